This design comes from an exercise in tuning for small area and a short achievable clock period on the open sky130 flow, not from production work.
RTL that was checked went through simulation tests only; none was proved equivalent to the original.
Runs are listed by start time; runs that overlapped did not see each other's results, and the first one shown may already differ from the original design.
Not every run is shown, and edits may drop behaviour that the tests do not exercise.
Function not checked in runs 2 to 11, 13, 24 and 25: the RTL went through the layout flow alone.
Power and IR drop assume default switching activity.

<file path="design.v">
module CSA (
    input  signed [63:0] A, B, C,
    output signed [63:0] Sum, Carry
);  
    genvar i;
    generate
        for (i = 0; i < 64; i = i + 1) begin : CSA_LOOP
            assign Sum[i] = A[i] ^ B[i] ^ C[i];
            assign Carry[i] = ((A[i] ^ B[i]) & C[i]) | (!(A[i] ^ B[i]) & A[i]);
        end
    endgenerate
endmodule
module KSA(
    input  [63:0] A, B,
    input         Cin,
    output [63:0] Sum,
    output        Cout
);
    wire [63:0] G0, P0;
    assign G0 = A & B;
    assign P0 = A ^ B;
    wire [63:0] G1, P1;
    wire [63:0] G2, P2;
    wire [63:0] G3, P3;
    wire [63:0] G4, P4;
    wire [63:0] G5, P5;
    wire [63:0] G6, P6;
    assign G1[0] = G0[0];
    assign P1[0] = P0[0];
    genvar i;
    generate
        for (i = 1; i < 64; i = i + 1) begin
            assign G1[i] = G0[i] | (P0[i] & G0[i-1]);
            assign P1[i] = P0[i] & P0[i-1];
        end
    endgenerate
    assign G2[1:0] = G1[1:0];
    assign P2[1:0] = P1[1:0];
    generate
        for (i = 2; i < 64; i = i + 1) begin
            assign G2[i] = G1[i] | (P1[i] & G1[i-2]);
            assign P2[i] = P1[i] & P1[i-2];
        end
    endgenerate
    assign G3[3:0] = G2[3:0];
    assign P3[3:0] = P2[3:0];
    generate
        for (i = 4; i < 64; i = i + 1) begin
            assign G3[i] = G2[i] | (P2[i] & G2[i-4]);
            assign P3[i] = P2[i] & P2[i-4];
        end
    endgenerate
    assign G4[7:0] = G3[7:0];
    assign P4[7:0] = P3[7:0];
    generate
        for (i = 8; i < 64; i = i + 1) begin
            assign G4[i] = G3[i] | (P3[i] & G3[i-8]);
            assign P4[i] = P3[i] & P3[i-8];
        end
    endgenerate
    assign G5[15:0] = G4[15:0];
    assign P5[15:0] = P4[15:0];
    generate
        for (i = 16; i < 64; i = i + 1) begin
            assign G5[i] = G4[i] | (P4[i] & G4[i-16]);
            assign P5[i] = P4[i] & P4[i-16];
        end
    endgenerate
    assign G6[31:0] = G5[31:0];
    assign P6[31:0] = P5[31:0];
    generate
        for (i = 32; i < 64; i = i + 1) begin
             assign G6[i] = G5[i] | (P5[i] & G5[i-32]);
             assign P6[i] = P5[i] & P5[i-32];          
        end
    endgenerate
    wire [64:0] C;
    assign C[0] = Cin;
    generate
        for (i = 0; i < 64; i = i + 1) begin
            assign C[i+1] = G6[i] | (P6[i] & Cin);
        end
    endgenerate
    assign Sum  = P0 ^ C[63:0];
    assign Cout = C[64];
endmodule
module Booth #(
    parameter WIDTH = 32,
    parameter N     = WIDTH / 2    
)(
    input  CLK, RST,
    input  [WIDTH-1:0] x, y,
    output reg [2*WIDTH-1:0] p
);
    reg  [2:0] cc [0:N-1];                    
    reg  signed [WIDTH+1:0] pp  [0:N-1];      
    reg  signed [2*WIDTH-1:0] spp [0:N-1];    
    reg  signed [WIDTH:0] inv_x;              
    wire signed [2*WIDTH-1:0] prod;           
    integer kk;
    always @(*) begin
        inv_x = {~x[WIDTH-1], ~x} + 1;
        cc[0] = {y[1], y[0], 1'b0};
        for (kk = 1; kk < N; kk = kk + 1)
            cc[kk] = {y[2*kk + 1], y[2*kk], y[2*kk - 1]};
        for (kk = 0; kk < N; kk = kk + 1) begin
            case (cc[kk])
                3'b000, 3'b111: pp[kk] = 0;                       
                3'b001, 3'b010: pp[kk] = {{2{x[WIDTH-1]}}, x};    
                3'b011:         pp[kk] = {x[WIDTH-1], x, 1'b0};   
                3'b100:         pp[kk] = {inv_x, 1'b0};           
                3'b101, 3'b110: pp[kk] = {inv_x[WIDTH], inv_x};   
                default:        pp[kk] = 0;
            endcase
            spp[kk] = $signed(pp[kk]) <<< (2 * kk);
        end
    end
    wire [63:0] S0,  C0,  S1,  C1,  S2,  C2,  S3,  C3,  S4,  C4;
    wire [63:0] S5,  C5,  S6,  C6,  S7,  C7;
    wire [63:0] S8,  C8,  S9,  C9;
    wire [63:0] S10, C10, S11, C11;
    wire [63:0] S12, C12;
    wire [63:0] S13, C13;
    CSA csa1 (.A(spp[0]),  .B(spp[1]),  .C(spp[2]),  .Sum(S0),  .Carry(C0));
    CSA csa2 (.A(spp[3]),  .B(spp[4]),  .C(spp[5]),  .Sum(S1),  .Carry(C1));
    CSA csa3 (.A(spp[6]),  .B(spp[7]),  .C(spp[8]),  .Sum(S2),  .Carry(C2));
    CSA csa4 (.A(spp[9]),  .B(spp[10]), .C(spp[11]), .Sum(S3),  .Carry(C3));
    CSA csa5 (.A(spp[12]), .B(spp[13]), .C(spp[14]), .Sum(S4),  .Carry(C4));
    CSA csa6 (.A(S0),  .B({C0[62:0],1'b0}), .C(S1),  .Sum(S5),  .Carry(C5));
    CSA csa7 (.A({C1[62:0],1'b0}), .B(S2),  .C({C2[62:0],1'b0}), .Sum(S6), .Carry(C6));
    CSA csa8 (.A(S3),  .B({C3[62:0],1'b0}), .C(S4),  .Sum(S7),  .Carry(C7));
    CSA csa9  (.A(S5), .B({C5[62:0],1'b0}), .C(S6),  .Sum(S8),  .Carry(C8));
    CSA csa10 (.A({C6[62:0],1'b0}), .B(S7), .C({C7[62:0],1'b0}), .Sum(S9), .Carry(C9));
    CSA csa11 (.A(S8), .B({C8[62:0],1'b0}), .C(S9),  .Sum(S10), .Carry(C10));
    CSA csa12 (.A({C9[62:0],1'b0}), .B({C4[62:0],1'b0}), .C(spp[15]), .Sum(S11), .Carry(C11));
    CSA csa13 (.A(S10), .B({C10[62:0],1'b0}), .C(S11), .Sum(S12), .Carry(C12));
    CSA csa14 (.A(S12), .B({C12[62:0],1'b0}), .C({C11[62:0],1'b0}), .Sum(S13), .Carry(C13));
    reg signed [63:0] C13_reg, S13_reg;
    always @(posedge CLK) begin
        if (RST) begin
            C13_reg <= 0;
            S13_reg <= 0;
        end else begin
            C13_reg <= C13;
            S13_reg <= S13;
        end
    end
    KSA CPA (.A(S13_reg), .B({C13_reg[62:0],1'b0}), .Cin(1'b0), .Sum(prod));
    always @(posedge CLK) begin
        if (RST)
            p <= 0;
        else
            p <= prod;
    end
endmodule
</file>
<file path="run.sh">
#!/bin/bash
# synth_recipe.tcl (not shown) runs the flow's synth.tcl, then flattens the netlist and writes it again
# the make line also repeats each setting of config.mk as NAME=value (left out here)
make -C /OpenROAD-flow-scripts/flow DESIGN_CONFIG=/design/flow/config.mk WORK_HOME=/design/flow/orfs CLKGATE_MAP_FILE= SYNTH_SCRIPT=/design/flow/synth_recipe.tcl finish
</file>
<file path="config.mk">
export PLATFORM = sky130hd
export DESIGN_NAME = Booth
export DESIGN_NICKNAME = Booth
export VERILOG_FILES = /design/flow/design.v
export SDC_FILE = /design/flow/constraint.sdc
export NUM_CORES = 4
export LEC_CHECK = 0
export CAP_MARGIN = 20
export CORE_MARGIN = 2
export CORE_UTILIZATION = 40
export SLEW_MARGIN = 20
</file>
<file path="constraint.sdc">
create_clock -name core_clock -period 7.5 [get_ports {CLK}]
set_input_delay 1.5000 -clock core_clock [delete_from_list [all_inputs] [get_ports {CLK}]]
set_output_delay 1.5000 -clock core_clock [all_outputs]
set_load 0.01 [all_outputs]
</file>
==> results.txt, run 1 <==
* Via-per-instance ratio at 6.77
* Pwr Total at 0.0237 W
* Worst Setup SP: x[17]
* Unrepaired setup endpoints after global routing: false
* Clock transition at path regs at 0.08 ns
* Layout cells sized above 1 at 0.175
* Critical path's most frequent cell: xnor2_1
* Max_cap viols at 0
* Max frequency at 138 MHz
* Sequential Power Share at 0.066
* Hold Path Class: reg2reg
* Slowest cell on crit path: o21ai_0
* Most frequent cells in the layout: 1047 x buf_4, 864 x xnor2_1, 659 x nand2_1, 633 x nor2_1, 595 x o21ai_0
* Routed WL at 325000 um
* Slew @ Worst Pin at 1.27 ns
* Fin worst setup slack at 0.263 ns
* DRC errors left at 0
* CP bufs+invs at 3
* Antenna violations before repair at 21
* Clock sinks at 184
* R2R Path End: p[62]
* Critical-path cell list: clkdlybuf4s50_1 -> or4_4 -> buf_4 -> nor4_4 -> buf_4 -> nand3_1 -> and2_1 -> o21ai_0 -> xor2_1 -> xnor2_1 -> xnor3_1 -> or3_1 -> and2_1 -> xnor2_1 -> maj3_1 -> xnor2_1 -> xnor2_1 -> nor2_1
* Tcrit/Tclk final at 0.965
* Layout Nets at 7558
* #FFs+latches synth at 184
* Netlist cell types at 98
* CP required at 7.82 ns
* Largest fanout on the critical path at 12
* Vias post-DR at 60304
* Vias in the first global route at 54130
* IO Port Bufs at 129
* Area after DPL at 0.0557 sq mm
* Slew margin rel. at 0.142
* DR iter-0 viols at 10531
* Mapped Cells at 6742
* I/O pin total at 130
* Num rows at 125
* PwrDens at 421 mW/mm^2
* Hold WS at 0.443 ns
* Final max-slew violation count at 0
* Initial Utilization at 0.402
* Reg2Reg Depth at 19
* Ranking of synthesized cells by area: xnor2_1 16%, dfxtp_1 7.9%, maj3_1 7.2%, o21ai_0 6.4%, a21oi_1 5.7%
* Net switching fraction of the power at 0.483
* Flop-to-flop setup slack at 1.98 ns
* Number of synthesized flops with an enable pin at 0
* Reg-to-Reg Start: C13_reg[7]
* All-layer global routing usage at 0.523
* Core area at 0.116 sq mm
* CTS tree: done
* Final Hold Violating Endpoints at 0
* Ys async rst share at 0
* P_sw at 0.0114 W
* Clock Latency Late Sink at 0.47 ns
* Routability cong. at 1.11
* VDD IR max at 0.434 mV
* Status: finished clean
* Die height at 345 um
* Largest net degree at the start of global routing at 80
* H-tree levels at 4
* Post-CTS Setup Bufs at 0
* CTS Buf Count at 17
* Post-route ant nets at 0
* Design area at 0.0564 sq mm
* Leak at 22.7 nW
* Synth-to-Final Area Change at 21.3%
* Crit Path Class: in2reg
* Post-synth top area share at 0.163
* CP endpoint: S13_reg[49]
* Routed WL per cell at 36.5 um
* Dominant synthesized flop cell: dfxtp_1
* Pre-CTS WS at -0.0255 ns
* Critical Path Max Stage Delay at 0.67 ns
* Drt pass-1 iters at 10
* GRT overflow at 0
* CP endpoint kind: flop
* Post-DP HPWL at 258000 um
* Most common cell after layout, fill and taps aside: buf_4
* Largest area contributor in the netlist: xnor2_1
* Crit path time final at 7.24 ns
* CP delay by family, top: simple AND/OR/NAND/NOR gates
* Setup Viol. Count Final at 0
* Arr. time, crit path at 7.56 ns
* CP Depth at 18
* Die area at 0.119 sq mm
* Seq/Total Area, Yosys at 0.0793
* Max Clock Skew at 0.0141 ns
* Number of warnings issued by yosys at 7
* Clock power frac at 0.040
* Fill cell count at 11828
* Clock Path Buffers at 2
* First-pass GRT wire length at 438000 um
* Hold buffers post-CTS at 0
* Total negative setup slack at 0 ns
* Die X at 345 um
* Post-cts gate resize count at 0
* Synthesized area at 0.0465 sq mm
* Mean Syn Cell Area at 6.89 sq um
* Cell internal pwr at 0.0123 W
* Power share of the combinational group at 0.894
* CP Launch Type: primary input
* CTS Root Cell: clkbuf_16
==> kinds of logic after synthesis <==
kind of cell | synth area share
xor gates and xnor gates | 0.241
adders and majority gates | 0.109
buffers and inverters | 0.0648
muxes | 0.0317
AOI/OAI and AO/OA | 0.303
and+or+nand+nor | 0.171
DFF | 0.0793
==> layer usage <==
metal,wire (um),global-route usage
met1,124000,0.663
met2,123000,0.710
met3,53600,0.245
met4,25000,0.319
met5,79,0
==> layout make-up <==
type | count | area (sq um) | area share
diodes | 14 | 35.0 | 0.000621
multi-input cells | 5780 | 39900 | 0.707
clock buffers | 17 | 425 | 0.00754
flip-flops and latches | 184 | 3680 | 0.0653
clock inverters | 15 | 215 | 0.00382
well taps | 1524 | 1910 | 0.0338
inverters | 167 | 627 | 0.0111
repair buffers | 1210 | 9640 | 0.171
==> power by group through the flow <==
stage	Sequential, W	Combinational, W	Clock, W
2_1_floorplan	0.00162	0.0138	0
3_3_place_gp	0.00159	0.0203	0
3_5_place_dp	0.00159	0.0207	0
4_1_cts	0.00157	0.0208	0.000973
5_1_grt	0.00160	0.0227	0.00101
6_report	0.00157	0.0212	0.000954
==> Yosys cell counts (all sizes together) (96+ instances only) <==
master and n:
xnor2 868, nand2 659, nor2 640, o21ai 599
a21oi 533, clkbuf 458, maj3 340, xor2 263
dfxtp 184, inv 154, buf 153, o22ai 132
ha 129, mux2i 120, nor3 116, nor2b 96
==> per-stage QoR <==
step,util,cells
after floorplan,-,6742
after global placement,0.481,8862
after detailed placement,0.481,8864
after CTS,0.487,8896
after global routing,0.487,8898
final,0.487,8911
==> worst min-delay path by stage <==
| stage | start | end | slack, ns | depth (start not counted) |
|---|---|---|---|---|
| floorplan | S13_reg[0] | p[0] | 0.41 | 1 |
| global placement | S13_reg[5] | p[5] | 0.42 | 1 |
| detailed placement | S13_reg[3] | p[3] | 0.43 | 1 |
| CTS | S13_reg[3] | p[3] | 0.45 | 1 |
| global route | S13_reg[4] | p[4] | 0.46 | 1 |
| finish | S13_reg[3] | p[3] | 0.44 | 1 |
==> run 2: too many edits to list; what changed since run 1 <==
design.v: 155 -> 2765 lines; modules unchanged: 0
  FA: new, 7 lines
  BSEL: new, 6 lines
  BSELN: new, 6 lines
  HA: new, 7 lines
  KSA: edited, 74 -> 6 lines
  Booth: edited, 69 -> 2733 lines, shown in part
  removed: CSA
==> module FA as of run 2 <==
module FA (
    input  a, b, c,
    output s, co
);
    assign s  = a ^ b ^ c;
    assign co = (a & b) | (a & c) | (b & c);
endmodule
==> module BSEL as of run 2 <==
module BSEL (
    input  one, two, neg, a, b,
    output pp
);
    assign pp = neg ^ ((one & a) | (two & b));
endmodule
==> module BSELN as of run 2 <==
module BSELN (
    input  one, two, neg, a, b,
    output pp
);
    assign pp = ~(neg ^ ((one & a) | (two & b)));
endmodule
==> module HA as of run 2 <==
module HA (
    input  a, b,
    output s, co
);
    assign s  = a ^ b;
    assign co = a & b;
endmodule
==> module KSA as of run 2 <==
module KSA (
    input  [63:0] A, B,
    output [63:0] Sum
);
    assign Sum = A + B;
endmodule
==> module Booth as of run 2, first 44 of 2733 lines <==
module Booth (
    input  CLK, RST,
    input  [31:0] x, y,
    output [63:0] p
);
    reg [31:0] xr, yr;
    reg        rst_r;
    always @(posedge CLK) begin
        xr <= x;
        yr <= y;
        rst_r <= RST;
    end
    wire [15:0] one, two, neg;
    wire [32:0] yy = {yr, 1'b0};
    genvar j;
    generate
        for (j = 0; j < 16; j = j + 1) begin : enc
            assign one[j] = yy[2*j+1] ^ yy[2*j];
            assign two[j] = (yy[2*j+2] & ~yy[2*j+1] & ~yy[2*j]) | (~yy[2*j+2] & yy[2*j+1] & yy[2*j]);
            assign neg[j] = yy[2*j+2];
        end
    endgenerate
    wire [33:0] xe = {xr[31], xr, 1'b0};
    wire pp0_0;
    BSEL u_b0_0 (.one(one[0]), .two(two[0]), .neg(neg[0]), .a(xe[1]), .b(xe[0]), .pp(pp0_0));
    wire pp0_1;
    BSEL u_b0_1 (.one(one[0]), .two(two[0]), .neg(neg[0]), .a(xe[2]), .b(xe[1]), .pp(pp0_1));
    wire pp0_2;
    BSEL u_b0_2 (.one(one[0]), .two(two[0]), .neg(neg[0]), .a(xe[3]), .b(xe[2]), .pp(pp0_2));
    wire pp0_3;
    BSEL u_b0_3 (.one(one[0]), .two(two[0]), .neg(neg[0]), .a(xe[4]), .b(xe[3]), .pp(pp0_3));
    wire pp0_4;
    BSEL u_b0_4 (.one(one[0]), .two(two[0]), .neg(neg[0]), .a(xe[5]), .b(xe[4]), .pp(pp0_4));
    wire pp0_5;
    BSEL u_b0_5 (.one(one[0]), .two(two[0]), .neg(neg[0]), .a(xe[6]), .b(xe[5]), .pp(pp0_5));
    wire pp0_6;
    BSEL u_b0_6 (.one(one[0]), .two(two[0]), .neg(neg[0]), .a(xe[7]), .b(xe[6]), .pp(pp0_6));
    wire pp0_7;
    BSEL u_b0_7 (.one(one[0]), .two(two[0]), .neg(neg[0]), .a(xe[8]), .b(xe[7]), .pp(pp0_7));
    wire pp0_8;
    BSEL u_b0_8 (.one(one[0]), .two(two[0]), .neg(neg[0]), .a(xe[9]), .b(xe[8]), .pp(pp0_8));
    wire pp0_9;
    BSEL u_b0_9 (.one(one[0]), .two(two[0]), .neg(neg[0]), .a(xe[10]), .b(xe[9]), .pp(pp0_9));
    wire pp0_10;
--- a/config.mk
+++ b/config.mk
@@ -9,3 +9,5 @@
 export CORE_MARGIN = 2
 export CORE_UTILIZATION = 40
 export SLEW_MARGIN = 20
+export SYNTH_HIERARCHICAL = 1
+export SYNTH_MINIMUM_KEEP_SIZE = 0
==> run 2 against run 1 <==
Compared with the run above: global-route usage fell by 25 points; register-to-register slack worse by 0.13 ns; clock skew increased by 0.0019 ns; non-clock buffer count is 992 lower.
==> results.txt, run 2 <==
* IO Port Bufs at 129
* Max Clock Skew at 0.0160 ns
* Core area at 0.0727 sq mm
* DR iter-0 viols at 1887
* Routed WL at 103000 um
* Max FFs per register at 64
* Synthesized area at 0.0293 sq mm
* Leak at 11.3 nW
* Dominant synthesized flop cell: dfxtp_1
* CTS tree: done
* Power share of the combinational group at 0.824
* Post-CTS Setup Bufs at 0
* Final max-slew violation count at 0
* Slew @ Worst Pin at 1.23 ns
* PwrDens at 501 mW/mm^2
* Mean Syn Cell Area at 12.1 sq um
* Crit path time final at 5.97 ns
* First-pass GRT wire length at 155000 um
* Crit Path Class: reg2out
* Arr. time, crit path at 4.47 ns
* Net switching fraction of the power at 0.488
* Clock power frac at 0.056
* Via-per-instance ratio at 6.04
* GRT overflow at 0
* Largest fanout on the critical path at 6
* Hold Path Class: reg2reg
* Netlist cell types at 58
* CP required at 6.00 ns
* DRC errors left at 0
* Critical-path cell list: ha_1 -> fa_1 -> a21o_1 -> nand3_1 -> a311o_1 -> a21o_1 -> nand2_1 -> a41oi_1 -> a21oi_1 -> a221oi_1 -> o21ai_0 -> xor2_1 -> nor2b_2 -> clkdlybuf4s50_1
* CTS Root Cell: clkbuf_16
* Flop-to-flop setup slack at 1.85 ns
* Total negative setup slack at 0 ns
* Fill cell count at 6551
* Vias in the first global route at 23517
* Largest net degree at the start of global routing at 59
* Post-synth top area share at 0.298
* CTS Buf Count at 17
* Most frequent cells in the layout: 550 x xnor2_1, 528 x a22oi_2, 435 x fa_1, 141 x dfxtp_1, 129 x clkdlybuf4s50_1
* Largest area contributor in the netlist: fa_1
* Sequential Power Share at 0.119
* Commonest cells in the netlist: 550 x xnor2_1, 528 x a22oi_2, 435 x fa_1
* Slew margin rel. at 0.178
* Number of diodes at 0
* Die X at 275 um
* Critical path's most frequent cell: a21o_1
* Mapped Cells at 2429
* CP bufs+invs at 1
* Post-route ant nets at 0
* Routed WL per cell at 28.3 um
* Most frequent cell after synthesis: xnor2_1
* CP Launch Type: flop
* Unrepaired setup endpoints after global routing: false
* Clock Latency Late Sink at 0.50 ns
* Initial Utilization at 0.403
* Number of warnings issued by yosys at 7
* H-tree levels at 4
* All-layer global routing usage at 0.276
* Hold buffers post-CTS at 0
* Layout Nets at 3278
* P_sw at 0.00818 W
* Ranking of synthesized cells by area: fa_1 30%, a22oi_2 23%, xnor2_1 16%, dfxtp_1 13%, ha_1 5.3%
* Num rows at 99
* Tcrit/Tclk final at 0.796
* I/O pin total at 130
* Critical Path Max Stage Delay at 0.55 ns
* Most common cell after layout, fill and taps aside: xnor2_1
* Seq/Total Area, Yosys at 0.131
* Cell internal pwr at 0.00859 W
* Vias post-DR at 21906
* Clock Path Buffers at 2
* Number of synthesized flops with an enable pin at 0
* Final Hold Violating Endpoints at 0
* Die area at 0.0754 sq mm
* Max frequency at 168 MHz
* Largest reg by FF count: sa
* #FFs+latches synth at 191
* VDD IR max at 0.434 mV
* Slowest cell on crit path: a221oi_1
* Max_cap viols at 0
* CP endpoint kind: output port
* CP delay by family, top: compound AO/OA/AOI/OAI gates
* Routability cong. at 0.912
* Status: finished clean
* Post-cts gate resize count at 0
* Die height at 275 um
* Synth-to-Final Area Change at 14.4%
* Pwr Total at 0.0168 W
* Setup Viol. Count Final at 0
* Hold WS at 0.697 ns
* Drt pass-1 iters at 7
* Clock sinks at 191
* Ys async rst share at 0
* Post-DP HPWL at 74900 um
* Layout cells sized above 1 at 0.302
* Antenna violations before repair at 1
* Clock transition at path regs at 0.08 ns
==> run 2: worst paths after layout <==
path | from | end | cells past startpoint
max | sa[0] | p[56] | 14
min | yr[1] | fb_in[0] | 1
max reg2reg | yr[25] | fb_in[41] | 12
min reg2reg | yr[1] | fb_in[0] | 1
==> run 2: area by class of cell <==
cell class | count | area, sq um | area share
inverters | 29 | 109 | 0.00325
clock inverters | 13 | 139 | 0.00415
multi-input cells | 2196 | 25700 | 0.767
repair buffers | 218 | 2010 | 0.0601
flip-flops and latches | 191 | 3890 | 0.116
clock buffers | 19 | 443 | 0.0132
well taps | 959 | 1200 | 0.0358
==> run 2: modules after synthesis, one instance, submodules excluded <==
| module | cells inside | flops+latches | copies in the design |
|---|---|---|---|
| BSEL | 2 | 0 | 512 |
| BSELN | 2 | 0 | 16 |
| FA | 1 | 0 | 434 |
| KSA | 537 | 0 | 1 |
| HA | 1 | 0 | 61 |
| Booth | 341 | 191 | 1 |
==> run 2: kinds of logic after synthesis <==
family                     Yosys count  synth area share
AOI/OAI and AO/OA                  758             0.275
xor gates and xnor gates           603             0.180
adders and majority gates          559             0.351
and+or+nand+nor                    257            0.0532
DFF                                191             0.131
buffers and inverters               60           0.00987
other                                1          0.000128
==> run 2: power groups by stage <==
stage,sequential (W),clock (W),combinational (W)
final,0.00200,0.000945,0.0138
after global routing,0.00201,0.00101,0.0155
after CTS,0.00199,0.000983,0.0138
after detailed placement,0.00201,0,0.0137
after global placement,0.00202,0,0.0133
after floorplan,0.00197,0,0.00899
==> run 2: metrics by stage <==
step	cells	worst slack [ns]	utilization	instance area, sq um
global placement	3591	1.99	0.452	32800
finish	3625	1.53	0.460	33500
CTS	3623	1.47	0.460	33400
floorplan	2447	0.614	-	29400
detailed placement	3591	1.96	0.452	32800
global route	3625	1.28	0.460	33500
==> run 2: routing by layer <==
layer / wire, um / track usage / vias up
met5: 0 / 0.00313 / -
met1: 44600 / 0.385 / 11412
met2: 46700 / 0.429 / 1052
met4: 3320 / 0.0951 / 0
met3: 8110 / 0.0507 / 179
li1: - / - / 9263
==> run 3, diff against run 2 <==
--- a/design.v
+++ b/design.v
@@ -28,30 +28,481 @@
     input  [63:0] A, B,
     output [63:0] Sum
 );
-    assign Sum = A + B;
+    wire [63:0] g0 = A & B;
+    wire [63:0] p0 = A ^ B;
+    wire gg0 = g0[1] | (p0[1] & g0[0]);
+    wire pp0 = p0[1] & p0[0];
+    wire gg1 = g0[3] | (p0[3] & g0[2]);
+    wire pp1 = p0[3] & p0[2];
+    wire gg2 = g0[5] | (p0[5] & g0[4]);
+    wire pp2 = p0[5] & p0[4];
+    wire gg3 = g0[7] | (p0[7] & g0[6]);
+    wire pp3 = p0[7] & p0[6];
+    wire gg4 = g0[9] | (p0[9] & g0[8]);
+    wire pp4 = p0[9] & p0[8];
+    wire gg5 = g0[11] | (p0[11] & g0[10]);
+    wire pp5 = p0[11] & p0[10];
+    wire gg6 = g0[13] | (p0[13] & g0[12]);
+    wire pp6 = p0[13] & p0[12];
+    wire gg7 = g0[15] | (p0[15] & g0[14]);
+    wire pp7 = p0[15] & p0[14];
+    wire gg8 = g0[17] | (p0[17] & g0[16]);
+    wire pp8 = p0[17] & p0[16];
+    wire gg9 = g0[19] | (p0[19] & g0[18]);
+    wire pp9 = p0[19] & p0[18];
+    wire gg10 = g0[21] | (p0[21] & g0[20]);
+    wire pp10 = p0[21] & p0[20];
+    wire gg11 = g0[23] | (p0[23] & g0[22]);
+    wire pp11 = p0[23] & p0[22];
+    wire gg12 = g0[25] | (p0[25] & g0[24]);
+    wire pp12 = p0[25] & p0[24];
+    wire gg13 = g0[27] | (p0[27] & g0[26]);
+    wire pp13 = p0[27] & p0[26];
+    wire gg14 = g0[29] | (p0[29] & g0[28]);
+    wire pp14 = p0[29] & p0[28];
+    wire gg15 = g0[31] | (p0[31] & g0[30]);
+    wire pp15 = p0[31] & p0[30];
+    wire gg16 = g0[33] | (p0[33] & g0[32]);
+    wire pp16 = p0[33] & p0[32];
+    wire gg17 = g0[35] | (p0[35] & g0[34]);
+    wire pp17 = p0[35] & p0[34];
+    wire gg18 = g0[37] | (p0[37] & g0[36]);
+    wire pp18 = p0[37] & p0[36];
+    wire gg19 = g0[39] | (p0[39] & g0[38]);
+    wire pp19 = p0[39] & p0[38];
+    wire gg20 = g0[41] | (p0[41] & g0[40]);
+    wire pp20 = p0[41] & p0[40];
+    wire gg21 = g0[43] | (p0[43] & g0[42]);
+    wire pp21 = p0[43] & p0[42];
+    wire gg22 = g0[45] | (p0[45] & g0[44]);
+    wire pp22 = p0[45] & p0[44];
+    wire gg23 = g0[47] | (p0[47] & g0[46]);
+    wire pp23 = p0[47] & p0[46];
+    wire gg24 = g0[49] | (p0[49] & g0[48]);
+    wire pp24 = p0[49] & p0[48];
+    wire gg25 = g0[51] | (p0[51] & g0[50]);
+    wire pp25 = p0[51] & p0[50];
+    wire gg26 = g0[53] | (p0[53] & g0[52]);
+    wire pp26 = p0[53] & p0[52];
+    wire gg27 = g0[55] | (p0[55] & g0[54]);
+    wire pp27 = p0[55] & p0[54];
+    wire gg28 = g0[57] | (p0[57] & g0[56]);
+    wire pp28 = p0[57] & p0[56];
+    wire gg29 = g0[59] | (p0[59] & g0[58]);
+    wire pp29 = p0[59] & p0[58];
+    wire gg30 = g0[61] | (p0[61] & g0[60]);
+    wire pp30 = p0[61] & p0[60];
+    wire gg31 = g0[63] | (p0[63] & g0[62]);
+    wire pp31 = p0[63] & p0[62];
+    wire gg32 = g0[2] | (p0[2] & gg0);
+    wire pp32 = p0[2] & pp0;
+    wire gg33 = gg1 | (pp1 & gg0);
+    wire pp33 = pp1 & pp0;
+    wire gg34 = g0[6] | (p0[6] & gg2);
+    wire pp34 = p0[6] & pp2;
+    wire gg35 = gg3 | (pp3 & gg2);
+    wire pp35 = pp3 & pp2;
+    wire gg36 = g0[10] | (p0[10] & gg4);
+    wire pp36 = p0[10] & pp4;
+    wire gg37 = gg5 | (pp5 & gg4);
+    wire pp37 = pp5 & pp4;
+    wire gg38 = g0[14] | (p0[14] & gg6);
+    wire pp38 = p0[14] & pp6;
+    wire gg39 = gg7 | (pp7 & gg6);
+    wire pp39 = pp7 & pp6;
+    wire gg40 = g0[18] | (p0[18] & gg8);
+    wire pp40 = p0[18] & pp8;
+    wire gg41 = gg9 | (pp9 & gg8);
+    wire pp41 = pp9 & pp8;
+    wire gg42 = g0[22] | (p0[22] & gg10);
+    wire pp42 = p0[22] & pp10;
+    wire gg43 = gg11 | (pp11 & gg10);
+    wire pp43 = pp11 & pp10;
+    wire gg44 = g0[26] | (p0[26] & gg12);
+    wire pp44 = p0[26] & pp12;
+    wire gg45 = gg13 | (pp13 & gg12);
+    wire pp45 = pp13 & pp12;
+    wire gg46 = g0[30] | (p0[30] & gg14);
+    wire pp46 = p0[30] & pp14;
+    wire gg47 = gg15 | (pp15 & gg14);
+    wire pp47 = pp15 & pp14;
+    wire gg48 = g0[34] | (p0[34] & gg16);
+    wire pp48 = p0[34] & pp16;
+    wire gg49 = gg17 | (pp17 & gg16);
+    wire pp49 = pp17 & pp16;
+    wire gg50 = g0[38] | (p0[38] & gg18);
+    wire pp50 = p0[38] & pp18;
+    wire gg51 = gg19 | (pp19 & gg18);
+    wire pp51 = pp19 & pp18;
+    wire gg52 = g0[42] | (p0[42] & gg20);
+    wire pp52 = p0[42] & pp20;
+    wire gg53 = gg21 | (pp21 & gg20);
+    wire pp53 = pp21 & pp20;
+    wire gg54 = g0[46] | (p0[46] & gg22);
+    wire pp54 = p0[46] & pp22;
+    wire gg55 = gg23 | (pp23 & gg22);
+    wire pp55 = pp23 & pp22;
+    wire gg56 = g0[50] | (p0[50] & gg24);
+    wire pp56 = p0[50] & pp24;
+    wire gg57 = gg25 | (pp25 & gg24);
+    wire pp57 = pp25 & pp24;
+    wire gg58 = g0[54] | (p0[54] & gg26);
+    wire pp58 = p0[54] & pp26;
+    wire gg59 = gg27 | (pp27 & gg26);
+    wire pp59 = pp27 & pp26;
+    wire gg60 = g0[58] | (p0[58] & gg28);
+    wire pp60 = p0[58] & pp28;
+    wire gg61 = gg29 | (pp29 & gg28);
+    wire pp61 = pp29 & pp28;
+    wire gg62 = g0[62] | (p0[62] & gg30);
+    wire pp62 = p0[62] & pp30;
+    wire gg63 = gg31 | (pp31 & gg30);
+    wire pp63 = pp31 & pp30;
+    wire gg64 = g0[4] | (p0[4] & gg33);
+    wire pp64 = p0[4] & pp33;
+    wire gg65 = gg2 | (pp2 & gg33);
+    wire pp65 = pp2 & pp33;
+    wire gg66 = gg34 | (pp34 & gg33);
+    wire pp66 = pp34 & pp33;
+    wire gg67 = gg35 | (pp35 & gg33);
+    wire pp67 = pp35 & pp33;
+    wire gg68 = g0[12] | (p0[12] & gg37);
+    wire pp68 = p0[12] & pp37;
+    wire gg69 = gg6 | (pp6 & gg37);
+    wire pp69 = pp6 & pp37;
+    wire gg70 = gg38 | (pp38 & gg37);
+    wire pp70 = pp38 & pp37;
+    wire gg71 = gg39 | (pp39 & gg37);
+    wire pp71 = pp39 & pp37;
+    wire gg72 = g0[20] | (p0[20] & gg41);
+    wire pp72 = p0[20] & pp41;
+    wire gg73 = gg10 | (pp10 & gg41);
+    wire pp73 = pp10 & pp41;
+    wire gg74 = gg42 | (pp42 & gg41);
+    wire pp74 = pp42 & pp41;
+    wire gg75 = gg43 | (pp43 & gg41);
+    wire pp75 = pp43 & pp41;
+    wire gg76 = g0[28] | (p0[28] & gg45);
+    wire pp76 = p0[28] & pp45;
+    wire gg77 = gg14 | (pp14 & gg45);
+    wire pp77 = pp14 & pp45;
+    wire gg78 = gg46 | (pp46 & gg45);
+    wire pp78 = pp46 & pp45;
+    wire gg79 = gg47 | (pp47 & gg45);
+    wire pp79 = pp47 & pp45;
+    wire gg80 = g0[36] | (p0[36] & gg49);
+    wire pp80 = p0[36] & pp49;
+    wire gg81 = gg18 | (pp18 & gg49);
+    wire pp81 = pp18 & pp49;
+    wire gg82 = gg50 | (pp50 & gg49);
+    wire pp82 = pp50 & pp49;
+    wire gg83 = gg51 | (pp51 & gg49);
+    wire pp83 = pp51 & pp49;
+    wire gg84 = g0[44] | (p0[44] & gg53);
+    wire pp84 = p0[44] & pp53;
+    wire gg85 = gg22 | (pp22 & gg53);
+    wire pp85 = pp22 & pp53;
+    wire gg86 = gg54 | (pp54 & gg53);
+    wire pp86 = pp54 & pp53;
+    wire gg87 = gg55 | (pp55 & gg53);
+    wire pp87 = pp55 & pp53;
+    wire gg88 = g0[52] | (p0[52] & gg57);
+    wire pp88 = p0[52] & pp57;
+    wire gg89 = gg26 | (pp26 & gg57);
+    wire pp89 = pp26 & pp57;
+    wire gg90 = gg58 | (pp58 & gg57);
+    wire pp90 = pp58 & pp57;
+    wire gg91 = gg59 | (pp59 & gg57);
+    wire pp91 = pp59 & pp57;
+    wire gg92 = g0[60] | (p0[60] & gg61);
+    wire pp92 = p0[60] & pp61;
+    wire gg93 = gg30 | (pp30 & gg61);
+    wire pp93 = pp30 & pp61;
+    wire gg94 = gg62 | (pp62 & gg61);
+    wire pp94 = pp62 & pp61;
+    wire gg95 = gg63 | (pp63 & gg61);
+    wire pp95 = pp63 & pp61;
+    wire gg96 = g0[8] | (p0[8] & gg67);
+    wire pp96 = p0[8] & pp67;
+    wire gg97 = gg4 | (pp4 & gg67);
+    wire pp97 = pp4 & pp67;
+    wire gg98 = gg36 | (pp36 & gg67);
+    wire pp98 = pp36 & pp67;
+    wire gg99 = gg37 | (pp37 & gg67);
+    wire pp99 = pp37 & pp67;
+    wire gg100 = gg68 | (pp68 & gg67);
+    wire pp100 = pp68 & pp67;
+    wire gg101 = gg69 | (pp69 & gg67);
+    wire pp101 = pp69 & pp67;
+    wire gg102 = gg70 | (pp70 & gg67);
+    wire pp102 = pp70 & pp67;
+    wire gg103 = gg71 | (pp71 & gg67);
+    wire pp103 = pp71 & pp67;
+    wire gg104 = g0[24] | (p0[24] & gg75);
+    wire pp104 = p0[24] & pp75;
+    wire gg105 = gg12 | (pp12 & gg75);
+    wire pp105 = pp12 & pp75;
+    wire gg106 = gg44 | (pp44 & gg75);
+    wire pp106 = pp44 & pp75;
+    wire gg107 = gg45 | (pp45 & gg75);
+    wire pp107 = pp45 & pp75;
+    wire gg108 = gg76 | (pp76 & gg75);
+    wire pp108 = pp76 & pp75;
+    wire gg109 = gg77 | (pp77 & gg75);
+    wire pp109 = pp77 & pp75;
+    wire gg110 = gg78 | (pp78 & gg75);
+    wire pp110 = pp78 & pp75;
+    wire gg111 = gg79 | (pp79 & gg75);
+    wire pp111 = pp79 & pp75;
+    wire gg112 = g0[40] | (p0[40] & gg83);
+    wire pp112 = p0[40] & pp83;
+    wire gg113 = gg20 | (pp20 & gg83);
+    wire pp113 = pp20 & pp83;
+    wire gg114 = gg52 | (pp52 & gg83);
+    wire pp114 = pp52 & pp83;
+    wire gg115 = gg53 | (pp53 & gg83);
+    wire pp115 = pp53 & pp83;
+    wire gg116 = gg84 | (pp84 & gg83);
+    wire pp116 = pp84 & pp83;
+    wire gg117 = gg85 | (pp85 & gg83);
+    wire pp117 = pp85 & pp83;
+    wire gg118 = gg86 | (pp86 & gg83);
+    wire pp118 = pp86 & pp83;
+    wire gg119 = gg87 | (pp87 & gg83);
+    wire pp119 = pp87 & pp83;
+    wire gg120 = g0[56] | (p0[56] & gg91);
+    wire pp120 = p0[56] & pp91;
+    wire gg121 = gg28 | (pp28 & gg91);
+    wire pp121 = pp28 & pp91;
+    wire gg122 = gg60 | (pp60 & gg91);
+    wire pp122 = pp60 & pp91;
+    wire gg123 = gg61 | (pp61 & gg91);
+    wire pp123 = pp61 & pp91;
+    wire gg124 = gg92 | (pp92 & gg91);
+    wire pp124 = pp92 & pp91;
+    wire gg125 = gg93 | (pp93 & gg91);
+    wire pp125 = pp93 & pp91;
+    wire gg126 = gg94 | (pp94 & gg91);
+    wire pp126 = pp94 & pp91;
+    wire gg127 = gg95 | (pp95 & gg91);
+    wire pp127 = pp95 & pp91;
+    wire gg128 = g0[16] | (p0[16] & gg103);
+    wire pp128 = p0[16] & pp103;
+    wire gg129 = gg8 | (pp8 & gg103);
+    wire pp129 = pp8 & pp103;
+    wire gg130 = gg40 | (pp40 & gg103);
+    wire pp130 = pp40 & pp103;
+    wire gg131 = gg41 | (pp41 & gg103);
+    wire pp131 = pp41 & pp103;
+    wire gg132 = gg72 | (pp72 & gg103);
+    wire pp132 = pp72 & pp103;
+    wire gg133 = gg73 | (pp73 & gg103);
+    wire pp133 = pp73 & pp103;
+    wire gg134 = gg74 | (pp74 & gg103);
+    wire pp134 = pp74 & pp103;
+    wire gg135 = gg75 | (pp75 & gg103);
+    wire pp135 = pp75 & pp103;
+    wire gg136 = gg104 | (pp104 & gg103);
+    wire pp136 = pp104 & pp103;
+    wire gg137 = gg105 | (pp105 & gg103);
+    wire pp137 = pp105 & pp103;
+    wire gg138 = gg106 | (pp106 & gg103);
+    wire pp138 = pp106 & pp103;
+    wire gg139 = gg107 | (pp107 & gg103);
+    wire pp139 = pp107 & pp103;
+    wire gg140 = gg108 | (pp108 & gg103);
+    wire pp140 = pp108 & pp103;
+    wire gg141 = gg109 | (pp109 & gg103);
+    wire pp141 = pp109 & pp103;
+    wire gg142 = gg110 | (pp110 & gg103);
+    wire pp142 = pp110 & pp103;
+    wire gg143 = gg111 | (pp111 & gg103);
+    wire pp143 = pp111 & pp103;
+    wire gg144 = g0[48] | (p0[48] & gg119);
+    wire pp144 = p0[48] & pp119;
+    wire gg145 = gg24 | (pp24 & gg119);
+    wire pp145 = pp24 & pp119;
+    wire gg146 = gg56 | (pp56 & gg119);
+    wire pp146 = pp56 & pp119;
+    wire gg147 = gg57 | (pp57 & gg119);
+    wire pp147 = pp57 & pp119;
+    wire gg148 = gg88 | (pp88 & gg119);
+    wire pp148 = pp88 & pp119;
+    wire gg149 = gg89 | (pp89 & gg119);
+    wire pp149 = pp89 & pp119;
+    wire gg150 = gg90 | (pp90 & gg119);
+    wire pp150 = pp90 & pp119;
+    wire gg151 = gg91 | (pp91 & gg119);
+    wire pp151 = pp91 & pp119;
+    wire gg152 = gg120 | (pp120 & gg119);
+    wire pp152 = pp120 & pp119;
+    wire gg153 = gg121 | (pp121 & gg119);
+    wire pp153 = pp121 & pp119;
+    wire gg154 = gg122 | (pp122 & gg119);
+    wire pp154 = pp122 & pp119;
+    wire gg155 = gg123 | (pp123 & gg119);
+    wire pp155 = pp123 & pp119;
+    wire gg156 = gg124 | (pp124 & gg119);
+    wire pp156 = pp124 & pp119;
+    wire gg157 = gg125 | (pp125 & gg119);
+    wire pp157 = pp125 & pp119;
+    wire gg158 = gg126 | (pp126 & gg119);
+    wire pp158 = pp126 & pp119;
+    wire gg159 = gg127 | (pp127 & gg119);
+    wire pp159 = pp127 & pp119;
+    wire gg160 = g0[32] | (p0[32] & gg143);
+    wire pp160 = p0[32] & pp143;
+    wire gg161 = gg16 | (pp16 & gg143);
+    wire pp161 = pp16 & pp143;
+    wire gg162 = gg48 | (pp48 & gg143);
+    wire pp162 = pp48 & pp143;
+    wire gg163 = gg49 | (pp49 & gg143);
+    wire pp163 = pp49 & pp143;
+    wire gg164 = gg80 | (pp80 & gg143);
+    wire pp164 = pp80 & pp143;
+    wire gg165 = gg81 | (pp81 & gg143);
+    wire pp165 = pp81 & pp143;
+    wire gg166 = gg82 | (pp82 & gg143);
+    wire pp166 = pp82 & pp143;
+    wire gg167 = gg83 | (pp83 & gg143);
+    wire pp167 = pp83 & pp143;
+    wire gg168 = gg112 | (pp112 & gg143);
+    wire pp168 = pp112 & pp143;
+    wire gg169 = gg113 | (pp113 & gg143);
+    wire pp169 = pp113 & pp143;
+    wire gg170 = gg114 | (pp114 & gg143);
+    wire pp170 = pp114 & pp143;
+    wire gg171 = gg115 | (pp115 & gg143);
+    wire pp171 = pp115 & pp143;
+    wire gg172 = gg116 | (pp116 & gg143);
+    wire pp172 = pp116 & pp143;
+    wire gg173 = gg117 | (pp117 & gg143);
+    wire pp173 = pp117 & pp143;
+    wire gg174 = gg118 | (pp118 & gg143);
+    wire pp174 = pp118 & pp143;
+    wire gg175 = gg119 | (pp119 & gg143);
+    wire pp175 = pp119 & pp143;
+    wire gg176 = gg144 | (pp144 & gg143);
+    wire pp176 = pp144 & pp143;
+    wire gg177 = gg145 | (pp145 & gg143);
+    wire pp177 = pp145 & pp143;
+    wire gg178 = gg146 | (pp146 & gg143);
+    wire pp178 = pp146 & pp143;
+    wire gg179 = gg147 | (pp147 & gg143);
+    wire pp179 = pp147 & pp143;
+    wire gg180 = gg148 | (pp148 & gg143);
+    wire pp180 = pp148 & pp143;
+    wire gg181 = gg149 | (pp149 & gg143);
+    wire pp181 = pp149 & pp143;
+    wire gg182 = gg150 | (pp150 & gg143);
+    wire pp182 = pp150 & pp143;
+    wire gg183 = gg151 | (pp151 & gg143);
+    wire pp183 = pp151 & pp143;
+    wire gg184 = gg152 | (pp152 & gg143);
+    wire pp184 = pp152 & pp143;
+    wire gg185 = gg153 | (pp153 & gg143);
+    wire pp185 = pp153 & pp143;
+    wire gg186 = gg154 | (pp154 & gg143);
+    wire pp186 = pp154 & pp143;
+    wire gg187 = gg155 | (pp155 & gg143);
+    wire pp187 = pp155 & pp143;
+    wire gg188 = gg156 | (pp156 & gg143);
+    wire pp188 = pp156 & pp143;
+    wire gg189 = gg157 | (pp157 & gg143);
+    wire pp189 = pp157 & pp143;
+    wire gg190 = gg158 | (pp158 & gg143);
+    wire pp190 = pp158 & pp143;
+    wire gg191 = gg159 | (pp159 & gg143);
+    wire pp191 = pp159 & pp143;
+    assign Sum[0] = p0[0];
+    assign Sum[1] = p0[1] ^ g0[0];
+    assign Sum[2] = p0[2] ^ gg0;
+    assign Sum[3] = p0[3] ^ gg32;
+    assign Sum[4] = p0[4] ^ gg33;
+    assign Sum[5] = p0[5] ^ gg64;
+    assign Sum[6] = p0[6] ^ gg65;
+    assign Sum[7] = p0[7] ^ gg66;
+    assign Sum[8] = p0[8] ^ gg67;
+    assign Sum[9] = p0[9] ^ gg96;
+    assign Sum[10] = p0[10] ^ gg97;
+    assign Sum[11] = p0[11] ^ gg98;
+    assign Sum[12] = p0[12] ^ gg99;
+    assign Sum[13] = p0[13] ^ gg100;
+    assign Sum[14] = p0[14] ^ gg101;
+    assign Sum[15] = p0[15] ^ gg102;
+    assign Sum[16] = p0[16] ^ gg103;
+    assign Sum[17] = p0[17] ^ gg128;
+    assign Sum[18] = p0[18] ^ gg129;
+    assign Sum[19] = p0[19] ^ gg130;
+    assign Sum[20] = p0[20] ^ gg131;
+    assign Sum[21] = p0[21] ^ gg132;
+    assign Sum[22] = p0[22] ^ gg133;
+    assign Sum[23] = p0[23] ^ gg134;
+    assign Sum[24] = p0[24] ^ gg135;
+    assign Sum[25] = p0[25] ^ gg136;
+    assign Sum[26] = p0[26] ^ gg137;
+    assign Sum[27] = p0[27] ^ gg138;
+    assign Sum[28] = p0[28] ^ gg139;
+    assign Sum[29] = p0[29] ^ gg140;
+    assign Sum[30] = p0[30] ^ gg141;
+    assign Sum[31] = p0[31] ^ gg142;
+    assign Sum[32] = p0[32] ^ gg143;
+    assign Sum[33] = p0[33] ^ gg160;
+    assign Sum[34] = p0[34] ^ gg161;
+    assign Sum[35] = p0[35] ^ gg162;
+    assign Sum[36] = p0[36] ^ gg163;
+    assign Sum[37] = p0[37] ^ gg164;
+    assign Sum[38] = p0[38] ^ gg165;
+    assign Sum[39] = p0[39] ^ gg166;
+    assign Sum[40] = p0[40] ^ gg167;
+    assign Sum[41] = p0[41] ^ gg168;
+    assign Sum[42] = p0[42] ^ gg169;
+    assign Sum[43] = p0[43] ^ gg170;
+    assign Sum[44] = p0[44] ^ gg171;
+    assign Sum[45] = p0[45] ^ gg172;
+    assign Sum[46] = p0[46] ^ gg173;
+    assign Sum[47] = p0[47] ^ gg174;
+    assign Sum[48] = p0[48] ^ gg175;
+    assign Sum[49] = p0[49] ^ gg176;
+    assign Sum[50] = p0[50] ^ gg177;
+    assign Sum[51] = p0[51] ^ gg178;
+    assign Sum[52] = p0[52] ^ gg179;
+    assign Sum[53] = p0[53] ^ gg180;
+    assign Sum[54] = p0[54] ^ gg181;
+    assign Sum[55] = p0[55] ^ gg182;
+    assign Sum[56] = p0[56] ^ gg183;
+    assign Sum[57] = p0[57] ^ gg184;
+    assign Sum[58] = p0[58] ^ gg185;
+    assign Sum[59] = p0[59] ^ gg186;
+    assign Sum[60] = p0[60] ^ gg187;
+    assign Sum[61] = p0[61] ^ gg188;
+    assign Sum[62] = p0[62] ^ gg189;
+    assign Sum[63] = p0[63] ^ gg190;
 endmodule
 module Booth (
     input  CLK, RST,
     input  [31:0] x, y,
     output [63:0] p
 );
-    reg [31:0] xr, yr;
-    reg        rst_r;
-    always @(posedge CLK) begin
-        xr <= x;
-        yr <= y;
-        rst_r <= RST;
-    end
-    wire [15:0] one, two, neg;
-    wire [32:0] yy = {yr, 1'b0};
+    wire [32:0] yy = {y, 1'b0};
+    wire [15:0] one_d, two_d;
     genvar j;
     generate
         for (j = 0; j < 16; j = j + 1) begin : enc
-            assign one[j] = yy[2*j+1] ^ yy[2*j];
-            assign two[j] = (yy[2*j+2] & ~yy[2*j+1] & ~yy[2*j]) | (~yy[2*j+2] & yy[2*j+1] & yy[2*j]);
-            assign neg[j] = yy[2*j+2];
+            assign one_d[j] = yy[2*j+1] ^ yy[2*j];
+            assign two_d[j] = (yy[2*j+2] & ~yy[2*j+1] & ~yy[2*j]) | (~yy[2*j+2] & yy[2*j+1] & yy[2*j]);
         end
     endgenerate
+    reg [31:0] xr;
+    reg [15:0] one, two, neg;
+    reg        rst_r;
+    always @(posedge CLK) begin
+        xr    <= x;
+        one   <= one_d;
+        two   <= two_d;
+        neg   <= {y[31], y[29], y[27], y[25], y[23], y[21], y[19], y[17], y[15], y[13], y[11], y[9], y[7], y[5], y[3], y[1]};
+        rst_r <= RST;
+    end
     wire [33:0] xe = {xr[31], xr, 1'b0};
     wire pp0_0;
     BSEL u_b0_0 (.one(one[0]), .two(two[0]), .neg(neg[0]), .a(xe[1]), .b(xe[0]), .pp(pp0_0));
@@ -2204,7 +2655,7 @@
     FA u_fa68 (.a(fc58), .b(fs64), .c(fs65), .s(fs68), .co(fc68));
     FA u_fa69 (.a(fs66), .b(fc59), .c(fc60), .s(fs69), .co(fc69));
     FA u_fa70 (.a(fs67), .b(fs68), .c(fc61), .s(fs70), .co(fc70));
-    FA u_fa71 (.a(fc62), .b(fs69), .c(fs70), .s(fs71), .co(fc71));
+    FA u_fa71 (.a(fs69), .b(fc62), .c(fs70), .s(fs71), .co(fc71));
     HA u_ha17 (.a(fc63), .b(hc16), .s(hs17), .co(hc17));
     FA u_fa72 (.a(neg[10]), .b(pp0_20), .c(pp1_18), .s(fs72), .co(fc72));
     FA u_fa73 (.a(pp2_16), .b(pp3_14), .c(pp4_12), .s(fs73), .co(fc73));
@@ -2257,7 +2708,7 @@
     FA u_fa116 (.a(fs110), .b(fs111), .c(fs112), .s(fs116), .co(fc116));
     FA u_fa117 (.a(fs113), .b(fc104), .c(fc105), .s(fs117), .co(fc117));
     FA u_fa118 (.a(fs114), .b(fs115), .c(fs116), .s(fs118), .co(fc118));
-    FA u_fa119 (.a(fc106), .b(fc107), .c(fs117), .s(fs119), .co(fc119));
+    FA u_fa119 (.a(fc106), .b(fs117), .c(fc107), .s(fs119), .co(fc119));
     FA u_fa120 (.a(fs118), .b(fc108), .c(fs119), .s(fs120), .co(fc120));
     HA u_ha22 (.a(fc109), .b(fs120), .s(hs22), .co(hc22));
     FA u_fa121 (.a(pp0_25), .b(pp1_23), .c(pp2_21), .s(fs121), .co(fc121));
@@ -2269,7 +2720,7 @@
     FA u_fa127 (.a(fs122), .b(fs123), .c(fs124), .s(fs127), .co(fc127));
     FA u_fa128 (.a(fc114), .b(fc115), .c(fc116), .s(fs128), .co(fc128));
     FA u_fa129 (.a(fs125), .b(fs126), .c(fs127), .s(fs129), .co(fc129));
-    FA u_fa130 (.a(fc117), .b(fc118), .c(fs128), .s(fs130), .co(fc130));
+    FA u_fa130 (.a(fc117), .b(fs128), .c(fc118), .s(fs130), .co(fc130));
     FA u_fa131 (.a(fs129), .b(fc119), .c(fs130), .s(fs131), .co(fc131));
     HA u_ha23 (.a(fc120), .b(fs131), .s(hs23), .co(hc23));
     FA u_fa132 (.a(neg[13]), .b(pp0_26), .c(pp1_24), .s(fs132), .co(fc132));
@@ -2282,7 +2733,7 @@
     FA u_fa139 (.a(fs134), .b(fs135), .c(fs136), .s(fs139), .co(fc139));
     FA u_fa140 (.a(fc125), .b(fc126), .c(fc127), .s(fs140), .co(fc140));
     FA u_fa141 (.a(fs137), .b(fs138), .c(fs139), .s(fs141), .co(fc141));
-    FA u_fa142 (.a(fc128), .b(fc129), .c(fs140), .s(fs142), .co(fc142));
+    FA u_fa142 (.a(fc128), .b(fs140), .c(fc129), .s(fs142), .co(fc142));
     FA u_fa143 (.a(fs141), .b(fc130), .c(fs142), .s(fs143), .co(fc143));
     HA u_ha24 (.a(fc131), .b(fs143), .s(hs24), .co(hc24));
     FA u_fa144 (.a(pp0_27), .b(pp1_25), .c(pp2_23), .s(fs144), .co(fc144));
@@ -2295,8 +2746,8 @@
     FA u_fa151 (.a(fs146), .b(fs147), .c(fc137), .s(fs151), .co(fc151));
     FA u_fa152 (.a(fc138), .b(fc139), .c(fs148), .s(fs152), .co(fc152));
     FA u_fa153 (.a(fs149), .b(fs150), .c(fc140), .s(fs153), .co(fc153));
-    FA u_fa154 (.a(fs151), .b(fc141), .c(fs152), .s(fs154), .co(fc154));
-    FA u_fa155 (.a(fc142), .b(fs153), .c(fs154), .s(fs155), .co(fc155));
+    FA u_fa154 (.a(fs151), .b(fs152), .c(fc141), .s(fs154), .co(fc154));
+    FA u_fa155 (.a(fs153), .b(fc142), .c(fs154), .s(fs155), .co(fc155));
     HA u_ha25 (.a(fc143), .b(fs155), .s(hs25), .co(hc25));
     FA u_fa156 (.a(neg[14]), .b(pp0_28), .c(pp1_26), .s(fs156), .co(fc156));
     FA u_fa157 (.a(pp2_24), .b(pp3_22), .c(pp4_20), .s(fs157), .co(fc157));
@@ -2310,7 +2761,7 @@
     FA u_fa165 (.a(fc150), .b(fs161), .c(fs162), .s(fs165), .co(fc165));
     FA u_fa166 (.a(fs163), .b(fc151), .c(fc152), .s(fs166), .co(fc166));
     FA u_fa167 (.a(fs164), .b(fs165), .c(fc153), .s(fs167), .co(fc167));
-    FA u_fa168 (.a(fc154), .b(fs166), .c(fs167), .s(fs168), .co(fc168));
+    FA u_fa168 (.a(fs166), .b(fc154), .c(fs167), .s(fs168), .co(fc168));
     HA u_ha26 (.a(fc155), .b(hc25), .s(hs26), .co(hc26));
     FA u_fa169 (.a(pp0_29), .b(pp1_27), .c(pp2_25), .s(fs169), .co(fc169));
     FA u_fa170 (.a(pp3_23), .b(pp4_21), .c(pp5_19), .s(fs170), .co(fc170));
@@ -2322,8 +2773,8 @@
     FA u_fa176 (.a(fs170), .b(fs171), .c(fs172), .s(fs176), .co(fc176));
     FA u_fa177 (.a(fs173), .b(fc161), .c(fc162), .s(fs177), .co(fc177));
     FA u_fa178 (.a(fc163), .b(fs174), .c(fs175), .s(fs178), .co(fc178));
-    FA u_fa179 (.a(fs176), .b(fc164), .c(fc165), .s(fs179), .co(fc179));
-    FA u_fa180 (.a(fs177), .b(fs178), .c(fc166), .s(fs180), .co(fc180));
+    FA u_fa179 (.a(fs176), .b(fc164), .c(fs177), .s(fs179), .co(fc179));
+    FA u_fa180 (.a(fc165), .b(fs178), .c(fc166), .s(fs180), .co(fc180));
     FA u_fa181 (.a(fs179), .b(fc167), .c(fs180), .s(fs181), .co(fc181));
     HA u_ha27 (.a(fc168), .b(fs181), .s(hs27), .co(hc27));
     FA u_fa182 (.a(neg[15]), .b(pp0_30), .c(pp1_28), .s(fs182), .co(fc182));
@@ -2337,8 +2788,8 @@
     FA u_fa190 (.a(fs184), .b(fs185), .c(fs186), .s(fs190), .co(fc190));
     FA u_fa191 (.a(fc174), .b(fc175), .c(fc176), .s(fs191), .co(fc191));
     FA u_fa192 (.a(fs187), .b(fs188), .c(fs189), .s(fs192), .co(fc192));
-    FA u_fa193 (.a(fs190), .b(fc177), .c(fc178), .s(fs193), .co(fc193));
-    FA u_fa194 (.a(fs191), .b(fs192), .c(fc179), .s(fs194), .co(fc194));
+    FA u_fa193 (.a(fs190), .b(fc177), .c(fs191), .s(fs193), .co(fc193));
+    FA u_fa194 (.a(fc178), .b(fs192), .c(fc179), .s(fs194), .co(fc194));
     FA u_fa195 (.a(fs193), .b(fc180), .c(fs194), .s(fs195), .co(fc195));
     HA u_ha28 (.a(fc181), .b(fs195), .s(hs28), .co(hc28));
     FA u_fa196 (.a(pp0_31), .b(pp1_29), .c(pp2_27), .s(fs196), .co(fc196));
@@ -2352,8 +2803,8 @@
     FA u_fa204 (.a(fs199), .b(fs200), .c(fc187), .s(fs204), .co(fc204));
     FA u_fa205 (.a(fc188), .b(fc189), .c(fc190), .s(fs205), .co(fc205));
     FA u_fa206 (.a(fs201), .b(fs202), .c(fs203), .s(fs206), .co(fc206));
-    FA u_fa207 (.a(fc191), .b(fs204), .c(fc192), .s(fs207), .co(fc207));
-    FA u_fa208 (.a(fs205), .b(fs206), .c(fc193), .s(fs208), .co(fc208));
+    FA u_fa207 (.a(fc191), .b(fs204), .c(fs205), .s(fs207), .co(fc207));
+    FA u_fa208 (.a(fc192), .b(fs206), .c(fc193), .s(fs208), .co(fc208));
     FA u_fa209 (.a(fs207), .b(fc194), .c(fs208), .s(fs209), .co(fc209));
     HA u_ha29 (.a(fc195), .b(fs209), .s(hs29), .co(hc29));
     assign iv0 = ~pp0_32;
@@ -2368,8 +2819,8 @@
     FA u_fa218 (.a(fs213), .b(fs214), .c(fc201), .s(fs218), .co(fc218));
     FA u_fa219 (.a(fc202), .b(fc203), .c(fs215), .s(fs219), .co(fc219));
     FA u_fa220 (.a(fs216), .b(fs217), .c(fc204), .s(fs220), .co(fc220));
-    FA u_fa221 (.a(fc205), .b(fs218), .c(fc206), .s(fs221), .co(fc221));
-    FA u_fa222 (.a(fs219), .b(fs220), .c(fc207), .s(fs222), .co(fc222));
+    FA u_fa221 (.a(fc205), .b(fs218), .c(fs219), .s(fs221), .co(fc221));
+    FA u_fa222 (.a(fc206), .b(fs220), .c(fc207), .s(fs222), .co(fc222));
     FA u_fa223 (.a(fs221), .b(fc208), .c(fs222), .s(fs223), .co(fc223));
     HA u_ha30 (.a(fc209), .b(fs223), .s(hs30), .co(hc30));
     assign iv1 = ~pp1_31;
@@ -2442,8 +2893,8 @@
     FA u_fa284 (.a(fs278), .b(fs279), .c(fs280), .s(fs284), .co(fc284));
     FA u_fa285 (.a(fs281), .b(fc270), .c(fc271), .s(fs285), .co(fc285));
     FA u_fa286 (.a(fc272), .b(fs282), .c(fs283), .s(fs286), .co(fc286));
-    FA u_fa287 (.a(fs284), .b(fc273), .c(fc274), .s(fs287), .co(fc287));
-    FA u_fa288 (.a(fs285), .b(fs286), .c(fc275), .s(fs288), .co(fc288));
+    FA u_fa287 (.a(fs284), .b(fc273), .c(fs285), .s(fs287), .co(fc287));
+    FA u_fa288 (.a(fs286), .b(fc274), .c(fc275), .s(fs288), .co(fc288));
     FA u_fa289 (.a(fs287), .b(fc276), .c(fs288), .s(fs289), .co(fc289));
     HA u_ha35 (.a(fc277), .b(fs289), .s(hs35), .co(hc35));
     FA u_fa290 (.a(pp3_32), .b(pp4_30), .c(pp5_28), .s(fs290), .co(fc290));
@@ -2535,8 +2986,8 @@
     FA u_fa365 (.a(fc353), .b(fc354), .c(fc355), .s(fs365), .co(fc365));
     FA u_fa366 (.a(fs362), .b(fs363), .c(fs364), .s(fs366), .co(fc366));
     FA u_fa367 (.a(fc356), .b(fc357), .c(fs365), .s(fs367), .co(fc367));
-    FA u_fa368 (.a(fs366), .b(fc358), .c(fc359), .s(fs368), .co(fc368));
-    FA u_fa369 (.a(fs367), .b(fc360), .c(fs368), .s(fs369), .co(fc369));
+    FA u_fa368 (.a(fs366), .b(fc358), .c(fs367), .s(fs368), .co(fc368));
+    FA u_fa369 (.a(fc359), .b(fc360), .c(fs368), .s(fs369), .co(fc369));
     HA u_ha43 (.a(fc361), .b(fs369), .s(hs43), .co(hc43));
     FA u_fa370 (.a(pp7_32), .b(pp8_30), .c(pp9_28), .s(fs370), .co(fc370));
     FA u_fa371 (.a(pp10_26), .b(pp11_24), .c(pp12_22), .s(fs371), .co(fc371));
@@ -2577,7 +3028,7 @@
     FA u_fa400 (.a(pp15_20), .b(pp9_31), .c(fc392), .s(fs400), .co(fc400));
     FA u_fa401 (.a(fc393), .b(fs398), .c(fs399), .s(fs401), .co(fc401));
     FA u_fa402 (.a(fc394), .b(fc395), .c(fs400), .s(fs402), .co(fc402));
-    FA u_fa403 (.a(fs401), .b(fc396), .c(fs402), .s(fs403), .co(fc403));
+    FA u_fa403 (.a(fs401), .b(fs402), .c(fc396), .s(fs403), .co(fc403));
     HA u_ha48 (.a(fs403), .b(fc397), .s(hs48), .co(hc48));
     assign iv10 = ~pp10_31;
     FA u_fa404 (.a(pp11_29), .b(pp12_27), .c(pp13_25), .s(fs404), .co(fc404));
==> run 3 against run 2 <==
Compared with the run above: still clean; hold slack gained 0.056 ns; via count fell by 5.4%; utilization rose by 0.15 points; synthesized cell count is 6.9% lower; maximum frequency fell by 9.3%; critical path depth is the same; routed wire length fell by 3.4%; non-clock buffer count up 5; highest routed layer unchanged.
==> results.txt, run 3 <==
* Largest net degree at the start of global routing at 39
* Largest area contributor in the netlist: fa_1
* CP bufs+invs at 2
* Worst Setup SP: sa[0]
* Number of synthesized flops with an enable pin at 0
* Total negative setup slack at 0 ns
* #FFs+latches synth at 207
* Routed WL at 99300 um
* Crit path time final at 6.58 ns
* CP endpoint kind: output port
* Reg-to-Reg Start: xr[20]
* Critical Path Max Stage Delay at 0.84 ns
* Fill cell count at 6437
* Post-DP HPWL at 71900 um
* Post-synth top area share at 0.307
* Commonest cells in the netlist: 546 x xnor2_1, 528 x a22oi_2, 440 x fa_1
* Layout Nets at 3152
* Sequential Area at 0.00426 sq mm
* Post-Synth XOR/XNOR Area at 0.182
* Cell Count, Final, Fillers Out at 3495
* Crit Path Class: reg2out
* Hold Path Class: reg2reg
* DRC errors left at 0
* Max Clock Skew at 0.0236 ns
* Ranking of synthesized cells by area: fa_1 31%, a22oi_2 23%, xnor2_1 17%, dfxtp_1 14%, ha_1 5.4%
* Ys async rst share at 0
* Most common cell after layout, fill and taps aside: xnor2_1
* Status: finished clean
* Number of warnings issued by yosys at 7
* Vias post-DR at 20718
* Slowest cell on crit path: o31ai_2
* Mean Syn Cell Area at 12.7 sq um
* Mux cell area share after synthesis at 0
* Num rows at 98
* CTS Root Cell: clkbuf_16
* Routability cong. at 0.900
* VDD IR max at 0.405 mV
* Clock Path Buffers at 3
* Largest fanout on the critical path at 5
* CTS Buf Count at 27
* Seq/Total Area, Yosys at 0.145
* Largest reg by FF count: sa
* Die height at 272 um
* CTS tree: done
* GRT overflow at 0
* Clock Latency Late Sink at 0.59 ns
* Post-synthesis compound-gate area fraction at 0.260
* H-tree levels at 1
* Final Hold Violating Endpoints at 0
* IO Port Bufs at 129
* Clock sinks at 207
* Hold wc startpoint: neg[0]
* Fin worst setup slack at 0.921 ns
* DR iter-0 viols at 1670
* Slew @ Worst Pin at 1.13 ns
* Via-per-instance ratio at 5.93
* Core area at 0.0712 sq mm
* Dominant synthesized flop cell: dfxtp_1
* Setup Viol. Count Final at 0
* Placed cell count at 3443
* Adder-cell share of the synthesized area at 0.361
* Max frequency at 152 MHz
* Pre-CTS WS at 1.55 ns
* Simple-gate portion of the synthesized area at 0.0418
* Critical-path cell list: ha_1 -> inv_1 -> fa_1 -> nand2b_1 -> a211oi_2 -> o21ai_1 -> a211oi_1 -> o31ai_2 -> o22ai_2 -> or2_1 -> a21oi_2 -> xnor2_1 -> nor2b_2 -> clkdlybuf4s50_1
* Leak at 11.1 nW
* Final max-slew violation count at 0
* Layout cells sized above 1 at 0.325
* Initial Utilization at 0.402
* Main combinational cell family by area after synthesis: adder cells
* Post-cts gate resize count at 0
* Synth-to-Final Area Change at 14.8%
* Tcrit/Tclk final at 0.877
* Antenna violations before repair at 1
* First-pass GRT wire length at 148000 um
* I/O pin total at 130
* Synthesized area at 0.0287 sq mm
* Netlist cell types at 62
* Slew margin rel. at 0.250
* Vias in the first global route at 22597
* Post-CTS Setup Bufs at 0
* Final core occ at 0.462
* All-layer global routing usage at 0.267
* Hold buffers post-CTS at 0
* Clock transition at path regs at 0.06 ns
* Routed WL per cell at 28.4 um
* Hold WS at 0.753 ns
* Unrepaired setup endpoints after global routing: false
* Mapped Cells at 2262
* Die X at 272 um
* CP delay by family, top: compound AO/OA/AOI/OAI gates
* PwrDens at 496 mW/mm^2
* Max_cap viols at 0
* Footprint of the multi-input gates at 0.0243 sq mm
* Drt pass-1 iters at 5
* Post-route ant nets at 0
* Arr. time, crit path at 5.08 ns
* Most frequent cell after synthesis: xnor2_1
* Most frequent cells in the layout: 546 x xnor2_1, 528 x a22oi_2, 440 x fa_1, 129 x clkdlybuf4s50_1, 126 x dfxtp_1
* Max FFs per register at 64
* CP required at 6.00 ns
* Die area at 0.0738 sq mm
* CP Launch Type: flop
[run 3: cell count changes in the layout (fill, tap and decap cells not counted), sizes merged, moves of 7 or more]
cell    before  now
a21oi       75   34
nand2       55   18
a21o        37    7
inv         37   60
o21ai       52   34
dfxtp      191  207
clkbuf      19   34
nand4       16    4
o21a        13    3
nor2        33   25
o21bai      15    7
nand3       18   11
[run 3: power by group]
part | total (W) | leakage [nW] | internal (W) | switching (W)
Sequential | 0.00218 | 1.74 | 0.00181 | 0.000372
Clock | 0.00143 | 0.475 | 0.000866 | 0.000567
Combinational | 0.0127 | 8.86 | 0.00615 | 0.00656
[run 3: path summary, 6_finish.rpt]
check,end,slack (ns),cells after the start
setup / recovery,p[58],0.92,14
hold / removal,fb_in[0],0.75,1
setup reg to reg,fb_in[36],2.50,10
hold reg to reg,fb_in[0],0.75,1
[run 3: final cells by class]
| cell class | instances | area share |
|---|---|---|
| antenna | 1 | 0.0000760 |
| clock buffer | 33 | 0.0219 |
| clock inverter | 17 | 0.00757 |
| inverter | 55 | 0.00627 |
| multi-input combinational | 2009 | 0.738 |
| sequential | 207 | 0.129 |
| tap | 950 | 0.0361 |
| timing repair buffer | 223 | 0.0611 |
[run 3: cell families (layout without fill, tap and decap cells)]
group | after synthesis | in the layout
flops | 207 | 207
compound gates | 649 | 649
other cells | 1 | 19
simple gates | 184 | 184
fa+ha+maj | 563 | 563
buf+inv | 63 | 328
xor+xnor | 595 | 595
[run 3: Yosys stat by module, one instance, submodules excluded]
module	cell area, sq um	cells inside	flops+latches	times used
Booth	5270	357	207	1
KSA	2700	354	0	1
BSEL	21.3	2	0	512
BSELN	21.3	2	0	16
FA	20.0	1	0	434
HA	12.5	1	0	61
[run 3: per-stage QoR]
| step | cell area [sq um] | total power (W) |
|---|---|---|
| final | 32900 | 0.0163 |
| after global routing | 32900 | 0.0181 |
| after CTS | 32900 | 0.0166 |
| after detailed placement | 31900 | 0.0150 |
| after global placement | 31900 | 0.0150 |
| after floorplan | 28700 | 0.0105 |
[run 3: routing by layer]
metal  up-vias  share of wire  GRT usage
met1     10779           0.41      0.346
met5         -              0          0
li1       8677              -          -
met2       993           0.46      0.425
met3       269          0.083     0.0563
met4         0          0.050      0.127
==> run 4, diff against run 3 <==
--- a/config.mk
+++ b/config.mk
@@ -8,6 +8,7 @@
 export CAP_MARGIN = 20
 export CORE_MARGIN = 2
 export CORE_UTILIZATION = 40
+export SETUP_SLACK_MARGIN = 3.8
 export SLEW_MARGIN = 20
 export SYNTH_HIERARCHICAL = 1
 export SYNTH_MINIMUM_KEEP_SIZE = 0
==> run 4 against run 3 <==
Compared with the run above: non-clock buffer count grew 474; utilization rose by 12 points; synthesized cell count stayed put; clock-buffer cell count grew 5; via count rose by 20%; critical path depth up 3.
==> results.txt, run 4 <==
* Most frequent cell after synthesis: xnor2_1
* Pwr Total at 0.0198 W
* Slew margin rel. at 0.445
* Number of warnings issued by yosys at 7
* Layout cells sized above 1 at 0.589
* Clock transition at path regs at 0.06 ns
* Die area at 0.0738 sq mm
* Commonest cells in the netlist: 546 x xnor2_1, 528 x a22oi_2, 440 x fa_1
* Initial Utilization at 0.402
* Antenna violations before repair at 0
* Die X at 272 um
* Area after DPL at 0.0320 sq mm
* Max FFs per register at 64
* Sequential Area at 0.00446 sq mm
* Core area at 0.0712 sq mm
* Via-per-instance ratio at 6.29
* Num rows at 98
* M2 GR Usage at 0.550
* Max_cap viols at 0
* Placed cell count at 3353
* All-layer global routing usage at 0.361
* DRC errors left at 0
* Hold Path Class: reg2reg
* Footprint of the multi-input gates at 0.0266 sq mm
* Clock sinks at 207
* PwrDens at 476 mW/mm^2
* Routability cong. at 0.822
* Post-DP HPWL at 62500 um
* Setup Viol. Count Final at 0
* Synth-to-Final Area Change at 45.3%
* GR peak layer: met2
* Worst Setup SP: sa[0]
* Die height at 272 um
* Fill cell count at 5419
* Total negative setup slack at 0 ns
* Routed WL at 136000 um
* #FFs+latches synth at 207
* Seq/Total Area, Yosys at 0.145
* Vias in the first global route at 26552
* Number of synthesized flops with an enable pin at 0
* Unrepaired setup endpoints after global routing: true
* H-tree levels at 1
* Tcrit/Tclk final at 0.715
* I/O pin total at 130
* First-pass GRT wire length at 192000 um
* Ranking of synthesized cells by area: fa_1 31%, a22oi_2 23%, xnor2_1 17%, dfxtp_1 14%, ha_1 5.4%
* Max Clock Skew at 0.0215 ns
* DR iter-0 viols at 2760
* Synthesized area at 0.0287 sq mm
* Status: finished clean
* CP Launch Type: flop
* Post-synth top area share at 0.307
* Max frequency at 186 MHz
* Slowest cell on crit path: fa_2
* CTS Root Cell: clkbuf_16
* Ys async rst share at 0
* Number of diodes at 0
* Slew @ Worst Pin at 0.833 ns
* CP bufs+invs at 5
* M1 GR Usage at 0.428
* Hold wc startpoint: neg[0]
* CP delay by family, top: compound AO/OA/AOI/OAI gates
* Critical-path cell list: ha_2 -> inv_2 -> fa_2 -> nand2b_4 -> a211oi_4 -> o21ai_4 -> a211oi_4 -> buf_6 -> o31ai_4 -> buf_6 -> o22ai_4 -> or2_1 -> buf_4 -> a21oi_2 -> xnor2_1 -> nor2b_4 -> dlygate4sd2_1
* Vias post-DR at 24917
* Largest area contributor in the netlist: fa_1
* Crit Path Class: reg2out
* Drt pass-1 iters at 6
* Final Hold Violating Endpoints at 0
* Critical Path Max Stage Delay at 0.35 ns
* Design area at 0.0416 sq mm
* VDD IR max at 0.438 mV
* Mapped Cells at 2262
* Most common cell after layout, fill and taps aside: a22oi_2
* Largest net degree at the start of global routing at 29
* CTS tree: done
* Routed WL per cell at 34.4 um
* Final core occ at 0.584
* Crit path time final at 5.36 ns
* Arr. time, crit path at 3.86 ns
* Layout Nets at 3624
* Largest fanout on the critical path at 4
* Reg-to-Reg Start: one[1]
* Final max-slew violation count at 0
* CTS Buf Count at 25
* Post-route ant nets at 0
* Largest reg by FF count: sa
* Leak at 15.0 nW
* GRT overflow at 0
* Netlist cell types at 62
* CP endpoint kind: output port
* Most frequent cells in the layout: 528 x a22oi_2, 468 x xnor2_1, 289 x buf_4, 236 x fa_1, 204 x fa_2
* IO Port Bufs at 129
* Dominant synthesized flop cell: dfxtp_1
* Clock Latency Late Sink at 0.62 ns
* CP required at 6.00 ns
* Cell Count, Final, Fillers Out at 3964
* Grt met3 use at 0.120
* Clock Path Buffers at 3
* Mean Syn Cell Area at 12.7 sq um
[run 4: timing repair]
action | CTS | global route
gates cloned | 2 | 0
gates resized for setup | 532 | 201
endpoints found under the hold margin | 0 | 0
pin swaps | 179 | 155
hold buffers | 0 | 0
setup buffers | 512 | 51
setup endpoints to repair | 130 | 134
[run 4: final timing paths]
kind              slack [ns]         to  depth (start not counted)
setup / recovery        2.14      p[58]                         17
hold / removal          0.91   fb_in[0]                          2
setup reg to reg        3.42  fb_in[36]                         10
hold reg to reg         0.91   fb_in[0]                          2
[run 4: cells by family (layout without fill, tap and decap cells)]
logic type | count (synthesis) | in the layout | synth area share
buffers and inverters | 63 | 798 | 0.0104
AND/OR/NAND/NOR | 184 | 184 | 0.0418
adder cells (fa/ha/maj) | 563 | 563 | 0.361
flip-flops | 207 | 207 | 0.145
AO/OA/AOI/OAI | 649 | 649 | 0.260
XOR/XNOR | 595 | 595 | 0.182
other | 1 | 18 | 0.000131
[run 4: layer usage]
metal	vias to the layer above	wire (um)
met5	-	0
met3	605	16400
met2	1954	59700
li1	9639	-
met1	12719	48000
met4	0	12100
[run 4: final cells by class]
| cell class | instances | share of cell area |
|---|---|---|
| Clock buffer | 38 | 0.0174 |
| Clock inverter | 8 | 0.00252 |
| Inverter | 55 | 0.00496 |
| Multi-Input combinational cell | 2009 | 0.638 |
| Sequential cell | 207 | 0.107 |
| Tap cell | 950 | 0.0286 |
| Timing Repair Buffer | 697 | 0.202 |
[run 4: stage by stage]
| step | hold slack [ns] | setup WS, ns |
|---|---|---|
| after floorplan | 0.586 | 3.41 |
| after global placement | 0.691 | 1.96 |
| after detailed placement | 0.696 | 1.88 |
| after CTS | 0.874 | 2.16 |
| after global routing | 0.899 | 2.02 |
| final | 0.908 | 2.14 |
[run 4: per-module statistics from Yosys (local to each module, per instance)]
module	cells inside	flops+latches	times used	area [sq um]
HA	1	0	61	12.5
Booth	357	207	1	5270
BSELN	2	0	16	21.3
KSA	354	0	1	2700
FA	1	0	434	20.0
BSEL	2	0	512	21.3
[run 4: power breakdown]
group	switching, W	internal, W
logic	0.00809	0.00837
clock network	0.000566	0.000736
registers	0.000241	0.00181
total	0.00890	0.0109
[run 4: worst reg2reg max path, cell delays in order, from the launching register on]
cell and delay [ns]:
dfxtp_4 0.42, buf_6 0.16, a22oi_2 0.15, xor2_1 0.25, fa_2 0.52, fa_2 0.41
fa_2 0.46, fa_2 0.36, fa_2 0.54, fa_1 0.41, ha_2 0.33
==> run 5, diff against run 4 <==
--- a/config.mk
+++ b/config.mk
@@ -8,7 +8,7 @@
 export CAP_MARGIN = 20
 export CORE_MARGIN = 2
 export CORE_UTILIZATION = 40
-export SETUP_SLACK_MARGIN = 3.8
+export SETUP_SLACK_MARGIN = 3.0
 export SLEW_MARGIN = 20
 export SYNTH_HIERARCHICAL = 1
 export SYNTH_MINIMUM_KEEP_SIZE = 0
==> run 5 against run 4 <==
Compared with the run above: cell count fell by 8.7%; via count is 13% lower; flip-flop and latch count did not move; largest power group unchanged; die area unchanged; combinational power shrank 18%; clock-buffer cell count down 3; largest cell class unchanged; setup slack better by 0.011 ns; global-route usage decreased by 8.8 points; critical endpoint is now p[43]; synthesized cell count unchanged; sequential power grew 5%; hold slack got worse by 0.19 ns; non-clock buffer count is 345 lower.
==> results.txt, run 5 <==
* Clock Latency Late Sink at 0.61 ns
* Arr. time, crit path at 3.85 ns
* Max_cap viols at 0
* Number of diodes at 0
* Cell internal pwr at 0.00912 W
* Critical-path cell list: ha_2 -> inv_2 -> fa_2 -> nand2b_4 -> a211oi_4 -> o21ai_4 -> a211oi_4 -> buf_6 -> a31oi_4 -> o21ai_4 -> buf_6 -> a311oi_4 -> o21ba_1 -> xnor2_1 -> nor2b_2 -> buf_2
* Largest net degree at the start of global routing at 35
* Design area at 0.0349 sq mm
* Max Clock Skew at 0.0158 ns
* Post-synth top area share at 0.307
* Drt pass-1 iters at 6
* Leak at 12.1 nW
* CTS Buf Count at 27
* Number of synthesized flops with an enable pin at 0
* Netlist cell types at 62
* Largest reg by FF count: sa
* Die height at 272 um
* Final core occ at 0.490
* CP Launch Type: flop
* Clock transition at path regs at 0.06 ns
* Seq/Total Area, Yosys at 0.145
* Mux cell area share after synthesis at 0
* First-pass GRT wire length at 151000 um
* Most frequent cells in the layout: 534 x xnor2_1, 528 x a22oi_2, 437 x fa_1, 160 x buf_4, 122 x dfxtp_1
* CP required at 6.00 ns
* Initial Utilization at 0.402
* Routed WL per cell at 28.4 um
* GRT overflow at 0
* CTS tree: done
* Synthesized area at 0.0287 sq mm
* Crit Path Class: reg2out
* Status: finished clean
* Dominant synthesized flop cell: dfxtp_1
* Setup Viol. Count Final at 0
* I/O pin total at 130
* Net switching fraction of the power at 0.464
* Post-Synth XOR/XNOR Area at 0.182
* Sequential Area at 0.00439 sq mm
* Hold buffers post-CTS at 0
* Mean Syn Cell Area at 12.7 sq um
* CP endpoint kind: output port
* Most common cell after layout, fill and taps aside: xnor2_1
* Largest fanout on the critical path at 4
* Post-synthesis compound-gate area fraction at 0.260
* Die area at 0.0738 sq mm
* Ranking of synthesized cells by area: fa_1 31%, a22oi_2 23%, xnor2_1 17%, dfxtp_1 14%, ha_1 5.4%
* Mapped Cells at 2262
* Layout cells sized above 1 at 0.418
* Core area at 0.0712 sq mm
* Final max-slew violation count at 0
* Via-per-instance ratio at 5.95
* #FFs+latches synth at 207
* Layout Nets at 3281
* Hold WS at 0.718 ns
* DR iter-0 viols at 1726
* Routability cong. at 0.893
* Post-DP HPWL at 71500 um
* Max FFs per register at 64
* Total negative setup slack at 0 ns
* Hold Path Class: reg2reg
* P_sw at 0.00789 W
* Synth-to-Final Area Change at 21.9%
* Slew @ Worst Pin at 0.900 ns
* All-layer global routing usage at 0.273
* Commonest cells in the netlist: 546 x xnor2_1, 528 x a22oi_2, 440 x fa_1
* Number of warnings issued by yosys at 7
* Fill cell count at 6317
* Routed WL at 103000 um
* Slowest cell on crit path: fa_2
* VDD IR max at 0.324 mV
* Ys async rst share at 0
* Max frequency at 187 MHz
* CTS Root Cell: clkbuf_16
* Die X at 272 um
* Critical Path Max Stage Delay at 0.36 ns
* Tcrit/Tclk final at 0.714
* Sequential Power Share at 0.127
* Crit path time final at 5.35 ns
* Clock power frac at 0.080
* Vias in the first global route at 23086
* Main combinational cell family by area after synthesis: adder cells
* Area after DPL at 0.0319 sq mm
* Vias post-DR at 21554
* PwrDens at 487 mW/mm^2
* Final Hold Violating Endpoints at 0
* Post-route ant nets at 0
* H-tree levels at 1
* Clock sinks at 207
* Antenna violations before repair at 1
* Power share of the combinational group at 0.793
* Largest area contributor in the netlist: fa_1
* Slew margin rel. at 0.400
* Most frequent cell after synthesis: xnor2_1
* Clock Path Buffers at 3
* Unrepaired setup endpoints after global routing: true
* Num rows at 98
* IO Port Bufs at 129
* DRC errors left at 0
* Adder-cell share of the synthesized area at 0.361
* Footprint of the multi-input gates at 0.0251 sq mm
* Simple-gate portion of the synthesized area at 0.0418
-- run 5: worst paths after layout --
check	start	to	slack, ns	depth (start not counted)
max	sa[0]	p[43]	2.15	16
min	neg[1]	sa[2]	0.72	1
max reg2reg	xr[26]	fb_in[32]	3.07	10
min reg2reg	neg[1]	sa[2]	0.72	1
-- run 5: worst max-delay path: cells and delay by family (launching register included) --
kind	cells	cell delay (ns)
XOR/XNOR	1	0.11
AND/OR/NAND/NOR	2	0.30
adder cells (fa/ha/maj)	2	0.52
AO/OA/AOI/OAI	7	1.50
buffers and inverters	4	0.49
flip-flops	1	0.31
-- run 5: Yosys stat by module (local to each module, per instance) --
module	flip-flops and latches	cells inside	cell area (sq um)	copies in the design
FA	0	1	20.0	434
Booth	207	357	5270	1
HA	0	1	12.5	61
KSA	0	354	2700	1
BSELN	0	2	21.3	16
BSEL	0	2	21.3	512
-- run 5: metal layers --
metal | routed length (um) | global-route usage
met5 | 0 | 0
met3 | 8350 | 0.0546
met4 | 4310 | 0.105
met1 | 41700 | 0.356
met2 | 48600 | 0.447
-- run 5: cell type report --
cell class / instances / area share
clock buffers: 35 / 0.0216
inverters: 55 / 0.00591
multi-input cells: 2009 / 0.719
flip-flops and latches: 207 / 0.126
well taps: 950 / 0.0340
repair buffers: 352 / 0.0892
clock inverters: 12 / 0.00473
-- run 5: cells by family after synthesis --
logic type | Yosys count
AOI/OAI and AO/OA | 649
other | 1
xor gates and xnor gates | 595
adders and majority gates | 563
and+or+nand+nor | 184
DFF | 207
buffers and inverters | 63
-- run 5: power groups by stage --
stage	clock, W	combinational, W	sequential, W
floorplan	0	0.00822	0.00224
global placement	0	0.0126	0.00220
detailed placement	0	0.0127	0.00222
CTS	0.00140	0.0133	0.00219
global route	0.00143	0.0152	0.00218
finish	0.00136	0.0135	0.00216
-- run 5: stage by stage --
stage                     worst slack [ns]  power (W)  instances
after floorplan                       3.20     0.0105       2279
after global placement                1.62     0.0148       3444
after detailed placement              1.63     0.0149       3444
after CTS                             2.10     0.0169       3532
after global routing                  2.01     0.0188       3620
final                                 2.15     0.0170       3620
-- run 5: repair_timing --
action | CTS | global route
buffers inserted | 41 | 88
setup endpoints to repair | 103 | 82
hold endpoints to repair | 0 | 0
pin swaps | 69 | 49
resized for setup | 357 | 137
gates cloned | 0 | 0
## Run 6: large edit since run 5, in outline
design.v: 3216 -> 3321 lines; modules unchanged: 4
  KSA: edited, 455 -> 537 lines
  CPALEAF: new, 8 lines
  Booth: edited, 2735 -> 2750 lines, shown in part
==> module KSA, changes in run 6 <==
@@ -1,9 +1,91 @@
 module KSA (
     input  [63:0] A, B,
+    input  clr,
     output [63:0] Sum
 );
-    wire [63:0] g0 = A & B;
-    wire [63:0] p0 = A ^ B;
+    wire [63:0] g0, p0, h;
+    assign g0[0] = 1'b0;
+    assign p0[0] = A[0];
+    assign h[0] = A[0] & ~clr;
+    assign g0[1] = 1'b0;
+    assign p0[1] = A[1];
+    assign h[1] = A[1] & ~clr;
+    assign g0[2] = 1'b0;
+    assign p0[2] = A[2];
+    assign h[2] = A[2] & ~clr;
+    assign g0[3] = 1'b0;
+    assign p0[3] = A[3];
+    assign h[3] = A[3] & ~clr;
+    assign g0[4] = 1'b0;
+    assign p0[4] = A[4];
+    assign h[4] = A[4] & ~clr;
+    assign g0[5] = 1'b0;
+    assign p0[5] = A[5];
+    assign h[5] = A[5] & ~clr;
+    assign g0[6] = 1'b0;
+    assign p0[6] = A[6];
+    assign h[6] = A[6] & ~clr;
+    assign g0[7] = 1'b0;
+    assign p0[7] = A[7];
+    assign h[7] = A[7] & ~clr;
+    CPALEAF u_l8 (.a(A[8]), .b(B[8]), .clr(clr), .g(g0[8]), .p(p0[8]), .h(h[8]));
+    CPALEAF u_l9 (.a(A[9]), .b(B[9]), .clr(clr), .g(g0[9]), .p(p0[9]), .h(h[9]));
+    CPALEAF u_l10 (.a(A[10]), .b(B[10]), .clr(clr), .g(g0[10]), .p(p0[10]), .h(h[10]));
+    CPALEAF u_l11 (.a(A[11]), .b(B[11]), .clr(clr), .g(g0[11]), .p(p0[11]), .h(h[11]));
+    CPALEAF u_l12 (.a(A[12]), .b(B[12]), .clr(clr), .g(g0[12]), .p(p0[12]), .h(h[12]));
+    CPALEAF u_l13 (.a(A[13]), .b(B[13]), .clr(clr), .g(g0[13]), .p(p0[13]), .h(h[13]));
+    CPALEAF u_l14 (.a(A[14]), .b(B[14]), .clr(clr), .g(g0[14]), .p(p0[14]), .h(h[14]));
+    CPALEAF u_l15 (.a(A[15]), .b(B[15]), .clr(clr), .g(g0[15]), .p(p0[15]), .h(h[15]));
+    CPALEAF u_l16 (.a(A[16]), .b(B[16]), .clr(clr), .g(g0[16]), .p(p0[16]), .h(h[16]));
+    CPALEAF u_l17 (.a(A[17]), .b(B[17]), .clr(clr), .g(g0[17]), .p(p0[17]), .h(h[17]));
+    CPALEAF u_l18 (.a(A[18]), .b(B[18]), .clr(clr), .g(g0[18]), .p(p0[18]), .h(h[18]));
+    CPALEAF u_l19 (.a(A[19]), .b(B[19]), .clr(clr), .g(g0[19]), .p(p0[19]), .h(h[19]));
+    CPALEAF u_l20 (.a(A[20]), .b(B[20]), .clr(clr), .g(g0[20]), .p(p0[20]), .h(h[20]));
+    CPALEAF u_l21 (.a(A[21]), .b(B[21]), .clr(clr), .g(g0[21]), .p(p0[21]), .h(h[21]));
+    CPALEAF u_l22 (.a(A[22]), .b(B[22]), .clr(clr), .g(g0[22]), .p(p0[22]), .h(h[22]));
+    CPALEAF u_l23 (.a(A[23]), .b(B[23]), .clr(clr), .g(g0[23]), .p(p0[23]), .h(h[23]));
+    CPALEAF u_l24 (.a(A[24]), .b(B[24]), .clr(clr), .g(g0[24]), .p(p0[24]), .h(h[24]));
+    CPALEAF u_l25 (.a(A[25]), .b(B[25]), .clr(clr), .g(g0[25]), .p(p0[25]), .h(h[25]));
+    CPALEAF u_l26 (.a(A[26]), .b(B[26]), .clr(clr), .g(g0[26]), .p(p0[26]), .h(h[26]));
+    CPALEAF u_l27 (.a(A[27]), .b(B[27]), .clr(clr), .g(g0[27]), .p(p0[27]), .h(h[27]));
+    CPALEAF u_l28 (.a(A[28]), .b(B[28]), .clr(clr), .g(g0[28]), .p(p0[28]), .h(h[28]));
+    CPALEAF u_l29 (.a(A[29]), .b(B[29]), .clr(clr), .g(g0[29]), .p(p0[29]), .h(h[29]));
+    CPALEAF u_l30 (.a(A[30]), .b(B[30]), .clr(clr), .g(g0[30]), .p(p0[30]), .h(h[30]));
+    CPALEAF u_l31 (.a(A[31]), .b(B[31]), .clr(clr), .g(g0[31]), .p(p0[31]), .h(h[31]));
+    CPALEAF u_l32 (.a(A[32]), .b(B[32]), .clr(clr), .g(g0[32]), .p(p0[32]), .h(h[32]));
+    CPALEAF u_l33 (.a(A[33]), .b(B[33]), .clr(clr), .g(g0[33]), .p(p0[33]), .h(h[33]));
+    CPALEAF u_l34 (.a(A[34]), .b(B[34]), .clr(clr), .g(g0[34]), .p(p0[34]), .h(h[34]));
+    CPALEAF u_l35 (.a(A[35]), .b(B[35]), .clr(clr), .g(g0[35]), .p(p0[35]), .h(h[35]));
+    CPALEAF u_l36 (.a(A[36]), .b(B[36]), .clr(clr), .g(g0[36]), .p(p0[36]), .h(h[36]));
+    CPALEAF u_l37 (.a(A[37]), .b(B[37]), .clr(clr), .g(g0[37]), .p(p0[37]), .h(h[37]));
+    CPALEAF u_l38 (.a(A[38]), .b(B[38]), .clr(clr), .g(g0[38]), .p(p0[38]), .h(h[38]));
+    CPALEAF u_l39 (.a(A[39]), .b(B[39]), .clr(clr), .g(g0[39]), .p(p0[39]), .h(h[39]));
+    CPALEAF u_l40 (.a(A[40]), .b(B[40]), .clr(clr), .g(g0[40]), .p(p0[40]), .h(h[40]));
+    CPALEAF u_l41 (.a(A[41]), .b(B[41]), .clr(clr), .g(g0[41]), .p(p0[41]), .h(h[41]));
+    CPALEAF u_l42 (.a(A[42]), .b(B[42]), .clr(clr), .g(g0[42]), .p(p0[42]), .h(h[42]));
+    CPALEAF u_l43 (.a(A[43]), .b(B[43]), .clr(clr), .g(g0[43]), .p(p0[43]), .h(h[43]));
+    CPALEAF u_l44 (.a(A[44]), .b(B[44]), .clr(clr), .g(g0[44]), .p(p0[44]), .h(h[44]));
+    CPALEAF u_l45 (.a(A[45]), .b(B[45]), .clr(clr), .g(g0[45]), .p(p0[45]), .h(h[45]));
+    CPALEAF u_l46 (.a(A[46]), .b(B[46]), .clr(clr), .g(g0[46]), .p(p0[46]), .h(h[46]));
+    CPALEAF u_l47 (.a(A[47]), .b(B[47]), .clr(clr), .g(g0[47]), .p(p0[47]), .h(h[47]));
+    CPALEAF u_l48 (.a(A[48]), .b(B[48]), .clr(clr), .g(g0[48]), .p(p0[48]), .h(h[48]));
+    CPALEAF u_l49 (.a(A[49]), .b(B[49]), .clr(clr), .g(g0[49]), .p(p0[49]), .h(h[49]));
+    CPALEAF u_l50 (.a(A[50]), .b(B[50]), .clr(clr), .g(g0[50]), .p(p0[50]), .h(h[50]));
+    CPALEAF u_l51 (.a(A[51]), .b(B[51]), .clr(clr), .g(g0[51]), .p(p0[51]), .h(h[51]));
+    CPALEAF u_l52 (.a(A[52]), .b(B[52]), .clr(clr), .g(g0[52]), .p(p0[52]), .h(h[52]));
+    CPALEAF u_l53 (.a(A[53]), .b(B[53]), .clr(clr), .g(g0[53]), .p(p0[53]), .h(h[53]));
+    CPALEAF u_l54 (.a(A[54]), .b(B[54]), .clr(clr), .g(g0[54]), .p(p0[54]), .h(h[54]));
+    CPALEAF u_l55 (.a(A[55]), .b(B[55]), .clr(clr), .g(g0[55]), .p(p0[55]), .h(h[55]));
+    CPALEAF u_l56 (.a(A[56]), .b(B[56]), .clr(clr), .g(g0[56]), .p(p0[56]), .h(h[56]));
+    CPALEAF u_l57 (.a(A[57]), .b(B[57]), .clr(clr), .g(g0[57]), .p(p0[57]), .h(h[57]));
+    CPALEAF u_l58 (.a(A[58]), .b(B[58]), .clr(clr), .g(g0[58]), .p(p0[58]), .h(h[58]));
+    CPALEAF u_l59 (.a(A[59]), .b(B[59]), .clr(clr), .g(g0[59]), .p(p0[59]), .h(h[59]));
+    CPALEAF u_l60 (.a(A[60]), .b(B[60]), .clr(clr), .g(g0[60]), .p(p0[60]), .h(h[60]));
+    CPALEAF u_l61 (.a(A[61]), .b(B[61]), .clr(clr), .g(g0[61]), .p(p0[61]), .h(h[61]));
+    CPALEAF u_l62 (.a(A[62]), .b(B[62]), .clr(clr), .g(g0[62]), .p(p0[62]), .h(h[62]));
+    assign g0[63] = 1'b0;
+    assign p0[63] = A[63];
+    assign h[63] = A[63] & ~clr;
     wire gg0 = g0[1] | (p0[1] & g0[0]);
     wire pp0 = p0[1] & p0[0];
     wire gg1 = g0[3] | (p0[3] & g0[2]);
@@ -388,68 +470,68 @@
     wire pp190 = pp158 & pp143;
     wire gg191 = gg159 | (pp159 & gg143);
     wire pp191 = pp159 & pp143;
-    assign Sum[0] = p0[0];
-    assign Sum[1] = p0[1] ^ g0[0];
-    assign Sum[2] = p0[2] ^ gg0;
-    assign Sum[3] = p0[3] ^ gg32;
-    assign Sum[4] = p0[4] ^ gg33;
-    assign Sum[5] = p0[5] ^ gg64;
-    assign Sum[6] = p0[6] ^ gg65;
-    assign Sum[7] = p0[7] ^ gg66;
-    assign Sum[8] = p0[8] ^ gg67;
-    assign Sum[9] = p0[9] ^ gg96;
-    assign Sum[10] = p0[10] ^ gg97;
-    assign Sum[11] = p0[11] ^ gg98;
-    assign Sum[12] = p0[12] ^ gg99;
-    assign Sum[13] = p0[13] ^ gg100;
-    assign Sum[14] = p0[14] ^ gg101;
-    assign Sum[15] = p0[15] ^ gg102;
-    assign Sum[16] = p0[16] ^ gg103;
-    assign Sum[17] = p0[17] ^ gg128;
-    assign Sum[18] = p0[18] ^ gg129;
-    assign Sum[19] = p0[19] ^ gg130;
-    assign Sum[20] = p0[20] ^ gg131;
-    assign Sum[21] = p0[21] ^ gg132;
-    assign Sum[22] = p0[22] ^ gg133;
-    assign Sum[23] = p0[23] ^ gg134;
-    assign Sum[24] = p0[24] ^ gg135;
-    assign Sum[25] = p0[25] ^ gg136;
-    assign Sum[26] = p0[26] ^ gg137;
-    assign Sum[27] = p0[27] ^ gg138;
-    assign Sum[28] = p0[28] ^ gg139;
-    assign Sum[29] = p0[29] ^ gg140;
-    assign Sum[30] = p0[30] ^ gg141;
-    assign Sum[31] = p0[31] ^ gg142;
-    assign Sum[32] = p0[32] ^ gg143;
-    assign Sum[33] = p0[33] ^ gg160;
-    assign Sum[34] = p0[34] ^ gg161;
-    assign Sum[35] = p0[35] ^ gg162;
-    assign Sum[36] = p0[36] ^ gg163;
-    assign Sum[37] = p0[37] ^ gg164;
-    assign Sum[38] = p0[38] ^ gg165;
-    assign Sum[39] = p0[39] ^ gg166;
-    assign Sum[40] = p0[40] ^ gg167;
-    assign Sum[41] = p0[41] ^ gg168;
-    assign Sum[42] = p0[42] ^ gg169;
-    assign Sum[43] = p0[43] ^ gg170;
-    assign Sum[44] = p0[44] ^ gg171;
-    assign Sum[45] = p0[45] ^ gg172;
-    assign Sum[46] = p0[46] ^ gg173;
-    assign Sum[47] = p0[47] ^ gg174;
-    assign Sum[48] = p0[48] ^ gg175;
-    assign Sum[49] = p0[49] ^ gg176;
-    assign Sum[50] = p0[50] ^ gg177;
-    assign Sum[51] = p0[51] ^ gg178;
-    assign Sum[52] = p0[52] ^ gg179;
-    assign Sum[53] = p0[53] ^ gg180;
-    assign Sum[54] = p0[54] ^ gg181;
-    assign Sum[55] = p0[55] ^ gg182;
-    assign Sum[56] = p0[56] ^ gg183;
-    assign Sum[57] = p0[57] ^ gg184;
-    assign Sum[58] = p0[58] ^ gg185;
-    assign Sum[59] = p0[59] ^ gg186;
-    assign Sum[60] = p0[60] ^ gg187;
-    assign Sum[61] = p0[61] ^ gg188;
-    assign Sum[62] = p0[62] ^ gg189;
-    assign Sum[63] = p0[63] ^ gg190;
+    assign Sum[0] = h[0];
+    assign Sum[1] = h[1] ^ g0[0];
+    assign Sum[2] = h[2] ^ gg0;
+    assign Sum[3] = h[3] ^ gg32;
+    assign Sum[4] = h[4] ^ gg33;
+    assign Sum[5] = h[5] ^ gg64;
+    assign Sum[6] = h[6] ^ gg65;
+    assign Sum[7] = h[7] ^ gg66;
+    assign Sum[8] = h[8] ^ gg67;
+    assign Sum[9] = h[9] ^ gg96;
+    assign Sum[10] = h[10] ^ gg97;
+    assign Sum[11] = h[11] ^ gg98;
+    assign Sum[12] = h[12] ^ gg99;
+    assign Sum[13] = h[13] ^ gg100;
+    assign Sum[14] = h[14] ^ gg101;
+    assign Sum[15] = h[15] ^ gg102;
+    assign Sum[16] = h[16] ^ gg103;
+    assign Sum[17] = h[17] ^ gg128;
+    assign Sum[18] = h[18] ^ gg129;
+    assign Sum[19] = h[19] ^ gg130;
+    assign Sum[20] = h[20] ^ gg131;
+    assign Sum[21] = h[21] ^ gg132;
+    assign Sum[22] = h[22] ^ gg133;
+    assign Sum[23] = h[23] ^ gg134;
+    assign Sum[24] = h[24] ^ gg135;
+    assign Sum[25] = h[25] ^ gg136;
+    assign Sum[26] = h[26] ^ gg137;
+    assign Sum[27] = h[27] ^ gg138;
+    assign Sum[28] = h[28] ^ gg139;
+    assign Sum[29] = h[29] ^ gg140;
+    assign Sum[30] = h[30] ^ gg141;
+    assign Sum[31] = h[31] ^ gg142;
+    assign Sum[32] = h[32] ^ gg143;
+    assign Sum[33] = h[33] ^ gg160;
+    assign Sum[34] = h[34] ^ gg161;
+    assign Sum[35] = h[35] ^ gg162;
+    assign Sum[36] = h[36] ^ gg163;
+    assign Sum[37] = h[37] ^ gg164;
+    assign Sum[38] = h[38] ^ gg165;
+    assign Sum[39] = h[39] ^ gg166;
+    assign Sum[40] = h[40] ^ gg167;
+    assign Sum[41] = h[41] ^ gg168;
+    assign Sum[42] = h[42] ^ gg169;
+    assign Sum[43] = h[43] ^ gg170;
+    assign Sum[44] = h[44] ^ gg171;
+    assign Sum[45] = h[45] ^ gg172;
+    assign Sum[46] = h[46] ^ gg173;
+    assign Sum[47] = h[47] ^ gg174;
+    assign Sum[48] = h[48] ^ gg175;
+    assign Sum[49] = h[49] ^ gg176;
+    assign Sum[50] = h[50] ^ gg177;
+    assign Sum[51] = h[51] ^ gg178;
+    assign Sum[52] = h[52] ^ gg179;
+    assign Sum[53] = h[53] ^ gg180;
+    assign Sum[54] = h[54] ^ gg181;
+    assign Sum[55] = h[55] ^ gg182;
+    assign Sum[56] = h[56] ^ gg183;
+    assign Sum[57] = h[57] ^ gg184;
+    assign Sum[58] = h[58] ^ gg185;
+    assign Sum[59] = h[59] ^ gg186;
+    assign Sum[60] = h[60] ^ gg187;
+    assign Sum[61] = h[61] ^ gg188;
+    assign Sum[62] = h[62] ^ gg189;
+    assign Sum[63] = h[63] ^ gg190;
 endmodule
==> module CPALEAF as of run 6 <==
module CPALEAF (
    input  a, b, clr,
    output g, p, h
);
    assign g = a & b & ~clr;
    assign p = a ^ b;
    assign h = p & ~clr;
endmodule
==> module Booth, changes in run 6, first 109 of 2016 lines <==
@@ -1127,46 +1127,46 @@
     wire fc14;
     wire fs15;
     wire fc15;
-    wire hs8;
-    wire hc8;
     wire fs16;
     wire fc16;
     wire fs17;
     wire fc17;
     wire fs18;
     wire fc18;
+    wire hs8;
+    wire hc8;
     wire fs19;
     wire fc19;
-    wire hs9;
-    wire hc9;
     wire fs20;
     wire fc20;
     wire fs21;
     wire fc21;
     wire fs22;
     wire fc22;
+    wire hs9;
+    wire hc9;
     wire fs23;
     wire fc23;
     wire fs24;
     wire fc24;
-    wire hs10;
-    wire hc10;
     wire fs25;
     wire fc25;
     wire fs26;
     wire fc26;
+    wire hs10;
+    wire hc10;
     wire fs27;
     wire fc27;
     wire fs28;
     wire fc28;
     wire fs29;
     wire fc29;
-    wire hs11;
-    wire hc11;
     wire fs30;
     wire fc30;
     wire fs31;
     wire fc31;
+    wire hs11;
+    wire hc11;
     wire fs32;
     wire fc32;
     wire fs33;
@@ -1175,10 +1175,10 @@
     wire fc34;
     wire fs35;
     wire fc35;
-    wire hs12;
-    wire hc12;
     wire fs36;
     wire fc36;
+    wire hs12;
+    wire hc12;
     wire fs37;
     wire fc37;
     wire fs38;
@@ -1189,10 +1189,10 @@
     wire fc40;
     wire fs41;
     wire fc41;
-    wire hs13;
-    wire hc13;
     wire fs42;
     wire fc42;
+    wire hs13;
+    wire hc13;
     wire fs43;
     wire fc43;
     wire fs44;
@@ -1237,10 +1237,10 @@
     wire fc61;
     wire fs62;
     wire fc62;
-    wire fs63;
-    wire fc63;
     wire hs16;
     wire hc16;
+    wire fs63;
+    wire fc63;
     wire fs64;
     wire fc64;
     wire fs65;
@@ -1255,10 +1255,10 @@
     wire fc69;
     wire fs70;
     wire fc70;
-    wire fs71;
-    wire fc71;
     wire hs17;
     wire hc17;
+    wire fs71;
+    wire fc71;
     wire fs72;
     wire fc72;
     wire fs73;
@@ -1273,12 +1273,12 @@
     wire fc77;
--- a/config.mk
+++ b/config.mk
@@ -8,7 +8,7 @@
 export CAP_MARGIN = 20
 export CORE_MARGIN = 2
 export CORE_UTILIZATION = 40
-export SETUP_SLACK_MARGIN = 3.0
+export SETUP_SLACK_MARGIN = 3.3
 export SLEW_MARGIN = 20
 export SYNTH_HIERARCHICAL = 1
 export SYNTH_MINIMUM_KEEP_SIZE = 0
==> run 6 against run 5 <==
Compared with the run above: non-clock buffer count increased by 215; combinational power about the same; synthesized area decreased by 0.82%; hold slack improved by 0.20 ns; synthesized cell count about the same; die area decreased by 0.80%; flip-flop and latch count decreased by 7; highest routed layer unchanged.
==> results.txt, run 6 <==
* Clock Latency Late Sink at 0.53 ns
* Clock Path Buffers at 2
* Total negative setup slack at 0 ns
* Layout cells sized above 1 at 0.441
* Largest reg by FF count: sa
* Largest net degree at the start of global routing at 33
* Post-DP HPWL at 63600 um
* DRC errors left at 0
* Vias post-DR at 23578
* Commonest cells in the netlist: 538 x xnor2_1, 528 x a22oi_2, 441 x fa_1
* Critical-path cell list: ha_4 -> nand4_1 -> or2_1 -> or3_4 -> nor4_4 -> buf_6 -> o21ai_4 -> buf_12 -> o21bai_4 -> a221oi_4 -> o21a_2 -> buf_6 -> o311ai_4 -> buf_2
* Setup Viol. Count Final at 0
* IO Port Bufs at 129
* Die X at 271 um
* Core area at 0.0701 sq mm
* Num rows at 97
* Critical path's most frequent cell: buf_6
* Max FFs per register at 64
* Netlist cell types at 55
* Mean Syn Cell Area at 12.6 sq um
* Final Hold Violating Endpoints at 0
* Largest fanout on the critical path at 5
* Most common cell after layout, fill and taps aside: a22oi_2
* CTS Buf Count at 17
* Post-synth top area share at 0.311
* Dominant synthesized flop cell: dfxtp_1
* CP endpoint kind: output port
* Tcrit/Tclk final at 0.677
* DR iter-0 viols at 2417
* Largest area contributor in the netlist: fa_1
* Ys async rst share at 0
* H-tree levels at 4
* Post-route ant nets at 0
* Hold Path Class: reg2reg
* Die height at 271 um
* Reg2Reg Depth at 10
* Initial Utilization at 0.405
* Clock transition at path regs at 0.09 ns
* Max frequency at 197 MHz
* Unrepaired setup endpoints after global routing: true
* Synthesized area at 0.0284 sq mm
* Antenna violations before repair at 1
* Footprint of the multi-input gates at 0.0250 sq mm
* CP Launch Type: flop
* Hold WS at 0.918 ns
* Max_cap viols at 0
* Vias in the first global route at 25210
* Routed WL at 116000 um
* Crit Path Class: reg2out
* Slowest cell on crit path: or3_4
* Routability cong. at 0.882
* Die area at 0.0732 sq mm
* Seq/Total Area, Yosys at 0.141
* First-pass GRT wire length at 168000 um
* I/O pin total at 130
* Sequential Area at 0.00431 sq mm
* Synth-to-Final Area Change at 32.5%
* Mapped Cells at 2263
* Number of synthesized flops with an enable pin at 0
* Hold Path Depth at 2
* #FFs+latches synth at 200
* GRT overflow at 0
* Drt pass-1 iters at 7
* Max Clock Skew at 0.0222 ns
* PwrDens at 447 mW/mm^2
* Ranking of synthesized cells by area: fa_1 31%, a22oi_2 23%, xnor2_1 17%, dfxtp_1 14%, ha_1 5.2%
* Routed WL per cell at 30.5 um
* Via-per-instance ratio at 6.19
* Layout Nets at 3479
* CP required at 6.00 ns
* Crit path time final at 5.08 ns
* CTS tree: done
* Clock sinks at 200
* VDD IR max at 0.495 mV
* Leak at 13.5 nW
* Status: finished clean
* All-layer global routing usage at 0.312
* CTS Root Cell: clkbuf_16
* Most frequent cells in the layout: 528 x a22oi_2, 516 x xnor2_1, 401 x fa_1, 243 x buf_4, 125 x buf_12
* Fill cell count at 5929
* Final max-slew violation count at 0
* Critical Path Max Stage Delay at 0.40 ns
* Most frequent cell after synthesis: xnor2_1
* Number of warnings issued by yosys at 7
* Arr. time, crit path at 3.58 ns
## run 6: metal layers
| layer | track usage | up-vias | part of all wire |
|---|---|---|---|
| li1 | - | 9367 | - |
| met1 | 0.382 | 12021 | 0.37 |
| met2 | 0.485 | 1680 | 0.45 |
| met3 | 0.0794 | 510 | 0.11 |
| met4 | 0.212 | 0 | 0.074 |
| met5 | 0 | - | 0 |
## run 6: cell families (layout without fill, tap and decap cells)
| logic type | after synthesis | in the layout | share of synthesized area |
|---|---|---|---|
| other | 1 | 17 | 0.000132 |
| multiplexers | 2 | 2 | 0.000704 |
| XOR/XNOR | 594 | 594 | 0.183 |
| buffers and inverters | 41 | 631 | 0.00660 |
| adder cells (fa/ha/maj) | 558 | 558 | 0.362 |
| AND/OR/NAND/NOR | 222 | 222 | 0.0469 |
| AO/OA/AOI/OAI | 645 | 645 | 0.259 |
| flip-flops | 200 | 200 | 0.141 |
## run 6: path summary, 6_finish.rpt
check,startpoint,endpoint,slack (ns)
worst min-delay path,neg[0],sa[0],0.92
worst max register to register,xr[4],fb_in[28],3.28
worst max-delay path,fb_in[24],p[62],2.42
worst min register to register,neg[0],sa[0],0.92
## run 6: repair_timing
item / CTS / global route
endpoints found under the setup margin: 115 / 82
pin swaps: 51 / 59
gates cloned: 3 / 0
gates resized for setup: 326 / 127
hold buffers: 0 / 0
setup buffers: 271 / 114
## run 6: critical path: cells and delay by family, from the launching register on
kind	cells	cell delay, ns
AOI/OAI and AO/OA	5	0.79
adders and majority gates	1	0.27
buffers and inverters	4	0.62
DFF	1	0.35
and+or+nand+nor	4	1.01
## run 6: power breakdown
group / total [W] / leakage [nW] / internal, W / switching, W
Combinational: 0.0138 / 11.5 / 0.00654 / 0.00728
Sequential: 0.00198 / 1.71 / 0.00176 / 0.000219
Clock: 0.00104 / 0.312 / 0.000473 / 0.000566
## run 6: per-stage QoR
| step | cells | total power [W] | worst slack [ns] | instance area, sq um | util |
|---|---|---|---|---|---|
| 2_1_floorplan | 2278 | 0.00986 | 3.25 | 28800 | - |
| 5_1_grt | 3808 | 0.0184 | 2.27 | 37700 | 0.537 |
| 3_5_place_dp | 3388 | 0.0146 | 2.01 | 31600 | 0.450 |
| 6_report | 3809 | 0.0168 | 2.42 | 37700 | 0.537 |
| 3_3_place_gp | 3388 | 0.0147 | 2.06 | 31600 | 0.450 |
| 4_1_cts | 3694 | 0.0162 | 2.44 | 36200 | 0.516 |
## run 6: modules after synthesis (local to each module, per instance)
module | times used | flops+latches | cells inside | area [sq um]
HA | 62 | 0 | 1 | 12.5
FA | 441 | 0 | 1 | 20.0
BSEL | 512 | 0 | 2 | 21.3
Booth | 1 | 200 | 279 | 4490
CPALEAF | 55 | 0 | 3 | 25.0
BSELN | 16 | 0 | 2 | 21.3
KSA | 1 | 0 | 260 | 1720
## run 6: final cells by class
type	count	area share
Inverter	32	0.00319
Tap cell	940	0.0312
Multi-Input combinational cell	2037	0.663
Clock inverter	15	0.00601
Sequential cell	200	0.114
Timing Repair Buffer	567	0.171
Antenna cell	1	0.0000664
Clock buffer	17	0.0113
==> run 7, diff against run 6 <==
==> flow/run.sh (new file) <==
#!/bin/bash
# Own layout flow: the standard flow, plus one step after floorplan that
# sets every combinational cell to the smallest drive strength of its family
# (Yosys/ABC map with a fixed load and tends to pick oversized gates). The
# later resizer steps (repair_design, repair_timing) size up what needs it.
set -euo pipefail
here=$(pwd)
export POST_FLOORPLAN_TCL="$here/flow/downsize.tcl"
bash standard.sh > "$here/standard.log" 2>&1
==> flow/downsize.tcl (new file) <==
# Swap each combinational standard cell for the smallest-drive cell of the same
# function (same footprint family); leave flops, adders, buffers and ties alone.
set n 0
foreach inst [get_cells *] {
  set master [get_property $inst ref_name]
  if {![regexp {^sky130_fd_sc_hd__([a-z0-9]+)_([0-9]+)$} $master -> base size]} { continue }
  if {[regexp {^(df|sdf|edf|dl|fa|ha|conb|tap|fill|decap|buf|clkbuf|clkdly|dlygate|dlymetal|inv|clkinv|diode|lpflow|probe)} $base]} { continue }
  set best ""
  set bestsize 1000
  foreach lc [get_lib_cells sky130_fd_sc_hd__${base}_*] {
    set nm [get_name $lc]
    if {![regexp "^sky130_fd_sc_hd__${base}_(\[0-9\]+)\$" $nm -> s]} { continue }
    if {[get_property $lc dont_use]} { continue }
    if {$s < $bestsize} { set bestsize $s; set best $nm }
  }
  if {$best ne "" && $best ne $master} {
    replace_cell $inst $best
    incr n
  }
}
puts "downsize: replaced $n cells"
==> standard.sh (new file) <==
#!/bin/bash
# synth_recipe.tcl (not shown) runs the flow's synth.tcl, then flattens the netlist and writes it again
# the make line also repeats each setting of config.mk as NAME=value (left out here)
make -C /OpenROAD-flow-scripts/flow DESIGN_CONFIG=/design/flow/config.mk WORK_HOME=/design/flow/orfs CLKGATE_MAP_FILE= SYNTH_SCRIPT=/design/flow/synth_recipe.tcl "${@:-finish}"
removed: run.sh
==> run 7 against run 6 <==
Compared with the run above: non-clock buffer count down 72; still clean on timing, DRC and antenna; maximum frequency down 1.4%; critical path depth grew 3; synthesized cell count did not move; global-route usage decreased by 2.8 points; utilization is 5.1 points lower; routed wire length shrank 8.0%; cell count decreased by 1.9%; via count down 2.1%.
==> results.txt, run 7 <==
* Mean Syn Cell Area at 12.6 sq um
* Post-synth top area share at 0.311
* Power share of the combinational group at 0.817
* Dominant synthesized flop cell: dfxtp_1
* Net switching fraction of the power at 0.474
* Cell internal pwr at 0.00850 W
* H-tree levels at 4
* Max Clock Skew at 0.0171 ns
* Num rows at 97
* Slowest cell on crit path: dfxtp_2
* Die X at 271 um
* Leak at 12.7 nW
* Final core occ at 0.486
* Status: finished clean
* Crit path time final at 5.15 ns
* P_sw at 0.00765 W
* Total negative setup slack at 0 ns
* Mapped Cells at 2263
* Design area at 0.0341 sq mm
* Most common cell after layout, fill and taps aside: xnor2_1
* Critical path's most frequent cell: buf_6
* Hold buffers post-CTS at 0
* Hold wc startpoint: neg[0]
* Die area at 0.0732 sq mm
* Clock transition at path regs at 0.08 ns
* Sequential Power Share at 0.125
* #FFs+latches synth at 200
* CP required at 6.00 ns
* Largest reg by FF count: sa
* GRT overflow at 0
* IO Port Bufs at 129
* Slew @ Worst Pin at 0.618 ns
* Clock Latency Late Sink at 0.52 ns
* Antenna violations before repair at 3
* Seq/Total Area, Yosys at 0.141
* Number of diodes at 0
* CP Launch Type: flop
* Final max-slew violation count at 0
* Setup Viol. Count Final at 0
* Vias in the first global route at 24546
* Arr. time, crit path at 3.65 ns
* Slew margin rel. at 0.587
* Pwr Total at 0.0161 W
* Via-per-instance ratio at 6.18
* Ranking of synthesized cells by area: fa_1 31%, a22oi_2 23%, xnor2_1 17%, dfxtp_1 14%, ha_1 5.2%
* Number of synthesized flops with an enable pin at 0
* CP endpoint kind: output port
* Worst Setup SP: fb_in[24]
* CTS tree: done
* Clock Path Buffers at 2
* Layout cells sized above 1 at 0.246
* DR iter-0 viols at 2867
* Commonest cells in the netlist: 538 x xnor2_1, 528 x a22oi_2, 441 x fa_1
* Critical-path cell list: ha_4 -> nand4_1 -> buf_4 -> buf_6 -> buf_6 -> nor4_4 -> a221oi_2 -> o211ai_1 -> buf_4 -> o21ai_2 -> buf_6 -> o22ai_4 -> buf_6 -> nand4_1 -> a311oi_2 -> xor2_1 -> buf_2
* Fin worst setup slack at 2.35 ns
* Core area at 0.0701 sq mm
* I/O pin total at 130
* Drt pass-1 iters at 8
* All-layer global routing usage at 0.285
* CTS Root Cell: clkbuf_16
* Layout Nets at 3407
* Synthesized area at 0.0284 sq mm
* Critical Path Max Stage Delay at 0.33 ns
* Max FFs per register at 64
* DRC errors left at 0
* Initial Utilization at 0.405
* Most frequent cell after synthesis: xnor2_1
* CTS Buf Count at 17
* Clock sinks at 200
* Routability cong. at 0.869
* Max_cap viols at 0
* Post-DP HPWL at 58000 um
* Crit Path Class: reg2out
* Most frequent cells in the layout: 522 x xnor2_1, 507 x a22oi_1, 411 x fa_1, 197 x buf_4, 115 x nor2b_1
* Flop-to-flop setup slack at 3.24 ns
* Number of warnings issued by yosys at 7
* Vias post-DR at 23080
* Fill cell count at 6321
* Pre-CTS WS at 1.31 ns
* Reg-to-Reg Start: one[5]
* Largest area contributor in the netlist: fa_1
* Clock power frac at 0.058
* PwrDens at 474 mW/mm^2
* First-pass GRT wire length at 155000 um
* Die height at 271 um
* Final Hold Violating Endpoints at 0
* Synth-to-Final Area Change at 19.9%
* Largest net degree at the start of global routing at 37
* Post-route ant nets at 0
* Unrepaired setup endpoints after global routing: true
* Hold Path Class: reg2reg
* VDD IR max at 0.561 mV
* CP delay by family, top: buffers and inverters
* Tcrit/Tclk final at 0.687
* Routed WL at 107000 um
* CP bufs+invs at 7
* Largest fanout on the critical path at 5
* Max frequency at 194 MHz
* Area after DPL at 0.0287 sq mm
* Routed WL per cell at 28.6 um
* Ys async rst share at 0
* Netlist cell types at 55
==> run 7: cell counts after synthesis <==
Identical to the previous run, type by type.
==> run 7: area by class of cell <==
cell class | count | area, sq um | share of cell area
clock buffer | 17 | 425 | 0.0125
clock inverter | 15 | 154 | 0.00452
inverter | 32 | 120 | 0.00353
multi-input combinational | 2037 | 22500 | 0.661
sequential | 200 | 4300 | 0.126
tap | 940 | 1180 | 0.0345
timing repair buffer | 495 | 5370 | 0.158
==> run 7: metal layers <==
layer	vias to the layer above	GRT usage	share of wire
li1	9213	-	-
met1	11523	0.334	0.35
met2	1825	0.438	0.45
met3	514	0.110	0.13
met4	5	0.177	0.069
met5	-	0.0138	0.00098
==> run 7: tightest hold or removal path: stages (launching register included) <==
cell and delay (ns):
dfxtp_4 0.38, buf_4 0.26, ha_1 0.18
==> run 7: Yosys stat by module, one instance, submodules excluded <==
module	flops+latches	copies in the design	area [sq um]
BSEL	0	512	21.3
BSELN	0	16	21.3
Booth	200	1	4490
CPALEAF	0	55	25.0
FA	0	441	20.0
HA	0	62	12.5
KSA	0	1	1720
==> run 7: kinds of logic after synthesis <==
| logic type | Yosys count | synth area share |
|---|---|---|
| flip-flops | 200 | 0.141 |
| buffers and inverters | 41 | 0.00660 |
| XOR/XNOR | 594 | 0.183 |
| other | 1 | 0.000132 |
| AO/OA/AOI/OAI | 645 | 0.259 |
| adder cells (fa/ha/maj) | 558 | 0.362 |
| multiplexers | 2 | 0.000704 |
| AND/OR/NAND/NOR | 222 | 0.0469 |
==> run 7: worst paths after layout <==
kind                                  end  depth (start not counted)
worst max-delay path                p[53]                         17
worst min-delay path                sa[0]                          2
worst max register to register  fb_in[32]                         10
worst min register to register      sa[0]                          2
==> run 7: through the flow <==
stage / cells / hold slack, ns
3_5_place_dp: 3380 / 0.801
6_report: 3736 / 0.850
4_1_cts: 3656 / 0.843
5_1_grt: 3736 / 0.872
2_1_floorplan: 2278 / 0.910
3_3_place_gp: 3380 / 0.793
==> run 7: what timing repair did <==
action                                  in CTS  in global routing
pin swaps                                   62                 68
resized for setup                          440                102
gates cloned                                 4                  1
endpoints found under the setup margin     103                 71
buffers inserted                           240                 79
==> run 7: power groups by stage <==
stage	registers, W	clock network (W)	logic, W
floorplan	0.00219	0	0.00767
global placement	0.00218	0	0.0118
detailed placement	0.00219	0	0.0119
CTS	0.00203	0.000965	0.0129
global route	0.00204	0.00100	0.0148
finish	0.00202	0.000935	0.0132
## Run 8: large edit since run 7, in outline
design.v: 3321 -> 2331 lines; modules unchanged: 2
  BSEL8: new, 6 lines
  BSEL8N: new, 6 lines
  BSEL8B: new, 6 lines
  BSEL8A: new, 6 lines
  GPLEAF: new, 7 lines
  PLEAF: new, 6 lines
  KSA: edited, 537 -> 390 lines, not shown
  X3ADD: new, 159 lines
  Booth: edited, 2750 -> 1731 lines, shown in part
  removed: BSEL, BSELN, CPALEAF
==> module BSEL8 as of run 8 <==
module BSEL8 (
    input  s1, s2, s3, s4, neg, a, b, t, c,
    output pp
);
    assign pp = neg ^ ((s1 & a) | (s2 & b) | (s3 & t) | (s4 & c));
endmodule
==> module BSEL8N as of run 8 <==
module BSEL8N (
    input  s1, s2, s3, s4, neg, a, b, t, c,
    output pp
);
    assign pp = ~(neg ^ ((s1 & a) | (s2 & b) | (s3 & t) | (s4 & c)));
endmodule
==> module BSEL8B as of run 8 <==
module BSEL8B (
    input  s1, s2, s3, neg, a, b, t,
    output pp
);
    assign pp = neg ^ ((s1 & a) | (s2 & b) | (s3 & t));
endmodule
==> module BSEL8A as of run 8 <==
module BSEL8A (
    input  s13, neg, a,
    output pp
);
    assign pp = neg ^ (s13 & a);
endmodule
==> module GPLEAF as of run 8 <==
module GPLEAF (
    input  a, b, rst,
    output g, p
);
    assign g = a & b & ~rst;
    assign p = (a ^ b) & ~rst;
endmodule
==> module PLEAF as of run 8 <==
module PLEAF (
    input  a, rst,
    output p
);
    assign p = a & ~rst;
endmodule
==> module X3ADD as of run 8 <==
module X3ADD (
    input  [31:0] x,
    output [33:0] x3
);
    wire [33:0] a = {x[31], x[31], x};
    wire [33:0] b = {x[31], x, 1'b0};
    wire [33:1] g, p;
    HA u_h1 (.a(a[1]), .b(b[1]), .s(p[1]), .co(g[1]));
    HA u_h2 (.a(a[2]), .b(b[2]), .s(p[2]), .co(g[2]));
    HA u_h3 (.a(a[3]), .b(b[3]), .s(p[3]), .co(g[3]));
    HA u_h4 (.a(a[4]), .b(b[4]), .s(p[4]), .co(g[4]));
    HA u_h5 (.a(a[5]), .b(b[5]), .s(p[5]), .co(g[5]));
    HA u_h6 (.a(a[6]), .b(b[6]), .s(p[6]), .co(g[6]));
    HA u_h7 (.a(a[7]), .b(b[7]), .s(p[7]), .co(g[7]));
    HA u_h8 (.a(a[8]), .b(b[8]), .s(p[8]), .co(g[8]));
    HA u_h9 (.a(a[9]), .b(b[9]), .s(p[9]), .co(g[9]));
    HA u_h10 (.a(a[10]), .b(b[10]), .s(p[10]), .co(g[10]));
    HA u_h11 (.a(a[11]), .b(b[11]), .s(p[11]), .co(g[11]));
    HA u_h12 (.a(a[12]), .b(b[12]), .s(p[12]), .co(g[12]));
    HA u_h13 (.a(a[13]), .b(b[13]), .s(p[13]), .co(g[13]));
    HA u_h14 (.a(a[14]), .b(b[14]), .s(p[14]), .co(g[14]));
    HA u_h15 (.a(a[15]), .b(b[15]), .s(p[15]), .co(g[15]));
    HA u_h16 (.a(a[16]), .b(b[16]), .s(p[16]), .co(g[16]));
    HA u_h17 (.a(a[17]), .b(b[17]), .s(p[17]), .co(g[17]));
    HA u_h18 (.a(a[18]), .b(b[18]), .s(p[18]), .co(g[18]));
    HA u_h19 (.a(a[19]), .b(b[19]), .s(p[19]), .co(g[19]));
    HA u_h20 (.a(a[20]), .b(b[20]), .s(p[20]), .co(g[20]));
    HA u_h21 (.a(a[21]), .b(b[21]), .s(p[21]), .co(g[21]));
    HA u_h22 (.a(a[22]), .b(b[22]), .s(p[22]), .co(g[22]));
    HA u_h23 (.a(a[23]), .b(b[23]), .s(p[23]), .co(g[23]));
    HA u_h24 (.a(a[24]), .b(b[24]), .s(p[24]), .co(g[24]));
    HA u_h25 (.a(a[25]), .b(b[25]), .s(p[25]), .co(g[25]));
    HA u_h26 (.a(a[26]), .b(b[26]), .s(p[26]), .co(g[26]));
    HA u_h27 (.a(a[27]), .b(b[27]), .s(p[27]), .co(g[27]));
    HA u_h28 (.a(a[28]), .b(b[28]), .s(p[28]), .co(g[28]));
    HA u_h29 (.a(a[29]), .b(b[29]), .s(p[29]), .co(g[29]));
    HA u_h30 (.a(a[30]), .b(b[30]), .s(p[30]), .co(g[30]));
    HA u_h31 (.a(a[31]), .b(b[31]), .s(p[31]), .co(g[31]));
    HA u_h32 (.a(a[32]), .b(b[32]), .s(p[32]), .co(g[32]));
    HA u_h33 (.a(a[33]), .b(b[33]), .s(p[33]), .co(g[33]));
    wire gg0 = g[2] | (p[2] & g[1]);
    wire gg1 = g[4] | (p[4] & g[3]);
    wire pp1 = p[4] & p[3];
    wire gg2 = g[6] | (p[6] & g[5]);
    wire pp2 = p[6] & p[5];
    wire gg3 = g[8] | (p[8] & g[7]);
    wire pp3 = p[8] & p[7];
    wire gg4 = g[10] | (p[10] & g[9]);
    wire pp4 = p[10] & p[9];
    wire gg5 = g[12] | (p[12] & g[11]);
    wire pp5 = p[12] & p[11];
    wire gg6 = g[14] | (p[14] & g[13]);
    wire pp6 = p[14] & p[13];
    wire gg7 = g[16] | (p[16] & g[15]);
    wire pp7 = p[16] & p[15];
    wire gg8 = g[18] | (p[18] & g[17]);
    wire pp8 = p[18] & p[17];
    wire gg9 = g[20] | (p[20] & g[19]);
    wire pp9 = p[20] & p[19];
    wire gg10 = g[22] | (p[22] & g[21]);
    wire pp10 = p[22] & p[21];
    wire gg11 = g[24] | (p[24] & g[23]);
    wire pp11 = p[24] & p[23];
    wire gg12 = g[26] | (p[26] & g[25]);
    wire pp12 = p[26] & p[25];
    wire gg13 = g[28] | (p[28] & g[27]);
    wire pp13 = p[28] & p[27];
    wire gg14 = g[30] | (p[30] & g[29]);
    wire pp14 = p[30] & p[29];
    wire gg15 = g[32] | (p[32] & g[31]);
    wire pp15 = p[32] & p[31];
    wire gg16 = gg1 | (pp1 & gg0);
    wire gg17 = gg3 | (pp3 & gg2);
    wire pp17 = pp3 & pp2;
    wire gg18 = gg5 | (pp5 & gg4);
    wire pp18 = pp5 & pp4;
    wire gg19 = gg7 | (pp7 & gg6);
    wire pp19 = pp7 & pp6;
    wire gg20 = gg9 | (pp9 & gg8);
    wire pp20 = pp9 & pp8;
    wire gg21 = gg11 | (pp11 & gg10);
    wire pp21 = pp11 & pp10;
    wire gg22 = gg13 | (pp13 & gg12);
    wire pp22 = pp13 & pp12;
    wire gg23 = gg15 | (pp15 & gg14);
    wire pp23 = pp15 & pp14;
    wire gg24 = gg17 | (pp17 & gg16);
    wire gg25 = gg19 | (pp19 & gg18);
    wire pp25 = pp19 & pp18;
    wire gg26 = gg21 | (pp21 & gg20);
    wire pp26 = pp21 & pp20;
    wire gg27 = gg23 | (pp23 & gg22);
    wire pp27 = pp23 & pp22;
    wire gg28 = gg25 | (pp25 & gg24);
    wire gg29 = gg27 | (pp27 & gg26);
    wire pp29 = pp27 & pp26;
    wire gg30 = gg29 | (pp29 & gg28);
    wire gg31 = gg26 | (pp26 & gg28);
    wire gg32 = gg18 | (pp18 & gg24);
    wire gg33 = gg20 | (pp20 & gg28);
    wire gg34 = gg22 | (pp22 & gg31);
    wire gg35 = gg2 | (pp2 & gg16);
    wire gg36 = gg4 | (pp4 & gg24);
    wire gg37 = gg6 | (pp6 & gg32);
    wire gg38 = gg8 | (pp8 & gg28);
    wire gg39 = gg10 | (pp10 & gg33);
    wire gg40 = gg12 | (pp12 & gg31);
    wire gg41 = gg14 | (pp14 & gg34);
    wire gg42 = g[3] | (p[3] & gg0);
    wire gg43 = g[5] | (p[5] & gg16);
    wire gg44 = g[7] | (p[7] & gg35);
    wire gg45 = g[9] | (p[9] & gg24);
    wire gg46 = g[11] | (p[11] & gg36);
    wire gg47 = g[13] | (p[13] & gg32);
    wire gg48 = g[15] | (p[15] & gg37);
    wire gg49 = g[17] | (p[17] & gg28);
    wire gg50 = g[19] | (p[19] & gg38);
    wire gg51 = g[21] | (p[21] & gg33);
    wire gg52 = g[23] | (p[23] & gg39);
    wire gg53 = g[25] | (p[25] & gg31);
    wire gg54 = g[27] | (p[27] & gg40);
    wire gg55 = g[29] | (p[29] & gg34);
    wire gg56 = g[31] | (p[31] & gg41);
    wire gg57 = g[33] | (p[33] & gg30);
    assign x3[0] = x[0];
    assign x3[1] = p[1];
    assign x3[2] = p[2] ^ g[1];
    assign x3[3] = p[3] ^ gg0;
    assign x3[4] = p[4] ^ gg42;
    assign x3[5] = p[5] ^ gg16;
    assign x3[6] = p[6] ^ gg43;
    assign x3[7] = p[7] ^ gg35;
    assign x3[8] = p[8] ^ gg44;
    assign x3[9] = p[9] ^ gg24;
    assign x3[10] = p[10] ^ gg45;
    assign x3[11] = p[11] ^ gg36;
    assign x3[12] = p[12] ^ gg46;
    assign x3[13] = p[13] ^ gg32;
    assign x3[14] = p[14] ^ gg47;
    assign x3[15] = p[15] ^ gg37;
    assign x3[16] = p[16] ^ gg48;
    assign x3[17] = p[17] ^ gg28;
    assign x3[18] = p[18] ^ gg49;
    assign x3[19] = p[19] ^ gg38;
    assign x3[20] = p[20] ^ gg50;
    assign x3[21] = p[21] ^ gg33;
    assign x3[22] = p[22] ^ gg51;
    assign x3[23] = p[23] ^ gg39;
    assign x3[24] = p[24] ^ gg52;
    assign x3[25] = p[25] ^ gg31;
    assign x3[26] = p[26] ^ gg53;
    assign x3[27] = p[27] ^ gg40;
    assign x3[28] = p[28] ^ gg54;
    assign x3[29] = p[29] ^ gg34;
    assign x3[30] = p[30] ^ gg55;
    assign x3[31] = p[31] ^ gg41;
    assign x3[32] = p[32] ^ gg56;
    assign x3[33] = p[33] ^ gg30;
endmodule
==> module Booth, changes in run 8, first 48 of 3698 lines <==
@@ -3,1160 +3,506 @@
     input  [31:0] x, y,
     output [63:0] p
 );
-    wire [32:0] yy = {y, 1'b0};
-    wire [15:0] one_d, two_d;
+    wire [34:0] yy = {y[31], y[31], y, 1'b0};    
+    wire [10:0] s1_d, s2_d, s3_d, s4_d, neg_d;
     genvar j;
     generate
-        for (j = 0; j < 16; j = j + 1) begin : enc
-            assign one_d[j] = yy[2*j+1] ^ yy[2*j];
-            assign two_d[j] = (yy[2*j+2] & ~yy[2*j+1] & ~yy[2*j]) | (~yy[2*j+2] & yy[2*j+1] & yy[2*j]);
+        for (j = 0; j < 11; j = j + 1) begin : enc
+            wire       b3 = yy[3*j+3];
+            wire [2:0] u  = {yy[3*j+2], yy[3*j+1], yy[3*j]} ^ {3{b3}};
+            assign s1_d[j]  = ~u[2] & (u[1] ^ u[0]);
+            assign s2_d[j]  = (~u[2] & u[1] & u[0]) | (u[2] & ~u[1] & ~u[0]);
+            assign s3_d[j]  = u[2] & (u[1] ^ u[0]);
+            assign s4_d[j]  = u[2] & u[1] & u[0];
+            assign neg_d[j] = b3;
         end
     endgenerate
+    wire [33:0] x3_d;
+    X3ADD u_x3 (.x(x), .x3(x3_d));
     reg [31:0] xr;
-    reg [15:0] one, two, neg;
-    reg        rst_r;
+    reg [33:1] x3r;
+    reg [10:0] s1, s2, s3, s4, neg;
     always @(posedge CLK) begin
-        xr    <= x;
-        one   <= one_d;
-        two   <= two_d;
-        neg   <= {y[31], y[29], y[27], y[25], y[23], y[21], y[19], y[17], y[15], y[13], y[11], y[9], y[7], y[5], y[3], y[1]};
-        rst_r <= RST;
+        xr  <= x;
+        x3r <= x3_d[33:1];
+        s1  <= s1_d;
+        s2  <= s2_d;
+        s3  <= s3_d;
+        s4  <= s4_d;
+        neg <= neg_d;
     end
-    wire [33:0] xe = {xr[31], xr, 1'b0};
-    wire pp0_0;
-    BSEL u_b0_0 (.one(one[0]), .two(two[0]), .neg(neg[0]), .a(xe[1]), .b(xe[0]), .pp(pp0_0));
-    wire pp0_1;
--- a/config.mk
+++ b/config.mk
@@ -5,10 +5,11 @@
 export SDC_FILE = /design/flow/constraint.sdc
 export NUM_CORES = 4
 export LEC_CHECK = 0
+export ABC_CLOCK_PERIOD_IN_PS = 1500
 export CAP_MARGIN = 20
 export CORE_MARGIN = 2
 export CORE_UTILIZATION = 40
-export SETUP_SLACK_MARGIN = 3.3
+export SETUP_SLACK_MARGIN = 3.5
 export SLEW_MARGIN = 20
 export SYNTH_HIERARCHICAL = 1
 export SYNTH_MINIMUM_KEEP_SIZE = 0
==> run 8 against run 7 <==
Compared with the run above: routed wire length is 13% higher; design area is 8.0% higher; clock-buffer cell count up 16; total power rose by 40%; clock power up 52%; critical path type unchanged.
==> results.txt, run 8 <==
* Max frequency at 205 MHz
* Leak at 13.6 nW
* Sequential Area at 0.00516 sq mm
* CP Launch Type: flop
* Worst Setup SP: pr[41]
* Unrepaired setup endpoints after global routing: true
* Die area at 0.0753 sq mm
* Reg2Reg Depth at 10
* CP required at 6.00 ns
* R2R Path End: pr[38]
* Most frequent cells in the layout: 412 x xnor2_1, 361 x a22o_1, 204 x a221oi_1, 157 x a221oi_2, 155 x fa_2
* Fill cell count at 6275
* Max Clock Skew at 0.0121 ns
* Footprint of the multi-input gates at 0.0251 sq mm
* Largest net degree at the start of global routing at 73
* Layout Nets at 3539
* Vias post-DR at 26506
* IO Port Bufs at 129
* Clock transition at path regs at 0.07 ns
* Routed WL per cell at 30.2 um
* Clock sinks at 237
* DRC errors left at 0
* Routed WL at 120000 um
* Crit path time final at 4.87 ns
* Status: finished clean
* Setup Viol. Count Final at 0
* Slew @ Worst Pin at 0.993 ns
* Via-per-instance ratio at 6.65
* Mapped Cells at 2512
* Die X at 274 um
* Slowest cell on crit path: a221o_2
* Crit Path Class: reg2out
* Final max-slew violation count at 0
* Total negative setup slack at 0 ns
* Max_cap viols at 0
* CTS Buf Count at 26
* All-layer global routing usage at 0.305
* Synth-to-Final Area Change at 25.8%
* CP endpoint kind: output port
* Drt pass-1 iters at 12
* GRT overflow at 0
* Initial Utilization at 0.402
* Die height at 274 um
* Final Hold Violating Endpoints at 0
* Number of warnings issued by yosys at 7
* I/O pin total at 130
* Clock Path Buffers at 3
* Hold buffers post-CTS at 0
* Arr. time, crit path at 3.37 ns
* Design area at 0.0368 sq mm
* Clock Latency Late Sink at 0.61 ns
* Slew margin rel. at 0.338
* Layout cells sized above 1 at 0.332
* Reg-to-Reg Start: s1[8]
* Flop-to-flop setup slack at 3.13 ns
* Post-DP HPWL at 68400 um
* Tcrit/Tclk final at 0.650
* Post-route ant nets at 0
* Pwr Total at 0.0226 W
* H-tree levels at 1
* Core area at 0.0727 sq mm
* PwrDens at 615 mW/mm^2
* DR iter-0 viols at 3762
* Largest fanout on the critical path at 5
* Critical Path Max Stage Delay at 0.44 ns
* Area after DPL at 0.0302 sq mm
* Most common cell after layout, fill and taps aside: xnor2_1
* Max FFs per register at 64
* Critical-path cell list: a211oi_4 -> o31ai_2 -> o41a_1 -> a221o_2 -> a22o_4 -> a2111o_1 -> a221oi_2 -> xnor2_1 -> buf_2
* CTS Root Cell: clkbuf_16
* Routability cong. at 0.921
* Mean Syn Cell Area at 11.6 sq um
* Num rows at 99
* Vias in the first global route at 26708
* Antenna violations before repair at 1
* CP endpoint: p[59]
* Synthesized area at 0.0292 sq mm
* First-pass GRT wire length at 174000 um
* Largest reg by FF count: pr
* Hold Path Class: reg2reg
* VDD IR max at 0.592 mV
* CTS tree: done
==> run 8: metrics by stage <==
| step | instances | setup slack [ns] | utilization | hold WS (ns) |
|---|---|---|---|---|
| floorplan | 2592 | 2.98 | - | 0.935 |
| global placement | 3701 | 2.21 | 0.416 | 1.03 |
| detailed placement | 3701 | 2.16 | 0.416 | 1.06 |
| CTS | 3916 | 2.59 | 0.480 | 1.02 |
| global route | 3984 | 2.52 | 0.506 | 1.05 |
| finish | 3984 | 2.63 | 0.506 | 1.02 |
==> run 8: layout make-up <==
type / count / share of cell area
multi-input cells: 2307 / 0.683
flip-flops and latches: 237 / 0.140
repair buffers: 394 / 0.114
well taps: 959 / 0.0326
clock buffers: 33 / 0.0201
clock inverters: 15 / 0.00592
inverters: 38 / 0.00388
diodes: 1 / 0.0000680
==> run 8: how the worst min path moves through the flow <==
stage                      start  endpoint  slack, ns  depth (start not counted)
final                      xr[0]     pr[0]       1.02                          4
after global routing       xr[0]     pr[0]       1.05                          4
after CTS                  xr[0]     pr[0]       1.02                          4
after global placement    neg[0]     pr[0]       1.03                          3
after floorplan           neg[0]     pr[0]       0.93                          3
after detailed placement  neg[0]     pr[0]       1.06                          2
==> run 8: critical path, delay by kind of cell, from the launching register on <==
kind	cells	cell delay, ns
buffers and inverters	1	0.15
DFF	1	0.36
xor gates and xnor gates	1	0.15
AOI/OAI and AO/OA	7	2.12
==> run 8: metal layers <==
metal / vias to the layer above / GRT usage / wire length, um
met5: - / 0.00834 / 265
met4: 8 / 0.179 / 9300
met3: 679 / 0.116 / 16400
met2: 2094 / 0.453 / 49900
met1: 12833 / 0.376 / 44500
li1: 10892 / - / -
==> run 8: power by group <==
part / total, W / switching [W] / internal [W]
combinational: 0.0187 / 0.00805 / 0.0106
sequential: 0.00252 / 0.000786 / 0.00174
clock: 0.00142 / 0.000580 / 0.000841
total: 0.0226 / 0.00941 / 0.0132
==> run 8: what timing repair did <==
item / 4_1_cts / 5_1_grt
gates resized for setup: 708 / 249
setup buffers: 164 / 61
gates cloned: 3 / 6
endpoints found under the setup margin: 120 / 128
pin swaps: 208 / 181
hold endpoints to repair: 0 / 0
==> run 9, diff against run 8 <==
--- a/design.v
+++ b/design.v
@@ -53,327 +53,390 @@
     input  [63:0] G, P,
     output [63:0] Sum
 );
-    wire gg0 = G[1] | (P[1] & G[0]);
-    wire gg1 = G[3] | (P[3] & G[2]);
-    wire pp1 = P[3] & P[2];
-    wire gg2 = G[5] | (P[5] & G[4]);
-    wire pp2 = P[5] & P[4];
-    wire gg3 = G[7] | (P[7] & G[6]);
-    wire pp3 = P[7] & P[6];
-    wire gg4 = G[9] | (P[9] & G[8]);
-    wire pp4 = P[9] & P[8];
-    wire gg5 = G[11] | (P[11] & G[10]);
-    wire pp5 = P[11] & P[10];
-    wire gg6 = G[13] | (P[13] & G[12]);
-    wire pp6 = P[13] & P[12];
-    wire gg7 = G[15] | (P[15] & G[14]);
-    wire pp7 = P[15] & P[14];
-    wire gg8 = G[17] | (P[17] & G[16]);
-    wire pp8 = P[17] & P[16];
-    wire gg9 = G[19] | (P[19] & G[18]);
-    wire pp9 = P[19] & P[18];
-    wire gg10 = G[21] | (P[21] & G[20]);
-    wire pp10 = P[21] & P[20];
-    wire gg11 = G[23] | (P[23] & G[22]);
-    wire pp11 = P[23] & P[22];
-    wire gg12 = G[25] | (P[25] & G[24]);
-    wire pp12 = P[25] & P[24];
-    wire gg13 = G[27] | (P[27] & G[26]);
-    wire pp13 = P[27] & P[26];
-    wire gg14 = G[29] | (P[29] & G[28]);
-    wire pp14 = P[29] & P[28];
-    wire gg15 = G[31] | (P[31] & G[30]);
-    wire pp15 = P[31] & P[30];
-    wire gg16 = G[33] | (P[33] & G[32]);
-    wire pp16 = P[33] & P[32];
-    wire gg17 = G[35] | (P[35] & G[34]);
-    wire pp17 = P[35] & P[34];
-    wire gg18 = G[37] | (P[37] & G[36]);
-    wire pp18 = P[37] & P[36];
-    wire gg19 = G[39] | (P[39] & G[38]);
-    wire pp19 = P[39] & P[38];
-    wire gg20 = G[41] | (P[41] & G[40]);
-    wire pp20 = P[41] & P[40];
-    wire gg21 = G[43] | (P[43] & G[42]);
-    wire pp21 = P[43] & P[42];
-    wire gg22 = G[45] | (P[45] & G[44]);
-    wire pp22 = P[45] & P[44];
-    wire gg23 = G[47] | (P[47] & G[46]);
-    wire pp23 = P[47] & P[46];
-    wire gg24 = G[49] | (P[49] & G[48]);
-    wire pp24 = P[49] & P[48];
-    wire gg25 = G[51] | (P[51] & G[50]);
-    wire pp25 = P[51] & P[50];
-    wire gg26 = G[53] | (P[53] & G[52]);
-    wire pp26 = P[53] & P[52];
-    wire gg27 = G[55] | (P[55] & G[54]);
-    wire pp27 = P[55] & P[54];
-    wire gg28 = G[57] | (P[57] & G[56]);
-    wire pp28 = P[57] & P[56];
-    wire gg29 = G[59] | (P[59] & G[58]);
-    wire pp29 = P[59] & P[58];
-    wire gg30 = G[61] | (P[61] & G[60]);
-    wire pp30 = P[61] & P[60];
-    wire gg31 = G[63] | (P[63] & G[62]);
-    wire pp31 = P[63] & P[62];
-    wire gg32 = G[2] | (P[2] & gg0);
-    wire gg33 = gg1 | (pp1 & gg0);
-    wire gg34 = G[6] | (P[6] & gg2);
-    wire pp34 = P[6] & pp2;
-    wire gg35 = gg3 | (pp3 & gg2);
-    wire pp35 = pp3 & pp2;
-    wire gg36 = G[10] | (P[10] & gg4);
-    wire pp36 = P[10] & pp4;
-    wire gg37 = gg5 | (pp5 & gg4);
-    wire pp37 = pp5 & pp4;
-    wire gg38 = G[14] | (P[14] & gg6);
-    wire pp38 = P[14] & pp6;
-    wire gg39 = gg7 | (pp7 & gg6);
-    wire pp39 = pp7 & pp6;
-    wire gg40 = G[18] | (P[18] & gg8);
-    wire pp40 = P[18] & pp8;
-    wire gg41 = gg9 | (pp9 & gg8);
-    wire pp41 = pp9 & pp8;
-    wire gg42 = G[22] | (P[22] & gg10);
-    wire pp42 = P[22] & pp10;
-    wire gg43 = gg11 | (pp11 & gg10);
-    wire pp43 = pp11 & pp10;
-    wire gg44 = G[26] | (P[26] & gg12);
-    wire pp44 = P[26] & pp12;
-    wire gg45 = gg13 | (pp13 & gg12);
-    wire pp45 = pp13 & pp12;
-    wire gg46 = G[30] | (P[30] & gg14);
-    wire pp46 = P[30] & pp14;
-    wire gg47 = gg15 | (pp15 & gg14);
-    wire pp47 = pp15 & pp14;
-    wire gg48 = G[34] | (P[34] & gg16);
-    wire pp48 = P[34] & pp16;
-    wire gg49 = gg17 | (pp17 & gg16);
-    wire pp49 = pp17 & pp16;
-    wire gg50 = G[38] | (P[38] & gg18);
-    wire pp50 = P[38] & pp18;
-    wire gg51 = gg19 | (pp19 & gg18);
-    wire pp51 = pp19 & pp18;
-    wire gg52 = G[42] | (P[42] & gg20);
-    wire pp52 = P[42] & pp20;
-    wire gg53 = gg21 | (pp21 & gg20);
-    wire pp53 = pp21 & pp20;
-    wire gg54 = G[46] | (P[46] & gg22);
-    wire pp54 = P[46] & pp22;
-    wire gg55 = gg23 | (pp23 & gg22);
-    wire pp55 = pp23 & pp22;
-    wire gg56 = G[50] | (P[50] & gg24);
-    wire pp56 = P[50] & pp24;
-    wire gg57 = gg25 | (pp25 & gg24);
-    wire pp57 = pp25 & pp24;
-    wire gg58 = G[54] | (P[54] & gg26);
-    wire pp58 = P[54] & pp26;
-    wire gg59 = gg27 | (pp27 & gg26);
-    wire pp59 = pp27 & pp26;
-    wire gg60 = G[58] | (P[58] & gg28);
-    wire pp60 = P[58] & pp28;
-    wire gg61 = gg29 | (pp29 & gg28);
-    wire pp61 = pp29 & pp28;
-    wire gg62 = G[62] | (P[62] & gg30);
-    wire pp62 = P[62] & pp30;
-    wire gg63 = gg31 | (pp31 & gg30);
-    wire pp63 = pp31 & pp30;
-    wire gg64 = G[4] | (P[4] & gg33);
-    wire gg65 = gg2 | (pp2 & gg33);
-    wire gg66 = gg34 | (pp34 & gg33);
-    wire gg67 = gg35 | (pp35 & gg33);
-    wire gg68 = G[12] | (P[12] & gg37);
-    wire pp68 = P[12] & pp37;
-    wire gg69 = gg6 | (pp6 & gg37);
-    wire pp69 = pp6 & pp37;
-    wire gg70 = gg38 | (pp38 & gg37);
-    wire pp70 = pp38 & pp37;
-    wire gg71 = gg39 | (pp39 & gg37);
-    wire pp71 = pp39 & pp37;
-    wire gg72 = G[20] | (P[20] & gg41);
-    wire pp72 = P[20] & pp41;
-    wire gg73 = gg10 | (pp10 & gg41);
-    wire pp73 = pp10 & pp41;
-    wire gg74 = gg42 | (pp42 & gg41);
-    wire pp74 = pp42 & pp41;
-    wire gg75 = gg43 | (pp43 & gg41);
-    wire pp75 = pp43 & pp41;
-    wire gg76 = G[28] | (P[28] & gg45);
-    wire pp76 = P[28] & pp45;
-    wire gg77 = gg14 | (pp14 & gg45);
-    wire pp77 = pp14 & pp45;
-    wire gg78 = gg46 | (pp46 & gg45);
-    wire pp78 = pp46 & pp45;
-    wire gg79 = gg47 | (pp47 & gg45);
-    wire pp79 = pp47 & pp45;
-    wire gg80 = G[36] | (P[36] & gg49);
-    wire pp80 = P[36] & pp49;
-    wire gg81 = gg18 | (pp18 & gg49);
-    wire pp81 = pp18 & pp49;
-    wire gg82 = gg50 | (pp50 & gg49);
-    wire pp82 = pp50 & pp49;
-    wire gg83 = gg51 | (pp51 & gg49);
-    wire pp83 = pp51 & pp49;
-    wire gg84 = G[44] | (P[44] & gg53);
-    wire pp84 = P[44] & pp53;
-    wire gg85 = gg22 | (pp22 & gg53);
-    wire pp85 = pp22 & pp53;
-    wire gg86 = gg54 | (pp54 & gg53);
-    wire pp86 = pp54 & pp53;
-    wire gg87 = gg55 | (pp55 & gg53);
-    wire pp87 = pp55 & pp53;
-    wire gg88 = G[52] | (P[52] & gg57);
-    wire pp88 = P[52] & pp57;
-    wire gg89 = gg26 | (pp26 & gg57);
-    wire pp89 = pp26 & pp57;
-    wire gg90 = gg58 | (pp58 & gg57);
-    wire pp90 = pp58 & pp57;
-    wire gg91 = gg59 | (pp59 & gg57);
-    wire pp91 = pp59 & pp57;
-    wire gg92 = G[60] | (P[60] & gg61);
-    wire pp92 = P[60] & pp61;
-    wire gg93 = gg30 | (pp30 & gg61);
-    wire pp93 = pp30 & pp61;
-    wire gg94 = gg62 | (pp62 & gg61);
-    wire pp94 = pp62 & pp61;
-    wire gg95 = gg63 | (pp63 & gg61);
-    wire pp95 = pp63 & pp61;
-    wire gg96 = G[8] | (P[8] & gg67);
-    wire gg97 = gg4 | (pp4 & gg67);
-    wire gg98 = gg36 | (pp36 & gg67);
-    wire gg99 = gg37 | (pp37 & gg67);
-    wire gg100 = gg68 | (pp68 & gg67);
-    wire gg101 = gg69 | (pp69 & gg67);
-    wire gg102 = gg70 | (pp70 & gg67);
-    wire gg103 = gg71 | (pp71 & gg67);
-    wire gg104 = G[24] | (P[24] & gg75);
-    wire pp104 = P[24] & pp75;
-    wire gg105 = gg12 | (pp12 & gg75);
-    wire pp105 = pp12 & pp75;
-    wire gg106 = gg44 | (pp44 & gg75);
-    wire pp106 = pp44 & pp75;
-    wire gg107 = gg45 | (pp45 & gg75);
-    wire pp107 = pp45 & pp75;
-    wire gg108 = gg76 | (pp76 & gg75);
-    wire pp108 = pp76 & pp75;
-    wire gg109 = gg77 | (pp77 & gg75);
-    wire pp109 = pp77 & pp75;
-    wire gg110 = gg78 | (pp78 & gg75);
-    wire pp110 = pp78 & pp75;
-    wire gg111 = gg79 | (pp79 & gg75);
-    wire pp111 = pp79 & pp75;
-    wire gg112 = G[40] | (P[40] & gg83);
-    wire pp112 = P[40] & pp83;
-    wire gg113 = gg20 | (pp20 & gg83);
-    wire pp113 = pp20 & pp83;
-    wire gg114 = gg52 | (pp52 & gg83);
-    wire pp114 = pp52 & pp83;
-    wire gg115 = gg53 | (pp53 & gg83);
-    wire pp115 = pp53 & pp83;
-    wire gg116 = gg84 | (pp84 & gg83);
-    wire pp116 = pp84 & pp83;
-    wire gg117 = gg85 | (pp85 & gg83);
-    wire pp117 = pp85 & pp83;
-    wire gg118 = gg86 | (pp86 & gg83);
-    wire pp118 = pp86 & pp83;
-    wire gg119 = gg87 | (pp87 & gg83);
-    wire pp119 = pp87 & pp83;
-    wire gg120 = G[56] | (P[56] & gg91);
-    wire pp120 = P[56] & pp91;
-    wire gg121 = gg28 | (pp28 & gg91);
-    wire pp121 = pp28 & pp91;
-    wire gg122 = gg60 | (pp60 & gg91);
-    wire pp122 = pp60 & pp91;
-    wire gg123 = gg61 | (pp61 & gg91);
-    wire pp123 = pp61 & pp91;
-    wire gg124 = gg92 | (pp92 & gg91);
-    wire pp124 = pp92 & pp91;
-    wire gg125 = gg93 | (pp93 & gg91);
-    wire pp125 = pp93 & pp91;
-    wire gg126 = gg94 | (pp94 & gg91);
-    wire pp126 = pp94 & pp91;
-    wire gg127 = gg95 | (pp95 & gg91);
-    wire pp127 = pp95 & pp91;
-    wire gg128 = G[16] | (P[16] & gg103);
-    wire gg129 = gg8 | (pp8 & gg103);
-    wire gg130 = gg40 | (pp40 & gg103);
-    wire gg131 = gg41 | (pp41 & gg103);
-    wire gg132 = gg72 | (pp72 & gg103);
-    wire gg133 = gg73 | (pp73 & gg103);
-    wire gg134 = gg74 | (pp74 & gg103);
-    wire gg135 = gg75 | (pp75 & gg103);
-    wire gg136 = gg104 | (pp104 & gg103);
-    wire gg137 = gg105 | (pp105 & gg103);
-    wire gg138 = gg106 | (pp106 & gg103);
-    wire gg139 = gg107 | (pp107 & gg103);
-    wire gg140 = gg108 | (pp108 & gg103);
-    wire gg141 = gg109 | (pp109 & gg103);
-    wire gg142 = gg110 | (pp110 & gg103);
-    wire gg143 = gg111 | (pp111 & gg103);
-    wire gg144 = G[48] | (P[48] & gg119);
-    wire pp144 = P[48] & pp119;
-    wire gg145 = gg24 | (pp24 & gg119);
-    wire pp145 = pp24 & pp119;
-    wire gg146 = gg56 | (pp56 & gg119);
-    wire pp146 = pp56 & pp119;
-    wire gg147 = gg57 | (pp57 & gg119);
-    wire pp147 = pp57 & pp119;
-    wire gg148 = gg88 | (pp88 & gg119);
-    wire pp148 = pp88 & pp119;
-    wire gg149 = gg89 | (pp89 & gg119);
-    wire pp149 = pp89 & pp119;
-    wire gg150 = gg90 | (pp90 & gg119);
-    wire pp150 = pp90 & pp119;
-    wire gg151 = gg91 | (pp91 & gg119);
-    wire pp151 = pp91 & pp119;
-    wire gg152 = gg120 | (pp120 & gg119);
-    wire pp152 = pp120 & pp119;
-    wire gg153 = gg121 | (pp121 & gg119);
-    wire pp153 = pp121 & pp119;
-    wire gg154 = gg122 | (pp122 & gg119);
-    wire pp154 = pp122 & pp119;
-    wire gg155 = gg123 | (pp123 & gg119);
-    wire pp155 = pp123 & pp119;
-    wire gg156 = gg124 | (pp124 & gg119);
-    wire pp156 = pp124 & pp119;
-    wire gg157 = gg125 | (pp125 & gg119);
-    wire pp157 = pp125 & pp119;
-    wire gg158 = gg126 | (pp126 & gg119);
-    wire pp158 = pp126 & pp119;
-    wire gg159 = gg127 | (pp127 & gg119);
-    wire pp159 = pp127 & pp119;
-    wire gg160 = G[32] | (P[32] & gg143);
-    wire gg161 = gg16 | (pp16 & gg143);
-    wire gg162 = gg48 | (pp48 & gg143);
-    wire gg163 = gg49 | (pp49 & gg143);
-    wire gg164 = gg80 | (pp80 & gg143);
-    wire gg165 = gg81 | (pp81 & gg143);
-    wire gg166 = gg82 | (pp82 & gg143);
-    wire gg167 = gg83 | (pp83 & gg143);
-    wire gg168 = gg112 | (pp112 & gg143);
-    wire gg169 = gg113 | (pp113 & gg143);
-    wire gg170 = gg114 | (pp114 & gg143);
-    wire gg171 = gg115 | (pp115 & gg143);
-    wire gg172 = gg116 | (pp116 & gg143);
-    wire gg173 = gg117 | (pp117 & gg143);
-    wire gg174 = gg118 | (pp118 & gg143);
-    wire gg175 = gg119 | (pp119 & gg143);
-    wire gg176 = gg144 | (pp144 & gg143);
-    wire gg177 = gg145 | (pp145 & gg143);
-    wire gg178 = gg146 | (pp146 & gg143);
-    wire gg179 = gg147 | (pp147 & gg143);
-    wire gg180 = gg148 | (pp148 & gg143);
-    wire gg181 = gg149 | (pp149 & gg143);
-    wire gg182 = gg150 | (pp150 & gg143);
-    wire gg183 = gg151 | (pp151 & gg143);
-    wire gg184 = gg152 | (pp152 & gg143);
-    wire gg185 = gg153 | (pp153 & gg143);
-    wire gg186 = gg154 | (pp154 & gg143);
-    wire gg187 = gg155 | (pp155 & gg143);
-    wire gg188 = gg156 | (pp156 & gg143);
-    wire gg189 = gg157 | (pp157 & gg143);
-    wire gg190 = gg158 | (pp158 & gg143);
-    wire gg191 = gg159 | (pp159 & gg143);
+    wire gg0;
+    PGGRY u_pg0 (.gh(G[1]), .ph(P[1]), .gl(G[0]), .g(gg0));
+    wire gg1, pp1;
+    PGBLK u_pg1 (.gh(G[3]), .ph(P[3]), .gl(G[2]), .pl(P[2]), .g(gg1), .p(pp1));
+    wire gg2, pp2;
+    PGBLK u_pg2 (.gh(G[5]), .ph(P[5]), .gl(G[4]), .pl(P[4]), .g(gg2), .p(pp2));
+    wire gg3, pp3;
+    PGBLK u_pg3 (.gh(G[7]), .ph(P[7]), .gl(G[6]), .pl(P[6]), .g(gg3), .p(pp3));
+    wire gg4, pp4;
+    PGBLK u_pg4 (.gh(G[9]), .ph(P[9]), .gl(G[8]), .pl(P[8]), .g(gg4), .p(pp4));
+    wire gg5, pp5;
+    PGBLK u_pg5 (.gh(G[11]), .ph(P[11]), .gl(G[10]), .pl(P[10]), .g(gg5), .p(pp5));
+    wire gg6, pp6;
+    PGBLK u_pg6 (.gh(G[13]), .ph(P[13]), .gl(G[12]), .pl(P[12]), .g(gg6), .p(pp6));
+    wire gg7, pp7;
+    PGBLK u_pg7 (.gh(G[15]), .ph(P[15]), .gl(G[14]), .pl(P[14]), .g(gg7), .p(pp7));
+    wire gg8, pp8;
+    PGBLK u_pg8 (.gh(G[17]), .ph(P[17]), .gl(G[16]), .pl(P[16]), .g(gg8), .p(pp8));
+    wire gg9, pp9;
+    PGBLK u_pg9 (.gh(G[19]), .ph(P[19]), .gl(G[18]), .pl(P[18]), .g(gg9), .p(pp9));
+    wire gg10, pp10;
+    PGBLK u_pg10 (.gh(G[21]), .ph(P[21]), .gl(G[20]), .pl(P[20]), .g(gg10), .p(pp10));
+    wire gg11, pp11;
+    PGBLK u_pg11 (.gh(G[23]), .ph(P[23]), .gl(G[22]), .pl(P[22]), .g(gg11), .p(pp11));
+    wire gg12, pp12;
+    PGBLK u_pg12 (.gh(G[25]), .ph(P[25]), .gl(G[24]), .pl(P[24]), .g(gg12), .p(pp12));
+    wire gg13, pp13;
+    PGBLK u_pg13 (.gh(G[27]), .ph(P[27]), .gl(G[26]), .pl(P[26]), .g(gg13), .p(pp13));
+    wire gg14, pp14;
+    PGBLK u_pg14 (.gh(G[29]), .ph(P[29]), .gl(G[28]), .pl(P[28]), .g(gg14), .p(pp14));
+    wire gg15, pp15;
+    PGBLK u_pg15 (.gh(G[31]), .ph(P[31]), .gl(G[30]), .pl(P[30]), .g(gg15), .p(pp15));
+    wire gg16, pp16;
+    PGBLK u_pg16 (.gh(G[33]), .ph(P[33]), .gl(G[32]), .pl(P[32]), .g(gg16), .p(pp16));
+    wire gg17, pp17;
+    PGBLK u_pg17 (.gh(G[35]), .ph(P[35]), .gl(G[34]), .pl(P[34]), .g(gg17), .p(pp17));
+    wire gg18, pp18;
+    PGBLK u_pg18 (.gh(G[37]), .ph(P[37]), .gl(G[36]), .pl(P[36]), .g(gg18), .p(pp18));
+    wire gg19, pp19;
+    PGBLK u_pg19 (.gh(G[39]), .ph(P[39]), .gl(G[38]), .pl(P[38]), .g(gg19), .p(pp19));
+    wire gg20, pp20;
+    PGBLK u_pg20 (.gh(G[41]), .ph(P[41]), .gl(G[40]), .pl(P[40]), .g(gg20), .p(pp20));
+    wire gg21, pp21;
+    PGBLK u_pg21 (.gh(G[43]), .ph(P[43]), .gl(G[42]), .pl(P[42]), .g(gg21), .p(pp21));
+    wire gg22, pp22;
+    PGBLK u_pg22 (.gh(G[45]), .ph(P[45]), .gl(G[44]), .pl(P[44]), .g(gg22), .p(pp22));
+    wire gg23, pp23;
+    PGBLK u_pg23 (.gh(G[47]), .ph(P[47]), .gl(G[46]), .pl(P[46]), .g(gg23), .p(pp23));
+    wire gg24, pp24;
+    PGBLK u_pg24 (.gh(G[49]), .ph(P[49]), .gl(G[48]), .pl(P[48]), .g(gg24), .p(pp24));
+    wire gg25, pp25;
+    PGBLK u_pg25 (.gh(G[51]), .ph(P[51]), .gl(G[50]), .pl(P[50]), .g(gg25), .p(pp25));
+    wire gg26, pp26;
+    PGBLK u_pg26 (.gh(G[53]), .ph(P[53]), .gl(G[52]), .pl(P[52]), .g(gg26), .p(pp26));
+    wire gg27, pp27;
+    PGBLK u_pg27 (.gh(G[55]), .ph(P[55]), .gl(G[54]), .pl(P[54]), .g(gg27), .p(pp27));
+    wire gg28, pp28;
+    PGBLK u_pg28 (.gh(G[57]), .ph(P[57]), .gl(G[56]), .pl(P[56]), .g(gg28), .p(pp28));
+    wire gg29, pp29;
+    PGBLK u_pg29 (.gh(G[59]), .ph(P[59]), .gl(G[58]), .pl(P[58]), .g(gg29), .p(pp29));
+    wire gg30, pp30;
+    PGBLK u_pg30 (.gh(G[61]), .ph(P[61]), .gl(G[60]), .pl(P[60]), .g(gg30), .p(pp30));
+    wire gg31, pp31;
+    PGBLK u_pg31 (.gh(G[63]), .ph(P[63]), .gl(G[62]), .pl(P[62]), .g(gg31), .p(pp31));
+    wire gg32;
+    PGGRY u_pg32 (.gh(G[2]), .ph(P[2]), .gl(gg0), .g(gg32));
+    wire gg33;
+    PGGRY u_pg33 (.gh(gg1), .ph(pp1), .gl(gg0), .g(gg33));
+    wire gg34, pp34;
+    PGBLK u_pg34 (.gh(G[6]), .ph(P[6]), .gl(gg2), .pl(pp2), .g(gg34), .p(pp34));
+    wire gg35, pp35;
+    PGBLK u_pg35 (.gh(gg3), .ph(pp3), .gl(gg2), .pl(pp2), .g(gg35), .p(pp35));
+    wire gg36, pp36;
+    PGBLK u_pg36 (.gh(G[10]), .ph(P[10]), .gl(gg4), .pl(pp4), .g(gg36), .p(pp36));
+    wire gg37, pp37;
+    PGBLK u_pg37 (.gh(gg5), .ph(pp5), .gl(gg4), .pl(pp4), .g(gg37), .p(pp37));
+    wire gg38, pp38;
+    PGBLK u_pg38 (.gh(G[14]), .ph(P[14]), .gl(gg6), .pl(pp6), .g(gg38), .p(pp38));
+    wire gg39, pp39;
+    PGBLK u_pg39 (.gh(gg7), .ph(pp7), .gl(gg6), .pl(pp6), .g(gg39), .p(pp39));
+    wire gg40, pp40;
+    PGBLK u_pg40 (.gh(G[18]), .ph(P[18]), .gl(gg8), .pl(pp8), .g(gg40), .p(pp40));
+    wire gg41, pp41;
+    PGBLK u_pg41 (.gh(gg9), .ph(pp9), .gl(gg8), .pl(pp8), .g(gg41), .p(pp41));
+    wire gg42, pp42;
+    PGBLK u_pg42 (.gh(G[22]), .ph(P[22]), .gl(gg10), .pl(pp10), .g(gg42), .p(pp42));
+    wire gg43, pp43;
+    PGBLK u_pg43 (.gh(gg11), .ph(pp11), .gl(gg10), .pl(pp10), .g(gg43), .p(pp43));
+    wire gg44, pp44;
+    PGBLK u_pg44 (.gh(G[26]), .ph(P[26]), .gl(gg12), .pl(pp12), .g(gg44), .p(pp44));
+    wire gg45, pp45;
+    PGBLK u_pg45 (.gh(gg13), .ph(pp13), .gl(gg12), .pl(pp12), .g(gg45), .p(pp45));
+    wire gg46, pp46;
+    PGBLK u_pg46 (.gh(G[30]), .ph(P[30]), .gl(gg14), .pl(pp14), .g(gg46), .p(pp46));
+    wire gg47, pp47;
+    PGBLK u_pg47 (.gh(gg15), .ph(pp15), .gl(gg14), .pl(pp14), .g(gg47), .p(pp47));
+    wire gg48, pp48;
+    PGBLK u_pg48 (.gh(G[34]), .ph(P[34]), .gl(gg16), .pl(pp16), .g(gg48), .p(pp48));
+    wire gg49, pp49;
+    PGBLK u_pg49 (.gh(gg17), .ph(pp17), .gl(gg16), .pl(pp16), .g(gg49), .p(pp49));
+    wire gg50, pp50;
+    PGBLK u_pg50 (.gh(G[38]), .ph(P[38]), .gl(gg18), .pl(pp18), .g(gg50), .p(pp50));
+    wire gg51, pp51;
+    PGBLK u_pg51 (.gh(gg19), .ph(pp19), .gl(gg18), .pl(pp18), .g(gg51), .p(pp51));
+    wire gg52, pp52;
+    PGBLK u_pg52 (.gh(G[42]), .ph(P[42]), .gl(gg20), .pl(pp20), .g(gg52), .p(pp52));
+    wire gg53, pp53;
+    PGBLK u_pg53 (.gh(gg21), .ph(pp21), .gl(gg20), .pl(pp20), .g(gg53), .p(pp53));
+    wire gg54, pp54;
+    PGBLK u_pg54 (.gh(G[46]), .ph(P[46]), .gl(gg22), .pl(pp22), .g(gg54), .p(pp54));
+    wire gg55, pp55;
+    PGBLK u_pg55 (.gh(gg23), .ph(pp23), .gl(gg22), .pl(pp22), .g(gg55), .p(pp55));
+    wire gg56, pp56;
+    PGBLK u_pg56 (.gh(G[50]), .ph(P[50]), .gl(gg24), .pl(pp24), .g(gg56), .p(pp56));
+    wire gg57, pp57;
+    PGBLK u_pg57 (.gh(gg25), .ph(pp25), .gl(gg24), .pl(pp24), .g(gg57), .p(pp57));
+    wire gg58, pp58;
+    PGBLK u_pg58 (.gh(G[54]), .ph(P[54]), .gl(gg26), .pl(pp26), .g(gg58), .p(pp58));
+    wire gg59, pp59;
+    PGBLK u_pg59 (.gh(gg27), .ph(pp27), .gl(gg26), .pl(pp26), .g(gg59), .p(pp59));
+    wire gg60, pp60;
+    PGBLK u_pg60 (.gh(G[58]), .ph(P[58]), .gl(gg28), .pl(pp28), .g(gg60), .p(pp60));
+    wire gg61, pp61;
+    PGBLK u_pg61 (.gh(gg29), .ph(pp29), .gl(gg28), .pl(pp28), .g(gg61), .p(pp61));
+    wire gg62, pp62;
+    PGBLK u_pg62 (.gh(G[62]), .ph(P[62]), .gl(gg30), .pl(pp30), .g(gg62), .p(pp62));
+    wire gg63, pp63;
+    PGBLK u_pg63 (.gh(gg31), .ph(pp31), .gl(gg30), .pl(pp30), .g(gg63), .p(pp63));
+    wire gg64;
+    PGGRY u_pg64 (.gh(G[4]), .ph(P[4]), .gl(gg33), .g(gg64));
+    wire gg65;
+    PGGRY u_pg65 (.gh(gg2), .ph(pp2), .gl(gg33), .g(gg65));
+    wire gg66;
+    PGGRY u_pg66 (.gh(gg34), .ph(pp34), .gl(gg33), .g(gg66));
+    wire gg67;
+    PGGRY u_pg67 (.gh(gg35), .ph(pp35), .gl(gg33), .g(gg67));
+    wire gg68, pp68;
+    PGBLK u_pg68 (.gh(G[12]), .ph(P[12]), .gl(gg37), .pl(pp37), .g(gg68), .p(pp68));
+    wire gg69, pp69;
+    PGBLK u_pg69 (.gh(gg6), .ph(pp6), .gl(gg37), .pl(pp37), .g(gg69), .p(pp69));
+    wire gg70, pp70;
+    PGBLK u_pg70 (.gh(gg38), .ph(pp38), .gl(gg37), .pl(pp37), .g(gg70), .p(pp70));
+    wire gg71, pp71;
+    PGBLK u_pg71 (.gh(gg39), .ph(pp39), .gl(gg37), .pl(pp37), .g(gg71), .p(pp71));
+    wire gg72, pp72;
+    PGBLK u_pg72 (.gh(G[20]), .ph(P[20]), .gl(gg41), .pl(pp41), .g(gg72), .p(pp72));
+    wire gg73, pp73;
+    PGBLK u_pg73 (.gh(gg10), .ph(pp10), .gl(gg41), .pl(pp41), .g(gg73), .p(pp73));
+    wire gg74, pp74;
+    PGBLK u_pg74 (.gh(gg42), .ph(pp42), .gl(gg41), .pl(pp41), .g(gg74), .p(pp74));
+    wire gg75, pp75;
+    PGBLK u_pg75 (.gh(gg43), .ph(pp43), .gl(gg41), .pl(pp41), .g(gg75), .p(pp75));
+    wire gg76, pp76;
+    PGBLK u_pg76 (.gh(G[28]), .ph(P[28]), .gl(gg45), .pl(pp45), .g(gg76), .p(pp76));
+    wire gg77, pp77;
+    PGBLK u_pg77 (.gh(gg14), .ph(pp14), .gl(gg45), .pl(pp45), .g(gg77), .p(pp77));
+    wire gg78, pp78;
+    PGBLK u_pg78 (.gh(gg46), .ph(pp46), .gl(gg45), .pl(pp45), .g(gg78), .p(pp78));
+    wire gg79, pp79;
+    PGBLK u_pg79 (.gh(gg47), .ph(pp47), .gl(gg45), .pl(pp45), .g(gg79), .p(pp79));
+    wire gg80, pp80;
+    PGBLK u_pg80 (.gh(G[36]), .ph(P[36]), .gl(gg49), .pl(pp49), .g(gg80), .p(pp80));
+    wire gg81, pp81;
+    PGBLK u_pg81 (.gh(gg18), .ph(pp18), .gl(gg49), .pl(pp49), .g(gg81), .p(pp81));
+    wire gg82, pp82;
+    PGBLK u_pg82 (.gh(gg50), .ph(pp50), .gl(gg49), .pl(pp49), .g(gg82), .p(pp82));
+    wire gg83, pp83;
+    PGBLK u_pg83 (.gh(gg51), .ph(pp51), .gl(gg49), .pl(pp49), .g(gg83), .p(pp83));
+    wire gg84, pp84;
+    PGBLK u_pg84 (.gh(G[44]), .ph(P[44]), .gl(gg53), .pl(pp53), .g(gg84), .p(pp84));
+    wire gg85, pp85;
+    PGBLK u_pg85 (.gh(gg22), .ph(pp22), .gl(gg53), .pl(pp53), .g(gg85), .p(pp85));
+    wire gg86, pp86;
+    PGBLK u_pg86 (.gh(gg54), .ph(pp54), .gl(gg53), .pl(pp53), .g(gg86), .p(pp86));
+    wire gg87, pp87;
+    PGBLK u_pg87 (.gh(gg55), .ph(pp55), .gl(gg53), .pl(pp53), .g(gg87), .p(pp87));
+    wire gg88, pp88;
+    PGBLK u_pg88 (.gh(G[52]), .ph(P[52]), .gl(gg57), .pl(pp57), .g(gg88), .p(pp88));
+    wire gg89, pp89;
+    PGBLK u_pg89 (.gh(gg26), .ph(pp26), .gl(gg57), .pl(pp57), .g(gg89), .p(pp89));
+    wire gg90, pp90;
+    PGBLK u_pg90 (.gh(gg58), .ph(pp58), .gl(gg57), .pl(pp57), .g(gg90), .p(pp90));
+    wire gg91, pp91;
+    PGBLK u_pg91 (.gh(gg59), .ph(pp59), .gl(gg57), .pl(pp57), .g(gg91), .p(pp91));
+    wire gg92, pp92;
+    PGBLK u_pg92 (.gh(G[60]), .ph(P[60]), .gl(gg61), .pl(pp61), .g(gg92), .p(pp92));
+    wire gg93, pp93;
+    PGBLK u_pg93 (.gh(gg30), .ph(pp30), .gl(gg61), .pl(pp61), .g(gg93), .p(pp93));
+    wire gg94, pp94;
+    PGBLK u_pg94 (.gh(gg62), .ph(pp62), .gl(gg61), .pl(pp61), .g(gg94), .p(pp94));
+    wire gg95, pp95;
+    PGBLK u_pg95 (.gh(gg63), .ph(pp63), .gl(gg61), .pl(pp61), .g(gg95), .p(pp95));
+    wire gg96;
+    PGGRY u_pg96 (.gh(G[8]), .ph(P[8]), .gl(gg67), .g(gg96));
+    wire gg97;
+    PGGRY u_pg97 (.gh(gg4), .ph(pp4), .gl(gg67), .g(gg97));
+    wire gg98;
+    PGGRY u_pg98 (.gh(gg36), .ph(pp36), .gl(gg67), .g(gg98));
+    wire gg99;
+    PGGRY u_pg99 (.gh(gg37), .ph(pp37), .gl(gg67), .g(gg99));
+    wire gg100;
+    PGGRY u_pg100 (.gh(gg68), .ph(pp68), .gl(gg67), .g(gg100));
+    wire gg101;
+    PGGRY u_pg101 (.gh(gg69), .ph(pp69), .gl(gg67), .g(gg101));
+    wire gg102;
+    PGGRY u_pg102 (.gh(gg70), .ph(pp70), .gl(gg67), .g(gg102));
+    wire gg103;
+    PGGRY u_pg103 (.gh(gg71), .ph(pp71), .gl(gg67), .g(gg103));
+    wire gg104, pp104;
+    PGBLK u_pg104 (.gh(G[24]), .ph(P[24]), .gl(gg75), .pl(pp75), .g(gg104), .p(pp104));
+    wire gg105, pp105;
+    PGBLK u_pg105 (.gh(gg12), .ph(pp12), .gl(gg75), .pl(pp75), .g(gg105), .p(pp105));
+    wire gg106, pp106;
+    PGBLK u_pg106 (.gh(gg44), .ph(pp44), .gl(gg75), .pl(pp75), .g(gg106), .p(pp106));
+    wire gg107, pp107;
+    PGBLK u_pg107 (.gh(gg45), .ph(pp45), .gl(gg75), .pl(pp75), .g(gg107), .p(pp107));
+    wire gg108, pp108;
+    PGBLK u_pg108 (.gh(gg76), .ph(pp76), .gl(gg75), .pl(pp75), .g(gg108), .p(pp108));
+    wire gg109, pp109;
+    PGBLK u_pg109 (.gh(gg77), .ph(pp77), .gl(gg75), .pl(pp75), .g(gg109), .p(pp109));
+    wire gg110, pp110;
+    PGBLK u_pg110 (.gh(gg78), .ph(pp78), .gl(gg75), .pl(pp75), .g(gg110), .p(pp110));
+    wire gg111, pp111;
+    PGBLK u_pg111 (.gh(gg79), .ph(pp79), .gl(gg75), .pl(pp75), .g(gg111), .p(pp111));
+    wire gg112, pp112;
+    PGBLK u_pg112 (.gh(G[40]), .ph(P[40]), .gl(gg83), .pl(pp83), .g(gg112), .p(pp112));
+    wire gg113, pp113;
+    PGBLK u_pg113 (.gh(gg20), .ph(pp20), .gl(gg83), .pl(pp83), .g(gg113), .p(pp113));
+    wire gg114, pp114;
+    PGBLK u_pg114 (.gh(gg52), .ph(pp52), .gl(gg83), .pl(pp83), .g(gg114), .p(pp114));
+    wire gg115, pp115;
+    PGBLK u_pg115 (.gh(gg53), .ph(pp53), .gl(gg83), .pl(pp83), .g(gg115), .p(pp115));
+    wire gg116, pp116;
+    PGBLK u_pg116 (.gh(gg84), .ph(pp84), .gl(gg83), .pl(pp83), .g(gg116), .p(pp116));
+    wire gg117, pp117;
+    PGBLK u_pg117 (.gh(gg85), .ph(pp85), .gl(gg83), .pl(pp83), .g(gg117), .p(pp117));
+    wire gg118, pp118;
+    PGBLK u_pg118 (.gh(gg86), .ph(pp86), .gl(gg83), .pl(pp83), .g(gg118), .p(pp118));
+    wire gg119, pp119;
+    PGBLK u_pg119 (.gh(gg87), .ph(pp87), .gl(gg83), .pl(pp83), .g(gg119), .p(pp119));
+    wire gg120, pp120;
+    PGBLK u_pg120 (.gh(G[56]), .ph(P[56]), .gl(gg91), .pl(pp91), .g(gg120), .p(pp120));
+    wire gg121, pp121;
+    PGBLK u_pg121 (.gh(gg28), .ph(pp28), .gl(gg91), .pl(pp91), .g(gg121), .p(pp121));
+    wire gg122, pp122;
+    PGBLK u_pg122 (.gh(gg60), .ph(pp60), .gl(gg91), .pl(pp91), .g(gg122), .p(pp122));
+    wire gg123, pp123;
+    PGBLK u_pg123 (.gh(gg61), .ph(pp61), .gl(gg91), .pl(pp91), .g(gg123), .p(pp123));
+    wire gg124, pp124;
+    PGBLK u_pg124 (.gh(gg92), .ph(pp92), .gl(gg91), .pl(pp91), .g(gg124), .p(pp124));
+    wire gg125, pp125;
+    PGBLK u_pg125 (.gh(gg93), .ph(pp93), .gl(gg91), .pl(pp91), .g(gg125), .p(pp125));
+    wire gg126, pp126;
+    PGBLK u_pg126 (.gh(gg94), .ph(pp94), .gl(gg91), .pl(pp91), .g(gg126), .p(pp126));
+    wire gg127, pp127;
+    PGBLK u_pg127 (.gh(gg95), .ph(pp95), .gl(gg91), .pl(pp91), .g(gg127), .p(pp127));
+    wire gg128;
+    PGGRY u_pg128 (.gh(G[16]), .ph(P[16]), .gl(gg103), .g(gg128));
+    wire gg129;
+    PGGRY u_pg129 (.gh(gg8), .ph(pp8), .gl(gg103), .g(gg129));
+    wire gg130;
+    PGGRY u_pg130 (.gh(gg40), .ph(pp40), .gl(gg103), .g(gg130));
+    wire gg131;
+    PGGRY u_pg131 (.gh(gg41), .ph(pp41), .gl(gg103), .g(gg131));
+    wire gg132;
+    PGGRY u_pg132 (.gh(gg72), .ph(pp72), .gl(gg103), .g(gg132));
+    wire gg133;
+    PGGRY u_pg133 (.gh(gg73), .ph(pp73), .gl(gg103), .g(gg133));
+    wire gg134;
+    PGGRY u_pg134 (.gh(gg74), .ph(pp74), .gl(gg103), .g(gg134));
+    wire gg135;
+    PGGRY u_pg135 (.gh(gg75), .ph(pp75), .gl(gg103), .g(gg135));
+    wire gg136;
+    PGGRY u_pg136 (.gh(gg104), .ph(pp104), .gl(gg103), .g(gg136));
+    wire gg137;
+    PGGRY u_pg137 (.gh(gg105), .ph(pp105), .gl(gg103), .g(gg137));
+    wire gg138;
+    PGGRY u_pg138 (.gh(gg106), .ph(pp106), .gl(gg103), .g(gg138));
+    wire gg139;
+    PGGRY u_pg139 (.gh(gg107), .ph(pp107), .gl(gg103), .g(gg139));
+    wire gg140;
+    PGGRY u_pg140 (.gh(gg108), .ph(pp108), .gl(gg103), .g(gg140));
+    wire gg141;
+    PGGRY u_pg141 (.gh(gg109), .ph(pp109), .gl(gg103), .g(gg141));
+    wire gg142;
+    PGGRY u_pg142 (.gh(gg110), .ph(pp110), .gl(gg103), .g(gg142));
+    wire gg143;
+    PGGRY u_pg143 (.gh(gg111), .ph(pp111), .gl(gg103), .g(gg143));
+    wire gg144, pp144;
+    PGBLK u_pg144 (.gh(G[48]), .ph(P[48]), .gl(gg119), .pl(pp119), .g(gg144), .p(pp144));
+    wire gg145, pp145;
+    PGBLK u_pg145 (.gh(gg24), .ph(pp24), .gl(gg119), .pl(pp119), .g(gg145), .p(pp145));
+    wire gg146, pp146;
+    PGBLK u_pg146 (.gh(gg56), .ph(pp56), .gl(gg119), .pl(pp119), .g(gg146), .p(pp146));
+    wire gg147, pp147;
+    PGBLK u_pg147 (.gh(gg57), .ph(pp57), .gl(gg119), .pl(pp119), .g(gg147), .p(pp147));
+    wire gg148, pp148;
+    PGBLK u_pg148 (.gh(gg88), .ph(pp88), .gl(gg119), .pl(pp119), .g(gg148), .p(pp148));
+    wire gg149, pp149;
+    PGBLK u_pg149 (.gh(gg89), .ph(pp89), .gl(gg119), .pl(pp119), .g(gg149), .p(pp149));
+    wire gg150, pp150;
+    PGBLK u_pg150 (.gh(gg90), .ph(pp90), .gl(gg119), .pl(pp119), .g(gg150), .p(pp150));
+    wire gg151, pp151;
+    PGBLK u_pg151 (.gh(gg91), .ph(pp91), .gl(gg119), .pl(pp119), .g(gg151), .p(pp151));
+    wire gg152, pp152;
+    PGBLK u_pg152 (.gh(gg120), .ph(pp120), .gl(gg119), .pl(pp119), .g(gg152), .p(pp152));
+    wire gg153, pp153;
+    PGBLK u_pg153 (.gh(gg121), .ph(pp121), .gl(gg119), .pl(pp119), .g(gg153), .p(pp153));
+    wire gg154, pp154;
+    PGBLK u_pg154 (.gh(gg122), .ph(pp122), .gl(gg119), .pl(pp119), .g(gg154), .p(pp154));
+    wire gg155, pp155;
+    PGBLK u_pg155 (.gh(gg123), .ph(pp123), .gl(gg119), .pl(pp119), .g(gg155), .p(pp155));
+    wire gg156, pp156;
+    PGBLK u_pg156 (.gh(gg124), .ph(pp124), .gl(gg119), .pl(pp119), .g(gg156), .p(pp156));
+    wire gg157, pp157;
+    PGBLK u_pg157 (.gh(gg125), .ph(pp125), .gl(gg119), .pl(pp119), .g(gg157), .p(pp157));
+    wire gg158, pp158;
+    PGBLK u_pg158 (.gh(gg126), .ph(pp126), .gl(gg119), .pl(pp119), .g(gg158), .p(pp158));
+    wire gg159, pp159;
+    PGBLK u_pg159 (.gh(gg127), .ph(pp127), .gl(gg119), .pl(pp119), .g(gg159), .p(pp159));
+    wire gg160;
+    PGGRY u_pg160 (.gh(G[32]), .ph(P[32]), .gl(gg143), .g(gg160));
+    wire gg161;
+    PGGRY u_pg161 (.gh(gg16), .ph(pp16), .gl(gg143), .g(gg161));
+    wire gg162;
+    PGGRY u_pg162 (.gh(gg48), .ph(pp48), .gl(gg143), .g(gg162));
+    wire gg163;
+    PGGRY u_pg163 (.gh(gg49), .ph(pp49), .gl(gg143), .g(gg163));
+    wire gg164;
+    PGGRY u_pg164 (.gh(gg80), .ph(pp80), .gl(gg143), .g(gg164));
+    wire gg165;
+    PGGRY u_pg165 (.gh(gg81), .ph(pp81), .gl(gg143), .g(gg165));
+    wire gg166;
+    PGGRY u_pg166 (.gh(gg82), .ph(pp82), .gl(gg143), .g(gg166));
+    wire gg167;
+    PGGRY u_pg167 (.gh(gg83), .ph(pp83), .gl(gg143), .g(gg167));
+    wire gg168;
+    PGGRY u_pg168 (.gh(gg112), .ph(pp112), .gl(gg143), .g(gg168));
+    wire gg169;
+    PGGRY u_pg169 (.gh(gg113), .ph(pp113), .gl(gg143), .g(gg169));
+    wire gg170;
+    PGGRY u_pg170 (.gh(gg114), .ph(pp114), .gl(gg143), .g(gg170));
+    wire gg171;
+    PGGRY u_pg171 (.gh(gg115), .ph(pp115), .gl(gg143), .g(gg171));
+    wire gg172;
+    PGGRY u_pg172 (.gh(gg116), .ph(pp116), .gl(gg143), .g(gg172));
+    wire gg173;
+    PGGRY u_pg173 (.gh(gg117), .ph(pp117), .gl(gg143), .g(gg173));
+    wire gg174;
+    PGGRY u_pg174 (.gh(gg118), .ph(pp118), .gl(gg143), .g(gg174));
+    wire gg175;
+    PGGRY u_pg175 (.gh(gg119), .ph(pp119), .gl(gg143), .g(gg175));
+    wire gg176;
+    PGGRY u_pg176 (.gh(gg144), .ph(pp144), .gl(gg143), .g(gg176));
+    wire gg177;
+    PGGRY u_pg177 (.gh(gg145), .ph(pp145), .gl(gg143), .g(gg177));
+    wire gg178;
+    PGGRY u_pg178 (.gh(gg146), .ph(pp146), .gl(gg143), .g(gg178));
+    wire gg179;
+    PGGRY u_pg179 (.gh(gg147), .ph(pp147), .gl(gg143), .g(gg179));
+    wire gg180;
+    PGGRY u_pg180 (.gh(gg148), .ph(pp148), .gl(gg143), .g(gg180));
+    wire gg181;
+    PGGRY u_pg181 (.gh(gg149), .ph(pp149), .gl(gg143), .g(gg181));
+    wire gg182;
+    PGGRY u_pg182 (.gh(gg150), .ph(pp150), .gl(gg143), .g(gg182));
+    wire gg183;
+    PGGRY u_pg183 (.gh(gg151), .ph(pp151), .gl(gg143), .g(gg183));
+    wire gg184;
+    PGGRY u_pg184 (.gh(gg152), .ph(pp152), .gl(gg143), .g(gg184));
+    wire gg185;
+    PGGRY u_pg185 (.gh(gg153), .ph(pp153), .gl(gg143), .g(gg185));
+    wire gg186;
+    PGGRY u_pg186 (.gh(gg154), .ph(pp154), .gl(gg143), .g(gg186));
+    wire gg187;
+    PGGRY u_pg187 (.gh(gg155), .ph(pp155), .gl(gg143), .g(gg187));
+    wire gg188;
+    PGGRY u_pg188 (.gh(gg156), .ph(pp156), .gl(gg143), .g(gg188));
+    wire gg189;
+    PGGRY u_pg189 (.gh(gg157), .ph(pp157), .gl(gg143), .g(gg189));
+    wire gg190;
+    PGGRY u_pg190 (.gh(gg158), .ph(pp158), .gl(gg143), .g(gg190));
+    wire gg191;
+    PGGRY u_pg191 (.gh(gg159), .ph(pp159), .gl(gg143), .g(gg191));
     assign Sum[0] = P[0];
     assign Sum[1] = P[1] ^ G[0];
     assign Sum[2] = P[2] ^ gg0;
@@ -479,90 +542,122 @@
     HA u_h31 (.a(a[31]), .b(b[31]), .s(p[31]), .co(g[31]));
     HA u_h32 (.a(a[32]), .b(b[32]), .s(p[32]), .co(g[32]));
     HA u_h33 (.a(a[33]), .b(b[33]), .s(p[33]), .co(g[33]));
-    wire gg0 = g[2] | (p[2] & g[1]);
-    wire gg1 = g[4] | (p[4] & g[3]);
-    wire pp1 = p[4] & p[3];
-    wire gg2 = g[6] | (p[6] & g[5]);
-    wire pp2 = p[6] & p[5];
-    wire gg3 = g[8] | (p[8] & g[7]);
-    wire pp3 = p[8] & p[7];
-    wire gg4 = g[10] | (p[10] & g[9]);
-    wire pp4 = p[10] & p[9];
-    wire gg5 = g[12] | (p[12] & g[11]);
-    wire pp5 = p[12] & p[11];
-    wire gg6 = g[14] | (p[14] & g[13]);
-    wire pp6 = p[14] & p[13];
-    wire gg7 = g[16] | (p[16] & g[15]);
-    wire pp7 = p[16] & p[15];
-    wire gg8 = g[18] | (p[18] & g[17]);
-    wire pp8 = p[18] & p[17];
-    wire gg9 = g[20] | (p[20] & g[19]);
-    wire pp9 = p[20] & p[19];
-    wire gg10 = g[22] | (p[22] & g[21]);
-    wire pp10 = p[22] & p[21];
-    wire gg11 = g[24] | (p[24] & g[23]);
-    wire pp11 = p[24] & p[23];
-    wire gg12 = g[26] | (p[26] & g[25]);
-    wire pp12 = p[26] & p[25];
-    wire gg13 = g[28] | (p[28] & g[27]);
-    wire pp13 = p[28] & p[27];
-    wire gg14 = g[30] | (p[30] & g[29]);
-    wire pp14 = p[30] & p[29];
-    wire gg15 = g[32] | (p[32] & g[31]);
-    wire pp15 = p[32] & p[31];
-    wire gg16 = gg1 | (pp1 & gg0);
-    wire gg17 = gg3 | (pp3 & gg2);
-    wire pp17 = pp3 & pp2;
-    wire gg18 = gg5 | (pp5 & gg4);
-    wire pp18 = pp5 & pp4;
-    wire gg19 = gg7 | (pp7 & gg6);
-    wire pp19 = pp7 & pp6;
-    wire gg20 = gg9 | (pp9 & gg8);
-    wire pp20 = pp9 & pp8;
-    wire gg21 = gg11 | (pp11 & gg10);
-    wire pp21 = pp11 & pp10;
-    wire gg22 = gg13 | (pp13 & gg12);
-    wire pp22 = pp13 & pp12;
-    wire gg23 = gg15 | (pp15 & gg14);
-    wire pp23 = pp15 & pp14;
-    wire gg24 = gg17 | (pp17 & gg16);
-    wire gg25 = gg19 | (pp19 & gg18);
-    wire pp25 = pp19 & pp18;
-    wire gg26 = gg21 | (pp21 & gg20);
-    wire pp26 = pp21 & pp20;
-    wire gg27 = gg23 | (pp23 & gg22);
-    wire pp27 = pp23 & pp22;
-    wire gg28 = gg25 | (pp25 & gg24);
-    wire gg29 = gg27 | (pp27 & gg26);
-    wire pp29 = pp27 & pp26;
-    wire gg30 = gg29 | (pp29 & gg28);
-    wire gg31 = gg26 | (pp26 & gg28);
-    wire gg32 = gg18 | (pp18 & gg24);
-    wire gg33 = gg20 | (pp20 & gg28);
-    wire gg34 = gg22 | (pp22 & gg31);
-    wire gg35 = gg2 | (pp2 & gg16);
-    wire gg36 = gg4 | (pp4 & gg24);
-    wire gg37 = gg6 | (pp6 & gg32);
-    wire gg38 = gg8 | (pp8 & gg28);
-    wire gg39 = gg10 | (pp10 & gg33);
-    wire gg40 = gg12 | (pp12 & gg31);
-    wire gg41 = gg14 | (pp14 & gg34);
-    wire gg42 = g[3] | (p[3] & gg0);
-    wire gg43 = g[5] | (p[5] & gg16);
-    wire gg44 = g[7] | (p[7] & gg35);
-    wire gg45 = g[9] | (p[9] & gg24);
-    wire gg46 = g[11] | (p[11] & gg36);
-    wire gg47 = g[13] | (p[13] & gg32);
-    wire gg48 = g[15] | (p[15] & gg37);
-    wire gg49 = g[17] | (p[17] & gg28);
-    wire gg50 = g[19] | (p[19] & gg38);
-    wire gg51 = g[21] | (p[21] & gg33);
-    wire gg52 = g[23] | (p[23] & gg39);
-    wire gg53 = g[25] | (p[25] & gg31);
-    wire gg54 = g[27] | (p[27] & gg40);
-    wire gg55 = g[29] | (p[29] & gg34);
-    wire gg56 = g[31] | (p[31] & gg41);
-    wire gg57 = g[33] | (p[33] & gg30);
+    wire gg0;
+    PGGRY u_pg0 (.gh(g[2]), .ph(p[2]), .gl(g[1]), .g(gg0));
+    wire gg1, pp1;
+    PGBLK u_pg1 (.gh(g[4]), .ph(p[4]), .gl(g[3]), .pl(p[3]), .g(gg1), .p(pp1));
+    wire gg2, pp2;
+    PGBLK u_pg2 (.gh(g[6]), .ph(p[6]), .gl(g[5]), .pl(p[5]), .g(gg2), .p(pp2));
+    wire gg3, pp3;
+    PGBLK u_pg3 (.gh(g[8]), .ph(p[8]), .gl(g[7]), .pl(p[7]), .g(gg3), .p(pp3));
+    wire gg4, pp4;
+    PGBLK u_pg4 (.gh(g[10]), .ph(p[10]), .gl(g[9]), .pl(p[9]), .g(gg4), .p(pp4));
+    wire gg5, pp5;
+    PGBLK u_pg5 (.gh(g[12]), .ph(p[12]), .gl(g[11]), .pl(p[11]), .g(gg5), .p(pp5));
+    wire gg6, pp6;
+    PGBLK u_pg6 (.gh(g[14]), .ph(p[14]), .gl(g[13]), .pl(p[13]), .g(gg6), .p(pp6));
+    wire gg7, pp7;
+    PGBLK u_pg7 (.gh(g[16]), .ph(p[16]), .gl(g[15]), .pl(p[15]), .g(gg7), .p(pp7));
+    wire gg8, pp8;
+    PGBLK u_pg8 (.gh(g[18]), .ph(p[18]), .gl(g[17]), .pl(p[17]), .g(gg8), .p(pp8));
+    wire gg9, pp9;
+    PGBLK u_pg9 (.gh(g[20]), .ph(p[20]), .gl(g[19]), .pl(p[19]), .g(gg9), .p(pp9));
+    wire gg10, pp10;
+    PGBLK u_pg10 (.gh(g[22]), .ph(p[22]), .gl(g[21]), .pl(p[21]), .g(gg10), .p(pp10));
+    wire gg11, pp11;
+    PGBLK u_pg11 (.gh(g[24]), .ph(p[24]), .gl(g[23]), .pl(p[23]), .g(gg11), .p(pp11));
+    wire gg12, pp12;
+    PGBLK u_pg12 (.gh(g[26]), .ph(p[26]), .gl(g[25]), .pl(p[25]), .g(gg12), .p(pp12));
+    wire gg13, pp13;
+    PGBLK u_pg13 (.gh(g[28]), .ph(p[28]), .gl(g[27]), .pl(p[27]), .g(gg13), .p(pp13));
+    wire gg14, pp14;
+    PGBLK u_pg14 (.gh(g[30]), .ph(p[30]), .gl(g[29]), .pl(p[29]), .g(gg14), .p(pp14));
+    wire gg15, pp15;
+    PGBLK u_pg15 (.gh(g[32]), .ph(p[32]), .gl(g[31]), .pl(p[31]), .g(gg15), .p(pp15));
+    wire gg16;
+    PGGRY u_pg16 (.gh(gg1), .ph(pp1), .gl(gg0), .g(gg16));
+    wire gg17, pp17;
+    PGBLK u_pg17 (.gh(gg3), .ph(pp3), .gl(gg2), .pl(pp2), .g(gg17), .p(pp17));
+    wire gg18, pp18;
+    PGBLK u_pg18 (.gh(gg5), .ph(pp5), .gl(gg4), .pl(pp4), .g(gg18), .p(pp18));
+    wire gg19, pp19;
+    PGBLK u_pg19 (.gh(gg7), .ph(pp7), .gl(gg6), .pl(pp6), .g(gg19), .p(pp19));
+    wire gg20, pp20;
+    PGBLK u_pg20 (.gh(gg9), .ph(pp9), .gl(gg8), .pl(pp8), .g(gg20), .p(pp20));
+    wire gg21, pp21;
+    PGBLK u_pg21 (.gh(gg11), .ph(pp11), .gl(gg10), .pl(pp10), .g(gg21), .p(pp21));
+    wire gg22, pp22;
+    PGBLK u_pg22 (.gh(gg13), .ph(pp13), .gl(gg12), .pl(pp12), .g(gg22), .p(pp22));
+    wire gg23, pp23;
+    PGBLK u_pg23 (.gh(gg15), .ph(pp15), .gl(gg14), .pl(pp14), .g(gg23), .p(pp23));
+    wire gg24;
+    PGGRY u_pg24 (.gh(gg17), .ph(pp17), .gl(gg16), .g(gg24));
+    wire gg25, pp25;
+    PGBLK u_pg25 (.gh(gg19), .ph(pp19), .gl(gg18), .pl(pp18), .g(gg25), .p(pp25));
+    wire gg26, pp26;
+    PGBLK u_pg26 (.gh(gg21), .ph(pp21), .gl(gg20), .pl(pp20), .g(gg26), .p(pp26));
+    wire gg27, pp27;
+    PGBLK u_pg27 (.gh(gg23), .ph(pp23), .gl(gg22), .pl(pp22), .g(gg27), .p(pp27));
+    wire gg28;
+    PGGRY u_pg28 (.gh(gg25), .ph(pp25), .gl(gg24), .g(gg28));
+    wire gg29, pp29;
+    PGBLK u_pg29 (.gh(gg27), .ph(pp27), .gl(gg26), .pl(pp26), .g(gg29), .p(pp29));
+    wire gg30;
+    PGGRY u_pg30 (.gh(gg29), .ph(pp29), .gl(gg28), .g(gg30));
+    wire gg31;
+    PGGRY u_pg31 (.gh(gg26), .ph(pp26), .gl(gg28), .g(gg31));
+    wire gg32;
+    PGGRY u_pg32 (.gh(gg18), .ph(pp18), .gl(gg24), .g(gg32));
+    wire gg33;
+    PGGRY u_pg33 (.gh(gg20), .ph(pp20), .gl(gg28), .g(gg33));
+    wire gg34;
+    PGGRY u_pg34 (.gh(gg22), .ph(pp22), .gl(gg31), .g(gg34));
+    wire gg35;
+    PGGRY u_pg35 (.gh(gg2), .ph(pp2), .gl(gg16), .g(gg35));
+    wire gg36;
+    PGGRY u_pg36 (.gh(gg4), .ph(pp4), .gl(gg24), .g(gg36));
+    wire gg37;
+    PGGRY u_pg37 (.gh(gg6), .ph(pp6), .gl(gg32), .g(gg37));
+    wire gg38;
+    PGGRY u_pg38 (.gh(gg8), .ph(pp8), .gl(gg28), .g(gg38));
+    wire gg39;
+    PGGRY u_pg39 (.gh(gg10), .ph(pp10), .gl(gg33), .g(gg39));
+    wire gg40;
+    PGGRY u_pg40 (.gh(gg12), .ph(pp12), .gl(gg31), .g(gg40));
+    wire gg41;
+    PGGRY u_pg41 (.gh(gg14), .ph(pp14), .gl(gg34), .g(gg41));
+    wire gg42;
+    PGGRY u_pg42 (.gh(g[3]), .ph(p[3]), .gl(gg0), .g(gg42));
+    wire gg43;
+    PGGRY u_pg43 (.gh(g[5]), .ph(p[5]), .gl(gg16), .g(gg43));
+    wire gg44;
+    PGGRY u_pg44 (.gh(g[7]), .ph(p[7]), .gl(gg35), .g(gg44));
+    wire gg45;
+    PGGRY u_pg45 (.gh(g[9]), .ph(p[9]), .gl(gg24), .g(gg45));
+    wire gg46;
+    PGGRY u_pg46 (.gh(g[11]), .ph(p[11]), .gl(gg36), .g(gg46));
+    wire gg47;
+    PGGRY u_pg47 (.gh(g[13]), .ph(p[13]), .gl(gg32), .g(gg47));
+    wire gg48;
+    PGGRY u_pg48 (.gh(g[15]), .ph(p[15]), .gl(gg37), .g(gg48));
+    wire gg49;
+    PGGRY u_pg49 (.gh(g[17]), .ph(p[17]), .gl(gg28), .g(gg49));
+    wire gg50;
+    PGGRY u_pg50 (.gh(g[19]), .ph(p[19]), .gl(gg38), .g(gg50));
+    wire gg51;
+    PGGRY u_pg51 (.gh(g[21]), .ph(p[21]), .gl(gg33), .g(gg51));
+    wire gg52;
+    PGGRY u_pg52 (.gh(g[23]), .ph(p[23]), .gl(gg39), .g(gg52));
+    wire gg53;
+    PGGRY u_pg53 (.gh(g[25]), .ph(p[25]), .gl(gg31), .g(gg53));
+    wire gg54;
+    PGGRY u_pg54 (.gh(g[27]), .ph(p[27]), .gl(gg40), .g(gg54));
+    wire gg55;
+    PGGRY u_pg55 (.gh(g[29]), .ph(p[29]), .gl(gg34), .g(gg55));
+    wire gg56;
+    PGGRY u_pg56 (.gh(g[31]), .ph(p[31]), .gl(gg41), .g(gg56));
+    wire gg57;
+    PGGRY u_pg57 (.gh(g[33]), .ph(p[33]), .gl(gg30), .g(gg57));
     assign x3[0] = x[0];
     assign x3[1] = p[1];
     assign x3[2] = p[2] ^ g[1];
@@ -598,6 +693,19 @@
     assign x3[32] = p[32] ^ gg56;
     assign x3[33] = p[33] ^ gg30;
 endmodule
+module PGBLK (
+    input  gh, ph, gl, pl,
+    output g, p
+);
+    assign g = gh | (ph & gl);
+    assign p = ph & pl;
+endmodule
+module PGGRY (
+    input  gh, ph, gl,
+    output g
+);
+    assign g = gh | (ph & gl);
+endmodule
 module Booth (
     input  CLK, RST,
     input  [31:0] x, y,
--- a/config.mk
+++ b/config.mk
@@ -5,7 +5,6 @@
 export SDC_FILE = /design/flow/constraint.sdc
 export NUM_CORES = 4
 export LEC_CHECK = 0
-export ABC_CLOCK_PERIOD_IN_PS = 1500
 export CAP_MARGIN = 20
 export CORE_MARGIN = 2
 export CORE_UTILIZATION = 40
==> run 9 against run 8 <==
Compared with the run above: still clean on timing, DRC and antenna; total power down 6.3%; maximum frequency up 11%; die area up 2.5%.
==> results.txt, run 9 <==
* Fill cell count at 6688
* Worst Setup SP: pr[9]
* Largest fanout on the critical path at 8
* All-layer global routing usage at 0.307
* Hold Path Class: reg2reg
* Max frequency at 228 MHz
* Number of warnings issued by yosys at 7
* Clock Latency Late Sink at 0.59 ns
* Synthesized area at 0.0300 sq mm
* Vias in the first global route at 27227
* Crit path time final at 4.39 ns
* Crit Path Class: reg2out
* Most frequent cells in the layout: 370 x xnor2_1, 362 x a22o_1, 237 x a21o_1, 193 x a221oi_1, 166 x a221oi_2
* CTS tree: done
* DR iter-0 viols at 4277
* Setup Viol. Count Final at 0
* Clock Path Buffers at 3
* Clock sinks at 237
* Initial Utilization at 0.403
* First-pass GRT wire length at 179000 um
* Layout cells sized above 1 at 0.276
* Slew @ Worst Pin at 1.02 ns
* Num rows at 100
* Status: finished clean
* CP endpoint kind: output port
* Critical path's most frequent cell: a21o_1
* GRT overflow at 0
* Antenna violations before repair at 4
* IO Port Bufs at 129
* Die X at 278 um
* CTS Root Cell: clkbuf_16
* DRC errors left at 0
* CTS Buf Count at 27
* Vias post-DR at 27065
* Clock transition at path regs at 0.06 ns
* Layout Nets at 3507
* Routed WL per cell at 31.5 um
* H-tree levels at 1
* Leak at 15.2 nW
* VDD IR max at 0.766 mV
* Critical Path Max Stage Delay at 0.32 ns
* Footprint of the multi-input gates at 0.0253 sq mm
* Post-DP HPWL at 66300 um
* Pre-CTS WS at 2.73 ns
* Tcrit/Tclk final at 0.585
* Max Clock Skew at 0.0195 ns
* Grt met3 use at 0.149
* Mapped Cells at 2561
* Via-per-instance ratio at 6.79
* PwrDens at 578 mW/mm^2
* Hold wc startpoint: neg[10]
* Final max-slew violation count at 0
* Fin worst setup slack at 3.11 ns
* Largest net degree at the start of global routing at 85
* Slowest cell on crit path: dfxtp_2
* Mean Syn Cell Area at 11.7 sq um
* Routability cong. at 0.927
* GR peak layer: met2
* Most common cell after layout, fill and taps aside: xnor2_1
* Reg-to-Reg Start: s3[4]
* Total negative setup slack at 0 ns
* CP required at 6.00 ns
* Die height at 278 um
* Arr. time, crit path at 2.89 ns
* Post-route ant nets at 0
* Max FFs per register at 64
* M1 GR Usage at 0.369
* Drt pass-1 iters at 10
* Max_cap viols at 0
* I/O pin total at 130
* Hold buffers post-CTS at 0
* Final Hold Violating Endpoints at 0
* Slew margin rel. at 0.320
* Core area at 0.0743 sq mm
* Critical-path cell list: a21o_1 -> a21o_1 -> a21o_1 -> a21o_4 -> buf_12 -> a21o_4 -> clkbuf_16 -> a21o_1 -> xor2_2 -> buf_2
* Unrepaired setup endpoints after global routing: true
* Synth-to-Final Area Change at 22.3%
* Sequential Area at 0.00510 sq mm
* Die area at 0.0772 sq mm
* Routed WL at 126000 um
* CP Launch Type: flop
* M2 GR Usage at 0.439
* Largest reg by FF count: pr
==> run 9: worst paths after layout <==
check                               to  slack (ns)  cells past startpoint
worst min-delay path            pr[63]        1.06                      5
worst max-delay path             p[38]        3.11                     10
worst min register to register  pr[63]        1.06                      5
worst max register to register  pr[38]        3.12                     12
==> run 9: area by class of cell <==
| cell class | count | share of cell area |
|---|---|---|
| antenna | 3 | 0.000205 |
| tap | 969 | 0.0331 |
| timing repair buffer | 338 | 0.110 |
| clock buffer | 38 | 0.0218 |
| inverter | 22 | 0.00225 |
| multi-input combinational | 2368 | 0.691 |
| clock inverter | 11 | 0.00276 |
| sequential | 237 | 0.139 |
==> run 9: what timing repair did <==
item	in CTS	in global routing
buffers inserted	107	53
cloned	8	9
endpoints found under the hold margin	0	0
gates resized for setup	502	241
setup endpoints to repair	120	123
pin swaps	149	152
==> run 9: report_power, final <==
group	internal, W	switching [W]	total [W]
sequential	0.00173	0.000701	0.00243
combinational	0.00955	0.00789	0.0174
clock	0.000777	0.000565	0.00134
total	0.0121	0.00916	0.0212
==> run 9: per-layer routing <==
metal	vias to the layer above	part of all wire	wire [um]
met5	-	0.0024	300
met4	14	0.082	10400
met3	764	0.16	19800
met2	2286	0.40	50300
met1	13129	0.36	45000
li1	10872	-	-
==> run 9: per-stage QoR <==
step	std cells	hold slack [ns]	instance area (sq um)	util	total power, W
after floorplan	2637	0.935	30700	-	0.0122
after global placement	3757	1.06	31000	0.418	0.0161
after detailed placement	3757	1.08	31000	0.418	0.0163
after CTS	3921	1.07	35200	0.474	0.0197
after global routing	3983	1.13	36700	0.493	0.0233
final	3986	1.06	36700	0.493	0.0212
==> run 9: worst max-delay path, delay by kind of cell (launching register included) <==
| family | cells | cell delay [ns] |
|---|---|---|
| buffers and inverters | 3 | 0.51 |
| DFF | 1 | 0.32 |
| xor gates and xnor gates | 1 | 0.22 |
| AOI/OAI and AO/OA | 6 | 1.25 |
==> run 10, diff against run 9 <==
--- a/flow/run.sh
+++ b/flow/run.sh
@@ -6,4 +6,6 @@
 set -euo pipefail
 here=$(pwd)
 export POST_FLOORPLAN_TCL="$here/flow/downsize.tcl"
+# buffer the ports with a plain buffer (the default pick is a slow delay cell)
+export BUFFER_PORTS_ARGS="-buffer_cell sky130_fd_sc_hd__buf_2"
 bash standard.sh > "$here/standard.log" 2>&1
--- a/config.mk
+++ b/config.mk
@@ -8,7 +8,7 @@
 export CAP_MARGIN = 20
 export CORE_MARGIN = 2
 export CORE_UTILIZATION = 40
-export SETUP_SLACK_MARGIN = 3.5
+export SETUP_SLACK_MARGIN = 3.1
 export SLEW_MARGIN = 20
 export SYNTH_HIERARCHICAL = 1
 export SYNTH_MINIMUM_KEEP_SIZE = 0
==> run 10 against run 9 <==
Compared with the run above: cell count down 1.9%; design area fell by 8.7%; sequential share of layout area increased by 1.1 points; non-clock buffer count down 72; critical path depth is 2 higher; flip-flop and latch count did not move; global-route usage fell by 3.2 points; still clean on timing, DRC and antenna; maximum frequency down 1.1%; total power fell by 18%.
==> results.txt, run 10 <==
* Status: finished clean
* CP delay by family, top: adder cells
* Flop-to-flop setup slack at 3.06 ns
* CTS Buf Count at 27
* Clock transition at path regs at 0.06 ns
* Slowest cell on crit path: fa_2
* Vias in the first global route at 25936
* Number of warnings issued by yosys at 7
* Critical path's most frequent cell: fa_1
* Hold WS at 1.06 ns
* Slew @ Worst Pin at 0.656 ns
* Initial Utilization at 0.403
* Die area at 0.0772 sq mm
* I/O pin total at 130
* IO Port Bufs at 129
* Clock Latency Late Sink at 0.59 ns
* CP required at 7.93 ns
* Hold buffers post-CTS at 0
* Final max-slew violation count at 0
* Post-DP HPWL at 68600 um
* PwrDens at 519 mW/mm^2
* Slew margin rel. at 0.563
* Synth-to-Final Area Change at 11.7%
* Hold Path Class: in2reg
* All-layer global routing usage at 0.276
* Layout Nets at 3435
* Crit path time final at 4.44 ns
* CTS tree: done
* Leak at 14.4 nW
* Unrepaired setup endpoints after global routing: true
* Die X at 278 um
* Largest net degree at the start of global routing at 70
* Tcrit/Tclk final at 0.592
* GRT overflow at 0
* Core area at 0.0743 sq mm
* Synthesized area at 0.0300 sq mm
* Critical-path cell list: buf_6 -> a22o_1 -> a221oi_1 -> xnor2_1 -> fa_1 -> fa_1 -> fa_2 -> fa_1 -> fa_2 -> ha_4 -> ha_4 -> nor2b_1
* Routed WL per cell at 29.3 um
* Max frequency at 225 MHz
* CP endpoint kind: flop
* Via-per-instance ratio at 6.60
* Footprint of the multi-input gates at 0.0239 sq mm
* Layout cells sized above 1 at 0.198
* Crit Path Class: reg2reg
* Setup Viol. Count Final at 0
* DRC errors left at 0
* Clock Path Buffers at 3
* H-tree levels at 1
* Num rows at 100
* Drt pass-1 iters at 13
* Largest fanout on the critical path at 35
* Die height at 278 um
* First-pass GRT wire length at 163000 um
* Most frequent cells in the layout: 380 x xnor2_1, 362 x a22o_1, 273 x a221oi_1, 240 x a21o_1, 234 x fa_1
* Final Hold Violating Endpoints at 0
* Clock sinks at 237
* Most common cell after layout, fill and taps aside: xnor2_1
* Routability cong. at 0.969
* Mapped Cells at 2561
* CTS Root Cell: clkbuf_16
* Vias post-DR at 25806
* Post-route ant nets at 0
* Largest reg by FF count: pr
* Fill cell count at 6950
* Max FFs per register at 64
* Mean Syn Cell Area at 11.7 sq um
* CP bufs+invs at 1
* Routed WL at 115000 um
* Max Clock Skew at 0.0201 ns
* Total negative setup slack at 0 ns
* DR iter-0 viols at 3274
* CP Launch Type: flop
* Sequential Area at 0.00504 sq mm
* Max_cap viols at 0
* Critical Path Max Stage Delay at 0.58 ns
* Antenna violations before repair at 2
* VDD IR max at 0.423 mV
* Arr. time, crit path at 4.87 ns
==> run 10: layout make-up <==
cell class,count,share of cell area
antenna,1,0.0000747
tap,969,0.0362
multi-input combinational,2368,0.714
clock inverter,6,0.00194
sequential,237,0.150
timing repair buffer,266,0.0707
inverter,22,0.00247
clock buffer,41,0.0242
==> run 10: metal layers <==
layer / vias to the layer above / share of wire / global-route usage
li1: 10689 / - / -
met1: 12665 / 0.37 / 0.344
met4: 6 / 0.069 / 0.145
met2: 1899 / 0.43 / 0.422
met3: 547 / 0.13 / 0.0909
met5: - / 0.00058 / 0
==> run 10: timing repair <==
action / in CTS / in global routing
setup buffers: 21 / 54
endpoints found under the setup margin: 85 / 65
cloned: 0 / 2
resized for setup: 167 / 172
pin swaps: 15 / 53
==> run 10: power breakdown <==
part	switching, W	leakage (nW)	internal (W)
sequential	0.000634	2.00	0.00173
combinational	0.00661	12.0	0.00709
clock	0.000547	0.427	0.000772
==> run 10: final timing paths <==
kind	from	endpoint	cells after the start
hold reg to reg	neg[0]	pr[0]	4
setup / recovery	s3[9]	pr[38]	12
setup reg to reg	s3[9]	pr[38]	12
hold / removal	x[0]	xr[0]	1
==> run 10: metrics by stage <==
stage / util / area, sq um / setup WS, ns / total power (W) / cells
final: 0.451 / 33500 / 3.06 / 0.0174 / 3910
after global routing: 0.451 / 33500 / 2.96 / 0.0195 / 3909
after CTS: 0.430 / 31900 / 3.08 / 0.0168 / 3853
after detailed placement: 0.407 / 30300 / 2.39 / 0.0151 / 3785
after global placement: 0.407 / 30300 / 2.45 / 0.0150 / 3785
after floorplan: - / 30400 / 2.98 / 0.0113 / 2637
==> run 11, diff against run 10 <==
--- a/design.v
+++ b/design.v
@@ -16,13 +16,36 @@
     input  s1, s2, s3, s4, neg, a, b, t, c,
     output pp
 );
-    assign pp = neg ^ ((s1 & a) | (s2 & b) | (s3 & t) | (s4 & c));
+    wire u, v;
+    AOI22X2 u0 (.s1(s1), .a(a), .s2(s2), .b(b), .s3(s3), .t(t), .s4(s4), .c(c), .u(u), .v(v));
+    NANDXOR u2 (.u(u), .v(v), .neg(neg), .pp(pp));
 endmodule
 module BSEL8N (
     input  s1, s2, s3, s4, neg, a, b, t, c,
     output pp
 );
-    assign pp = ~(neg ^ ((s1 & a) | (s2 & b) | (s3 & t) | (s4 & c)));
+    wire u, v;
+    AOI22X2 u0 (.s1(s1), .a(a), .s2(s2), .b(b), .s3(s3), .t(t), .s4(s4), .c(c), .u(u), .v(v));
+    NANDXNOR u2 (.u(u), .v(v), .neg(neg), .pp(pp));
+endmodule
+module AOI22X2 (
+    input  s1, a, s2, b, s3, t, s4, c,
+    output u, v
+);
+    assign u = ~((s1 & a) | (s2 & b));
+    assign v = ~((s3 & t) | (s4 & c));
+endmodule
+module NANDXOR (
+    input  u, v, neg,
+    output pp
+);
+    assign pp = neg ^ ~(u & v);
+endmodule
+module NANDXNOR (
+    input  u, v, neg,
+    output pp
+);
+    assign pp = ~(neg ^ ~(u & v));
 endmodule
 module BSEL8B (
     input  s1, s2, s3, neg, a, b, t,
@@ -36,21 +59,28 @@
 );
     assign pp = neg ^ (s13 & a);
 endmodule
+module BSEL4 (
+    input  s1, s2, neg, a, b,
+    output pp
+);
+    assign pp = neg ^ ((s1 & a) | (s2 & b));
+endmodule
+module BSEL4N (
+    input  s1, s2, neg, a, b,
+    output pp
+);
+    assign pp = ~(neg ^ ((s1 & a) | (s2 & b)));
+endmodule
 module GPLEAF (
     input  a, b, rst,
     output g, p
 );
     assign g = a & b & ~rst;
-    assign p = (a ^ b) & ~rst;
-endmodule
-module PLEAF (
-    input  a, rst,
-    output p
-);
-    assign p = a & ~rst;
+    assign p = a ^ b;
 endmodule
 module KSA (
     input  [63:0] G, P,
+    input  clr,
     output [63:0] Sum
 );
     wire gg0;
@@ -437,70 +467,71 @@
     PGGRY u_pg190 (.gh(gg158), .ph(pp158), .gl(gg143), .g(gg190));
     wire gg191;
     PGGRY u_pg191 (.gh(gg159), .ph(pp159), .gl(gg143), .g(gg191));
-    assign Sum[0] = P[0];
-    assign Sum[1] = P[1] ^ G[0];
-    assign Sum[2] = P[2] ^ gg0;
-    assign Sum[3] = P[3] ^ gg32;
-    assign Sum[4] = P[4] ^ gg33;
-    assign Sum[5] = P[5] ^ gg64;
-    assign Sum[6] = P[6] ^ gg65;
-    assign Sum[7] = P[7] ^ gg66;
-    assign Sum[8] = P[8] ^ gg67;
-    assign Sum[9] = P[9] ^ gg96;
-    assign Sum[10] = P[10] ^ gg97;
-    assign Sum[11] = P[11] ^ gg98;
-    assign Sum[12] = P[12] ^ gg99;
-    assign Sum[13] = P[13] ^ gg100;
-    assign Sum[14] = P[14] ^ gg101;
-    assign Sum[15] = P[15] ^ gg102;
-    assign Sum[16] = P[16] ^ gg103;
-    assign Sum[17] = P[17] ^ gg128;
-    assign Sum[18] = P[18] ^ gg129;
-    assign Sum[19] = P[19] ^ gg130;
-    assign Sum[20] = P[20] ^ gg131;
-    assign Sum[21] = P[21] ^ gg132;
-    assign Sum[22] = P[22] ^ gg133;
-    assign Sum[23] = P[23] ^ gg134;
-    assign Sum[24] = P[24] ^ gg135;
-    assign Sum[25] = P[25] ^ gg136;
-    assign Sum[26] = P[26] ^ gg137;
-    assign Sum[27] = P[27] ^ gg138;
-    assign Sum[28] = P[28] ^ gg139;
-    assign Sum[29] = P[29] ^ gg140;
-    assign Sum[30] = P[30] ^ gg141;
-    assign Sum[31] = P[31] ^ gg142;
-    assign Sum[32] = P[32] ^ gg143;
-    assign Sum[33] = P[33] ^ gg160;
-    assign Sum[34] = P[34] ^ gg161;
-    assign Sum[35] = P[35] ^ gg162;
-    assign Sum[36] = P[36] ^ gg163;
-    assign Sum[37] = P[37] ^ gg164;
-    assign Sum[38] = P[38] ^ gg165;
-    assign Sum[39] = P[39] ^ gg166;
-    assign Sum[40] = P[40] ^ gg167;
-    assign Sum[41] = P[41] ^ gg168;
-    assign Sum[42] = P[42] ^ gg169;
-    assign Sum[43] = P[43] ^ gg170;
-    assign Sum[44] = P[44] ^ gg171;
-    assign Sum[45] = P[45] ^ gg172;
-    assign Sum[46] = P[46] ^ gg173;
-    assign Sum[47] = P[47] ^ gg174;
-    assign Sum[48] = P[48] ^ gg175;
-    assign Sum[49] = P[49] ^ gg176;
-    assign Sum[50] = P[50] ^ gg177;
-    assign Sum[51] = P[51] ^ gg178;
-    assign Sum[52] = P[52] ^ gg179;
-    assign Sum[53] = P[53] ^ gg180;
-    assign Sum[54] = P[54] ^ gg181;
-    assign Sum[55] = P[55] ^ gg182;
-    assign Sum[56] = P[56] ^ gg183;
-    assign Sum[57] = P[57] ^ gg184;
-    assign Sum[58] = P[58] ^ gg185;
-    assign Sum[59] = P[59] ^ gg186;
-    assign Sum[60] = P[60] ^ gg187;
-    assign Sum[61] = P[61] ^ gg188;
-    assign Sum[62] = P[62] ^ gg189;
-    assign Sum[63] = P[63] ^ gg190;
+    wire [63:0] h = P & ~{64{clr}};
+    assign Sum[0] = h[0];
+    assign Sum[1] = h[1] ^ G[0];
+    assign Sum[2] = h[2] ^ gg0;
+    assign Sum[3] = h[3] ^ gg32;
+    assign Sum[4] = h[4] ^ gg33;
+    assign Sum[5] = h[5] ^ gg64;
+    assign Sum[6] = h[6] ^ gg65;
+    assign Sum[7] = h[7] ^ gg66;
+    assign Sum[8] = h[8] ^ gg67;
+    assign Sum[9] = h[9] ^ gg96;
+    assign Sum[10] = h[10] ^ gg97;
+    assign Sum[11] = h[11] ^ gg98;
+    assign Sum[12] = h[12] ^ gg99;
+    assign Sum[13] = h[13] ^ gg100;
+    assign Sum[14] = h[14] ^ gg101;
+    assign Sum[15] = h[15] ^ gg102;
+    assign Sum[16] = h[16] ^ gg103;
+    assign Sum[17] = h[17] ^ gg128;
+    assign Sum[18] = h[18] ^ gg129;
+    assign Sum[19] = h[19] ^ gg130;
+    assign Sum[20] = h[20] ^ gg131;
+    assign Sum[21] = h[21] ^ gg132;
+    assign Sum[22] = h[22] ^ gg133;
+    assign Sum[23] = h[23] ^ gg134;
+    assign Sum[24] = h[24] ^ gg135;
+    assign Sum[25] = h[25] ^ gg136;
+    assign Sum[26] = h[26] ^ gg137;
+    assign Sum[27] = h[27] ^ gg138;
+    assign Sum[28] = h[28] ^ gg139;
+    assign Sum[29] = h[29] ^ gg140;
+    assign Sum[30] = h[30] ^ gg141;
+    assign Sum[31] = h[31] ^ gg142;
+    assign Sum[32] = h[32] ^ gg143;
+    assign Sum[33] = h[33] ^ gg160;
+    assign Sum[34] = h[34] ^ gg161;
+    assign Sum[35] = h[35] ^ gg162;
+    assign Sum[36] = h[36] ^ gg163;
+    assign Sum[37] = h[37] ^ gg164;
+    assign Sum[38] = h[38] ^ gg165;
+    assign Sum[39] = h[39] ^ gg166;
+    assign Sum[40] = h[40] ^ gg167;
+    assign Sum[41] = h[41] ^ gg168;
+    assign Sum[42] = h[42] ^ gg169;
+    assign Sum[43] = h[43] ^ gg170;
+    assign Sum[44] = h[44] ^ gg171;
+    assign Sum[45] = h[45] ^ gg172;
+    assign Sum[46] = h[46] ^ gg173;
+    assign Sum[47] = h[47] ^ gg174;
+    assign Sum[48] = h[48] ^ gg175;
+    assign Sum[49] = h[49] ^ gg176;
+    assign Sum[50] = h[50] ^ gg177;
+    assign Sum[51] = h[51] ^ gg178;
+    assign Sum[52] = h[52] ^ gg179;
+    assign Sum[53] = h[53] ^ gg180;
+    assign Sum[54] = h[54] ^ gg181;
+    assign Sum[55] = h[55] ^ gg182;
+    assign Sum[56] = h[56] ^ gg183;
+    assign Sum[57] = h[57] ^ gg184;
+    assign Sum[58] = h[58] ^ gg185;
+    assign Sum[59] = h[59] ^ gg186;
+    assign Sum[60] = h[60] ^ gg187;
+    assign Sum[61] = h[61] ^ gg188;
+    assign Sum[62] = h[62] ^ gg189;
+    assign Sum[63] = h[63] ^ gg190;
 endmodule
 module X3ADD (
     input  [31:0] x,
@@ -1093,38 +1124,38 @@
     wire pp9_34; BSEL8N u_b9_34 (.s1(s1[9]), .s2(s2[9]), .s3(s3[9]), .s4(s4[9]), .neg(neg[9]), .a(xe[36]), .b(xe[35]), .t(x3e[34]), .c(xe[34]), .pp(pp9_34));
     wire pp10_0; BSEL8A u_b10_0 (.s13(s1[10] | s3[10]), .neg(neg[10]), .a(xr[0]), .pp(pp10_0));
     wire pp10_1; BSEL8B u_b10_1 (.s1(s1[10]), .s2(s2[10]), .s3(s3[10]), .neg(neg[10]), .a(xe[3]), .b(xe[2]), .t(x3e[1]), .pp(pp10_1));
-    wire pp10_2; BSEL8 u_b10_2 (.s1(s1[10]), .s2(s2[10]), .s3(s3[10]), .s4(s4[10]), .neg(neg[10]), .a(xe[4]), .b(xe[3]), .t(x3e[2]), .c(xe[2]), .pp(pp10_2));
-    wire pp10_3; BSEL8 u_b10_3 (.s1(s1[10]), .s2(s2[10]), .s3(s3[10]), .s4(s4[10]), .neg(neg[10]), .a(xe[5]), .b(xe[4]), .t(x3e[3]), .c(xe[3]), .pp(pp10_3));
-    wire pp10_4; BSEL8 u_b10_4 (.s1(s1[10]), .s2(s2[10]), .s3(s3[10]), .s4(s4[10]), .neg(neg[10]), .a(xe[6]), .b(xe[5]), .t(x3e[4]), .c(xe[4]), .pp(pp10_4));
-    wire pp10_5; BSEL8 u_b10_5 (.s1(s1[10]), .s2(s2[10]), .s3(s3[10]), .s4(s4[10]), .neg(neg[10]), .a(xe[7]), .b(xe[6]), .t(x3e[5]), .c(xe[5]), .pp(pp10_5));
-    wire pp10_6; BSEL8 u_b10_6 (.s1(s1[10]), .s2(s2[10]), .s3(s3[10]), .s4(s4[10]), .neg(neg[10]), .a(xe[8]), .b(xe[7]), .t(x3e[6]), .c(xe[6]), .pp(pp10_6));
-    wire pp10_7; BSEL8 u_b10_7 (.s1(s1[10]), .s2(s2[10]), .s3(s3[10]), .s4(s4[10]), .neg(neg[10]), .a(xe[9]), .b(xe[8]), .t(x3e[7]), .c(xe[7]), .pp(pp10_7));
-    wire pp10_8; BSEL8 u_b10_8 (.s1(s1[10]), .s2(s2[10]), .s3(s3[10]), .s4(s4[10]), .neg(neg[10]), .a(xe[10]), .b(xe[9]), .t(x3e[8]), .c(xe[8]), .pp(pp10_8));
-    wire pp10_9; BSEL8 u_b10_9 (.s1(s1[10]), .s2(s2[10]), .s3(s3[10]), .s4(s4[10]), .neg(neg[10]), .a(xe[11]), .b(xe[10]), .t(x3e[9]), .c(xe[9]), .pp(pp10_9));
-    wire pp10_10; BSEL8 u_b10_10 (.s1(s1[10]), .s2(s2[10]), .s3(s3[10]), .s4(s4[10]), .neg(neg[10]), .a(xe[12]), .b(xe[11]), .t(x3e[10]), .c(xe[10]), .pp(pp10_10));
-    wire pp10_11; BSEL8 u_b10_11 (.s1(s1[10]), .s2(s2[10]), .s3(s3[10]), .s4(s4[10]), .neg(neg[10]), .a(xe[13]), .b(xe[12]), .t(x3e[11]), .c(xe[11]), .pp(pp10_11));
-    wire pp10_12; BSEL8 u_b10_12 (.s1(s1[10]), .s2(s2[10]), .s3(s3[10]), .s4(s4[10]), .neg(neg[10]), .a(xe[14]), .b(xe[13]), .t(x3e[12]), .c(xe[12]), .pp(pp10_12));
-    wire pp10_13; BSEL8 u_b10_13 (.s1(s1[10]), .s2(s2[10]), .s3(s3[10]), .s4(s4[10]), .neg(neg[10]), .a(xe[15]), .b(xe[14]), .t(x3e[13]), .c(xe[13]), .pp(pp10_13));
-    wire pp10_14; BSEL8 u_b10_14 (.s1(s1[10]), .s2(s2[10]), .s3(s3[10]), .s4(s4[10]), .neg(neg[10]), .a(xe[16]), .b(xe[15]), .t(x3e[14]), .c(xe[14]), .pp(pp10_14));
-    wire pp10_15; BSEL8 u_b10_15 (.s1(s1[10]), .s2(s2[10]), .s3(s3[10]), .s4(s4[10]), .neg(neg[10]), .a(xe[17]), .b(xe[16]), .t(x3e[15]), .c(xe[15]), .pp(pp10_15));
-    wire pp10_16; BSEL8 u_b10_16 (.s1(s1[10]), .s2(s2[10]), .s3(s3[10]), .s4(s4[10]), .neg(neg[10]), .a(xe[18]), .b(xe[17]), .t(x3e[16]), .c(xe[16]), .pp(pp10_16));
-    wire pp10_17; BSEL8 u_b10_17 (.s1(s1[10]), .s2(s2[10]), .s3(s3[10]), .s4(s4[10]), .neg(neg[10]), .a(xe[19]), .b(xe[18]), .t(x3e[17]), .c(xe[17]), .pp(pp10_17));
-    wire pp10_18; BSEL8 u_b10_18 (.s1(s1[10]), .s2(s2[10]), .s3(s3[10]), .s4(s4[10]), .neg(neg[10]), .a(xe[20]), .b(xe[19]), .t(x3e[18]), .c(xe[18]), .pp(pp10_18));
-    wire pp10_19; BSEL8 u_b10_19 (.s1(s1[10]), .s2(s2[10]), .s3(s3[10]), .s4(s4[10]), .neg(neg[10]), .a(xe[21]), .b(xe[20]), .t(x3e[19]), .c(xe[19]), .pp(pp10_19));
-    wire pp10_20; BSEL8 u_b10_20 (.s1(s1[10]), .s2(s2[10]), .s3(s3[10]), .s4(s4[10]), .neg(neg[10]), .a(xe[22]), .b(xe[21]), .t(x3e[20]), .c(xe[20]), .pp(pp10_20));
-    wire pp10_21; BSEL8 u_b10_21 (.s1(s1[10]), .s2(s2[10]), .s3(s3[10]), .s4(s4[10]), .neg(neg[10]), .a(xe[23]), .b(xe[22]), .t(x3e[21]), .c(xe[21]), .pp(pp10_21));
-    wire pp10_22; BSEL8 u_b10_22 (.s1(s1[10]), .s2(s2[10]), .s3(s3[10]), .s4(s4[10]), .neg(neg[10]), .a(xe[24]), .b(xe[23]), .t(x3e[22]), .c(xe[22]), .pp(pp10_22));
-    wire pp10_23; BSEL8 u_b10_23 (.s1(s1[10]), .s2(s2[10]), .s3(s3[10]), .s4(s4[10]), .neg(neg[10]), .a(xe[25]), .b(xe[24]), .t(x3e[23]), .c(xe[23]), .pp(pp10_23));
-    wire pp10_24; BSEL8 u_b10_24 (.s1(s1[10]), .s2(s2[10]), .s3(s3[10]), .s4(s4[10]), .neg(neg[10]), .a(xe[26]), .b(xe[25]), .t(x3e[24]), .c(xe[24]), .pp(pp10_24));
-    wire pp10_25; BSEL8 u_b10_25 (.s1(s1[10]), .s2(s2[10]), .s3(s3[10]), .s4(s4[10]), .neg(neg[10]), .a(xe[27]), .b(xe[26]), .t(x3e[25]), .c(xe[25]), .pp(pp10_25));
-    wire pp10_26; BSEL8 u_b10_26 (.s1(s1[10]), .s2(s2[10]), .s3(s3[10]), .s4(s4[10]), .neg(neg[10]), .a(xe[28]), .b(xe[27]), .t(x3e[26]), .c(xe[26]), .pp(pp10_26));
-    wire pp10_27; BSEL8 u_b10_27 (.s1(s1[10]), .s2(s2[10]), .s3(s3[10]), .s4(s4[10]), .neg(neg[10]), .a(xe[29]), .b(xe[28]), .t(x3e[27]), .c(xe[27]), .pp(pp10_27));
-    wire pp10_28; BSEL8 u_b10_28 (.s1(s1[10]), .s2(s2[10]), .s3(s3[10]), .s4(s4[10]), .neg(neg[10]), .a(xe[30]), .b(xe[29]), .t(x3e[28]), .c(xe[28]), .pp(pp10_28));
-    wire pp10_29; BSEL8 u_b10_29 (.s1(s1[10]), .s2(s2[10]), .s3(s3[10]), .s4(s4[10]), .neg(neg[10]), .a(xe[31]), .b(xe[30]), .t(x3e[29]), .c(xe[29]), .pp(pp10_29));
-    wire pp10_30; BSEL8 u_b10_30 (.s1(s1[10]), .s2(s2[10]), .s3(s3[10]), .s4(s4[10]), .neg(neg[10]), .a(xe[32]), .b(xe[31]), .t(x3e[30]), .c(xe[30]), .pp(pp10_30));
-    wire pp10_31; BSEL8 u_b10_31 (.s1(s1[10]), .s2(s2[10]), .s3(s3[10]), .s4(s4[10]), .neg(neg[10]), .a(xe[33]), .b(xe[32]), .t(x3e[31]), .c(xe[31]), .pp(pp10_31));
-    wire pp10_32; BSEL8 u_b10_32 (.s1(s1[10]), .s2(s2[10]), .s3(s3[10]), .s4(s4[10]), .neg(neg[10]), .a(xe[34]), .b(xe[33]), .t(x3e[32]), .c(xe[32]), .pp(pp10_32));
-    wire pp10_33; BSEL8 u_b10_33 (.s1(s1[10]), .s2(s2[10]), .s3(s3[10]), .s4(s4[10]), .neg(neg[10]), .a(xe[35]), .b(xe[34]), .t(x3e[33]), .c(xe[33]), .pp(pp10_33));
+    wire pp10_2; BSEL4 u_b10_2 (.s1(s1[10]), .s2(s2[10]), .neg(neg[10]), .a(xe[4]), .b(xe[3]), .pp(pp10_2));
+    wire pp10_3; BSEL4 u_b10_3 (.s1(s1[10]), .s2(s2[10]), .neg(neg[10]), .a(xe[5]), .b(xe[4]), .pp(pp10_3));
+    wire pp10_4; BSEL4 u_b10_4 (.s1(s1[10]), .s2(s2[10]), .neg(neg[10]), .a(xe[6]), .b(xe[5]), .pp(pp10_4));
+    wire pp10_5; BSEL4 u_b10_5 (.s1(s1[10]), .s2(s2[10]), .neg(neg[10]), .a(xe[7]), .b(xe[6]), .pp(pp10_5));
+    wire pp10_6; BSEL4 u_b10_6 (.s1(s1[10]), .s2(s2[10]), .neg(neg[10]), .a(xe[8]), .b(xe[7]), .pp(pp10_6));
+    wire pp10_7; BSEL4 u_b10_7 (.s1(s1[10]), .s2(s2[10]), .neg(neg[10]), .a(xe[9]), .b(xe[8]), .pp(pp10_7));
+    wire pp10_8; BSEL4 u_b10_8 (.s1(s1[10]), .s2(s2[10]), .neg(neg[10]), .a(xe[10]), .b(xe[9]), .pp(pp10_8));
+    wire pp10_9; BSEL4 u_b10_9 (.s1(s1[10]), .s2(s2[10]), .neg(neg[10]), .a(xe[11]), .b(xe[10]), .pp(pp10_9));
+    wire pp10_10; BSEL4 u_b10_10 (.s1(s1[10]), .s2(s2[10]), .neg(neg[10]), .a(xe[12]), .b(xe[11]), .pp(pp10_10));
+    wire pp10_11; BSEL4 u_b10_11 (.s1(s1[10]), .s2(s2[10]), .neg(neg[10]), .a(xe[13]), .b(xe[12]), .pp(pp10_11));
+    wire pp10_12; BSEL4 u_b10_12 (.s1(s1[10]), .s2(s2[10]), .neg(neg[10]), .a(xe[14]), .b(xe[13]), .pp(pp10_12));
+    wire pp10_13; BSEL4 u_b10_13 (.s1(s1[10]), .s2(s2[10]), .neg(neg[10]), .a(xe[15]), .b(xe[14]), .pp(pp10_13));
+    wire pp10_14; BSEL4 u_b10_14 (.s1(s1[10]), .s2(s2[10]), .neg(neg[10]), .a(xe[16]), .b(xe[15]), .pp(pp10_14));
+    wire pp10_15; BSEL4 u_b10_15 (.s1(s1[10]), .s2(s2[10]), .neg(neg[10]), .a(xe[17]), .b(xe[16]), .pp(pp10_15));
+    wire pp10_16; BSEL4 u_b10_16 (.s1(s1[10]), .s2(s2[10]), .neg(neg[10]), .a(xe[18]), .b(xe[17]), .pp(pp10_16));
+    wire pp10_17; BSEL4 u_b10_17 (.s1(s1[10]), .s2(s2[10]), .neg(neg[10]), .a(xe[19]), .b(xe[18]), .pp(pp10_17));
+    wire pp10_18; BSEL4 u_b10_18 (.s1(s1[10]), .s2(s2[10]), .neg(neg[10]), .a(xe[20]), .b(xe[19]), .pp(pp10_18));
+    wire pp10_19; BSEL4 u_b10_19 (.s1(s1[10]), .s2(s2[10]), .neg(neg[10]), .a(xe[21]), .b(xe[20]), .pp(pp10_19));
+    wire pp10_20; BSEL4 u_b10_20 (.s1(s1[10]), .s2(s2[10]), .neg(neg[10]), .a(xe[22]), .b(xe[21]), .pp(pp10_20));
+    wire pp10_21; BSEL4 u_b10_21 (.s1(s1[10]), .s2(s2[10]), .neg(neg[10]), .a(xe[23]), .b(xe[22]), .pp(pp10_21));
+    wire pp10_22; BSEL4 u_b10_22 (.s1(s1[10]), .s2(s2[10]), .neg(neg[10]), .a(xe[24]), .b(xe[23]), .pp(pp10_22));
+    wire pp10_23; BSEL4 u_b10_23 (.s1(s1[10]), .s2(s2[10]), .neg(neg[10]), .a(xe[25]), .b(xe[24]), .pp(pp10_23));
+    wire pp10_24; BSEL4 u_b10_24 (.s1(s1[10]), .s2(s2[10]), .neg(neg[10]), .a(xe[26]), .b(xe[25]), .pp(pp10_24));
+    wire pp10_25; BSEL4 u_b10_25 (.s1(s1[10]), .s2(s2[10]), .neg(neg[10]), .a(xe[27]), .b(xe[26]), .pp(pp10_25));
+    wire pp10_26; BSEL4 u_b10_26 (.s1(s1[10]), .s2(s2[10]), .neg(neg[10]), .a(xe[28]), .b(xe[27]), .pp(pp10_26));
+    wire pp10_27; BSEL4 u_b10_27 (.s1(s1[10]), .s2(s2[10]), .neg(neg[10]), .a(xe[29]), .b(xe[28]), .pp(pp10_27));
+    wire pp10_28; BSEL4 u_b10_28 (.s1(s1[10]), .s2(s2[10]), .neg(neg[10]), .a(xe[30]), .b(xe[29]), .pp(pp10_28));
+    wire pp10_29; BSEL4 u_b10_29 (.s1(s1[10]), .s2(s2[10]), .neg(neg[10]), .a(xe[31]), .b(xe[30]), .pp(pp10_29));
+    wire pp10_30; BSEL4 u_b10_30 (.s1(s1[10]), .s2(s2[10]), .neg(neg[10]), .a(xe[32]), .b(xe[31]), .pp(pp10_30));
+    wire pp10_31; BSEL4 u_b10_31 (.s1(s1[10]), .s2(s2[10]), .neg(neg[10]), .a(xe[33]), .b(xe[32]), .pp(pp10_31));
+    wire pp10_32; BSEL4 u_b10_32 (.s1(s1[10]), .s2(s2[10]), .neg(neg[10]), .a(xe[34]), .b(xe[33]), .pp(pp10_32));
+    wire pp10_33; BSEL4 u_b10_33 (.s1(s1[10]), .s2(s2[10]), .neg(neg[10]), .a(xe[35]), .b(xe[34]), .pp(pp10_33));
     wire hs0;
     wire hc0;
     wire hs1;
@@ -2239,23 +2270,24 @@
     assign iv20 = ~pp10_33;
     HA u_ha62 (.a(pp10_32), .b(iv20), .s(hs62), .co(hc62));
     reg  [63:0] gr, pr;
+    reg         rst_r;
     wire [63:0] g_d, p_d;
     assign g_d[0] = 1'b0;
-    PLEAF u_gp0 (.a(hs0), .rst(RST), .p(p_d[0]));
+    assign p_d[0] = hs0;
     assign g_d[1] = 1'b0;
-    PLEAF u_gp1 (.a(hs1), .rst(RST), .p(p_d[1]));
+    assign p_d[1] = hs1;
     assign g_d[2] = 1'b0;
-    PLEAF u_gp2 (.a(hs2), .rst(RST), .p(p_d[2]));
+    assign p_d[2] = hs2;
     assign g_d[3] = 1'b0;
-    PLEAF u_gp3 (.a(hs3), .rst(RST), .p(p_d[3]));
+    assign p_d[3] = hs3;
     assign g_d[4] = 1'b0;
-    PLEAF u_gp4 (.a(hs4), .rst(RST), .p(p_d[4]));
+    assign p_d[4] = hs4;
     assign g_d[5] = 1'b0;
-    PLEAF u_gp5 (.a(hs5), .rst(RST), .p(p_d[5]));
+    assign p_d[5] = hs5;
     assign g_d[6] = 1'b0;
-    PLEAF u_gp6 (.a(hs6), .rst(RST), .p(p_d[6]));
+    assign p_d[6] = hs6;
     assign g_d[7] = 1'b0;
-    PLEAF u_gp7 (.a(hs7), .rst(RST), .p(p_d[7]));
+    assign p_d[7] = hs7;
     GPLEAF u_gp8 (.a(hc7), .b(fs8), .rst(RST), .g(g_d[8]), .p(p_d[8]));
     GPLEAF u_gp9 (.a(fc8), .b(hs8), .rst(RST), .g(g_d[9]), .p(p_d[9]));
     GPLEAF u_gp10 (.a(hc8), .b(hs9), .rst(RST), .g(g_d[10]), .p(p_d[10]));
@@ -2313,6 +2345,7 @@
     GPLEAF u_gp62 (.a(hc60), .b(hs61), .rst(RST), .g(g_d[62]), .p(p_d[62]));
     GPLEAF u_gp63 (.a(hc61), .b(hs62), .rst(RST), .g(g_d[63]), .p(p_d[63]));
     always @(posedge CLK) begin
+        rst_r <= RST;
         pr[0] <= p_d[0];
         pr[1] <= p_d[1];
         pr[2] <= p_d[2];
@@ -2435,5 +2468,5 @@
         pr[63] <= p_d[63];
     end
     wire [63:0] gq = {gr[63], gr[62], gr[61], gr[60], gr[59], gr[58], gr[57], gr[56], gr[55], gr[54], gr[53], gr[52], gr[51], gr[50], gr[49], gr[48], gr[47], gr[46], gr[45], gr[44], gr[43], gr[42], gr[41], gr[40], gr[39], gr[38], gr[37], gr[36], gr[35], gr[34], gr[33], gr[32], gr[31], gr[30], gr[29], gr[28], gr[27], gr[26], gr[25], gr[24], gr[23], gr[22], gr[21], gr[20], gr[19], gr[18], gr[17], gr[16], gr[15], gr[14], gr[13], gr[12], gr[11], gr[10], gr[9], gr[8], 1'b0, 1'b0, 1'b0, 1'b0, 1'b0, 1'b0, 1'b0, 1'b0};
-    KSA u_cpa (.G(gq), .P(pr), .Sum(p));
+    KSA u_cpa (.G(gq), .P(pr), .clr(rst_r), .Sum(p));
 endmodule
==> run 11 against run 10 <==
Compared with the run above: hold slack got worse by 0.16 ns; synthesized cell count increased by 12%; clock skew increased by 0.011 ns; sequential power increased by 14%; highest routed layer is now met4; total power decreased by 10%; design area decreased by 5.9%; non-clock buffer count decreased by 89; critical path type unchanged; synthesized area increased by 8.8%; still clean on timing, DRC and antenna; combinational power decreased by 17%.
==> results.txt, run 11 <==
* I/O pin total at 130
* Most common cell after layout, fill and taps aside: a22oi_1
* Max_cap viols at 0
* Core area at 0.0807 sq mm
* R2R Path End: gr[32]
* Clock transition at path regs at 0.06 ns
* DR iter-0 viols at 3779
* CP Launch Type: flop
* Fin worst setup slack at 3.16 ns
* Total negative setup slack at 0 ns
* IO Port Bufs at 129
* Clock Path Buffers at 3
* Largest reg by FF count: pr
* Die height at 290 um
* Sequential Power Share at 0.172
* Largest net degree at the start of global routing at 65
* Max Clock Skew at 0.0306 ns
* Most frequent cells in the layout: 692 x a22oi_1, 359 x xor2_1, 350 x nand2_1, 281 x fa_1, 240 x a21o_1
* Hold buffers post-CTS at 0
* CP endpoint kind: flop
* Slew margin rel. at 0.298
* Synthesized area at 0.0326 sq mm
* CTS Root Cell: clkbuf_16
* H-tree levels at 1
* Vias in the first global route at 25475
* Largest fanout on the critical path at 10
* CTS Buf Count at 27
* Final Hold Violating Endpoints at 0
* Clock Latency Late Sink at 0.58 ns
* Initial Utilization at 0.404
* Mapped Cells at 2866
* Reg2Reg Depth at 11
* Clock power frac at 0.095
* GRT overflow at 0
* Drt pass-1 iters at 11
* Number of warnings issued by yosys at 7
* Tcrit/Tclk final at 0.579
* Unrepaired setup endpoints after global routing: true
* First-pass GRT wire length at 158000 um
* CP required at 7.94 ns
* All-layer global routing usage at 0.245
* Power share of the combinational group at 0.734
* Reg-to-Reg Start: x3r[9]
* Hold Path Class: reg2reg
* Layout Nets at 3581
* Vias post-DR at 25240
* Max frequency at 230 MHz
* Final core occ at 0.391
* Leak at 14.6 nW
* Sequential Area at 0.00504 sq mm
* Crit path time final at 4.34 ns
* Layout cells sized above 1 at 0.113
* Antenna violations before repair at 4
* Die area at 0.0839 sq mm
* CTS tree: done
* Crit Path Class: reg2reg
* Post-route ant nets at 0
* Routed WL at 104000 um
* Cell internal pwr at 0.00838 W
* Status: finished clean
* Mean Syn Cell Area at 11.4 sq um
* Net switching fraction of the power at 0.463
* Routed WL per cell at 25.1 um
* Num rows at 104
* Hold WS at 0.904 ns
* Max FFs per register at 64
* Setup Viol. Count Final at 0
* Arr. time, crit path at 4.79 ns
* DRC errors left at 0
* Hold wc startpoint: neg[0]
* Footprint of the multi-input gates at 0.0230 sq mm
* Flop-to-flop setup slack at 3.16 ns
* Fill cell count at 7993
* Routability cong. at 0.914
* Post-DP HPWL at 65800 um
* Final max-slew violation count at 0
* VDD IR max at 0.467 mV
* P_sw at 0.00722 W
* Clock sinks at 238
* Synth-to-Final Area Change at -3.37%
* Pre-CTS WS at 2.91 ns
* Via-per-instance ratio at 6.08
* Hold Path End: pr[0]
* Die X at 290 um
* Slew @ Worst Pin at 1.05 ns
* PwrDens at 495 mW/mm^2
* Hold Path Depth at 2
-- run 11: timing repair --
action                     4_1_cts  5_1_grt
setup buffers                    1        6
setup endpoints to repair       61       70
resized for setup               57       59
pin swaps                        0        2
-- run 11: cell type report --
class                           instances  share of cell area
Antenna cell                            2            0.000159
Clock buffer                           39              0.0261
Clock inverter                         10             0.00571
Inverter                               22             0.00262
Multi-Input combinational cell       2602               0.728
Sequential cell                       238               0.160
Tap cell                             1060              0.0421
Timing Repair Buffer                  177              0.0353
-- run 11: power by group through the flow --
stage	Clock, W	Combinational, W	Sequential [W]
CTS	0.00151	0.0116	0.00263
detailed placement	0	0.0114	0.00266
global route	0.00156	0.0134	0.00269
floorplan	0	0.00908	0.00266
finish	0.00147	0.0114	0.00268
global placement	0	0.0112	0.00266
-- run 11: worst max-delay path by stage --
stage                start      to  slack [ns]  cells after the start
floorplan           xr[31]  gr[38]        3.01                     11
global placement    neg[3]  gr[32]        2.95                     10
detailed placement  neg[3]  gr[32]        2.91                     10
CTS                 gr[32]   p[61]        3.06                      8
global route         s1[0]  gr[32]        3.08                     12
finish              x3r[9]  gr[32]        3.16                     11
-- run 11: per-stage QoR --
stage	area, sq um	std cells	power [W]
finish	31500	4150	0.0156
global route	31500	4150	0.0177
CTS	31300	4142	0.0158
detailed placement	30100	4092	0.0140
global placement	30100	4092	0.0138
floorplan	32800	2878	0.0117
-- run 11: worst max-delay path, cell delays in order (launching register included) --
cell	delay [ns]
dfxtp_1	0.84
a22oi_1	0.21
nand2_1	0.12
xor2_1	0.20
fa_1	0.46
fa_1	0.40
fa_1	0.47
fa_1	0.54
fa_1	0.41
ha_1	0.29
ha_1	0.17
nor2b_1	0.12
-- run 11: metal layers --
layer  share of wire  up-vias  track usage
met3            0.13      393       0.0702
met2            0.43     1752        0.370
met4           0.053        0        0.127
li1                -    10903            -
met1            0.39    12192        0.319
met5               0        -            0
==> run 12, diff against run 11 <==
--- a/design.v
+++ b/design.v
@@ -16,36 +16,13 @@
     input  s1, s2, s3, s4, neg, a, b, t, c,
     output pp
 );
-    wire u, v;
-    AOI22X2 u0 (.s1(s1), .a(a), .s2(s2), .b(b), .s3(s3), .t(t), .s4(s4), .c(c), .u(u), .v(v));
-    NANDXOR u2 (.u(u), .v(v), .neg(neg), .pp(pp));
+    assign pp = neg ^ ((s1 & a) | (s2 & b) | (s3 & t) | (s4 & c));
 endmodule
 module BSEL8N (
     input  s1, s2, s3, s4, neg, a, b, t, c,
     output pp
 );
-    wire u, v;
-    AOI22X2 u0 (.s1(s1), .a(a), .s2(s2), .b(b), .s3(s3), .t(t), .s4(s4), .c(c), .u(u), .v(v));
-    NANDXNOR u2 (.u(u), .v(v), .neg(neg), .pp(pp));
-endmodule
-module AOI22X2 (
-    input  s1, a, s2, b, s3, t, s4, c,
-    output u, v
-);
-    assign u = ~((s1 & a) | (s2 & b));
-    assign v = ~((s3 & t) | (s4 & c));
-endmodule
-module NANDXOR (
-    input  u, v, neg,
-    output pp
-);
-    assign pp = neg ^ ~(u & v);
-endmodule
-module NANDXNOR (
-    input  u, v, neg,
-    output pp
-);
-    assign pp = ~(neg ^ ~(u & v));
+    assign pp = ~(neg ^ ((s1 & a) | (s2 & b) | (s3 & t) | (s4 & c)));
 endmodule
 module BSEL8B (
     input  s1, s2, s3, neg, a, b, t,
==> run 12 against run 11 <==
Compared with the run above: cell count decreased by 7.7%; via count decreased by 2.3%; still clean on timing, DRC and antenna; highest routed layer is now met5; first-iteration DRC count is 5.6% lower; utilization up 2.3 points; design area grew 1.1%; clock power hardly changed; non-clock buffer count up 31; critical path type unchanged; critical endpoint is now gr[41]; synthesized cell count decreased by 12%; die area decreased by 5.0%.
==> results.txt, run 12 <==
* Clock Path Buffers at 3
* Flop-to-flop setup slack at 3.14 ns
* Synth-to-Final Area Change at 2.91%
* CTS Root Cell: clkbuf_16
* Largest fanout on the critical path at 10
* DRC errors left at 0
* Crit path time final at 4.36 ns
* Antenna violations before repair at 5
* Most common cell after layout, fill and taps aside: xnor2_1
* Pre-CTS WS at 2.57 ns
* Die X at 282 um
* Max_cap viols at 0
* Critical-path cell list: a22o_1 -> a221oi_1 -> xnor2_1 -> fa_1 -> fa_1 -> fa_1 -> fa_1 -> fa_1 -> ha_1 -> ha_1 -> nor2b_1
* Crit Path Class: reg2reg
* CTS tree: done
* Cell Count, Final, Fillers Out at 3832
* Hold Path End: pr[0]
* CP Launch Type: flop
* Arr. time, crit path at 4.79 ns
* CP Depth at 11
* All-layer global routing usage at 0.254
* Initial Utilization at 0.402
* Clock transition at path regs at 0.06 ns
* Number of warnings issued by yosys at 7
* Reg2Reg Depth at 11
* Mean Syn Cell Area at 12.2 sq um
* Final Hold Violating Endpoints at 0
* Final core occ at 0.414
* Routed WL per cell at 27.9 um
* Hold Path Class: reg2reg
* Routed WL at 107000 um
* Vias in the first global route at 24703
* Layout cells sized above 1 at 0.158
* Mapped Cells at 2536
* Routability cong. at 0.939
* Drt pass-1 iters at 6
* Hold WS at 0.972 ns
* R2R Path End: gr[41]
* CTS Buf Count at 27
* Fill cell count at 7368
* Vias post-DR at 24666
* Slowest cell on crit path: dfxtp_2
* Max FFs per register at 64
* Clock Latency Late Sink at 0.59 ns
* Via-per-instance ratio at 6.44
* Synthesized area at 0.0310 sq mm
* Tcrit/Tclk final at 0.581
* Clock power frac at 0.092
* Post-DP HPWL at 68300 um
* Final max-slew violation count at 0
* Most frequent cells in the layout: 439 x xnor2_1, 330 x a22o_1, 288 x a221oi_1, 271 x fa_1, 239 x a21o_1
* Total negative setup slack at 0 ns
* Slew margin rel. at 0.533
* Critical path's most frequent cell: fa_1
* Critical Path Max Stage Delay at 0.61 ns
* CP endpoint kind: flop
* Layout Nets at 3282
* Max Clock Skew at 0.0212 ns
* I/O pin total at 130
* First-pass GRT wire length at 156000 um
* DR iter-0 viols at 3567
* Cell internal pwr at 0.00862 W
* Sequential Power Share at 0.165
* Hold wc startpoint: xr[0]
* Reg-to-Reg Start: x3r[24]
* Placed cell count at 3756
* IO Port Bufs at 129
* Fin worst setup slack at 3.14 ns
* P_sw at 0.00732 W
* Status: finished clean
* Setup Viol. Count Final at 0
* Largest net degree at the start of global routing at 65
* Clock sinks at 238
* Num rows at 102
* Hold buffers post-CTS at 0
* Core area at 0.0771 sq mm
* Net switching fraction of the power at 0.459
* Unrepaired setup endpoints after global routing: true
* Die height at 282 um
* Slew @ Worst Pin at 0.700 ns
* Power share of the combinational group at 0.743
* Hold Path Depth at 4
* Largest reg by FF count: pr
* Die area at 0.0797 sq mm
* Post-route ant nets at 0
* H-tree levels at 1
* GRT overflow at 0
* CP bufs+invs at 0
* Leak at 13.3 nW
* CP required at 7.94 ns
* VDD IR max at 0.290 mV
* PwrDens at 500 mW/mm^2
* Max frequency at 229 MHz
* CP delay by family, top: adder cells
## run 12: timing repair
action	in CTS	in global routing
hold endpoints to repair	0	0
cloned	0	0
gates resized for setup	112	118
setup endpoints to repair	86	65
pin swaps	7	22
setup buffers	4	20
## run 12: area by class of cell
cell class,count,area [sq um],share of cell area
well taps,1040,1300,0.0408
clock inverters,15,215,0.00675
inverters,22,82.6,0.00259
repair buffers,208,1550,0.0486
clock buffers,35,766,0.0240
flip-flops and latches,238,5060,0.159
multi-input cells,2272,22900,0.718
diodes,2,5.00,0.000157
## run 12: metal layers
metal / GRT usage / wire length [um] / vias up
li1: - / - / 10324
met1: 0.330 / 39900 / 12065
met2: 0.386 / 45400 / 1777
met3: 0.0729 / 14400 / 494
met4: 0.126 / 6920 / 6
met5: 0 / 45 / -
## run 12: worst min-delay path, stage by stage, from the launching register on
cell and delay, ns:
dfxtp_1 0.30, buf_4 0.26, nand2_1 0.14, xnor2_1 0.12
ha_1 0.11
## run 12: stage by stage
stage	total power, W	instance area [sq um]
final	0.0159	31900
after global routing	0.0178	31900
after CTS	0.0159	31100
after detailed placement	0.0142	29800
after global placement	0.0140	29800
after floorplan	0.0117	31100
## run 12: worst max path at each step
stage,end,from
2_1_floorplan,gr[38],xr[31]
3_3_place_gp,gr[41],s3[6]
3_5_place_dp,gr[41],s3[6]
4_1_cts,gr[38],neg[7]
5_1_grt,gr[33],s3[2]
6_report,gr[41],x3r[24]
## run 12: power by group through the flow
stage / clock (W) / sequential [W] / combinational (W)
floorplan: 0 / 0.00255 / 0.00918
global placement: 0 / 0.00260 / 0.0114
detailed placement: 0 / 0.00261 / 0.0116
CTS: 0.00149 / 0.00258 / 0.0119
global route: 0.00154 / 0.00263 / 0.0137
finish: 0.00146 / 0.00263 / 0.0118
==> run 13, diff against run 12 <==
--- a/design.v
+++ b/design.v
@@ -16,13 +16,36 @@
     input  s1, s2, s3, s4, neg, a, b, t, c,
     output pp
 );
-    assign pp = neg ^ ((s1 & a) | (s2 & b) | (s3 & t) | (s4 & c));
+    wire u, v;
+    AOI22X2 u0 (.s1(s1), .a(a), .s2(s2), .b(b), .s3(s3), .t(t), .s4(s4), .c(c), .u(u), .v(v));
+    NANDXOR u2 (.u(u), .v(v), .neg(neg), .pp(pp));
 endmodule
 module BSEL8N (
     input  s1, s2, s3, s4, neg, a, b, t, c,
     output pp
 );
-    assign pp = ~(neg ^ ((s1 & a) | (s2 & b) | (s3 & t) | (s4 & c)));
+    wire u, v;
+    AOI22X2 u0 (.s1(s1), .a(a), .s2(s2), .b(b), .s3(s3), .t(t), .s4(s4), .c(c), .u(u), .v(v));
+    NANDXNOR u2 (.u(u), .v(v), .neg(neg), .pp(pp));
+endmodule
+module AOI22X2 (
+    input  s1, a, s2, b, s3, t, s4, c,
+    output u, v
+);
+    assign u = ~((s1 & a) | (s2 & b));
+    assign v = ~((s3 & t) | (s4 & c));
+endmodule
+module NANDXOR (
+    input  u, v, neg,
+    output pp
+);
+    assign pp = neg ^ ~(u & v);
+endmodule
+module NANDXNOR (
+    input  u, v, neg,
+    output pp
+);
+    assign pp = ~(neg ^ ~(u & v));
 endmodule
 module BSEL8B (
     input  s1, s2, s3, neg, a, b, t,
--- a/config.mk
+++ b/config.mk
@@ -8,7 +8,7 @@
 export CAP_MARGIN = 20
 export CORE_MARGIN = 2
 export CORE_UTILIZATION = 40
-export SETUP_SLACK_MARGIN = 3.1
+export SETUP_SLACK_MARGIN = 3.4
 export SLEW_MARGIN = 20
 export SYNTH_HIERARCHICAL = 1
 export SYNTH_MINIMUM_KEEP_SIZE = 0
==> run 13 against run 12 <==
Compared with the run above: first-iteration DRC count grew 37%; critical path depth grew 1; cell count grew 13%; routed wire length grew 16%; non-clock buffer count grew 163; sequential share of layout area shrank 1.2 points.
==> results.txt, run 13 <==
* Hold Path Depth at 2
* IO Port Bufs at 129
* CP endpoint kind: flop
* Layout cells sized above 1 at 0.223
* Status: finished clean
* Tcrit/Tclk final at 0.560
* I/O pin total at 130
* Largest reg by FF count: pr
* Arr. time, crit path at 4.66 ns
* Crit path time final at 4.20 ns
* P_sw at 0.00836 W
* CP required at 7.95 ns
* Reg2Reg Depth at 12
* Crit Path Class: reg2reg
* Post-DP HPWL at 65600 um
* GRT overflow at 0
* Largest fanout on the critical path at 8
* Max Clock Skew at 0.0127 ns
* Clock Path Buffers at 3
* Number of warnings issued by yosys at 7
* Max frequency at 238 MHz
* Clock Latency Late Sink at 0.59 ns
* Routed WL per cell at 28.4 um
* Drt pass-1 iters at 15
* Clock sinks at 238
* Hold Path Class: reg2reg
* First-pass GRT wire length at 174000 um
* CTS Root Cell: clkbuf_16
* Mean Syn Cell Area at 11.4 sq um
* Final max-slew violation count at 0
* Cell internal pwr at 0.00980 W
* Final Hold Violating Endpoints at 0
* Die height at 290 um
* Total negative setup slack at 0 ns
* H-tree levels at 1
* Slew @ Worst Pin at 1.00 ns
* Mapped Cells at 2866
* Final core occ at 0.434
* Most frequent cells in the layout: 663 x a22oi_1, 341 x nand2_1, 328 x xor2_1, 237 x a21o_1, 214 x fa_1
* DRC errors left at 0
* Setup Viol. Count Final at 0
* CTS tree: done
* Via-per-instance ratio at 6.24
* CTS Buf Count at 26
* Pwr Total at 0.0182 W
* Most common cell after layout, fill and taps aside: a22oi_1
* Antenna violations before repair at 4
* Core area at 0.0807 sq mm
* Hold WS at 0.882 ns
* Routability cong. at 0.889
* VDD IR max at 0.441 mV
* Clock power frac at 0.073
* Layout Nets at 3779
* Max_cap viols at 0
* Max FFs per register at 64
* Unrepaired setup endpoints after global routing: true
* Slew margin rel. at 0.331
* PwrDens at 519 mW/mm^2
* CP Launch Type: flop
* DR iter-0 viols at 4888
* Num rows at 104
* Vias post-DR at 27137
* Die X at 290 um
* Vias in the first global route at 26042
* Sequential Power Share at 0.142
* Power share of the combinational group at 0.784
* Die area at 0.0839 sq mm
* Net switching fraction of the power at 0.461
* Synthesized area at 0.0326 sq mm
* Initial Utilization at 0.404
* Clock transition at path regs at 0.06 ns
* All-layer global routing usage at 0.276
* Number of diodes at 0
* Leak at 16.0 nW
* Routed WL at 124000 um
* Synth-to-Final Area Change at 7.27%
* Largest net degree at the start of global routing at 65
* Post-route ant nets at 0
[run 13: area by class of cell]
type,instances,area (sq um)
fill,7704,45700
clock buffer,32,724
multi-input combinational,2607,23900
tap,1060,1330
inverter,22,82.6
sequential,238,5130
timing repair buffer,371,3690
clock inverter,16,158
[run 13: per-stage QoR]
step                      area [sq um]  std cells  setup WS (ns)
after floorplan                  33000       2878           3.01
after global placement           30200       4082           2.99
after detailed placement         30200       4082           2.94
after CTS                        33200       4243           3.31
after global routing             35000       4346           3.24
final                            35000       4346           3.30
[run 13: timing repair]
action | CTS | global route
cloned | 4 | 3
gates resized for setup | 167 | 198
pin swaps | 22 | 77
buffers inserted | 109 | 100
setup endpoints to repair | 92 | 83
hold buffers | 0 | 0
[run 13: worst max-delay path, cell delays in order, from the launching register on]
cell and delay (ns):
dfxtp_4 0.50, buf_4 0.27, a22oi_1 0.11, nand2_1 0.14
xor2_2 0.20, fa_2 0.48, fa_1 0.48, fa_2 0.36
fa_2 0.54, fa_1 0.45, ha_4 0.24, ha_1 0.17
nor2b_1 0.12
[run 13: power groups by stage]
stage	sequential (W)	clock [W]	combinational, W
final	0.00258	0.00133	0.0142
after global routing	0.00257	0.00142	0.0163
after CTS	0.00253	0.00136	0.0127
after detailed placement	0.00268	0	0.0120
after global placement	0.00268	0	0.0118
after floorplan	0.00266	0	0.00946
[run 13: routing by layer]
| metal | GRT usage | vias up | part of all wire |
|---|---|---|---|
| met2 | 0.400 | 2269 | 0.40 |
| met5 | 0.00625 | - | 0.0014 |
| met3 | 0.0956 | 644 | 0.15 |
| met4 | 0.158 | 9 | 0.078 |
| met1 | 0.355 | 12919 | 0.37 |
| li1 | - | 11296 | - |
[run 13: path summary, 6_finish.rpt]
kind	startpoint	to	slack, ns
max	s1[3]	gr[37]	3.30
min	neg[0]	pr[0]	0.88
max reg2reg	s1[3]	gr[37]	3.30
min reg2reg	neg[0]	pr[0]	0.88
==> run 14, diff against run 13 <==
--- a/design.v
+++ b/design.v
@@ -83,455 +83,493 @@
     input  clr,
     output [63:0] Sum
 );
+    wire [63:0] h = P & ~{64{clr}};
+    assign Sum[0] = h[0];
     wire gg0;
-    PGGRY u_pg0 (.gh(G[1]), .ph(P[1]), .gl(G[0]), .g(gg0));
+    PGG000_1 u_pg0 (.gh(G[1]), .ph(P[1]), .gl(G[0]), .g(gg0));
     wire gg1, pp1;
-    PGBLK u_pg1 (.gh(G[3]), .ph(P[3]), .gl(G[2]), .pl(P[2]), .g(gg1), .p(pp1));
+    PGB0000_1 u_pg1 (.gh(G[3]), .ph(P[3]), .gl(G[2]), .pl(P[2]), .g(gg1), .p(pp1));
     wire gg2, pp2;
-    PGBLK u_pg2 (.gh(G[5]), .ph(P[5]), .gl(G[4]), .pl(P[4]), .g(gg2), .p(pp2));
+    PGB0000_1 u_pg2 (.gh(G[5]), .ph(P[5]), .gl(G[4]), .pl(P[4]), .g(gg2), .p(pp2));
     wire gg3, pp3;
-    PGBLK u_pg3 (.gh(G[7]), .ph(P[7]), .gl(G[6]), .pl(P[6]), .g(gg3), .p(pp3));
+    PGB0000_1 u_pg3 (.gh(G[7]), .ph(P[7]), .gl(G[6]), .pl(P[6]), .g(gg3), .p(pp3));
     wire gg4, pp4;
-    PGBLK u_pg4 (.gh(G[9]), .ph(P[9]), .gl(G[8]), .pl(P[8]), .g(gg4), .p(pp4));
+    PGB0000_1 u_pg4 (.gh(G[9]), .ph(P[9]), .gl(G[8]), .pl(P[8]), .g(gg4), .p(pp4));
     wire gg5, pp5;
-    PGBLK u_pg5 (.gh(G[11]), .ph(P[11]), .gl(G[10]), .pl(P[10]), .g(gg5), .p(pp5));
+    PGB0000_1 u_pg5 (.gh(G[11]), .ph(P[11]), .gl(G[10]), .pl(P[10]), .g(gg5), .p(pp5));
     wire gg6, pp6;
-    PGBLK u_pg6 (.gh(G[13]), .ph(P[13]), .gl(G[12]), .pl(P[12]), .g(gg6), .p(pp6));
+    PGB0000_1 u_pg6 (.gh(G[13]), .ph(P[13]), .gl(G[12]), .pl(P[12]), .g(gg6), .p(pp6));
     wire gg7, pp7;
-    PGBLK u_pg7 (.gh(G[15]), .ph(P[15]), .gl(G[14]), .pl(P[14]), .g(gg7), .p(pp7));
+    PGB0000_1 u_pg7 (.gh(G[15]), .ph(P[15]), .gl(G[14]), .pl(P[14]), .g(gg7), .p(pp7));
     wire gg8, pp8;
-    PGBLK u_pg8 (.gh(G[17]), .ph(P[17]), .gl(G[16]), .pl(P[16]), .g(gg8), .p(pp8));
+    PGB0000_1 u_pg8 (.gh(G[17]), .ph(P[17]), .gl(G[16]), .pl(P[16]), .g(gg8), .p(pp8));
     wire gg9, pp9;
-    PGBLK u_pg9 (.gh(G[19]), .ph(P[19]), .gl(G[18]), .pl(P[18]), .g(gg9), .p(pp9));
+    PGB0000_1 u_pg9 (.gh(G[19]), .ph(P[19]), .gl(G[18]), .pl(P[18]), .g(gg9), .p(pp9));
     wire gg10, pp10;
-    PGBLK u_pg10 (.gh(G[21]), .ph(P[21]), .gl(G[20]), .pl(P[20]), .g(gg10), .p(pp10));
+    PGB0000_1 u_pg10 (.gh(G[21]), .ph(P[21]), .gl(G[20]), .pl(P[20]), .g(gg10), .p(pp10));
     wire gg11, pp11;
-    PGBLK u_pg11 (.gh(G[23]), .ph(P[23]), .gl(G[22]), .pl(P[22]), .g(gg11), .p(pp11));
+    PGB0000_1 u_pg11 (.gh(G[23]), .ph(P[23]), .gl(G[22]), .pl(P[22]), .g(gg11), .p(pp11));
     wire gg12, pp12;
-    PGBLK u_pg12 (.gh(G[25]), .ph(P[25]), .gl(G[24]), .pl(P[24]), .g(gg12), .p(pp12));
+    PGB0000_1 u_pg12 (.gh(G[25]), .ph(P[25]), .gl(G[24]), .pl(P[24]), .g(gg12), .p(pp12));
     wire gg13, pp13;
-    PGBLK u_pg13 (.gh(G[27]), .ph(P[27]), .gl(G[26]), .pl(P[26]), .g(gg13), .p(pp13));
+    PGB0000_1 u_pg13 (.gh(G[27]), .ph(P[27]), .gl(G[26]), .pl(P[26]), .g(gg13), .p(pp13));
     wire gg14, pp14;
-    PGBLK u_pg14 (.gh(G[29]), .ph(P[29]), .gl(G[28]), .pl(P[28]), .g(gg14), .p(pp14));
+    PGB0000_1 u_pg14 (.gh(G[29]), .ph(P[29]), .gl(G[28]), .pl(P[28]), .g(gg14), .p(pp14));
     wire gg15, pp15;
-    PGBLK u_pg15 (.gh(G[31]), .ph(P[31]), .gl(G[30]), .pl(P[30]), .g(gg15), .p(pp15));
+    PGB0000_1 u_pg15 (.gh(G[31]), .ph(P[31]), .gl(G[30]), .pl(P[30]), .g(gg15), .p(pp15));
     wire gg16, pp16;
-    PGBLK u_pg16 (.gh(G[33]), .ph(P[33]), .gl(G[32]), .pl(P[32]), .g(gg16), .p(pp16));
+    PGB0000_1 u_pg16 (.gh(G[33]), .ph(P[33]), .gl(G[32]), .pl(P[32]), .g(gg16), .p(pp16));
     wire gg17, pp17;
-    PGBLK u_pg17 (.gh(G[35]), .ph(P[35]), .gl(G[34]), .pl(P[34]), .g(gg17), .p(pp17));
+    PGB0000_1 u_pg17 (.gh(G[35]), .ph(P[35]), .gl(G[34]), .pl(P[34]), .g(gg17), .p(pp17));
     wire gg18, pp18;
-    PGBLK u_pg18 (.gh(G[37]), .ph(P[37]), .gl(G[36]), .pl(P[36]), .g(gg18), .p(pp18));
+    PGB0000_1 u_pg18 (.gh(G[37]), .ph(P[37]), .gl(G[36]), .pl(P[36]), .g(gg18), .p(pp18));
     wire gg19, pp19;
-    PGBLK u_pg19 (.gh(G[39]), .ph(P[39]), .gl(G[38]), .pl(P[38]), .g(gg19), .p(pp19));
+    PGB0000_1 u_pg19 (.gh(G[39]), .ph(P[39]), .gl(G[38]), .pl(P[38]), .g(gg19), .p(pp19));
     wire gg20, pp20;
-    PGBLK u_pg20 (.gh(G[41]), .ph(P[41]), .gl(G[40]), .pl(P[40]), .g(gg20), .p(pp20));
+    PGB0000_1 u_pg20 (.gh(G[41]), .ph(P[41]), .gl(G[40]), .pl(P[40]), .g(gg20), .p(pp20));
     wire gg21, pp21;
-    PGBLK u_pg21 (.gh(G[43]), .ph(P[43]), .gl(G[42]), .pl(P[42]), .g(gg21), .p(pp21));
+    PGB0000_1 u_pg21 (.gh(G[43]), .ph(P[43]), .gl(G[42]), .pl(P[42]), .g(gg21), .p(pp21));
     wire gg22, pp22;
-    PGBLK u_pg22 (.gh(G[45]), .ph(P[45]), .gl(G[44]), .pl(P[44]), .g(gg22), .p(pp22));
+    PGB0000_1 u_pg22 (.gh(G[45]), .ph(P[45]), .gl(G[44]), .pl(P[44]), .g(gg22), .p(pp22));
     wire gg23, pp23;
-    PGBLK u_pg23 (.gh(G[47]), .ph(P[47]), .gl(G[46]), .pl(P[46]), .g(gg23), .p(pp23));
+    PGB0000_1 u_pg23 (.gh(G[47]), .ph(P[47]), .gl(G[46]), .pl(P[46]), .g(gg23), .p(pp23));
     wire gg24, pp24;
-    PGBLK u_pg24 (.gh(G[49]), .ph(P[49]), .gl(G[48]), .pl(P[48]), .g(gg24), .p(pp24));
+    PGB0000_1 u_pg24 (.gh(G[49]), .ph(P[49]), .gl(G[48]), .pl(P[48]), .g(gg24), .p(pp24));
     wire gg25, pp25;
-    PGBLK u_pg25 (.gh(G[51]), .ph(P[51]), .gl(G[50]), .pl(P[50]), .g(gg25), .p(pp25));
+    PGB0000_1 u_pg25 (.gh(G[51]), .ph(P[51]), .gl(G[50]), .pl(P[50]), .g(gg25), .p(pp25));
     wire gg26, pp26;
-    PGBLK u_pg26 (.gh(G[53]), .ph(P[53]), .gl(G[52]), .pl(P[52]), .g(gg26), .p(pp26));
+    PGB0000_1 u_pg26 (.gh(G[53]), .ph(P[53]), .gl(G[52]), .pl(P[52]), .g(gg26), .p(pp26));
     wire gg27, pp27;
-    PGBLK u_pg27 (.gh(G[55]), .ph(P[55]), .gl(G[54]), .pl(P[54]), .g(gg27), .p(pp27));
+    PGB0000_1 u_pg27 (.gh(G[55]), .ph(P[55]), .gl(G[54]), .pl(P[54]), .g(gg27), .p(pp27));
     wire gg28, pp28;
-    PGBLK u_pg28 (.gh(G[57]), .ph(P[57]), .gl(G[56]), .pl(P[56]), .g(gg28), .p(pp28));
+    PGB0000_1 u_pg28 (.gh(G[57]), .ph(P[57]), .gl(G[56]), .pl(P[56]), .g(gg28), .p(pp28));
     wire gg29, pp29;
-    PGBLK u_pg29 (.gh(G[59]), .ph(P[59]), .gl(G[58]), .pl(P[58]), .g(gg29), .p(pp29));
+    PGB0000_1 u_pg29 (.gh(G[59]), .ph(P[59]), .gl(G[58]), .pl(P[58]), .g(gg29), .p(pp29));
     wire gg30, pp30;
-    PGBLK u_pg30 (.gh(G[61]), .ph(P[61]), .gl(G[60]), .pl(P[60]), .g(gg30), .p(pp30));
+    PGB0000_1 u_pg30 (.gh(G[61]), .ph(P[61]), .gl(G[60]), .pl(P[60]), .g(gg30), .p(pp30));
     wire gg31, pp31;
-    PGBLK u_pg31 (.gh(G[63]), .ph(P[63]), .gl(G[62]), .pl(P[62]), .g(gg31), .p(pp31));
+    PGB0000_1 u_pg31 (.gh(G[63]), .ph(P[63]), .gl(G[62]), .pl(P[62]), .g(gg31), .p(pp31));
     wire gg32;
-    PGGRY u_pg32 (.gh(G[2]), .ph(P[2]), .gl(gg0), .g(gg32));
-    wire gg33;
-    PGGRY u_pg33 (.gh(gg1), .ph(pp1), .gl(gg0), .g(gg33));
+    PGG111_0 u_pg32 (.gh(gg1), .ph(pp1), .gl(gg0), .g(gg32));
+    wire gg33, pp33;
+    PGB1111_0 u_pg33 (.gh(gg2), .ph(pp2), .gl(gg1), .pl(pp1), .g(gg33), .p(pp33));
     wire gg34, pp34;
-    PGBLK u_pg34 (.gh(G[6]), .ph(P[6]), .gl(gg2), .pl(pp2), .g(gg34), .p(pp34));
+    PGB1111_0 u_pg34 (.gh(gg3), .ph(pp3), .gl(gg2), .pl(pp2), .g(gg34), .p(pp34));
     wire gg35, pp35;
-    PGBLK u_pg35 (.gh(gg3), .ph(pp3), .gl(gg2), .pl(pp2), .g(gg35), .p(pp35));
+    PGB1111_0 u_pg35 (.gh(gg4), .ph(pp4), .gl(gg3), .pl(pp3), .g(gg35), .p(pp35));
     wire gg36, pp36;
-    PGBLK u_pg36 (.gh(G[10]), .ph(P[10]), .gl(gg4), .pl(pp4), .g(gg36), .p(pp36));
+    PGB1111_0 u_pg36 (.gh(gg5), .ph(pp5), .gl(gg4), .pl(pp4), .g(gg36), .p(pp36));
     wire gg37, pp37;
-    PGBLK u_pg37 (.gh(gg5), .ph(pp5), .gl(gg4), .pl(pp4), .g(gg37), .p(pp37));
+    PGB1111_0 u_pg37 (.gh(gg6), .ph(pp6), .gl(gg5), .pl(pp5), .g(gg37), .p(pp37));
     wire gg38, pp38;
-    PGBLK u_pg38 (.gh(G[14]), .ph(P[14]), .gl(gg6), .pl(pp6), .g(gg38), .p(pp38));
+    PGB1111_0 u_pg38 (.gh(gg7), .ph(pp7), .gl(gg6), .pl(pp6), .g(gg38), .p(pp38));
     wire gg39, pp39;
-    PGBLK u_pg39 (.gh(gg7), .ph(pp7), .gl(gg6), .pl(pp6), .g(gg39), .p(pp39));
+    PGB1111_0 u_pg39 (.gh(gg8), .ph(pp8), .gl(gg7), .pl(pp7), .g(gg39), .p(pp39));
     wire gg40, pp40;
-    PGBLK u_pg40 (.gh(G[18]), .ph(P[18]), .gl(gg8), .pl(pp8), .g(gg40), .p(pp40));
+    PGB1111_0 u_pg40 (.gh(gg9), .ph(pp9), .gl(gg8), .pl(pp8), .g(gg40), .p(pp40));
     wire gg41, pp41;
-    PGBLK u_pg41 (.gh(gg9), .ph(pp9), .gl(gg8), .pl(pp8), .g(gg41), .p(pp41));
+    PGB1111_0 u_pg41 (.gh(gg10), .ph(pp10), .gl(gg9), .pl(pp9), .g(gg41), .p(pp41));
     wire gg42, pp42;
-    PGBLK u_pg42 (.gh(G[22]), .ph(P[22]), .gl(gg10), .pl(pp10), .g(gg42), .p(pp42));
+    PGB1111_0 u_pg42 (.gh(gg11), .ph(pp11), .gl(gg10), .pl(pp10), .g(gg42), .p(pp42));
     wire gg43, pp43;
-    PGBLK u_pg43 (.gh(gg11), .ph(pp11), .gl(gg10), .pl(pp10), .g(gg43), .p(pp43));
+    PGB1111_0 u_pg43 (.gh(gg12), .ph(pp12), .gl(gg11), .pl(pp11), .g(gg43), .p(pp43));
     wire gg44, pp44;
-    PGBLK u_pg44 (.gh(G[26]), .ph(P[26]), .gl(gg12), .pl(pp12), .g(gg44), .p(pp44));
+    PGB1111_0 u_pg44 (.gh(gg13), .ph(pp13), .gl(gg12), .pl(pp12), .g(gg44), .p(pp44));
     wire gg45, pp45;
-    PGBLK u_pg45 (.gh(gg13), .ph(pp13), .gl(gg12), .pl(pp12), .g(gg45), .p(pp45));
+    PGB1111_0 u_pg45 (.gh(gg14), .ph(pp14), .gl(gg13), .pl(pp13), .g(gg45), .p(pp45));
     wire gg46, pp46;
-    PGBLK u_pg46 (.gh(G[30]), .ph(P[30]), .gl(gg14), .pl(pp14), .g(gg46), .p(pp46));
+    PGB1111_0 u_pg46 (.gh(gg15), .ph(pp15), .gl(gg14), .pl(pp14), .g(gg46), .p(pp46));
     wire gg47, pp47;
-    PGBLK u_pg47 (.gh(gg15), .ph(pp15), .gl(gg14), .pl(pp14), .g(gg47), .p(pp47));
+    PGB1111_0 u_pg47 (.gh(gg16), .ph(pp16), .gl(gg15), .pl(pp15), .g(gg47), .p(pp47));
     wire gg48, pp48;
-    PGBLK u_pg48 (.gh(G[34]), .ph(P[34]), .gl(gg16), .pl(pp16), .g(gg48), .p(pp48));
+    PGB1111_0 u_pg48 (.gh(gg17), .ph(pp17), .gl(gg16), .pl(pp16), .g(gg48), .p(pp48));
     wire gg49, pp49;
-    PGBLK u_pg49 (.gh(gg17), .ph(pp17), .gl(gg16), .pl(pp16), .g(gg49), .p(pp49));
+    PGB1111_0 u_pg49 (.gh(gg18), .ph(pp18), .gl(gg17), .pl(pp17), .g(gg49), .p(pp49));
     wire gg50, pp50;
-    PGBLK u_pg50 (.gh(G[38]), .ph(P[38]), .gl(gg18), .pl(pp18), .g(gg50), .p(pp50));
+    PGB1111_0 u_pg50 (.gh(gg19), .ph(pp19), .gl(gg18), .pl(pp18), .g(gg50), .p(pp50));
     wire gg51, pp51;
-    PGBLK u_pg51 (.gh(gg19), .ph(pp19), .gl(gg18), .pl(pp18), .g(gg51), .p(pp51));
+    PGB1111_0 u_pg51 (.gh(gg20), .ph(pp20), .gl(gg19), .pl(pp19), .g(gg51), .p(pp51));
     wire gg52, pp52;
-    PGBLK u_pg52 (.gh(G[42]), .ph(P[42]), .gl(gg20), .pl(pp20), .g(gg52), .p(pp52));
+    PGB1111_0 u_pg52 (.gh(gg21), .ph(pp21), .gl(gg20), .pl(pp20), .g(gg52), .p(pp52));
     wire gg53, pp53;
-    PGBLK u_pg53 (.gh(gg21), .ph(pp21), .gl(gg20), .pl(pp20), .g(gg53), .p(pp53));
+    PGB1111_0 u_pg53 (.gh(gg22), .ph(pp22), .gl(gg21), .pl(pp21), .g(gg53), .p(pp53));
     wire gg54, pp54;
-    PGBLK u_pg54 (.gh(G[46]), .ph(P[46]), .gl(gg22), .pl(pp22), .g(gg54), .p(pp54));
+    PGB1111_0 u_pg54 (.gh(gg23), .ph(pp23), .gl(gg22), .pl(pp22), .g(gg54), .p(pp54));
     wire gg55, pp55;
-    PGBLK u_pg55 (.gh(gg23), .ph(pp23), .gl(gg22), .pl(pp22), .g(gg55), .p(pp55));
+    PGB1111_0 u_pg55 (.gh(gg24), .ph(pp24), .gl(gg23), .pl(pp23), .g(gg55), .p(pp55));
     wire gg56, pp56;
-    PGBLK u_pg56 (.gh(G[50]), .ph(P[50]), .gl(gg24), .pl(pp24), .g(gg56), .p(pp56));
+    PGB1111_0 u_pg56 (.gh(gg25), .ph(pp25), .gl(gg24), .pl(pp24), .g(gg56), .p(pp56));
     wire gg57, pp57;
-    PGBLK u_pg57 (.gh(gg25), .ph(pp25), .gl(gg24), .pl(pp24), .g(gg57), .p(pp57));
+    PGB1111_0 u_pg57 (.gh(gg26), .ph(pp26), .gl(gg25), .pl(pp25), .g(gg57), .p(pp57));
     wire gg58, pp58;
-    PGBLK u_pg58 (.gh(G[54]), .ph(P[54]), .gl(gg26), .pl(pp26), .g(gg58), .p(pp58));
+    PGB1111_0 u_pg58 (.gh(gg27), .ph(pp27), .gl(gg26), .pl(pp26), .g(gg58), .p(pp58));
     wire gg59, pp59;
-    PGBLK u_pg59 (.gh(gg27), .ph(pp27), .gl(gg26), .pl(pp26), .g(gg59), .p(pp59));
+    PGB1111_0 u_pg59 (.gh(gg28), .ph(pp28), .gl(gg27), .pl(pp27), .g(gg59), .p(pp59));
     wire gg60, pp60;
-    PGBLK u_pg60 (.gh(G[58]), .ph(P[58]), .gl(gg28), .pl(pp28), .g(gg60), .p(pp60));
+    PGB1111_0 u_pg60 (.gh(gg29), .ph(pp29), .gl(gg28), .pl(pp28), .g(gg60), .p(pp60));
     wire gg61, pp61;
-    PGBLK u_pg61 (.gh(gg29), .ph(pp29), .gl(gg28), .pl(pp28), .g(gg61), .p(pp61));
+    PGB1111_0 u_pg61 (.gh(gg30), .ph(pp30), .gl(gg29), .pl(pp29), .g(gg61), .p(pp61));
     wire gg62, pp62;
-    PGBLK u_pg62 (.gh(G[62]), .ph(P[62]), .gl(gg30), .pl(pp30), .g(gg62), .p(pp62));
-    wire gg63, pp63;
-    PGBLK u_pg63 (.gh(gg31), .ph(pp31), .gl(gg30), .pl(pp30), .g(gg63), .p(pp63));
+    PGB1111_0 u_pg62 (.gh(gg31), .ph(pp31), .gl(gg30), .pl(pp30), .g(gg62), .p(pp62));
+    wire gg63;
+    PGG001_1 u_pg63 (.gh(gg33), .ph(pp33), .gl(gg0), .g(gg63));
     wire gg64;
-    PGGRY u_pg64 (.gh(G[4]), .ph(P[4]), .gl(gg33), .g(gg64));
-    wire gg65;
-    PGGRY u_pg65 (.gh(gg2), .ph(pp2), .gl(gg33), .g(gg65));
-    wire gg66;
-    PGGRY u_pg66 (.gh(gg34), .ph(pp34), .gl(gg33), .g(gg66));
-    wire gg67;
-    PGGRY u_pg67 (.gh(gg35), .ph(pp35), .gl(gg33), .g(gg67));
+    PGG000_1 u_pg64 (.gh(gg34), .ph(pp34), .gl(gg32), .g(gg64));
+    wire gg65, pp65;
+    PGB0000_1 u_pg65 (.gh(gg35), .ph(pp35), .gl(gg33), .pl(pp33), .g(gg65), .p(pp65));
+    wire gg66, pp66;
+    PGB0000_1 u_pg66 (.gh(gg36), .ph(pp36), .gl(gg34), .pl(pp34), .g(gg66), .p(pp66));
+    wire gg67, pp67;
+    PGB0000_1 u_pg67 (.gh(gg37), .ph(pp37), .gl(gg35), .pl(pp35), .g(gg67), .p(pp67));
     wire gg68, pp68;
-    PGBLK u_pg68 (.gh(G[12]), .ph(P[12]), .gl(gg37), .pl(pp37), .g(gg68), .p(pp68));
+    PGB0000_1 u_pg68 (.gh(gg38), .ph(pp38), .gl(gg36), .pl(pp36), .g(gg68), .p(pp68));
     wire gg69, pp69;
-    PGBLK u_pg69 (.gh(gg6), .ph(pp6), .gl(gg37), .pl(pp37), .g(gg69), .p(pp69));
+    PGB0000_1 u_pg69 (.gh(gg39), .ph(pp39), .gl(gg37), .pl(pp37), .g(gg69), .p(pp69));
     wire gg70, pp70;
-    PGBLK u_pg70 (.gh(gg38), .ph(pp38), .gl(gg37), .pl(pp37), .g(gg70), .p(pp70));
+    PGB0000_1 u_pg70 (.gh(gg40), .ph(pp40), .gl(gg38), .pl(pp38), .g(gg70), .p(pp70));
     wire gg71, pp71;
-    PGBLK u_pg71 (.gh(gg39), .ph(pp39), .gl(gg37), .pl(pp37), .g(gg71), .p(pp71));
+    PGB0000_1 u_pg71 (.gh(gg41), .ph(pp41), .gl(gg39), .pl(pp39), .g(gg71), .p(pp71));
     wire gg72, pp72;
-    PGBLK u_pg72 (.gh(G[20]), .ph(P[20]), .gl(gg41), .pl(pp41), .g(gg72), .p(pp72));
+    PGB0000_1 u_pg72 (.gh(gg42), .ph(pp42), .gl(gg40), .pl(pp40), .g(gg72), .p(pp72));
     wire gg73, pp73;
-    PGBLK u_pg73 (.gh(gg10), .ph(pp10), .gl(gg41), .pl(pp41), .g(gg73), .p(pp73));
+    PGB0000_1 u_pg73 (.gh(gg43), .ph(pp43), .gl(gg41), .pl(pp41), .g(gg73), .p(pp73));
     wire gg74, pp74;
-    PGBLK u_pg74 (.gh(gg42), .ph(pp42), .gl(gg41), .pl(pp41), .g(gg74), .p(pp74));
+    PGB0000_1 u_pg74 (.gh(gg44), .ph(pp44), .gl(gg42), .pl(pp42), .g(gg74), .p(pp74));
     wire gg75, pp75;
-    PGBLK u_pg75 (.gh(gg43), .ph(pp43), .gl(gg41), .pl(pp41), .g(gg75), .p(pp75));
+    PGB0000_1 u_pg75 (.gh(gg45), .ph(pp45), .gl(gg43), .pl(pp43), .g(gg75), .p(pp75));
     wire gg76, pp76;
-    PGBLK u_pg76 (.gh(G[28]), .ph(P[28]), .gl(gg45), .pl(pp45), .g(gg76), .p(pp76));
+    PGB0000_1 u_pg76 (.gh(gg46), .ph(pp46), .gl(gg44), .pl(pp44), .g(gg76), .p(pp76));
     wire gg77, pp77;
-    PGBLK u_pg77 (.gh(gg14), .ph(pp14), .gl(gg45), .pl(pp45), .g(gg77), .p(pp77));
+    PGB0000_1 u_pg77 (.gh(gg47), .ph(pp47), .gl(gg45), .pl(pp45), .g(gg77), .p(pp77));
     wire gg78, pp78;
-    PGBLK u_pg78 (.gh(gg46), .ph(pp46), .gl(gg45), .pl(pp45), .g(gg78), .p(pp78));
+    PGB0000_1 u_pg78 (.gh(gg48), .ph(pp48), .gl(gg46), .pl(pp46), .g(gg78), .p(pp78));
     wire gg79, pp79;
-    PGBLK u_pg79 (.gh(gg47), .ph(pp47), .gl(gg45), .pl(pp45), .g(gg79), .p(pp79));
+    PGB0000_1 u_pg79 (.gh(gg49), .ph(pp49), .gl(gg47), .pl(pp47), .g(gg79), .p(pp79));
     wire gg80, pp80;
-    PGBLK u_pg80 (.gh(G[36]), .ph(P[36]), .gl(gg49), .pl(pp49), .g(gg80), .p(pp80));
+    PGB0000_1 u_pg80 (.gh(gg50), .ph(pp50), .gl(gg48), .pl(pp48), .g(gg80), .p(pp80));
     wire gg81, pp81;
-    PGBLK u_pg81 (.gh(gg18), .ph(pp18), .gl(gg49), .pl(pp49), .g(gg81), .p(pp81));
+    PGB0000_1 u_pg81 (.gh(gg51), .ph(pp51), .gl(gg49), .pl(pp49), .g(gg81), .p(pp81));
     wire gg82, pp82;
-    PGBLK u_pg82 (.gh(gg50), .ph(pp50), .gl(gg49), .pl(pp49), .g(gg82), .p(pp82));
+    PGB0000_1 u_pg82 (.gh(gg52), .ph(pp52), .gl(gg50), .pl(pp50), .g(gg82), .p(pp82));
     wire gg83, pp83;
-    PGBLK u_pg83 (.gh(gg51), .ph(pp51), .gl(gg49), .pl(pp49), .g(gg83), .p(pp83));
+    PGB0000_1 u_pg83 (.gh(gg53), .ph(pp53), .gl(gg51), .pl(pp51), .g(gg83), .p(pp83));
     wire gg84, pp84;
-    PGBLK u_pg84 (.gh(G[44]), .ph(P[44]), .gl(gg53), .pl(pp53), .g(gg84), .p(pp84));
+    PGB0000_1 u_pg84 (.gh(gg54), .ph(pp54), .gl(gg52), .pl(pp52), .g(gg84), .p(pp84));
     wire gg85, pp85;
-    PGBLK u_pg85 (.gh(gg22), .ph(pp22), .gl(gg53), .pl(pp53), .g(gg85), .p(pp85));
+    PGB0000_1 u_pg85 (.gh(gg55), .ph(pp55), .gl(gg53), .pl(pp53), .g(gg85), .p(pp85));
     wire gg86, pp86;
-    PGBLK u_pg86 (.gh(gg54), .ph(pp54), .gl(gg53), .pl(pp53), .g(gg86), .p(pp86));
+    PGB0000_1 u_pg86 (.gh(gg56), .ph(pp56), .gl(gg54), .pl(pp54), .g(gg86), .p(pp86));
     wire gg87, pp87;
-    PGBLK u_pg87 (.gh(gg55), .ph(pp55), .gl(gg53), .pl(pp53), .g(gg87), .p(pp87));
+    PGB0000_1 u_pg87 (.gh(gg57), .ph(pp57), .gl(gg55), .pl(pp55), .g(gg87), .p(pp87));
     wire gg88, pp88;
-    PGBLK u_pg88 (.gh(G[52]), .ph(P[52]), .gl(gg57), .pl(pp57), .g(gg88), .p(pp88));
+    PGB0000_1 u_pg88 (.gh(gg58), .ph(pp58), .gl(gg56), .pl(pp56), .g(gg88), .p(pp88));
     wire gg89, pp89;
-    PGBLK u_pg89 (.gh(gg26), .ph(pp26), .gl(gg57), .pl(pp57), .g(gg89), .p(pp89));
+    PGB0000_1 u_pg89 (.gh(gg59), .ph(pp59), .gl(gg57), .pl(pp57), .g(gg89), .p(pp89));
     wire gg90, pp90;
-    PGBLK u_pg90 (.gh(gg58), .ph(pp58), .gl(gg57), .pl(pp57), .g(gg90), .p(pp90));
+    PGB0000_1 u_pg90 (.gh(gg60), .ph(pp60), .gl(gg58), .pl(pp58), .g(gg90), .p(pp90));
     wire gg91, pp91;
-    PGBLK u_pg91 (.gh(gg59), .ph(pp59), .gl(gg57), .pl(pp57), .g(gg91), .p(pp91));
+    PGB0000_1 u_pg91 (.gh(gg61), .ph(pp61), .gl(gg59), .pl(pp59), .g(gg91), .p(pp91));
     wire gg92, pp92;
-    PGBLK u_pg92 (.gh(G[60]), .ph(P[60]), .gl(gg61), .pl(pp61), .g(gg92), .p(pp92));
-    wire gg93, pp93;
-    PGBLK u_pg93 (.gh(gg30), .ph(pp30), .gl(gg61), .pl(pp61), .g(gg93), .p(pp93));
-    wire gg94, pp94;
-    PGBLK u_pg94 (.gh(gg62), .ph(pp62), .gl(gg61), .pl(pp61), .g(gg94), .p(pp94));
-    wire gg95, pp95;
-    PGBLK u_pg95 (.gh(gg63), .ph(pp63), .gl(gg61), .pl(pp61), .g(gg95), .p(pp95));
+    PGB0000_1 u_pg92 (.gh(gg62), .ph(pp62), .gl(gg60), .pl(pp60), .g(gg92), .p(pp92));
+    wire gg93;
+    PGG111_0 u_pg93 (.gh(gg65), .ph(pp65), .gl(gg0), .g(gg93));
+    wire gg94;
+    PGG110_0 u_pg94 (.gh(gg66), .ph(pp66), .gl(gg32), .g(gg94));
+    wire gg95;
+    PGG111_0 u_pg95 (.gh(gg67), .ph(pp67), .gl(gg63), .g(gg95));
     wire gg96;
-    PGGRY u_pg96 (.gh(G[8]), .ph(P[8]), .gl(gg67), .g(gg96));
-    wire gg97;
-    PGGRY u_pg97 (.gh(gg4), .ph(pp4), .gl(gg67), .g(gg97));
-    wire gg98;
-    PGGRY u_pg98 (.gh(gg36), .ph(pp36), .gl(gg67), .g(gg98));
-    wire gg99;
-    PGGRY u_pg99 (.gh(gg37), .ph(pp37), .gl(gg67), .g(gg99));
-    wire gg100;
-    PGGRY u_pg100 (.gh(gg68), .ph(pp68), .gl(gg67), .g(gg100));
-    wire gg101;
-    PGGRY u_pg101 (.gh(gg69), .ph(pp69), .gl(gg67), .g(gg101));
-    wire gg102;
-    PGGRY u_pg102 (.gh(gg70), .ph(pp70), .gl(gg67), .g(gg102));
-    wire gg103;
-    PGGRY u_pg103 (.gh(gg71), .ph(pp71), .gl(gg67), .g(gg103));
+    PGG111_0 u_pg96 (.gh(gg68), .ph(pp68), .gl(gg64), .g(gg96));
+    wire gg97, pp97;
+    PGB1111_0 u_pg97 (.gh(gg69), .ph(pp69), .gl(gg65), .pl(pp65), .g(gg97), .p(pp97));
+    wire gg98, pp98;
+    PGB1111_0 u_pg98 (.gh(gg70), .ph(pp70), .gl(gg66), .pl(pp66), .g(gg98), .p(pp98));
+    wire gg99, pp99;
+    PGB1111_0 u_pg99 (.gh(gg71), .ph(pp71), .gl(gg67), .pl(pp67), .g(gg99), .p(pp99));
+    wire gg100, pp100;
+    PGB1111_0 u_pg100 (.gh(gg72), .ph(pp72), .gl(gg68), .pl(pp68), .g(gg100), .p(pp100));
+    wire gg101, pp101;
+    PGB1111_0 u_pg101 (.gh(gg73), .ph(pp73), .gl(gg69), .pl(pp69), .g(gg101), .p(pp101));
+    wire gg102, pp102;
+    PGB1111_0 u_pg102 (.gh(gg74), .ph(pp74), .gl(gg70), .pl(pp70), .g(gg102), .p(pp102));
+    wire gg103, pp103;
+    PGB1111_0 u_pg103 (.gh(gg75), .ph(pp75), .gl(gg71), .pl(pp71), .g(gg103), .p(pp103));
     wire gg104, pp104;
-    PGBLK u_pg104 (.gh(G[24]), .ph(P[24]), .gl(gg75), .pl(pp75), .g(gg104), .p(pp104));
+    PGB1111_0 u_pg104 (.gh(gg76), .ph(pp76), .gl(gg72), .pl(pp72), .g(gg104), .p(pp104));
     wire gg105, pp105;
-    PGBLK u_pg105 (.gh(gg12), .ph(pp12), .gl(gg75), .pl(pp75), .g(gg105), .p(pp105));
+    PGB1111_0 u_pg105 (.gh(gg77), .ph(pp77), .gl(gg73), .pl(pp73), .g(gg105), .p(pp105));
     wire gg106, pp106;
-    PGBLK u_pg106 (.gh(gg44), .ph(pp44), .gl(gg75), .pl(pp75), .g(gg106), .p(pp106));
+    PGB1111_0 u_pg106 (.gh(gg78), .ph(pp78), .gl(gg74), .pl(pp74), .g(gg106), .p(pp106));
     wire gg107, pp107;
-    PGBLK u_pg107 (.gh(gg45), .ph(pp45), .gl(gg75), .pl(pp75), .g(gg107), .p(pp107));
+    PGB1111_0 u_pg107 (.gh(gg79), .ph(pp79), .gl(gg75), .pl(pp75), .g(gg107), .p(pp107));
     wire gg108, pp108;
-    PGBLK u_pg108 (.gh(gg76), .ph(pp76), .gl(gg75), .pl(pp75), .g(gg108), .p(pp108));
+    PGB1111_0 u_pg108 (.gh(gg80), .ph(pp80), .gl(gg76), .pl(pp76), .g(gg108), .p(pp108));
     wire gg109, pp109;
-    PGBLK u_pg109 (.gh(gg77), .ph(pp77), .gl(gg75), .pl(pp75), .g(gg109), .p(pp109));
+    PGB1111_0 u_pg109 (.gh(gg81), .ph(pp81), .gl(gg77), .pl(pp77), .g(gg109), .p(pp109));
     wire gg110, pp110;
-    PGBLK u_pg110 (.gh(gg78), .ph(pp78), .gl(gg75), .pl(pp75), .g(gg110), .p(pp110));
+    PGB1111_0 u_pg110 (.gh(gg82), .ph(pp82), .gl(gg78), .pl(pp78), .g(gg110), .p(pp110));
     wire gg111, pp111;
-    PGBLK u_pg111 (.gh(gg79), .ph(pp79), .gl(gg75), .pl(pp75), .g(gg111), .p(pp111));
+    PGB1111_0 u_pg111 (.gh(gg83), .ph(pp83), .gl(gg79), .pl(pp79), .g(gg111), .p(pp111));
     wire gg112, pp112;
-    PGBLK u_pg112 (.gh(G[40]), .ph(P[40]), .gl(gg83), .pl(pp83), .g(gg112), .p(pp112));
+    PGB1111_0 u_pg112 (.gh(gg84), .ph(pp84), .gl(gg80), .pl(pp80), .g(gg112), .p(pp112));
     wire gg113, pp113;
-    PGBLK u_pg113 (.gh(gg20), .ph(pp20), .gl(gg83), .pl(pp83), .g(gg113), .p(pp113));
+    PGB1111_0 u_pg113 (.gh(gg85), .ph(pp85), .gl(gg81), .pl(pp81), .g(gg113), .p(pp113));
     wire gg114, pp114;
-    PGBLK u_pg114 (.gh(gg52), .ph(pp52), .gl(gg83), .pl(pp83), .g(gg114), .p(pp114));
+    PGB1111_0 u_pg114 (.gh(gg86), .ph(pp86), .gl(gg82), .pl(pp82), .g(gg114), .p(pp114));
     wire gg115, pp115;
-    PGBLK u_pg115 (.gh(gg53), .ph(pp53), .gl(gg83), .pl(pp83), .g(gg115), .p(pp115));
+    PGB1111_0 u_pg115 (.gh(gg87), .ph(pp87), .gl(gg83), .pl(pp83), .g(gg115), .p(pp115));
     wire gg116, pp116;
-    PGBLK u_pg116 (.gh(gg84), .ph(pp84), .gl(gg83), .pl(pp83), .g(gg116), .p(pp116));
+    PGB1111_0 u_pg116 (.gh(gg88), .ph(pp88), .gl(gg84), .pl(pp84), .g(gg116), .p(pp116));
     wire gg117, pp117;
-    PGBLK u_pg117 (.gh(gg85), .ph(pp85), .gl(gg83), .pl(pp83), .g(gg117), .p(pp117));
+    PGB1111_0 u_pg117 (.gh(gg89), .ph(pp89), .gl(gg85), .pl(pp85), .g(gg117), .p(pp117));
     wire gg118, pp118;
-    PGBLK u_pg118 (.gh(gg86), .ph(pp86), .gl(gg83), .pl(pp83), .g(gg118), .p(pp118));
+    PGB1111_0 u_pg118 (.gh(gg90), .ph(pp90), .gl(gg86), .pl(pp86), .g(gg118), .p(pp118));
     wire gg119, pp119;
-    PGBLK u_pg119 (.gh(gg87), .ph(pp87), .gl(gg83), .pl(pp83), .g(gg119), .p(pp119));
+    PGB1111_0 u_pg119 (.gh(gg91), .ph(pp91), .gl(gg87), .pl(pp87), .g(gg119), .p(pp119));
     wire gg120, pp120;
-    PGBLK u_pg120 (.gh(G[56]), .ph(P[56]), .gl(gg91), .pl(pp91), .g(gg120), .p(pp120));
-    wire gg121, pp121;
-    PGBLK u_pg121 (.gh(gg28), .ph(pp28), .gl(gg91), .pl(pp91), .g(gg121), .p(pp121));
-    wire gg122, pp122;
-    PGBLK u_pg122 (.gh(gg60), .ph(pp60), .gl(gg91), .pl(pp91), .g(gg122), .p(pp122));
-    wire gg123, pp123;
-    PGBLK u_pg123 (.gh(gg61), .ph(pp61), .gl(gg91), .pl(pp91), .g(gg123), .p(pp123));
-    wire gg124, pp124;
-    PGBLK u_pg124 (.gh(gg92), .ph(pp92), .gl(gg91), .pl(pp91), .g(gg124), .p(pp124));
-    wire gg125, pp125;
-    PGBLK u_pg125 (.gh(gg93), .ph(pp93), .gl(gg91), .pl(pp91), .g(gg125), .p(pp125));
-    wire gg126, pp126;
-    PGBLK u_pg126 (.gh(gg94), .ph(pp94), .gl(gg91), .pl(pp91), .g(gg126), .p(pp126));
-    wire gg127, pp127;
-    PGBLK u_pg127 (.gh(gg95), .ph(pp95), .gl(gg91), .pl(pp91), .g(gg127), .p(pp127));
+    PGB1111_0 u_pg120 (.gh(gg92), .ph(pp92), .gl(gg88), .pl(pp88), .g(gg120), .p(pp120));
+    wire gg121;
+    PGG001_1 u_pg121 (.gh(gg97), .ph(pp97), .gl(gg0), .g(gg121));
+    wire gg122;
+    PGG000_1 u_pg122 (.gh(gg98), .ph(pp98), .gl(gg32), .g(gg122));
+    wire gg123;
+    PGG001_1 u_pg123 (.gh(gg99), .ph(pp99), .gl(gg63), .g(gg123));
+    wire gg124;
+    PGG001_1 u_pg124 (.gh(gg100), .ph(pp100), .gl(gg64), .g(gg124));
+    wire gg125;
+    PGG000_1 u_pg125 (.gh(gg101), .ph(pp101), .gl(gg93), .g(gg125));
+    wire gg126;
+    PGG000_1 u_pg126 (.gh(gg102), .ph(pp102), .gl(gg94), .g(gg126));
+    wire gg127;
+    PGG000_1 u_pg127 (.gh(gg103), .ph(pp103), .gl(gg95), .g(gg127));
     wire gg128;
-    PGGRY u_pg128 (.gh(G[16]), .ph(P[16]), .gl(gg103), .g(gg128));
-    wire gg129;
-    PGGRY u_pg129 (.gh(gg8), .ph(pp8), .gl(gg103), .g(gg129));
-    wire gg130;
-    PGGRY u_pg130 (.gh(gg40), .ph(pp40), .gl(gg103), .g(gg130));
-    wire gg131;
-    PGGRY u_pg131 (.gh(gg41), .ph(pp41), .gl(gg103), .g(gg131));
-    wire gg132;
-    PGGRY u_pg132 (.gh(gg72), .ph(pp72), .gl(gg103), .g(gg132));
-    wire gg133;
-    PGGRY u_pg133 (.gh(gg73), .ph(pp73), .gl(gg103), .g(gg133));
-    wire gg134;
-    PGGRY u_pg134 (.gh(gg74), .ph(pp74), .gl(gg103), .g(gg134));
-    wire gg135;
-    PGGRY u_pg135 (.gh(gg75), .ph(pp75), .gl(gg103), .g(gg135));
-    wire gg136;
-    PGGRY u_pg136 (.gh(gg104), .ph(pp104), .gl(gg103), .g(gg136));
-    wire gg137;
-    PGGRY u_pg137 (.gh(gg105), .ph(pp105), .gl(gg103), .g(gg137));
-    wire gg138;
-    PGGRY u_pg138 (.gh(gg106), .ph(pp106), .gl(gg103), .g(gg138));
-    wire gg139;
-    PGGRY u_pg139 (.gh(gg107), .ph(pp107), .gl(gg103), .g(gg139));
-    wire gg140;
-    PGGRY u_pg140 (.gh(gg108), .ph(pp108), .gl(gg103), .g(gg140));
-    wire gg141;
-    PGGRY u_pg141 (.gh(gg109), .ph(pp109), .gl(gg103), .g(gg141));
-    wire gg142;
-    PGGRY u_pg142 (.gh(gg110), .ph(pp110), .gl(gg103), .g(gg142));
-    wire gg143;
-    PGGRY u_pg143 (.gh(gg111), .ph(pp111), .gl(gg103), .g(gg143));
+    PGG000_1 u_pg128 (.gh(gg104), .ph(pp104), .gl(gg96), .g(gg128));
+    wire gg129, pp129;
+    PGB0000_1 u_pg129 (.gh(gg105), .ph(pp105), .gl(gg97), .pl(pp97), .g(gg129), .p(pp129));
+    wire gg130, pp130;
+    PGB0000_1 u_pg130 (.gh(gg106), .ph(pp106), .gl(gg98), .pl(pp98), .g(gg130), .p(pp130));
+    wire gg131, pp131;
+    PGB0000_1 u_pg131 (.gh(gg107), .ph(pp107), .gl(gg99), .pl(pp99), .g(gg131), .p(pp131));
+    wire gg132, pp132;
+    PGB0000_1 u_pg132 (.gh(gg108), .ph(pp108), .gl(gg100), .pl(pp100), .g(gg132), .p(pp132));
+    wire gg133, pp133;
+    PGB0000_1 u_pg133 (.gh(gg109), .ph(pp109), .gl(gg101), .pl(pp101), .g(gg133), .p(pp133));
+    wire gg134, pp134;
+    PGB0000_1 u_pg134 (.gh(gg110), .ph(pp110), .gl(gg102), .pl(pp102), .g(gg134), .p(pp134));
+    wire gg135, pp135;
+    PGB0000_1 u_pg135 (.gh(gg111), .ph(pp111), .gl(gg103), .pl(pp103), .g(gg135), .p(pp135));
+    wire gg136, pp136;
+    PGB0000_1 u_pg136 (.gh(gg112), .ph(pp112), .gl(gg104), .pl(pp104), .g(gg136), .p(pp136));
+    wire gg137, pp137;
+    PGB0000_1 u_pg137 (.gh(gg113), .ph(pp113), .gl(gg105), .pl(pp105), .g(gg137), .p(pp137));
+    wire gg138, pp138;
+    PGB0000_1 u_pg138 (.gh(gg114), .ph(pp114), .gl(gg106), .pl(pp106), .g(gg138), .p(pp138));
+    wire gg139, pp139;
+    PGB0000_1 u_pg139 (.gh(gg115), .ph(pp115), .gl(gg107), .pl(pp107), .g(gg139), .p(pp139));
+    wire gg140, pp140;
+    PGB0000_1 u_pg140 (.gh(gg116), .ph(pp116), .gl(gg108), .pl(pp108), .g(gg140), .p(pp140));
+    wire gg141, pp141;
+    PGB0000_1 u_pg141 (.gh(gg117), .ph(pp117), .gl(gg109), .pl(pp109), .g(gg141), .p(pp141));
+    wire gg142, pp142;
+    PGB0000_1 u_pg142 (.gh(gg118), .ph(pp118), .gl(gg110), .pl(pp110), .g(gg142), .p(pp142));
+    wire gg143, pp143;
+    PGB0000_1 u_pg143 (.gh(gg119), .ph(pp119), .gl(gg111), .pl(pp111), .g(gg143), .p(pp143));
     wire gg144, pp144;
-    PGBLK u_pg144 (.gh(G[48]), .ph(P[48]), .gl(gg119), .pl(pp119), .g(gg144), .p(pp144));
-    wire gg145, pp145;
-    PGBLK u_pg145 (.gh(gg24), .ph(pp24), .gl(gg119), .pl(pp119), .g(gg145), .p(pp145));
-    wire gg146, pp146;
-    PGBLK u_pg146 (.gh(gg56), .ph(pp56), .gl(gg119), .pl(pp119), .g(gg146), .p(pp146));
-    wire gg147, pp147;
-    PGBLK u_pg147 (.gh(gg57), .ph(pp57), .gl(gg119), .pl(pp119), .g(gg147), .p(pp147));
-    wire gg148, pp148;
-    PGBLK u_pg148 (.gh(gg88), .ph(pp88), .gl(gg119), .pl(pp119), .g(gg148), .p(pp148));
-    wire gg149, pp149;
-    PGBLK u_pg149 (.gh(gg89), .ph(pp89), .gl(gg119), .pl(pp119), .g(gg149), .p(pp149));
-    wire gg150, pp150;
-    PGBLK u_pg150 (.gh(gg90), .ph(pp90), .gl(gg119), .pl(pp119), .g(gg150), .p(pp150));
-    wire gg151, pp151;
-    PGBLK u_pg151 (.gh(gg91), .ph(pp91), .gl(gg119), .pl(pp119), .g(gg151), .p(pp151));
-    wire gg152, pp152;
-    PGBLK u_pg152 (.gh(gg120), .ph(pp120), .gl(gg119), .pl(pp119), .g(gg152), .p(pp152));
-    wire gg153, pp153;
-    PGBLK u_pg153 (.gh(gg121), .ph(pp121), .gl(gg119), .pl(pp119), .g(gg153), .p(pp153));
-    wire gg154, pp154;
-    PGBLK u_pg154 (.gh(gg122), .ph(pp122), .gl(gg119), .pl(pp119), .g(gg154), .p(pp154));
-    wire gg155, pp155;
-    PGBLK u_pg155 (.gh(gg123), .ph(pp123), .gl(gg119), .pl(pp119), .g(gg155), .p(pp155));
-    wire gg156, pp156;
-    PGBLK u_pg156 (.gh(gg124), .ph(pp124), .gl(gg119), .pl(pp119), .g(gg156), .p(pp156));
-    wire gg157, pp157;
-    PGBLK u_pg157 (.gh(gg125), .ph(pp125), .gl(gg119), .pl(pp119), .g(gg157), .p(pp157));
-    wire gg158, pp158;
-    PGBLK u_pg158 (.gh(gg126), .ph(pp126), .gl(gg119), .pl(pp119), .g(gg158), .p(pp158));
-    wire gg159, pp159;
-    PGBLK u_pg159 (.gh(gg127), .ph(pp127), .gl(gg119), .pl(pp119), .g(gg159), .p(pp159));
+    PGB0000_1 u_pg144 (.gh(gg120), .ph(pp120), .gl(gg112), .pl(pp112), .g(gg144), .p(pp144));
+    wire gg145;
+    PGG111_0 u_pg145 (.gh(gg129), .ph(pp129), .gl(gg0), .g(gg145));
+    wire gg146;
+    PGG110_0 u_pg146 (.gh(gg130), .ph(pp130), .gl(gg32), .g(gg146));
+    wire gg147;
+    PGG111_0 u_pg147 (.gh(gg131), .ph(pp131), .gl(gg63), .g(gg147));
+    wire gg148;
+    PGG111_0 u_pg148 (.gh(gg132), .ph(pp132), .gl(gg64), .g(gg148));
+    wire gg149;
+    PGG110_0 u_pg149 (.gh(gg133), .ph(pp133), .gl(gg93), .g(gg149));
+    wire gg150;
+    PGG110_0 u_pg150 (.gh(gg134), .ph(pp134), .gl(gg94), .g(gg150));
+    wire gg151;
+    PGG110_0 u_pg151 (.gh(gg135), .ph(pp135), .gl(gg95), .g(gg151));
+    wire gg152;
+    PGG110_0 u_pg152 (.gh(gg136), .ph(pp136), .gl(gg96), .g(gg152));
+    wire gg153;
+    PGG111_0 u_pg153 (.gh(gg137), .ph(pp137), .gl(gg121), .g(gg153));
+    wire gg154;
+    PGG111_0 u_pg154 (.gh(gg138), .ph(pp138), .gl(gg122), .g(gg154));
+    wire gg155;
+    PGG111_0 u_pg155 (.gh(gg139), .ph(pp139), .gl(gg123), .g(gg155));
+    wire gg156;
+    PGG111_0 u_pg156 (.gh(gg140), .ph(pp140), .gl(gg124), .g(gg156));
+    wire gg157;
+    PGG111_0 u_pg157 (.gh(gg141), .ph(pp141), .gl(gg125), .g(gg157));
+    wire gg158;
+    PGG111_0 u_pg158 (.gh(gg142), .ph(pp142), .gl(gg126), .g(gg158));
+    wire gg159;
+    PGG111_0 u_pg159 (.gh(gg143), .ph(pp143), .gl(gg127), .g(gg159));
     wire gg160;
-    PGGRY u_pg160 (.gh(G[32]), .ph(P[32]), .gl(gg143), .g(gg160));
+    PGG111_0 u_pg160 (.gh(gg144), .ph(pp144), .gl(gg128), .g(gg160));
     wire gg161;
-    PGGRY u_pg161 (.gh(gg16), .ph(pp16), .gl(gg143), .g(gg161));
+    PGG001_1 u_pg161 (.gh(G[2]), .ph(P[2]), .gl(gg0), .g(gg161));
     wire gg162;
-    PGGRY u_pg162 (.gh(gg48), .ph(pp48), .gl(gg143), .g(gg162));
+    PGG000_1 u_pg162 (.gh(G[4]), .ph(P[4]), .gl(gg32), .g(gg162));
     wire gg163;
-    PGGRY u_pg163 (.gh(gg49), .ph(pp49), .gl(gg143), .g(gg163));
+    PGG001_1 u_pg163 (.gh(G[6]), .ph(P[6]), .gl(gg63), .g(gg163));
     wire gg164;
-    PGGRY u_pg164 (.gh(gg80), .ph(pp80), .gl(gg143), .g(gg164));
+    PGG001_1 u_pg164 (.gh(G[8]), .ph(P[8]), .gl(gg64), .g(gg164));
     wire gg165;
-    PGGRY u_pg165 (.gh(gg81), .ph(pp81), .gl(gg143), .g(gg165));
+    PGG000_1 u_pg165 (.gh(G[10]), .ph(P[10]), .gl(gg93), .g(gg165));
     wire gg166;
-    PGGRY u_pg166 (.gh(gg82), .ph(pp82), .gl(gg143), .g(gg166));
+    PGG000_1 u_pg166 (.gh(G[12]), .ph(P[12]), .gl(gg94), .g(gg166));
     wire gg167;
-    PGGRY u_pg167 (.gh(gg83), .ph(pp83), .gl(gg143), .g(gg167));
+    PGG000_1 u_pg167 (.gh(G[14]), .ph(P[14]), .gl(gg95), .g(gg167));
     wire gg168;
-    PGGRY u_pg168 (.gh(gg112), .ph(pp112), .gl(gg143), .g(gg168));
+    PGG000_1 u_pg168 (.gh(G[16]), .ph(P[16]), .gl(gg96), .g(gg168));
     wire gg169;
-    PGGRY u_pg169 (.gh(gg113), .ph(pp113), .gl(gg143), .g(gg169));
+    PGG001_1 u_pg169 (.gh(G[18]), .ph(P[18]), .gl(gg121), .g(gg169));
     wire gg170;
-    PGGRY u_pg170 (.gh(gg114), .ph(pp114), .gl(gg143), .g(gg170));
+    PGG001_1 u_pg170 (.gh(G[20]), .ph(P[20]), .gl(gg122), .g(gg170));
     wire gg171;
-    PGGRY u_pg171 (.gh(gg115), .ph(pp115), .gl(gg143), .g(gg171));
+    PGG001_1 u_pg171 (.gh(G[22]), .ph(P[22]), .gl(gg123), .g(gg171));
     wire gg172;
-    PGGRY u_pg172 (.gh(gg116), .ph(pp116), .gl(gg143), .g(gg172));
+    PGG001_1 u_pg172 (.gh(G[24]), .ph(P[24]), .gl(gg124), .g(gg172));
     wire gg173;
-    PGGRY u_pg173 (.gh(gg117), .ph(pp117), .gl(gg143), .g(gg173));
+    PGG001_1 u_pg173 (.gh(G[26]), .ph(P[26]), .gl(gg125), .g(gg173));
     wire gg174;
-    PGGRY u_pg174 (.gh(gg118), .ph(pp118), .gl(gg143), .g(gg174));
+    PGG001_1 u_pg174 (.gh(G[28]), .ph(P[28]), .gl(gg126), .g(gg174));
     wire gg175;
-    PGGRY u_pg175 (.gh(gg119), .ph(pp119), .gl(gg143), .g(gg175));
+    PGG001_1 u_pg175 (.gh(G[30]), .ph(P[30]), .gl(gg127), .g(gg175));
     wire gg176;
-    PGGRY u_pg176 (.gh(gg144), .ph(pp144), .gl(gg143), .g(gg176));
+    PGG001_1 u_pg176 (.gh(G[32]), .ph(P[32]), .gl(gg128), .g(gg176));
     wire gg177;
-    PGGRY u_pg177 (.gh(gg145), .ph(pp145), .gl(gg143), .g(gg177));
+    PGG000_1 u_pg177 (.gh(G[34]), .ph(P[34]), .gl(gg145), .g(gg177));
     wire gg178;
-    PGGRY u_pg178 (.gh(gg146), .ph(pp146), .gl(gg143), .g(gg178));
+    PGG000_1 u_pg178 (.gh(G[36]), .ph(P[36]), .gl(gg146), .g(gg178));
     wire gg179;
-    PGGRY u_pg179 (.gh(gg147), .ph(pp147), .gl(gg143), .g(gg179));
+    PGG000_1 u_pg179 (.gh(G[38]), .ph(P[38]), .gl(gg147), .g(gg179));
     wire gg180;
-    PGGRY u_pg180 (.gh(gg148), .ph(pp148), .gl(gg143), .g(gg180));
+    PGG000_1 u_pg180 (.gh(G[40]), .ph(P[40]), .gl(gg148), .g(gg180));
     wire gg181;
-    PGGRY u_pg181 (.gh(gg149), .ph(pp149), .gl(gg143), .g(gg181));
+    PGG000_1 u_pg181 (.gh(G[42]), .ph(P[42]), .gl(gg149), .g(gg181));
     wire gg182;
-    PGGRY u_pg182 (.gh(gg150), .ph(pp150), .gl(gg143), .g(gg182));
+    PGG000_1 u_pg182 (.gh(G[44]), .ph(P[44]), .gl(gg150), .g(gg182));
     wire gg183;
-    PGGRY u_pg183 (.gh(gg151), .ph(pp151), .gl(gg143), .g(gg183));
+    PGG000_1 u_pg183 (.gh(G[46]), .ph(P[46]), .gl(gg151), .g(gg183));
     wire gg184;
-    PGGRY u_pg184 (.gh(gg152), .ph(pp152), .gl(gg143), .g(gg184));
+    PGG000_1 u_pg184 (.gh(G[48]), .ph(P[48]), .gl(gg152), .g(gg184));
     wire gg185;
-    PGGRY u_pg185 (.gh(gg153), .ph(pp153), .gl(gg143), .g(gg185));
+    PGG000_1 u_pg185 (.gh(G[50]), .ph(P[50]), .gl(gg153), .g(gg185));
     wire gg186;
-    PGGRY u_pg186 (.gh(gg154), .ph(pp154), .gl(gg143), .g(gg186));
+    PGG000_1 u_pg186 (.gh(G[52]), .ph(P[52]), .gl(gg154), .g(gg186));
     wire gg187;
-    PGGRY u_pg187 (.gh(gg155), .ph(pp155), .gl(gg143), .g(gg187));
+    PGG000_1 u_pg187 (.gh(G[54]), .ph(P[54]), .gl(gg155), .g(gg187));
     wire gg188;
-    PGGRY u_pg188 (.gh(gg156), .ph(pp156), .gl(gg143), .g(gg188));
+    PGG000_1 u_pg188 (.gh(G[56]), .ph(P[56]), .gl(gg156), .g(gg188));
     wire gg189;
-    PGGRY u_pg189 (.gh(gg157), .ph(pp157), .gl(gg143), .g(gg189));
+    PGG000_1 u_pg189 (.gh(G[58]), .ph(P[58]), .gl(gg157), .g(gg189));
     wire gg190;
-    PGGRY u_pg190 (.gh(gg158), .ph(pp158), .gl(gg143), .g(gg190));
+    PGG000_1 u_pg190 (.gh(G[60]), .ph(P[60]), .gl(gg158), .g(gg190));
     wire gg191;
-    PGGRY u_pg191 (.gh(gg159), .ph(pp159), .gl(gg143), .g(gg191));
-    wire [63:0] h = P & ~{64{clr}};
-    assign Sum[0] = h[0];
+    PGG000_1 u_pg191 (.gh(G[62]), .ph(P[62]), .gl(gg159), .g(gg191));
     assign Sum[1] = h[1] ^ G[0];
-    assign Sum[2] = h[2] ^ gg0;
-    assign Sum[3] = h[3] ^ gg32;
-    assign Sum[4] = h[4] ^ gg33;
-    assign Sum[5] = h[5] ^ gg64;
-    assign Sum[6] = h[6] ^ gg65;
-    assign Sum[7] = h[7] ^ gg66;
-    assign Sum[8] = h[8] ^ gg67;
-    assign Sum[9] = h[9] ^ gg96;
-    assign Sum[10] = h[10] ^ gg97;
-    assign Sum[11] = h[11] ^ gg98;
-    assign Sum[12] = h[12] ^ gg99;
-    assign Sum[13] = h[13] ^ gg100;
-    assign Sum[14] = h[14] ^ gg101;
-    assign Sum[15] = h[15] ^ gg102;
-    assign Sum[16] = h[16] ^ gg103;
-    assign Sum[17] = h[17] ^ gg128;
-    assign Sum[18] = h[18] ^ gg129;
-    assign Sum[19] = h[19] ^ gg130;
-    assign Sum[20] = h[20] ^ gg131;
-    assign Sum[21] = h[21] ^ gg132;
-    assign Sum[22] = h[22] ^ gg133;
-    assign Sum[23] = h[23] ^ gg134;
-    assign Sum[24] = h[24] ^ gg135;
-    assign Sum[25] = h[25] ^ gg136;
-    assign Sum[26] = h[26] ^ gg137;
-    assign Sum[27] = h[27] ^ gg138;
-    assign Sum[28] = h[28] ^ gg139;
-    assign Sum[29] = h[29] ^ gg140;
-    assign Sum[30] = h[30] ^ gg141;
-    assign Sum[31] = h[31] ^ gg142;
-    assign Sum[32] = h[32] ^ gg143;
-    assign Sum[33] = h[33] ^ gg160;
-    assign Sum[34] = h[34] ^ gg161;
-    assign Sum[35] = h[35] ^ gg162;
-    assign Sum[36] = h[36] ^ gg163;
-    assign Sum[37] = h[37] ^ gg164;
-    assign Sum[38] = h[38] ^ gg165;
-    assign Sum[39] = h[39] ^ gg166;
-    assign Sum[40] = h[40] ^ gg167;
-    assign Sum[41] = h[41] ^ gg168;
-    assign Sum[42] = h[42] ^ gg169;
-    assign Sum[43] = h[43] ^ gg170;
-    assign Sum[44] = h[44] ^ gg171;
-    assign Sum[45] = h[45] ^ gg172;
-    assign Sum[46] = h[46] ^ gg173;
-    assign Sum[47] = h[47] ^ gg174;
-    assign Sum[48] = h[48] ^ gg175;
-    assign Sum[49] = h[49] ^ gg176;
-    assign Sum[50] = h[50] ^ gg177;
-    assign Sum[51] = h[51] ^ gg178;
-    assign Sum[52] = h[52] ^ gg179;
-    assign Sum[53] = h[53] ^ gg180;
-    assign Sum[54] = h[54] ^ gg181;
-    assign Sum[55] = h[55] ^ gg182;
-    assign Sum[56] = h[56] ^ gg183;
-    assign Sum[57] = h[57] ^ gg184;
-    assign Sum[58] = h[58] ^ gg185;
-    assign Sum[59] = h[59] ^ gg186;
-    assign Sum[60] = h[60] ^ gg187;
-    assign Sum[61] = h[61] ^ gg188;
-    assign Sum[62] = h[62] ^ gg189;
-    assign Sum[63] = h[63] ^ gg190;
+    assign Sum[2] = ~(h[2] ^ gg0);
+    assign Sum[3] = ~(h[3] ^ gg161);
+    assign Sum[4] = h[4] ^ gg32;
+    assign Sum[5] = ~(h[5] ^ gg162);
+    assign Sum[6] = ~(h[6] ^ gg63);
+    assign Sum[7] = ~(h[7] ^ gg163);
+    assign Sum[8] = ~(h[8] ^ gg64);
+    assign Sum[9] = ~(h[9] ^ gg164);
+    assign Sum[10] = h[10] ^ gg93;
+    assign Sum[11] = ~(h[11] ^ gg165);
+    assign Sum[12] = h[12] ^ gg94;
+    assign Sum[13] = ~(h[13] ^ gg166);
+    assign Sum[14] = h[14] ^ gg95;
+    assign Sum[15] = ~(h[15] ^ gg167);
+    assign Sum[16] = h[16] ^ gg96;
+    assign Sum[17] = ~(h[17] ^ gg168);
+    assign Sum[18] = ~(h[18] ^ gg121);
+    assign Sum[19] = ~(h[19] ^ gg169);
+    assign Sum[20] = ~(h[20] ^ gg122);
+    assign Sum[21] = ~(h[21] ^ gg170);
+    assign Sum[22] = ~(h[22] ^ gg123);
+    assign Sum[23] = ~(h[23] ^ gg171);
+    assign Sum[24] = ~(h[24] ^ gg124);
+    assign Sum[25] = ~(h[25] ^ gg172);
+    assign Sum[26] = ~(h[26] ^ gg125);
+    assign Sum[27] = ~(h[27] ^ gg173);
+    assign Sum[28] = ~(h[28] ^ gg126);
+    assign Sum[29] = ~(h[29] ^ gg174);
+    assign Sum[30] = ~(h[30] ^ gg127);
+    assign Sum[31] = ~(h[31] ^ gg175);
+    assign Sum[32] = ~(h[32] ^ gg128);
+    assign Sum[33] = ~(h[33] ^ gg176);
+    assign Sum[34] = h[34] ^ gg145;
+    assign Sum[35] = ~(h[35] ^ gg177);
+    assign Sum[36] = h[36] ^ gg146;
+    assign Sum[37] = ~(h[37] ^ gg178);
+    assign Sum[38] = h[38] ^ gg147;
+    assign Sum[39] = ~(h[39] ^ gg179);
+    assign Sum[40] = h[40] ^ gg148;
+    assign Sum[41] = ~(h[41] ^ gg180);
+    assign Sum[42] = h[42] ^ gg149;
+    assign Sum[43] = ~(h[43] ^ gg181);
+    assign Sum[44] = h[44] ^ gg150;
+    assign Sum[45] = ~(h[45] ^ gg182);
+    assign Sum[46] = h[46] ^ gg151;
+    assign Sum[47] = ~(h[47] ^ gg183);
+    assign Sum[48] = h[48] ^ gg152;
+    assign Sum[49] = ~(h[49] ^ gg184);
+    assign Sum[50] = h[50] ^ gg153;
+    assign Sum[51] = ~(h[51] ^ gg185);
+    assign Sum[52] = h[52] ^ gg154;
+    assign Sum[53] = ~(h[53] ^ gg186);
+    assign Sum[54] = h[54] ^ gg155;
+    assign Sum[55] = ~(h[55] ^ gg187);
+    assign Sum[56] = h[56] ^ gg156;
+    assign Sum[57] = ~(h[57] ^ gg188);
+    assign Sum[58] = h[58] ^ gg157;
+    assign Sum[59] = ~(h[59] ^ gg189);
+    assign Sum[60] = h[60] ^ gg158;
+    assign Sum[61] = ~(h[61] ^ gg190);
+    assign Sum[62] = h[62] ^ gg159;
+    assign Sum[63] = ~(h[63] ^ gg191);
+endmodule
+module PGB0000_1 (
+    input  gh, ph, gl, pl,
+    output g, p
+);
+    assign g = ~(gh | (ph & gl));
+    assign p = ~(ph & pl);
+endmodule
+module PGB1111_0 (
+    input  gh, ph, gl, pl,
+    output g, p
+);
+    assign g = ~gh | (~ph & ~gl);
+    assign p = ~ph & ~pl;
+endmodule
+module PGG000_1 (
+    input  gh, ph, gl,
+    output g
+);
+    assign g = ~(gh | (ph & gl));
+endmodule
+module PGG001_1 (
+    input  gh, ph, gl,
+    output g
+);
+    assign g = ~(gh | (ph & ~gl));
+endmodule
+module PGG110_0 (
+    input  gh, ph, gl,
+    output g
+);
+    assign g = ~gh | (~ph & gl);
+endmodule
+module PGG111_0 (
+    input  gh, ph, gl,
+    output g
+);
+    assign g = ~gh | (~ph & ~gl);
 endmodule
 module X3ADD (
     input  [31:0] x,
==> run 14 against run 13 <==
Compared with the run above: still clean; flip-flop and latch count stayed put; non-clock buffer count down 10; maximum frequency is 1.1% higher; hold slack worse by 0.020 ns; first-iteration DRC count about the same; combinational power down 9.9%; global-route usage grew 0.33 points; total power fell by 8.7%; clock power decreased by 9%; cell count shrank 0.23%; design area is 3.7% lower; register-to-register slack improved by 0.05 ns; largest cell class unchanged.
==> results.txt, run 14 <==
* Mapped Cells at 2887
* Final Hold Violating Endpoints at 0
* Core area at 0.0787 sq mm
* Largest fanout on the critical path at 10
* PwrDens at 492 mW/mm^2
* Die height at 286 um
* Slew @ Worst Pin at 0.993 ns
* GR peak layer: met2
* I/O pin total at 130
* DRC errors left at 0
* Status: finished clean
* Largest net degree at the start of global routing at 65
* Number of warnings issued by yosys at 7
* Cell internal pwr at 0.00867 W
* Reg-to-Reg Start: x3r[23]
* Crit path time final at 4.15 ns
* M2 GR Usage at 0.416
* Largest reg by FF count: pr
* CTS Buf Count at 23
* H-tree levels at 1
* Post-DP HPWL at 72000 um
* Hold WS at 0.862 ns
* Synth-to-Final Area Change at 6.31%
* Via-per-instance ratio at 6.18
* Clock sinks at 238
* Routed WL per cell at 28.3 um
* Max FFs per register at 64
* Leak at 14.2 nW
* Final max-slew violation count at 0
* Total negative setup slack at 0 ns
* Mean Syn Cell Area at 11.0 sq um
* CP endpoint kind: flop
* Setup Viol. Count Final at 0
* All-layer global routing usage at 0.279
* Most frequent cells in the layout: 674 x a22oi_1, 406 x nand2_1, 345 x xor2_1, 234 x fa_1, 145 x ha_1
* Sequential Area at 0.00514 sq mm
* GRT overflow at 0
* Die X at 286 um
* Max_cap viols at 0
* Pwr Total at 0.0166 W
* CP required at 7.91 ns
* Clock Latency Late Sink at 0.57 ns
* First-pass GRT wire length at 172000 um
* Power share of the combinational group at 0.771
* Initial Utilization at 0.403
* Layout Nets at 3782
* IO Port Bufs at 129
* Most common cell after layout, fill and taps aside: a22oi_1
* Clock Path Buffers at 3
* Drt pass-1 iters at 12
* CTS Root Cell: clkbuf_16
* Hold buffers post-CTS at 0
* Antenna violations before repair at 3
* Layout cells sized above 1 at 0.221
* Clock transition at path regs at 0.09 ns
* Tcrit/Tclk final at 0.554
* Sequential Power Share at 0.156
* CP Launch Type: flop
* Num rows at 103
* M1 GR Usage at 0.348
* Die area at 0.0815 sq mm
* Hold wc startpoint: neg[0]
* Arr. time, crit path at 4.57 ns
* DR iter-0 viols at 4890
* P_sw at 0.00791 W
* Footprint of the multi-input gates at 0.0230 sq mm
* Net switching fraction of the power at 0.477
* Crit Path Class: reg2reg
* Post-route ant nets at 0
* Routability cong. at 0.934
* Grt met3 use at 0.101
* Worst Setup SP: x3r[23]
* Max Clock Skew at 0.0213 ns
* Slew margin rel. at 0.331
* Unrepaired setup endpoints after global routing: true
* Clock power frac at 0.073
* Vias post-DR at 26802
* Hold Path Class: reg2reg
* Routed WL at 123000 um
* Fill cell count at 7489
* CTS tree: done
* Vias in the first global route at 25732
* VDD IR max at 0.447 mV
* Max frequency at 241 MHz
* Synthesized area at 0.0317 sq mm
==> run 14: cell type report <==
cell class | instances | area share
Clock buffer | 30 | 0.0190
Sequential cell | 238 | 0.152
Tap cell | 1050 | 0.0390
Antenna cell | 1 | 0.0000742
Timing Repair Buffer | 361 | 0.0976
Inverter | 43 | 0.00479
Multi-Input combinational cell | 2602 | 0.683
Clock inverter | 11 | 0.00371
==> run 14: worst paths after layout <==
check | end | slack [ns] | cells after the start
worst min register to register | pr[0] | 0.86 | 2
worst min-delay path | pr[0] | 0.86 | 2
worst max-delay path | gr[31] | 3.35 | 11
worst max register to register | gr[31] | 3.35 | 11
==> run 14: what timing repair did <==
action                     in CTS  in global routing
resized for setup             224                158
pin swaps                      11                 23
setup endpoints to repair      94                 76
buffers inserted              126                 78
cloned                          1                  2
==> run 14: layer usage <==
metal	up-vias	routed length, um
li1	11290	-
met1	12565	44400
met2	2305	50500
met3	630	17600
met4	12	10100
met5	-	203
==> run 14: power by group through the flow <==
stage	sequential (W)	clock, W	combinational, W
2_1_floorplan	0.00264	0	0.00923
4_1_cts	0.00252	0.00122	0.0125
3_5_place_dp	0.00268	0	0.0118
5_1_grt	0.00258	0.00127	0.0148
6_report	0.00258	0.00121	0.0128
3_3_place_gp	0.00267	0	0.0117
==> run 14: metrics by stage <==
step                 util  cells  instance area [sq um]  setup WS, ns
floorplan               -   2899                  32000          3.01
global placement    0.374   4087                  29400          2.99
detailed placement  0.374   4087                  29400          2.95
CTS                 0.410   4255                  32300          3.32
global route        0.428   4335                  33700          3.26
finish              0.428   4336                  33700          3.35
==> run 14: critical path, cell delays in order (launching register included) <==
cell     delay, ns
dfxtp_2       0.60
a22oi_1       0.16
nand2_1       0.14
xor2_1        0.22
fa_2          0.50
fa_1          0.45
fa_1          0.41
fa_1          0.53
fa_1          0.41
ha_1          0.29
ha_1          0.17
nor2b_1       0.12
==> run 15, diff against run 14 <==
--- a/config.mk
+++ b/config.mk
@@ -8,6 +8,8 @@
 export CAP_MARGIN = 20
 export CORE_MARGIN = 2
 export CORE_UTILIZATION = 40
+export CTS_CLUSTER_DIAMETER = 150
+export CTS_CLUSTER_SIZE = 30
 export SETUP_SLACK_MARGIN = 3.4
 export SLEW_MARGIN = 20
 export SYNTH_HIERARCHICAL = 1
==> run 15 against run 14 <==
Compared with the run above: die area stayed put; sequential power barely moved; via count is 1.1% lower; hold slack gained 0.072 ns.
==> results.txt, run 15 <==
* Max_cap viols at 0
* Crit Path Class: reg2reg
* Total negative setup slack at 0 ns
* Max FFs per register at 64
* CP endpoint kind: flop
* R2R Path End: gr[41]
* Largest net degree at the start of global routing at 65
* All-layer global routing usage at 0.279
* Design area at 0.0337 sq mm
* Routability cong. at 0.934
* PwrDens at 482 mW/mm^2
* Most common cell after layout, fill and taps aside: a22oi_1
* CTS Buf Count at 11
* Num rows at 103
* Leak at 14.1 nW
* Core area at 0.0787 sq mm
* Mapped Cells at 2887
* Clock sinks at 238
* Worst Setup SP: s1[4]
* CTS tree: done
* Unrepaired setup endpoints after global routing: true
* Tcrit/Tclk final at 0.558
* Crit path time final at 4.19 ns
* Clock transition at path regs at 0.12 ns
* Slew margin rel. at 0.255
* Via-per-instance ratio at 6.12
* Number of warnings issued by yosys at 7
* Status: finished clean
* Hold Path Class: reg2reg
* Hold buffers post-CTS at 0
* H-tree levels at 1
* Area after DPL at 0.0294 sq mm
* Clock Latency Late Sink at 0.54 ns
* Layout cells sized above 1 at 0.234
* CTS Root Cell: clkbuf_16
* Most frequent cells in the layout: 682 x a22oi_1, 402 x nand2_1, 347 x xor2_1, 227 x fa_1, 152 x buf_4
* GRT overflow at 0
* Layout Nets at 3795
* Drt pass-1 iters at 12
* Routed WL at 121000 um
* Flop-to-flop setup slack at 3.31 ns
* Number of diodes at 0
* Mean Syn Cell Area at 11.0 sq um
* Reg2Reg Depth at 13
* Die height at 286 um
* Final Hold Violating Endpoints at 0
* Die X at 286 um
* Initial Utilization at 0.403
* Post-route ant nets at 0
* VDD IR max at 0.420 mV
* I/O pin total at 130
* Vias post-DR at 26514
* CP Launch Type: flop
* Routed WL per cell at 27.9 um
* Synth-to-Final Area Change at 6.26%
* Post-DP HPWL at 72000 um
* Synthesized area at 0.0317 sq mm
* Max Clock Skew at 0.0373 ns
* Pre-CTS WS at 2.95 ns
* Antenna violations before repair at 4
* First-pass GRT wire length at 173000 um
* DRC errors left at 0
* Reg-to-Reg Start: s1[4]
* Final max-slew violation count at 0
* Fin worst setup slack at 3.31 ns
* IO Port Bufs at 129
* Largest reg by FF count: pr
* Largest fanout on the critical path at 17
* Max frequency at 239 MHz
* CP required at 7.87 ns
* Clock Path Buffers at 3
* Setup Viol. Count Final at 0
* DR iter-0 viols at 4752
* Vias in the first global route at 25666
* Arr. time, crit path at 4.56 ns
* Die area at 0.0815 sq mm
* CP endpoint: gr[41]
* Slew @ Worst Pin at 1.11 ns
-- run 15: cell type report --
class                      count  area (sq um)
sequential                   238          5150
multi-input combinational   2602         23300
inverter                      43           161
clock buffer                  15           300
tap                         1050          1310
timing repair buffer         386          3500
fill                        7488         45100
-- run 15: worst min-delay path by stage --
stage                     slack (ns)  cells past startpoint     to    from
after CTS                       0.93                      2  pr[0]  neg[0]
after detailed placement        0.94                      4  pr[0]   xr[0]
after floorplan                 0.88                      3  pr[1]  x3r[1]
final                           0.93                      2  pr[0]  neg[0]
after global placement          0.93                      4  pr[0]   xr[0]
after global routing            0.97                      2  pr[0]  neg[0]
-- run 15: per-stage QoR --
stage | hold slack (ns) | util | total power, W | cells
2_1_floorplan | 0.879 | - | 0.0119 | 2899
3_3_place_gp | 0.927 | 0.374 | 0.0144 | 4087
3_5_place_dp | 0.938 | 0.374 | 0.0145 | 4087
4_1_cts | 0.931 | 0.407 | 0.0158 | 4249
5_1_grt | 0.968 | 0.428 | 0.0182 | 4334
6_report | 0.934 | 0.428 | 0.0162 | 4334
-- run 15: layer usage --
| metal | vias up | wire length, um | track usage |
|---|---|---|---|
| met5 | - | 184 | 0.00640 |
| met3 | 578 | 16900 | 0.0997 |
| met2 | 2126 | 49900 | 0.420 |
| met1 | 12487 | 44000 | 0.350 |
| met4 | 12 | 9890 | 0.148 |
| li1 | 11311 | - | - |
-- run 15: power by group --
part           total (W)  internal [W]  switching [W]
Combinational     0.0129       0.00614        0.00680
Sequential       0.00258       0.00194       0.000640
Clock           0.000705      0.000284       0.000421
Total             0.0162       0.00836        0.00786
-- run 15: repair_timing --
| action | 4_1_cts | 5_1_grt |
|---|---|---|
| gates cloned | 0 | 0 |
| endpoints found under the setup margin | 96 | 79 |
| resized for setup | 199 | 251 |
| setup buffers | 147 | 85 |
| pin swaps | 7 | 43 |
-- run 15: critical path, stage by stage, from the launching register on --
cell	delay [ns]
dfxtp_4	0.50
buf_6	0.22
buf_4	0.14
buf_8	0.19
a22oi_1	0.11
nand2_1	0.10
xor2_1	0.21
fa_1	0.45
fa_2	0.63
fa_1	0.45
fa_1	0.44
ha_1	0.29
ha_1	0.17
nor2b_1	0.12
==> run 16, diff against run 15 <==
--- a/config.mk
+++ b/config.mk
@@ -8,9 +8,8 @@
 export CAP_MARGIN = 20
 export CORE_MARGIN = 2
 export CORE_UTILIZATION = 40
-export CTS_CLUSTER_DIAMETER = 150
-export CTS_CLUSTER_SIZE = 30
-export SETUP_SLACK_MARGIN = 3.4
+export PLACE_DENSITY = 0.5
+export SETUP_SLACK_MARGIN = 3.1
 export SLEW_MARGIN = 20
 export SYNTH_HIERARCHICAL = 1
 export SYNTH_MINIMUM_KEEP_SIZE = 0
==> run 16 against run 15 <==
Compared with the run above: setup slack got worse by 0.17 ns; routed wire length fell by 1.8%; via count fell by 3.8%; clock power rose by 100%; global-route usage fell by 0.52 points; die area did not move; critical path depth fell by 2; cell count fell by 3.6%; combinational power fell by 4%; non-clock buffer count fell by 189; critical path type unchanged; critical endpoint is now gr[31]; largest power group unchanged.
==> results.txt, run 16 <==
* Status: finished clean
* Placed cell count at 4095
* Tcrit/Tclk final at 0.581
* VDD IR max at 0.386 mV
* Hold buffers post-CTS at 0
* Fill cell count at 7729
* Number of diodes at 0
* Vias post-DR at 25517
* Initial Utilization at 0.403
* Sequential Power Share at 0.162
* Antenna violations before repair at 1
* Layout Nets at 3621
* Cell Count, Final, Fillers Out at 4178
* Most frequent cells in the layout: 692 x a22oi_1, 422 x nand2_1, 359 x xor2_1, 280 x fa_1, 153 x ha_1
* Die X at 286 um
* Routed WL per cell at 28.4 um
* Arr. time, crit path at 4.78 ns
* Max Clock Skew at 0.0382 ns
* CP required at 7.93 ns
* Clock Path Buffers at 3
* Max frequency at 230 MHz
* Leak at 13.2 nW
* Unrepaired setup endpoints after global routing: true
* Routed WL at 119000 um
* Hold Path Class: reg2reg
* M2 GR Usage at 0.406
* Routability cong. at 0.926
* Max FFs per register at 64
* Crit Path Class: reg2reg
* CP endpoint kind: flop
* Die area at 0.0815 sq mm
* Net switching fraction of the power at 0.485
* PwrDens at 528 mW/mm^2
* Drt pass-1 iters at 7
* Clock sinks at 238
* Max_cap viols at 0
* Cell internal pwr at 0.00851 W
* CTS Buf Count at 26
* Total negative setup slack at 0 ns
* CTS Root Cell: clkbuf_16
* Final max-slew violation count at 0
* Via-per-instance ratio at 6.11
* Clock Latency Late Sink at 0.59 ns
* Largest fanout on the critical path at 32
* IO Port Bufs at 129
* First-pass GRT wire length at 170000 um
* Setup Viol. Count Final at 0
* CTS tree: done
* Post-route ant nets at 0
* P_sw at 0.00800 W
* Clock power frac at 0.086
* DR iter-0 viols at 4425
* Largest reg by FF count: pr
* Slew @ Worst Pin at 0.969 ns
* Core area at 0.0787 sq mm
* Largest net degree at the start of global routing at 63
* M1 GR Usage at 0.373
* Mapped Cells at 2887
* Synthesized area at 0.0317 sq mm
* Number of warnings issued by yosys at 7
* GRT overflow at 0
* Synth-to-Final Area Change at -1.36%
* I/O pin total at 130
* Num rows at 103
* H-tree levels at 1
* Die height at 286 um
* Vias in the first global route at 25405
* Layout cells sized above 1 at 0.126
* CP Launch Type: flop
* Area after DPL at 0.0294 sq mm
* DRC errors left at 0
* Final Hold Violating Endpoints at 0
* Most common cell after layout, fill and taps aside: a22oi_1
* Crit path time final at 4.36 ns
* Mean Syn Cell Area at 11.0 sq um
* Power share of the combinational group at 0.752
* Slew margin rel. at 0.354
* All-layer global routing usage at 0.274
* Grt met3 use at 0.0832
* Clock transition at path regs at 0.06 ns
* Design area at 0.0313 sq mm
* Pwr Total at 0.0165 W
* Post-DP HPWL at 78100 um
* GR peak layer: met2
[run 16: critical path, cell delays in order, from the launching register on]
cell,delay [ns]
dfxtp_4,0.68
a22oi_1,0.13
nand2_1,0.15
xor2_1,0.30
fa_1,0.53
fa_1,0.46
fa_1,0.40
fa_1,0.51
fa_1,0.42
ha_1,0.29
ha_1,0.17
nor2b_1,0.13
[run 16: area by class of cell]
| cell class | instances | area, sq um | share of cell area |
|---|---|---|---|
| Inverter | 43 | 161 | 0.00516 |
| Clock inverter | 12 | 213 | 0.00680 |
| Tap cell | 1050 | 1310 | 0.0420 |
| Clock buffer | 36 | 748 | 0.0239 |
| Sequential cell | 238 | 5070 | 0.162 |
| Multi-Input combinational cell | 2602 | 22200 | 0.711 |
| Timing Repair Buffer | 197 | 1520 | 0.0487 |
[run 16: metrics by stage]
step	worst slack, ns	hold slack, ns	util
finish	3.14	0.949	0.397
global placement	2.92	0.909	0.373
detailed placement	2.82	0.916	0.373
floorplan	3.01	0.879	-
global route	3.05	1.00	0.397
CTS	2.98	0.937	0.388
[run 16: layer usage]
layer | share of wire | routed length, um | up-vias
met2 | 0.41 | 49200 | 1957
met1 | 0.40 | 47400 | 12203
met3 | 0.13 | 15500 | 390
li1 | - | - | 10965
met5 | 0.00011 | 13 | -
met4 | 0.055 | 6540 | 2
[run 16: power groups by stage]
stage          combinational [W]  sequential (W)  clock (W)
2_1_floorplan            0.00885         0.00264          0
3_3_place_gp              0.0121         0.00268          0
3_5_place_dp              0.0121         0.00269          0
4_1_cts                   0.0124         0.00265    0.00145
5_1_grt                   0.0143         0.00267    0.00150
6_report                  0.0124         0.00267    0.00142
[run 16: what timing repair did]
action,CTS,global route
gates cloned,0,0
endpoints found under the hold margin,0,0
pin swaps,1,2
endpoints found under the setup margin,60,58
buffers inserted,5,30
gates resized for setup,100,72
[run 16: final timing paths]
path / start / end / slack, ns / cells past startpoint
worst max register to register: xr[16] / gr[31] / 3.14 / 11
worst min-delay path: xr[0] / pr[0] / 0.95 / 4
worst max-delay path: xr[16] / gr[31] / 3.14 / 11
worst min register to register: xr[0] / pr[0] / 0.95 / 4
==> run 17, diff against run 16 <==
--- a/config.mk
+++ b/config.mk
@@ -8,7 +8,7 @@
 export CAP_MARGIN = 20
 export CORE_MARGIN = 2
 export CORE_UTILIZATION = 40
-export PLACE_DENSITY = 0.5
+export PLACE_DENSITY = 0.75
 export SETUP_SLACK_MARGIN = 3.1
 export SLEW_MARGIN = 20
 export SYNTH_HIERARCHICAL = 1
==> run 17 against run 16 <==
Compared with the run above: still clean; clock-buffer cell count shrank 12; cell count shrank 0.65%; hold slack gained 0.043 ns; combinational power shrank 6%; clock skew shrank 0.017 ns; synthesized area is the same; total power shrank 6.7%; clock power shrank 18%; routed wire length shrank 15%; sequential power shrank 2%; global-route usage shrank 3.9 points; register-to-register slack lost 0.04 ns; critical endpoint is now gr[32]; largest power group unchanged.
==> results.txt, run 17 <==
* Synth-to-Final Area Change at -3.22%
* Hold buffers post-CTS at 0
* Die area at 0.0815 sq mm
* Crit path time final at 4.39 ns
* Critical Path Max Stage Delay at 0.80 ns
* Die X at 286 um
* Max Clock Skew at 0.0215 ns
* Most common cell after layout, fill and taps aside: a22oi_1
* Setup Viol. Count Final at 0
* I/O pin total at 130
* CP required at 7.91 ns
* Final max-slew violation count at 0
* Routed WL per cell at 24.3 um
* Mapped Cells at 2887
* All-layer global routing usage at 0.235
* Vias in the first global route at 24741
* Clock transition at path regs at 0.07 ns
* Critical path's most frequent cell: fa_1
* Fill cell count at 7770
* VDD IR max at 0.411 mV
* DR iter-0 viols at 4567
* Slowest cell on crit path: dfxtp_1
* Routed WL at 101000 um
* Largest reg by FF count: pr
* Post-route ant nets at 0
* Antenna violations before repair at 9
* CTS Buf Count at 22
* Post-DP HPWL at 69000 um
* Largest net degree at the start of global routing at 64
* Hold WS at 0.993 ns
* Core area at 0.0787 sq mm
* Num rows at 103
* GRT overflow at 0
* Layout Nets at 3597
* Final Hold Violating Endpoints at 0
* Clock Path Buffers at 3
* Unrepaired setup endpoints after global routing: true
* Largest fanout on the critical path at 10
* CTS tree: done
* Die height at 286 um
* Hold Path Class: reg2reg
* First-pass GRT wire length at 151000 um
* Number of warnings issued by yosys at 7
* Worst Setup SP: x3r[15]
* Total negative setup slack at 0 ns
* CTS Root Cell: clkbuf_16
* Layout cells sized above 1 at 0.112
* Mean Syn Cell Area at 11.0 sq um
* Status: finished clean
* Clock sinks at 238
* Slew @ Worst Pin at 1.03 ns
* Slew margin rel. at 0.305
* Max_cap viols at 0
* PwrDens at 502 mW/mm^2
* Tcrit/Tclk final at 0.586
* IO Port Bufs at 129
* Via-per-instance ratio at 6.15
* Routability cong. at 1.01
* CP endpoint kind: flop
* Vias post-DR at 25538
* Max FFs per register at 64
* CP Launch Type: flop
* Critical-path cell list: a22oi_1 -> nand2_1 -> xor2_1 -> fa_1 -> fa_1 -> fa_1 -> fa_1 -> fa_1 -> ha_1 -> ha_1 -> nor2b_1
* Drt pass-1 iters at 13
* DRC errors left at 0
* Clock Latency Late Sink at 0.56 ns
* Crit Path Class: reg2reg
* Initial Utilization at 0.403
* Hold wc startpoint: xr[0]
* Arr. time, crit path at 4.80 ns
* Synthesized area at 0.0317 sq mm
* Max frequency at 228 MHz
* Leak at 12.9 nW
* Most frequent cells in the layout: 692 x a22oi_1, 422 x nand2_1, 359 x xor2_1, 281 x fa_1, 153 x ha_1
* Reg-to-Reg Start: x3r[15]
* H-tree levels at 1
run 17: cell types whose count changed in the layout (fill, tap and decap cells not counted), sizes merged:
cell	delta
buf	-20
inv	+2
bufinv	-3
clkinv	+4
diode	+2
clkbuf	-12
run 17: worst paths after layout:
kind,slack [ns],endpoint,cells past startpoint
hold reg to reg,0.99,pr[0],4
hold / removal,0.99,pr[0],4
setup / recovery,3.11,gr[32],11
setup reg to reg,3.11,gr[32],11
run 17: metal layers:
| metal | vias up | routed length, um | GRT usage |
|---|---|---|---|
| li1 | 10916 | - | - |
| met1 | 11905 | 35800 | 0.291 |
| met2 | 2138 | 42900 | 0.365 |
| met3 | 565 | 14600 | 0.0786 |
| met4 | 14 | 7240 | 0.116 |
| met5 | - | 81 | 0 |
run 17: cell type report:
class	instances	area (sq um)	area share
clock buffer	24	568	0.0185
antenna	2	5.00	0.000163
tap	1050	1310	0.0428
timing repair buffer	177	1210	0.0394
inverter	43	161	0.00526
clock inverter	15	176	0.00575
multi-input combinational	2602	22200	0.724
sequential	238	5050	0.165
run 17: critical path, delay by kind of cell (launching register included):
kind / cells / cell delay (ns)
xor+xnor: 1 / 0.24
simple gates: 2 / 0.24
fa+ha+maj: 7 / 2.77
flops: 1 / 0.80
compound gates: 1 / 0.20
run 17: what timing repair did:
item                                    4_1_cts  5_1_grt
pin swaps                                     2        0
setup buffers                                 2       10
endpoints found under the setup margin       43       47
cloned                                        0        0
resized for setup                            54       85
run 17: stage by stage:
step	total power [W]	util	cells	cell area [sq um]	setup slack, ns
2_1_floorplan	0.0115	-	2899	31900	3.01
3_3_place_gp	0.0134	0.373	4098	29400	3.01
3_5_place_dp	0.0139	0.373	4098	29400	2.99
4_1_cts	0.0154	0.385	4139	30300	3.09
5_1_grt	0.0172	0.390	4149	30700	3.02
6_report	0.0154	0.390	4151	30700	3.11
run 17: power by group:
group / internal (W) / switching [W] / total [W]
clock network: 0.000633 / 0.000527 / 0.00116
registers: 0.00193 / 0.000680 / 0.00261
logic: 0.00547 / 0.00617 / 0.0116
total: 0.00803 / 0.00738 / 0.0154
==> run 18, diff against run 17 <==
--- a/config.mk
+++ b/config.mk
@@ -8,7 +8,6 @@
 export CAP_MARGIN = 20
 export CORE_MARGIN = 2
 export CORE_UTILIZATION = 40
-export PLACE_DENSITY = 0.75
 export SETUP_SLACK_MARGIN = 3.1
 export SLEW_MARGIN = 20
 export SYNTH_HIERARCHICAL = 1
==> run 18 against run 17 <==
Compared with the run above: routed wire length up 6.5%; maximum frequency grew 0.97%; synthesized cell count did not move; clock skew decreased by 0.0066 ns; via count down 2.2%; flip-flop and latch count unchanged; utilization grew 0.28 points; cell count increased by 0.55%; clock-buffer cell count grew 3; register-to-register slack improved by 0.06 ns; combinational power barely moved; synthesized area stayed put.
==> results.txt, run 18 <==
* GRT overflow at 0
* Arr. time, crit path at 2.85 ns
* Design area at 0.0309 sq mm
* Die area at 0.0815 sq mm
* Initial Utilization at 0.403
* Critical-path cell list: nand2_1 -> nor2_1 -> nand2_1 -> o21ai_2 -> a21oi_1 -> o21ai_1 -> a21oi_1 -> xnor2_1 -> buf_2
* Final max-slew violation count at 0
* Tcrit/Tclk final at 0.580
* Post-DP HPWL at 73200 um
* Pwr Total at 0.0157 W
* Vias in the first global route at 24274
* Crit path time final at 4.35 ns
* Status: finished clean
* Hold wc startpoint: xr[0]
* First-pass GRT wire length at 159000 um
* Unrepaired setup endpoints after global routing: true
* Clock Latency Late Sink at 0.55 ns
* Drt pass-1 iters at 8
* Largest fanout on the critical path at 3
* CTS tree: done
* Hold Path Class: reg2reg
* Placed cell count at 4114
* Max frequency at 230 MHz
* Max Clock Skew at 0.0149 ns
* DR iter-0 viols at 3806
* Largest net degree at the start of global routing at 60
* Vias post-DR at 24977
* Clock sinks at 238
* Num rows at 103
* Synth-to-Final Area Change at -2.52%
* CP Launch Type: flop
* Fill cell count at 7846
* Max FFs per register at 64
* Mapped Cells at 2887
* Post-route ant nets at 0
* H-tree levels at 1
* Antenna violations before repair at 3
* Slew margin rel. at 0.379
* PwrDens at 509 mW/mm^2
* DRC errors left at 0
* Final Hold Violating Endpoints at 0
* VDD IR max at 0.342 mV
* I/O pin total at 130
* IO Port Bufs at 129
* Max_cap viols at 0
* CTS Buf Count at 24
* All-layer global routing usage at 0.254
* Via-per-instance ratio at 5.98
* Die X at 286 um
* Largest reg by FF count: pr
* Most common cell after layout, fill and taps aside: a22oi_1
* Total negative setup slack at 0 ns
* Slew @ Worst Pin at 0.922 ns
* Die height at 286 um
* Slowest cell on crit path: dfxtp_1
* Routed WL at 107000 um
* Setup Viol. Count Final at 0
* Synthesized area at 0.0317 sq mm
* Worst Setup SP: pr[32]
* Crit Path Class: reg2out
* CTS Root Cell: clkbuf_16
* Layout cells sized above 1 at 0.125
* Most frequent cells in the layout: 692 x a22oi_1, 422 x nand2_1, 359 x xor2_1, 281 x fa_1, 153 x ha_1
* Number of warnings issued by yosys at 7
* Clock Path Buffers at 3
* CP endpoint kind: output port
* Reg-to-Reg Start: x3r[16]
* Number of diodes at 0
* Leak at 13.1 nW
* Sequential Area at 0.00504 sq mm
* Routability cong. at 1.07
* Cell Count, Final, Fillers Out at 4174
* Area after DPL at 0.0295 sq mm
* CP required at 6.00 ns
* Clock transition at path regs at 0.07 ns
* Critical Path Max Stage Delay at 0.39 ns
* Layout Nets at 3619
* Mean Syn Cell Area at 11.0 sq um
* Core area at 0.0787 sq mm
* Routed WL per cell at 25.7 um
* Footprint of the multi-input gates at 0.0222 sq mm
## run 18: cell type report
cell class                 instances  share of cell area
timing repair buffer             197              0.0426
inverter                          43             0.00522
clock inverter                    17             0.00619
sequential                       238               0.163
clock buffer                      27              0.0211
multi-input combinational       2602               0.719
tap                             1050              0.0425
## run 18: routing by layer
| metal | GRT usage | share of wire | vias to the layer above |
|---|---|---|---|
| li1 | - | - | 10960 |
| met1 | 0.337 | 0.39 | 11837 |
| met2 | 0.382 | 0.43 | 1829 |
| met3 | 0.0819 | 0.13 | 347 |
| met4 | 0.0999 | 0.048 | 4 |
| met5 | 0 | 0.00020 | - |
## run 18: timing repair
item | CTS | global route
hold buffers | 0 | 0
pin swaps | 2 | 1
endpoints found under the setup margin | 55 | 70
endpoints found under the hold margin | 0 | 0
resized for setup | 76 | 83
buffers inserted | 5 | 11
## run 18: through the flow
step | util | hold WS [ns] | setup slack [ns]
floorplan | - | 0.879 | 3.01
global placement | 0.375 | 0.961 | 2.95
detailed placement | 0.375 | 0.960 | 2.96
CTS | 0.388 | 0.987 | 3.10
global route | 0.392 | 0.966 | 3.04
finish | 0.392 | 0.916 | 3.15
## run 18: worst paths after layout
| check | endpoint | slack [ns] | cells past startpoint |
|---|---|---|---|
| worst max register to register | gr[38] | 3.17 | 11 |
| worst min-delay path | pr[0] | 0.92 | 3 |
| worst max-delay path | p[37] | 3.15 | 9 |
| worst min register to register | pr[0] | 0.92 | 3 |
## run 18: worst max-delay path, delay by kind of cell, from the launching register on
kind | cells | cell delay (ns)
XOR/XNOR | 1 | 0.28
buffers and inverters | 1 | 0.19
flip-flops | 1 | 0.39
AO/OA/AOI/OAI | 4 | 0.82
AND/OR/NAND/NOR | 3 | 0.62
## run 18: report_power, final
group | total [W] | switching, W | leakage [nW] | internal [W]
registers | 0.00257 | 0.000639 | 2.02 | 0.00193
logic | 0.0119 | 0.00636 | 10.6 | 0.00552
clock network | 0.00128 | 0.000536 | 0.425 | 0.000739
total | 0.0157 | 0.00754 | 13.1 | 0.00819
==> run 19, diff against run 18 <==
--- a/design.v
+++ b/design.v
@@ -75,7 +75,8 @@
     input  a, b, rst,
     output g, p
 );
-    assign g = a & b & ~rst;
+    wire   bn = b & ~rst;
+    assign g = a & bn;
     assign p = a ^ b;
 endmodule
 module KSA (
--- a/flow/run.sh
+++ b/flow/run.sh
@@ -7,5 +7,5 @@
 here=$(pwd)
 export POST_FLOORPLAN_TCL="$here/flow/downsize.tcl"
 # buffer the ports with a plain buffer (the default pick is a slow delay cell)
-export BUFFER_PORTS_ARGS="-buffer_cell sky130_fd_sc_hd__buf_2"
+export BUFFER_PORTS_ARGS="-buffer_cell sky130_fd_sc_hd__buf_1"
 bash standard.sh > "$here/standard.log" 2>&1
==> run 19 against run 18 <==
Compared with the run above: register-to-register slack got worse by 0.07 ns; critical path depth grew 1; still clean; critical path type is now reg2reg; non-clock buffer count down 11; sequential power increased by 3%; design area down 1.9%; global-route usage rose by 1.5 points; combinational power up 9%; routed wire length is 4.7% higher; flip-flop and latch count stayed put; clock power is 9% lower; utilization is 0.095 points lower.
==> results.txt, run 19 <==
* Setup Viol. Count Final at 0
* H-tree levels at 1
* PwrDens at 552 mW/mm^2
* Power share of the combinational group at 0.773
* Num rows at 102
* Clock Latency Late Sink at 0.57 ns
* CP Launch Type: flop
* Cell Count, Final, Fillers Out at 4151
* Slowest cell on crit path: dfxtp_1
* CTS Root Cell: clkbuf_16
* Routed WL at 112000 um
* Largest reg by FF count: pr
* Largest fanout on the critical path at 11
* CP bufs+invs at 0
* Most frequent cells in the layout: 692 x a22oi_1, 421 x nand2_1, 414 x xor2_1, 291 x fa_1, 149 x dfxtp_1
* GRT overflow at 0
* Leak at 12.6 nW
* Max frequency at 227 MHz
* Arr. time, crit path at 4.84 ns
* Die height at 284 um
* CP endpoint kind: flop
* Synthesized area at 0.0313 sq mm
* IO Port Bufs at 129
* Most common cell after layout, fill and taps aside: a22oi_1
* M2 GR Usage at 0.404
* Core area at 0.0775 sq mm
* Slew margin rel. at 0.347
* Net switching fraction of the power at 0.490
* Routability cong. at 1.00
* Drt pass-1 iters at 12
* VDD IR max at 0.464 mV
* Post-DP HPWL at 73000 um
* Final max-slew violation count at 0
* All-layer global routing usage at 0.269
* Max Clock Skew at 0.0352 ns
* Status: finished clean
* CTS tree: done
* Clock transition at path regs at 0.07 ns
* Placed cell count at 4103
* Total negative setup slack at 0 ns
* M1 GR Usage at 0.342
* Number of warnings issued by yosys at 7
* Die area at 0.0805 sq mm
* Crit path time final at 4.40 ns
* DR iter-0 viols at 4307
* Post-route ant nets at 0
* Max FFs per register at 64
* Critical path's most frequent cell: fa_1
* CP required at 7.93 ns
* Via-per-instance ratio at 6.18
* Final Hold Violating Endpoints at 0
* Final core occ at 0.392
* I/O pin total at 130
* Mean Syn Cell Area at 10.8 sq um
* Cell internal pwr at 0.00854 W
* Max_cap viols at 0
* Vias in the first global route at 25423
* Flop-to-flop setup slack at 3.10 ns
* Critical-path cell list: a22oi_1 -> nand2_1 -> xor2_1 -> fa_1 -> fa_1 -> fa_1 -> fa_1 -> fa_1 -> ha_1 -> and3b_1
* Clock Path Buffers at 3
* Vias post-DR at 25634
* Mapped Cells at 2887
* Antenna violations before repair at 4
* Tcrit/Tclk final at 0.587
* Hold buffers post-CTS at 0
* CTS Buf Count at 22
* Die X at 284 um
* CP Depth at 10
* Synth-to-Final Area Change at -3.06%
* Fill cell count at 7754
* Clock sinks at 238
* Layout Nets at 3550
* Unrepaired setup endpoints after global routing: true
* Crit Path Class: reg2reg
* P_sw at 0.00821 W
* Grt met3 use at 0.101
* First-pass GRT wire length at 166000 um
* Critical Path Max Stage Delay at 0.93 ns
* Initial Utilization at 0.404
* Fin worst setup slack at 3.10 ns
* CP delay by family, top: adder cells
* GR peak layer: met2
* Clock power frac at 0.069
* Hold Path Depth at 4
* Pwr Total at 0.0167 W
* DRC errors left at 0
* Sequential Power Share at 0.157
* Layout cells sized above 1 at 0.0701
* Pre-CTS WS at 3.03 ns
* Hold Path Class: reg2reg
* Slew @ Worst Pin at 0.970 ns
* Routed WL per cell at 27.0 um
* Reg2Reg Depth at 10
* Largest net degree at the start of global routing at 65
## run 19: area by class of cell
cell class / instances / area [sq um] / area share
flip-flops and latches: 238 / 5000 / 0.165
diodes: 2 / 5.00 / 0.000165
repair buffers: 186 / 961 / 0.0317
clock inverters: 11 / 140 / 0.00462
clock buffers: 29 / 607 / 0.0200
inverters: 43 / 161 / 0.00532
well taps: 1040 / 1300 / 0.0429
multi-input cells: 2602 / 22200 / 0.730
## run 19: per-layer routing
| layer | up-vias | wire length [um] |
|---|---|---|
| li1 | 10932 | - |
| met1 | 12165 | 42200 |
| met4 | 8 | 6280 |
| met5 | - | 62 |
| met2 | 2059 | 47400 |
| met3 | 470 | 16200 |
## run 19: per-stage QoR
stage                     instance area (sq um)  hold WS (ns)
after floorplan                           31400         0.879
after global placement                    29200         0.918
after detailed placement                  29200         0.902
after CTS                                 30100         0.930
after global routing                      30300          1.00
final                                     30300         0.933
## run 19: final timing paths
check,from,end
max reg2reg,x3r[11],gr[37]
min reg2reg,xr[0],pr[0]
min,xr[0],pr[0]
max,x3r[11],gr[37]
## run 19: worst reg2reg max path: cells and delay by family (launching register included)
| kind | cells | cell delay, ns |
|---|---|---|
| and+or+nand+nor | 2 | 0.30 |
| DFF | 1 | 0.93 |
| AOI/OAI and AO/OA | 1 | 0.21 |
| xor gates and xnor gates | 1 | 0.09 |
| adders and majority gates | 6 | 2.73 |
## run 19: timing repair
| item | 4_1_cts | 5_1_grt |
|---|---|---|
| gates cloned | 0 | 0 |
| setup endpoints to repair | 50 | 61 |
| resized for setup | 59 | 72 |
| pin swaps | 0 | 1 |
| setup buffers | 3 | 3 |
## run 19: power by group through the flow
stage,combinational (W),sequential (W),clock (W)
global route,0.0146,0.00263,0.00123
CTS,0.0128,0.00257,0.00119
finish,0.0130,0.00264,0.00116
detailed placement,0.0127,0.00260,0
floorplan,0.00958,0.00264,0
global placement,0.0124,0.00260,0
==> run 20, diff against run 19 <==
--- a/config.mk
+++ b/config.mk
@@ -8,7 +8,7 @@
 export CAP_MARGIN = 20
 export CORE_MARGIN = 2
 export CORE_UTILIZATION = 40
-export SETUP_SLACK_MARGIN = 3.1
+export SETUP_SLACK_MARGIN = 3.0
 export SLEW_MARGIN = 20
 export SYNTH_HIERARCHICAL = 1
 export SYNTH_MINIMUM_KEEP_SIZE = 0
==> run 20 against run 19 <==
Compared with the run above: critical path depth did not move; setup slack worse by 0.050 ns; first-iteration DRC count fell by 13%; sequential power fell by 4%; clock power increased by 18%; largest cell class unchanged.
==> results.txt, run 20 <==
* Status: finished clean
* Design area at 0.0304 sq mm
* Layout Nets at 3568
* Clock transition at path regs at 0.07 ns
* Mapped Cells at 2887
* Hold WS at 1.00 ns
* Unrepaired setup endpoints after global routing: true
* Initial Utilization at 0.404
* PwrDens at 550 mW/mm^2
* Reg2Reg Depth at 10
* Arr. time, crit path at 4.89 ns
* Setup Viol. Count Final at 0
* Area after DPL at 0.0293 sq mm
* Number of diodes at 0
* Clock Latency Late Sink at 0.58 ns
* Die X at 284 um
* Max FFs per register at 64
* Final Hold Violating Endpoints at 0
* CP Launch Type: flop
* Flop-to-flop setup slack at 3.05 ns
* H-tree levels at 1
* Tcrit/Tclk final at 0.594
* Max frequency at 225 MHz
* Slew margin rel. at 0.340
* Core area at 0.0775 sq mm
* Clock Path Buffers at 3
* Grt met3 use at 0.0765
* Hold Path Class: reg2reg
* Post-DP HPWL at 73100 um
* Number of warnings issued by yosys at 7
* Die area at 0.0805 sq mm
* Synthesized area at 0.0313 sq mm
* DR iter-0 viols at 3755
* Antenna violations before repair at 1
* CTS Buf Count at 24
* Most common cell after layout, fill and taps aside: a22oi_1
* Pre-CTS WS at 3.02 ns
* Leak at 12.7 nW
* Mean Syn Cell Area at 10.8 sq um
* Fill cell count at 7753
* Routed WL at 105000 um
* Max_cap viols at 0
* Slew @ Worst Pin at 0.979 ns
* Vias in the first global route at 24792
* Drt pass-1 iters at 7
* Final core occ at 0.393
* Vias post-DR at 24922
* IO Port Bufs at 129
* Via-per-instance ratio at 5.98
* DRC errors left at 0
* Clock sinks at 238
* Fin worst setup slack at 3.05 ns
* Crit Path Class: reg2reg
* Hold Path Depth at 3
* CP endpoint kind: flop
* Largest fanout on the critical path at 10
* Num rows at 102
* Total negative setup slack at 0 ns
* Most frequent cells in the layout: 692 x a22oi_1, 422 x nand2_1, 414 x xor2_1, 294 x fa_1, 182 x dfxtp_1
* CTS Root Cell: clkbuf_16
* Layout cells sized above 1 at 0.0604
* CP required at 7.94 ns
* Largest net degree at the start of global routing at 96
* CTS tree: done
* First-pass GRT wire length at 159000 um
* VDD IR max at 0.386 mV
* GRT overflow at 0
* Post-route ant nets at 0
* M1 GR Usage at 0.334
* GR peak layer: met2
* Die height at 284 um
* Hold buffers post-CTS at 0
* Max Clock Skew at 0.0348 ns
* Routability cong. at 0.960
* Largest reg by FF count: pr
* Crit path time final at 4.45 ns
* Synth-to-Final Area Change at -2.81%
* All-layer global routing usage at 0.253
* I/O pin total at 130
* Final max-slew violation count at 0
* Routed WL per cell at 25.2 um
* M2 GR Usage at 0.388
==> run 20: repair_timing <==
item	in CTS	in global routing
pin swaps	1	0
resized for setup	19	46
endpoints found under the setup margin	18	49
setup buffers	1	3
==> run 20: final timing paths <==
path / start / end
max: x3r[24] / pr[36]
min: xr[0] / pr[0]
max reg2reg: x3r[24] / pr[36]
min reg2reg: xr[0] / pr[0]
==> run 20: layout make-up <==
cell class                 count  area (sq um)  area share
clock buffer                  28           636      0.0209
clock inverter                16           274     0.00901
inverter                      43           161     0.00531
multi-input combinational   2602         22100       0.726
sequential                   238          4900       0.161
tap                         1040          1300      0.0428
timing repair buffer         202          1050      0.0345
==> run 20: critical path, cell delays in order, from the launching register on <==
cell and delay, ns:
dfxtp_1 0.95, a22oi_1 0.20, nand2_1 0.13, xor2_1 0.10, fa_1 0.62, fa_1 0.51
fa_1 0.45, fa_1 0.51, fa_1 0.41, ha_1 0.30, xor2_1 0.16
==> run 20: routing by layer <==
metal | vias up | wire length (um)
met5 | - | 13
met4 | 2 | 4580
met3 | 308 | 13500
met2 | 1763 | 45300
met1 | 11883 | 41500
li1 | 10966 | -
==> run 20: report_power, final <==
group / internal, W / switching [W]
sequential: 0.00193 / 0.000600
combinational: 0.00592 / 0.00692
clock: 0.000825 / 0.000540
total: 0.00867 / 0.00806
==> run 20: stage by stage <==
stage	total power, W	std cells
floorplan	0.0122	2899
global placement	0.0149	4121
detailed placement	0.0152	4121
CTS	0.0167	4166
global route	0.0185	4169
finish	0.0167	4169
==> run 21, diff against run 20 <==
--- a/config.mk
+++ b/config.mk
@@ -8,7 +8,7 @@
 export CAP_MARGIN = 20
 export CORE_MARGIN = 2
 export CORE_UTILIZATION = 40
-export SETUP_SLACK_MARGIN = 3.0
+export SETUP_SLACK_MARGIN = 3.25
 export SLEW_MARGIN = 20
 export SYNTH_HIERARCHICAL = 1
 export SYNTH_MINIMUM_KEEP_SIZE = 0
==> run 21 against run 20 <==
Compared with the run above: still clean; sequential share of layout area rose by 0.33 points; hold slack got worse by 0.068 ns; routed wire length grew 4.9%; first-iteration DRC count up 15%; critical path type unchanged; largest power group unchanged.
==> results.txt, run 21 <==
* Status: finished clean
* Slew @ Worst Pin at 0.971 ns
* IO Port Bufs at 129
* Clock power frac at 0.068
* I/O pin total at 130
* R2R Path End: pr[37]
* Hold Path Depth at 4
* PwrDens at 547 mW/mm^2
* Sequential Area at 0.00507 sq mm
* Routed WL at 110000 um
* Slowest cell on crit path: dfxtp_1
* Final max-slew violation count at 0
* DR iter-0 viols at 4318
* Footprint of the multi-input gates at 0.0223 sq mm
* Cell internal pwr at 0.00862 W
* Initial Utilization at 0.404
* Layout Nets at 3553
* Cell Count, Final, Fillers Out at 4154
* CP endpoint kind: flop
* Core area at 0.0775 sq mm
* P_sw at 0.00825 W
* Largest reg by FF count: pr
* Critical path's most frequent cell: fa_1
* Drt pass-1 iters at 11
* Hold Path End: pr[0]
* Arr. time, crit path at 4.68 ns
* Max frequency at 235 MHz
* Placed cell count at 4081
* Die X at 284 um
* Most common cell after layout, fill and taps aside: a22oi_1
* Total negative setup slack at 0 ns
* Net switching fraction of the power at 0.489
* Hold wc startpoint: xr[0]
* Post-route ant nets at 0
* Power share of the combinational group at 0.775
* All-layer global routing usage at 0.256
* Clock Latency Late Sink at 0.55 ns
* CP Launch Type: flop
* Fill cell count at 7755
* Flop-to-flop setup slack at 3.25 ns
* Synth-to-Final Area Change at -1.38%
* Clock Path Buffers at 3
* Largest net degree at the start of global routing at 57
* Crit path time final at 4.25 ns
* Unrepaired setup endpoints after global routing: true
* Setup Viol. Count Final at 0
* Synthesized area at 0.0313 sq mm
* Clock sinks at 238
* Via-per-instance ratio at 6.13
* CTS tree: done
* CP delay by family, top: adder cells
* Antenna violations before repair at 0
* Clock transition at path regs at 0.07 ns
* Mean Syn Cell Area at 10.8 sq um
* Max_cap viols at 0
* Mapped Cells at 2887
* Reg2Reg Depth at 10
* Routability cong. at 0.960
* Crit Path Class: reg2reg
* Vias post-DR at 25470
* Critical-path cell list: a22oi_1 -> nand2_1 -> xor2_1 -> fa_1 -> fa_1 -> fa_1 -> fa_1 -> fa_1 -> ha_1 -> xor2_1
* Slew margin rel. at 0.346
* Critical Path Max Stage Delay at 0.81 ns
* Leak at 12.7 nW
* CTS Buf Count at 23
* CTS Root Cell: clkbuf_16
* Hold buffers post-CTS at 0
* Die area at 0.0805 sq mm
* Max FFs per register at 64
* CP bufs+invs at 0
* Die height at 284 um
* Sequential Power Share at 0.158
* Number of warnings issued by yosys at 7
* Hold Path Class: reg2reg
* Num rows at 102
* Vias in the first global route at 24449
* CP required at 7.92 ns
* Final Hold Violating Endpoints at 0
* DRC errors left at 0
* Max Clock Skew at 0.0202 ns
* VDD IR max at 0.371 mV
* Most frequent cells in the layout: 692 x a22oi_1, 421 x nand2_1, 415 x xor2_1, 274 x fa_1, 141 x xnor2_1
* Tcrit/Tclk final at 0.567
* GRT overflow at 0
* Largest fanout on the critical path at 10
* Layout cells sized above 1 at 0.0919
* Post-DP HPWL at 71700 um
* Routed WL per cell at 26.5 um
* Reg-to-Reg Start: x3r[17]
* First-pass GRT wire length at 160000 um
* H-tree levels at 1
==> run 21: changes by cell type in the layout (fill, tap and decap cells not counted), moves of 14 or more <==
cell,before,now
dfxtp_4,27,71
dfxtp_1,182,132
o21ai_0,66,42
buf_4,71,30
fa_2,0,20
nor2_1,62,46
nor2_2,0,14
fa_1,294,274
==> run 21: timing repair <==
item,in CTS,in global routing
buffers inserted,8,22
pin swaps,2,3
endpoints found under the setup margin,65,65
gates resized for setup,116,103
gates cloned,0,0
==> run 21: stage by stage <==
step / setup WS, ns / total power (W) / util / instance area [sq um] / hold WS, ns
after floorplan: 3.08 / 0.0124 / - / 31500 / 0.879
after global placement: 3.12 / 0.0151 / 0.376 / 29100 / 0.923
after detailed placement: 3.08 / 0.0154 / 0.376 / 29100 / 0.916
after CTS: 3.19 / 0.0167 / 0.390 / 30200 / 0.931
after global routing: 3.11 / 0.0186 / 0.398 / 30900 / 0.975
final: 3.25 / 0.0169 / 0.398 / 30900 / 0.936
==> run 21: worst max-delay path by stage <==
stage,to,slack [ns],depth (start not counted),from
floorplan,gr[38],3.08,10,xr[31]
global placement,gr[32],3.12,10,s3[3]
detailed placement,pr[32],3.08,10,s3[3]
CTS,p[59],3.19,9,pr[9]
global route,p[59],3.11,9,pr[45]
finish,pr[37],3.25,10,x3r[17]
==> run 21: power by group through the flow <==
stage	registers [W]	clock network (W)	logic, W
final	0.00266	0.00114	0.0131
after detailed placement	0.00266	0	0.0127
after global routing	0.00266	0.00122	0.0148
after floorplan	0.00264	0	0.00972
after CTS	0.00262	0.00118	0.0129
after global placement	0.00266	0	0.0125
==> run 21: area by class of cell <==
cell class / instances / share of cell area
clock inverters: 13 / 0.00333
diodes: 1 / 0.0000811
clock buffers: 29 / 0.0210
multi-input cells: 2602 / 0.724
inverters: 43 / 0.00523
well taps: 1040 / 0.0422
flip-flops and latches: 238 / 0.164
repair buffers: 188 / 0.0401
==> run 21: metal layers <==
layer,part of all wire,vias to the layer above,global-route usage
met4,0.066,0,0.114
met5,0,-,0
met1,0.39,12084,0.347
met3,0.13,448,0.0695
li1,-,10952,-
met2,0.42,1986,0.381
==> run 21: worst min-delay path, cell delays in order, from the launching register on <==
cell and delay [ns]:
dfxtp_1 0.30, buf_4 0.24, nand2_1 0.12, xnor2_1 0.12, ha_1 0.12
==> run 22, diff against run 21 <==
--- a/config.mk
+++ b/config.mk
@@ -8,7 +8,7 @@
 export CAP_MARGIN = 20
 export CORE_MARGIN = 2
 export CORE_UTILIZATION = 40
-export SETUP_SLACK_MARGIN = 3.25
+export SETUP_SLACK_MARGIN = 3.5
 export SLEW_MARGIN = 20
 export SYNTH_HIERARCHICAL = 1
 export SYNTH_MINIMUM_KEEP_SIZE = 0
==> run 22 against run 21 <==
Compared with the run above: via count rose by 5.6%; sequential share of layout area fell by 1.3 points; non-clock buffer count rose by 151; clock-buffer cell count rose by 3; cell count rose by 3.7%; hold slack improved by 0.011 ns; critical path depth rose by 1; clock power barely moved; setup slack improved by 0.19 ns; combinational power rose by 9%; highest routed layer is now met5.
==> results.txt, run 22 <==
* CTS Root Cell: clkbuf_16
* Largest reg by FF count: pr
* Most frequent cells in the layout: 681 x a22oi_1, 405 x xor2_1, 384 x nand2_1, 227 x fa_1, 131 x xnor2_1
* Setup Viol. Count Final at 0
* Max_cap viols at 0
* Routed WL at 124000 um
* Slew margin rel. at 0.323
* Mapped Cells at 2887
* IO Port Bufs at 129
* Clock Path Buffers at 3
* Drt pass-1 iters at 11
* CP delay by family, top: adder cells
* Largest net degree at the start of global routing at 65
* Antenna violations before repair at 2
* Die X at 284 um
* PwrDens at 533 mW/mm^2
* Total negative setup slack at 0 ns
* Crit path time final at 4.06 ns
* Critical Path Max Stage Delay at 0.60 ns
* DRC errors left at 0
* CP bufs+invs at 1
* First-pass GRT wire length at 174000 um
* Layout cells sized above 1 at 0.219
* Arr. time, crit path at 4.50 ns
* VDD IR max at 0.551 mV
* Slew @ Worst Pin at 1.00 ns
* Clock Latency Late Sink at 0.55 ns
* I/O pin total at 130
* Reg-to-Reg Start: s1[0]
* Die height at 284 um
* Leak at 14.0 nW
* Core area at 0.0775 sq mm
* Flop-to-flop setup slack at 3.44 ns
* H-tree levels at 1
* Via-per-instance ratio at 6.25
* Clock transition at path regs at 0.06 ns
* Pre-CTS WS at 3.11 ns
* Unrepaired setup endpoints after global routing: true
* Vias post-DR at 26908
* Clock sinks at 238
* Num rows at 102
* Final Hold Violating Endpoints at 0
* Status: finished clean
* Tcrit/Tclk final at 0.541
* GRT overflow at 0
* Final max-slew violation count at 0
* CP endpoint: gr[33]
* Post-DP HPWL at 71500 um
* Mean Syn Cell Area at 10.8 sq um
* Hold buffers post-CTS at 0
* Max FFs per register at 64
* CTS Buf Count at 23
* CP Launch Type: flop
* Post-route ant nets at 0
* Synthesized area at 0.0313 sq mm
* Synth-to-Final Area Change at 8.47%
* Critical path's most frequent cell: fa_1
* Vias in the first global route at 25598
* Reg2Reg Depth at 11
* DR iter-0 viols at 4816
* Hold Path Class: reg2reg
* CP endpoint kind: flop
* Routability cong. at 0.956
* Max Clock Skew at 0.0211 ns
* Die area at 0.0805 sq mm
* All-layer global routing usage at 0.283
* CTS tree: done
* R2R Path End: gr[33]
* CP required at 7.94 ns
* Fin worst setup slack at 3.44 ns
* Worst Setup SP: s1[0]
* Critical-path cell list: buf_4 -> a22oi_1 -> nand2_1 -> xor2_1 -> fa_2 -> fa_1 -> fa_1 -> fa_2 -> fa_1 -> ha_1 -> and3b_1
* Most common cell after layout, fill and taps aside: a22oi_1
* Largest fanout on the critical path at 7
* Hold Path Depth at 4
* Slowest cell on crit path: fa_2
* CP Depth at 11
* Number of warnings issued by yosys at 7
* Layout Nets at 3704
* Max frequency at 246 MHz
* Routed WL per cell at 28.9 um
* Initial Utilization at 0.404
* Crit Path Class: reg2reg
run 22: worst min-delay path: stages (launching register included):
cell     delay, ns
dfxtp_1       0.30
buf_4         0.24
nand2_1       0.12
xnor2_1       0.12
ha_1          0.12
run 22: cell type report:
| type | count | area, sq um |
|---|---|---|
| repair buffers | 339 | 3040 |
| diodes | 3 | 7.51 |
| clock buffers | 32 | 681 |
| well taps | 1040 | 1300 |
| flip-flops and latches | 238 | 5150 |
| multi-input cells | 2602 | 23500 |
| inverters | 43 | 161 |
| fillers | 7477 | 43500 |
| clock inverters | 10 | 71.3 |
run 22: repair_timing:
| item | CTS | global route |
|---|---|---|
| endpoints found under the setup margin | 92 | 83 |
| buffers inserted | 85 | 91 |
| cloned | 0 | 4 |
| pin swaps | 25 | 73 |
| resized for setup | 281 | 314 |
run 22: power by group:
part           switching (W)  total, W  internal [W]  leakage (nW)
Clock               0.000509   0.00115      0.000641         0.375
Combinational        0.00757    0.0143       0.00672          11.6
Sequential          0.000685   0.00264       0.00196          2.03
run 22: stage by stage:
step                      utilization  hold slack (ns)  power, W  std cells  cell area (sq um)
after floorplan                     -            0.879    0.0124       2899              31600
after global placement          0.377            0.918    0.0152       4082              29200
after detailed placement        0.377            0.927    0.0154       4082              29200
after CTS                       0.412            0.951    0.0171       4209              31900
after global routing            0.438             1.00    0.0199       4304              33900
final                           0.438            0.946    0.0181       4307              33900
run 22: how the worst min path moves through the flow:
stage,slack [ns],from,to
after floorplan,0.88,x3r[1],pr[1]
after global routing,1.00,xr[0],pr[0]
after detailed placement,0.93,xr[0],pr[0]
after CTS,0.95,xr[0],pr[0]
after global placement,0.92,xr[0],pr[0]
final,0.95,xr[0],pr[0]
run 22: routing by layer:
layer,global-route usage,vias to the layer above,part of all wire
li1,-,11263,-
met1,0.353,12652,0.36
met2,0.429,2348,0.42
met3,0.105,643,0.15
met4,0.143,2,0.080
met5,0,-,0.00043
==> run 23, diff against run 22 <==
--- a/config.mk
+++ b/config.mk
@@ -8,7 +8,7 @@
 export CAP_MARGIN = 20
 export CORE_MARGIN = 2
 export CORE_UTILIZATION = 40
-export SETUP_SLACK_MARGIN = 3.5
+export SETUP_SLACK_MARGIN = 3.35
 export SLEW_MARGIN = 20
 export SYNTH_HIERARCHICAL = 1
 export SYNTH_MINIMUM_KEEP_SIZE = 0
==> run 23 against run 22 <==
Compared with the run above: still clean on timing, DRC and antenna; flip-flop and latch count unchanged; utilization down 2.2 points; die area unchanged; cell count down 2.1%; highest routed layer unchanged.
==> results.txt, run 23 <==
* Status: finished clean
* Crit path time final at 4.15 ns
* Clock power frac at 0.065
* Drt pass-1 iters at 11
* Initial Utilization at 0.404
* Post-route ant nets at 0
* GRT overflow at 0
* Die height at 284 um
* Final Hold Violating Endpoints at 0
* Hold Path End: pr[0]
* First-pass GRT wire length at 164000 um
* Synthesized area at 0.0313 sq mm
* DRC errors left at 0
* Crit Path Class: reg2out
* Layout cells sized above 1 at 0.137
* Max Clock Skew at 0.0239 ns
* Clock Latency Late Sink at 0.56 ns
* Hold Path Depth at 4
* I/O pin total at 130
* Hold wc startpoint: xr[0]
* CTS Buf Count at 24
* Clock sinks at 238
* VDD IR max at 0.528 mV
* Most frequent cells in the layout: 689 x a22oi_1, 414 x xor2_1, 409 x nand2_1, 266 x fa_1, 138 x xnor2_1
* CP endpoint kind: output port
* Layout Nets at 3614
* P_sw at 0.00860 W
* Hold buffers post-CTS at 0
* Largest net degree at the start of global routing at 65
* Total negative setup slack at 0 ns
* Antenna violations before repair at 2
* Reg2Reg Depth at 11
* Hold WS at 0.925 ns
* Critical-path cell list: nand2_1 -> nor2_2 -> nand2_2 -> nor2_2 -> nand2_1 -> o21ai_4 -> a21oi_1 -> xnor2_1 -> buf_1
* Die area at 0.0805 sq mm
* H-tree levels at 1
* Fill cell count at 7581
* Final max-slew violation count at 0
* Arr. time, crit path at 2.65 ns
* Mean Syn Cell Area at 10.8 sq um
* Routability cong. at 0.997
* Hold Path Class: reg2reg
* Vias in the first global route at 25609
* Die X at 284 um
* CTS Root Cell: clkbuf_16
* DR iter-0 viols at 4680
* CP Launch Type: flop
* Flop-to-flop setup slack at 3.38 ns
* Max frequency at 241 MHz
* Slew @ Worst Pin at 0.945 ns
* Setup Viol. Count Final at 0
* Core area at 0.0775 sq mm
* Mapped Cells at 2887
* Leak at 13.3 nW
* Vias post-DR at 26355
* Synth-to-Final Area Change at 2.91%
* Most common cell after layout, fill and taps aside: a22oi_1
* CP required at 6.00 ns
* Slowest cell on crit path: dfxtp_1
* Critical Path Max Stage Delay at 0.38 ns
* Slew margin rel. at 0.363
* Largest fanout on the critical path at 3
* CP bufs+invs at 1
* Post-DP HPWL at 72200 um
* Via-per-instance ratio at 6.25
* Clock transition at path regs at 0.06 ns
* Largest reg by FF count: pr
* Net switching fraction of the power at 0.491
* CTS tree: done
* Max FFs per register at 64
* CP delay by family, top: simple AND/OR/NAND/NOR gates
* All-layer global routing usage at 0.263
* Clock Path Buffers at 3
* Max_cap viols at 0
* R2R Path End: gr[38]
* IO Port Bufs at 129
* Routed WL at 118000 um
* Pwr Total at 0.0175 W
* Number of warnings issued by yosys at 7
* Reg-to-Reg Start: s3[7]
* Num rows at 102
* Unrepaired setup endpoints after global routing: true
* Power share of the combinational group at 0.787
* Tcrit/Tclk final at 0.553
* Sequential Power Share at 0.147
* PwrDens at 543 mW/mm^2
* Routed WL per cell at 28.0 um
* Cell internal pwr at 0.00890 W
## run 23: worst min-delay path: stages, from the launching register on
cell     delay, ns
dfxtp_1       0.30
buf_4         0.24
nand2_1       0.12
xnor2_1       0.11
ha_1          0.11
## run 23: layout make-up
| cell class | instances | area [sq um] | share of cell area |
|---|---|---|---|
| sequential | 238 | 5050 | 0.157 |
| tap | 1040 | 1300 | 0.0404 |
| multi-input combinational | 2602 | 22700 | 0.706 |
| timing repair buffer | 248 | 2190 | 0.0681 |
| clock inverter | 11 | 71.3 | 0.00222 |
| antenna | 3 | 7.51 | 0.000233 |
| clock buffer | 32 | 672 | 0.0209 |
| inverter | 43 | 161 | 0.00501 |
## run 23: per-layer routing
| layer | GRT usage | up-vias | wire length (um) |
|---|---|---|---|
| li1 | - | 11082 | - |
| met1 | 0.337 | 12515 | 43400 |
| met2 | 0.401 | 2122 | 48900 |
| met3 | 0.0849 | 632 | 16300 |
| met4 | 0.123 | 4 | 9350 |
| met5 | 0 | - | 21 |
## run 23: per-stage QoR
step | worst slack, ns | area [sq um] | std cells | utilization
after CTS | 3.26 | 30500 | 4148 | 0.393
after detailed placement | 3.08 | 29200 | 4094 | 0.377
after global placement | 3.11 | 29200 | 4094 | 0.377
final | 3.35 | 32200 | 4217 | 0.416
after global routing | 3.30 | 32200 | 4214 | 0.416
after floorplan | 3.08 | 31500 | 2899 | -
## run 23: power by group through the flow
stage / registers (W) / logic [W] / clock network [W]
floorplan: 0.00264 / 0.00977 / 0
global placement: 0.00261 / 0.0127 / 0
detailed placement: 0.00261 / 0.0130 / 0
CTS: 0.00258 / 0.0133 / 0.00116
global route: 0.00257 / 0.0154 / 0.00121
finish: 0.00258 / 0.0138 / 0.00114
## run 23: how the worst max path moves through the flow
stage               cells past startpoint  startpoint  slack [ns]      to
floorplan                              10      xr[31]        3.08  gr[38]
global placement                        9      neg[7]        3.11  gr[33]
global route                           11       s3[7]        3.30  gr[38]
finish                                  9      pr[33]        3.35   p[53]
CTS                                     9      pr[46]        3.26   p[59]
detailed placement                     10      xr[31]        3.08  gr[38]
## run 23: repair_timing
item                       4_1_cts  5_1_grt
setup endpoints to repair       76       76
pin swaps                       10       15
setup buffers                   11       66
resized for setup              173      174
==> run 24, diff against run 23 <==
--- a/design.v
+++ b/design.v
@@ -47,6 +47,18 @@
 );
     assign pp = ~(neg ^ ~(u & v));
 endmodule
+module BSEL8H (
+    input  s124, s3, neg, a, t,
+    output pp
+);
+    assign pp = neg ^ ((s124 & a) | (s3 & t));
+endmodule
+module BSEL8HN (
+    input  s124, s3, neg, a, t,
+    output pp
+);
+    assign pp = ~(neg ^ ((s124 & a) | (s3 & t)));
+endmodule
 module BSEL8B (
     input  s1, s2, s3, neg, a, b, t,
     output pp
@@ -810,6 +822,7 @@
         neg <= neg_d;
     end
     wire [36:0] xe  = {{3{xr[31]}}, xr, 2'b00};         
+    wire [10:0] s124 = s1 | s2 | s4;                    
     wire [34:0] x3e = {x3r[33], x3r, xr[0]};             
     wire pp0_0; BSEL8A u_b0_0 (.s13(s1[0] | s3[0]), .neg(neg[0]), .a(xr[0]), .pp(pp0_0));
     wire pp0_1; BSEL8B u_b0_1 (.s1(s1[0]), .s2(s2[0]), .s3(s3[0]), .neg(neg[0]), .a(xe[3]), .b(xe[2]), .t(x3e[1]), .pp(pp0_1));
@@ -844,8 +857,8 @@
     wire pp0_30; BSEL8 u_b0_30 (.s1(s1[0]), .s2(s2[0]), .s3(s3[0]), .s4(s4[0]), .neg(neg[0]), .a(xe[32]), .b(xe[31]), .t(x3e[30]), .c(xe[30]), .pp(pp0_30));
     wire pp0_31; BSEL8 u_b0_31 (.s1(s1[0]), .s2(s2[0]), .s3(s3[0]), .s4(s4[0]), .neg(neg[0]), .a(xe[33]), .b(xe[32]), .t(x3e[31]), .c(xe[31]), .pp(pp0_31));
     wire pp0_32; BSEL8 u_b0_32 (.s1(s1[0]), .s2(s2[0]), .s3(s3[0]), .s4(s4[0]), .neg(neg[0]), .a(xe[34]), .b(xe[33]), .t(x3e[32]), .c(xe[32]), .pp(pp0_32));
-    wire pp0_33; BSEL8 u_b0_33 (.s1(s1[0]), .s2(s2[0]), .s3(s3[0]), .s4(s4[0]), .neg(neg[0]), .a(xe[35]), .b(xe[34]), .t(x3e[33]), .c(xe[33]), .pp(pp0_33));
-    wire pp0_34; BSEL8N u_b0_34 (.s1(s1[0]), .s2(s2[0]), .s3(s3[0]), .s4(s4[0]), .neg(neg[0]), .a(xe[36]), .b(xe[35]), .t(x3e[34]), .c(xe[34]), .pp(pp0_34));
+    wire pp0_33; BSEL8H u_b0_33 (.s124(s124[0]), .s3(s3[0]), .neg(neg[0]), .a(xr[31]), .t(x3e[33]), .pp(pp0_33));
+    wire pp0_34; BSEL8HN u_b0_34 (.s124(s124[0]), .s3(s3[0]), .neg(neg[0]), .a(xr[31]), .t(x3e[34]), .pp(pp0_34));
     wire pp1_0; BSEL8A u_b1_0 (.s13(s1[1] | s3[1]), .neg(neg[1]), .a(xr[0]), .pp(pp1_0));
     wire pp1_1; BSEL8B u_b1_1 (.s1(s1[1]), .s2(s2[1]), .s3(s3[1]), .neg(neg[1]), .a(xe[3]), .b(xe[2]), .t(x3e[1]), .pp(pp1_1));
     wire pp1_2; BSEL8 u_b1_2 (.s1(s1[1]), .s2(s2[1]), .s3(s3[1]), .s4(s4[1]), .neg(neg[1]), .a(xe[4]), .b(xe[3]), .t(x3e[2]), .c(xe[2]), .pp(pp1_2));
@@ -879,8 +892,8 @@
     wire pp1_30; BSEL8 u_b1_30 (.s1(s1[1]), .s2(s2[1]), .s3(s3[1]), .s4(s4[1]), .neg(neg[1]), .a(xe[32]), .b(xe[31]), .t(x3e[30]), .c(xe[30]), .pp(pp1_30));
     wire pp1_31; BSEL8 u_b1_31 (.s1(s1[1]), .s2(s2[1]), .s3(s3[1]), .s4(s4[1]), .neg(neg[1]), .a(xe[33]), .b(xe[32]), .t(x3e[31]), .c(xe[31]), .pp(pp1_31));
     wire pp1_32; BSEL8 u_b1_32 (.s1(s1[1]), .s2(s2[1]), .s3(s3[1]), .s4(s4[1]), .neg(neg[1]), .a(xe[34]), .b(xe[33]), .t(x3e[32]), .c(xe[32]), .pp(pp1_32));
-    wire pp1_33; BSEL8 u_b1_33 (.s1(s1[1]), .s2(s2[1]), .s3(s3[1]), .s4(s4[1]), .neg(neg[1]), .a(xe[35]), .b(xe[34]), .t(x3e[33]), .c(xe[33]), .pp(pp1_33));
-    wire pp1_34; BSEL8N u_b1_34 (.s1(s1[1]), .s2(s2[1]), .s3(s3[1]), .s4(s4[1]), .neg(neg[1]), .a(xe[36]), .b(xe[35]), .t(x3e[34]), .c(xe[34]), .pp(pp1_34));
+    wire pp1_33; BSEL8H u_b1_33 (.s124(s124[1]), .s3(s3[1]), .neg(neg[1]), .a(xr[31]), .t(x3e[33]), .pp(pp1_33));
+    wire pp1_34; BSEL8HN u_b1_34 (.s124(s124[1]), .s3(s3[1]), .neg(neg[1]), .a(xr[31]), .t(x3e[34]), .pp(pp1_34));
     wire pp2_0; BSEL8A u_b2_0 (.s13(s1[2] | s3[2]), .neg(neg[2]), .a(xr[0]), .pp(pp2_0));
     wire pp2_1; BSEL8B u_b2_1 (.s1(s1[2]), .s2(s2[2]), .s3(s3[2]), .neg(neg[2]), .a(xe[3]), .b(xe[2]), .t(x3e[1]), .pp(pp2_1));
     wire pp2_2; BSEL8 u_b2_2 (.s1(s1[2]), .s2(s2[2]), .s3(s3[2]), .s4(s4[2]), .neg(neg[2]), .a(xe[4]), .b(xe[3]), .t(x3e[2]), .c(xe[2]), .pp(pp2_2));
@@ -914,8 +927,8 @@
     wire pp2_30; BSEL8 u_b2_30 (.s1(s1[2]), .s2(s2[2]), .s3(s3[2]), .s4(s4[2]), .neg(neg[2]), .a(xe[32]), .b(xe[31]), .t(x3e[30]), .c(xe[30]), .pp(pp2_30));
     wire pp2_31; BSEL8 u_b2_31 (.s1(s1[2]), .s2(s2[2]), .s3(s3[2]), .s4(s4[2]), .neg(neg[2]), .a(xe[33]), .b(xe[32]), .t(x3e[31]), .c(xe[31]), .pp(pp2_31));
     wire pp2_32; BSEL8 u_b2_32 (.s1(s1[2]), .s2(s2[2]), .s3(s3[2]), .s4(s4[2]), .neg(neg[2]), .a(xe[34]), .b(xe[33]), .t(x3e[32]), .c(xe[32]), .pp(pp2_32));
-    wire pp2_33; BSEL8 u_b2_33 (.s1(s1[2]), .s2(s2[2]), .s3(s3[2]), .s4(s4[2]), .neg(neg[2]), .a(xe[35]), .b(xe[34]), .t(x3e[33]), .c(xe[33]), .pp(pp2_33));
-    wire pp2_34; BSEL8N u_b2_34 (.s1(s1[2]), .s2(s2[2]), .s3(s3[2]), .s4(s4[2]), .neg(neg[2]), .a(xe[36]), .b(xe[35]), .t(x3e[34]), .c(xe[34]), .pp(pp2_34));
+    wire pp2_33; BSEL8H u_b2_33 (.s124(s124[2]), .s3(s3[2]), .neg(neg[2]), .a(xr[31]), .t(x3e[33]), .pp(pp2_33));
+    wire pp2_34; BSEL8HN u_b2_34 (.s124(s124[2]), .s3(s3[2]), .neg(neg[2]), .a(xr[31]), .t(x3e[34]), .pp(pp2_34));
     wire pp3_0; BSEL8A u_b3_0 (.s13(s1[3] | s3[3]), .neg(neg[3]), .a(xr[0]), .pp(pp3_0));
     wire pp3_1; BSEL8B u_b3_1 (.s1(s1[3]), .s2(s2[3]), .s3(s3[3]), .neg(neg[3]), .a(xe[3]), .b(xe[2]), .t(x3e[1]), .pp(pp3_1));
     wire pp3_2; BSEL8 u_b3_2 (.s1(s1[3]), .s2(s2[3]), .s3(s3[3]), .s4(s4[3]), .neg(neg[3]), .a(xe[4]), .b(xe[3]), .t(x3e[2]), .c(xe[2]), .pp(pp3_2));
@@ -949,8 +962,8 @@
     wire pp3_30; BSEL8 u_b3_30 (.s1(s1[3]), .s2(s2[3]), .s3(s3[3]), .s4(s4[3]), .neg(neg[3]), .a(xe[32]), .b(xe[31]), .t(x3e[30]), .c(xe[30]), .pp(pp3_30));
     wire pp3_31; BSEL8 u_b3_31 (.s1(s1[3]), .s2(s2[3]), .s3(s3[3]), .s4(s4[3]), .neg(neg[3]), .a(xe[33]), .b(xe[32]), .t(x3e[31]), .c(xe[31]), .pp(pp3_31));
     wire pp3_32; BSEL8 u_b3_32 (.s1(s1[3]), .s2(s2[3]), .s3(s3[3]), .s4(s4[3]), .neg(neg[3]), .a(xe[34]), .b(xe[33]), .t(x3e[32]), .c(xe[32]), .pp(pp3_32));
-    wire pp3_33; BSEL8 u_b3_33 (.s1(s1[3]), .s2(s2[3]), .s3(s3[3]), .s4(s4[3]), .neg(neg[3]), .a(xe[35]), .b(xe[34]), .t(x3e[33]), .c(xe[33]), .pp(pp3_33));
-    wire pp3_34; BSEL8N u_b3_34 (.s1(s1[3]), .s2(s2[3]), .s3(s3[3]), .s4(s4[3]), .neg(neg[3]), .a(xe[36]), .b(xe[35]), .t(x3e[34]), .c(xe[34]), .pp(pp3_34));
+    wire pp3_33; BSEL8H u_b3_33 (.s124(s124[3]), .s3(s3[3]), .neg(neg[3]), .a(xr[31]), .t(x3e[33]), .pp(pp3_33));
+    wire pp3_34; BSEL8HN u_b3_34 (.s124(s124[3]), .s3(s3[3]), .neg(neg[3]), .a(xr[31]), .t(x3e[34]), .pp(pp3_34));
     wire pp4_0; BSEL8A u_b4_0 (.s13(s1[4] | s3[4]), .neg(neg[4]), .a(xr[0]), .pp(pp4_0));
     wire pp4_1; BSEL8B u_b4_1 (.s1(s1[4]), .s2(s2[4]), .s3(s3[4]), .neg(neg[4]), .a(xe[3]), .b(xe[2]), .t(x3e[1]), .pp(pp4_1));
     wire pp4_2; BSEL8 u_b4_2 (.s1(s1[4]), .s2(s2[4]), .s3(s3[4]), .s4(s4[4]), .neg(neg[4]), .a(xe[4]), .b(xe[3]), .t(x3e[2]), .c(xe[2]), .pp(pp4_2));
@@ -984,8 +997,8 @@
     wire pp4_30; BSEL8 u_b4_30 (.s1(s1[4]), .s2(s2[4]), .s3(s3[4]), .s4(s4[4]), .neg(neg[4]), .a(xe[32]), .b(xe[31]), .t(x3e[30]), .c(xe[30]), .pp(pp4_30));
     wire pp4_31; BSEL8 u_b4_31 (.s1(s1[4]), .s2(s2[4]), .s3(s3[4]), .s4(s4[4]), .neg(neg[4]), .a(xe[33]), .b(xe[32]), .t(x3e[31]), .c(xe[31]), .pp(pp4_31));
     wire pp4_32; BSEL8 u_b4_32 (.s1(s1[4]), .s2(s2[4]), .s3(s3[4]), .s4(s4[4]), .neg(neg[4]), .a(xe[34]), .b(xe[33]), .t(x3e[32]), .c(xe[32]), .pp(pp4_32));
-    wire pp4_33; BSEL8 u_b4_33 (.s1(s1[4]), .s2(s2[4]), .s3(s3[4]), .s4(s4[4]), .neg(neg[4]), .a(xe[35]), .b(xe[34]), .t(x3e[33]), .c(xe[33]), .pp(pp4_33));
-    wire pp4_34; BSEL8N u_b4_34 (.s1(s1[4]), .s2(s2[4]), .s3(s3[4]), .s4(s4[4]), .neg(neg[4]), .a(xe[36]), .b(xe[35]), .t(x3e[34]), .c(xe[34]), .pp(pp4_34));
+    wire pp4_33; BSEL8H u_b4_33 (.s124(s124[4]), .s3(s3[4]), .neg(neg[4]), .a(xr[31]), .t(x3e[33]), .pp(pp4_33));
+    wire pp4_34; BSEL8HN u_b4_34 (.s124(s124[4]), .s3(s3[4]), .neg(neg[4]), .a(xr[31]), .t(x3e[34]), .pp(pp4_34));
     wire pp5_0; BSEL8A u_b5_0 (.s13(s1[5] | s3[5]), .neg(neg[5]), .a(xr[0]), .pp(pp5_0));
     wire pp5_1; BSEL8B u_b5_1 (.s1(s1[5]), .s2(s2[5]), .s3(s3[5]), .neg(neg[5]), .a(xe[3]), .b(xe[2]), .t(x3e[1]), .pp(pp5_1));
     wire pp5_2; BSEL8 u_b5_2 (.s1(s1[5]), .s2(s2[5]), .s3(s3[5]), .s4(s4[5]), .neg(neg[5]), .a(xe[4]), .b(xe[3]), .t(x3e[2]), .c(xe[2]), .pp(pp5_2));
@@ -1019,8 +1032,8 @@
     wire pp5_30; BSEL8 u_b5_30 (.s1(s1[5]), .s2(s2[5]), .s3(s3[5]), .s4(s4[5]), .neg(neg[5]), .a(xe[32]), .b(xe[31]), .t(x3e[30]), .c(xe[30]), .pp(pp5_30));
     wire pp5_31; BSEL8 u_b5_31 (.s1(s1[5]), .s2(s2[5]), .s3(s3[5]), .s4(s4[5]), .neg(neg[5]), .a(xe[33]), .b(xe[32]), .t(x3e[31]), .c(xe[31]), .pp(pp5_31));
     wire pp5_32; BSEL8 u_b5_32 (.s1(s1[5]), .s2(s2[5]), .s3(s3[5]), .s4(s4[5]), .neg(neg[5]), .a(xe[34]), .b(xe[33]), .t(x3e[32]), .c(xe[32]), .pp(pp5_32));
-    wire pp5_33; BSEL8 u_b5_33 (.s1(s1[5]), .s2(s2[5]), .s3(s3[5]), .s4(s4[5]), .neg(neg[5]), .a(xe[35]), .b(xe[34]), .t(x3e[33]), .c(xe[33]), .pp(pp5_33));
-    wire pp5_34; BSEL8N u_b5_34 (.s1(s1[5]), .s2(s2[5]), .s3(s3[5]), .s4(s4[5]), .neg(neg[5]), .a(xe[36]), .b(xe[35]), .t(x3e[34]), .c(xe[34]), .pp(pp5_34));
+    wire pp5_33; BSEL8H u_b5_33 (.s124(s124[5]), .s3(s3[5]), .neg(neg[5]), .a(xr[31]), .t(x3e[33]), .pp(pp5_33));
+    wire pp5_34; BSEL8HN u_b5_34 (.s124(s124[5]), .s3(s3[5]), .neg(neg[5]), .a(xr[31]), .t(x3e[34]), .pp(pp5_34));
     wire pp6_0; BSEL8A u_b6_0 (.s13(s1[6] | s3[6]), .neg(neg[6]), .a(xr[0]), .pp(pp6_0));
     wire pp6_1; BSEL8B u_b6_1 (.s1(s1[6]), .s2(s2[6]), .s3(s3[6]), .neg(neg[6]), .a(xe[3]), .b(xe[2]), .t(x3e[1]), .pp(pp6_1));
     wire pp6_2; BSEL8 u_b6_2 (.s1(s1[6]), .s2(s2[6]), .s3(s3[6]), .s4(s4[6]), .neg(neg[6]), .a(xe[4]), .b(xe[3]), .t(x3e[2]), .c(xe[2]), .pp(pp6_2));
@@ -1054,8 +1067,8 @@
     wire pp6_30; BSEL8 u_b6_30 (.s1(s1[6]), .s2(s2[6]), .s3(s3[6]), .s4(s4[6]), .neg(neg[6]), .a(xe[32]), .b(xe[31]), .t(x3e[30]), .c(xe[30]), .pp(pp6_30));
     wire pp6_31; BSEL8 u_b6_31 (.s1(s1[6]), .s2(s2[6]), .s3(s3[6]), .s4(s4[6]), .neg(neg[6]), .a(xe[33]), .b(xe[32]), .t(x3e[31]), .c(xe[31]), .pp(pp6_31));
     wire pp6_32; BSEL8 u_b6_32 (.s1(s1[6]), .s2(s2[6]), .s3(s3[6]), .s4(s4[6]), .neg(neg[6]), .a(xe[34]), .b(xe[33]), .t(x3e[32]), .c(xe[32]), .pp(pp6_32));
-    wire pp6_33; BSEL8 u_b6_33 (.s1(s1[6]), .s2(s2[6]), .s3(s3[6]), .s4(s4[6]), .neg(neg[6]), .a(xe[35]), .b(xe[34]), .t(x3e[33]), .c(xe[33]), .pp(pp6_33));
-    wire pp6_34; BSEL8N u_b6_34 (.s1(s1[6]), .s2(s2[6]), .s3(s3[6]), .s4(s4[6]), .neg(neg[6]), .a(xe[36]), .b(xe[35]), .t(x3e[34]), .c(xe[34]), .pp(pp6_34));
+    wire pp6_33; BSEL8H u_b6_33 (.s124(s124[6]), .s3(s3[6]), .neg(neg[6]), .a(xr[31]), .t(x3e[33]), .pp(pp6_33));
+    wire pp6_34; BSEL8HN u_b6_34 (.s124(s124[6]), .s3(s3[6]), .neg(neg[6]), .a(xr[31]), .t(x3e[34]), .pp(pp6_34));
     wire pp7_0; BSEL8A u_b7_0 (.s13(s1[7] | s3[7]), .neg(neg[7]), .a(xr[0]), .pp(pp7_0));
     wire pp7_1; BSEL8B u_b7_1 (.s1(s1[7]), .s2(s2[7]), .s3(s3[7]), .neg(neg[7]), .a(xe[3]), .b(xe[2]), .t(x3e[1]), .pp(pp7_1));
     wire pp7_2; BSEL8 u_b7_2 (.s1(s1[7]), .s2(s2[7]), .s3(s3[7]), .s4(s4[7]), .neg(neg[7]), .a(xe[4]), .b(xe[3]), .t(x3e[2]), .c(xe[2]), .pp(pp7_2));
@@ -1089,8 +1102,8 @@
     wire pp7_30; BSEL8 u_b7_30 (.s1(s1[7]), .s2(s2[7]), .s3(s3[7]), .s4(s4[7]), .neg(neg[7]), .a(xe[32]), .b(xe[31]), .t(x3e[30]), .c(xe[30]), .pp(pp7_30));
     wire pp7_31; BSEL8 u_b7_31 (.s1(s1[7]), .s2(s2[7]), .s3(s3[7]), .s4(s4[7]), .neg(neg[7]), .a(xe[33]), .b(xe[32]), .t(x3e[31]), .c(xe[31]), .pp(pp7_31));
     wire pp7_32; BSEL8 u_b7_32 (.s1(s1[7]), .s2(s2[7]), .s3(s3[7]), .s4(s4[7]), .neg(neg[7]), .a(xe[34]), .b(xe[33]), .t(x3e[32]), .c(xe[32]), .pp(pp7_32));
-    wire pp7_33; BSEL8 u_b7_33 (.s1(s1[7]), .s2(s2[7]), .s3(s3[7]), .s4(s4[7]), .neg(neg[7]), .a(xe[35]), .b(xe[34]), .t(x3e[33]), .c(xe[33]), .pp(pp7_33));
-    wire pp7_34; BSEL8N u_b7_34 (.s1(s1[7]), .s2(s2[7]), .s3(s3[7]), .s4(s4[7]), .neg(neg[7]), .a(xe[36]), .b(xe[35]), .t(x3e[34]), .c(xe[34]), .pp(pp7_34));
+    wire pp7_33; BSEL8H u_b7_33 (.s124(s124[7]), .s3(s3[7]), .neg(neg[7]), .a(xr[31]), .t(x3e[33]), .pp(pp7_33));
+    wire pp7_34; BSEL8HN u_b7_34 (.s124(s124[7]), .s3(s3[7]), .neg(neg[7]), .a(xr[31]), .t(x3e[34]), .pp(pp7_34));
     wire pp8_0; BSEL8A u_b8_0 (.s13(s1[8] | s3[8]), .neg(neg[8]), .a(xr[0]), .pp(pp8_0));
     wire pp8_1; BSEL8B u_b8_1 (.s1(s1[8]), .s2(s2[8]), .s3(s3[8]), .neg(neg[8]), .a(xe[3]), .b(xe[2]), .t(x3e[1]), .pp(pp8_1));
     wire pp8_2; BSEL8 u_b8_2 (.s1(s1[8]), .s2(s2[8]), .s3(s3[8]), .s4(s4[8]), .neg(neg[8]), .a(xe[4]), .b(xe[3]), .t(x3e[2]), .c(xe[2]), .pp(pp8_2));
@@ -1124,8 +1137,8 @@
     wire pp8_30; BSEL8 u_b8_30 (.s1(s1[8]), .s2(s2[8]), .s3(s3[8]), .s4(s4[8]), .neg(neg[8]), .a(xe[32]), .b(xe[31]), .t(x3e[30]), .c(xe[30]), .pp(pp8_30));
     wire pp8_31; BSEL8 u_b8_31 (.s1(s1[8]), .s2(s2[8]), .s3(s3[8]), .s4(s4[8]), .neg(neg[8]), .a(xe[33]), .b(xe[32]), .t(x3e[31]), .c(xe[31]), .pp(pp8_31));
     wire pp8_32; BSEL8 u_b8_32 (.s1(s1[8]), .s2(s2[8]), .s3(s3[8]), .s4(s4[8]), .neg(neg[8]), .a(xe[34]), .b(xe[33]), .t(x3e[32]), .c(xe[32]), .pp(pp8_32));
-    wire pp8_33; BSEL8 u_b8_33 (.s1(s1[8]), .s2(s2[8]), .s3(s3[8]), .s4(s4[8]), .neg(neg[8]), .a(xe[35]), .b(xe[34]), .t(x3e[33]), .c(xe[33]), .pp(pp8_33));
-    wire pp8_34; BSEL8N u_b8_34 (.s1(s1[8]), .s2(s2[8]), .s3(s3[8]), .s4(s4[8]), .neg(neg[8]), .a(xe[36]), .b(xe[35]), .t(x3e[34]), .c(xe[34]), .pp(pp8_34));
+    wire pp8_33; BSEL8H u_b8_33 (.s124(s124[8]), .s3(s3[8]), .neg(neg[8]), .a(xr[31]), .t(x3e[33]), .pp(pp8_33));
+    wire pp8_34; BSEL8HN u_b8_34 (.s124(s124[8]), .s3(s3[8]), .neg(neg[8]), .a(xr[31]), .t(x3e[34]), .pp(pp8_34));
     wire pp9_0; BSEL8A u_b9_0 (.s13(s1[9] | s3[9]), .neg(neg[9]), .a(xr[0]), .pp(pp9_0));
     wire pp9_1; BSEL8B u_b9_1 (.s1(s1[9]), .s2(s2[9]), .s3(s3[9]), .neg(neg[9]), .a(xe[3]), .b(xe[2]), .t(x3e[1]), .pp(pp9_1));
     wire pp9_2; BSEL8 u_b9_2 (.s1(s1[9]), .s2(s2[9]), .s3(s3[9]), .s4(s4[9]), .neg(neg[9]), .a(xe[4]), .b(xe[3]), .t(x3e[2]), .c(xe[2]), .pp(pp9_2));
@@ -1159,8 +1172,8 @@
     wire pp9_30; BSEL8 u_b9_30 (.s1(s1[9]), .s2(s2[9]), .s3(s3[9]), .s4(s4[9]), .neg(neg[9]), .a(xe[32]), .b(xe[31]), .t(x3e[30]), .c(xe[30]), .pp(pp9_30));
     wire pp9_31; BSEL8 u_b9_31 (.s1(s1[9]), .s2(s2[9]), .s3(s3[9]), .s4(s4[9]), .neg(neg[9]), .a(xe[33]), .b(xe[32]), .t(x3e[31]), .c(xe[31]), .pp(pp9_31));
     wire pp9_32; BSEL8 u_b9_32 (.s1(s1[9]), .s2(s2[9]), .s3(s3[9]), .s4(s4[9]), .neg(neg[9]), .a(xe[34]), .b(xe[33]), .t(x3e[32]), .c(xe[32]), .pp(pp9_32));
-    wire pp9_33; BSEL8 u_b9_33 (.s1(s1[9]), .s2(s2[9]), .s3(s3[9]), .s4(s4[9]), .neg(neg[9]), .a(xe[35]), .b(xe[34]), .t(x3e[33]), .c(xe[33]), .pp(pp9_33));
-    wire pp9_34; BSEL8N u_b9_34 (.s1(s1[9]), .s2(s2[9]), .s3(s3[9]), .s4(s4[9]), .neg(neg[9]), .a(xe[36]), .b(xe[35]), .t(x3e[34]), .c(xe[34]), .pp(pp9_34));
+    wire pp9_33; BSEL8H u_b9_33 (.s124(s124[9]), .s3(s3[9]), .neg(neg[9]), .a(xr[31]), .t(x3e[33]), .pp(pp9_33));
+    wire pp9_34; BSEL8HN u_b9_34 (.s124(s124[9]), .s3(s3[9]), .neg(neg[9]), .a(xr[31]), .t(x3e[34]), .pp(pp9_34));
     wire pp10_0; BSEL8A u_b10_0 (.s13(s1[10] | s3[10]), .neg(neg[10]), .a(xr[0]), .pp(pp10_0));
     wire pp10_1; BSEL8B u_b10_1 (.s1(s1[10]), .s2(s2[10]), .s3(s3[10]), .neg(neg[10]), .a(xe[3]), .b(xe[2]), .t(x3e[1]), .pp(pp10_1));
     wire pp10_2; BSEL4 u_b10_2 (.s1(s1[10]), .s2(s2[10]), .neg(neg[10]), .a(xe[4]), .b(xe[3]), .pp(pp10_2));
--- a/config.mk
+++ b/config.mk
@@ -8,7 +8,7 @@
 export CAP_MARGIN = 20
 export CORE_MARGIN = 2
 export CORE_UTILIZATION = 40
-export SETUP_SLACK_MARGIN = 3.35
+export SETUP_SLACK_MARGIN = 3.25
 export SLEW_MARGIN = 20
 export SYNTH_HIERARCHICAL = 1
 export SYNTH_MINIMUM_KEEP_SIZE = 0
==> run 24 against run 23 <==
Compared with the run above: still clean on timing, DRC and antenna; cell count shrank 1.4%; clock power up 8%; clock-buffer cell count is 2 lower; sequential power hardly changed; synthesized cell count shrank 1.0%; routed wire length shrank 4.5%; via count fell by 4.4%; synthesized area is 0.84% lower; first-iteration DRC count decreased by 16%; setup slack lost 0.093 ns; critical path type is now reg2reg; highest routed layer unchanged.
==> results.txt, run 24 <==
* Max Clock Skew at 0.0262 ns
* Total negative setup slack at 0 ns
* Area after DPL at 0.0289 sq mm
* Design area at 0.0312 sq mm
* Grt met3 use at 0.0777
* Reg-to-Reg Start: s1[2]
* CTS tree: done
* M1 GR Usage at 0.342
* Vias in the first global route at 24520
* Core area at 0.0771 sq mm
* Hold WS at 0.923 ns
* Clock transition at path regs at 0.07 ns
* R2R Path End: gr[42]
* H-tree levels at 1
* Reg2Reg Depth at 10
* Drt pass-1 iters at 12
* M2 GR Usage at 0.401
* I/O pin total at 130
* Layout Nets at 3557
* Unrepaired setup endpoints after global routing: true
* Die area at 0.0798 sq mm
* Final Hold Violating Endpoints at 0
* Vias post-DR at 25192
* Largest fanout on the critical path at 18
* Most common cell after layout, fill and taps aside: a22oi_1
* Routed WL per cell at 27.1 um
* Arr. time, crit path at 4.67 ns
* Clock sinks at 238
* Mapped Cells at 2857
* Max frequency at 236 MHz
* Max FFs per register at 64
* Synthesized area at 0.0310 sq mm
* GRT overflow at 0
* Clock Path Buffers at 3
* Sequential Area at 0.00506 sq mm
* Most frequent cells in the layout: 671 x a22oi_1, 415 x xor2_1, 401 x nand2_1, 291 x fa_1, 138 x xnor2_1
* Tcrit/Tclk final at 0.566
* Hold wc startpoint: xr[0]
* Hold Path End: pr[0]
* Largest net degree at the start of global routing at 65
* Final max-slew violation count at 0
* Clock Latency Late Sink at 0.56 ns
* Mean Syn Cell Area at 10.9 sq um
* IO Port Bufs at 129
* Crit path time final at 4.24 ns
* Layout cells sized above 1 at 0.0992
* Die height at 283 um
* Initial Utilization at 0.402
* Flop-to-flop setup slack at 3.26 ns
* CTS Root Cell: clkbuf_16
* All-layer global routing usage at 0.264
* CTS Buf Count at 22
* CP Launch Type: flop
* CP endpoint kind: flop
* First-pass GRT wire length at 159000 um
* Hold buffers post-CTS at 0
* Synth-to-Final Area Change at 0.569%
* Via-per-instance ratio at 6.06
* Slew margin rel. at 0.362
* DRC errors left at 0
* CP required at 7.93 ns
* Hold Path Depth at 4
* Die X at 283 um
* Post-route ant nets at 0
* Routability cong. at 0.997
* Post-DP HPWL at 72700 um
* PwrDens at 547 mW/mm^2
* Slew @ Worst Pin at 0.948 ns
* VDD IR max at 0.479 mV
* Status: finished clean
* Crit Path Class: reg2reg
* Leak at 13.0 nW
* Routed WL at 113000 um
* Largest reg by FF count: pr
* DR iter-0 viols at 3913
* Num rows at 102
* GR peak layer: met2
* Antenna violations before repair at 1
* Number of warnings issued by yosys at 7
* Fill cell count at 7687
* Max_cap viols at 0
* Setup Viol. Count Final at 0
* Footprint of the multi-input gates at 0.0222 sq mm
* Hold Path Class: reg2reg
==> run 24: cell count changes in the layout (fill, tap and decap cells not counted), sizes merged, moves of 3 or more <==
cell,before,now
a22oi,692,672
buf,235,215
nand2,422,402
or3,0,10
clkbuf,45,38
bufinv,0,3
==> run 24: critical path, stage by stage (launching register included) <==
cell and delay, ns:
dfxtp_4 0.43, or3_1 0.39, a22oi_1 0.24, xor2_1 0.27
fa_1 0.48, fa_1 0.43, fa_2 0.43, fa_1 0.53
fa_1 0.42, ha_1 0.30, and3b_1 0.17
==> run 24: worst max-delay path by stage <==
| stage | startpoint | to | slack (ns) |
|---|---|---|---|
| 2_1_floorplan | s4[1] | gr[38] | 3.23 |
| 3_3_place_gp | s4[1] | pr[38] | 3.03 |
| 3_5_place_dp | xr[21] | gr[38] | 3.00 |
| 4_1_cts | pr[12] | p[59] | 3.17 |
| 5_1_grt | pr[25] | p[39] | 3.17 |
| 6_report | s1[2] | gr[42] | 3.26 |
==> run 24: final cells by class <==
type                       count  area share
multi-input combinational   2572       0.710
clock buffer                  30      0.0213
inverter                      43     0.00517
antenna                        1   0.0000802
sequential                   238       0.162
timing repair buffer         223      0.0552
clock inverter                10     0.00437
tap                         1040      0.0417
==> run 24: metrics by stage <==
stage	setup slack (ns)	util	cells	total power [W]
6_report	3.26	0.405	4157	0.0171
5_1_grt	3.17	0.405	4156	0.0188
4_1_cts	3.17	0.392	4114	0.0167
3_5_place_dp	3.00	0.375	4056	0.0153
3_3_place_gp	3.03	0.375	4056	0.0151
2_1_floorplan	3.23	-	2869	0.0122
==> run 24: repair_timing <==
action                     4_1_cts  5_1_grt
pin swaps                        3        8
setup buffers                   18       42
setup endpoints to repair       69       59
gates resized for setup        139       78
==> run 24: where the power goes <==
group          total, W  internal [W]  switching (W)
Clock           0.00123      0.000725       0.000500
Combinational    0.0133       0.00609        0.00720
Sequential      0.00256       0.00193       0.000634
Total            0.0171       0.00874        0.00834
==> run 24: metal layers <==
| layer | wire length [um] | share of wire | up-vias |
|---|---|---|---|
| met5 | 94 | 0.00083 | - |
| met3 | 15100 | 0.13 | 439 |
| met2 | 47100 | 0.42 | 1915 |
| met1 | 42400 | 0.38 | 11929 |
| met4 | 7960 | 0.071 | 6 |
| li1 | - | - | 10903 |
==> run 25, diff against run 24 <==
--- a/config.mk
+++ b/config.mk
@@ -8,7 +8,7 @@
 export CAP_MARGIN = 20
 export CORE_MARGIN = 2
 export CORE_UTILIZATION = 40
-export SETUP_SLACK_MARGIN = 3.25
+export SETUP_SLACK_MARGIN = 3.2
 export SLEW_MARGIN = 20
 export SYNTH_HIERARCHICAL = 1
 export SYNTH_MINIMUM_KEEP_SIZE = 0
==> run 25 against run 24 <==
Compared with the run above: still clean on timing, DRC and antenna; flip-flop and latch count stayed put; utilization is 0.62 points lower; register-to-register slack hardly changed; first-iteration DRC count is 4.4% higher; cell count is 0.63% lower; critical endpoint is now gr[40]; highest routed layer is now met4.
==> results.txt, run 25 <==
* Status: finished clean
* Final Hold Violating Endpoints at 0
* Critical Path Max Stage Delay at 0.52 ns
* Arr. time, crit path at 4.68 ns
* Clock transition at path regs at 0.06 ns
* Via-per-instance ratio at 6.09
* Number of warnings issued by yosys at 7
* VDD IR max at 0.436 mV
* Die area at 0.0798 sq mm
* Final max-slew violation count at 0
* Synth-to-Final Area Change at -0.968%
* DRC errors left at 0
* Antenna violations before repair at 1
* Clock Path Buffers at 3
* Core area at 0.0771 sq mm
* IO Port Bufs at 129
* Synthesized area at 0.0310 sq mm
* Max frequency at 235 MHz
* Pwr Total at 0.0167 W
* Post-DP HPWL at 71900 um
* DR iter-0 viols at 4085
* CTS Root Cell: clkbuf_16
* Routed WL per cell at 26.8 um
* Design area at 0.0307 sq mm
* Die height at 283 um
* Setup Viol. Count Final at 0
* All-layer global routing usage at 0.265
* Slew margin rel. at 0.379
* Unrepaired setup endpoints after global routing: true
* Pre-CTS WS at 3.02 ns
* Area after DPL at 0.0289 sq mm
* CTS Buf Count at 23
* Routed WL at 111000 um
* CP delay by family, top: adder cells
* Max_cap viols at 0
* Largest net degree at the start of global routing at 65
* Critical-path cell list: buf_4 -> a22oi_1 -> nand2_1 -> xor2_1 -> fa_1 -> fa_1 -> fa_1 -> fa_1 -> fa_1 -> ha_1 -> and3b_1
* H-tree levels at 1
* Leak at 12.7 nW
* Tcrit/Tclk final at 0.567
* CP Launch Type: flop
* Mapped Cells at 2857
* Critical path's most frequent cell: fa_1
* CTS tree: done
* Largest reg by FF count: pr
* First-pass GRT wire length at 160000 um
* Vias post-DR at 25150
* Drt pass-1 iters at 8
* Hold Path Class: reg2reg
* Slowest cell on crit path: fa_1
* Clock Latency Late Sink at 0.55 ns
* Max FFs per register at 64
* Most frequent cells in the layout: 669 x a22oi_1, 411 x xor2_1, 401 x nand2_1, 287 x fa_1, 137 x xnor2_1
* Die X at 283 um
* Initial Utilization at 0.402
* Layout cells sized above 1 at 0.0932
* Clock sinks at 238
* Slew @ Worst Pin at 0.922 ns
* Num rows at 102
* I/O pin total at 130
* Mean Syn Cell Area at 10.9 sq um
* Crit path time final at 4.25 ns
* Fin worst setup slack at 3.25 ns
* PwrDens at 543 mW/mm^2
* Largest fanout on the critical path at 32
* Layout Nets at 3531
* Most common cell after layout, fill and taps aside: a22oi_1
* Sequential Area at 0.00505 sq mm
* Routability cong. at 1.04
* Crit Path Class: reg2reg
* Final core occ at 0.399
* Post-route ant nets at 0
* Fill cell count at 7731
* CP bufs+invs at 1
* CP endpoint kind: flop
* CP required at 7.93 ns
* Footprint of the multi-input gates at 0.0222 sq mm
* Total negative setup slack at 0 ns
* GRT overflow at 0
* Hold buffers post-CTS at 0
* Max Clock Skew at 0.0105 ns
* Vias in the first global route at 24314
[run 25: layout make-up]
class	instances	share of cell area
inverters	43	0.00525
multi-input cells	2572	0.723
clock inverters	10	0.00265
diodes	1	0.0000814
flip-flops and latches	238	0.164
well taps	1040	0.0424
repair buffers	196	0.0416
clock buffers	31	0.0210
[run 25: worst reg2reg max path: stages (launching register included)]
cell and delay [ns]:
dfxtp_2 0.31, buf_4 0.45, a22oi_1 0.18, nand2_1 0.12, xor2_1 0.22, fa_1 0.47, fa_1 0.44, fa_1 0.42
fa_1 0.52, fa_1 0.44, ha_1 0.37, and3b_1 0.19
[run 25: routing by layer]
metal	share of wire	track usage	routed length, um	up-vias
met2	0.42	0.392	46700	1887
met3	0.13	0.0844	14500	446
met1	0.38	0.345	42500	11984
li1	-	-	-	10833
met5	0	0.00366	0	-
met4	0.064	0.131	7120	0
[run 25: final timing paths]
kind,to,slack [ns],startpoint,cells past startpoint
hold / removal,pr[0],0.92,s1[0],4
setup reg to reg,gr[40],3.25,xr[20],11
hold reg to reg,pr[0],0.92,s1[0],4
setup / recovery,gr[40],3.25,xr[20],11
[run 25: power breakdown]
part           total, W  internal (W)  switching (W)
sequential      0.00263       0.00193       0.000702
clock           0.00111      0.000610       0.000499
combinational    0.0129       0.00595        0.00699
[run 25: metrics by stage]
stage               instances  hold WS [ns]
finish                   4131         0.921
global route             4130         0.969
CTS                      4105         0.934
detailed placement       4058         0.918
global placement         4058         0.912
floorplan                2869         0.879
[run 25: what timing repair did]
item                                    CTS  global route
gates resized for setup                 113           118
pin swaps                                 3            13
setup buffers                             6            25
gates cloned                              0             0
endpoints found under the setup margin   68            60
==> run 26, diff against run 25 <==
==> design.v: back to that of run 19 <==
--- a/config.mk
+++ b/config.mk
@@ -8,7 +8,8 @@
 export CAP_MARGIN = 20
 export CORE_MARGIN = 2
 export CORE_UTILIZATION = 40
-export SETUP_SLACK_MARGIN = 3.2
+export CTS_BUF_LIST = sky130_fd_sc_hd__clkbuf_8
+export SETUP_SLACK_MARGIN = 3.25
 export SLEW_MARGIN = 20
 export SYNTH_HIERARCHICAL = 1
 export SYNTH_MINIMUM_KEEP_SIZE = 0
==> run 26 against run 25 <==
Compared with the run above: routed wire length grew 1.2%; register-to-register slack hardly changed; flip-flop and latch count stayed put; highest routed layer unchanged; clock power is essentially flat.
==> results.txt, run 26 <==
* Hold Path End: pr[63]
* Crit Path Class: reg2reg
* I/O pin total at 130
* CTS Root Cell: clkbuf_8
* Final Hold Violating Endpoints at 0
* Clock power frac at 0.067
* Clock Path Buffers at 3
* M2 GR Usage at 0.380
* H-tree levels at 2
* Routed WL per cell at 26.8 um
* Vias post-DR at 25634
* Most frequent cells in the layout: 692 x a22oi_1, 422 x nand2_1, 415 x xor2_1, 274 x fa_1, 141 x xnor2_1
* GR peak layer: met2
* Routability cong. at 0.960
* Vias in the first global route at 24543
* Initial Utilization at 0.404
* Post-DP HPWL at 71700 um
* CTS Buf Count at 36
* Max_cap viols at 0
* Die X at 284 um
* Drt pass-1 iters at 8
* Hold wc startpoint: neg[10]
* Reg2Reg Depth at 10
* CP required at 7.95 ns
* Pwr Total at 0.0169 W
* Synthesized area at 0.0313 sq mm
* Power share of the combinational group at 0.776
* Cell internal pwr at 0.00865 W
* Reg-to-Reg Start: x3r[14]
* DR iter-0 viols at 4129
* Max frequency at 235 MHz
* CTS tree: done
* Crit path time final at 4.26 ns
* Cell Count, Final, Fillers Out at 4186
* R2R Path End: gr[34]
* Max Clock Skew at 0.0534 ns
* VDD IR max at 0.366 mV
* First-pass GRT wire length at 160000 um
* Routed WL at 112000 um
* Clock sinks at 238
* Design area at 0.0311 sq mm
* Hold buffers post-CTS at 0
* Leak at 12.9 nW
* Tcrit/Tclk final at 0.568
* Pre-CTS WS at 3.08 ns
* Status: finished clean
* CP Launch Type: flop
* Core area at 0.0775 sq mm
* M1 GR Usage at 0.347
* Die height at 284 um
* Flop-to-flop setup slack at 3.24 ns
* Hold Path Class: reg2reg
* CP endpoint kind: flop
* Most common cell after layout, fill and taps aside: a22oi_1
* Hold Path Depth at 4
* Layout Nets at 3578
* All-layer global routing usage at 0.257
* Max FFs per register at 64
* Grt met3 use at 0.0768
* Setup Viol. Count Final at 0
* Number of warnings issued by yosys at 7
* DRC errors left at 0
* Arr. time, crit path at 4.71 ns
* Largest fanout on the critical path at 10
* Slew margin rel. at 0.350
* Mean Syn Cell Area at 10.8 sq um
* Num rows at 102
* Placed cell count at 4081
* Clock transition at path regs at 0.07 ns
* Unrepaired setup endpoints after global routing: true
* P_sw at 0.00822 W
* Mapped Cells at 2887
* Layout cells sized above 1 at 0.0989
* GRT overflow at 0
* Fin worst setup slack at 3.24 ns
* Largest reg by FF count: pr
* Synth-to-Final Area Change at -0.608%
* Slew @ Worst Pin at 0.965 ns
* Die area at 0.0805 sq mm
* Via-per-instance ratio at 6.12
* Clock Latency Late Sink at 0.59 ns
* IO Port Bufs at 129
* PwrDens at 543 mW/mm^2
* Final max-slew violation count at 0
* Post-route ant nets at 0
* Total negative setup slack at 0 ns
* Net switching fraction of the power at 0.487
* Largest net degree at the start of global routing at 57
* Sequential Power Share at 0.157
* Area after DPL at 0.0291 sq mm
* Antenna violations before repair at 1
run 26: worst max-delay path by stage:
stage / startpoint / end / slack [ns] / cells past startpoint
final: x3r[14] / gr[34] / 3.24 / 10
after global routing: pr[32] / p[41] / 3.14 / 9
after CTS: pr[9] / p[59] / 3.20 / 9
after detailed placement: s3[3] / pr[32] / 3.08 / 10
after global placement: s3[3] / gr[32] / 3.12 / 10
after floorplan: xr[31] / gr[38] / 3.08 / 10
run 26: area by class of cell:
type                    instances  area, sq um
fillers                      7736        46400
diodes                          1         2.50
repair buffers                200         1460
inverters                      43          161
flip-flops and latches        238         5080
clock inverters                15          124
well taps                    1040         1300
clock buffers                  47          647
multi-input cells            2602        22300
run 26: stage by stage:
stage	util	hold slack, ns
floorplan	-	0.879
global placement	0.376	0.923
detailed placement	0.376	0.916
CTS	0.391	0.944
global route	0.401	0.974
finish	0.401	0.944
run 26: what timing repair did:
action	in CTS	in global routing
buffers inserted	8	34
pin swaps	4	5
setup endpoints to repair	67	63
gates resized for setup	126	103
run 26: power by group through the flow:
stage / logic (W) / clock network, W / registers (W)
after floorplan: 0.00972 / 0 / 0.00264
after CTS: 0.0129 / 0.00116 / 0.00262
after global routing: 0.0148 / 0.00121 / 0.00264
final: 0.0131 / 0.00113 / 0.00264
after detailed placement: 0.0127 / 0 / 0.00266
after global placement: 0.0125 / 0 / 0.00266
run 26: per-layer routing:
| metal | part of all wire | vias to the layer above |
|---|---|---|
| met4 | 0.063 | 0 |
| li1 | - | 10991 |
| met2 | 0.42 | 2094 |
| met1 | 0.38 | 12080 |
| met3 | 0.14 | 469 |
| met5 | 0 | - |
run 26: critical path, stage by stage (launching register included):
cell and delay (ns):
dfxtp_1 0.79, a22oi_1 0.19, nand2_1 0.11, xor2_1 0.35
fa_1 0.42, fa_2 0.50, fa_2 0.36, fa_1 0.51
fa_1 0.41, ha_1 0.30, and3b_1 0.17
==> run 27, diff against run 26 <==
--- a/design.v
+++ b/design.v
@@ -1934,9 +1934,9 @@
     HA u_ha1 (.a(pp0_1), .b(hc0), .s(hs1), .co(hc1));
     HA u_ha2 (.a(pp0_2), .b(hc1), .s(hs2), .co(hc2));
     FA u_fa0 (.a(neg[1]), .b(pp0_3), .c(pp1_0), .s(fs0), .co(fc0));
-    HA u_ha3 (.a(fs0), .b(hc2), .s(hs3), .co(hc3));
+    HA u_ha3 (.a(hc2), .b(fs0), .s(hs3), .co(hc3));
     FA u_fa1 (.a(pp0_4), .b(pp1_1), .c(fc0), .s(fs1), .co(fc1));
-    HA u_ha4 (.a(fs1), .b(hc3), .s(hs4), .co(hc4));
+    HA u_ha4 (.a(hc3), .b(fs1), .s(hs4), .co(hc4));
     FA u_fa2 (.a(pp0_5), .b(pp1_2), .c(fc1), .s(fs2), .co(fc2));
     HA u_ha5 (.a(hc4), .b(fs2), .s(hs5), .co(hc5));
     FA u_fa3 (.a(neg[2]), .b(pp0_6), .c(pp1_3), .s(fs3), .co(fc3));
@@ -1967,12 +1967,12 @@
     FA u_fa21 (.a(pp0_14), .b(pp1_11), .c(pp2_8), .s(fs21), .co(fc21));
     FA u_fa22 (.a(pp3_5), .b(pp4_2), .c(fc18), .s(fs22), .co(fc22));
     FA u_fa23 (.a(fs21), .b(fc19), .c(fs22), .s(fs23), .co(fc23));
-    HA u_ha13 (.a(fc20), .b(fs23), .s(hs13), .co(hc13));
+    HA u_ha13 (.a(fc20), .b(hc12), .s(hs13), .co(hc13));
     FA u_fa24 (.a(neg[5]), .b(pp0_15), .c(pp1_12), .s(fs24), .co(fc24));
     FA u_fa25 (.a(pp2_9), .b(pp3_6), .c(pp4_3), .s(fs25), .co(fc25));
     FA u_fa26 (.a(pp5_0), .b(fc21), .c(fs24), .s(fs26), .co(fc26));
     FA u_fa27 (.a(fs25), .b(fc22), .c(fs26), .s(fs27), .co(fc27));
-    HA u_ha14 (.a(fc23), .b(fs27), .s(hs14), .co(hc14));
+    HA u_ha14 (.a(fc23), .b(hc13), .s(hs14), .co(hc14));
     FA u_fa28 (.a(pp0_16), .b(pp1_13), .c(pp2_10), .s(fs28), .co(fc28));
     FA u_fa29 (.a(pp3_7), .b(pp4_4), .c(pp5_1), .s(fs29), .co(fc29));
     FA u_fa30 (.a(fc24), .b(fc25), .c(fs28), .s(fs30), .co(fc30));
@@ -2062,7 +2062,7 @@
     FA u_fa102 (.a(fc92), .b(fs98), .c(fs99), .s(fs102), .co(fc102));
     FA u_fa103 (.a(fs100), .b(fc93), .c(fc94), .s(fs103), .co(fc103));
     FA u_fa104 (.a(fs101), .b(fs102), .c(fc95), .s(fs104), .co(fc104));
-    FA u_fa105 (.a(fs103), .b(fc96), .c(fs104), .s(fs105), .co(fc105));
+    FA u_fa105 (.a(fc96), .b(fs103), .c(fs104), .s(fs105), .co(fc105));
     HA u_ha27 (.a(fc97), .b(hc26), .s(hs27), .co(hc27));
     FA u_fa106 (.a(pp0_29), .b(pp1_26), .c(pp2_23), .s(fs106), .co(fc106));
     FA u_fa107 (.a(pp3_20), .b(pp4_17), .c(pp5_14), .s(fs107), .co(fc107));
@@ -2163,8 +2163,8 @@
     FA u_fa189 (.a(fc177), .b(fc178), .c(fc179), .s(fs189), .co(fc189));
     FA u_fa190 (.a(fs186), .b(fs187), .c(fs188), .s(fs190), .co(fc190));
     FA u_fa191 (.a(fc180), .b(fc181), .c(fs189), .s(fs191), .co(fc191));
-    FA u_fa192 (.a(fs190), .b(fc182), .c(fs191), .s(fs192), .co(fc192));
-    FA u_fa193 (.a(fc183), .b(fc184), .c(fs192), .s(fs193), .co(fc193));
+    FA u_fa192 (.a(fs190), .b(fc182), .c(fc183), .s(fs192), .co(fc192));
+    FA u_fa193 (.a(fs191), .b(fc184), .c(fs192), .s(fs193), .co(fc193));
     HA u_ha37 (.a(fc185), .b(fs193), .s(hs37), .co(hc37));
     assign iv4 = ~pp2_33;
     FA u_fa194 (.a(pp3_30), .b(pp4_27), .c(pp5_24), .s(fs194), .co(fc194));
@@ -2217,7 +2217,7 @@
     FA u_fa233 (.a(iv7), .b(fc224), .c(fc225), .s(fs233), .co(fc233));
     FA u_fa234 (.a(fc226), .b(fs231), .c(fs232), .s(fs234), .co(fc234));
     FA u_fa235 (.a(fc227), .b(fc228), .c(fs233), .s(fs235), .co(fc235));
-    FA u_fa236 (.a(fs234), .b(fs235), .c(fc229), .s(fs236), .co(fc236));
+    FA u_fa236 (.a(fs234), .b(fc229), .c(fs235), .s(fs236), .co(fc236));
     HA u_ha43 (.a(fs236), .b(fc230), .s(hs43), .co(hc43));
     assign iv8 = ~pp4_33;
     FA u_fa237 (.a(pp5_30), .b(pp6_27), .c(pp7_24), .s(fs237), .co(fc237));
@@ -2275,7 +2275,7 @@
     FA u_fa276 (.a(pp8_29), .b(pp9_26), .c(pp10_23), .s(fs276), .co(fc276));
     FA u_fa277 (.a(iv13), .b(fc272), .c(fc273), .s(fs277), .co(fc277));
     FA u_fa278 (.a(fs276), .b(fc274), .c(fs277), .s(fs278), .co(fc278));
-    HA u_ha52 (.a(fs278), .b(fc275), .s(hs52), .co(hc52));
+    HA u_ha52 (.a(fc275), .b(fs278), .s(hs52), .co(hc52));
     assign iv14 = ~pp7_33;
     FA u_fa279 (.a(pp8_30), .b(pp9_27), .c(pp10_24), .s(fs279), .co(fc279));
     FA u_fa280 (.a(pp7_32), .b(iv14), .c(fc276), .s(fs280), .co(fc280));
@@ -2333,8 +2333,8 @@
     GPLEAF u_gp11 (.a(hc9), .b(hs10), .rst(RST), .g(g_d[11]), .p(p_d[11]));
     GPLEAF u_gp12 (.a(hc10), .b(hs11), .rst(RST), .g(g_d[12]), .p(p_d[12]));
     GPLEAF u_gp13 (.a(fs20), .b(hs12), .rst(RST), .g(g_d[13]), .p(p_d[13]));
-    GPLEAF u_gp14 (.a(hc12), .b(hs13), .rst(RST), .g(g_d[14]), .p(p_d[14]));
-    GPLEAF u_gp15 (.a(hc13), .b(hs14), .rst(RST), .g(g_d[15]), .p(p_d[15]));
+    GPLEAF u_gp14 (.a(fs23), .b(hs13), .rst(RST), .g(g_d[14]), .p(p_d[14]));
+    GPLEAF u_gp15 (.a(fs27), .b(hs14), .rst(RST), .g(g_d[15]), .p(p_d[15]));
     GPLEAF u_gp16 (.a(hc14), .b(hs15), .rst(RST), .g(g_d[16]), .p(p_d[16]));
     GPLEAF u_gp17 (.a(hc15), .b(hs16), .rst(RST), .g(g_d[17]), .p(p_d[17]));
     GPLEAF u_gp18 (.a(hc16), .b(hs17), .rst(RST), .g(g_d[18]), .p(p_d[18]));
--- a/config.mk
+++ b/config.mk
@@ -8,7 +8,6 @@
 export CAP_MARGIN = 20
 export CORE_MARGIN = 2
 export CORE_UTILIZATION = 40
-export CTS_BUF_LIST = sky130_fd_sc_hd__clkbuf_8
 export SETUP_SLACK_MARGIN = 3.25
 export SLEW_MARGIN = 20
 export SYNTH_HIERARCHICAL = 1
==> run 27 against run 26 <==
Compared with the run above: cell count decreased by 0.81%; routed wire length decreased by 1.6%; non-clock buffer count fell by 15; clock-buffer cell count down 12; synthesized cell count did not move; clock skew decreased by 0.015 ns; critical path type is now reg2out.
==> results.txt, run 27 <==
* Slew @ Worst Pin at 0.931 ns
* Number of diodes at 0
* Cell internal pwr at 0.00866 W
* Largest net degree at the start of global routing at 65
* Clock sinks at 238
* Drt pass-1 iters at 9
* Max_cap viols at 0
* Clock Latency Late Sink at 0.58 ns
* CTS tree: done
* Die area at 0.0805 sq mm
* Mean Syn Cell Area at 10.8 sq um
* DR iter-0 viols at 3800
* Hold Path Class: reg2reg
* CP Launch Type: flop
* Layout Nets at 3551
* Fin worst setup slack at 3.28 ns
* Leak at 12.7 nW
* Max Clock Skew at 0.0381 ns
* Clock transition at path regs at 0.07 ns
* Unrepaired setup endpoints after global routing: true
* CP required at 6.00 ns
* Vias post-DR at 25352
* Most common cell after layout, fill and taps aside: a22oi_1
* DRC errors left at 0
* Clock Path Buffers at 3
* VDD IR max at 0.520 mV
* Tcrit/Tclk final at 0.562
* Final Hold Violating Endpoints at 0
* Synth-to-Final Area Change at -1.53%
* Num rows at 102
* Sequential Power Share at 0.157
* Cell Count, Final, Fillers Out at 4152
* Critical path's most frequent cell: a21oi_1
* Critical-path cell list: nand2_1 -> o21ai_0 -> a21oi_1 -> o21ai_0 -> a21oi_1 -> o21ai_4 -> a21oi_1 -> xnor2_1 -> buf_1
* Routability cong. at 0.945
* Core area at 0.0775 sq mm
* Status: finished clean
* Max frequency at 237 MHz
* GRT overflow at 0
* Power share of the combinational group at 0.770
* Placed cell count at 4088
* H-tree levels at 1
* Final max-slew violation count at 0
* I/O pin total at 130
* Max FFs per register at 64
* Crit Path Class: reg2out
* Number of warnings issued by yosys at 7
* Post-DP HPWL at 71800 um
* Initial Utilization at 0.404
* Routed WL at 110000 um
* Slew margin rel. at 0.379
* Via-per-instance ratio at 6.11
* Vias in the first global route at 25274
* Mapped Cells at 2887
* IO Port Bufs at 129
* Largest reg by FF count: pr
* Slowest cell on crit path: o21ai_0
* All-layer global routing usage at 0.264
* First-pass GRT wire length at 164000 um
* Hold buffers post-CTS at 0
* Crit path time final at 4.22 ns
* Pre-CTS WS at 3.11 ns
* Antenna violations before repair at 1
* Die height at 284 um
* Setup Viol. Count Final at 0
* Clock power frac at 0.073
* Layout cells sized above 1 at 0.0958
* CTS Root Cell: clkbuf_16
* Routed WL per cell at 26.6 um
* CP endpoint kind: output port
* PwrDens at 551 mW/mm^2
* Critical Path Max Stage Delay at 0.39 ns
* Largest fanout on the critical path at 3
* Hold WS at 0.974 ns
* Post-route ant nets at 0
* P_sw at 0.00831 W
* Die X at 284 um
* Area after DPL at 0.0292 sq mm
* Total negative setup slack at 0 ns
* CTS Buf Count at 24
* Net switching fraction of the power at 0.489
* Synthesized area at 0.0313 sq mm
* Arr. time, crit path at 2.72 ns
* Design area at 0.0308 sq mm
* Most frequent cells in the layout: 692 x a22oi_1, 420 x nand2_1, 415 x xor2_1, 277 x fa_1, 140 x xnor2_1
[run 27: area by class of cell]
| cell class | count | area [sq um] |
|---|---|---|
| inverter | 43 | 161 |
| tap | 1040 | 1300 |
| clock inverter | 9 | 116 |
| fill | 7717 | 46700 |
| clock buffer | 35 | 693 |
| timing repair buffer | 185 | 1090 |
| sequential | 238 | 5050 |
| multi-input combinational | 2602 | 22400 |
[run 27: critical path, delay by kind of cell (launching register included)]
kind / cells / cell delay (ns)
and+or+nand+nor: 1 / 0.12
DFF: 1 / 0.36
AOI/OAI and AO/OA: 6 / 1.26
buffers and inverters: 1 / 0.18
xor gates and xnor gates: 1 / 0.24
[run 27: repair_timing]
action,in CTS,in global routing
setup endpoints to repair,65,72
resized for setup,115,121
buffers inserted,11,9
pin swaps,2,4
gates cloned,0,0
[run 27: through the flow]
stage / utilization / power (W)
after CTS: 0.392 / 0.0168
after global routing: 0.398 / 0.0187
after global placement: 0.376 / 0.0151
final: 0.398 / 0.0170
after floorplan: - / 0.0122
after detailed placement: 0.376 / 0.0154
[run 27: worst paths after layout]
check / slack, ns / start / endpoint / cells after the start
max: 3.28 / pr[38] / p[53] / 9
min: 0.97 / xr[0] / pr[0] / 4
max reg2reg: 3.30 / xr[10] / pr[33] / 11
min reg2reg: 0.97 / xr[0] / pr[0] / 4
[run 27: routing by layer]
| metal | track usage | up-vias | share of wire |
|---|---|---|---|
| li1 | - | 10937 | - |
| met1 | 0.337 | 12120 | 0.38 |
| met2 | 0.399 | 1859 | 0.42 |
| met3 | 0.0965 | 434 | 0.13 |
| met4 | 0.113 | 2 | 0.057 |
| met5 | 0 | - | 0.00034 |
[run 27: power by group through the flow]
stage / Combinational, W / Sequential, W / Clock (W)
after global routing: 0.0147 / 0.00267 / 0.00132
after detailed placement: 0.0127 / 0.00264 / 0
final: 0.0131 / 0.00266 / 0.00124
after CTS: 0.0129 / 0.00260 / 0.00127
after global placement: 0.0124 / 0.00264 / 0
after floorplan: 0.00958 / 0.00264 / 0

## what the ideal ports hide
In the flow no input, the clock included, has a driving cell. The finished layouts below were timed again as built, in two steps. Step 1, drivers: a clkbuf_16 drives CLK and a buf_2 each remaining input, both assumed. Step 2 times the ports against the registers' clock, not the clock port: input delays grow and output delays shrink by t, the midpoint of the rising clock arrivals with the driver on. a / b / c = ideal ports / drivers / drivers and shift; a / b = the first two.
| run | t, ns | setup WS [ns] | clock arrival spread, ns |
|---|---|---|---|
| run 1 | 0.526 | 0.263 / 0.300 / -0.226 | 0.016 / 0.017 |
| run 2 | 0.560 | 1.530 / 1.464 / 1.853 | 0.016 / 0.016 |
| run 3 | 0.642 | 0.921 / 0.858 / 1.500 | 0.023 / 0.024 |
| run 4 | 0.680 | 2.137 / 2.068 / 2.748 | 0.022 / 0.022 |
| run 5 | 0.664 | 2.148 / 2.081 / 2.745 | 0.017 / 0.016 |
| run 6 | 0.577 | 2.424 / 2.362 / 2.939 | 0.023 / 0.022 |
| run 7 | 0.573 | 2.351 / 2.290 / 2.862 | 0.019 / 0.019 |
| run 8 | 0.672 | 2.626 / 2.554 / 2.981 | 0.012 / 0.012 |
| run 9 | 0.655 | 3.110 / 3.040 / 3.076 | 0.019 / 0.020 |
| run 10 | 0.637 | 3.061 / 3.061 / 3.061 | 0.022 / 0.022 |
| run 11 | 0.629 | 3.156 / 3.153 / 3.156 | 0.031 / 0.031 |
| run 12 | 0.647 | 3.142 / 3.128 / 3.142 | 0.023 / 0.023 |
| run 13 | 0.649 | 3.298 / 3.298 / 3.298 | 0.013 / 0.013 |
| run 14 | 0.619 | 3.345 / 3.313 / 3.272 | 0.021 / 0.021 |
| run 15 | 0.587 | 3.315 / 3.292 / 3.290 | 0.037 / 0.037 |
| run 16 | 0.636 | 3.145 / 3.086 / 3.145 | 0.040 / 0.040 |
| run 17 | 0.611 | 3.105 / 3.070 / 3.105 | 0.022 / 0.023 |
| run 18 | 0.611 | 3.148 / 3.085 / 3.171 | 0.015 / 0.015 |
| run 19 | 0.617 | 3.096 / 3.062 / 3.096 | 0.035 / 0.035 |
| run 20 | 0.624 | 3.046 / 3.019 / 3.046 | 0.035 / 0.036 |
| run 21 | 0.601 | 3.247 / 3.242 / 3.247 | 0.022 / 0.022 |
| run 22 | 0.611 | 3.441 / 3.441 / 3.308 | 0.021 / 0.021 |
| run 23 | 0.615 | 3.349 / 3.281 / 3.334 | 0.025 / 0.026 |
| run 24 | 0.605 | 3.256 / 3.233 / 3.256 | 0.026 / 0.027 |
| run 25 | 0.605 | 3.251 / 3.235 / 3.251 | 0.011 / 0.011 |
| run 26 | 0.625 | 3.239 / 3.239 / 3.239 | 0.053 / 0.053 |
| run 27 | 0.623 | 3.283 / 3.220 / 3.299 | 0.040 / 0.040 |
Met with ideal ports but missed after step 2: setup timing in run 1. For run 1, which loses most, drivers alone change the setup slack by +0.037 ns; drivers and shift together by -0.489 ns.
